This is an optimization exercise on Yosys and OpenROAD, whose aim is small area and a short achievable clock period, not a production implementation. At most, simulation tests tie the RTL to the original design; equivalence was not proved. The runs stand in the order in which they began. Some may have run side by side, so a run need not build on the results above it, and the first need not be the original design. Some runs may be left out. An edit can pass the tests and still lose a function that they never use. Only the layout flow was run in runs 2 to 16, 19 to 25, 27 to 30, 32, 33, 36, 37, 39, 40, 42 to 44, 46, 47, 52, 54 to 58, 62 and 63; the RTL was not checked for function there. Power and IR drop assume default switching activity.

## flow/design.v

```verilog
`timescale 1ns / 1ps
`default_nettype none
module ArithmaticUnit(
		input wire clock_i, isWb_i, enable_i,
		input wire [4:0] wbAddress_i,
		input wire [6:0] opCode_i,
		input wire [15:0] pOperand_i, sOperand_i,
		output reg wbEnable_o, 
		output reg [4:0] wbAddress_o,
		output reg [15:0] wbData_o,
		output reg [1:0] statusWriteback_o  
    );
	always @(posedge clock_i)
	begin
		if(enable_i)
		begin
			wbEnable_o <= isWb_i;
			wbAddress_o <= wbAddress_i; 
			case(opCode_i)
			0: begin wbEnable_o <= 0; wbData_o <= 0; end 
			1: begin wbData_o <= pOperand_i + sOperand_i; if ((pOperand_i + sOperand_i) < pOperand_i) begin statusWriteback_o[0] <= 0; statusWriteback_o[1] <= 1; end else begin statusWriteback_o[0] <= 0; statusWriteback_o[1] <= 0; end end 
			2: begin wbData_o <= pOperand_i - sOperand_i; if ((pOperand_i - sOperand_i) > pOperand_i) begin statusWriteback_o[0] <= 1; statusWriteback_o[1] <= 0;end else begin statusWriteback_o[0] <= 0; statusWriteback_o[1] <= 0; end end 
			3: begin wbData_o <= pOperand_i * sOperand_i; end 
			endcase
		end
	end
endmodule
```

## flow/run.sh

```bash
#!/bin/bash
# synth_recipe.tcl (not shown) runs the flow's synth.tcl, then flattens the netlist and writes it again
# the make line also repeats each setting of config.mk as NAME=value (left out here)
make -C /OpenROAD-flow-scripts/flow DESIGN_CONFIG=/design/flow/config.mk WORK_HOME=/design/flow/orfs CLKGATE_MAP_FILE= SYNTH_SCRIPT=/design/flow/synth_recipe.tcl finish
```

## flow/config.mk

```make
export PLATFORM = sky130hd
export DESIGN_NAME = ArithmaticUnit
export DESIGN_NICKNAME = ArithmaticUnit
export VERILOG_FILES = /design/flow/design.v
export SDC_FILE = /design/flow/constraint.sdc
export NUM_CORES = 4
export LEC_CHECK = 0
export CAP_MARGIN = 20
export CORE_MARGIN = 2
export CORE_UTILIZATION = 40
export SLEW_MARGIN = 20
```

## flow/constraint.sdc

```tcl
create_clock -name core_clock -period 8.0 [get_ports {clock_i}]
set_input_delay 1.6000 -clock core_clock [delete_from_list [all_inputs] [get_ports {clock_i}]]
set_output_delay 1.6000 -clock core_clock [all_outputs]
set_load 0.01 [all_outputs]
```

==> results of run 1 <==
## power groups by stage
| stage | clock [uW] | sequential [uW] | combinational (uW) |
|---|---|---|---|
| after global placement | 0 | 146 | 1860 |
| after global routing | 111 | 143 | 2090 |
| after floorplan | 0 | 148 | 1320 |
| after CTS | 106 | 143 | 1890 |
| after detailed placement | 0 | 146 | 1870 |
| final | 104 | 143 | 1880 |
## worst max-delay path by stage
stage	from	endpoint	slack (ns)	cells past startpoint
finish	sOperand_i[5]	wbData_o[15]$_DFFE_PP_	0.59	20
floorplan	sOperand_i[1]	wbData_o[15]$_DFFE_PP_	1.18	20
CTS	sOperand_i[5]	wbData_o[15]$_DFFE_PP_	0.59	20
global placement	sOperand_i[5]	wbData_o[15]$_DFFE_PP_	0.35	20
global route	sOperand_i[5]	wbData_o[15]$_DFFE_PP_	0.31	20
detailed placement	sOperand_i[5]	wbData_o[15]$_DFFE_PP_	0.37	20
## synthesized netlist by cell type (6+ instances only)
cell	count	area, um2
o21a_1	11	82.6
nor3_1	14	70.1
xnor2_1	47	412
a21oi_1	34	170
edfxtp_1	24	721
nand2b_1	6	37.5
and2_1	15	93.8
fa_1	81	1620
xor2_1	14	123
a21o_1	14	105
nand3_1	10	50.1
o21ai_0	16	80.1
nor2b_1	8	50.1
nor2_1	92	345
ha_1	111	1390
o21ai_1	7	35.0
nand2_1	89	334
clkbuf_1	10	37.5
a211oi_1	6	45.0
inv_1	157	589
## metal layers
layer  vias to the layer above  global-route usage  routed length (um)
met3                        31              0.0267                1220
met2                       203               0.368                9810
met1                      2899               0.309                9200
met4                         0              0.0467                 484
met5                         -                   0                   0
li1                       2950                   -                   -
## stage by stage
step | power [uW] | instances
global route | 2350 | 1164
global placement | 2010 | 1161
finish | 2130 | 1164
floorplan | 1460 | 863
detailed placement | 2020 | 1161
CTS | 2140 | 1164
## state kept, by name, indices dropped and copies added (netlist names)
| register | cells |
|---|---|
| wbData_o | 16 |
| statusWriteback_o | 2 |
| wbEnable_o | 1 |
| wbAddress_o | 5 |
## cell usage in the layout (no fill, tap or decap), types with 3 or more instances in the layout
cell type,Yosys,layout
inv_1,157,157
ha_1,111,111
nor2_1,92,92
nand2_1,89,89
fa_1,81,81
clkdlybuf4s50_1,0,70
xnor2_1,47,47
a21oi_1,34,34
edfxtp_1,24,24
buf_4,0,19
o21ai_0,16,16
and2_1,15,15
nor3_1,14,14
a21o_1,14,14
xor2_1,14,14
o21a_1,11,11
nand3_1,10,10
nor2b_1,8,8
o21ai_1,7,7
nand2b_1,6,6
a211oi_1,6,6
clkinv_1,5,5
a31oi_1,5,5
or3_1,5,5
nand4_1,5,5
a22oi_1,5,5
o21bai_1,4,4
mux2_2,4,4
o31ai_1,3,3
o221ai_1,3,3
and3_1,3,3
mux2i_1,3,3
clkbuf_16,0,3
## final cells by class
| cell class | instances | area [um2] |
|---|---|---|
| clock buffer | 3 | 75.1 |
| inverter | 162 | 608 |
| timing repair buffer | 89 | 843 |
| fill | 1760 | 9530 |
| multi-input combinational | 657 | 5780 |
| sequential | 24 | 721 |
| tap | 229 | 287 |
## cells by family after synthesis
family / Yosys count
AOI/OAI and AO/OA: 135
buffers and inverters: 182
DFF: 24
adders and majority gates: 192
xor gates and xnor gates: 62
muxes: 7
and+or+nand+nor: 261
==> summary.txt, run 1 <==
deepest clock path buffer count=2; largest net degree at the start of global routing=22; Finished Core Util=0.466; outcome=timing/DRC/antenna clean; Worst Hold Depth=1; CP Max Fanout=8; WP data required=8.10 ns; ANT nets after route=0; asr flop ratio synth=0; cts bufs inserted=3; Slowest cell on crit path=clkdlybuf4s50_1; ys flop type=edfxtp_1; Clock power frac=0.049; complex-gate fraction of the synthesized area=0.133; Logic pwr share=0.884; largest family of logic cells by synthesized area=adder cells; crit end category=flip-flop; Mapped Area=7220 um2; Startpoint Class=input port; Mapped Cells=863; port buffer count=70; Flop pwr share=0.067; Layout area overhead=15.1%; global-route wire length before repair=33600 um; post-CTS setup buffers=0; Seq/Total Area, Yosys=0.0998; H-tree Lvls=1; Max transition margin=0.410; DRC Markers=0; Fin. Hold Viols=0; switch share=0.536; initial antenna violation count=0; fin crit share=0.927; CTS sink cnt=24; Placed Area=8230 um2; post-DR wirelength/cell=17.8 um; CP cell instances=clkdlybuf4s50_1, clkinv_1, nor2_1, fa_1, inv_1, fa_1, inv_1, fa_1, fa_1, fa_1, inv_1, fa_1, inv_1, ha_1, nand3_1, a21oi_1, nor3_1, or3_2, a21bo_2, o211ai_2; total gr overflow=0; PD cells=256 nW/um2; RD Place Congestion=0.929; Via Count=6083; setup ws final=0.587 ns; TritonCTS clock tree=done; crit-path max cell delay=0.64 ns; final WL=20700 um; CP delay by family, top=adder cells; post-synthesis mux area share=0.0104; XOR/XNOR Fraction of Synth Area=0.0771; Synthesis Warnings=1; IO Count=71; final net count=1176; design area=8310 um2; Slew @ Worst Pin=0.883 ns; syn nets=1102; initial core utilization=0.405; Synth cell types=72; Place WS=0.373 ns; Int Pwr=987 uW; drt first pass iters=5; Setup Crit Path Kind=input port to flip-flop; number of gates resized after CTS=0; Pleak=0.00395 uW; post-synthesis adder-cell area fraction=0.417; highest clock rate=135 MHz; Tmin final=7.41 ns; RSZ-0062 raised after global routing=false; Rows=49; hold buffer count at CTS=0; Net Switching=1140 uW; Synth Register Bits=24; setup TNS=0 ns; simple-gate share of the synthesized area=0.163; Post-synth EDFFs=24; Via-to-Cell Ratio=5.23; Top cell by count, worst path=fa_1; CTS root buf=clkbuf_16; hold endpoint=wbAddress_o[2]$_DFFE_PP_; worst path buffer plus inverter count=6; vias in the first global route=6157; share of cells above drive strength 1=0.0449; Tot GR Track Use=0.220; HP Start=wbAddress_i[2]; Max Cap Violations=0; Placeable Area=17800 um2; CTS clk-pin slew, worst paths=0.06 ns; Die Width=138 um; Final Hold Slack=1.90 ns; Data arrival, critical path=7.51 ns; Post-Syn Area per Cell=8.37 um2; Worst IR Drop VDD=0.176 mV; Hold Path Class=input port to flip-flop; DPL Wire Length=17900 um; Pins Over Slew Limit=0; die area=19100 um2; DIE HEIGHT=138 um; Inserted Diodes=0; Final setup viols=0; DRT iter0 DRCs=466
## Run 2: large edit since run 1, in outline
flow/design.v: 27 -> 241 lines; modules unchanged: 0
  ArithmaticUnit: edited, 25 -> 239 lines, shown in part
==> module ArithmaticUnit, changes in run 2, first 26 of 248 lines <==
@@ -3,23 +3,237 @@
 		input wire [4:0] wbAddress_i,
 		input wire [6:0] opCode_i,
 		input wire [15:0] pOperand_i, sOperand_i,
-		output reg wbEnable_o, 
+		output reg wbEnable_o,
 		output reg [4:0] wbAddress_o,
 		output reg [15:0] wbData_o,
 		output reg [1:0] statusWriteback_o  
     );
+	wire [15:0] P = pOperand_i;
+	wire [15:0] S = sOperand_i;
+	wire mul = opCode_i[1] & opCode_i[0];
+	wire sub = opCode_i[1] & ~opCode_i[0];
+	wire as  = opCode_i[1] ^ opCode_i[0];
+	wire [7:0] one, two, neg;
+	assign one[0] = (mul & P[0]) | as;
+	assign two[0] = mul & P[1] & ~P[0];
+	assign neg[0] = (mul & P[1]) | sub;
+	genvar k;
+	generate for (k = 1; k < 8; k = k + 1) begin : enc
+		assign one[k] = mul & (P[2*k] ^ P[2*k-1]);
+		assign two[k] = mul & ((P[2*k+1] & ~P[2*k] & ~P[2*k-1]) | (~P[2*k+1] & P[2*k] & P[2*k-1]));
+		assign neg[k] = mul & P[2*k+1];
+	end endgenerate
+	wire pp0_0 = ((one[0] & S[0]) | (two[0] & 1'b0)) ^ neg[0];
==> run 2 against run 1 <==
  * Highest routed layer unchanged
  * Setup slack improved by 0.45 ns
  * Die area decreased by 26%
  * Critical path depth decreased by 3
  * Sequential share of layout area increased by 3.1 points
  * Final area decreased by 26%
  * Via count decreased by 15%
  * Sequential power increased by 25%
  * Hold slack improved by 0.0011 ns
  * Synthesized cell count decreased by 20%
  * Final cell count decreased by 24%
  * Power decreased by 48%
==> summary.txt, run 2 <==
Seq/Total Area, Yosys=0.136 (was 0.0998); Slowest cell on crit path=ha_1 (was clkdlybuf4s50_1); Pleak=0.00249 uW (was 0.00395 uW); Hold Path Class=input port to flip-flop (unchanged); ys flop type=edfxtp_1 (unchanged); Synth top cells by count=94 x o21ai_0, 67 x nor2_1, 66 x inv_1 (was 157 x inv_1, 111 x ha_1, 92 x nor2_1); port buffer count=70 (unchanged); Slew @ Worst Pin=0.906 ns (was 0.883 ns); Mapped Area=5280 um2 (was 7220 um2); CTS sink cnt=24 (unchanged); ANT nets after route=0 (unchanged); Final setup viols=0 (unchanged); setup ws final=1.04 ns (was 0.587 ns); Max Cap Violations=0 (unchanged); max reg flops=16 (unchanged); Tmin final=6.96 ns (was 7.41 ns); Startpoint Class=input port (unchanged); DRC Markers=0 (unchanged); Fin. Hold Viols=0 (unchanged); Synth cell types=54 (was 72); share of cells above drive strength 1=0.0376 (was 0.0449); syn nets=818 (was 1102); hold endpoint=wbAddress_o[3]$_DFFE_PP_ (was wbAddress_o[2]$_DFFE_PP_); Worst Hold Depth=1 (unchanged); largest net degree at the start of global routing=45 (was 22); Most flops, register=wbData_o (unchanged); crit end category=flip-flop (unchanged); Inserted Diodes=0 (unchanged); CTS clk-pin slew, worst paths=0.06 ns (about the same); Via Count=5141 (was 6083); RD Place Congestion=0.935 (was 0.929); Place WS=0.791 ns (was 0.373 ns); CP delay by family, top=adder cells (unchanged); Post-Syn Area per Cell=7.62 um2 (was 8.37 um2); Placeable Area=12800 um2 (was 17800 um2); Data arrival, critical path=7.07 ns (was 7.51 ns); RSZ-0062 raised after global routing=false (unchanged); crit-path max cell delay=0.77 ns (was 0.64 ns); DRT iter0 DRCs=459 (was 466); outcome=timing/DRC/antenna clean (unchanged); hold buffer count at CTS=0 (unchanged); TritonCTS clock tree=done (unchanged); H-tree Lvls=1 (unchanged); cts bufs inserted=3 (unchanged); Die Width=119 um (was 138 um); highest clock rate=144 MHz (was 135 MHz); initial core utilization=0.413 (was 0.405); fin crit share=0.870 (was 0.927); Largest regs=wbData_o (16), wbAddress_o (5), statusWriteback_o (2) (unchanged); Max transition margin=0.396 (was 0.410); total gr overflow=0 (unchanged); die area=14100 um2 (was 19100 um2); final net count=844 (was 1176); number of gates resized after CTS=0 (unchanged); Layout area overhead=15.9% (was 15.1%); drt first pass iters=6 (was 5); IO Count=71 (unchanged); asr flop ratio synth=0 (unchanged); Rows=41 (was 49); Finished Core Util=0.479 (was 0.466); DPL Wire Length=11800 um (was 17900 um); setup TNS=0 ns (unchanged); Pins Over Slew Limit=0 (unchanged); worst path buffer plus inverter count=3 (was 6); vias in the first global route=4779 (was 6157); DIE HEIGHT=119 um (was 138 um); Final Hold Slack=1.90 ns (about the same); commonest non-fill, non-tap cells in the layout=94 x o21ai_0, 70 x clkdlybuf4s50_1, 67 x nor2_1 (was 157 x inv_1, 111 x ha_1, 92 x nor2_1); Synthesis Warnings=1 (unchanged); final WL=15200 um (was 20700 um); WP data required=8.12 ns (was 8.10 ns)
[run 2: cells by family after synthesis]
| logic type | Yosys count | synth area share |
|---|---|---|
| fa+ha+maj | 82 | 0.255 |
| xor+xnor | 41 | 0.0680 |
| compound gates | 238 | 0.290 |
| buf+inv | 129 | 0.0943 |
| mux | 1 | 0.00190 |
| flops | 24 | 0.136 |
| simple gates | 178 | 0.154 |
[run 2: report_power, final]
group,internal [uW],switching (uW)
Combinational,347,477
Clock,66.6,37.7
Sequential,178,1.18
[run 2: worst max-delay path by stage]
| stage | from | to | slack (ns) | depth (start not counted) |
|---|---|---|---|---|
| 2_1_floorplan | opCode_i[1] | wbData_o[15]$_DFFE_PP_ | 2.07 | 16 |
| 3_3_place_gp | pOperand_i[1] | statusWriteback_o[1]$_DFFE_PP_ | 0.93 | 19 |
| 3_5_place_dp | opCode_i[1] | wbData_o[15]$_DFFE_PP_ | 0.79 | 17 |
| 4_1_cts | opCode_i[1] | wbData_o[15]$_DFFE_PP_ | 1.03 | 17 |
| 5_1_grt | opCode_i[1] | wbData_o[15]$_DFFE_PP_ | 0.69 | 17 |
| 6_report | opCode_i[1] | wbData_o[15]$_DFFE_PP_ | 1.04 | 17 |
[run 2: layout make-up]
class	count	area, um2	share of cell area
timing repair buffer	82	791	0.129
sequential	24	721	0.118
clock inverter	1	3.75	0.000613
inverter	68	255	0.0417
tap	172	215	0.0351
clock buffer	3	75.1	0.0123
multi-input combinational	540	4060	0.663
[run 2: through the flow]
step	total power, uW	instances	area [um2]
CTS	1110	890	6120
finish	1110	890	6120
global placement	982	886	6040
floorplan	800	693	5280
global route	1220	890	6120
detailed placement	998	886	6040
[run 2: metal layers]
| metal | vias to the layer above | wire, um | global-route usage |
|---|---|---|---|
| li1 | 2473 | - | - |
| met1 | 2383 | 6630 | 0.287 |
| met2 | 251 | 6960 | 0.351 |
| met3 | 34 | 1130 | 0.0230 |
| met4 | 0 | 475 | 0.0759 |
| met5 | - | 0 | 0 |
==> run 3, diff against run 2 <==
--- a/flow/config.mk
+++ b/flow/config.mk
@@ -8,4 +8,5 @@
 export CAP_MARGIN = 20
 export CORE_MARGIN = 2
 export CORE_UTILIZATION = 40
+export SETUP_SLACK_MARGIN = 2.5
 export SLEW_MARGIN = 20
==> run 3 against run 2 <==
  * Routed wire length grew 15%
  * Die area is the same
  * Via count is 6.0% higher
  * Clock power hardly changed
  * Final cell count increased by 4.5%
  * Sequential share of layout area decreased by 1.4 points
  * Largest cell class unchanged
==> summary.txt, run 3 <==
Synth Register Bits=24 (unchanged); Via Count=5449 (was 5141); DPL Wire Length=12200 um (was 11800 um); syn nets=818 (unchanged); cts bufs inserted=3 (unchanged); Synthesis Warnings=1 (unchanged); Setup Crit Path Kind=input port to flip-flop (unchanged); Startpoint Class=input port (unchanged); ANT nets after route=0 (unchanged); PD cells=196 nW/um2 (was 181 nW/um2); port buffer count=70 (unchanged); ys flop type=edfxtp_1 (unchanged); Place WS=1.19 ns (was 0.791 ns); Die Width=119 um (unchanged); Pins Over Slew Limit=0 (unchanged); CTS sink cnt=24 (unchanged); commonest non-fill, non-tap cells in the layout=83 x o21ai_0, 57 x nor2_1, 56 x inv_1 (was 94 x o21ai_0, 70 x clkdlybuf4s50_1, 67 x nor2_1); Tot GR Track Use=0.237 (was 0.212); Placeable Area=12800 um2 (unchanged); Data arrival, critical path=5.52 ns (was 7.07 ns); Worst IR Drop VDD=0.110 mV (was 0.0942 mV); Rows=41 (unchanged); H-tree Lvls=1 (unchanged); Mapped Area=5280 um2 (unchanged); Most flops, register=wbData_o (unchanged); CTS root buf=clkbuf_16 (unchanged); worst path buffer plus inverter count=3 (unchanged); Mapped Cells=693 (unchanged); post-synthesis adder-cell area fraction=0.255 (unchanged); Slowest cell on crit path=fa_1 (was ha_1); CP delay by family, top=adder cells (unchanged); hold endpoint=statusWriteback_o[1]$_DFFE_PP_ (was wbAddress_o[3]$_DFFE_PP_); Via-to-Cell Ratio=5.86 (was 5.78); CP cell instances=buf_4, inv_1, o21ai_0, o221ai_1, a222oi_1, a2bb2oi_2, fa_1, fa_1, inv_1, fa_1, fa_2, ha_2, or4_4, a21oi_2, nand4_1, o21a_1 (was clkdlybuf4s50_1, ha_1, a21o_1, a22oi_1, xnor2_1, ha_1, fa_1, inv_1, fa_1, fa_1, inv_1, ha_1, a21oi_1, nand2_1, and3_1, or4b_1, nand4bb_1); most frequent cell after synthesis=o21ai_0 (unchanged); DIE HEIGHT=119 um (unchanged); Top cell by count, worst path=fa_1; Seq/Total Area, Yosys=0.136 (unchanged); IO Count=71 (unchanged); global-route wire length before repair=26900 um (was 24500 um); outcome=timing/DRC/antenna clean (unchanged); XOR/XNOR Fraction of Synth Area=0.0680 (unchanged); crit end category=flip-flop (unchanged); CP Max Fanout=9 (was 23); Synth cell types=54 (unchanged); Final setup viols=0 (unchanged); Tmin final=5.51 ns (was 6.96 ns); Post-Syn Area per Cell=7.62 um2 (unchanged); WP data required=8.01 ns (was 8.12 ns); top cells by area, synth=fa_1 17%, edfxtp_1 14%, o21ai_0 8.9% (unchanged); CTS clk-pin slew, worst paths=0.06 ns (about the same); share of cells above drive strength 1=0.220 (was 0.0376); hold buffer count at CTS=0 (unchanged); Worst Hold Depth=4 (was 1); final net count=884 (was 844); post-DR wirelength/cell=18.7 um (was 17.1 um); crit-path max cell delay=0.48 ns (was 0.77 ns); HP Start=opCode_i[1] (was wbAddress_i[3]); complex-gate fraction of the synthesized area=0.290 (unchanged); final WL=17400 um (was 15200 um); DRC Markers=0 (unchanged); Layout area overhead=31.5% (was 15.9%); setup TNS=0 ns (unchanged); asr flop ratio synth=0 (unchanged); initial core utilization=0.413 (unchanged); biggest area consumer among synthesized cells=fa_1 (unchanged); simple-gate share of the synthesized area=0.154 (unchanged); Final Hold Slack=1.82 ns (was 1.90 ns); total gr overflow=0 (unchanged); setup ws final=2.49 ns (was 1.04 ns); highest clock rate=181 MHz (was 144 MHz)
==> run 3: metrics by stage <==
step	util	instance area (um2)	std cells	power, uW
4_1_cts	0.525	6700	917	1230
5_1_grt	0.544	6940	930	1480
3_3_place_gp	0.482	6160	881	1040
2_1_floorplan	-	5490	693	871
6_report	0.544	6940	930	1360
3_5_place_dp	0.482	6160	881	1060
==> run 3: how the worst max path moves through the flow <==
| stage | start | end | slack, ns |
|---|---|---|---|
| 2_1_floorplan | pOperand_i[2] | wbData_o[15]$_DFFE_PP_ | 2.33 |
| 3_3_place_gp | opCode_i[1] | wbData_o[15]$_DFFE_PP_ | 1.32 |
| 3_5_place_dp | opCode_i[1] | wbData_o[15]$_DFFE_PP_ | 1.19 |
| 4_1_cts | opCode_i[1] | wbData_o[15]$_DFFE_PP_ | 2.43 |
| 5_1_grt | pOperand_i[11] | statusWriteback_o[1]$_DFFE_PP_ | 2.37 |
| 6_report | sOperand_i[11] | statusWriteback_o[1]$_DFFE_PP_ | 2.49 |
==> run 3: what timing repair did <==
item | 4_1_cts | 5_1_grt
cloned | 4 | 1
pin swaps | 35 | 47
setup endpoints to repair | 10 | 8
buffers inserted | 28 | 12
gates resized for setup | 184 | 71
==> run 3: area by class of cell <==
cell class              instances  area [um2]
well taps                     172         215
repair buffers                121        1210
inverters                      68         273
multi-input cells             541        4450
flip-flops and latches         24         721
fillers                      1169        5830
clock buffers                   3        75.1
clock inverters                 1        3.75
==> run 3: metal layers <==
layer  wire, um  global-route usage
met5          0                   0
met4        788               0.101
met3       1280              0.0263
met2       8010               0.398
met1       7340               0.309
==> run 3: where the power goes <==
part | leakage [uW] | switching, uW | internal, uW
Sequential | 0.000220 | 1.06 | 178
Combinational | 0.00257 | 582 | 492
Clock | 0.0000385 | 40.2 | 66.8
==> run 4, diff against run 3 <==
--- a/flow/config.mk
+++ b/flow/config.mk
@@ -8,5 +8,5 @@
 export CAP_MARGIN = 20
 export CORE_MARGIN = 2
 export CORE_UTILIZATION = 40
-export SETUP_SLACK_MARGIN = 2.5
+export SETUP_SLACK_MARGIN = 3.5
 export SLEW_MARGIN = 20
==> run 4 against run 3 <==
  * First-iteration DRC count shrank 28%
  * Flip-flop and latch count unchanged
  * Largest power group unchanged
  * Die area did not move
  * Power rose by 11%
  * Still clean on timing, DRC and antenna
==> summary.txt, run 4 <==
worst path buffer plus inverter count=3 (unchanged); RSZ-0062 raised after global routing=true (unchanged); syn nets=818 (unchanged); Worst IR Drop VDD=0.116 mV (was 0.110 mV); dpl cells=880 (was 881); Slowest cell on crit path=a222oi_1 (was fa_1); CP cell instances=buf_12, and2_4, buf_6, a222oi_1, a2bb2oi_2, fa_1, fa_2, inv_1, fa_1, fa_2, ha_4, or4_4, a21oi_2, nand4_1, o21a_1 (was buf_4, inv_1, o21ai_0, o221ai_1, a222oi_1, a2bb2oi_2, fa_1, fa_1, inv_1, fa_1, fa_2, ha_2, or4_4, a21oi_2, nand4_1, o21a_1); Worst Hold Depth=3 (was 4); Tmin final=5.51 ns (about the same); setup ws final=2.49 ns (about the same); port buffer count=70 (unchanged); Finished Core Util=0.554 (was 0.544); IO Count=71 (unchanged); fin crit share=0.689 (about the same); met3 Track Usage GR=0.0283 (was 0.0263); met2 GRT Util=0.386 (was 0.398); RD Place Congestion=0.925 (was 0.961); Setup Crit Path Kind=input port to flip-flop (unchanged); post-synth top area share=0.167 (unchanged); Non-Filler Instances=940 (was 930); CTS clk-pin slew, worst paths=0.06 ns (about the same); HP Start=opCode_i[1] (unchanged); gr busiest metal=met2 (unchanged); cts bufs inserted=3 (unchanged); Highest Signal Layer=met4 (unchanged); initial core utilization=0.413 (unchanged); setup TNS=0 ns (unchanged); initial antenna violation count=0 (unchanged); max reg flops=16 (unchanged); Routed met3 length=1060 um (was 1280 um); Fin. Hold Viols=0 (unchanged); Layout area overhead=33.9% (was 31.5%); Place WS=1.11 ns (was 1.19 ns); hold buffer count at CTS=0 (unchanged); power consumption=1510 uW (was 1360 uW); highest clock rate=181 MHz (about the same); ys flop type=edfxtp_1 (unchanged); ANT nets after route=0 (unchanged); DPL Wire Length=12100 um (was 12200 um); CP Max Fanout=8 (was 9); Pleak=0.00285 uW (was 0.00283 uW); Layout fillers=1129 (was 1169); Hold Path Class=input port to flip-flop (unchanged); Rows=41 (unchanged); Max Cap Violations=0 (unchanged); share of cells above drive strength 1=0.254 (was 0.220); most frequent cell after synthesis=o21ai_0 (unchanged); deepest clock path buffer count=2 (unchanged); WL met1=7490 um (was 7340 um); post-DR wirelength/cell=18.0 um (was 18.7 um); TritonCTS clock tree=done (unchanged); Mapped Area=5280 um2 (unchanged); H-tree Lvls=1 (unchanged); Final Hold Slack=1.74 ns (was 1.82 ns); PD cells=213 nW/um2 (was 196 nW/um2); Pins Over Slew Limit=0 (unchanged); Synthesis Warnings=1 (unchanged); final net count=894 (was 884); outcome=timing/DRC/antenna clean (unchanged); crit-path max cell delay=0.56 ns (was 0.48 ns); Placed Area=6280 um2 (was 6160 um2); Synth cell types=54 (unchanged); total gr overflow=0 (unchanged); Mapped Cells=693 (unchanged); Startpoint Class=input port (unchanged); Synth Register Bits=24 (unchanged); final WL=16900 um (was 17400 um); Via Count=5377 (was 5449); Data arrival, critical path=5.53 ns (was 5.52 ns); grt met1 use=0.323 (was 0.309); asr flop ratio synth=0 (unchanged)
-- run 4: cell counts after synthesis --
No cell type changed its count.
-- run 4: what timing repair did --
action                                  in CTS  in global routing
gates cloned                                 2                  0
endpoints found under the setup margin      16                 13
gates resized for setup                    197                 36
setup buffers                               44                 10
pin swaps                                   61                 31
-- run 4: kinds of logic (layout without fill, tap and decap cells) --
family | after synthesis | count (layout) | share of synthesized area
AO/OA/AOI/OAI | 238 | 238 | 0.290
XOR/XNOR | 41 | 41 | 0.0680
adder cells (fa/ha/maj) | 82 | 82 | 0.255
buffers and inverters | 129 | 203 | 0.0943
flip-flops | 24 | 24 | 0.136
multiplexers | 1 | 1 | 0.00190
AND/OR/NAND/NOR | 178 | 179 | 0.154
-- run 4: worst max path at each step --
stage	start	to	slack, ns	cells past startpoint
final	pOperand_i[1]	statusWriteback_o[1]$_DFFE_PP_	2.49	15
after detailed placement	opCode_i[0]	statusWriteback_o[1]$_DFFE_PP_	1.11	20
after global placement	opCode_i[0]	statusWriteback_o[1]$_DFFE_PP_	1.20	20
after CTS	pOperand_i[4]	statusWriteback_o[1]$_DFFE_PP_	2.51	18
after floorplan	pOperand_i[2]	statusWriteback_o[1]$_DFFE_PP_	2.42	20
after global routing	pOperand_i[1]	statusWriteback_o[0]$_DFFE_PP_	2.33	18
-- run 4: final cells by class --
| class | count | area [um2] | share of cell area |
|---|---|---|---|
| Multi-Input combinational cell | 541 | 4540 | 0.642 |
| Sequential cell | 24 | 721 | 0.102 |
| Clock inverter | 1 | 30.0 | 0.00425 |
| Timing Repair Buffer | 131 | 1220 | 0.173 |
| Inverter | 68 | 272 | 0.0384 |
| Clock buffer | 3 | 75.1 | 0.0106 |
| Tap cell | 172 | 215 | 0.0304 |
-- run 4: where the power goes --
part / switching [uW] / total, uW / internal, uW
clock: 41.0 / 140 / 99.4
combinational: 623 / 1190 / 563
sequential: 1.28 / 179 / 178
==> run 5, diff against run 4 <==
--- a/flow/config.mk
+++ b/flow/config.mk
@@ -7,6 +7,6 @@
 export LEC_CHECK = 0
 export CAP_MARGIN = 20
 export CORE_MARGIN = 2
-export CORE_UTILIZATION = 40
-export SETUP_SLACK_MARGIN = 3.5
+export CORE_UTILIZATION = 60
+export SETUP_SLACK_MARGIN = 2.5
 export SLEW_MARGIN = 20
==> run 5 against run 4 <==
  * Final area fell by 4.4%
  * Setup slack got worse by 0.068 ns
  * Area after synthesis did not move
  * Maximum frequency is 1.2% lower
  * Core utilization grew 23 points
  * Via count rose by 4.9%
  * Global-route usage is 11 points higher
  * Sequential share of layout area is 0.47 points higher
  * Critical path type unchanged
  * Critical endpoint is now wbData_o[15]$_DFFE_PP_
  * Largest power group unchanged
==> summary.txt, run 5 <==
Inserted Diodes=0 (unchanged); syn nets=818 (unchanged); Synth Register Bits=24 (unchanged); switch share=0.477 (was 0.442); Setup Crit Path Kind=input port to flip-flop (unchanged); TritonCTS clock tree=done (unchanged); RSZ-0062 raised after global routing=true (unchanged); share of cells above drive strength 1=0.221 (was 0.254); CP delay by family, top=adder cells (unchanged); Layout area overhead=28.0% (was 33.9%); Pleak=0.00280 uW (was 0.00285 uW); Die Width=97.8 um (was 119 um); design area=6760 um2 (was 7070 um2); Worst IR Drop VDD=0.141 mV (was 0.116 mV); CTS clk-pin slew, worst paths=0.08 ns (was 0.06 ns); Hold Path Class=input port to flip-flop (unchanged); initial core utilization=0.612 (was 0.413); ys flop type=edfxtp_1 (unchanged); Largest regs=wbData_o (16), wbAddress_o (5), statusWriteback_o (2) (unchanged); Mapped Area=5280 um2 (unchanged); DPL Wire Length=11800 um (was 12100 um); Int Pwr=681 uW (was 841 uW); CP Max Fanout=5 (was 8); Via-to-Cell Ratio=6.47 (was 5.72); vias in the first global route=5409 (was 5115); post-synth top area share=0.167 (unchanged); Slowest cell on crit path=fa_2 (was a222oi_1); PD cells=193 nW/um2 (was 213 nW/um2); commonest non-fill, non-tap cells in the layout=76 x o21ai_0, 58 x nor2_1, 56 x inv_1 (was 76 x o21ai_0, 59 x nor2_1, 53 x nand2_1); Via Count=5641 (was 5377); Synth top cells by count=94 x o21ai_0, 67 x nor2_1, 66 x inv_1 (unchanged); Clock power frac=0.054 (was 0.093); fin crit share=0.698 (was 0.689); Final Hold Slack=1.83 ns (was 1.74 ns); post-DR wirelength/cell=19.6 um (was 18.0 um); WP data required=8.12 ns (was 8.01 ns); port buffer count=70 (unchanged); cts bufs inserted=3 (unchanged); Non-Filler Instances=872 (was 940); Synth cell types=54 (unchanged); Synthesis Warnings=1 (unchanged); Data arrival, critical path=5.70 ns (was 5.53 ns); comb pwr=1050 uW (was 1190 uW); outcome=timing/DRC/antenna clean (unchanged); drt first pass iters=6 (unchanged); Net Switching=621 uW (was 666 uW); Final setup viols=0 (unchanged); Placed Area=6060 um2 (was 6280 um2); Finished Core Util=0.783 (was 0.554); Clk. pwr=70.7 uW (was 140 uW); Max transition margin=0.542 (was 0.564); Most flops, register=wbData_o (unchanged); CTS root buf=clkbuf_8 (was clkbuf_16); Post-synth EDFFs=24 (unchanged); die area=9570 um2 (was 14100 um2); top cells by area, synth=fa_1 17%, edfxtp_1 14%, o21ai_0 8.9% (unchanged); Max Cap Violations=0 (unchanged); RD Place Congestion=1.03 (was 0.925); total gr overflow=0 (unchanged); initial antenna violation count=0 (unchanged); dpl cells=817 (was 880); deepest clock path buffer count=2 (unchanged); Logic pwr share=0.808 (was 0.788); H-tree Lvls=1 (unchanged); setup TNS=0 ns (unchanged); Tot GR Track Use=0.348 (was 0.235); power consumption=1300 uW (was 1510 uW); DRT iter0 DRCs=633 (was 456); IO Count=71 (unchanged); Fin. Hold Viols=0 (unchanged); crit end category=flip-flop (unchanged)
run 5: changes by cell type in the layout (fill, tap and decap cells not counted), sizes merged:
cell / before / now
buf: 81 / 77
bufbuf: 1 / 2
bufinv: 1 / 0
clkbuf: 6 / 11
clkdlybuf4s15: 3 / 0
clkinv: 2 / 3
dlygate4sd2: 4 / 2
nor3: 7 / 6
run 5: cell type report:
cell class,count,area [um2]
well taps,108,135
multi-input cells,540,4420
flip-flops and latches,24,721
fillers,633,1880
clock inverters,1,3.75
repair buffers,128,1170
inverters,68,269
clock buffers,3,41.3
run 5: worst min-delay path by stage:
stage                         startpoint                             end  slack (ns)  depth (start not counted)
after floorplan           wbAddress_i[0]        wbAddress_o[0]$_DFFE_PP_        1.70                          0
after global placement    wbAddress_i[3]        wbAddress_o[3]$_DFFE_PP_        2.16                          1
after CTS                    opCode_i[1]  statusWriteback_o[0]$_DFFE_PP_        1.82                          4
after global routing         opCode_i[1]  statusWriteback_o[0]$_DFFE_PP_        1.84                          4
final                        opCode_i[1]  statusWriteback_o[0]$_DFFE_PP_        1.83                          4
after detailed placement  wbAddress_i[3]        wbAddress_o[3]$_DFFE_PP_        2.16                          1
run 5: per-layer routing:
layer | wire, um | vias up | global-route usage
met5 | 0 | - | 0
met4 | 798 | 0 | 0.130
met3 | 1540 | 68 | 0.0344
met2 | 8130 | 371 | 0.594
met1 | 6670 | 2634 | 0.458
li1 | - | 2568 | -
run 5: logic make-up (layout without fill, tap and decap cells):
kind of cell	count (synthesis)	after routing	synth area share
flip-flops	24	24	0.136
AO/OA/AOI/OAI	238	238	0.290
multiplexers	1	1	0.00190
AND/OR/NAND/NOR	178	178	0.154
buffers and inverters	129	200	0.0943
XOR/XNOR	41	41	0.0680
adder cells (fa/ha/maj)	82	82	0.255
run 5: timing repair:
item / in CTS / in global routing
endpoints found under the hold margin: 0 / 0
buffers inserted: 42 / 7
gates resized for setup: 208 / 43
gates cloned: 2 / 0
setup endpoints to repair: 13 / 7
pin swaps: 55 / 40
==> run 6, diff against run 5 <==
--- a/flow/config.mk
+++ b/flow/config.mk
@@ -5,8 +5,9 @@
 export SDC_FILE = /design/flow/constraint.sdc
 export NUM_CORES = 4
 export LEC_CHECK = 0
+export ABC_CLOCK_PERIOD_IN_PS = 1000
 export CAP_MARGIN = 20
 export CORE_MARGIN = 2
-export CORE_UTILIZATION = 60
+export CORE_UTILIZATION = 40
 export SETUP_SLACK_MARGIN = 2.5
 export SLEW_MARGIN = 20
==> run 6 against run 5 <==
  * Still clean
  * Sequential power about the same
  * Setup slack better by 0.069 ns
  * Routed wire length up 1.6%
  * Synthesized cell count unchanged
  * Largest power group unchanged
==> summary.txt, run 6 <==
CTS root buf=clkbuf_16 (was clkbuf_8); DRC Markers=0 (unchanged); Top cell by count, worst path=fa_1; CTS sink cnt=24 (unchanged); final WL=17400 um (was 17100 um); commonest non-fill, non-tap cells in the layout=83 x o21ai_0, 57 x nor2_1, 56 x inv_1 (was 76 x o21ai_0, 58 x nor2_1, 56 x inv_1); Data arrival, critical path=5.52 ns (was 5.70 ns); Most flops, register=wbData_o (unchanged); Layout fillers=1169 (was 633); CP delay by family, top=adder cells (unchanged); dpl cells=881 (was 817); ys flop type=edfxtp_1 (unchanged); post-DR wirelength/cell=18.7 um (was 19.6 um); Final setup viols=0 (unchanged); setup ws final=2.49 ns (was 2.42 ns); Layout area overhead=31.5% (was 28.0%); asr flop ratio synth=0 (unchanged); initial antenna violation count=0 (unchanged); Max transition margin=0.526 (was 0.542); Placeable Area=12800 um2 (was 8640 um2); Fin. Hold Viols=0 (unchanged); DIE HEIGHT=119 um (was 97.8 um); Largest regs=wbData_o (16), wbAddress_o (5), statusWriteback_o (2) (unchanged); Post-synth EDFFs=24 (unchanged); TritonCTS clock tree=done (unchanged); power consumption=1360 uW (was 1300 uW); CP Max Fanout=9 (was 5); Placed Area=6160 um2 (was 6060 um2); design area=6940 um2 (was 6760 um2); fin crit share=0.689 (was 0.698); CTS clk-pin slew, worst paths=0.06 ns (was 0.08 ns); Inserted Diodes=0 (unchanged); final net count=884 (was 890); Mapped Area=5280 um2 (unchanged); max reg flops=16 (unchanged); Finished Core Util=0.544 (was 0.783); Mapped Cells=693 (unchanged); deepest clock path buffer count=2 (unchanged); Synth cell types=54 (unchanged); ANT nets after route=0 (unchanged); RD Place Congestion=0.961 (was 1.03); most frequent cell after synthesis=o21ai_0 (unchanged); WP data required=8.01 ns (was 8.12 ns); Die Width=119 um (was 97.8 um); drt first pass iters=7 (was 6); biggest area consumer among synthesized cells=fa_1 (unchanged); CP cell instances=buf_4, inv_1, o21ai_0, o221ai_1, a222oi_1, a2bb2oi_2, fa_1, fa_1, inv_1, fa_1, fa_2, ha_2, or4_4, a21oi_2, nand4_1, o21a_1 (was buf_12, or2_4, buf_6, buf_4, o221ai_1, a222oi_1, a2bb2oi_1, fa_1, inv_1, fa_2, fa_2, fa_1, ha_4, a21o_2, or4b_1, nand4bb_1); Via-to-Cell Ratio=5.86 (was 6.47); Synthesis Warnings=1 (unchanged); global-route wire length before repair=26900 um (was 27100 um); crit end category=flip-flop (unchanged); DRT iter0 DRCs=632 (was 633); initial core utilization=0.413 (was 0.612); Synth top cells by count=94 x o21ai_0, 67 x nor2_1, 66 x inv_1 (unchanged); top cells by area, synth=fa_1 17%, edfxtp_1 14%, o21ai_0 8.9% (unchanged); Place WS=1.19 ns (was 1.03 ns); Final Hold Slack=1.82 ns (was 1.83 ns); Startpoint Class=input port (unchanged); worst path buffer plus inverter count=3 (was 4); IO Count=71 (unchanged); Slew @ Worst Pin=0.710 ns (was 0.687 ns); share of cells above drive strength 1=0.220 (was 0.221); H-tree Lvls=1 (unchanged); commonest non-fill, non-tap cell in the layout=o21ai_0 (unchanged); Slowest cell on crit path=fa_1 (was fa_2); outcome=timing/DRC/antenna clean (unchanged); Synth Register Bits=24 (unchanged); post-synth top area share=0.167 (unchanged); highest clock rate=181 MHz (was 179 MHz); Non-Filler Instances=930 (was 872); Worst IR Drop VDD=0.110 mV (was 0.141 mV)
==> run 6: changes by cell type in the layout (fill, tap and decap cells not counted), sizes merged <==
cell	before	now
or2	5	6
clkdlybuf4s15	0	2
bufbuf	2	3
buf	77	67
==> run 6: report_power, final <==
part           total, uW  internal [uW]  switching [uW]
registers            179            178            1.06
logic               1070            492             582
clock network        107           66.8            40.2
==> run 6: routing by layer <==
metal	vias up	share of wire	global-route usage
met4	0	0.045	0.101
met3	58	0.073	0.0263
met2	276	0.46	0.398
met1	2557	0.42	0.309
li1	2558	-	-
met5	-	0	0
==> run 6: cell families after synthesis <==
logic type / count (synthesis) / share of synthesized area
compound gates: 238 / 0.290
xor+xnor: 41 / 0.0680
fa+ha+maj: 82 / 0.255
buf+inv: 129 / 0.0943
flops: 24 / 0.136
mux: 1 / 0.00190
simple gates: 178 / 0.154
==> run 6: final cells by class <==
| type | count | area, um2 | share of cell area |
|---|---|---|---|
| Inverter | 68 | 273 | 0.0393 |
| Sequential cell | 24 | 721 | 0.104 |
| Clock buffer | 3 | 75.1 | 0.0108 |
| Timing Repair Buffer | 121 | 1210 | 0.174 |
| Clock inverter | 1 | 3.75 | 0.000541 |
| Multi-Input combinational cell | 541 | 4450 | 0.641 |
| Tap cell | 172 | 215 | 0.0310 |
==> run 6: what timing repair did <==
item	CTS	global route
gates cloned	4	1
setup endpoints to repair	10	8
pin swaps	35	47
hold buffers	0	0
setup buffers	28	12
gates resized for setup	184	71
==> run 6: final timing paths <==
path                  slack, ns           start                              to  cells after the start
worst max-delay path       2.49  sOperand_i[11]  statusWriteback_o[1]$_DFFE_PP_                     16
worst min-delay path       1.82     opCode_i[1]  statusWriteback_o[1]$_DFFE_PP_                      4
## Run 7: large edit since run 6, in outline
flow/design.v: 241 -> 343 lines; modules unchanged: 0
  ArithmaticUnit: edited, 239 -> 341 lines, not shown
--- a/flow/config.mk
+++ b/flow/config.mk
@@ -5,9 +5,8 @@
 export SDC_FILE = /design/flow/constraint.sdc
 export NUM_CORES = 4
 export LEC_CHECK = 0
-export ABC_CLOCK_PERIOD_IN_PS = 1000
 export CAP_MARGIN = 20
 export CORE_MARGIN = 2
-export CORE_UTILIZATION = 40
+export CORE_UTILIZATION = 60
 export SETUP_SLACK_MARGIN = 2.5
 export SLEW_MARGIN = 20
==> run 7 against run 6 <==
  * Non-clock buffer count is 2 lower
  * Critical path depth is 1 higher
  * Die area fell by 33%
  * Global-route usage increased by 10 points
  * First-iteration DRC count rose by 8.1%
  * Area after synthesis is 1.6% lower
  * Flip-flop and latch count stayed put
  * Clock power is essentially flat
  * Setup slack lost 0.070 ns
  * Sequential power barely moved
  * Final area shrank 3.8%
  * Critical path type unchanged
  * Highest routed layer unchanged
==> summary.txt, run 7 <==
outcome=timing/DRC/antenna clean (unchanged); Pleak=0.00276 uW (was 0.00283 uW); dpl cells=803 (was 881); post-synthesis mux area share=0.00193 (was 0.00190); simple-gate share of the synthesized area=0.144 (was 0.154); Top cell by count, worst path=fa_2 (was fa_1); CTS sink cnt=24 (unchanged); Seq/Total Area, Yosys=0.139 (was 0.136); global-route wire length before repair=26500 um (was 26900 um); Tmin final=5.58 ns (was 5.51 ns); Most flops, register=wbData_o (unchanged); Worst Hold Depth=2 (was 4); Fin. Hold Viols=0 (unchanged); die area=9420 um2 (was 14100 um2); post-synthesis adder-cell area fraction=0.259 (was 0.255); DPL Wire Length=11700 um (was 12200 um); DRC Markers=0 (unchanged); Rows=33 (was 41); H-tree Lvls=1 (unchanged); HP Start=opCode_i[1] (unchanged); Synth cell types=52 (was 54); crit end category=flip-flop (unchanged); drt first pass iters=7 (unchanged); max reg flops=16 (unchanged); Final Hold Slack=1.68 ns (was 1.82 ns); CTS root buf=clkbuf_8 (was clkbuf_16); Pins Over Slew Limit=0 (unchanged); Synth top cells by count=104 x o21ai_0, 62 x nor2_1, 60 x nand2_1 (was 94 x o21ai_0, 67 x nor2_1, 66 x inv_1); Finished Core Util=0.805 (was 0.544); highest clock rate=179 MHz (was 181 MHz); post-DR wirelength/cell=20.4 um (was 18.7 um); Setup Crit Path Kind=input port to flip-flop (unchanged); total gr overflow=0 (unchanged); Synth Register Bits=24 (unchanged); Layout area overhead=28.6% (was 31.5%); Via-to-Cell Ratio=6.68 (was 5.86); largest net degree at the start of global routing=31 (unchanged); Max Cap Violations=0 (unchanged); post-synth top area share=0.170 (was 0.167); cts bufs inserted=3 (unchanged); XOR/XNOR Fraction of Synth Area=0.0691 (was 0.0680); complex-gate fraction of the synthesized area=0.299 (was 0.290); hold endpoint=statusWriteback_o[1]$_DFFE_PP_ (unchanged); commonest non-fill, non-tap cell in the layout=o21ai_0 (unchanged); most frequent cell after synthesis=o21ai_0 (unchanged); Inserted Diodes=0 (unchanged); Non-Filler Instances=851 (was 930); PD cells=204 nW/um2 (was 196 nW/um2); Via Count=5688 (was 5449); DIE HEIGHT=97.1 um (was 119 um); Synthesis Warnings=1 (unchanged); Largest regs=wbData_o (16), wbAddress_o (5), statusWriteback_o (2) (unchanged); syn nets=810 (was 818); fin crit share=0.698 (was 0.689); commonest non-fill, non-tap cells in the layout=93 x o21ai_0, 57 x nand2_1, 55 x nor2_1 (was 83 x o21ai_0, 57 x nor2_1, 56 x inv_1); vias in the first global route=5189 (was 5247); port buffer count=70 (unchanged); Max transition margin=0.529 (was 0.526); final WL=17300 um (was 17400 um); Data arrival, critical path=5.61 ns (was 5.52 ns); initial antenna violation count=0 (unchanged); ys flop type=edfxtp_1 (unchanged); largest family of logic cells by synthesized area=compound AO/OA/AOI/OAI gates (unchanged); top cells by area, synth=fa_1 17%, edfxtp_1 14%, o21ai_0 10% (was fa_1 17%, edfxtp_1 14%, o21ai_0 8.9%); IO Count=71 (unchanged); Worst IR Drop VDD=0.130 mV (was 0.110 mV); TritonCTS clock tree=done (unchanged); Mapped Cells=685 (was 693); Worst path depth=17 (was 16); Placeable Area=8300 um2 (was 12800 um2); CP delay by family, top=adder cells (unchanged)
run 7: changes by cell type after synthesis, sizes merged, moves of 5 or more:
cell    delta
a21oi      +5
a222oi     -5
a22oi     +10
a32oi      -5
buf        -7
clkbuf    +10
inv       -10
o21ai      +8
run 7: metal layers:
| metal | track usage | part of all wire | vias to the layer above | wire, um |
|---|---|---|---|---|
| met1 | 0.443 | 0.37 | 2624 | 6480 |
| met5 | 0 | 0 | - | 0 |
| li1 | - | - | 2520 | - |
| met2 | 0.593 | 0.47 | 431 | 8190 |
| met3 | 0.0338 | 0.098 | 113 | 1700 |
| met4 | 0.120 | 0.056 | 0 | 971 |
run 7: how the worst max path moves through the flow:
stage                         from                        endpoint  slack, ns
finish               pOperand_i[2]  statusWriteback_o[0]$_DFFE_PP_       2.42
global route         pOperand_i[1]          wbData_o[13]$_DFFE_PP_       2.28
CTS                 sOperand_i[11]  statusWriteback_o[1]$_DFFE_PP_       2.50
detailed placement     opCode_i[1]  statusWriteback_o[0]$_DFFE_PP_       1.04
global placement       opCode_i[1]  statusWriteback_o[0]$_DFFE_PP_       1.16
floorplan              opCode_i[1]          wbData_o[15]$_DFFE_PP_       2.38
run 7: timing repair:
action,CTS,global route
setup buffers,23,18
pin swaps,27,47
gates cloned,3,0
gates resized for setup,156,56
endpoints found under the setup margin,11,8
hold endpoints to repair,0,0
run 7: layout make-up:
class	instances	area, um2
well taps	105	131
clock inverters	1	30.0
clock buffers	3	41.3
repair buffers	119	1100
multi-input cells	542	4420
inverters	57	238
flip-flops and latches	24	721
fillers	551	1620
run 7: power breakdown:
group          leakage [uW]  internal (uW)  switching, uW  total, uW
clock network     0.0000357           66.9           38.4        105
logic               0.00251            499            584       1080
registers          0.000219            178           1.41        179
run 7: per-stage QoR:
step	setup slack (ns)	power (uW)	cell area, um2
after floorplan	2.38	836	5360
after global placement	1.16	959	5940
after detailed placement	1.04	997	5940
after CTS	2.50	1210	6420
after global routing	2.28	1460	6680
final	2.42	1370	6680
==> run 8, diff against run 7 <==
--- a/flow/design.v
+++ b/flow/design.v
@@ -228,87 +228,53 @@
 	wire [15:0] g0 = ra & rb;
 	wire [15:0] p0 = ra ^ rb;
 	wire g1_1 = g0[1] | (p0[1] & g0[0]);
-	wire g1_2 = g0[2] | (p0[2] & g0[1]);
-	wire p1_2 = p0[2] & p0[1];
 	wire g1_3 = g0[3] | (p0[3] & g0[2]);
 	wire p1_3 = p0[3] & p0[2];
-	wire g1_4 = g0[4] | (p0[4] & g0[3]);
-	wire p1_4 = p0[4] & p0[3];
 	wire g1_5 = g0[5] | (p0[5] & g0[4]);
 	wire p1_5 = p0[5] & p0[4];
-	wire g1_6 = g0[6] | (p0[6] & g0[5]);
-	wire p1_6 = p0[6] & p0[5];
 	wire g1_7 = g0[7] | (p0[7] & g0[6]);
 	wire p1_7 = p0[7] & p0[6];
-	wire g1_8 = g0[8] | (p0[8] & g0[7]);
-	wire p1_8 = p0[8] & p0[7];
 	wire g1_9 = g0[9] | (p0[9] & g0[8]);
 	wire p1_9 = p0[9] & p0[8];
-	wire g1_10 = g0[10] | (p0[10] & g0[9]);
-	wire p1_10 = p0[10] & p0[9];
 	wire g1_11 = g0[11] | (p0[11] & g0[10]);
 	wire p1_11 = p0[11] & p0[10];
-	wire g1_12 = g0[12] | (p0[12] & g0[11]);
-	wire p1_12 = p0[12] & p0[11];
 	wire g1_13 = g0[13] | (p0[13] & g0[12]);
 	wire p1_13 = p0[13] & p0[12];
-	wire g1_14 = g0[14] | (p0[14] & g0[13]);
-	wire p1_14 = p0[14] & p0[13];
 	wire g1_15 = g0[15] | (p0[15] & g0[14]);
 	wire p1_15 = p0[15] & p0[14];
-	wire g2_2 = g1_2 | (p1_2 & g0[0]);
+	wire g2_2 = g0[2] | (p0[2] & g1_1);
 	wire g2_3 = g1_3 | (p1_3 & g1_1);
-	wire g2_4 = g1_4 | (p1_4 & g1_2);
-	wire p2_4 = p1_4 & p1_2;
-	wire g2_5 = g1_5 | (p1_5 & g1_3);
-	wire p2_5 = p1_5 & p1_3;
-	wire g2_6 = g1_6 | (p1_6 & g1_4);
-	wire p2_6 = p1_6 & p1_4;
+	wire g2_6 = g0[6] | (p0[6] & g1_5);
+	wire p2_6 = p0[6] & p1_5;
 	wire g2_7 = g1_7 | (p1_7 & g1_5);
 	wire p2_7 = p1_7 & p1_5;
-	wire g2_8 = g1_8 | (p1_8 & g1_6);
-	wire p2_8 = p1_8 & p1_6;
-	wire g2_9 = g1_9 | (p1_9 & g1_7);
-	wire p2_9 = p1_9 & p1_7;
-	wire g2_10 = g1_10 | (p1_10 & g1_8);
-	wire p2_10 = p1_10 & p1_8;
+	wire g2_10 = g0[10] | (p0[10] & g1_9);
+	wire p2_10 = p0[10] & p1_9;
 	wire g2_11 = g1_11 | (p1_11 & g1_9);
 	wire p2_11 = p1_11 & p1_9;
-	wire g2_12 = g1_12 | (p1_12 & g1_10);
-	wire p2_12 = p1_12 & p1_10;
-	wire g2_13 = g1_13 | (p1_13 & g1_11);
-	wire p2_13 = p1_13 & p1_11;
-	wire g2_14 = g1_14 | (p1_14 & g1_12);
-	wire p2_14 = p1_14 & p1_12;
+	wire g2_14 = g0[14] | (p0[14] & g1_13);
+	wire p2_14 = p0[14] & p1_13;
 	wire g2_15 = g1_15 | (p1_15 & g1_13);
 	wire p2_15 = p1_15 & p1_13;
-	wire g3_4 = g2_4 | (p2_4 & g0[0]);
-	wire g3_5 = g2_5 | (p2_5 & g1_1);
-	wire g3_6 = g2_6 | (p2_6 & g2_2);
+	wire g3_4 = g0[4] | (p0[4] & g2_3);
+	wire g3_5 = g1_5 | (p1_5 & g2_3);
+	wire g3_6 = g2_6 | (p2_6 & g2_3);
 	wire g3_7 = g2_7 | (p2_7 & g2_3);
-	wire g3_8 = g2_8 | (p2_8 & g2_4);
-	wire p3_8 = p2_8 & p2_4;
-	wire g3_9 = g2_9 | (p2_9 & g2_5);
-	wire p3_9 = p2_9 & p2_5;
-	wire g3_10 = g2_10 | (p2_10 & g2_6);
-	wire p3_10 = p2_10 & p2_6;
-	wire g3_11 = g2_11 | (p2_11 & g2_7);
-	wire p3_11 = p2_11 & p2_7;
-	wire g3_12 = g2_12 | (p2_12 & g2_8);
-	wire p3_12 = p2_12 & p2_8;
-	wire g3_13 = g2_13 | (p2_13 & g2_9);
-	wire p3_13 = p2_13 & p2_9;
-	wire g3_14 = g2_14 | (p2_14 & g2_10);
-	wire p3_14 = p2_14 & p2_10;
+	wire g3_12 = g0[12] | (p0[12] & g2_11);
+	wire p3_12 = p0[12] & p2_11;
+	wire g3_13 = g1_13 | (p1_13 & g2_11);
+	wire p3_13 = p1_13 & p2_11;
+	wire g3_14 = g2_14 | (p2_14 & g2_11);
+	wire p3_14 = p2_14 & p2_11;
 	wire g3_15 = g2_15 | (p2_15 & g2_11);
 	wire p3_15 = p2_15 & p2_11;
-	wire g4_8 = g3_8 | (p3_8 & g0[0]);
-	wire g4_9 = g3_9 | (p3_9 & g1_1);
-	wire g4_10 = g3_10 | (p3_10 & g2_2);
-	wire g4_11 = g3_11 | (p3_11 & g2_3);
-	wire g4_12 = g3_12 | (p3_12 & g3_4);
-	wire g4_13 = g3_13 | (p3_13 & g3_5);
-	wire g4_14 = g3_14 | (p3_14 & g3_6);
+	wire g4_8 = g0[8] | (p0[8] & g3_7);
+	wire g4_9 = g1_9 | (p1_9 & g3_7);
+	wire g4_10 = g2_10 | (p2_10 & g3_7);
+	wire g4_11 = g2_11 | (p2_11 & g3_7);
+	wire g4_12 = g3_12 | (p3_12 & g3_7);
+	wire g4_13 = g3_13 | (p3_13 & g3_7);
+	wire g4_14 = g3_14 | (p3_14 & g3_7);
 	wire g4_15 = g3_15 | (p3_15 & g3_7);
 	wire [16:0] sum;
 	assign sum[0] = p0[0];
==> run 8 against run 7 <==
  * Synthesized cell count shrank 3.1%
  * Area after synthesis grew 2.2%
  * Maximum frequency grew 2.0%
  * Clock power is essentially flat
  * Global-route usage shrank 2.3 points
  * Routed wire length shrank 12%
  * Final area shrank 2.9%
  * Via count shrank 9.5%
  * Non-clock buffer count shrank 11
  * Still clean
  * Power shrank 12%
  * Largest power group unchanged
  * Setup slack gained 0.11 ns
  * Critical path type unchanged
==> summary.txt, run 8 <==
global-route wire length before repair=25000 um (was 26500 um); Seq/Total Area, Yosys=0.136 (was 0.139); final net count=844 (was 872); Post-synth EDFFs=24 (unchanged); top cells by area, synth=fa_1 18%, edfxtp_1 14%, o21ai_0 8.6% (was fa_1 17%, edfxtp_1 14%, o21ai_0 10%); Tot GR Track Use=0.317 (was 0.341); Tmin final=5.47 ns (was 5.58 ns); deepest clock path buffer count=2 (unchanged); Final Hold Slack=1.63 ns (was 1.68 ns); Layout area overhead=22.2% (was 28.6%); post-CTS setup buffers=23 (unchanged); Layout fillers=646 (was 551); RSZ-0062 raised after global routing=true (unchanged); WP data required=8.03 ns (about the same); hold endpoint=statusWriteback_o[1]$_DFFE_PP_ (unchanged); CTS sink cnt=24 (unchanged); CTS clk-pin slew, worst paths=0.08 ns (about the same); Synth top cells by count=91 x o21ai_0, 59 x inv_1, 58 x nand2_1 (was 104 x o21ai_0, 62 x nor2_1, 60 x nand2_1); Synthesis Warnings=1 (unchanged); post-synth top area share=0.177 (was 0.170); DRT iter0 DRCs=624 (was 683); Top cell by count, worst path=fa_2 (unchanged); Rows=34 (was 33); Pleak=0.00273 uW (was 0.00276 uW); HP Start=opCode_i[1] (unchanged); Non-Filler Instances=824 (was 851); crit end category=flip-flop (unchanged); port buffer count=70 (unchanged); largest net degree at the start of global routing=43 (was 31); syn nets=791 (was 810); Inserted Diodes=0 (unchanged); ys flop type=edfxtp_1 (unchanged); RD Place Congestion=0.953 (was 0.995); Mapped Cells=664 (was 685); CP Max Fanout=4 (was 6); initial core utilization=0.615 (was 0.626); Pins Over Slew Limit=0 (unchanged); H-tree Lvls=1 (unchanged); Place WS=1.24 ns (was 1.04 ns); Data arrival, critical path=5.50 ns (was 5.61 ns); Startpoint Class=input port (unchanged); Max Cap Violations=0 (unchanged); highest clock rate=183 MHz (was 179 MHz); DPL Wire Length=10600 um (was 11700 um); Mapped Area=5310 um2 (was 5200 um2); total gr overflow=0 (unchanged); dpl cells=785 (was 803); worst path buffer plus inverter count=4 (was 3); final WL=15300 um (was 17300 um); Worst Hold Depth=2 (unchanged); outcome=timing/DRC/antenna clean (unchanged); initial antenna violation count=0 (unchanged); cts bufs inserted=3 (unchanged); max reg flops=16 (unchanged); Fin. Hold Viols=0 (unchanged); DRC Markers=0 (unchanged); IO Count=71 (unchanged); Largest regs=wbData_o (16), wbAddress_o (5), statusWriteback_o (2) (unchanged); setup TNS=0 ns (unchanged); TritonCTS clock tree=done (unchanged); crit-path max cell delay=0.56 ns (was 0.58 ns); Hold Path Class=input port to flip-flop (unchanged); power consumption=1200 uW (was 1370 uW); Most flops, register=wbData_o (unchanged); CP cell instances=buf_4, ha_4, buf_6, a21o_4, buf_4, a22oi_2, xnor2_1, fa_1, inv_1, fa_2, fa_2, fa_2, ha_4, and3_4, o211ai_1, and3_1 (was buf_12, and2_4, nor3_4, buf_4, a22oi_2, a21oi_2, a21oi_2, fa_1, inv_1, fa_2, fa_2, fa_2, ha_4, and4_4, o2111ai_2, nand3_1, nor2_1); Die Width=98.1 um (was 97.1 um); Worst IR Drop VDD=0.110 mV (was 0.130 mV); Final setup viols=0 (unchanged); hold buffer count at CTS=0 (unchanged); drt first pass iters=6 (was 7); Synth Register Bits=24 (unchanged)
==> run 8: routing by layer <==
| layer | share of wire | global-route usage |
|---|---|---|
| met2 | 0.47 | 0.541 |
| met5 | 0 | 0 |
| met4 | 0.042 | 0.125 |
| met1 | 0.40 | 0.418 |
| met3 | 0.087 | 0.0308 |
==> run 8: cells by family (layout without fill, tap and decap cells) <==
kind of cell / Yosys count / count (layout) / share of synthesized area
buffers and inverters: 121 / 172 / 0.0971
adder cells (fa/ha/maj): 84 / 84 / 0.262
flip-flops: 24 / 24 / 0.136
multiplexers: 2 / 2 / 0.00377
AND/OR/NAND/NOR: 166 / 167 / 0.145
XOR/XNOR: 37 / 37 / 0.0624
AO/OA/AOI/OAI: 230 / 230 / 0.294
==> run 8: report_power, final <==
group	internal (uW)	leakage [uW]	switching (uW)
logic	428	0.00247	490
clock network	66.9	0.0000357	37.2
registers	177	0.000220	1.18
total	672	0.00273	529
==> run 8: worst max path at each step <==
stage,from,endpoint,slack [ns],cells past startpoint
6_report,opCode_i[0],statusWriteback_o[0]$_DFFE_PP_,2.53,16
5_1_grt,opCode_i[0],statusWriteback_o[0]$_DFFE_PP_,2.45,16
4_1_cts,sOperand_i[3],statusWriteback_o[1]$_DFFE_PP_,2.48,17
3_5_place_dp,pOperand_i[3],statusWriteback_o[1]$_DFFE_PP_,1.24,16
3_3_place_gp,pOperand_i[3],statusWriteback_o[1]$_DFFE_PP_,1.34,16
2_1_floorplan,opCode_i[0],wbData_o[12]$_DFFE_PP_,2.50,18
==> run 8: layout make-up <==
type                       instances  area (um2)  area share
tap                              108         135      0.0208
clock buffer                       3        41.3     0.00636
sequential                        24         721       0.111
clock inverter                     1        30.0     0.00463
multi-input combinational        520        4410       0.680
timing repair buffer             108         925       0.142
inverter                          60         228      0.0351
==> run 9, diff against run 8 <==
--- a/flow/design.v
+++ b/flow/design.v
@@ -225,75 +225,7 @@
 	wire fc42 = (fs19 & fc28) | (fs19 & fs29) | (fc28 & fs29);
 	wire [15:0] ra = {fc41, fc40, fc39, fc38, fc37, fc36, fc35, fc34, fc33, fc32, fc31, hc14, fc30, hc13, hc12, hs12};
 	wire [15:0] rb = {fs42, fs41, fs40, fs39, fs38, fs37, fs36, fs35, fs34, fs33, fs32, fs31, hs14, fs30, hs13, pp0_0};
-	wire [15:0] g0 = ra & rb;
-	wire [15:0] p0 = ra ^ rb;
-	wire g1_1 = g0[1] | (p0[1] & g0[0]);
-	wire g1_3 = g0[3] | (p0[3] & g0[2]);
-	wire p1_3 = p0[3] & p0[2];
-	wire g1_5 = g0[5] | (p0[5] & g0[4]);
-	wire p1_5 = p0[5] & p0[4];
-	wire g1_7 = g0[7] | (p0[7] & g0[6]);
-	wire p1_7 = p0[7] & p0[6];
-	wire g1_9 = g0[9] | (p0[9] & g0[8]);
-	wire p1_9 = p0[9] & p0[8];
-	wire g1_11 = g0[11] | (p0[11] & g0[10]);
-	wire p1_11 = p0[11] & p0[10];
-	wire g1_13 = g0[13] | (p0[13] & g0[12]);
-	wire p1_13 = p0[13] & p0[12];
-	wire g1_15 = g0[15] | (p0[15] & g0[14]);
-	wire p1_15 = p0[15] & p0[14];
-	wire g2_2 = g0[2] | (p0[2] & g1_1);
-	wire g2_3 = g1_3 | (p1_3 & g1_1);
-	wire g2_6 = g0[6] | (p0[6] & g1_5);
-	wire p2_6 = p0[6] & p1_5;
-	wire g2_7 = g1_7 | (p1_7 & g1_5);
-	wire p2_7 = p1_7 & p1_5;
-	wire g2_10 = g0[10] | (p0[10] & g1_9);
-	wire p2_10 = p0[10] & p1_9;
-	wire g2_11 = g1_11 | (p1_11 & g1_9);
-	wire p2_11 = p1_11 & p1_9;
-	wire g2_14 = g0[14] | (p0[14] & g1_13);
-	wire p2_14 = p0[14] & p1_13;
-	wire g2_15 = g1_15 | (p1_15 & g1_13);
-	wire p2_15 = p1_15 & p1_13;
-	wire g3_4 = g0[4] | (p0[4] & g2_3);
-	wire g3_5 = g1_5 | (p1_5 & g2_3);
-	wire g3_6 = g2_6 | (p2_6 & g2_3);
-	wire g3_7 = g2_7 | (p2_7 & g2_3);
-	wire g3_12 = g0[12] | (p0[12] & g2_11);
-	wire p3_12 = p0[12] & p2_11;
-	wire g3_13 = g1_13 | (p1_13 & g2_11);
-	wire p3_13 = p1_13 & p2_11;
-	wire g3_14 = g2_14 | (p2_14 & g2_11);
-	wire p3_14 = p2_14 & p2_11;
-	wire g3_15 = g2_15 | (p2_15 & g2_11);
-	wire p3_15 = p2_15 & p2_11;
-	wire g4_8 = g0[8] | (p0[8] & g3_7);
-	wire g4_9 = g1_9 | (p1_9 & g3_7);
-	wire g4_10 = g2_10 | (p2_10 & g3_7);
-	wire g4_11 = g2_11 | (p2_11 & g3_7);
-	wire g4_12 = g3_12 | (p3_12 & g3_7);
-	wire g4_13 = g3_13 | (p3_13 & g3_7);
-	wire g4_14 = g3_14 | (p3_14 & g3_7);
-	wire g4_15 = g3_15 | (p3_15 & g3_7);
-	wire [16:0] sum;
-	assign sum[0] = p0[0];
-	assign sum[1] = p0[1] ^ g0[0];
-	assign sum[2] = p0[2] ^ g1_1;
-	assign sum[3] = p0[3] ^ g2_2;
-	assign sum[4] = p0[4] ^ g2_3;
-	assign sum[5] = p0[5] ^ g3_4;
-	assign sum[6] = p0[6] ^ g3_5;
-	assign sum[7] = p0[7] ^ g3_6;
-	assign sum[8] = p0[8] ^ g3_7;
-	assign sum[9] = p0[9] ^ g4_8;
-	assign sum[10] = p0[10] ^ g4_9;
-	assign sum[11] = p0[11] ^ g4_10;
-	assign sum[12] = p0[12] ^ g4_11;
-	assign sum[13] = p0[13] ^ g4_12;
-	assign sum[14] = p0[14] ^ g4_13;
-	assign sum[15] = p0[15] ^ g4_14;
-	assign sum[16] = g4_15;
+	wire [16:0] sum = ra + rb;
 	wire cout = sum[16] | fc4 | fc5 | hc5 | fc18 | fc19 | fc29 | fc42;
 	wire arith = ~|opCode_i[6:2];
 	always @(posedge clock_i)
--- a/flow/config.mk
+++ b/flow/config.mk
@@ -8,5 +8,5 @@
 export CAP_MARGIN = 20
 export CORE_MARGIN = 2
 export CORE_UTILIZATION = 60
-export SETUP_SLACK_MARGIN = 2.5
+export SETUP_SLACK_MARGIN = 2.0
 export SLEW_MARGIN = 20
==> run 9 against run 8 <==
  * Area after synthesis is 0.57% lower
  * Hold slack better by 0.18 ns
  * Sequential share of layout area is 0.38 points higher
  * Highest routed layer unchanged
  * Still clean on timing, DRC and antenna
  * Routed wire length is 0.95% higher
  * First-iteration DRC count is 12% lower
  * Combinational power is 2% lower
  * Non-clock buffer count is 11 lower
  * Setup slack worse by 0.55 ns
  * Power is 4.1% lower
  * Critical path depth is 3 higher
==> summary.txt, run 9 <==
commonest non-fill, non-tap cells in the layout=91 x o21ai_0, 64 x inv_1, 61 x nor2_1 (was 89 x o21ai_0, 54 x inv_1, 54 x nand2_1); share of cells above drive strength 1=0.121 (was 0.211); HP Start=opCode_i[1] (unchanged); total gr overflow=0 (unchanged); deepest clock path buffer count=2 (unchanged); Fin. Hold Viols=0 (unchanged); DPL Wire Length=11500 um (was 10600 um); WP data required=8.03 ns (about the same); DIE HEIGHT=97.8 um (was 98.1 um); initial antenna violation count=0 (unchanged); Net Switching=558 uW (was 529 uW); Synth top cells by count=94 x o21ai_0, 67 x nor2_1, 66 x inv_1 (was 91 x o21ai_0, 59 x inv_1, 58 x nand2_1); H-tree Lvls=1 (unchanged); top cells by area, synth=fa_1 17%, edfxtp_1 14%, o21ai_0 8.9% (was fa_1 18%, edfxtp_1 14%, o21ai_0 8.6%); Rows=34 (unchanged); CTS root buf=clkbuf_8 (unchanged); register area=721 um2 (unchanged); Data arrival, critical path=6.04 ns (was 5.50 ns); asr flop ratio synth=0 (unchanged); hold buffer count at CTS=0 (unchanged); simple-gate share of the synthesized area=0.154 (was 0.145); largest net degree at the start of global routing=31 (was 43); Via-to-Cell Ratio=6.30 (was 6.25); ANT nets after route=0 (unchanged); Mapped Area=5280 um2 (was 5310 um2); crit path launch=pOperand_i[2] (was opCode_i[0]); Synth cell types=54 (was 59); CTS clk-pin slew, worst paths=0.08 ns (about the same); post-synth top area share=0.167 (was 0.177); XOR/XNOR Fraction of Synth Area=0.0680 (was 0.0624); Setup Crit Path Kind=input port to flip-flop (unchanged); CP Max Fanout=10 (was 4); max reg flops=16 (unchanged); CTS sink cnt=24 (unchanged); Logic pwr share=0.783 (was 0.765); Flop pwr share=0.156 (was 0.149); DRC Markers=0 (unchanged); global-route wire length before repair=24600 um (was 25000 um); footprint of the multi-input gates=4210 um2 (was 4410 um2); Worst Hold Depth=3 (was 2); Hold Path Class=input port to flip-flop (unchanged); Slew @ Worst Pin=0.799 ns (was 0.724 ns); Via Count=5298 (was 5150); Largest regs=wbData_o (16), wbAddress_o (5), statusWriteback_o (2) (unchanged); Layout fillers=682 (was 646); outcome=timing/DRC/antenna clean (unchanged); syn nets=818 (was 791); Pins Over Slew Limit=0 (unchanged); Post-Syn Area per Cell=7.62 um2 (was 8.00 um2); Most flops, register=wbData_o (unchanged); DRT iter0 DRCs=548 (was 624); final WL=15400 um (was 15300 um); die area=9570 um2 (was 9620 um2); Clock power frac=0.062 (was 0.087); RSZ-0062 raised after global routing=true (unchanged); crit end category=flip-flop (unchanged); post-synthesis mux area share=0.00190 (was 0.00377); largest family of logic cells by synthesized area=compound AO/OA/AOI/OAI gates (unchanged); Tot GR Track Use=0.311 (was 0.317); biggest area consumer among synthesized cells=fa_1 (unchanged); Layout area overhead=18.8% (was 22.2%); Int Pwr=594 uW (was 672 uW); Synthesis Warnings=1 (unchanged); Worst IR Drop VDD=0.112 mV (was 0.110 mV); Mapped Cells=693 (was 664); Die Width=97.8 um (was 98.1 um); RD Place Congestion=0.950 (was 0.953); fin crit share=0.752 (was 0.684); post-DR wirelength/cell=18.3 um (was 18.5 um); TritonCTS clock tree=done (unchanged); Startpoint Class=input port (unchanged)
==> run 9: layout make-up <==
type,count,area share
Multi-Input combinational cell,540,0.671
Timing Repair Buffer,97,0.143
Tap cell,108,0.0215
Clock buffer,3,0.00658
Inverter,68,0.0415
Clock inverter,1,0.000598
Sequential cell,24,0.115
==> run 9: metal layers <==
layer	global-route usage	routed length (um)
met4	0.122	597
met1	0.433	6520
met3	0.0222	1150
met2	0.507	7130
met5	0	0
==> run 9: cells by family after synthesis <==
kind of cell,Yosys count
AOI/OAI and AO/OA,238
and+or+nand+nor,178
buffers and inverters,129
adders and majority gates,82
xor gates and xnor gates,41
DFF,24
muxes,1
==> run 9: critical path, cell delays in order <==
cell and delay [ns]:
buf_4 0.16, and2_4 0.16, buf_6 0.13, nor3_4 0.06, a222oi_1 0.67, o21ai_1 0.21, fa_2 0.43, inv_1 0.08
fa_1 0.16, inv_1 0.05, fa_1 0.49, inv_1 0.05, fa_1 0.48, inv_1 0.04, ha_1 0.18, or4_1 0.54
a21oi_2 0.12, nand4_1 0.18, o21a_1 0.23
==> run 9: per-stage QoR <==
step / hold WS [ns] / power [uW] / std cells / area [um2]
2_1_floorplan: 1.70 / 800 / 693 / 5280
3_3_place_gp: 2.16 / 963 / 821 / 5960
3_5_place_dp: 2.16 / 996 / 821 / 5960
4_1_cts: 1.89 / 1090 / 830 / 6110
5_1_grt: 1.84 / 1250 / 841 / 6270
6_report: 1.80 / 1150 / 841 / 6270
==> run 9: what timing repair did <==
action	in CTS	in global routing
gates cloned	0	1
hold endpoints to repair	0	0
setup endpoints to repair	9	7
buffers inserted	5	10
resized for setup	60	67
pin swaps	11	20
==> run 9: power by group through the flow <==
stage	Clock (uW)	Combinational, uW	Sequential [uW]
floorplan	0	615	185
CTS	69.8	839	179
detailed placement	0	813	182
global placement	0	781	182
finish	70.9	901	179
global route	74.0	994	180
--- run 10: outline of the changes from run 9 ---
flow/design.v: 241 -> 317 lines; modules unchanged: 0
  ArithmaticUnit: edited, 239 -> 307 lines, shown in part
  pa_fa: new, 4 lines
  pa_ha: new, 4 lines
==> module ArithmaticUnit as of run 10, first 9 of 307 lines <==
module ArithmaticUnit(
		input wire clock_i, isWb_i, enable_i,
		input wire [4:0] wbAddress_i,
		input wire [6:0] opCode_i,
		input wire [15:0] pOperand_i, sOperand_i,
		output reg wbEnable_o,
		output reg [4:0] wbAddress_o,
		output reg [15:0] wbData_o,
		output reg [1:0] statusWriteback_o  
==> module pa_fa as of run 10 <==
module pa_fa(input wire a, b, c, output wire s, co);
	assign s = a ^ b ^ c;
	assign co = (a & b) | (a & c) | (b & c);
endmodule
==> module pa_ha as of run 10 <==
module pa_ha(input wire a, b, output wire s, co);
	assign s = a ^ b;
	assign co = a & b;
endmodule
--- a/flow/config.mk
+++ b/flow/config.mk
@@ -5,8 +5,11 @@
 export SDC_FILE = /design/flow/constraint.sdc
 export NUM_CORES = 4
 export LEC_CHECK = 0
+export ABC_AREA = 1
 export CAP_MARGIN = 20
 export CORE_MARGIN = 2
 export CORE_UTILIZATION = 60
-export SETUP_SLACK_MARGIN = 2.0
+export SETUP_SLACK_MARGIN = 2.5
 export SLEW_MARGIN = 20
+export SYNTH_HIERARCHICAL = 1
+export SYNTH_MINIMUM_KEEP_SIZE = 0
==> run 10 against run 9 <==
  * Still clean
  * Die area decreased by 17%
  * Setup slack improved by 0.56 ns
  * Clock-buffer cell count unchanged
  * Core utilization increased by 9.9 points
  * Hold slack got worse by 0.21 ns
  * Critical endpoint is now wbData_o[15]$_DFFE_PP_
  * Largest cell class unchanged
  * Highest routed layer unchanged
==> summary.txt, run 10 <==
initial antenna violation count=0 (unchanged); Seq/Total Area, Yosys=0.166 (was 0.136); IO Count=71 (unchanged); Data arrival, critical path=5.51 ns (was 6.04 ns); initial core utilization=0.609 (was 0.612); vias in the first global route=4178 (was 4988); highest clock rate=183 MHz (was 166 MHz); Layout fillers=464 (was 682); final net count=756 (was 859); Fin. Hold Viols=0 (unchanged); cts bufs inserted=3 (unchanged); Slew @ Worst Pin=0.640 ns (was 0.799 ns); crit end category=flip-flop (unchanged); Post-Syn Area per Cell=8.28 um2 (was 7.62 um2); Most flops, register=wbData_o (unchanged); crit path launch=opCode_i[0] (was pOperand_i[2]); total gr overflow=0 (unchanged); grt met1 use=0.421 (was 0.433); Final Hold Slack=1.59 ns (was 1.80 ns); largest net degree at the start of global routing=29 (was 31); Synth cell types=39 (was 54); number of gates resized after CTS=50 (was 60); metal2 WL=6580 um (was 7130 um); Synth top cells by count=125 x nand2_1, 65 x xor2_1, 47 x fa_1 (was 94 x o21ai_0, 67 x nor2_1, 66 x inv_1); Post-synth EDFFs=24 (unchanged); HP Start=opCode_i[1] (unchanged); Pleak=0.00284 uW (was 0.00267 uW); DPL Wire Length=9620 um (was 11500 um); gr busiest metal=met2 (unchanged); H-tree Lvls=1 (unchanged); Inserted Diodes=0 (unchanged); Placed Area=5080 um2 (was 5960 um2); switch share=0.455 (was 0.484); Tot GR Track Use=0.334 (was 0.311); share of cells above drive strength 1=0.213 (was 0.121); Net Switching=659 uW (was 558 uW); Mapped Cells=525 (was 693); Final setup viols=0 (unchanged); Max transition margin=0.572 (was 0.467); CP Max Fanout=8 (was 10); ANT nets after route=0 (unchanged); deepest clock path buffer count=2 (unchanged); hold endpoint=statusWriteback_o[1]$_DFFE_PP_ (unchanged); Highest Signal Layer=met4 (unchanged); Hold Path Class=input port to flip-flop (unchanged); Clock power frac=0.079 (was 0.062); biggest area consumer among synthesized cells=fa_1 (unchanged); Int Pwr=789 uW (was 594 uW); met3 Track Usage GR=0.0342 (was 0.0222); hold buffer count at CTS=0 (unchanged); CTS clk-pin slew, worst paths=0.10 ns (was 0.08 ns); commonest non-fill, non-tap cell in the layout=nand2_1 (was o21ai_0); global-route wire length before repair=20200 um (was 24600 um); Rows=31 (was 34); Largest regs=wbData_o (16), wbAddress_o (5), statusWriteback_o (2) (unchanged); RD Place Congestion=0.949 (was 0.950); Placeable Area=7140 um2 (was 8640 um2); top cells by area, synth=fa_1 22%, edfxtp_1 17%, xor2_1 13% (was fa_1 17%, edfxtp_1 14%, o21ai_0 8.9%); port buffer count=70 (unchanged); CP Capture Point=wbData_o[15]$_DFFE_PP_ (was statusWriteback_o[1]$_DFFE_PP_); Mapped Area=4350 um2 (was 5280 um2); DIE HEIGHT=89.1 um (was 97.8 um); Via Count=4217 (was 5298); Tmin final=5.45 ns (was 6.02 ns); Die Width=89.1 um (was 97.8 um); fin crit share=0.681 (was 0.752); TritonCTS clock tree=done (unchanged); Synthesis Warnings=7 (was 1); met2 GRT Util=0.580 (was 0.507); outcome=timing/DRC/antenna clean (unchanged); Startpoint Class=input port (unchanged)
-- run 10: cell families after synthesis --
family	synth area share
adders and majority gates	0.312
xor gates and xnor gates	0.133
AOI/OAI and AO/OA	0.116
DFF	0.166
buffers and inverters	0.0700
and+or+nand+nor	0.204
-- run 10: through the flow --
step | utilization | total power, uW | std cells | worst slack (ns)
CTS | 0.775 | 1240 | 716 | 2.50
floorplan | - | 792 | 525 | 2.51
detailed placement | 0.712 | 1010 | 681 | 1.07
global placement | 0.712 | 970 | 681 | 1.23
global route | 0.825 | 1570 | 727 | 2.43
finish | 0.825 | 1450 | 727 | 2.55
-- run 10: Yosys stat by module (local to each module, per instance) --
module          flip-flops and latches  times used  cell area [um2]  cells
ArithmaticUnit                      24           1             3300    467
pa_fa                                0          43             20.0      1
pa_ha                                0          15             12.5      1
-- run 10: worst max-delay path, stage by stage --
cell and delay, ns:
buf_8 0.08, ha_4 0.17, buf_6 0.16, nand3b_1 0.10, buf_4 0.18, o22ai_2 0.19, xor2_2 0.19, fa_1 0.48
fa_2 0.41, fa_1 0.53, fa_1 0.46, ha_4 0.28, a21oi_4 0.15, o21bai_1 0.11, a31oi_2 0.20, nand2_1 0.08
nand2_1 0.08, nand2_1 0.04
-- run 10: area by class of cell --
cell class / instances / area, um2 / share of cell area
clock buffer: 3 / 41.3 / 0.00701
tap: 99 / 124 / 0.0210
inverter: 49 / 210 / 0.0357
timing repair buffer: 116 / 1070 / 0.182
multi-input combinational: 435 / 3690 / 0.627
clock inverter: 1 / 30.0 / 0.00510
sequential: 24 / 721 / 0.122
-- run 10: power by group through the flow --
stage | clock (uW) | sequential (uW) | combinational, uW
global route | 119 | 193 | 1260
CTS | 114 | 192 | 937
finish | 114 | 192 | 1140
detailed placement | 0 | 195 | 818
global placement | 0 | 195 | 775
floorplan | 0 | 198 | 594
==> run 11, diff against run 10 <==
--- a/flow/config.mk
+++ b/flow/config.mk
@@ -9,7 +9,7 @@
 export CAP_MARGIN = 20
 export CORE_MARGIN = 2
 export CORE_UTILIZATION = 60
-export SETUP_SLACK_MARGIN = 2.5
+export SETUP_SLACK_MARGIN = 2.0
 export SLEW_MARGIN = 20
 export SYNTH_HIERARCHICAL = 1
 export SYNTH_MINIMUM_KEEP_SIZE = 0
==> run 11 against run 10 <==
  * Global-route usage is 2.5 points lower
  * Die area did not move
  * Maximum frequency is 6.4% lower
  * Critical path type unchanged
  * Largest cell class unchanged
  * Highest routed layer unchanged
==> summary.txt, run 11 <==
footprint of the multi-input gates=3470 um2 (was 3690 um2); simple-gate share of the synthesized area=0.204 (unchanged); worst path buffer plus inverter count=2 (was 3); Tmin final=5.82 ns (was 5.45 ns); TritonCTS clock tree=done (unchanged); CTS root buf=clkbuf_8 (unchanged); syn nets=652 (unchanged); share of cells above drive strength 1=0.110 (was 0.213); top cells by area, synth=fa_1 22%, edfxtp_1 17%, xor2_1 13% (unchanged); Most flops, register=wbData_o (unchanged); WP data required=8.03 ns (was 8.05 ns); Tot GR Track Use=0.309 (was 0.334); asr flop ratio synth=0 (unchanged); Post-synth EDFFs=24 (unchanged); drt first pass iters=5 (unchanged); total gr overflow=0 (unchanged); Int Pwr=670 uW (was 789 uW); post-synthesis mux area share=0 (unchanged); Max transition margin=0.556 (was 0.572); CP delay by family, top=adder cells (unchanged); cts bufs inserted=3 (unchanged); Rows=31 (unchanged); Seq/Total Area, Yosys=0.166 (unchanged); Synth cell types=39 (unchanged); post-DR wirelength/cell=17.8 um (was 18.0 um); deepest clock path buffer count=2 (unchanged); DRC Markers=0 (unchanged); commonest non-fill, non-tap cell in the layout=nand2_1 (unchanged); outcome=timing/DRC/antenna clean (unchanged); port buffer count=70 (unchanged); Layout fillers=584 (was 464); complex-gate fraction of the synthesized area=0.116 (unchanged); Placeable Area=7140 um2 (unchanged); die area=7940 um2 (unchanged); initial antenna violation count=0 (unchanged); setup TNS=0 ns (unchanged); H-tree Lvls=1 (unchanged); global-route wire length before repair=18500 um (was 20200 um); Slew @ Worst Pin=0.663 ns (was 0.640 ns); ys flop type=edfxtp_1 (unchanged); Synthesis Warnings=7 (unchanged); setup ws final=2.18 ns (was 2.55 ns); Final setup viols=0 (unchanged); Slowest cell on crit path=clkdlybuf4s50_1 (was fa_1); Mapped Cells=525 (unchanged); PD cells=223 nW/um2 (was 246 nW/um2); ANT nets after route=0 (unchanged); Top power group=combinational cells (unchanged); Worst IR Drop VDD=0.367 mV (was 0.472 mV); Via-to-Cell Ratio=5.70 (was 5.80); Place WS=1.07 ns (about the same); biggest area consumer among synthesized cells=fa_1 (unchanged); switch share=0.454 (was 0.455); Hold Path Class=input port to flip-flop (unchanged); post-synthesis adder-cell area fraction=0.312 (unchanged); P_seq=192 uW (about the same); Clk. pwr=115 uW (was 114 uW); Pins Over Slew Limit=0 (unchanged); Fin. Hold Viols=0 (unchanged); commonest non-fill, non-tap cells in the layout=121 x nand2_1, 68 x clkdlybuf4s50_1, 65 x xor2_1 (was 117 x nand2_1, 63 x xor2_1, 55 x clkdlybuf4s50_1); Layout area overhead=26.6% (was 35.5%); RD Place Congestion=0.927 (was 0.949); register area=721 um2 (unchanged); CP Max Fanout=6 (was 8); Logic pwr share=0.750 (was 0.789); Post-Syn Area per Cell=8.28 um2 (unchanged); fin crit share=0.728 (was 0.681); XOR/XNOR Fraction of Synth Area=0.133 (unchanged); Data arrival, critical path=5.86 ns (was 5.51 ns); hold buffer count at CTS=0 (unchanged); comb pwr=921 uW (was 1140 uW)
-- run 11: final cells by class --
type / count / area share
Multi-Input combinational cell: 435 / 0.630
Timing Repair Buffer: 96 / 0.169
Sequential cell: 24 / 0.131
Inverter: 49 / 0.0346
Clock inverter: 1 / 0.00546
Clock buffer: 3 / 0.00750
Tap cell: 99 / 0.0225
-- run 11: metal layers --
metal | vias up | share of wire | global-route usage
met5 | - | 0 | 0
met4 | 0 | 0.037 | 0.115
met3 | 46 | 0.065 | 0.0295
met2 | 204 | 0.50 | 0.545
met1 | 1879 | 0.39 | 0.392
li1 | 1903 | - | -
-- run 11: kinds of logic (layout without fill, tap and decap cells) --
kind of cell               after synthesis  after routing
and+or+nand+nor                        203            203
AOI/OAI and AO/OA                       86             86
DFF                                     24             24
xor gates and xnor gates                66             66
buffers and inverters                   66            149
adders and majority gates               80             80
-- run 11: stage by stage --
stage | std cells | hold slack [ns] | power (uW) | utilization | instance area (um2)
floorplan | 525 | 1.70 | 787 | - | 4350
global placement | 681 | 2.16 | 946 | 0.712 | 5080
detailed placement | 681 | 2.16 | 990 | 0.712 | 5080
CTS | 695 | 1.87 | 1120 | 0.739 | 5270
global route | 707 | 1.86 | 1340 | 0.771 | 5500
finish | 707 | 1.87 | 1230 | 0.771 | 5500
-- run 11: path summary, 6_finish.rpt --
path / cells after the start / startpoint / slack (ns) / endpoint
min: 1 / wbAddress_i[0] / 1.87 / wbAddress_o[0]$_DFFE_PP_
max: 16 / pOperand_i[1] / 2.18 / statusWriteback_o[1]$_DFFE_PP_
-- run 11: Yosys stat by module, one instance, submodules excluded --
module | flops+latches | area [um2]
pa_ha | 0 | 12.5
pa_fa | 0 | 20.0
ArithmaticUnit | 24 | 3300
-- run 11: timing repair --
| action | 4_1_cts | 5_1_grt |
|---|---|---|
| pin swaps | 4 | 10 |
| buffers inserted | 10 | 12 |
| resized for setup | 10 | 29 |
| setup endpoints to repair | 10 | 8 |
## Run 12: large edit since run 11, in outline
flow/design.v: 317 -> 396 lines; modules unchanged: 2
  ArithmaticUnit: edited, 307 -> 386 lines, shown in part
==> module ArithmaticUnit as of run 12, first 22 of 386 lines <==
module ArithmaticUnit(
		input wire clock_i, isWb_i, enable_i,
		input wire [4:0] wbAddress_i,
		input wire [6:0] opCode_i,
		input wire [15:0] pOperand_i, sOperand_i,
		output reg wbEnable_o,
		output reg [4:0] wbAddress_o,
		output reg [15:0] wbData_o,
		output reg [1:0] statusWriteback_o  
    );
	wire [15:0] P = pOperand_i;
	wire [15:0] S = sOperand_i;
	wire mul = opCode_i[1] & opCode_i[0];
	wire sub = opCode_i[1] & ~opCode_i[0];
	wire as  = opCode_i[1] ^ opCode_i[0];
	wire [15:0] sm;
	assign sm[0] = (mul & S[0]) | as;
	assign sm[15:1] = S[15:1] & {15{mul}};
	wire pp0_0 = P[0] & sm[0];
	wire pp0_1 = P[1] & sm[0];
	wire pp0_2 = P[2] & sm[0];
	wire pp0_3 = P[3] & sm[0];
--- a/flow/config.mk
+++ b/flow/config.mk
@@ -9,7 +9,7 @@
 export CAP_MARGIN = 20
 export CORE_MARGIN = 2
 export CORE_UTILIZATION = 60
-export SETUP_SLACK_MARGIN = 2.0
+export SETUP_SLACK_MARGIN = 2.5
 export SLEW_MARGIN = 20
 export SYNTH_HIERARCHICAL = 1
 export SYNTH_MINIMUM_KEEP_SIZE = 0
==> run 12 against run 11 <==
  * Still clean
  * First-iteration DRC count decreased by 2.9%
  * Area after synthesis increased by 6.8%
  * Sequential share of layout area decreased by 1.9 points
  * Hold slack got worse by 0.18 ns
  * Die area increased by 6.5%
  * Flip-flop and latch count unchanged
  * Setup slack improved by 0.051 ns
  * Combinational power increased by 2.9%
  * Via count increased by 9.2%
  * Synthesized cell count decreased by 3.2%
  * Non-clock buffer count increased by 25
  * Maximum frequency increased by 0.89%
  * Critical path type unchanged
==> summary.txt, run 12 <==
Final Hold Slack=1.69 ns (was 1.87 ns); Post-Syn Area per Cell=9.14 um2 (was 8.28 um2); Startpoint Class=input port (unchanged); Clk. pwr=107 uW (was 115 uW); global-route wire length before repair=22100 um (was 18500 um); Placed Area=5540 um2 (was 5080 um2); initial antenna violation count=0 (unchanged); Inserted Diodes=0 (unchanged); Die Width=92.0 um (was 89.1 um); ANT nets after route=0 (unchanged); syn nets=682 (was 652); Max Cap Violations=0 (unchanged); Finished Core Util=0.843 (was 0.771); Data arrival, critical path=5.81 ns (was 5.86 ns); largest family of logic cells by synthesized area=adder cells (unchanged); share of cells above drive strength 1=0.246 (was 0.110); post-CTS setup buffers=33 (was 10); PD cells=191 nW/um2 (was 223 nW/um2); Int Pwr=648 uW (was 670 uW); Logic pwr share=0.774 (was 0.750); power consumption=1230 uW (about the same); Layout area overhead=38.2% (was 26.6%); post-DR wirelength/cell=20.8 um (was 17.8 um); comb pwr=948 uW (was 921 uW); max reg flops=16 (unchanged); IO Count=71 (unchanged); Seq/Total Area, Yosys=0.155 (was 0.166); setup TNS=0 ns (unchanged); Hold Path Class=input port to flip-flop (unchanged); Net Switching=578 uW (was 558 uW); Top cell by count, worst path=fa_1 (unchanged); CTS sink cnt=24 (unchanged); Fin. Hold Viols=0 (unchanged); Rows=32 (was 31); Synth cell types=29 (was 39); complex-gate fraction of the synthesized area=0.0491 (was 0.116); Mapped Area=4640 um2 (was 4350 um2); Slew @ Worst Pin=0.356 ns (was 0.663 ns); Final setup viols=0 (unchanged); Max transition margin=0.762 (was 0.556); RD Place Congestion=0.964 (was 0.927); ys flop type=edfxtp_1 (unchanged); Flop pwr share=0.139 (was 0.156); final net count=792 (was 736); Tmin final=5.77 ns (was 5.82 ns); Most flops, register=wbData_o (unchanged); Synth Register Bits=24 (unchanged); metal2 WL=7540 um (was 6320 um); initial core utilization=0.610 (was 0.609); hold buffer count at CTS=0 (unchanged); post-synthesis adder-cell area fraction=0.493 (was 0.312); setup ws final=2.23 ns (was 2.18 ns); switch share=0.472 (was 0.454); dpl cells=665 (was 681); outcome=timing/DRC/antenna clean (unchanged); Mapped Cells=508 (was 525); Layout fillers=409 (was 584); RSZ-0062 raised after global routing=true (was false); crit path launch=pOperand_i[5] (was pOperand_i[1]); Via-to-Cell Ratio=6.12 (was 5.70); CP Capture Point=statusWriteback_o[0]$_DFFE_PP_ (was statusWriteback_o[1]$_DFFE_PP_); die area=8460 um2 (was 7940 um2); Top power group=combinational cells (unchanged); most frequent cell after synthesis=nor2_1 (was nand2_1); Slowest cell on crit path=fa_1 (was clkdlybuf4s50_1); Pleak=0.00303 uW (was 0.00265 uW); cts bufs inserted=3 (unchanged); post-synthesis mux area share=0 (unchanged); number of gates resized after CTS=86 (was 10); Pins Over Slew Limit=0 (unchanged); Highest Signal Layer=met4 (unchanged)
## run 12: cell types whose count changed after synthesis, sizes merged, moves of 6 or more
cell	delta
xnor2	+15
nand3	-16
nor2	+128
buf	-9
a21oi	+6
xor2	-56
fa	+46
nand2	-52
or2	-18
inv	-11
o22ai	-6
clkbuf	+9
o21ai	-44
## run 12: worst max-delay path: cells and delay by family
| family | cells | cell delay, ns |
|---|---|---|
| fa+ha+maj | 6 | 2.80 |
| buf+inv | 3 | 0.87 |
| simple gates | 6 | 0.54 |
## run 12: logic make-up (layout without fill, tap and decap cells)
kind of cell / Yosys count / in the layout
simple gates: 240 / 240
xor+xnor: 25 / 25
compound gates: 37 / 37
flops: 24 / 24
buf+inv: 55 / 164
fa+ha+maj: 127 / 127
## run 12: worst min path at each step
| stage | startpoint | to | slack (ns) | cells after the start |
|---|---|---|---|---|
| 2_1_floorplan | wbAddress_i[0] | wbAddress_o[0]$_DFFE_PP_ | 1.70 | 0 |
| 3_3_place_gp | wbAddress_i[4] | wbAddress_o[4]$_DFFE_PP_ | 2.16 | 1 |
| 3_5_place_dp | wbAddress_i[1] | wbAddress_o[1]$_DFFE_PP_ | 2.16 | 1 |
| 4_1_cts | opCode_i[1] | statusWriteback_o[0]$_DFFE_PP_ | 1.67 | 3 |
| 5_1_grt | opCode_i[1] | statusWriteback_o[0]$_DFFE_PP_ | 1.72 | 3 |
| 6_report | opCode_i[1] | statusWriteback_o[0]$_DFFE_PP_ | 1.69 | 3 |
## run 12: metal layers
metal | up-vias | global-route usage
met5 | - | 0
met4 | 0 | 0.157
met3 | 107 | 0.0403
met2 | 351 | 0.622
met1 | 2110 | 0.407
li1 | 1834 | -
## run 12: final cells by class
cell class	instances	area (um2)	share of cell area
well taps	102	128	0.0199
repair inverters	1	5.00	0.000780
clock buffers	3	41.3	0.00644
multi-input cells	429	4170	0.650
flip-flops and latches	24	721	0.112
inverters	38	179	0.0279
repair buffers	121	1140	0.178
clock inverters	1	30.0	0.00468
## Run 13: large edit since run 12, in outline
flow/design.v: 396 -> 329 lines; modules unchanged: 2
  ArithmaticUnit: edited, 386 -> 307 lines, shown in part
  pa_bpp: new, 3 lines, not shown
  pa_bpp0: new, 3 lines
  pa_bppx: new, 3 lines, not shown
  pa_bpp0x: new, 3 lines
==> module ArithmaticUnit as of run 13, first 12 of 307 lines <==
module ArithmaticUnit(
		input wire clock_i, isWb_i, enable_i,
		input wire [4:0] wbAddress_i,
		input wire [6:0] opCode_i,
		input wire [15:0] pOperand_i, sOperand_i,
		output reg wbEnable_o,
		output reg [4:0] wbAddress_o,
		output reg [15:0] wbData_o,
		output reg [1:0] statusWriteback_o  
    );
	wire [15:0] P = pOperand_i;
	wire [15:0] S = sOperand_i;
==> module pa_bpp0 as of run 13 <==
module pa_bpp0(input wire one, a, neg, output wire y);
	assign y = (one & a) ^ neg;
endmodule
==> module pa_bpp0x as of run 13 <==
module pa_bpp0x(input wire one, a, neg, e, p, output wire y);
	assign y = ((one & a) | (e & p)) ^ neg;
endmodule
--- a/flow/config.mk
+++ b/flow/config.mk
@@ -5,7 +5,7 @@
 export SDC_FILE = /design/flow/constraint.sdc
 export NUM_CORES = 4
 export LEC_CHECK = 0
-export ABC_AREA = 1
+export ABC_AREA = 0
 export CAP_MARGIN = 20
 export CORE_MARGIN = 2
 export CORE_UTILIZATION = 60
==> run 13 against run 12 <==
  * Die area decreased by 6.5%
  * Final area is 7.7% lower
  * Still clean
  * First-iteration DRC count decreased by 27%
  * Maximum frequency is 2.0% lower
  * Power up 41%
  * Core utilization is 1.9 points higher
  * Critical path type unchanged
  * Final cell count shrank 17%
  * Critical path depth fell by 1
  * Clock power increased by 5%
  * Routed wire length fell by 12%
==> summary.txt, run 13 <==
CTS sink cnt=24 (unchanged); Synth cell types=37 (was 29); Inserted Diodes=0 (unchanged); commonest non-fill, non-tap cells in the layout=76 x xnor2_1, 52 x a22oi_2, 43 x clkdlybuf4s50_1 (was 123 x nor2_1, 85 x fa_1, 58 x clkdlybuf4s50_1); Logic pwr share=0.822 (was 0.774); TritonCTS clock tree=done (unchanged); Startpoint Class=input port (unchanged); P_seq=195 uW (was 170 uW); vias in the first global route=3835 (was 4489); crit-path max cell delay=0.56 ns (was 0.54 ns); hold endpoint=statusWriteback_o[1]$_DFFE_PP_ (was statusWriteback_o[0]$_DFFE_PP_); Synth Register Bits=24 (unchanged); Die Width=88.9 um (was 92.0 um); Pins Over Slew Limit=0 (unchanged); initial core utilization=0.630 (was 0.610); Slowest cell on crit path=a222oi_1 (was fa_1); XOR/XNOR Fraction of Synth Area=0.180 (was 0.0472); Net Switching=778 uW (was 578 uW); H-tree Lvls=1 (unchanged); hold buffer count at CTS=0 (unchanged); RSZ-0062 raised after global routing=true (unchanged); IO Count=71 (unchanged); complex-gate fraction of the synthesized area=0.236 (was 0.0491); DRT iter0 DRCs=319 (was 438); fin crit share=0.736 (was 0.722); WP data required=8.07 ns (was 8.04 ns); number of gates resized after CTS=90 (was 86); post-synth top area share=0.218 (was 0.401); Clk. pwr=112 uW (was 107 uW); Worst IR Drop VDD=0.199 mV (was 0.133 mV); syn nets=510 (was 682); Tot GR Track Use=0.335 (was 0.343); HP Start=opCode_i[1] (unchanged); Layout fillers=354 (was 409); post-synthesis mux area share=0 (unchanged); Synthesis Warnings=7 (unchanged); die area=7900 um2 (was 8460 um2); Final setup viols=0 (unchanged); switch share=0.451 (was 0.472); PD cells=291 nW/um2 (was 191 nW/um2); Placeable Area=6870 um2 (was 7610 um2); highest clock rate=170 MHz (was 173 MHz); CP cell instances=buf_12, ha_4, and2_4, a222oi_1, xnor2_1, fa_1, fa_2, fa_1, fa_2, ha_4, inv_2, or3_1, or4_4, o311ai_2 (was clkdlybuf4s50_1, clkinvlp_4, buf_4, nor2_1, fa_1, fa_1, fa_1, fa_1, fa_1, ha_4, nand2_1, nand2_1, nor2_4, nand2_1, nor2_1); Via Count=3847 (was 4402); asr flop ratio synth=0 (unchanged); Seq/Total Area, Yosys=0.167 (was 0.155); Largest regs=wbData_o (16), wbAddress_o (5), statusWriteback_o (2) (unchanged); Max Cap Violations=0 (unchanged); CP delay by family, top=adder cells (unchanged); Flop pwr share=0.113 (was 0.139); port buffer count=70 (unchanged); DPL Wire Length=8480 um (was 9870 um); Placed Area=5210 um2 (was 5540 um2); deepest clock path buffer count=2 (unchanged); power consumption=1730 uW (was 1230 uW); design area=5920 um2 (was 6410 um2); Mapped Area=4320 um2 (was 4640 um2); global-route wire length before repair=19900 um (was 22100 um); Most flops, register=wbData_o (unchanged); share of cells above drive strength 1=0.349 (was 0.246); Max transition margin=0.453 (was 0.762); ANT nets after route=0 (unchanged); post-CTS setup buffers=41 (was 33); Int Pwr=948 uW (was 648 uW); post-DR wirelength/cell=22.1 um (was 20.8 um); outcome=timing/DRC/antenna clean (unchanged); Hold Path Class=input port to flip-flop (unchanged); Data arrival, critical path=5.97 ns (was 5.81 ns); ys flop type=edfxtp_1 (unchanged); comb pwr=1420 uW (was 948 uW); DRC Markers=0 (unchanged)
[run 13: worst max path at each step]
stage	startpoint	endpoint	slack [ns]	cells after the start
floorplan	opCode_i[0]	wbData_o[14]$_DFFE_PP_	2.28	14
global placement	opCode_i[1]	wbData_o[14]$_DFFE_PP_	1.12	15
detailed placement	opCode_i[1]	wbData_o[14]$_DFFE_PP_	0.99	15
CTS	opCode_i[1]	wbData_o[14]$_DFFE_PP_	2.30	14
global route	opCode_i[1]	wbData_o[14]$_DFFE_PP_	2.11	14
finish	opCode_i[1]	wbData_o[14]$_DFFE_PP_	2.11	14
[run 13: per-module statistics from Yosys, one instance, submodules excluded, excerpt]
| module | cells inside | cell area [um2] |
|---|---|---|
| ArithmaticUnit | 181 | 1840 |
| pa_bpp | 2 | 21.3 |
| pa_bpp0 | 2 | 12.5 |
| pa_bpp0x | 2 | 21.3 |
| pa_fa | 1 | 20.0 |
| pa_ha | 1 | 12.5 |
[run 13: logic make-up after synthesis]
group                    Yosys count
adder cells (fa/ha/maj)           80
XOR/XNOR                          89
buffers and inverters              9
flip-flops                        24
AND/OR/NAND/NOR                   81
AO/OA/AOI/OAI                    100
[run 13: layout make-up]
class / instances / area [um2] / share of cell area
multi-input combinational: 350 / 3880 / 0.655
timing repair buffer: 119 / 1100 / 0.187
sequential: 24 / 721 / 0.122
tap: 96 / 120 / 0.0203
clock buffer: 3 / 41.3 / 0.00697
clock inverter: 1 / 30.0 / 0.00507
inverter: 7 / 26.3 / 0.00444
[run 13: worst min-delay path: stages]
cell	delay (ns)
buf_12	0.08
buf_4	0.11
buf_4	0.11
a21oi_1	0.04
[run 13: metal layers]
metal	track usage	routed length, um
met2	0.596	6880
met4	0.105	396
met3	0.0240	728
met1	0.436	5230
met5	0	0
[run 13: metrics by stage]
stage	hold WS [ns]	instances	setup WS, ns
floorplan	1.70	383	2.28
global placement	2.16	548	1.12
detailed placement	2.17	548	0.989
CTS	1.83	593	2.30
global route	1.83	600	2.11
finish	1.83	600	2.11
==> run 14, diff against run 13 <==
==> flow/flow/run.sh (new file) <==
#!/bin/bash
# Standard ORFS layout, with smaller port buffers and free cell resizing.
set -euo pipefail
bash standard.sh MATCH_CELL_FOOTPRINT=0 "BUFFER_PORTS_ARGS=-buffer_cell sky130_fd_sc_hd__buf_2" finish > make_finish.log 2>&1
==> flow/standard.sh (new file) <==
#!/bin/bash
# synth_recipe.tcl (not shown) runs the flow's synth.tcl, then flattens the netlist and writes it again
# the make line also repeats each setting of config.mk as NAME=value (left out here)
make -C /OpenROAD-flow-scripts/flow DESIGN_CONFIG=/design/flow/config.mk WORK_HOME=/design/flow/orfs CLKGATE_MAP_FILE= SYNTH_SCRIPT=/design/flow/synth_recipe.tcl "${@:-finish}"
removed: flow/run.sh
==> run 14 against run 13 <==
  * Via count is 6.9% lower
  * Global-route usage decreased by 2.7 points
  * Synthesized cell count stayed put
  * Hold slack got worse by 0.35 ns
  * Clock-buffer cell count unchanged
  * Sequential power about the same
==> summary.txt, run 14 <==
outcome=timing/DRC/antenna clean (unchanged); Net Switching=636 uW (was 778 uW); Int Pwr=805 uW (was 948 uW); dpl cells=547 (was 548); RD Place Congestion=0.845 (was 0.879); syn nets=510 (unchanged); Worst IR Drop VDD=0.154 mV (was 0.199 mV); met3 Track Usage GR=0.0212 (was 0.0240); Place WS=1.50 ns (was 0.989 ns); setup ws final=2.35 ns (was 2.11 ns); HP Start=wbAddress_i[1] (was opCode_i[1]); Max Cap Violations=0 (unchanged); post-CTS setup buffers=24 (was 41); switch share=0.441 (was 0.451); CTS sink cnt=24 (unchanged); Tmin final=5.65 ns (was 5.89 ns); Seq/Total Area, Yosys=0.167 (unchanged); CTS root buf=clkbuf_8 (unchanged); max reg flops=16 (unchanged); Post-synth EDFFs=24 (unchanged); top cells by area, synth=fa_1 22%, edfxtp_1 17%, xnor2_1 16% (unchanged); commonest non-fill, non-tap cells in the layout=78 x xnor2_1, 68 x buf_2, 52 x a22oi_2 (was 76 x xnor2_1, 52 x a22oi_2, 43 x clkdlybuf4s50_1); die area=7900 um2 (unchanged); Logic pwr share=0.787 (was 0.822); Clock power frac=0.078 (was 0.065); cts bufs inserted=3 (unchanged); DIE HEIGHT=88.9 um (unchanged); WL met1=4940 um (was 5230 um); P_seq=195 uW (about the same); ys flop type=edfxtp_1 (unchanged); Final setup viols=0 (unchanged); Layout area overhead=24.5% (was 36.9%); total gr overflow=0 (unchanged); DRC Markers=0 (unchanged); port buffer count=70 (unchanged); Fin. Hold Viols=0 (unchanged); Pleak=0.00210 uW (was 0.00226 uW); commonest non-fill, non-tap cell in the layout=xnor2_1 (unchanged); Data arrival, critical path=5.74 ns (was 5.97 ns); design area=5380 um2 (was 5920 um2); gr busiest metal=met2 (unchanged); initial core utilization=0.630 (unchanged); Synth top cells by count=78 x xnor2_1, 52 x a22oi_2, 47 x fa_1 (unchanged); Mapped Cells=383 (unchanged); Hold Path Class=input port to flip-flop (unchanged); Startpoint Class=input port (unchanged); PD cells=268 nW/um2 (was 291 nW/um2); hold buffer count at CTS=0 (unchanged); Synth cell types=37 (unchanged); fin crit share=0.707 (was 0.736); share of cells above drive strength 1=0.417 (was 0.349); Die Width=88.9 um (unchanged); biggest area consumer among synthesized cells=fa_1 (unchanged); Non-Filler Instances=583 (was 600); Placed Area=4860 um2 (was 5210 um2); Slew @ Worst Pin=0.815 ns (was 0.820 ns); crit path launch=opCode_i[1] (unchanged); TritonCTS clock tree=done (unchanged); Pins Over Slew Limit=0 (unchanged); Via Count=3580 (was 3847); post-synth top area share=0.218 (unchanged); Via-to-Cell Ratio=6.14 (was 6.41); CP Max Fanout=7 (was 8); Synth Register Bits=24 (unchanged); final WL=11600 um (was 13200 um); vias in the first global route=3693 (was 3835); DRT iter0 DRCs=236 (was 319); most frequent cell after synthesis=xnor2_1 (unchanged); final net count=615 (was 632); Max transition margin=0.457 (was 0.453); Routed met3 length=572 um (was 728 um)
==> run 14: cell types whose count changed in the layout (fill, tap and decap cells not counted), moves of 3 or more <==
cell | previous run | this run
dlygate4sd2_1 | 17 | 0
and2_1 | 8 | 15
and2_4 | 11 | 5
clkdlybuf4s50_1 | 43 | 0
buf_2 | 4 | 68
buf_4 | 40 | 25
clkbuf_2 | 3 | 0
==> run 14: modules after synthesis (local to each module, per instance) <==
module | area, um2 | copies in the design | cells
ArithmaticUnit | 1840 | 1 | 181
pa_bpp | 21.3 | 51 | 2
pa_bpp0 | 12.5 | 7 | 2
pa_bpp0x | 21.3 | 1 | 2
pa_bppx | 18.8 | 13 | 2
pa_fa | 20.0 | 43 | 1
pa_ha | 12.5 | 15 | 1
==> run 14: worst max-delay path by stage <==
stage,end,slack [ns],depth (start not counted)
floorplan,wbData_o[14]$_DFFE_PP_,2.30,14
global placement,wbData_o[14]$_DFFE_PP_,1.56,15
detailed placement,wbData_o[14]$_DFFE_PP_,1.50,15
CTS,wbData_o[14]$_DFFE_PP_,2.41,15
global route,wbData_o[15]$_DFFE_PP_,2.26,16
finish,wbData_o[14]$_DFFE_PP_,2.35,15
==> run 14: final cells by class <==
class	count	area, um2
Clock buffer	3	41.3
Sequential cell	24	721
Clock inverter	1	30.0
Multi-Input combinational cell	350	3770
Fill cell	466	1490
Inverter	7	26.3
Tap cell	96	120
Timing Repair Buffer	102	672
==> run 14: cells by family after synthesis <==
family                   synth area share
adder cells (fa/ha/maj)             0.313
AND/OR/NAND/NOR                    0.0958
buffers and inverters             0.00781
XOR/XNOR                            0.180
AO/OA/AOI/OAI                       0.236
flip-flops                          0.167
==> run 14: worst max-delay path: stages <==
cell,delay [ns]
buf_8,0.10
ha_4,0.17
buf_6,0.14
and2_4,0.17
a222oi_1,0.31
xnor2_1,0.20
fa_1,0.48
fa_2,0.36
fa_1,0.51
fa_2,0.48
ha_4,0.29
inv_1,0.06
or3_1,0.36
or4_1,0.41
o311ai_1,0.10
==> run 15, diff against run 14 <==
--- a/flow/config.mk
+++ b/flow/config.mk
@@ -5,11 +5,11 @@
 export SDC_FILE = /design/flow/constraint.sdc
 export NUM_CORES = 4
 export LEC_CHECK = 0
-export ABC_AREA = 0
+export ABC_AREA = 1
 export CAP_MARGIN = 20
 export CORE_MARGIN = 2
 export CORE_UTILIZATION = 60
-export SETUP_SLACK_MARGIN = 2.5
+export SETUP_SLACK_MARGIN = 3.0
 export SLEW_MARGIN = 20
 export SYNTH_HIERARCHICAL = 1
 export SYNTH_MINIMUM_KEEP_SIZE = 0
==> run 15 against run 14 <==
  * First-iteration DRC count rose by 150%
  * Area after synthesis rose by 14%
  * Die area rose by 13%
  * Sequential share of layout area fell by 2.1 points
  * Maximum frequency rose by 2.8%
  * Combinational power fell by 4%
  * Flip-flop and latch count did not move
  * Critical endpoint is now wbData_o[15]$_DFFE_PP_
  * Largest power group unchanged
  * Highest routed layer unchanged
==> summary.txt, run 15 <==
outcome=timing/DRC/antenna clean (unchanged); initial antenna violation count=0 (unchanged); Logic pwr share=0.808 (was 0.787); TritonCTS clock tree=done (unchanged); RSZ-0062 raised after global routing=true (unchanged); fin crit share=0.688 (was 0.707); Finished Core Util=0.790 (was 0.784); die area=8940 um2 (was 7900 um2); CP delay by family, top=adder cells (unchanged); P_seq=184 uW (was 195 uW); highest clock rate=182 MHz (was 177 MHz); Place WS=1.48 ns (was 1.50 ns); biggest area consumer among synthesized cells=nand2_1 (was fa_1); crit end category=flip-flop (unchanged); power consumption=1350 uW (was 1440 uW); grt met1 use=0.427 (was 0.411); vias in the first global route=5458 (was 3693); CTS clk-pin slew, worst paths=0.09 ns (was 0.11 ns); setup ws final=2.50 ns (was 2.35 ns); CP Max Fanout=7 (unchanged); Non-Filler Instances=1014 (was 583); Pins Over Slew Limit=0 (unchanged); DRT iter0 DRCs=583 (was 236); Fin. Hold Viols=0 (unchanged); hold buffer count at CTS=0 (unchanged); Slowest cell on crit path=fa_1 (unchanged); DPL Wire Length=11100 um (was 8200 um); switch share=0.472 (was 0.441); Max Cap Violations=0 (unchanged); Clk. pwr=76.2 uW (was 112 uW); comb pwr=1090 uW (was 1130 uW); Worst path depth=21 (was 15); top cells by area, synth=nand2_1 31%, fa_1 19%, edfxtp_1 15% (was fa_1 22%, edfxtp_1 17%, xnor2_1 16%); Max transition margin=0.629 (was 0.457); met3 Track Usage GR=0.0487 (was 0.0212); Int Pwr=715 uW (was 805 uW); met2 GRT Util=0.648 (was 0.533); crit-path max cell delay=0.58 ns (was 0.51 ns); Top power group=combinational cells (unchanged); DRC Markers=0 (unchanged); Synthesis Warnings=7 (unchanged); CTS root buf=clkbuf_8 (unchanged); Mapped Cells=781 (was 383); total gr overflow=0 (unchanged); setup TNS=0 ns (unchanged); share of cells above drive strength 1=0.238 (was 0.417); CP cell instances=buf_8, ha_4, clkinvlp_4, buf_12, o31ai_4, buf_6, nand2_4, nand3_2, nand2_1, nand2_1, fa_1, fa_2, fa_1, fa_1, ha_4, inv_2, o21bai_1, a31oi_1, nand2_1, nand2_1, nand2_1 (was buf_8, ha_4, buf_6, and2_4, a222oi_1, xnor2_1, fa_1, fa_2, fa_1, fa_2, ha_4, inv_1, or3_1, or4_1, o311ai_1); Hold Path Class=input port to flip-flop (unchanged); commonest non-fill, non-tap cells in the layout=383 x nand2_1, 109 x inv_1, 76 x nand3_1 (was 78 x xnor2_1, 68 x buf_2, 52 x a22oi_2); Most flops, register=wbData_o (unchanged); Net Switching=639 uW (was 636 uW); Tmin final=5.50 ns (was 5.65 ns); RD Place Congestion=0.943 (was 0.845); Top cell by count, worst path=nand2_1; Via Count=5738 (was 3580); drt first pass iters=6 (unchanged); Tot GR Track Use=0.360 (was 0.308); Synth top cells by count=400 x nand2_1, 119 x inv_1, 84 x nand3_1 (was 78 x xnor2_1, 52 x a22oi_2, 47 x fa_1); ANT nets after route=0 (unchanged); Slew @ Worst Pin=0.553 ns (was 0.815 ns); Inserted Diodes=0 (unchanged); port buffer count=70 (unchanged); Placed Area=5560 um2 (was 4860 um2); cts bufs inserted=3 (unchanged); Startpoint Class=input port (unchanged); asr flop ratio synth=0 (unchanged); Seq/Total Area, Yosys=0.146 (was 0.167); post-synth top area share=0.305 (was 0.218); Placeable Area=8090 um2 (was 6870 um2); largest net degree at the start of global routing=24 (was 18); PD cells=212 nW/um2 (was 268 nW/um2)
-- run 15: area by class of cell --
type,instances,area [um2]
Multi-Input combinational cell,635,4190
Fill cell,589,1700
Clock inverter,1,3.75
Inverter,120,473
Timing Repair Buffer,123,815
Sequential cell,24,721
Timing Repair inverter,3,20.0
Clock buffer,3,41.3
Tap cell,105,131
-- run 15: how the worst min path moves through the flow --
stage,startpoint,end,cells after the start
after global routing,wbAddress_i[2],wbAddress_o[2]$_DFFE_PP_,1
after global placement,wbAddress_i[4],wbAddress_o[4]$_DFFE_PP_,1
final,wbAddress_i[2],wbAddress_o[2]$_DFFE_PP_,1
after floorplan,wbAddress_i[0],wbAddress_o[0]$_DFFE_PP_,0
after CTS,wbAddress_i[3],wbAddress_o[3]$_DFFE_PP_,1
after detailed placement,wbAddress_i[3],wbAddress_o[3]$_DFFE_PP_,1
-- run 15: cells by family after synthesis --
group | after synthesis | synth area share
compound gates | 25 | 0.0333
xor+xnor | 8 | 0.0142
fa+ha+maj | 80 | 0.275
buf+inv | 122 | 0.0936
flops | 24 | 0.146
simple gates | 522 | 0.437
-- run 15: what timing repair did --
| item | in CTS | in global routing |
|---|---|---|
| buffers inserted | 36 | 12 |
| gates cloned | 4 | 0 |
| setup endpoints to repair | 14 | 10 |
| resized for setup | 54 | 38 |
| pin swaps | 33 | 20 |
-- run 15: per-layer routing --
metal	wire length, um	share of wire
met1	6010	0.37
met2	8230	0.51
met3	1310	0.080
met4	729	0.045
met5	0	0
-- run 15: Yosys stat by module (local to each module, per instance) --
module          times used  cell area, um2  cells inside
ArithmaticUnit           1            1860           220
pa_bpp0x                 1            27.5             7
pa_ha                   15            12.5             1
pa_fa                   43            20.0             1
pa_bpp0                  7            20.0             5
pa_bpp                  51            27.5             7
pa_bppx                 13            33.8             8
==> run 16, diff against run 15 <==
--- a/flow/config.mk
+++ b/flow/config.mk
@@ -9,7 +9,7 @@
 export CAP_MARGIN = 20
 export CORE_MARGIN = 2
 export CORE_UTILIZATION = 60
-export SETUP_SLACK_MARGIN = 3.0
+export SETUP_SLACK_MARGIN = 2.5
 export SLEW_MARGIN = 20
 export SYNTH_HIERARCHICAL = 1
 export SYNTH_MINIMUM_KEEP_SIZE = 0
==> run 16 against run 15 <==
  * First-iteration DRC count down 4.1%
  * Non-clock buffer count down 8
  * Clock power up 54%
  * Final area down 2.0%
  * Maximum frequency down 0.95%
  * Critical path type unchanged
  * Critical endpoint unchanged
  * Largest cell class unchanged
==> summary.txt, run 16 <==
global-route wire length before repair=24500 um (was 24900 um); Hold Path Class=input port to flip-flop (unchanged); Layout fillers=613 (was 589); CTS root buf=clkbuf_8 (unchanged); highest clock rate=180 MHz (was 182 MHz); deepest clock path buffer count=2 (unchanged); asr flop ratio synth=0 (unchanged); post-synth top area share=0.305 (unchanged); RSZ-0062 raised after global routing=true (unchanged); hold buffer count at CTS=0 (unchanged); CP Capture Point=wbData_o[15]$_DFFE_PP_ (unchanged); Die Width=94.6 um (unchanged); DRC Markers=0 (unchanged); HP Start=wbAddress_i[1] (was wbAddress_i[2]); WP data required=8.04 ns (was 8.03 ns); final WL=16100 um (was 16300 um); Post-Syn Area per Cell=6.30 um2 (unchanged); Max transition margin=0.536 (was 0.629); Non-Filler Instances=1007 (was 1014); Inserted Diodes=0 (unchanged); power consumption=1330 uW (was 1350 uW); max reg flops=16 (unchanged); hold endpoint=wbAddress_o[1]$_DFFE_PP_ (was wbAddress_o[2]$_DFFE_PP_); outcome=timing/DRC/antenna clean (unchanged); biggest area consumer among synthesized cells=nand2_1 (unchanged); share of cells above drive strength 1=0.205 (was 0.238); Mapped Cells=781 (unchanged); footprint of the multi-input gates=4100 um2 (was 4190 um2); setup TNS=0 ns (unchanged); worst path buffer plus inverter count=5 (unchanged); cts bufs inserted=3 (unchanged); Final setup viols=0 (unchanged); Worst IR Drop VDD=0.155 mV (was 0.192 mV); CP cell instances=buf_8, ha_4, clkinvlp_4, buf_12, o31ai_4, buf_4, nand2_1, nand2_1, nand2_1, nand2_1, fa_2, fa_2, fa_1, fa_1, ha_4, inv_2, o21bai_1, a31oi_4, nand3_1, nand2_1 (was buf_8, ha_4, clkinvlp_4, buf_12, o31ai_4, buf_6, nand2_4, nand3_2, nand2_1, nand2_1, fa_1, fa_2, fa_1, fa_1, ha_4, inv_2, o21bai_1, a31oi_1, nand2_1, nand2_1, nand2_1); ANT nets after route=0 (unchanged); Synthesis Warnings=7 (unchanged); CTS sink cnt=24 (unchanged); initial core utilization=0.608 (unchanged); Post-synth EDFFs=24 (unchanged); crit end category=flip-flop (unchanged); Most flops, register=wbData_o (unchanged); Rows=33 (unchanged); RD Place Congestion=0.927 (was 0.943); final net count=1030 (was 1037); Finished Core Util=0.775 (was 0.790); CTS clk-pin slew, worst paths=0.11 ns (was 0.09 ns); Setup Crit Path Kind=input port to flip-flop (unchanged); Seq/Total Area, Yosys=0.146 (unchanged); Final Hold Slack=1.48 ns (was 1.50 ns); Layout area overhead=27.4% (was 29.9%); die area=8940 um2 (unchanged); Largest regs=wbData_o (16), wbAddress_o (5), statusWriteback_o (2) (unchanged); setup ws final=2.45 ns (was 2.50 ns); vias in the first global route=5219 (was 5458); Place WS=1.40 ns (was 1.48 ns); Pins Over Slew Limit=0 (unchanged); PD cells=212 nW/um2 (about the same); Worst path depth=20 (was 21); design area=6270 um2 (was 6390 um2); port buffer count=70 (unchanged); CP delay by family, top=adder cells (unchanged); post-DR wirelength/cell=16.0 um (about the same); Mapped Area=4920 um2 (unchanged); Synth Register Bits=24 (unchanged); CP Max Fanout=6 (was 7); Pleak=0.00334 uW (was 0.00340 uW); Tmin final=5.55 ns (was 5.50 ns); Data arrival, critical path=5.59 ns (was 5.53 ns); Startpoint Class=input port (unchanged); most frequent cell after synthesis=nand2_1 (unchanged); IO Count=71 (unchanged)
==> run 16: what timing repair did <==
action | CTS | global route
endpoints found under the setup margin | 10 | 8
buffers inserted | 35 | 7
pin swaps | 21 | 18
endpoints found under the hold margin | 0 | 0
resized for setup | 26 | 27
cloned | 4 | 0
==> run 16: layout make-up <==
class | instances | share of cell area
clock inverters | 1 | 0.00479
repair inverters | 3 | 0.00240
clock buffers | 3 | 0.00659
multi-input cells | 636 | 0.653
repair buffers | 115 | 0.121
well taps | 105 | 0.0210
flip-flops and latches | 24 | 0.115
inverters | 120 | 0.0760
==> run 16: cells by family after synthesis <==
group                    synth area share
AND/OR/NAND/NOR                     0.437
buffers and inverters              0.0936
flip-flops                          0.146
XOR/XNOR                           0.0142
adder cells (fa/ha/maj)             0.275
AO/OA/AOI/OAI                      0.0333
==> run 16: routing by layer <==
| metal | GRT usage | wire, um | up-vias | part of all wire |
|---|---|---|---|---|
| met3 | 0.0423 | 1380 | 78 | 0.086 |
| met5 | 0 | 0 | - | 0 |
| met2 | 0.638 | 7850 | 343 | 0.49 |
| met4 | 0.161 | 761 | 0 | 0.047 |
| li1 | - | - | 2703 | - |
| met1 | 0.434 | 6090 | 2616 | 0.38 |
==> run 16: Yosys stat by module (local to each module, per instance) <==
module          cell area [um2]  cells inside  flip-flops and latches
ArithmaticUnit             1860           220                      24
pa_bpp                     27.5             7                       0
pa_fa                      20.0             1                       0
pa_bpp0                    20.0             5                       0
pa_ha                      12.5             1                       0
pa_bpp0x                   27.5             7                       0
pa_bppx                    33.8             8                       0
==> run 16: where the power goes <==
part | leakage [uW] | switching (uW) | internal, uW
combinational | 0.00308 | 561 | 464
sequential | 0.000218 | 1.10 | 183
clock | 0.0000357 | 50.0 | 67.2
total | 0.00334 | 612 | 715
--- run 17: outline of the changes from run 16 ---
flow/design.v: 329 -> 401 lines; modules unchanged: 2
  ArithmaticUnit: edited, 307 -> 379 lines, shown in part
  pa_aoi22: new, 3 lines, not shown
  pa_aoi222: new, 3 lines, not shown
  pa_nand2: new, 3 lines
  pa_xnor2: new, 3 lines
  removed: pa_bpp, pa_bpp0, pa_bppx, pa_bpp0x
==> module ArithmaticUnit as of run 17, first 5 of 379 lines <==
module ArithmaticUnit(
		input wire clock_i, isWb_i, enable_i,
		input wire [4:0] wbAddress_i,
		input wire [6:0] opCode_i,
		input wire [15:0] pOperand_i, sOperand_i,
==> module pa_nand2 as of run 17 <==
module pa_nand2(input wire a, b, output wire y);
	assign y = ~(a & b);
endmodule
==> module pa_xnor2 as of run 17 <==
module pa_xnor2(input wire a, b, output wire y);
	assign y = ~(a ^ b);
endmodule
==> flow/flow/run.sh (replaced) <==
#!/bin/bash
# Standard ORFS layout, with smaller port buffers and free cell resizing.
set -euo pipefail
bash standard.sh MATCH_CELL_FOOTPRINT=0 ABC_LOAD_IN_FF=1 "BUFFER_PORTS_ARGS=-buffer_cell sky130_fd_sc_hd__buf_1" finish > make_finish.log 2>&1
--- a/flow/config.mk
+++ b/flow/config.mk
@@ -5,7 +5,6 @@
 export SDC_FILE = /design/flow/constraint.sdc
 export NUM_CORES = 4
 export LEC_CHECK = 0
-export ABC_AREA = 1
 export CAP_MARGIN = 20
 export CORE_MARGIN = 2
 export CORE_UTILIZATION = 60
==> run 17 against run 16 <==
  * Flip-flop and latch count is the same
  * Synthesized cell count decreased by 51%
  * Setup slack worse by 0.15 ns
  * Final cell count decreased by 45%
  * Clock-buffer cell count did not move
  * Clock power down 7%
  * Maximum frequency shrank 2.5%
  * Via count is 37% lower
  * Final area decreased by 21%
  * Sequential power up 6%
  * Hold slack better by 0.016 ns
  * Critical path type unchanged
==> summary.txt, run 17 <==
outcome=timing/DRC/antenna clean (unchanged); Synth top cells by count=79 x xnor2_1, 52 x a22oi_1, 47 x fa_1 (was 400 x nand2_1, 119 x inv_1, 84 x nand3_1); Largest regs=wbData_o (16), wbAddress_o (5), statusWriteback_o (2) (unchanged); Synthesis Warnings=7 (unchanged); Seq/Total Area, Yosys=0.177 (was 0.146); deepest clock path buffer count=2 (unchanged); CTS clk-pin slew, worst paths=0.09 ns (was 0.11 ns); post-synthesis mux area share=0 (unchanged); Tmin final=5.70 ns (was 5.55 ns); Fin. Hold Viols=0 (unchanged); Setup Crit Path Kind=input port to flip-flop (unchanged); initial antenna violation count=0 (unchanged); ANT nets after route=0 (unchanged); post-synthesis adder-cell area fraction=0.333 (was 0.275); DRT iter0 DRCs=360 (was 559); Place WS=1.47 ns (was 1.40 ns); share of cells above drive strength 1=0.172 (was 0.205); commonest non-fill, non-tap cell in the layout=xnor2_1 (was nand2_1); RSZ-0062 raised after global routing=true (unchanged); crit-path max cell delay=0.52 ns (was 0.57 ns); hold buffer count at CTS=0 (unchanged); Layout area overhead=21.7% (was 27.4%); cts bufs inserted=3 (unchanged); CP delay by family, top=adder cells (unchanged); Placed Area=4500 um2 (was 5540 um2); CP Capture Point=wbData_o[14]$_DFFE_PP_ (was wbData_o[15]$_DFFE_PP_); Slew @ Worst Pin=1.09 ns (was 0.695 ns); Rows=29 (was 33); asr flop ratio synth=0 (unchanged); Non-Filler Instances=554 (was 1007); CTS root buf=clkbuf_8 (unchanged); worst path buffer plus inverter count=2 (was 5); Pleak=0.00185 uW (was 0.00334 uW); complex-gate fraction of the synthesized area=0.187 (was 0.0333); crit end category=flip-flop (unchanged); DRC Markers=0 (unchanged); H-tree Lvls=1 (unchanged); IO Count=71 (unchanged); vias in the first global route=3616 (was 5219); CTS sink cnt=24 (unchanged); Pins Over Slew Limit=0 (unchanged); DPL Wire Length=7850 um (was 11200 um); most frequent cell after synthesis=xnor2_1 (was nand2_1); power consumption=1440 uW (was 1330 uW); XOR/XNOR Fraction of Synth Area=0.192 (was 0.0142); Mapped Cells=384 (was 781); Placeable Area=6460 um2 (was 8090 um2); simple-gate share of the synthesized area=0.102 (was 0.437); Most flops, register=wbData_o (unchanged); initial core utilization=0.629 (was 0.608); setup ws final=2.30 ns (was 2.45 ns); drt first pass iters=8 (was 6); syn nets=511 (was 908); Die Width=86.3 um (was 94.6 um); Mapped Area=4070 um2 (was 4920 um2); Via Count=3590 (was 5740); setup TNS=0 ns (unchanged); PD cells=290 nW/um2 (was 212 nW/um2); die area=7450 um2 (was 8940 um2); Via-to-Cell Ratio=6.48 (was 5.70); post-DR wirelength/cell=19.9 um (was 16.0 um); Post-Syn Area per Cell=10.6 um2 (was 6.30 um2); Finished Core Util=0.766 (was 0.775); TritonCTS clock tree=done (unchanged); largest net degree at the start of global routing=18 (was 24); CP Max Fanout=4 (was 6); Max Cap Violations=0 (unchanged); Layout fillers=458 (was 613); Final setup viols=0 (unchanged); Worst IR Drop VDD=0.193 mV (was 0.155 mV); top cells by area, synth=fa_1 23%, edfxtp_1 18%, xnor2_1 17% (was nand2_1 31%, fa_1 19%, edfxtp_1 15%)
-- run 17: changes by cell type after synthesis, sizes merged, moves of 6 or more --
cell / delta
o21ai: +10
nor2: +6
a22oi: +52
nand3: -87
a222oi: +13
and2: +24
xnor2: +77
nand4: -13
o31ai: -6
nand2: -378
inv: -111
-- run 17: layout make-up --
cell class | count | area (um2) | area share
Tap cell | 77 | 96.3 | 0.0195
Multi-Input combinational cell | 351 | 3540 | 0.715
Inverter | 8 | 30.0 | 0.00607
Timing Repair Buffer | 90 | 490 | 0.0992
Clock buffer | 3 | 41.3 | 0.00835
Clock inverter | 1 | 30.0 | 0.00607
Sequential cell | 24 | 721 | 0.146
-- run 17: modules after synthesis, one instance, submodules excluded --
module | cells inside | flip-flops and latches | copies in the design | area, um2
pa_aoi222 | 1 | 0 | 13 | 10.0
pa_aoi22 | 1 | 0 | 52 | 7.51
pa_nand2 | 1 | 0 | 7 | 3.75
pa_fa | 1 | 0 | 43 | 20.0
pa_xnor2 | 1 | 0 | 72 | 8.76
pa_ha | 1 | 0 | 15 | 12.5
ArithmaticUnit | 182 | 24 | 1 | 1840
-- run 17: report_power, final --
group          switching, uW  total, uW  internal [uW]  leakage [uW]
Sequential              1.23        195            194      0.000219
Clock                   42.1        109           67.0     0.0000357
Combinational            589       1130            543       0.00160
Total                    633       1440            803       0.00185
-- run 17: routing by layer --
layer,global-route usage,vias to the layer above,wire length [um]
met3,0.0343,24,831
met4,0.0966,0,267
met5,0,-,0
met2,0.517,212,5410
met1,0.408,1742,4500
li1,-,1612,-
-- run 17: timing repair --
item	in CTS	in global routing
pin swaps	18	13
endpoints found under the setup margin	9	8
setup buffers	14	6
hold endpoints to repair	0	0
gates cloned	1	0
gates resized for setup	38	32
-- run 17: kinds of logic (layout without fill, tap and decap cells) --
family,after synthesis,after routing
xor+xnor,89,89
buf+inv,10,102
fa+ha+maj,80,80
simple gates,81,81
flops,24,24
compound gates,100,101
==> run 18, diff against run 17 <==
==> flow/flow/run.sh (replaced) <==
#!/bin/bash
# Standard ORFS layout, with smaller port buffers and free cell resizing.
set -euo pipefail
bash standard.sh MATCH_CELL_FOOTPRINT=0 ABC_LOAD_IN_FF=1 "BUFFER_PORTS_ARGS=-buffer_cell sky130_fd_sc_hd__buf_2" finish > make_finish.log 2>&1
==> run 18 against run 17 <==
  * Synthesized cell count did not move
  * Sequential share of layout area shrank 0.29 points
  * Area after synthesis unchanged
  * Routed wire length increased by 0.53%
  * Non-clock buffer count grew 1
  * Final cell count did not move
  * Clock-buffer cell count unchanged
  * Largest cell class unchanged
  * Highest routed layer unchanged
==> summary.txt, run 18 <==
Mapped Area=4070 um2 (unchanged); Pleak=0.00201 uW (was 0.00185 uW); Synthesis Warnings=7 (unchanged); Synth top cells by count=79 x xnor2_1, 52 x a22oi_1, 47 x fa_1 (unchanged); Largest regs=wbData_o (16), wbAddress_o (5), statusWriteback_o (2) (unchanged); vias in the first global route=3564 (was 3616); H-tree Lvls=1 (unchanged); DIE HEIGHT=86.3 um (unchanged); Worst IR Drop VDD=0.184 mV (was 0.193 mV); TritonCTS clock tree=done (unchanged); CTS sink cnt=24 (unchanged); DRC Markers=0 (unchanged); share of cells above drive strength 1=0.321 (was 0.172); HP Start=wbAddress_i[4] (was wbAddress_i[2]); Most flops, register=wbData_o (unchanged); setup TNS=0 ns (unchanged); fin crit share=0.710 (was 0.712); crit end category=flip-flop (unchanged); Fin. Hold Viols=0 (unchanged); drt first pass iters=8 (unchanged); Synth cell types=37 (unchanged); DPL Wire Length=7970 um (was 7850 um); post-synth top area share=0.231 (unchanged); global-route wire length before repair=17400 um (was 17700 um); Clock power frac=0.075 (was 0.076); initial core utilization=0.629 (unchanged); crit path launch=opCode_i[1] (was pOperand_i[2]); Synth Register Bits=24 (unchanged); die area=7450 um2 (unchanged); ys flop type=edfxtp_1 (unchanged); biggest area consumer among synthesized cells=fa_1 (unchanged); initial antenna violation count=0 (unchanged); Non-Filler Instances=554 (unchanged); CP Max Fanout=8 (was 4); switch share=0.435 (was 0.441); Worst Hold Depth=1 (unchanged); total gr overflow=0 (unchanged); top cells by area, synth=fa_1 23%, edfxtp_1 18%, xnor2_1 17% (unchanged); commonest non-fill, non-tap cells in the layout=77 x xnor2_1, 67 x buf_2, 48 x a22oi_1 (was 78 x xnor2_1, 62 x buf_1, 50 x a22oi_1); Seq/Total Area, Yosys=0.177 (unchanged); Placeable Area=6460 um2 (unchanged); RSZ-0062 raised after global routing=true (unchanged); Rows=29 (unchanged); CTS root buf=clkbuf_8 (unchanged); Via Count=3621 (was 3590); asr flop ratio synth=0 (unchanged); deepest clock path buffer count=2 (unchanged); RD Place Congestion=0.911 (was 0.946); outcome=timing/DRC/antenna clean (unchanged); IO Count=71 (unchanged); final WL=11100 um (was 11000 um); commonest non-fill, non-tap cell in the layout=xnor2_1 (unchanged); Via-to-Cell Ratio=6.54 (was 6.48); CTS clk-pin slew, worst paths=0.10 ns (was 0.09 ns); Hold Path Class=input port to flip-flop (unchanged); most frequent cell after synthesis=xnor2_1 (unchanged); Logic pwr share=0.793 (was 0.788); Data arrival, critical path=5.78 ns (about the same); Post-Syn Area per Cell=10.6 um2 (unchanged); post-DR wirelength/cell=20.0 um (was 19.9 um); power consumption=1470 uW (was 1440 uW); Pins Over Slew Limit=0 (unchanged); Mapped Cells=384 (unchanged); ANT nets after route=0 (unchanged); Int Pwr=830 uW (was 803 uW); largest net degree at the start of global routing=18 (unchanged); Inserted Diodes=0 (unchanged); Post-synth EDFFs=24 (unchanged); DRT iter0 DRCs=340 (was 360); final net count=605 (unchanged); PD cells=291 nW/um2 (was 290 nW/um2)
## run 18: logic make-up (layout without fill, tap and decap cells)
family	Yosys count	count (layout)	synth area share
compound gates	100	100	0.187
xor+xnor	89	89	0.192
fa+ha+maj	80	80	0.333
buf+inv	10	103	0.00923
flops	24	24	0.177
simple gates	81	81	0.102
## run 18: metal layers
metal,up-vias,wire (um),GRT usage
met3,30,743,0.0286
met5,-,0,0
met2,186,5290,0.499
li1,1614,-,-
met4,0,327,0.119
met1,1791,4710,0.403
## run 18: power by group through the flow
stage	Sequential [uW]	Combinational (uW)	Clock, uW
finish	195	1160	110
global route	195	1280	113
CTS	195	1030	110
detailed placement	197	947	0
global placement	197	919	0
floorplan	201	740	0
## run 18: worst paths after layout
kind / end
setup / recovery: wbData_o[14]$_DFFE_PP_
hold / removal: wbAddress_o[4]$_DFFE_PP_
## run 18: per-stage QoR
stage	hold slack, ns	worst slack (ns)	cell area [um2]	util
2_1_floorplan	1.70	2.28	4160	-
3_3_place_gp	1.78	1.70	4590	0.710
3_5_place_dp	1.78	1.60	4590	0.710
4_1_cts	1.50	2.32	4870	0.754
5_1_grt	1.49	2.24	5050	0.781
6_report	1.50	2.32	5050	0.781
## run 18: layout make-up
type                            count  area, um2
Fill cell                         424       1410
Clock inverter                      1       30.0
Sequential cell                    24        721
Multi-Input combinational cell    350       3590
Clock buffer                        3       41.3
Timing Repair Buffer               91        534
Inverter                            8       30.0
Tap cell                           77       96.3
## run 18: what timing repair did
item / CTS / global route
pin swaps: 24 / 28
resized for setup: 36 / 29
hold buffers: 0 / 0
gates cloned: 0 / 0
setup endpoints to repair: 8 / 8
setup buffers: 14 / 7
## run 18: critical path: stages
cell	delay, ns
buf_8	0.10
ha_4	0.18
and2_4	0.16
a222oi_1	0.38
xnor2_1	0.20
fa_2	0.53
fa_2	0.41
fa_1	0.54
fa_1	0.47
ha_4	0.30
inv_2	0.04
or3_4	0.36
or4_4	0.43
o311ai_2	0.09
--- run 19: outline of the changes from run 18 ---
flow/design.v: 401 -> 352 lines; modules unchanged: 6
  ArithmaticUnit: edited, 379 -> 321 lines, not shown
  pa_xor2: new, 3 lines
  pa_and2: new, 3 lines
  pa_maj3: new, 3 lines
==> module pa_xor2 as of run 19 <==
module pa_xor2(input wire a, b, output wire y);
	assign y = a ^ b;
endmodule
==> module pa_and2 as of run 19 <==
module pa_and2(input wire a, b, output wire y);
	assign y = a & b;
endmodule
==> module pa_maj3 as of run 19 <==
module pa_maj3(input wire a, b, c, output wire y);
	assign y = (a & b) | (a & c) | (b & c);
endmodule
==> flow/flow/run.sh (replaced) <==
#!/bin/bash
# Standard ORFS layout, with smaller port buffers and free cell resizing.
set -euo pipefail
bash standard.sh MATCH_CELL_FOOTPRINT=0 ABC_LOAD_IN_FF=1 "BUFFER_PORTS_ARGS=-buffer_cell sky130_fd_sc_hd__buf_1" finish > make_finish.log 2>&1
==> run 19 against run 18 <==
  * Still clean
  * Core utilization shrank 6.0 points
  * Clock power is essentially flat
  * Synthesized cell count grew 26%
  * Critical endpoint is now statusWriteback_o[1]$_DFFE_PP_
  * Largest cell class unchanged
==> summary.txt, run 19 <==
outcome=timing/DRC/antenna clean (unchanged); CP delay by family, top=adder cells (unchanged); final WL=11700 um (was 11100 um); largest family of logic cells by synthesized area=XOR/XNOR gates (was adder cells); share of cells above drive strength 1=0.187 (was 0.321); syn nets=554 (was 511); Mapped Cells=485 (was 384); commonest non-fill, non-tap cells in the layout=110 x xor2_1, 79 x xnor2_1, 67 x buf_1 (was 77 x xnor2_1, 67 x buf_2, 48 x a22oi_1); CTS root buf=clkbuf_8 (unchanged); worst path buffer plus inverter count=5 (was 2); total gr overflow=0 (unchanged); CTS sink cnt=24 (unchanged); DIE HEIGHT=90.4 um (was 86.3 um); initial antenna violation count=0 (unchanged); cts bufs inserted=3 (unchanged); Placeable Area=7250 um2 (was 6460 um2); post-synth top area share=0.217 (was 0.231); fin crit share=0.684 (was 0.710); DPL Wire Length=8610 um (was 7970 um); Setup Crit Path Kind=input port to flip-flop (unchanged); Largest regs=wbData_o (16), wbAddress_o (5), statusWriteback_o (2) (unchanged); Hold Path Class=input port to flip-flop (unchanged); biggest area consumer among synthesized cells=xor2_1 (was fa_1); simple-gate share of the synthesized area=0.113 (was 0.102); highest clock rate=183 MHz (was 176 MHz); DRT iter0 DRCs=333 (was 340); deepest clock path buffer count=2 (unchanged); ANT nets after route=0 (unchanged); PD cells=273 nW/um2 (was 291 nW/um2); Seq/Total Area, Yosys=0.161 (was 0.177); crit-path max cell delay=0.32 ns (was 0.54 ns); CP Max Fanout=16 (was 8); ys flop type=edfxtp_1 (unchanged); Layout area overhead=16.8% (was 24.2%); CP cell instances=buf_1, inv_1, ha_4, a21o_4, a22oi_1, xnor2_1, xor2_1, buf_4, buf_4, maj3_2, xor2_1, xor2_1, buf_4, maj3_2, ha_1, nor4_1, nand2_1, a21oi_1, a21oi_1 (was buf_8, ha_4, and2_4, a222oi_1, xnor2_1, fa_2, fa_2, fa_1, fa_1, ha_4, inv_2, or3_4, or4_4, o311ai_2); top cells by area, synth=xor2_1 22%, edfxtp_1 16%, xnor2_1 15% (was fa_1 23%, edfxtp_1 18%, xnor2_1 17%); register area=721 um2 (unchanged); H-tree Lvls=1 (unchanged); RD Place Congestion=0.849 (was 0.911); Most flops, register=wbData_o (unchanged); Final Hold Slack=1.48 ns (was 1.50 ns); vias in the first global route=3878 (was 3564); Via-to-Cell Ratio=5.96 (was 6.54); Via Count=4072 (was 3621); WP data required=8.01 ns (was 8.10 ns); Layout fillers=623 (was 424); Fin. Hold Viols=0 (unchanged); Synth cell types=38 (was 37); Synth Register Bits=24 (unchanged); port buffer count=70 (unchanged); Tot GR Track Use=0.277 (was 0.299); Data arrival, critical path=5.48 ns (was 5.78 ns); Synth top cells by count=111 x xor2_1, 79 x xnor2_1, 52 x a22oi_1 (was 79 x xnor2_1, 52 x a22oi_1, 47 x fa_1); hold buffer count at CTS=0 (unchanged); Max Cap Violations=0 (unchanged); asr flop ratio synth=0 (unchanged); XOR/XNOR Fraction of Synth Area=0.372 (was 0.192); die area=8170 um2 (was 7450 um2); Tmin final=5.47 ns (was 5.68 ns); final net count=654 (was 605); crit end category=flip-flop (unchanged); drt first pass iters=6 (was 8); most frequent cell after synthesis=xor2_1 (was xnor2_1); Post-synth EDFFs=24 (unchanged); Synthesis Warnings=7 (unchanged); Mapped Area=4480 um2 (was 4070 um2); RSZ-0062 raised after global routing=true (unchanged); Die Width=90.4 um (was 86.3 um); Startpoint Class=input port (unchanged); setup TNS=0 ns (unchanged); footprint of the multi-input gates=3830 um2 (was 3590 um2)
==> run 19: cell count changes after synthesis <==
cell	delta
maj3_2	+43
fa_1	-43
and2_0	+15
ha_1	-15
xor2_1	+101
==> run 19: cells by family after synthesis <==
kind of cell,count (synthesis)
xor+xnor,190
compound gates,100
simple gates,96
fa+ha+maj,65
flops,24
buf+inv,10
==> run 19: layout make-up <==
class                           instances  share of cell area
Clock buffer                            3             0.00789
Clock inverter                          1             0.00574
Inverter                                8             0.00574
Multi-Input combinational cell        452               0.731
Sequential cell                        24               0.138
Tap cell                               99              0.0237
Timing Repair Buffer                   96              0.0882
==> run 19: power by group <==
| group | internal (uW) | switching, uW | total (uW) |
|---|---|---|---|
| Clock | 67.0 | 45.6 | 113 |
| Sequential | 194 | 1.20 | 195 |
| Combinational | 525 | 596 | 1120 |
==> run 19: final timing paths <==
path,start,end,slack (ns),cells after the start
max,opCode_i[0],statusWriteback_o[1]$_DFFE_PP_,2.53,19
min,wbAddress_i[2],wbAddress_o[2]$_DFFE_PP_,1.48,1
==> run 19: timing repair <==
action	in CTS	in global routing
pin swaps	6	25
cloned	0	1
endpoints found under the setup margin	12	6
resized for setup	29	25
setup buffers	6	20
hold endpoints to repair	0	0
==> run 19: metrics by stage <==
stage	utilization	power, uW	area (um2)	setup slack (ns)	instances
after floorplan	-	997	4480	2.52	485
after global placement	0.670	1150	4860	1.35	652
after detailed placement	0.670	1190	4860	1.25	652
after CTS	0.694	1320	5030	2.51	662
after global routing	0.722	1540	5230	2.38	683
final	0.722	1430	5230	2.53	683
==> run 19: routing by layer <==
metal  track usage  wire (um)
met4        0.0731        241
met2         0.493       5710
met1         0.354       4860
met3        0.0334        876
met5             0          0
==> run 19: Yosys stat by module (local to each module, per instance) <==
module	cells	flops+latches	times used
pa_xnor2	1	0	72
pa_maj3	1	0	43
ArithmaticUnit	182	24	1
pa_xor2	1	0	101
pa_and2	1	0	15
pa_aoi222	1	0	13
pa_nand2	1	0	7
pa_aoi22	1	0	52
==> run 20, diff against run 19 <==
--- a/flow/config.mk
+++ b/flow/config.mk
@@ -8,7 +8,7 @@
 export CAP_MARGIN = 20
 export CORE_MARGIN = 2
 export CORE_UTILIZATION = 60
-export SETUP_SLACK_MARGIN = 2.5
+export SETUP_SLACK_MARGIN = 3.0
 export SLEW_MARGIN = 20
 export SYNTH_HIERARCHICAL = 1
 export SYNTH_MINIMUM_KEEP_SIZE = 0
==> run 20 against run 19 <==
  * Clock-buffer cell count did not move
  * Critical path type unchanged
  * Routed wire length grew 16%
  * Maximum frequency grew 3.5%
  * Via count increased by 8.0%
  * Hold slack lost 0.0036 ns
  * Clock power about the same
  * Global-route usage is 2.7 points higher
  * Flip-flop and latch count unchanged
  * Highest routed layer unchanged
  * Still clean on timing, DRC and antenna
  * Core utilization rose by 11 points
==> summary.txt, run 20 <==
Logic pwr share=0.831 (was 0.785); Via-to-Cell Ratio=6.00 (was 5.96); drt first pass iters=6 (unchanged); dpl cells=653 (was 652); Rows=31 (unchanged); crit end category=flip-flop (unchanged); Worst Hold Depth=1 (unchanged); final net count=704 (was 654); design area=6040 um2 (was 5230 um2); Net Switching=820 uW (was 643 uW); CP Max Fanout=6 (was 16); Synth Register Bits=24 (unchanged); ANT nets after route=0 (unchanged); H-tree Lvls=1 (unchanged); Startpoint Class=input port (unchanged); non-clk buf share=0.150 (was 0.0882); Pins Over Slew Limit=0 (unchanged); Top power group=combinational cells (unchanged); total gr overflow=0 (unchanged); non-clock inverter count in the final layout=8 (unchanged); largest net degree at the start of global routing=19 (was 24); commonest non-fill, non-tap cell in the layout=xor2_1 (unchanged); hold endpoint=wbAddress_o[4]$_DFFE_PP_ (was wbAddress_o[2]$_DFFE_PP_); CTS root buf=clkbuf_8 (unchanged); TritonCTS clock tree=done (unchanged); WP data required=8.04 ns (was 8.01 ns); hold buffer count at CTS=0 (unchanged); max reg flops=16 (unchanged); Int Pwr=1010 uW (was 786 uW); Final setup viols=0 (unchanged); sequential cells=24 (unchanged); ys flop type=edfxtp_1 (unchanged); setup ws final=2.72 ns (was 2.53 ns); CTS sink cnt=24 (unchanged); DRC Markers=0 (unchanged); Most flops, register=wbData_o (unchanged); Flop pwr share=0.107 (was 0.136); Highest Signal Layer=met4 (unchanged); non-clock buffer count=146 (was 96); WL met1=5450 um (was 4860 um); multi-input combinational area share=0.694 (was 0.731); vias in the first global route=4218 (was 3878); Data arrival, critical path=5.32 ns (was 5.48 ns); Placed Area=4940 um2 (was 4860 um2); most frequent cell after synthesis=xor2_1 (unchanged); PD cells=303 nW/um2 (was 273 nW/um2); Seq/Total Area, Yosys=0.161 (unchanged); biggest area consumer among synthesized cells=xor2_1 (unchanged); setup TNS=0 ns (unchanged); DPL Wire Length=8820 um (was 8610 um); HP Start=wbAddress_i[4] (was wbAddress_i[2]); Max transition margin=0.265 (was 0.430); Place WS=1.82 ns (was 1.25 ns); RD Place Congestion=0.901 (was 0.849); syn nets=554 (unchanged); Synthesis Warnings=7 (unchanged); Setup Crit Path Kind=input port to flip-flop (unchanged); Routed met3 length=894 um (was 876 um); switch share=0.449 (was 0.450); Layout area overhead=34.8% (was 16.8%); Non-Filler Instances=733 (was 683); clkbuf count=3 (unchanged); post-DR wirelength/cell=18.5 um (was 17.1 um); fin crit share=0.661 (was 0.684); DIE HEIGHT=90.4 um (unchanged); share of cells above drive strength 1=0.338 (was 0.187); asr flop ratio synth=0 (unchanged); Placeable Area=7250 um2 (unchanged); top cell category=multi-input combinational cells (unchanged); n_taps=99 (unchanged); outcome=timing/DRC/antenna clean (unchanged)
-- run 20: cell counts after synthesis --
Identical to the previous run, type by type.
-- run 20: cell families after synthesis --
logic type / synth area share
DFF: 0.161
and+or+nand+nor: 0.113
AOI/OAI and AO/OA: 0.170
xor gates and xnor gates: 0.372
adders and majority gates: 0.176
buffers and inverters: 0.00838
-- run 20: how the worst max path moves through the flow --
| stage | startpoint | end | slack [ns] | depth (start not counted) |
|---|---|---|---|---|
| after floorplan | opCode_i[0] | wbData_o[14]$_DFFE_PP_ | 2.86 | 16 |
| after global placement | opCode_i[1] | wbData_o[14]$_DFFE_PP_ | 1.96 | 17 |
| after detailed placement | opCode_i[1] | wbData_o[14]$_DFFE_PP_ | 1.82 | 17 |
| after CTS | opCode_i[1] | wbData_o[14]$_DFFE_PP_ | 2.84 | 17 |
| after global routing | opCode_i[1] | wbData_o[15]$_DFFE_PP_ | 2.61 | 18 |
| final | opCode_i[1] | wbData_o[15]$_DFFE_PP_ | 2.72 | 18 |
-- run 20: timing repair --
item | in CTS | in global routing
hold endpoints to repair | 0 | 0
pin swaps | 44 | 71
setup buffers | 46 | 29
gates resized for setup | 53 | 51
setup endpoints to repair | 11 | 10
gates cloned | 1 | 0
-- run 20: worst max-delay path: stages --
cell and delay (ns):
buf_8 0.10, ha_4 0.17, buf_4 0.16, a21o_4 0.24, a22oi_2 0.21, xnor2_1 0.18, and2_4 0.20, xor2_1 0.16
xor2_1 0.40, maj3_2 0.34, xor2_2 0.21, xor2_2 0.20, ha_4 0.25, a21oi_4 0.19, o21bai_4 0.10, or3_4 0.38
o21ai_4 0.14, xnor2_1 0.09
-- run 20: metrics by stage --
stage	utilization	hold WS [ns]	power [uW]
CTS	0.763	1.48	1520
detailed placement	0.682	1.77	1240
global route	0.833	1.47	1940
finish	0.833	1.47	1830
global placement	0.682	1.77	1190
floorplan	-	1.70	1030
==> run 21, diff against run 20 <==
--- a/flow/config.mk
+++ b/flow/config.mk
@@ -8,7 +8,7 @@
 export CAP_MARGIN = 20
 export CORE_MARGIN = 2
 export CORE_UTILIZATION = 60
-export SETUP_SLACK_MARGIN = 3.0
+export SETUP_SLACK_MARGIN = 0
 export SLEW_MARGIN = 20
 export SYNTH_HIERARCHICAL = 1
 export SYNTH_MINIMUM_KEEP_SIZE = 0
==> run 21 against run 20 <==
  * Core utilization down 15 points
  * Largest cell class unchanged
  * Sequential power is essentially flat
  * Die area unchanged
  * Final area is 18% lower
  * Global-route usage is 3.6 points lower
  * Hold slack gained 0.015 ns
  * Maximum frequency shrank 20%
  * Non-clock buffer count is 74 lower
  * Critical path depth shrank 1
  * Synthesized cell count unchanged
  * Highest routed layer unchanged
  * Critical path type unchanged
  * Area after synthesis did not move
  * Final cell count fell by 10%
==> summary.txt, run 21 <==
cts bufs inserted=3 (unchanged); Slew @ Worst Pin=1.07 ns (was 1.10 ns); Post-synth EDFFs=24 (unchanged); highest clock rate=151 MHz (was 189 MHz); CP delay by family, top=simple AND/OR/NAND/NOR gates (was XOR/XNOR gates); final net count=629 (was 704); Pins Over Slew Limit=0 (unchanged); post-CTS setup buffers=0 (was 46); deepest clock path buffer count=2 (unchanged); TritonCTS clock tree=done (unchanged); crit end category=flip-flop (unchanged); DRT iter0 DRCs=290 (was 422); Post-Syn Area per Cell=9.24 um2 (unchanged); Tot GR Track Use=0.268 (was 0.304); grt met1 use=0.350 (was 0.380); CP cell instances=buf_1, ha_1, nand2_1, nor2_1, a22oi_1, xnor2_1, xor2_1, xor2_1, xor2_1, maj3_2, xor2_1, xor2_1, ha_1, inv_1, or3_1, or4_1, o311ai_0 (was buf_8, ha_4, buf_4, a21o_4, a22oi_2, xnor2_1, and2_4, xor2_1, xor2_1, maj3_2, xor2_2, xor2_2, ha_4, a21oi_4, o21bai_4, or3_4, o21ai_4, xnor2_1); CP Max Fanout=23 (was 6); Pleak=0.00195 uW (was 0.00248 uW); worst path buffer plus inverter count=2 (unchanged); Slowest cell on crit path=nor2_1 (was xor2_1); Synth Register Bits=24 (unchanged); top cells by area, synth=xor2_1 22%, edfxtp_1 16%, xnor2_1 15% (unchanged); Synth top cells by count=111 x xor2_1, 79 x xnor2_1, 52 x a22oi_1 (unchanged); Final Hold Slack=1.49 ns (was 1.47 ns); commonest non-fill, non-tap cell in the layout=xor2_1 (unchanged); DIE HEIGHT=90.4 um (unchanged); hold buffer count at CTS=0 (unchanged); WP data required=8.08 ns (was 8.04 ns); vias in the first global route=3879 (was 4218); Via Count=3879 (was 4399); share of cells above drive strength 1=0.102 (was 0.338); ys flop type=edfxtp_1 (unchanged); Startpoint Class=input port (unchanged); WL met1=4900 um (was 5450 um); most frequent cell after synthesis=xor2_1 (unchanged); syn nets=554 (unchanged); post-DR wirelength/cell=16.4 um (was 18.5 um); Synthesis Warnings=7 (unchanged); setup TNS=0 ns (unchanged); Tmin final=6.61 ns (was 5.28 ns); Mapped Cells=485 (unchanged); RD Place Congestion=0.870 (was 0.901); port buffer count=70 (unchanged); metal2 WL=5180 um (was 6750 um); Highest Signal Layer=met4 (unchanged); H-tree Lvls=1 (unchanged); Routed met3 length=538 um (was 894 um); post-synth top area share=0.217 (unchanged); Layout area overhead=10.4% (was 34.8%); met3 Track Usage GR=0.0275 (was 0.0326); die area=8170 um2 (unchanged); outcome=timing/DRC/antenna clean (unchanged); PD cells=262 nW/um2 (was 303 nW/um2); CP Capture Point=wbData_o[14]$_DFFE_PP_ (was wbData_o[15]$_DFFE_PP_); RSZ-0062 raised after global routing=false (was true); register area=721 um2 (unchanged); Top cell by count, worst path=xor2_1; CTS sink cnt=24 (unchanged); largest net degree at the start of global routing=24 (was 19); initial core utilization=0.618 (unchanged); Inserted Diodes=0 (unchanged); CTS root buf=clkbuf_8 (unchanged); total gr overflow=0 (unchanged); Data arrival, critical path=6.69 ns (was 5.32 ns); Seq/Total Area, Yosys=0.161 (unchanged); DPL Wire Length=8530 um (was 8820 um); CTS clk-pin slew, worst paths=0.10 ns (about the same); crit path launch=opCode_i[1] (unchanged); Die Width=90.4 um (unchanged); Setup Crit Path Kind=input port to flip-flop (unchanged); Placeable Area=7250 um2 (unchanged)
## run 21: modules after synthesis, one instance, submodules excluded
module,cell area (um2),cells inside,flip-flops and latches
pa_xnor2,8.76,1,0
pa_nand2,3.75,1,0
pa_maj3,11.3,1,0
ArithmaticUnit,1840,182,24
pa_aoi222,10.0,1,0
pa_aoi22,7.51,1,0
pa_xor2,8.76,1,0
pa_and2,6.26,1,0
## run 21: cells by family after synthesis
| logic type | share of synthesized area |
|---|---|
| flip-flops | 0.161 |
| XOR/XNOR | 0.372 |
| AO/OA/AOI/OAI | 0.170 |
| adder cells (fa/ha/maj) | 0.176 |
| AND/OR/NAND/NOR | 0.113 |
| buffers and inverters | 0.00838 |
## run 21: report_power, final
group	internal [uW]	switching, uW
logic	444	546
clock network	67.0	44.6
registers	194	1.27
total	705	592
## run 21: how the worst min path moves through the flow
stage / from / cells after the start / to / slack (ns)
2_1_floorplan: wbAddress_i[0] / 0 / wbAddress_o[0]$_DFFE_PP_ / 1.70
3_3_place_gp: wbAddress_i[0] / 1 / wbAddress_o[0]$_DFFE_PP_ / 1.77
3_5_place_dp: wbAddress_i[3] / 1 / wbAddress_o[3]$_DFFE_PP_ / 1.77
4_1_cts: wbAddress_i[3] / 1 / wbAddress_o[3]$_DFFE_PP_ / 1.48
5_1_grt: wbAddress_i[1] / 1 / wbAddress_o[1]$_DFFE_PP_ / 1.47
6_report: wbAddress_i[3] / 1 / wbAddress_o[3]$_DFFE_PP_ / 1.49
## run 21: cell type report
type / count / share of cell area
clock buffer: 3 / 0.00835
clock inverter: 1 / 0.00607
sequential: 24 / 0.146
timing repair buffer: 72 / 0.0562
tap: 99 / 0.0251
multi-input combinational: 451 / 0.753
inverter: 8 / 0.00607
## run 21: stage by stage
step	std cells	power (uW)	area, um2	setup WS (ns)
floorplan	485	997	4480	2.35
global placement	654	1150	4870	1.33
detailed placement	654	1180	4870	1.17
CTS	658	1290	4940	1.45
global route	658	1410	4940	1.09
finish	658	1300	4940	1.39
==> run 22, diff against run 21 <==
--- a/flow/config.mk
+++ b/flow/config.mk
@@ -8,7 +8,7 @@
 export CAP_MARGIN = 20
 export CORE_MARGIN = 2
 export CORE_UTILIZATION = 60
-export SETUP_SLACK_MARGIN = 0
+export SETUP_SLACK_MARGIN = 2.0
 export SLEW_MARGIN = 20
 export SYNTH_HIERARCHICAL = 1
 export SYNTH_MINIMUM_KEEP_SIZE = 0
==> run 22 against run 21 <==
  * Final cell count did not move
  * Synthesized cell count did not move
  * Largest power group unchanged
  * Core utilization rose by 0.59 points
  * Critical path type unchanged
  * Sequential share of layout area fell by 0.12 points
  * Maximum frequency rose by 15%
  * Power rose by 0.35%
  * Combinational power rose by 0.4%
==> summary.txt, run 22 <==
CTS clk-pin slew, worst paths=0.10 ns (about the same); commonest non-fill, non-tap cells in the layout=111 x xor2_1, 79 x xnor2_1, 69 x buf_1 (was 111 x xor2_1, 79 x xnor2_1, 70 x buf_1); Pins Over Slew Limit=0 (unchanged); asr flop ratio synth=0 (unchanged); final WL=10900 um (was 10800 um); CP Max Fanout=18 (was 23); XOR/XNOR Fraction of Synth Area=0.372 (unchanged); Max Cap Violations=0 (unchanged); Inserted Diodes=0 (unchanged); design area=4990 um2 (was 4940 um2); Startpoint Class=input port (unchanged); syn nets=554 (unchanged); top cells by area, synth=xor2_1 22%, edfxtp_1 16%, xnor2_1 15% (unchanged); Fin. Hold Viols=0 (unchanged); CTS sink cnt=24 (unchanged); Worst Hold Depth=1 (unchanged); Flop pwr share=0.150 (about the same); Finished Core Util=0.688 (was 0.682); crit end category=flip-flop (unchanged); die area=8170 um2 (unchanged); ys flop type=edfxtp_1 (unchanged); post-CTS setup buffers=0 (unchanged); CP Capture Point=wbData_o[14]$_DFFE_PP_ (unchanged); simple-gate share of the synthesized area=0.113 (unchanged); Die Width=90.4 um (unchanged); Mapped Cells=485 (unchanged); Via Count=3894 (was 3879); DRC Markers=0 (unchanged); Slew @ Worst Pin=0.808 ns (was 1.07 ns); Layout area overhead=11.3% (was 10.4%); hold endpoint=wbAddress_o[3]$_DFFE_PP_ (unchanged); outcome=timing/DRC/antenna clean (unchanged); complex-gate fraction of the synthesized area=0.170 (unchanged); global-route wire length before repair=18200 um (was 18100 um); total gr overflow=0 (unchanged); Place WS=1.17 ns (unchanged); H-tree Lvls=1 (unchanged); switch share=0.456 (about the same); Rows=31 (unchanged); Tmin final=5.75 ns (was 6.61 ns); Final setup viols=0 (unchanged); hold buffer count at CTS=0 (unchanged); PD cells=261 nW/um2 (was 262 nW/um2); Mapped Area=4480 um2 (unchanged); post-DR wirelength/cell=16.5 um (was 16.4 um); Setup Crit Path Kind=input port to flip-flop (unchanged); largest net degree at the start of global routing=24 (unchanged); Net Switching=594 uW (was 592 uW); Seq/Total Area, Yosys=0.161 (unchanged); vias in the first global route=3894 (was 3879); highest clock rate=174 MHz (was 151 MHz); fin crit share=0.718 (was 0.826); ANT nets after route=0 (unchanged); post-synthesis adder-cell area fraction=0.176 (unchanged); Synth cell types=38 (unchanged); Synth top cells by count=111 x xor2_1, 79 x xnor2_1, 52 x a22oi_1 (unchanged); largest family of logic cells by synthesized area=XOR/XNOR gates (unchanged); setup ws final=2.25 ns (was 1.39 ns); TritonCTS clock tree=done (unchanged); RD Place Congestion=0.870 (unchanged); final net count=629 (unchanged); Largest regs=wbData_o (16), wbAddress_o (5), statusWriteback_o (2) (unchanged); Post-Syn Area per Cell=9.24 um2 (unchanged); cts bufs inserted=3 (unchanged); biggest area consumer among synthesized cells=xor2_1 (unchanged); port buffer count=70 (unchanged); Data arrival, critical path=5.83 ns (was 6.69 ns); HP Start=wbAddress_i[3] (unchanged); DRT iter0 DRCs=292 (was 290); drt first pass iters=7 (was 5); commonest non-fill, non-tap cell in the layout=xor2_1 (unchanged)
==> run 22: metrics by stage <==
| step | hold slack, ns | total power (uW) |
|---|---|---|
| after global routing | 1.47 | 1410 |
| after detailed placement | 1.77 | 1180 |
| final | 1.49 | 1300 |
| after CTS | 1.48 | 1300 |
| after floorplan | 1.70 | 997 |
| after global placement | 1.77 | 1150 |
==> run 22: layout make-up <==
| class | instances | area, um2 |
|---|---|---|
| Multi-Input combinational cell | 451 | 3760 |
| Fill cell | 630 | 2270 |
| Sequential cell | 24 | 721 |
| Timing Repair Buffer | 72 | 279 |
| Tap cell | 99 | 124 |
| Clock buffer | 3 | 41.3 |
| Clock inverter | 1 | 30.0 |
| Inverter | 8 | 30.0 |
==> run 22: critical path, cell delays in order <==
cell	delay (ns)
buf_1	0.17
inv_1	0.13
ha_4	0.41
a21o_2	0.32
a22oi_1	0.16
xnor2_1	0.28
xor2_1	0.31
xor2_1	0.24
xor2_1	0.32
maj3_2	0.30
xor2_1	0.16
xor2_1	0.09
ha_1	0.38
inv_1	0.08
or3_1	0.37
or4_1	0.42
o311ai_0	0.11
==> run 22: cell families (layout without fill, tap and decap cells) <==
logic type | count (synthesis) | after routing
AOI/OAI and AO/OA | 100 | 100
adders and majority gates | 65 | 65
DFF | 24 | 24
buffers and inverters | 10 | 84
xor gates and xnor gates | 190 | 190
and+or+nand+nor | 96 | 96
==> run 22: per-layer routing <==
layer  vias to the layer above  wire (um)  global-route usage
li1                       1920          -                   -
met1                      1832       4980               0.350
met2                       128       5180               0.469
met3                        14        516              0.0275
met4                         0        184              0.0782
met5                         -          0                   0
==> run 22: power by group through the flow <==
stage	Clock [uW]	Combinational [uW]	Sequential, uW
2_1_floorplan	0	795	201
3_3_place_gp	0	952	198
3_5_place_dp	0	979	198
4_1_cts	114	987	195
5_1_grt	118	1100	195
6_report	112	994	195
## Run 23: large edit since run 22, in outline
flow/design.v: 352 -> 352 lines; modules unchanged: 9
  ArithmaticUnit: edited, 321 -> 321 lines, shown in part
==> module ArithmaticUnit, changes in run 23, first 17 of 111 lines <==
@@ -14,9 +14,9 @@
 	wire sub = opCode_i[1] & ~opCode_i[0];
 	wire as  = opCode_i[1] ^ opCode_i[0];
 	wire [7:0] one, two, neg;
-	assign one[0] = (mul & P[0]) | as;
-	assign two[0] = mul & P[1] & ~P[0];
-	assign neg[0] = (mul & P[1]) | sub;
+	assign one[0] = opCode_i[0] ? (~opCode_i[1] | P[0]) : opCode_i[1];
+	assign two[0] = opCode_i[1] & opCode_i[0] & P[1] & ~P[0];
+	assign neg[0] = opCode_i[1] & (~opCode_i[0] | P[1]);
 	genvar k;
 	generate for (k = 1; k < 8; k = k + 1) begin : enc
 		assign one[k] = mul & (P[2*k] ^ P[2*k-1]);
@@ -177,44 +177,44 @@
 	wire ng7 = neg[7];
 	wire xp0 = as & P[0];
 	wire xp1 = as & P[1];
--- a/flow/config.mk
+++ b/flow/config.mk
@@ -8,7 +8,7 @@
 export CAP_MARGIN = 20
 export CORE_MARGIN = 2
 export CORE_UTILIZATION = 60
-export SETUP_SLACK_MARGIN = 2.0
+export SETUP_SLACK_MARGIN = 2.5
 export SLEW_MARGIN = 20
 export SYNTH_HIERARCHICAL = 1
 export SYNTH_MINIMUM_KEEP_SIZE = 0
==> run 23 against run 22 <==
  * Sequential share of layout area hardly changed
  * Die area is 0.41% lower
  * Combinational power down 5.3%
  * Clock-buffer cell count stayed put
  * Critical path depth is 1 lower
  * First-iteration DRC count fell by 8.6%
  * Setup slack better by 0.42 ns
  * Final cell count up 0.30%
  * Core utilization up 0.39 points
  * Global-route usage fell by 1.0 points
  * Routed wire length fell by 3.5%
  * Flip-flop and latch count is the same
  * Critical path type unchanged
==> summary.txt, run 23 <==
CTS root buf=clkbuf_8 (unchanged); Max Cap Violations=0 (unchanged); most frequent cell after synthesis=xor2_1 (unchanged); syn nets=554 (unchanged); post-CTS setup buffers=0 (unchanged); post-synth top area share=0.228 (was 0.217); met2 GRT Util=0.433 (was 0.469); total gr overflow=0 (unchanged); asr flop ratio synth=0 (unchanged); Hold Path Class=input port to flip-flop (unchanged); Setup Crit Path Kind=input port to flip-flop (unchanged); Fin. Hold Viols=0 (unchanged); Layout fillers=630 (unchanged); outcome=timing/DRC/antenna clean (unchanged); switch share=0.467 (was 0.456); DPL Wire Length=8470 um (was 8530 um); global-route wire length before repair=17600 um (was 18200 um); WP data required=8.03 ns (was 8.08 ns); ANT nets after route=0 (unchanged); register area=721 um2 (unchanged); grt met1 use=0.365 (was 0.350); Non-Filler Instances=660 (was 658); footprint of the multi-input gates=3750 um2 (was 3760 um2); Placed Area=4850 um2 (was 4870 um2); Inserted Diodes=0 (unchanged); highest clock rate=188 MHz (was 174 MHz); Seq/Total Area, Yosys=0.162 (was 0.161); CP cell instances=buf_1, ha_4, and2_1, xnor2_2, xor2_1, xor2_1, xor2_1, xor2_1, xor2_1, xor2_1, ha_1, a21o_1, a21o_1, a21oi_1, o21ai_1, and2_0 (was buf_1, inv_1, ha_4, a21o_2, a22oi_1, xnor2_1, xor2_1, xor2_1, xor2_1, maj3_2, xor2_1, xor2_1, ha_1, inv_1, or3_1, or4_1, o311ai_0); DRC Markers=0 (unchanged); setup TNS=0 ns (unchanged); final net count=630 (was 629); Placeable Area=7210 um2 (was 7250 um2); Mapped Cells=486 (was 485); share of cells above drive strength 1=0.127 (was 0.120); metal2 WL=4860 um (was 5180 um); H-tree Lvls=1 (unchanged); Die Width=90.2 um (was 90.4 um); Pleak=0.00198 uW (was 0.00196 uW); number of gates resized after CTS=14 (was 11); Max transition margin=0.295 (was 0.461); Layout area overhead=11.8% (was 11.3%); Data arrival, critical path=5.36 ns (was 5.83 ns); die area=8140 um2 (was 8170 um2); design area=4990 um2 (about the same); crit-path max cell delay=0.54 ns (was 0.42 ns); Top cell by count, worst path=xor2_1 (unchanged); Tot GR Track Use=0.258 (was 0.268); fin crit share=0.666 (was 0.718); power consumption=1240 uW (was 1300 uW); max reg flops=16 (unchanged); Worst IR Drop VDD=0.126 mV (was 0.116 mV); Net Switching=579 uW (was 594 uW); Slew @ Worst Pin=1.06 ns (was 0.808 ns); Place WS=1.77 ns (was 1.17 ns); Final Hold Slack=1.50 ns (was 1.49 ns); Final setup viols=0 (unchanged); RD Place Congestion=0.917 (was 0.870); Startpoint Class=input port (unchanged); IO Count=71 (unchanged); Post-Syn Area per Cell=9.18 um2 (was 9.24 um2); TritonCTS clock tree=done (unchanged); met3 Track Usage GR=0.0142 (was 0.0275); CP Max Fanout=22 (was 18); Synth Register Bits=24 (unchanged); Clock power frac=0.085 (was 0.086); Tmin final=5.33 ns (was 5.75 ns); DRT iter0 DRCs=267 (was 292); dpl cells=655 (was 654); port buffer count=70 (unchanged); ys flop type=edfxtp_1 (unchanged); RSZ-0062 raised after global routing=true (was false)
[run 23: changes by cell type after synthesis, sizes merged, moves of 2 or more]
cell,before,now
and3,4,1
a311oi,2,0
nand3,0,2
a31o,2,0
xor2,111,116
o21ai,10,13
nor2,12,14
or3,2,0
o211ai,0,2
nor3,1,3
xnor2,79,74
[run 23: logic make-up after synthesis]
logic type                 count (synthesis)  share of synthesized area
xor gates and xnor gates                 190                      0.373
muxes                                      1                    0.00224
DFF                                       24                      0.162
adders and majority gates                 64                      0.174
AOI/OAI and AO/OA                        101                      0.171
buffers and inverters                     11                    0.00926
and+or+nand+nor                           95                      0.109
[run 23: power groups by stage]
stage	sequential, uW	combinational, uW	clock [uW]
2_1_floorplan	199	735	0
3_3_place_gp	196	879	0
3_5_place_dp	196	920	0
4_1_cts	193	929	106
5_1_grt	193	1050	112
6_report	193	941	106
[run 23: critical path: cells and delay by family]
family,cells,cell delay [ns]
adders and majority gates,2,0.59
AOI/OAI and AO/OA,4,0.69
and+or+nand+nor,2,0.74
buffers and inverters,1,0.18
xor gates and xnor gates,7,1.54
[run 23: final timing paths]
check | from | slack [ns] | to | depth (start not counted)
worst min-delay path | wbAddress_i[4] | 1.50 | wbAddress_o[4]$_DFFE_PP_ | 1
worst max-delay path | opCode_i[1] | 2.67 | statusWriteback_o[1]$_DFFE_PP_ | 16
[run 23: per-module statistics from Yosys, one instance, submodules excluded, excerpt]
module,flops+latches,times used,cells inside
ArithmaticUnit,24,1,183
pa_maj3,0,43,1
pa_aoi222,0,13,1
pa_xnor2,0,72,1
pa_aoi22,0,52,1
pa_and2,0,15,1
[run 23: layout make-up]
type	count	share of cell area
clock buffer	3	0.00828
clock inverter	1	0.00602
inverter	9	0.00677
multi-input combinational	451	0.752
sequential	24	0.144
tap	99	0.0248
timing repair buffer	73	0.0574
==> run 24, diff against run 23 <==
--- a/flow/design.v
+++ b/flow/design.v
@@ -186,11 +186,11 @@
 	wire hs3, hc3; pa_xor2 u_hs3 (.a(pp2_13), .b(pp3_13), .y(hs3)); pa_and2 u_hc3 (.a(pp2_13), .b(pp3_13), .y(hc3));
 	wire fs1_x, fs1, fc1; pa_xor2 u_fs1_x (.a(pp4_13), .b(pp5_13), .y(fs1_x)); pa_xor2 u_fs1 (.a(fs1_x), .b(pp6_13), .y(fs1)); pa_maj3 u_fc1 (.a(pp4_13), .b(pp5_13), .c(pp6_13), .y(fc1));
 	wire hs4, hc4; pa_xor2 u_hs4 (.a(ng7), .b(pp2_14), .y(hs4)); pa_and2 u_hc4 (.a(ng7), .b(pp2_14), .y(hc4));
-	wire fs2_x, fs2, fc2; pa_xor2 u_fs2_x (.a(pp3_14), .b(pp4_14), .y(fs2_x)); pa_xor2 u_fs2 (.a(fs2_x), .b(pp0_14), .y(fs2)); pa_maj3 u_fc2 (.a(pp3_14), .b(pp4_14), .c(pp0_14), .y(fc2));
+	wire fs2, fc2; pa_fa u_fs2 (.a(pp3_14), .b(pp4_14), .c(pp0_14), .s(fs2), .co(fc2));
 	wire fs3_x, fs3, fc3; pa_xor2 u_fs3_x (.a(pp5_14), .b(pp6_14), .y(fs3_x)); pa_xor2 u_fs3 (.a(fs3_x), .b(pp7_14), .y(fs3)); pa_maj3 u_fc3 (.a(pp5_14), .b(pp6_14), .c(pp7_14), .y(fc3));
 	wire hs5, hc5; pa_xor2 u_hs5 (.a(pp2_15), .b(pp3_15), .y(hs5)); pa_and2 u_hc5 (.a(pp2_15), .b(pp3_15), .y(hc5));
-	wire fs4_x, fs4, fc4; pa_xor2 u_fs4_x (.a(pp4_15), .b(pp5_15), .y(fs4_x)); pa_xor2 u_fs4 (.a(fs4_x), .b(pp1_15), .y(fs4)); pa_maj3 u_fc4 (.a(pp4_15), .b(pp5_15), .c(pp1_15), .y(fc4));
-	wire fs5_x, fs5, fc5; pa_xor2 u_fs5_x (.a(pp6_15), .b(pp7_15), .y(fs5_x)); pa_xor2 u_fs5 (.a(fs5_x), .b(pp0_15), .y(fs5)); pa_maj3 u_fc5 (.a(pp6_15), .b(pp7_15), .c(pp0_15), .y(fc5));
+	wire fs4, fc4; pa_fa u_fs4 (.a(pp4_15), .b(pp5_15), .c(pp1_15), .s(fs4), .co(fc4));
+	wire fs5, fc5; pa_fa u_fs5 (.a(pp6_15), .b(pp7_15), .c(pp0_15), .s(fs5), .co(fc5));
 	wire hs6, hc6; pa_xor2 u_hs6 (.a(ng3), .b(pp2_6), .y(hs6)); pa_and2 u_hc6 (.a(ng3), .b(pp2_6), .y(hc6));
 	wire hs7, hc7; pa_xor2 u_hs7 (.a(pp2_7), .b(pp3_7), .y(hs7)); pa_and2 u_hc7 (.a(pp2_7), .b(pp3_7), .y(hc7));
 	wire hs8, hc8; pa_xor2 u_hs8 (.a(ng4), .b(pp2_8), .y(hs8)); pa_and2 u_hc8 (.a(ng4), .b(pp2_8), .y(hc8));
@@ -211,9 +211,9 @@
 	wire fs19_x, fs19, fc19; pa_xor2 u_fs19_x (.a(fc3), .b(fs4), .y(fs19_x)); pa_xor2 u_fs19 (.a(fs19_x), .b(fs5), .y(fs19)); pa_maj3 u_fc19 (.a(fc3), .b(fs4), .c(fs5), .y(fc19));
 	wire hs10, hc10; pa_xor2 u_hs10 (.a(ng2), .b(pp2_4), .y(hs10)); pa_and2 u_hc10 (.a(ng2), .b(pp2_4), .y(hc10));
 	wire hs11, hc11; pa_xor2 u_hs11 (.a(pp2_5), .b(pp0_5), .y(hs11)); pa_and2 u_hc11 (.a(pp2_5), .b(pp0_5), .y(hc11));
-	wire fs20_x, fs20, fc20; pa_xor2 u_fs20_x (.a(pp3_6), .b(pp0_6), .y(fs20_x)); pa_xor2 u_fs20 (.a(fs20_x), .b(pp1_6), .y(fs20)); pa_maj3 u_fc20 (.a(pp3_6), .b(pp0_6), .c(pp1_6), .y(fc20));
-	wire fs21_x, fs21, fc21; pa_xor2 u_fs21_x (.a(pp0_7), .b(pp1_7), .y(fs21_x)); pa_xor2 u_fs21 (.a(fs21_x), .b(hc6), .y(fs21)); pa_maj3 u_fc21 (.a(pp0_7), .b(pp1_7), .c(hc6), .y(fc21));
-	wire fs22_x, fs22, fc22; pa_xor2 u_fs22_x (.a(pp1_8), .b(hc7), .y(fs22_x)); pa_xor2 u_fs22 (.a(fs22_x), .b(hs8), .y(fs22)); pa_maj3 u_fc22 (.a(pp1_8), .b(hc7), .c(hs8), .y(fc22));
+	wire fs20, fc20; pa_fa u_fs20 (.a(pp3_6), .b(pp0_6), .c(pp1_6), .s(fs20), .co(fc20));
+	wire fs21, fc21; pa_fa u_fs21 (.a(pp0_7), .b(pp1_7), .c(hc6), .s(fs21), .co(fc21));
+	wire fs22, fc22; pa_fa u_fs22 (.a(pp1_8), .b(hc7), .c(hs8), .s(fs22), .co(fc22));
 	wire fs23_x, fs23, fc23; pa_xor2 u_fs23_x (.a(hc8), .b(hs9), .y(fs23_x)); pa_xor2 u_fs23 (.a(fs23_x), .b(fc6), .y(fs23)); pa_maj3 u_fc23 (.a(hc8), .b(hs9), .c(fc6), .y(fc23));
 	wire fs24_x, fs24, fc24; pa_xor2 u_fs24_x (.a(hc9), .b(fc7), .y(fs24_x)); pa_xor2 u_fs24 (.a(fs24_x), .b(fs8), .y(fs24)); pa_maj3 u_fc24 (.a(hc9), .b(fc7), .c(fs8), .y(fc24));
 	wire fs25_x, fs25, fc25; pa_xor2 u_fs25_x (.a(fc9), .b(fs10), .y(fs25_x)); pa_xor2 u_fs25 (.a(fs25_x), .b(fs11), .y(fs25)); pa_maj3 u_fc25 (.a(fc9), .b(fs10), .c(fs11), .y(fc25));
@@ -223,14 +223,14 @@
 	wire fs29_x, fs29, fc29; pa_xor2 u_fs29_x (.a(fs18), .b(fc16), .y(fs29_x)); pa_xor2 u_fs29 (.a(fs29_x), .b(fc17), .y(fs29)); pa_maj3 u_fc29 (.a(fs18), .b(fc16), .c(fc17), .y(fc29));
 	wire hs12, hc12; pa_xor2 u_hs12 (.a(xp0), .b(ng0), .y(hs12)); pa_and2 u_hc12 (.a(xp0), .b(ng0), .y(hc12));
 	wire hs13, hc13; pa_xor2 u_hs13 (.a(xp1), .b(pp0_1), .y(hs13)); pa_and2 u_hc13 (.a(xp1), .b(pp0_1), .y(hc13));
-	wire fs30_x, fs30, fc30; pa_xor2 u_fs30_x (.a(ng1), .b(pp0_2), .y(fs30_x)); pa_xor2 u_fs30 (.a(fs30_x), .b(pp1_2), .y(fs30)); pa_maj3 u_fc30 (.a(ng1), .b(pp0_2), .c(pp1_2), .y(fc30));
+	wire fs30, fc30; pa_fa u_fs30 (.a(ng1), .b(pp0_2), .c(pp1_2), .s(fs30), .co(fc30));
 	wire hs14, hc14; pa_xor2 u_hs14 (.a(pp0_3), .b(pp1_3), .y(hs14)); pa_and2 u_hc14 (.a(pp0_3), .b(pp1_3), .y(hc14));
-	wire fs31_x, fs31, fc31; pa_xor2 u_fs31_x (.a(pp0_4), .b(pp1_4), .y(fs31_x)); pa_xor2 u_fs31 (.a(fs31_x), .b(hs10), .y(fs31)); pa_maj3 u_fc31 (.a(pp0_4), .b(pp1_4), .c(hs10), .y(fc31));
-	wire fs32_x, fs32, fc32; pa_xor2 u_fs32_x (.a(pp1_5), .b(hc10), .y(fs32_x)); pa_xor2 u_fs32 (.a(fs32_x), .b(hs11), .y(fs32)); pa_maj3 u_fc32 (.a(pp1_5), .b(hc10), .c(hs11), .y(fc32));
-	wire fs33_x, fs33, fc33; pa_xor2 u_fs33_x (.a(hs6), .b(hc11), .y(fs33_x)); pa_xor2 u_fs33 (.a(fs33_x), .b(fs20), .y(fs33)); pa_maj3 u_fc33 (.a(hs6), .b(hc11), .c(fs20), .y(fc33));
-	wire fs34_x, fs34, fc34; pa_xor2 u_fs34_x (.a(hs7), .b(fc20), .y(fs34_x)); pa_xor2 u_fs34 (.a(fs34_x), .b(fs21), .y(fs34)); pa_maj3 u_fc34 (.a(hs7), .b(fc20), .c(fs21), .y(fc34));
-	wire fs35_x, fs35, fc35; pa_xor2 u_fs35_x (.a(fs6), .b(fc21), .y(fs35_x)); pa_xor2 u_fs35 (.a(fs35_x), .b(fs22), .y(fs35)); pa_maj3 u_fc35 (.a(fs6), .b(fc21), .c(fs22), .y(fc35));
-	wire fs36_x, fs36, fc36; pa_xor2 u_fs36_x (.a(fs7), .b(fc22), .y(fs36_x)); pa_xor2 u_fs36 (.a(fs36_x), .b(fs23), .y(fs36)); pa_maj3 u_fc36 (.a(fs7), .b(fc22), .c(fs23), .y(fc36));
+	wire fs31, fc31; pa_fa u_fs31 (.a(pp0_4), .b(pp1_4), .c(hs10), .s(fs31), .co(fc31));
+	wire fs32, fc32; pa_fa u_fs32 (.a(pp1_5), .b(hc10), .c(hs11), .s(fs32), .co(fc32));
+	wire fs33, fc33; pa_fa u_fs33 (.a(hs6), .b(hc11), .c(fs20), .s(fs33), .co(fc33));
+	wire fs34, fc34; pa_fa u_fs34 (.a(hs7), .b(fc20), .c(fs21), .s(fs34), .co(fc34));
+	wire fs35, fc35; pa_fa u_fs35 (.a(fs6), .b(fc21), .c(fs22), .s(fs35), .co(fc35));
+	wire fs36, fc36; pa_fa u_fs36 (.a(fs7), .b(fc22), .c(fs23), .s(fs36), .co(fc36));
 	wire fs37_x, fs37, fc37; pa_xor2 u_fs37_x (.a(fs9), .b(fc23), .y(fs37_x)); pa_xor2 u_fs37 (.a(fs37_x), .b(fs24), .y(fs37)); pa_maj3 u_fc37 (.a(fs9), .b(fc23), .c(fs24), .y(fc37));
 	wire fs38_x, fs38, fc38; pa_xor2 u_fs38_x (.a(fc8), .b(fc24), .y(fs38_x)); pa_xor2 u_fs38 (.a(fs38_x), .b(fs25), .y(fs38)); pa_maj3 u_fc38 (.a(fc8), .b(fc24), .c(fs25), .y(fc38));
 	wire fs39_x, fs39, fc39; pa_xor2 u_fs39_x (.a(fs12), .b(fc25), .y(fs39_x)); pa_xor2 u_fs39 (.a(fs39_x), .b(fs26), .y(fs39)); pa_maj3 u_fc39 (.a(fs12), .b(fc25), .c(fs26), .y(fc39));
==> run 24 against run 23 <==
  * Sequential share of layout area shrank 0.097 points
  * Hold slack worse by 0.0011 ns
  * Routed wire length up 7.3%
  * Global-route usage increased by 1.8 points
  * Core utilization is 4.0 points higher
  * Clock-buffer cell count is the same
  * Critical path depth unchanged
  * Maximum frequency down 1.9%
  * Synthesized cell count down 7.2%
  * Final cell count is 3.8% lower
  * First-iteration DRC count shrank 1.1%
  * Critical path type unchanged
  * Critical endpoint is now wbData_o[15]$_DFFE_PP_
  * Largest cell class unchanged
==> summary.txt, run 24 <==
crit path launch=opCode_i[1] (unchanged); Synth top cells by count=86 x xor2_1, 78 x xnor2_1, 52 x a22oi_1 (was 116 x xor2_1, 74 x xnor2_1, 52 x a22oi_1); Max transition margin=0.422 (was 0.295); Worst IR Drop VDD=0.299 mV (was 0.126 mV); clkbuf count=3 (unchanged); biggest area consumer among synthesized cells=xor2_1 (unchanged); global-route wire length before repair=16900 um (was 17600 um); Synthesis Warnings=7 (unchanged); Logic pwr share=0.757 (was 0.759); syn nets=532 (was 554); top cell category=multi-input combinational cells (unchanged); CTS sink cnt=24 (unchanged); Placeable Area=6870 um2 (was 7210 um2); hold buffer count at CTS=0 (unchanged); Seq/Total Area, Yosys=0.167 (was 0.162); DRT iter0 DRCs=264 (was 267); Slew @ Worst Pin=0.868 ns (was 1.06 ns); switch share=0.449 (was 0.467); RSZ-0062 raised after global routing=false (was true); max reg flops=16 (unchanged); Layout fillers=571 (was 630); Synth cell types=35 (unchanged); Worst path depth=16 (unchanged); total gr overflow=0 (unchanged); Net Switching=552 uW (was 579 uW); Via Count=3806 (was 3905); post-synthesis mux area share=0 (was 0.00224); deepest clock path buffer count=2 (unchanged); ys flop type=edfxtp_1 (unchanged); drt first pass iters=6 (unchanged); CP cell instances=clkbuf_2, ha_4, buf_4, and2_2, a222oi_1, xnor2_1, maj3_2, xor2_1, xor2_1, xor2_2, ha_4, and3_1, a31o_2, o31ai_4, o21bai_1, xor2_1 (was buf_1, ha_4, and2_1, xnor2_2, xor2_1, xor2_1, xor2_1, xor2_1, xor2_1, xor2_1, ha_1, a21o_1, a21o_1, a21oi_1, o21ai_1, and2_0); H-tree Lvls=1 (unchanged); Setup Crit Path Kind=input port to flip-flop (unchanged); CP Capture Point=wbData_o[15]$_DFFE_PP_ (was statusWriteback_o[1]$_DFFE_PP_); crit-path max cell delay=0.37 ns (was 0.54 ns); largest net degree at the start of global routing=23 (unchanged); Max Cap Violations=0 (unchanged); CTS root buf=clkbuf_8 (unchanged); DRC Markers=0 (unchanged); CP delay by family, top=compound AO/OA/AOI/OAI gates (was XOR/XNOR gates); footprint of the multi-input gates=3700 um2 (was 3750 um2); Largest regs=wbData_o (16), wbAddress_o (5), statusWriteback_o (2) (unchanged); share of cells above drive strength 1=0.158 (was 0.127); Flop pwr share=0.157 (was 0.155); CTS clk-pin slew, worst paths=0.09 ns (about the same); Pleak=0.00198 uW (about the same); fin crit share=0.679 (was 0.666); final net count=621 (was 630); Data arrival, critical path=5.45 ns (was 5.36 ns); Synth Register Bits=24 (unchanged); DIE HEIGHT=88.7 um (was 90.2 um); clk cell area share=0.0142 (was 0.0143); final WL=11200 um (was 10500 um); PD cells=245 nW/um2 (was 249 nW/um2); top cells by area, synth=xor2_1 18%, edfxtp_1 17%, xnor2_1 16% (was xor2_1 23%, edfxtp_1 16%, xnor2_1 15%); DPL Wire Length=8190 um (was 8470 um); Tmin final=5.43 ns (was 5.33 ns); CP Max Fanout=13 (was 22); most frequent cell after synthesis=xor2_1 (unchanged); Slowest cell on crit path=a222oi_1 (was and2_1); port buffer count=70 (unchanged); Clock power frac=0.086 (was 0.085); largest family of logic cells by synthesized area=XOR/XNOR gates (unchanged); comb_multi_in=418 (was 451); worst path buffer plus inverter count=2 (was 1); Most flops, register=wbData_o (unchanged); WP data required=8.02 ns (was 8.03 ns); Top cell by count, worst path=xor2_1 (unchanged); outcome=timing/DRC/antenna clean (unchanged); highest clock rate=184 MHz (was 188 MHz); multi-input combinational area share=0.737 (was 0.752)
-- run 24: cell count changes after synthesis, moves of 3 or more --
cell | before | now
xor2_1 | 116 | 86
maj3_2 | 43 | 30
xnor2_1 | 74 | 78
o21ai_1 | 5 | 0
fa_1 | 4 | 17
a21oi_1 | 9 | 5
nand2_1 | 28 | 25
-- run 24: power by group through the flow --
stage	Combinational, uW	Sequential, uW	Clock (uW)
after floorplan	665	199	0
after global placement	820	196	0
after detailed placement	837	196	0
after CTS	846	193	109
after global routing	1030	194	113
final	932	193	106
-- run 24: how the worst min path moves through the flow --
stage	from	to	slack, ns	cells past startpoint
after CTS	wbAddress_i[4]	wbAddress_o[4]$_DFFE_PP_	1.49	1
after detailed placement	wbAddress_i[4]	wbAddress_o[4]$_DFFE_PP_	1.78	1
after global routing	wbAddress_i[0]	wbAddress_o[0]$_DFFE_PP_	1.48	1
after global placement	wbAddress_i[4]	wbAddress_o[4]$_DFFE_PP_	1.77	1
after floorplan	wbAddress_i[0]	wbAddress_o[0]$_DFFE_PP_	1.70	0
final	wbAddress_i[4]	wbAddress_o[4]$_DFFE_PP_	1.50	1
-- run 24: metal layers --
layer / GRT usage / up-vias / routed length [um]
met4: 0.0510 / 0 / 149
met1: 0.405 / 1786 / 4940
met2: 0.439 / 201 / 5190
li1: - / 1803 / -
met5: 0 / - / 0
met3: 0.0382 / 16 / 970
-- run 24: through the flow --
stage	total power, uW	setup WS, ns	instance area [um2]	hold WS, ns	instances
6_report	1230	2.57	5020	1.50	635
5_1_grt	1340	2.42	5020	1.48	635
4_1_cts	1150	2.54	4790	1.49	620
3_5_place_dp	1030	1.56	4690	1.78	616
3_3_place_gp	1020	1.67	4690	1.77	616
2_1_floorplan	865	2.56	4300	1.70	451
-- run 24: repair_timing --
item	CTS	global route
pin swaps	0	24
resized for setup	23	35
setup buffers	0	14
setup endpoints to repair	10	6
gates cloned	0	1
==> run 25, diff against run 24 <==
==> flow/design.v: back to that of run 23 <==
--- a/flow/config.mk
+++ b/flow/config.mk
@@ -8,7 +8,7 @@
 export CAP_MARGIN = 20
 export CORE_MARGIN = 2
 export CORE_UTILIZATION = 60
-export SETUP_SLACK_MARGIN = 2.5
+export SETUP_SLACK_MARGIN = 2.8
 export SLEW_MARGIN = 20
 export SYNTH_HIERARCHICAL = 1
 export SYNTH_MINIMUM_KEEP_SIZE = 0
==> run 25 against run 24 <==
  * Still clean
  * Global-route usage shrank 2.6 points
  * Core utilization is 0.39 points higher
  * Non-clock buffer count grew 10
  * Sequential share of layout area shrank 0.76 points
  * Area after synthesis rose by 3.7%
  * Final cell count is 7.6% higher
  * Sequential power is essentially flat
  * Critical path depth shrank 1
  * Setup slack gained 0.35 ns
  * Final area is 5.6% higher
  * First-iteration DRC count rose by 19%
  * Critical path type unchanged
  * Critical endpoint is now statusWriteback_o[1]$_DFFE_PP_
  * Largest power group unchanged
  * Highest routed layer unchanged
==> summary.txt, run 25 <==
Routed met3 length=617 um (was 970 um); design area=5300 um2 (was 5020 um2); TritonCTS clock tree=done (unchanged); worst path buffer plus inverter count=1 (was 2); Final Hold Slack=1.49 ns (was 1.50 ns); commonest non-fill, non-tap cell in the layout=xor2_1 (unchanged); Setup Crit Path Kind=input port to flip-flop (unchanged); top cells by area, synth=xor2_1 23%, edfxtp_1 16%, xnor2_1 15% (was xor2_1 18%, edfxtp_1 17%, xnor2_1 16%); WL met1=5080 um (was 4940 um); Fin. Hold Viols=0 (unchanged); Max Cap Violations=0 (unchanged); PD cells=251 nW/um2 (was 245 nW/um2); Top cell by count, worst path=xor2_1 (unchanged); RD Place Congestion=0.921 (was 0.918); total gr overflow=0 (unchanged); Layout area overhead=18.9% (was 16.7%); Highest Signal Layer=met4 (unchanged); final WL=11100 um (was 11200 um); Seq/Total Area, Yosys=0.162 (was 0.167); WP data required=8.02 ns (about the same); dpl cells=654 (was 616); port buffer count=70 (unchanged); post-DR wirelength/cell=16.2 um (was 17.7 um); asr flop ratio synth=0 (unchanged); Max transition margin=0.294 (was 0.422); Post-synth EDFFs=24 (unchanged); IO Count=71 (unchanged); Tot GR Track Use=0.250 (was 0.276); commonest non-fill, non-tap cells in the layout=114 x xor2_1, 70 x xnor2_1, 61 x buf_1 (was 81 x xor2_1, 75 x xnor2_1, 67 x buf_1); Final setup viols=0 (unchanged); Pleak=0.00216 uW (was 0.00198 uW); Placed Area=4850 um2 (was 4690 um2); CTS clk-pin slew, worst paths=0.10 ns (was 0.09 ns); Via-to-Cell Ratio=5.85 (was 5.99); DIE HEIGHT=90.2 um (was 88.7 um); most frequent cell after synthesis=xor2_1 (unchanged); Synth top cells by count=116 x xor2_1, 74 x xnor2_1, 52 x a22oi_1 (was 86 x xor2_1, 78 x xnor2_1, 52 x a22oi_1); Worst Hold Depth=1 (unchanged); RSZ-0062 raised after global routing=false (unchanged); fin crit share=0.635 (was 0.679); drt first pass iters=8 (was 6); ANT nets after route=0 (unchanged); Synth cell types=35 (unchanged); Synthesis Warnings=7 (unchanged); Startpoint Class=input port (unchanged); outcome=timing/DRC/antenna clean (unchanged); crit path launch=sOperand_i[2] (was opCode_i[1]); vias in the first global route=3600 (was 3454); DRC Markers=0 (unchanged); metal2 WL=5170 um (was 5190 um); cts bufs inserted=3 (unchanged); syn nets=554 (was 532); Pins Over Slew Limit=0 (unchanged); initial core utilization=0.618 (was 0.626); DPL Wire Length=8400 um (was 8190 um); HP Start=wbAddress_i[2] (was wbAddress_i[4]); H-tree Lvls=1 (unchanged); DRT iter0 DRCs=315 (was 264); global-route wire length before repair=17200 um (was 16900 um); Post-Syn Area per Cell=9.18 um2 (was 9.54 um2); Largest regs=wbData_o (16), wbAddress_o (5), statusWriteback_o (2) (unchanged); setup TNS=0 ns (unchanged); CP Max Fanout=14 (was 13); Most flops, register=wbData_o (unchanged); Inserted Diodes=0 (unchanged); post-synth top area share=0.228 (was 0.175); crit end category=flip-flop (unchanged); deepest clock path buffer count=2 (unchanged); ys flop type=edfxtp_1 (unchanged); hold buffer count at CTS=0 (unchanged); crit-path max cell delay=0.54 ns (was 0.37 ns)
==> run 25: cell count changes after synthesis, sizes merged, moves of 3 or more <==
cell	change
xor2	+30
fa	-13
maj3	+13
a21oi	+4
xnor2	-4
o21ai	+3
==> run 25: area by class of cell <==
type / instances / area (um2)
multi-input cells: 452 / 3870
fillers: 558 / 1910
flip-flops and latches: 24 / 721
repair buffers: 95 / 487
well taps: 99 / 124
clock buffers: 3 / 41.3
inverters: 9 / 33.8
clock inverters: 1 / 30.0
==> run 25: report_power, final <==
part	internal (uW)	switching, uW
combinational	468	563
sequential	191	1.24
clock	66.9	40.9
==> run 25: cell families after synthesis <==
logic type | share of synthesized area
xor gates and xnor gates | 0.373
AOI/OAI and AO/OA | 0.171
and+or+nand+nor | 0.109
adders and majority gates | 0.174
DFF | 0.162
buffers and inverters | 0.00926
muxes | 0.00224
==> run 25: path summary, 6_finish.rpt <==
path                              to
min         wbAddress_o[2]$_DFFE_PP_
max   statusWriteback_o[1]$_DFFE_PP_
==> run 25: routing by layer <==
layer | track usage | vias up
met3 | 0.0126 | 16
met1 | 0.357 | 1870
met4 | 0.0590 | 0
met5 | 0 | -
li1 | - | 1961
met2 | 0.419 | 146
==> run 25: what timing repair did <==
action                     4_1_cts  5_1_grt
gates resized for setup         23       51
gates cloned                     0        1
buffers inserted                 0       24
setup endpoints to repair        9        7
pin swaps                        0       36
==> run 25: per-stage QoR <==
step	total power [uW]	worst slack (ns)	utilization
after floorplan	934	2.76	-
after global placement	1070	2.14	0.672
after detailed placement	1100	1.97	0.672
after CTS	1220	2.72	0.686
after global routing	1440	2.75	0.735
final	1330	2.92	0.735
==> run 25: modules after synthesis, one instance, submodules excluded <==
module,flip-flops and latches,times used
ArithmaticUnit,24,1
pa_xor2,0,101
pa_xnor2,0,72
pa_nand2,0,7
pa_maj3,0,43
pa_aoi22,0,52
pa_aoi222,0,13
pa_and2,0,15
==> run 26, diff against run 25 <==
--- a/flow/design.v
+++ b/flow/design.v
@@ -239,8 +239,23 @@
 	wire fs42_x, fs42, fc42; pa_xor2 u_fs42_x (.a(fs19), .b(fc28), .y(fs42_x)); pa_xor2 u_fs42 (.a(fs42_x), .b(fs29), .y(fs42)); pa_maj3 u_fc42 (.a(fs19), .b(fc28), .c(fs29), .y(fc42));
 	wire [15:0] ra = {fc41, fc40, fc39, fc38, fc37, fc36, fc35, fc34, fc33, fc32, fc31, hc14, fc30, hc13, hc12, hs12};
 	wire [15:0] rb = {fs42, fs41, fs40, fs39, fs38, fs37, fs36, fs35, fs34, fs33, fs32, fs31, hs14, fs30, hs13, pp0_0};
-	wire [15:0] g0 = ra & rb;
-	wire [15:0] p0 = ra ^ rb;
+	wire [15:0] g0, p0;
+	pa_xor2 u_p0_0 (.a(ra[0]), .b(rb[0]), .y(p0[0])); pa_and2 u_g0_0 (.a(ra[0]), .b(rb[0]), .y(g0[0]));
+	pa_xor2 u_p0_1 (.a(ra[1]), .b(rb[1]), .y(p0[1])); pa_and2 u_g0_1 (.a(ra[1]), .b(rb[1]), .y(g0[1]));
+	pa_xor2 u_p0_2 (.a(ra[2]), .b(rb[2]), .y(p0[2])); pa_and2 u_g0_2 (.a(ra[2]), .b(rb[2]), .y(g0[2]));
+	pa_xor2 u_p0_3 (.a(ra[3]), .b(rb[3]), .y(p0[3])); pa_and2 u_g0_3 (.a(ra[3]), .b(rb[3]), .y(g0[3]));
+	pa_xor2 u_p0_4 (.a(ra[4]), .b(rb[4]), .y(p0[4])); pa_and2 u_g0_4 (.a(ra[4]), .b(rb[4]), .y(g0[4]));
+	pa_xor2 u_p0_5 (.a(ra[5]), .b(rb[5]), .y(p0[5])); pa_and2 u_g0_5 (.a(ra[5]), .b(rb[5]), .y(g0[5]));
+	pa_xor2 u_p0_6 (.a(ra[6]), .b(rb[6]), .y(p0[6])); pa_and2 u_g0_6 (.a(ra[6]), .b(rb[6]), .y(g0[6]));
+	pa_xor2 u_p0_7 (.a(ra[7]), .b(rb[7]), .y(p0[7])); pa_and2 u_g0_7 (.a(ra[7]), .b(rb[7]), .y(g0[7]));
+	pa_xor2 u_p0_8 (.a(ra[8]), .b(rb[8]), .y(p0[8])); pa_and2 u_g0_8 (.a(ra[8]), .b(rb[8]), .y(g0[8]));
+	pa_xor2 u_p0_9 (.a(ra[9]), .b(rb[9]), .y(p0[9])); pa_and2 u_g0_9 (.a(ra[9]), .b(rb[9]), .y(g0[9]));
+	pa_xor2 u_p0_10 (.a(ra[10]), .b(rb[10]), .y(p0[10])); pa_and2 u_g0_10 (.a(ra[10]), .b(rb[10]), .y(g0[10]));
+	pa_xor2 u_p0_11 (.a(ra[11]), .b(rb[11]), .y(p0[11])); pa_and2 u_g0_11 (.a(ra[11]), .b(rb[11]), .y(g0[11]));
+	pa_xor2 u_p0_12 (.a(ra[12]), .b(rb[12]), .y(p0[12])); pa_and2 u_g0_12 (.a(ra[12]), .b(rb[12]), .y(g0[12]));
+	pa_xor2 u_p0_13 (.a(ra[13]), .b(rb[13]), .y(p0[13])); pa_and2 u_g0_13 (.a(ra[13]), .b(rb[13]), .y(g0[13]));
+	pa_xor2 u_p0_14 (.a(ra[14]), .b(rb[14]), .y(p0[14])); pa_and2 u_g0_14 (.a(ra[14]), .b(rb[14]), .y(g0[14]));
+	pa_xor2 u_p0_15 (.a(ra[15]), .b(rb[15]), .y(p0[15])); pa_and2 u_g0_15 (.a(ra[15]), .b(rb[15]), .y(g0[15]));
 	wire g1_1 = g0[1] | (p0[1] & g0[0]);
 	wire g1_3 = g0[3] | (p0[3] & g0[2]);
 	wire p1_3 = p0[3] & p0[2];
@@ -292,21 +307,21 @@
 	wire g4_15 = g3_15 | (p3_15 & g3_7);
 	wire [16:0] sum;
 	assign sum[0] = p0[0];
-	assign sum[1] = p0[1] ^ g0[0];
-	assign sum[2] = p0[2] ^ g1_1;
-	assign sum[3] = p0[3] ^ g2_2;
-	assign sum[4] = p0[4] ^ g2_3;
-	assign sum[5] = p0[5] ^ g3_4;
-	assign sum[6] = p0[6] ^ g3_5;
-	assign sum[7] = p0[7] ^ g3_6;
-	assign sum[8] = p0[8] ^ g3_7;
-	assign sum[9] = p0[9] ^ g4_8;
-	assign sum[10] = p0[10] ^ g4_9;
-	assign sum[11] = p0[11] ^ g4_10;
-	assign sum[12] = p0[12] ^ g4_11;
-	assign sum[13] = p0[13] ^ g4_12;
-	assign sum[14] = p0[14] ^ g4_13;
-	assign sum[15] = p0[15] ^ g4_14;
+	pa_xor2 u_sum_1 (.a(p0[1]), .b(g0[0]), .y(sum[1]));
+	pa_xor2 u_sum_2 (.a(p0[2]), .b(g1_1), .y(sum[2]));
+	pa_xor2 u_sum_3 (.a(p0[3]), .b(g2_2), .y(sum[3]));
+	pa_xor2 u_sum_4 (.a(p0[4]), .b(g2_3), .y(sum[4]));
+	pa_xor2 u_sum_5 (.a(p0[5]), .b(g3_4), .y(sum[5]));
+	pa_xor2 u_sum_6 (.a(p0[6]), .b(g3_5), .y(sum[6]));
+	pa_xor2 u_sum_7 (.a(p0[7]), .b(g3_6), .y(sum[7]));
+	pa_xor2 u_sum_8 (.a(p0[8]), .b(g3_7), .y(sum[8]));
+	pa_xor2 u_sum_9 (.a(p0[9]), .b(g4_8), .y(sum[9]));
+	pa_xor2 u_sum_10 (.a(p0[10]), .b(g4_9), .y(sum[10]));
+	pa_xor2 u_sum_11 (.a(p0[11]), .b(g4_10), .y(sum[11]));
+	pa_xor2 u_sum_12 (.a(p0[12]), .b(g4_11), .y(sum[12]));
+	pa_xor2 u_sum_13 (.a(p0[13]), .b(g4_12), .y(sum[13]));
+	pa_xor2 u_sum_14 (.a(p0[14]), .b(g4_13), .y(sum[14]));
+	pa_xor2 u_sum_15 (.a(p0[15]), .b(g4_14), .y(sum[15]));
 	assign sum[16] = g4_15;
 	wire cout = sum[16] | hc5 | fc4 | fc5 | fc18 | fc19 | fc29 | fc42;
 	wire arith = ~|opCode_i[6:2];
--- a/flow/config.mk
+++ b/flow/config.mk
@@ -8,7 +8,7 @@
 export CAP_MARGIN = 20
 export CORE_MARGIN = 2
 export CORE_UTILIZATION = 60
-export SETUP_SLACK_MARGIN = 2.8
+export SETUP_SLACK_MARGIN = 2.5
 export SLEW_MARGIN = 20
 export SYNTH_HIERARCHICAL = 1
 export SYNTH_MINIMUM_KEEP_SIZE = 0
==> run 26 against run 25 <==
  * Critical path depth increased by 3
  * Clock power about the same
  * Combinational power decreased by 16%
  * Largest power group unchanged
  * Highest routed layer unchanged
==> summary.txt, run 26 <==
outcome=timing/DRC/antenna clean (unchanged); Fin. Hold Viols=0 (unchanged); non-clk buf share=0.0627 (was 0.0918); max reg flops=16 (unchanged); Most flops, register=wbData_o (unchanged); Via-to-Cell Ratio=5.88 (was 5.85); commonest non-fill, non-tap cell in the layout=xor2_1 (unchanged); Hold Path Class=input port to flip-flop (unchanged); sequential cells=24 (unchanged); Non-Filler Instances=665 (was 683); CTS clk-pin slew, worst paths=0.10 ns (about the same); Rows=31 (unchanged); PD cells=233 nW/um2 (was 251 nW/um2); multi-input combinational area share=0.751 (was 0.729); n_taps=99 (unchanged); footprint of the multi-input gates=3750 um2 (was 3870 um2); met2 GRT Util=0.475 (was 0.419); post-synth top area share=0.276 (was 0.228); ANT nets after route=0 (unchanged); Placeable Area=7180 um2 (was 7210 um2); Die Width=89.8 um (was 90.2 um); Int Pwr=624 uW (was 727 uW); Inserted Diodes=0 (unchanged); Synth cell types=28 (was 35); share of cells above drive strength 1=0.143 (was 0.212); setup ws final=2.79 ns (was 2.92 ns); gr busiest metal=met2 (unchanged); non-clock inverter count in the final layout=4 (was 9); Tot GR Track Use=0.265 (was 0.250); CTS root buf=clkbuf_8 (unchanged); Flop pwr share=0.166 (was 0.145); vias in the first global route=3755 (was 3600); deepest clock path buffer count=2 (unchanged); fin crit share=0.652 (was 0.635); Mapped Cells=488 (was 486); worst path buffer plus inverter count=2 (was 1); CTS sink cnt=24 (unchanged); syn nets=537 (was 554); Layout fillers=592 (was 558); comb_multi_in=458 (was 452); die area=8060 um2 (was 8140 um2); met3 Track Usage GR=0.0335 (was 0.0126); clkbuf count=3 (unchanged); TritonCTS clock tree=done (unchanged); global-route wire length before repair=17700 um (was 17200 um); grt met1 use=0.334 (was 0.357); Seq/total area=0.144 (was 0.136); Net Switching=539 uW (was 606 uW); largest net degree at the start of global routing=23 (unchanged); dpl cells=658 (was 654); top cell category=multi-input combinational cells (unchanged); clk cell area share=0.0143 (was 0.0134); crit end category=flip-flop (unchanged); Routed met3 length=793 um (was 617 um); Post-synth EDFFs=24 (unchanged); Synthesis Warnings=7 (unchanged); CP cell instances=buf_1, ha_4, nand2_1, nor2_2, buf_4, a22oi_1, xnor2_1, maj3_2, maj3_2, xor2_1, xor2_1, xor2_2, a21oi_1, o21ai_1, a21o_1, a21o_1, a21o_1, xor2_1 (was buf_1, a22oi_1, xnor2_1, xor2_1, xor2_2, xor2_2, xor2_1, xor2_1, maj3_2, ha_1, nor4_1, nand2_1, a21oi_2, o21ai_2, and2_0); most frequent cell after synthesis=xor2_1 (unchanged); hold buffer count at CTS=0 (unchanged); asr flop ratio synth=0 (unchanged); Mapped Area=4420 um2 (was 4460 um2); Largest regs=wbData_o (16), wbAddress_o (5), statusWriteback_o (2) (unchanged); CP delay by family, top=compound AO/OA/AOI/OAI gates (was XOR/XNOR gates); metal2 WL=5400 um (was 5170 um); Pleak=0.00201 uW (was 0.00216 uW); Max Cap Violations=0 (unchanged); switch share=0.463 (was 0.455); register area=721 um2 (unchanged); Tmin final=5.21 ns (was 5.08 ns); RSZ-0062 raised after global routing=false (unchanged); Placed Area=4820 um2 (was 4850 um2)
[run 26: cell families (layout without fill, tap and decap cells)]
logic type / Yosys count / count (layout) / synth area share
DFF: 24 / 24 / 0.163
buffers and inverters: 6 / 84 / 0.00510
and+or+nand+nor: 102 / 102 / 0.123
AOI/OAI and AO/OA: 100 / 100 / 0.175
xor gates and xnor gates: 211 / 211 / 0.419
adders and majority gates: 45 / 45 / 0.115
[run 26: modules after synthesis, one instance, submodules excluded]
module	flip-flops and latches	area, um2	cells inside
pa_and2	0	6.26	1
pa_aoi22	0	7.51	1
pa_xnor2	0	8.76	1
ArithmaticUnit	24	1400	138
pa_maj3	0	11.3	1
pa_xor2	0	8.76	1
pa_nand2	0	3.75	1
pa_aoi222	0	10.0	1
[run 26: power by group through the flow]
stage / logic, uW / registers (uW) / clock network (uW)
2_1_floorplan: 684 / 200 / 0
3_3_place_gp: 807 / 196 / 0
3_5_place_dp: 841 / 196 / 0
4_1_cts: 845 / 193 / 109
5_1_grt: 955 / 194 / 114
6_report: 862 / 193 / 107
[run 26: repair_timing]
| item | 4_1_cts | 5_1_grt |
|---|---|---|
| endpoints found under the setup margin | 7 | 7 |
| gates resized for setup | 16 | 31 |
| setup buffers | 0 | 3 |
| pin swaps | 0 | 8 |
[run 26: how the worst max path moves through the flow]
stage | start | to | slack, ns | cells after the start
global route | opCode_i[1] | wbData_o[14]$_DFFE_PP_ | 2.50 | 17
CTS | opCode_i[1] | wbData_o[14]$_DFFE_PP_ | 2.61 | 16
finish | opCode_i[1] | wbData_o[14]$_DFFE_PP_ | 2.79 | 18
global placement | opCode_i[1] | wbData_o[14]$_DFFE_PP_ | 2.01 | 16
detailed placement | opCode_i[1] | wbData_o[14]$_DFFE_PP_ | 1.76 | 16
floorplan | opCode_i[0] | wbData_o[14]$_DFFE_PP_ | 2.55 | 16
==> run 27, diff against run 26 <==
--- a/flow/design.v
+++ b/flow/design.v
@@ -257,53 +257,87 @@
 	pa_xor2 u_p0_14 (.a(ra[14]), .b(rb[14]), .y(p0[14])); pa_and2 u_g0_14 (.a(ra[14]), .b(rb[14]), .y(g0[14]));
 	pa_xor2 u_p0_15 (.a(ra[15]), .b(rb[15]), .y(p0[15])); pa_and2 u_g0_15 (.a(ra[15]), .b(rb[15]), .y(g0[15]));
 	wire g1_1 = g0[1] | (p0[1] & g0[0]);
+	wire g1_2 = g0[2] | (p0[2] & g0[1]);
+	wire p1_2 = p0[2] & p0[1];
 	wire g1_3 = g0[3] | (p0[3] & g0[2]);
 	wire p1_3 = p0[3] & p0[2];
+	wire g1_4 = g0[4] | (p0[4] & g0[3]);
+	wire p1_4 = p0[4] & p0[3];
 	wire g1_5 = g0[5] | (p0[5] & g0[4]);
 	wire p1_5 = p0[5] & p0[4];
+	wire g1_6 = g0[6] | (p0[6] & g0[5]);
+	wire p1_6 = p0[6] & p0[5];
 	wire g1_7 = g0[7] | (p0[7] & g0[6]);
 	wire p1_7 = p0[7] & p0[6];
+	wire g1_8 = g0[8] | (p0[8] & g0[7]);
+	wire p1_8 = p0[8] & p0[7];
 	wire g1_9 = g0[9] | (p0[9] & g0[8]);
 	wire p1_9 = p0[9] & p0[8];
+	wire g1_10 = g0[10] | (p0[10] & g0[9]);
+	wire p1_10 = p0[10] & p0[9];
 	wire g1_11 = g0[11] | (p0[11] & g0[10]);
 	wire p1_11 = p0[11] & p0[10];
+	wire g1_12 = g0[12] | (p0[12] & g0[11]);
+	wire p1_12 = p0[12] & p0[11];
 	wire g1_13 = g0[13] | (p0[13] & g0[12]);
 	wire p1_13 = p0[13] & p0[12];
+	wire g1_14 = g0[14] | (p0[14] & g0[13]);
+	wire p1_14 = p0[14] & p0[13];
 	wire g1_15 = g0[15] | (p0[15] & g0[14]);
 	wire p1_15 = p0[15] & p0[14];
-	wire g2_2 = g0[2] | (p0[2] & g1_1);
+	wire g2_2 = g1_2 | (p1_2 & g0[0]);
 	wire g2_3 = g1_3 | (p1_3 & g1_1);
-	wire g2_6 = g0[6] | (p0[6] & g1_5);
-	wire p2_6 = p0[6] & p1_5;
+	wire g2_4 = g1_4 | (p1_4 & g1_2);
+	wire p2_4 = p1_4 & p1_2;
+	wire g2_5 = g1_5 | (p1_5 & g1_3);
+	wire p2_5 = p1_5 & p1_3;
+	wire g2_6 = g1_6 | (p1_6 & g1_4);
+	wire p2_6 = p1_6 & p1_4;
 	wire g2_7 = g1_7 | (p1_7 & g1_5);
 	wire p2_7 = p1_7 & p1_5;
-	wire g2_10 = g0[10] | (p0[10] & g1_9);
-	wire p2_10 = p0[10] & p1_9;
+	wire g2_8 = g1_8 | (p1_8 & g1_6);
+	wire p2_8 = p1_8 & p1_6;
+	wire g2_9 = g1_9 | (p1_9 & g1_7);
+	wire p2_9 = p1_9 & p1_7;
+	wire g2_10 = g1_10 | (p1_10 & g1_8);
+	wire p2_10 = p1_10 & p1_8;
 	wire g2_11 = g1_11 | (p1_11 & g1_9);
 	wire p2_11 = p1_11 & p1_9;
-	wire g2_14 = g0[14] | (p0[14] & g1_13);
-	wire p2_14 = p0[14] & p1_13;
+	wire g2_12 = g1_12 | (p1_12 & g1_10);
+	wire p2_12 = p1_12 & p1_10;
+	wire g2_13 = g1_13 | (p1_13 & g1_11);
+	wire p2_13 = p1_13 & p1_11;
+	wire g2_14 = g1_14 | (p1_14 & g1_12);
+	wire p2_14 = p1_14 & p1_12;
 	wire g2_15 = g1_15 | (p1_15 & g1_13);
 	wire p2_15 = p1_15 & p1_13;
-	wire g3_4 = g0[4] | (p0[4] & g2_3);
-	wire g3_5 = g1_5 | (p1_5 & g2_3);
-	wire g3_6 = g2_6 | (p2_6 & g2_3);
+	wire g3_4 = g2_4 | (p2_4 & g0[0]);
+	wire g3_5 = g2_5 | (p2_5 & g1_1);
+	wire g3_6 = g2_6 | (p2_6 & g2_2);
 	wire g3_7 = g2_7 | (p2_7 & g2_3);
-	wire g3_12 = g0[12] | (p0[12] & g2_11);
-	wire p3_12 = p0[12] & p2_11;
-	wire g3_13 = g1_13 | (p1_13 & g2_11);
-	wire p3_13 = p1_13 & p2_11;
-	wire g3_14 = g2_14 | (p2_14 & g2_11);
-	wire p3_14 = p2_14 & p2_11;
+	wire g3_8 = g2_8 | (p2_8 & g2_4);
+	wire p3_8 = p2_8 & p2_4;
+	wire g3_9 = g2_9 | (p2_9 & g2_5);
+	wire p3_9 = p2_9 & p2_5;
+	wire g3_10 = g2_10 | (p2_10 & g2_6);
+	wire p3_10 = p2_10 & p2_6;
+	wire g3_11 = g2_11 | (p2_11 & g2_7);
+	wire p3_11 = p2_11 & p2_7;
+	wire g3_12 = g2_12 | (p2_12 & g2_8);
+	wire p3_12 = p2_12 & p2_8;
+	wire g3_13 = g2_13 | (p2_13 & g2_9);
+	wire p3_13 = p2_13 & p2_9;
+	wire g3_14 = g2_14 | (p2_14 & g2_10);
+	wire p3_14 = p2_14 & p2_10;
 	wire g3_15 = g2_15 | (p2_15 & g2_11);
 	wire p3_15 = p2_15 & p2_11;
-	wire g4_8 = g0[8] | (p0[8] & g3_7);
-	wire g4_9 = g1_9 | (p1_9 & g3_7);
-	wire g4_10 = g2_10 | (p2_10 & g3_7);
-	wire g4_11 = g2_11 | (p2_11 & g3_7);
-	wire g4_12 = g3_12 | (p3_12 & g3_7);
-	wire g4_13 = g3_13 | (p3_13 & g3_7);
-	wire g4_14 = g3_14 | (p3_14 & g3_7);
+	wire g4_8 = g3_8 | (p3_8 & g0[0]);
+	wire g4_9 = g3_9 | (p3_9 & g1_1);
+	wire g4_10 = g3_10 | (p3_10 & g2_2);
+	wire g4_11 = g3_11 | (p3_11 & g2_3);
+	wire g4_12 = g3_12 | (p3_12 & g3_4);
+	wire g4_13 = g3_13 | (p3_13 & g3_5);
+	wire g4_14 = g3_14 | (p3_14 & g3_6);
 	wire g4_15 = g3_15 | (p3_15 & g3_7);
 	wire [16:0] sum;
 	assign sum[0] = p0[0];
==> run 27 against run 26 <==
  * Sequential share of layout area fell by 0.73 points
  * Hold slack improved by 0.0060 ns
  * Area after synthesis increased by 2.2%
  * Clock-buffer cell count did not move
  * Critical path type unchanged
  * Critical endpoint is now wbData_o[15]$_DFFE_PP_
  * Combinational power increased by 9.7%
  * Final cell count grew 4.4%
  * Core utilization up 2.9 points
  * Global-route usage decreased by 0.20 points
  * Die area up 2.1%
  * Setup slack worse by 0.086 ns
  * Synthesized cell count rose by 3.1%
==> summary.txt, run 27 <==
register area=721 um2 (unchanged); Fin. Hold Viols=0 (unchanged); Die Width=90.7 um (was 89.8 um); Net Switching=582 uW (was 539 uW); Top power group=combinational cells (unchanged); global-route wire length before repair=17900 um (was 17700 um); setup TNS=0 ns (unchanged); switch share=0.468 (was 0.463); drt first pass iters=6 (unchanged); Flop pwr share=0.155 (was 0.166); Hold Path Class=input port to flip-flop (unchanged); clkbuf count=3 (unchanged); post-synth top area share=0.270 (was 0.276); Rows=31 (unchanged); Synth Register Bits=24 (unchanged); commonest non-fill, non-tap cells in the layout=137 x xor2_1, 71 x xnor2_1, 65 x buf_1 (was 137 x xor2_1, 71 x xnor2_1, 66 x buf_1); initial core utilization=0.622 (was 0.615); most frequent cell after synthesis=xor2_1 (unchanged); comb_multi_in=474 (was 458); port buffer count=70 (unchanged); cts bufs inserted=3 (unchanged); Synthesis Warnings=7 (unchanged); Pleak=0.00211 uW (was 0.00201 uW); WP data required=8.00 ns (was 8.01 ns); PD cells=237 nW/um2 (was 233 nW/um2); ys flop type=edfxtp_1 (unchanged); syn nets=552 (was 537); DRC Markers=0 (unchanged); total gr overflow=0 (unchanged); Slew @ Worst Pin=1.02 ns (was 0.868 ns); Int Pwr=662 uW (was 624 uW); Worst IR Drop VDD=0.105 mV (about the same); DRT iter0 DRCs=288 (was 303); Tmin final=5.30 ns (was 5.21 ns); commonest non-fill, non-tap cell in the layout=xor2_1 (unchanged); clk cell area share=0.0136 (was 0.0143); vias in the first global route=3652 (was 3755); footprint of the multi-input gates=3890 um2 (was 3750 um2); non-clock buffer count=90 (was 76); comb pwr=946 uW (was 862 uW); CTS clk-pin slew, worst paths=0.09 ns (was 0.10 ns); number of gates resized after CTS=21 (was 16); Inserted Diodes=0 (unchanged); IO Count=71 (unchanged); max reg flops=16 (unchanged); Post-synth EDFFs=24 (unchanged); H-tree Lvls=1 (unchanged); metal2 WL=5090 um (was 5400 um); Routed met3 length=621 um (was 793 um); initial antenna violation count=0 (unchanged); TritonCTS clock tree=done (unchanged); Mapped Area=4510 um2 (was 4420 um2); Data arrival, critical path=5.30 ns (was 5.23 ns); power consumption=1240 uW (was 1160 uW); Layout fillers=613 (was 592); Clock power frac=0.084 (was 0.092); Pins Over Slew Limit=0 (unchanged); CP Max Fanout=13 (was 22); hold buffer count at CTS=0 (unchanged); RD Place Congestion=0.915 (was 0.918); Largest regs=wbData_o (16), wbAddress_o (5), statusWriteback_o (2) (unchanged); CTS sink cnt=24 (unchanged); outcome=timing/DRC/antenna clean (unchanged); Mapped Cells=503 (was 488); met2 GRT Util=0.428 (was 0.475); Max Cap Violations=0 (unchanged); largest net degree at the start of global routing=23 (unchanged); DPL Wire Length=8560 um (was 8530 um); Synth top cells by count=139 x xor2_1, 72 x xnor2_1, 56 x and2_0 (unchanged); Tot GR Track Use=0.263 (was 0.265); n_taps=99 (unchanged)
==> run 27: cell count changes after synthesis, sizes merged, moves of 2 or more <==
cell / previous run / this run
nand3: 0 / 4
a221o: 0 / 2
o211ai: 0 / 2
a211oi: 0 / 2
nand2: 26 / 28
a21o: 10 / 8
and4: 0 / 2
a31oi: 0 / 2
==> run 27: per-module statistics from Yosys, one instance, submodules excluded, excerpt <==
| module | area [um2] | flip-flops and latches |
|---|---|---|
| pa_and2 | 6.26 | 0 |
| pa_aoi22 | 7.51 | 0 |
| pa_aoi222 | 10.0 | 0 |
| pa_maj3 | 11.3 | 0 |
| pa_nand2 | 3.75 | 0 |
| pa_xnor2 | 8.76 | 0 |
| pa_xor2 | 8.76 | 0 |
==> run 27: critical path, stage by stage <==
cell      delay (ns)
clkbuf_2        0.14
ha_4            0.18
clkbuf_2        0.16
nand2_1         0.10
nor2_4          0.19
buf_12          0.15
a22oi_1         0.08
xnor2_1         0.22
maj3_2          0.37
maj3_2          0.33
xor2_1          0.20
xor2_1          0.29
xor2_2          0.19
a22o_2          0.23
o41a_1          0.36
a221o_1         0.32
xor2_1          0.17
==> run 27: cell families after synthesis <==
family,share of synthesized area
simple gates,0.129
xor+xnor,0.410
compound gates,0.184
fa+ha+maj,0.113
buf+inv,0.00416
flops,0.160
==> run 27: through the flow <==
step | hold slack [ns] | setup slack [ns] | instance area, um2
2_1_floorplan | 1.70 | 2.59 | 4510
3_3_place_gp | 1.77 | 1.70 | 4890
3_5_place_dp | 1.77 | 1.76 | 4900
4_1_cts | 1.49 | 2.50 | 5020
5_1_grt | 1.50 | 2.45 | 5260
6_report | 1.49 | 2.70 | 5260
==> run 27: path summary, 6_finish.rpt <==
| path | end | from | slack [ns] |
|---|---|---|---|
| max | wbData_o[15]$_DFFE_PP_ | opCode_i[1] | 2.70 |
| min | wbAddress_o[1]$_DFFE_PP_ | wbAddress_i[1] | 1.49 |
==> run 28: too many edits to list; what changed since run 27 <==
flow/design.v: 401 -> 433 lines; modules unchanged: 9
  ArithmaticUnit: edited, 370 -> 390 lines, not shown
  pa_nor2: new, 3 lines
  pa_inv: new, 3 lines
  pa_aoi21: new, 3 lines
  pa_oai21: new, 3 lines
==> module pa_nor2 as of run 28 <==
module pa_nor2(input wire a, b, output wire y);
	assign y = ~(a | b);
endmodule
==> module pa_inv as of run 28 <==
module pa_inv(input wire a, output wire y);
	assign y = ~a;
endmodule
==> module pa_aoi21 as of run 28 <==
module pa_aoi21(input wire a1, a2, b1, output wire y);
	assign y = ~((a1 & a2) | b1);
endmodule
==> module pa_oai21 as of run 28 <==
module pa_oai21(input wire a1, a2, b1, output wire y);
	assign y = ~((a1 | a2) & b1);
endmodule
==> run 28 against run 27 <==
  * Still clean on timing, DRC and antenna
  * Combinational power rose by 21%
  * Critical path type unchanged
  * Hold slack got worse by 0.0093 ns
  * Routed wire length rose by 15%
  * Final cell count rose by 5.8%
  * Largest cell class unchanged
  * Flip-flop and latch count did not move
  * Power rose by 16%
  * Critical endpoint is now statusWriteback_o[1]$_DFFE_PP_
  * Via count rose by 8.7%
  * Maximum frequency fell by 1.2%
  * Setup slack got worse by 0.067 ns
  * Non-clock buffer count rose by 2
==> summary.txt, run 28 <==
outcome=timing/DRC/antenna clean (unchanged); most frequent cell after synthesis=xor2_1 (unchanged); biggest area consumer among synthesized cells=xor2_1 (unchanged); Int Pwr=712 uW (was 662 uW); clk cell area share=0.0132 (was 0.0136); Logic pwr share=0.786 (was 0.760); ys flop type=edfxtp_1 (unchanged); multi-input combinational area share=0.743 (was 0.740); Inserted Diodes=0 (unchanged); worst path buffer plus inverter count=2 (was 3); drt first pass iters=5 (was 6); HP Start=wbAddress_i[3] (was wbAddress_i[1]); highest clock rate=186 MHz (was 189 MHz); initial antenna violation count=0 (unchanged); commonest non-fill, non-tap cells in the layout=120 x xor2_1, 82 x xnor2_1, 63 x buf_1 (was 137 x xor2_1, 71 x xnor2_1, 65 x buf_1); Seq/Total Area, Yosys=0.157 (was 0.160); Synthesis Warnings=7 (unchanged); WP data required=8.03 ns (was 8.00 ns); Mapped Area=4590 um2 (was 4510 um2); max reg flops=16 (unchanged); Largest regs=wbData_o (16), wbAddress_o (5), statusWriteback_o (2) (unchanged); asr flop ratio synth=0 (unchanged); Max transition margin=0.461 (was 0.318); Slew @ Worst Pin=0.808 ns (was 1.02 ns); Rows=31 (unchanged); grt met1 use=0.372 (was 0.385); Final setup viols=0 (unchanged); Most flops, register=wbData_o (unchanged); RSZ-0062 raised after global routing=true (was false); setup ws final=2.63 ns (was 2.70 ns); vias in the first global route=4176 (was 3652); Startpoint Class=input port (unchanged); final WL=12700 um (was 11000 um); Tmin final=5.37 ns (was 5.30 ns); port buffer count=70 (unchanged); Clock power frac=0.079 (was 0.084); Pleak=0.00206 uW (was 0.00211 uW); setup TNS=0 ns (unchanged); non-clock inverter count in the final layout=7 (was 3); Net Switching=734 uW (was 582 uW); RD Place Congestion=0.916 (was 0.915); TritonCTS clock tree=done (unchanged); non-clock buffer count=92 (was 90); Placeable Area=7330 um2 (was 7250 um2); Worst Hold Depth=1 (unchanged); DIE HEIGHT=91.5 um (was 90.7 um); register area=721 um2 (unchanged); global-route wire length before repair=19900 um (was 17900 um); Final Hold Slack=1.49 ns (about the same)
run 28: how the worst max path moves through the flow:
stage | startpoint | end | cells after the start
CTS | pOperand_i[5] | statusWriteback_o[1]$_DFFE_PP_ | 19
global route | opCode_i[0] | statusWriteback_o[0]$_DFFE_PP_ | 19
global placement | opCode_i[1] | statusWriteback_o[1]$_DFFE_PP_ | 18
finish | pOperand_i[4] | statusWriteback_o[1]$_DFFE_PP_ | 18
floorplan | opCode_i[0] | statusWriteback_o[1]$_DFFE_PP_ | 18
detailed placement | opCode_i[1] | statusWriteback_o[1]$_DFFE_PP_ | 17
run 28: metrics by stage:
stage	instances	utilization	cell area, um2	power, uW
final	734	0.735	5390	1450
after global routing	734	0.735	5390	1560
after CTS	718	0.699	5120	1350
after detailed placement	714	0.685	5020	1230
after global placement	714	0.685	5020	1210
after floorplan	541	-	4590	1020
run 28: logic make-up after synthesis:
logic type | count (synthesis) | share of synthesized area
AOI/OAI and AO/OA | 125 | 0.183
adders and majority gates | 45 | 0.111
buffers and inverters | 9 | 0.00735
and+or+nand+nor | 127 | 0.139
DFF | 24 | 0.157
xor gates and xnor gates | 211 | 0.402
run 28: Yosys stat by module (local to each module, per instance):
module          cells  cell area [um2]  times used  flip-flops and latches
pa_and2             1             6.26          15                       0
pa_aoi22            1             7.51          52                       0
pa_nand2            1             3.75          35                       0
pa_aoi222           1             10.0          13                       0
pa_oai21            1             5.00          27                       0
pa_xnor2            1             8.76          82                       0
pa_inv              1             3.75           4                       0
ArithmaticUnit     89             1180           1                      24
pa_maj3             1             11.3          43                       0
pa_xor2             1             8.76         122                       0
pa_aoi21            1             5.00          22                       0
pa_nor2             1             3.75          37                       0
run 28: power groups by stage:
stage | Clock (uW) | Sequential (uW) | Combinational (uW)
after floorplan | 0 | 202 | 821
after global placement | 0 | 198 | 1010
after detailed placement | 0 | 198 | 1030
after CTS | 115 | 195 | 1040
after global routing | 121 | 196 | 1240
final | 114 | 195 | 1140
--- run 29: outline of the changes from run 28 ---
flow/design.v: 433 -> 406 lines; modules unchanged: 13
  ArithmaticUnit: edited, 390 -> 363 lines, not shown
==> run 29 against run 28 <==
  * Global-route usage down 1.4 points
  * Sequential power about the same
  * Setup slack improved by 0.073 ns
  * Flip-flop and latch count stayed put
  * Maximum frequency rose by 1.4%
  * Area after synthesis shrank 2.7%
  * Still clean
  * Synthesized cell count down 5.0%
  * Sequential share of layout area increased by 0.50 points
==> summary.txt, run 29 <==
PD cells=254 nW/um2 (was 268 nW/um2); DRC Markers=0 (unchanged); post-synthesis adder-cell area fraction=0.114 (was 0.111); crit path launch=opCode_i[0] (was pOperand_i[4]); met3 Track Usage GR=0.0259 (was 0.0241); Synth top cells by count=132 x xor2_1, 79 x xnor2_1, 52 x a22oi_1 (was 129 x xor2_1, 82 x xnor2_1, 52 x a22oi_1); Layout area overhead=16.2% (was 17.3%); Placed Area=4900 um2 (was 5020 um2); Data arrival, critical path=5.29 ns (was 5.39 ns); ys flop type=edfxtp_1 (unchanged); setup ws final=2.71 ns (was 2.63 ns); Setup Crit Path Kind=input port to flip-flop (unchanged); Via-to-Cell Ratio=5.92 (was 6.03); Final Hold Slack=1.48 ns (was 1.49 ns); Max transition margin=0.460 (was 0.461); H-tree Lvls=1 (unchanged); Inserted Diodes=0 (unchanged); Post-Syn Area per Cell=8.70 um2 (was 8.49 um2); Hold Path Class=input port to flip-flop (unchanged); vias in the first global route=3920 (was 4176); max reg flops=16 (unchanged); total gr overflow=0 (unchanged); Highest Signal Layer=met4 (unchanged); deepest clock path buffer count=2 (unchanged); IO Count=71 (unchanged); post-synthesis mux area share=0 (unchanged); crit end category=flip-flop (unchanged); die area=8160 um2 (was 8370 um2); commonest non-fill, non-tap cells in the layout=128 x xor2_1, 75 x xnor2_1, 64 x buf_1 (was 120 x xor2_1, 82 x xnor2_1, 63 x buf_1); DIE HEIGHT=90.3 um (was 91.5 um); Tmin final=5.29 ns (was 5.37 ns); CTS root buf=clkbuf_8 (unchanged); complex-gate fraction of the synthesized area=0.169 (was 0.183); Slew @ Worst Pin=0.810 ns (was 0.808 ns); Via Count=4148 (was 4425); biggest area consumer among synthesized cells=xor2_1 (unchanged); Layout fillers=594 (was 561); top cells by area, synth=xor2_1 26%, edfxtp_1 16%, xnor2_1 15% (was xor2_1 25%, edfxtp_1 16%, xnor2_1 16%); WL met1=5060 um (was 5370 um); Synth Register Bits=24 (unchanged); CP Capture Point=statusWriteback_o[1]$_DFFE_PP_ (unchanged); commonest non-fill, non-tap cell in the layout=xor2_1 (unchanged); Rows=31 (unchanged); Synth cell types=27 (unchanged); outcome=timing/DRC/antenna clean (unchanged); design area=5200 um2 (was 5390 um2); global-route wire length before repair=18800 um (was 19900 um); power consumption=1320 uW (was 1450 uW); DRT iter0 DRCs=303 (was 332); CP Max Fanout=22 (was 5); Pleak=0.00204 uW (was 0.00206 uW); Placeable Area=7250 um2 (was 7330 um2); Max Cap Violations=0 (unchanged); highest clock rate=189 MHz (was 186 MHz); grt met1 use=0.366 (was 0.372); port buffer count=70 (unchanged); Worst Hold Depth=1 (unchanged); CTS sink cnt=24 (unchanged); Mapped Cells=514 (was 541); Synthesis Warnings=7 (unchanged); metal2 WL=5500 um (was 6180 um); TritonCTS clock tree=done (unchanged); most frequent cell after synthesis=xor2_1 (unchanged); cts bufs inserted=3 (unchanged); share of cells above drive strength 1=0.159 (was 0.169); hold endpoint=wbAddress_o[4]$_DFFE_PP_ (was wbAddress_o[3]$_DFFE_PP_); asr flop ratio synth=0 (unchanged); Worst IR Drop VDD=0.165 mV (was 0.119 mV); Largest regs=wbData_o (16), wbAddress_o (5), statusWriteback_o (2) (unchanged); Die Width=90.3 um (was 91.5 um); largest net degree at the start of global routing=23 (unchanged)
[run 29: changes by cell type after synthesis, sizes merged]
cell / previous run / this run
a21oi: 24 / 14
nor2: 39 / 29
inv: 7 / 14
nand2: 36 / 29
o21ai: 27 / 20
xnor2: 82 / 79
xor2: 129 / 132
[run 29: per-module statistics from Yosys (local to each module, per instance), excerpt]
module | cell area, um2 | cells inside | times used | flip-flops and latches
ArithmaticUnit | 1180 | 89 | 1 | 24
pa_nand2 | 3.75 | 1 | 28 | 0
pa_and2 | 6.26 | 1 | 15 | 0
pa_aoi22 | 7.51 | 1 | 52 | 0
pa_xnor2 | 8.76 | 1 | 79 | 0
pa_inv | 3.75 | 1 | 11 | 0
pa_aoi21 | 5.00 | 1 | 12 | 0
[run 29: critical path: stages]
cell     delay, ns
buf_1         0.18
ha_4          0.28
and2_0        0.27
a22oi_1       0.14
xnor2_1       0.31
xor2_1        0.22
xor2_1        0.29
xor2_1        0.17
buf_4         0.16
maj3_2        0.33
xor2_2        0.19
xor2_2        0.18
nor2_1        0.15
nor2_1        0.07
a21oi_1       0.16
o21ai_1       0.08
a21oi_1       0.13
nor4b_4       0.26
a21oi_1       0.10
[run 29: report_power, final]
part	leakage, uW	internal [uW]	total (uW)	switching, uW
Sequential	0.000219	194	195	1.21
Clock	0.0000357	67.0	110	42.8
Combinational	0.00178	432	1020	585
Total	0.00204	693	1320	629
[run 29: cell type report]
| type | instances | area share |
|---|---|---|
| multi-input cells | 474 | 0.738 |
| clock buffers | 3 | 0.00795 |
| repair buffers | 86 | 0.0758 |
| inverters | 14 | 0.0101 |
| flip-flops and latches | 24 | 0.139 |
| clock inverters | 1 | 0.00578 |
| well taps | 99 | 0.0238 |
[run 29: what timing repair did]
item                                    in CTS  in global routing
endpoints found under the setup margin       9                  7
setup buffers                                0                  9
pin swaps                                    0                 11
resized for setup                           17                 31
cloned                                       0                  1
endpoints found under the hold margin        0                  0
## Run 30: large edit since run 29, in outline
flow/design.v: 406 -> 380 lines; modules unchanged: 13
  ArithmaticUnit: edited, 363 -> 337 lines, not shown
==> run 30 against run 29 <==
  * Still clean
  * Core utilization shrank 1.3 points
  * Critical path depth is 4 lower
  * Sequential share of layout area grew 0.32 points
  * Non-clock buffer count decreased by 12
==> summary.txt, run 30 <==
Routed met3 length=762 um (was 794 um); metal2 WL=5290 um (was 5500 um); crit-path max cell delay=0.59 ns (was 0.33 ns); Synthesis Warnings=7 (unchanged); Largest regs=wbData_o (16), wbAddress_o (5), statusWriteback_o (2) (unchanged); max reg flops=16 (unchanged); HP Start=wbAddress_i[4] (unchanged); crit end category=flip-flop (unchanged); design area=5080 um2 (was 5200 um2); total gr overflow=0 (unchanged); Placed Area=4840 um2 (was 4900 um2); Post-synth EDFFs=24 (unchanged); Synth Register Bits=24 (unchanged); post-DR wirelength/cell=16.5 um (was 16.4 um); Worst IR Drop VDD=0.128 mV (was 0.165 mV); PD cells=232 nW/um2 (was 254 nW/um2); Mapped Cells=480 (was 514); most frequent cell after synthesis=xor2_1 (unchanged); WP data required=8.02 ns (was 7.99 ns); ys flop type=edfxtp_1 (unchanged); Worst Hold Depth=1 (unchanged); largest net degree at the start of global routing=23 (unchanged); deepest clock path buffer count=2 (unchanged); die area=8090 um2 (was 8160 um2); Final setup viols=0 (unchanged); H-tree Lvls=1 (unchanged); Finished Core Util=0.704 (was 0.716); gr busiest metal=met2 (unchanged); Max transition margin=0.476 (was 0.460); post-CTS setup buffers=0 (unchanged); Slew @ Worst Pin=0.787 ns (was 0.810 ns); Tmin final=5.20 ns (was 5.29 ns); dpl cells=650 (was 687); post-synth top area share=0.275 (was 0.259); final net count=606 (was 652); asr flop ratio synth=0 (unchanged); number of gates resized after CTS=22 (was 17); Setup Crit Path Kind=input port to flip-flop (unchanged); Most flops, register=wbData_o (unchanged); Place WS=1.79 ns (was 1.47 ns); Net Switching=554 uW (was 629 uW); Post-Syn Area per Cell=9.24 um2 (was 8.70 um2); Data arrival, critical path=5.22 ns (was 5.29 ns); biggest area consumer among synthesized cells=xor2_1 (unchanged); CP Max Fanout=14 (was 22); Die Width=90.0 um (was 90.3 um); Max Cap Violations=0 (unchanged); DRC Markers=0 (unchanged); setup TNS=0 ns (unchanged); commonest non-fill, non-tap cell in the layout=xor2_1 (unchanged); CTS root buf=clkbuf_8 (unchanged); Seq/Total Area, Yosys=0.163 (was 0.161); met2 GRT Util=0.461 (was 0.491); Inserted Diodes=0 (unchanged); outcome=timing/DRC/antenna clean (unchanged); CTS sink cnt=24 (unchanged); Mapped Area=4430 um2 (was 4470 um2); Slowest cell on crit path=xor2_2 (was maj3_2); DIE HEIGHT=90.0 um (was 90.3 um); port buffer count=70 (unchanged); TritonCTS clock tree=done (unchanged); syn nets=529 (was 563); WL met1=4630 um (was 5060 um); setup ws final=2.80 ns (was 2.71 ns); Non-Filler Instances=655 (was 701); fin crit share=0.650 (was 0.662); initial core utilization=0.615 (was 0.617); Fin. Hold Viols=0 (unchanged); Pins Over Slew Limit=0 (unchanged); global-route wire length before repair=17300 um (was 18800 um); DPL Wire Length=8560 um (was 8830 um)
-- run 30: per-module statistics from Yosys (local to each module, per instance) --
module          cell area [um2]  copies in the design  cells inside
ArithmaticUnit             1420                     1           130
pa_and2                    6.26                    31             1
pa_aoi22                   7.51                    52             1
pa_aoi222                  10.0                    13             1
pa_maj3                    11.3                    43             1
pa_nand2                   3.75                     7             1
pa_xnor2                   8.76                    72             1
pa_xor2                    8.76                   132             1
-- run 30: layout make-up --
type | instances | area [um2] | area share
clock inverters | 1 | 30.0 | 0.00591
well taps | 99 | 124 | 0.0244
flip-flops and latches | 24 | 721 | 0.142
multi-input cells | 450 | 3850 | 0.758
repair buffers | 74 | 297 | 0.0584
clock buffers | 3 | 41.3 | 0.00813
inverters | 4 | 15.0 | 0.00296
-- run 30: cells by family (layout without fill, tap and decap cells) --
group,after synthesis,count (layout),share of synthesized area
compound gates,100,100,0.174
xor+xnor,211,211,0.417
fa+ha+maj,45,45,0.115
buf+inv,6,82,0.00508
flops,24,24,0.163
simple gates,94,94,0.127
-- run 30: worst max-delay path, delay by kind of cell --
family                     cells  cell delay (ns)
adders and majority gates      2             0.69
xor gates and xnor gates       6             1.55
buffers and inverters          1             0.23
AOI/OAI and AO/OA              6             1.15
-- run 30: worst max-delay path by stage --
stage,start,to,slack [ns]
6_report,pOperand_i[1],wbData_o[14]$_DFFE_PP_,2.80
5_1_grt,opCode_i[1],wbData_o[14]$_DFFE_PP_,2.48
4_1_cts,opCode_i[1],statusWriteback_o[0]$_DFFE_PP_,2.50
3_5_place_dp,opCode_i[1],statusWriteback_o[0]$_DFFE_PP_,1.79
3_3_place_gp,opCode_i[1],statusWriteback_o[0]$_DFFE_PP_,1.93
2_1_floorplan,opCode_i[0],wbData_o[14]$_DFFE_PP_,2.55
-- run 30: power by group through the flow --
stage                     clock (uW)  combinational (uW)  sequential, uW
after global routing             115                 961             194
after CTS                        111                 845             193
after floorplan                    0                 691             200
final                            110                 875             193
after detailed placement           0                 839             196
after global placement             0                 809             196
==> run 31, diff against run 30 <==
==> flow/design.v: back to that of run 26 <==
--- a/flow/config.mk
+++ b/flow/config.mk
@@ -7,7 +7,7 @@
 export LEC_CHECK = 0
 export CAP_MARGIN = 20
 export CORE_MARGIN = 2
-export CORE_UTILIZATION = 60
+export CORE_UTILIZATION = 70
 export SETUP_SLACK_MARGIN = 2.5
 export SLEW_MARGIN = 20
 export SYNTH_HIERARCHICAL = 1
==> run 31 against run 30 <==
  * Flip-flop and latch count is the same
  * Core utilization is 13 points higher
  * Synthesized cell count is 1.7% higher
  * Highest routed layer unchanged
  * Die area shrank 14%
  * Critical endpoint unchanged
  * Area after synthesis down 0.42%
==> summary.txt, run 31 <==
setup TNS=0 ns (unchanged); outcome=timing/DRC/antenna clean (unchanged); syn nets=537 (was 529); ANT nets after route=0 (unchanged); Die Width=83.4 um (was 90.0 um); Via-to-Cell Ratio=6.41 (was 5.95); hold buffer count at CTS=0 (unchanged); Synth Register Bits=24 (unchanged); Mapped Area=4420 um2 (was 4430 um2); Inserted Diodes=0 (unchanged); Synth cell types=28 (was 30); Setup Crit Path Kind=input port to flip-flop (unchanged); Most flops, register=wbData_o (unchanged); max reg flops=16 (unchanged); crit end category=flip-flop (unchanged); crit-path max cell delay=0.31 ns (was 0.59 ns); commonest non-fill, non-tap cells in the layout=133 x xor2_1, 71 x xnor2_1, 67 x buf_1 (was 131 x xor2_1, 72 x xnor2_1, 67 x buf_1); Pleak=0.00204 uW (was 0.00200 uW); DIE HEIGHT=83.4 um (was 90.0 um); RSZ-0062 raised after global routing=true (was false); die area=6960 um2 (was 8090 um2); Synth top cells by count=139 x xor2_1, 72 x xnor2_1, 56 x and2_0 (unchanged); hold endpoint=wbAddress_o[3]$_DFFE_PP_ (was wbAddress_o[4]$_DFFE_PP_); deepest clock path buffer count=2 (unchanged); HP Start=wbAddress_i[3] (was wbAddress_i[4]); cts bufs inserted=3 (unchanged); TritonCTS clock tree=done (unchanged); Seq/Total Area, Yosys=0.163 (about the same); largest net degree at the start of global routing=23 (unchanged); Pins Over Slew Limit=0 (unchanged); CTS root buf=clkbuf_8 (unchanged); total gr overflow=0 (unchanged); Data arrival, critical path=5.43 ns (was 5.22 ns); Synthesis Warnings=7 (unchanged); Mapped Cells=488 (was 480); ys flop type=edfxtp_1 (unchanged); Tmin final=5.41 ns (was 5.20 ns); commonest non-fill, non-tap cell in the layout=xor2_1 (unchanged); final net count=622 (was 606); CTS sink cnt=24 (unchanged); highest clock rate=185 MHz (was 192 MHz); Slowest cell on crit path=xnor2_1 (was xor2_2); Layout area overhead=14.2% (was 14.5%); CP Capture Point=wbData_o[14]$_DFFE_PP_ (unchanged); Final setup viols=0 (unchanged); Via Count=4150 (was 3898); CP delay by family, top=XOR/XNOR gates (unchanged); Largest regs=wbData_o (16), wbAddress_o (5), statusWriteback_o (2) (unchanged); final WL=12300 um (was 10800 um); worst path buffer plus inverter count=2 (was 1); CTS clk-pin slew, worst paths=0.10 ns (about the same); Slew @ Worst Pin=1.13 ns (was 0.787 ns); Max Cap Violations=0 (unchanged); Worst path depth=18 (was 15); asr flop ratio synth=0 (unchanged); Rows=28 (was 31); PD cells=247 nW/um2 (was 232 nW/um2); RD Place Congestion=0.948 (was 0.935); drt first pass iters=9 (unchanged); vias in the first global route=3876 (was 3634); CP Max Fanout=12 (was 14); most frequent cell after synthesis=xor2_1 (unchanged); Post-Syn Area per Cell=9.05 um2 (was 9.24 um2); DRC Markers=0 (unchanged); Placeable Area=6030 um2 (was 7210 um2); Fin. Hold Viols=0 (unchanged); Final Hold Slack=1.49 ns (was 1.48 ns); Worst Hold Depth=1 (unchanged); WP data required=8.02 ns (about the same); Top cell by count, worst path=xor2_1; H-tree Lvls=1 (unchanged)
## run 31: cell count changes in the layout (fill, tap and decap cells not counted), sizes merged
| cell | before | now |
|---|---|---|
| nor2 | 4 | 12 |
| nand3b | 7 | 0 |
| nand2b | 8 | 1 |
| and3b | 1 | 0 |
| nand2 | 11 | 26 |
| clkbuf | 6 | 7 |
| buf | 71 | 78 |
## run 31: layout make-up
| class | count | area (um2) |
|---|---|---|
| Timing Repair Buffer | 82 | 369 |
| Clock buffer | 3 | 41.3 |
| Tap cell | 75 | 93.8 |
| Clock inverter | 1 | 30.0 |
| Inverter | 4 | 15.0 |
| Multi-Input combinational cell | 458 | 3770 |
| Fill cell | 365 | 982 |
| Sequential cell | 24 | 721 |
## run 31: cells by family (layout without fill, tap and decap cells)
group,after synthesis,in the layout,synth area share
buf+inv,6,90,0.00510
xor+xnor,211,211,0.419
flops,24,24,0.163
fa+ha+maj,45,45,0.115
compound gates,100,100,0.175
simple gates,102,102,0.123
## run 31: through the flow
step,instances,setup WS [ns],power (uW),area [um2],util
finish,647,2.59,1250,5040,0.837
global route,647,2.43,1320,5040,0.837
CTS,636,2.54,1170,4860,0.807
detailed placement,632,1.62,1050,4770,0.792
global placement,632,1.92,993,4770,0.792
floorplan,488,2.55,883,4420,-
## run 31: per-layer routing
| metal | part of all wire | vias to the layer above | GRT usage |
|---|---|---|---|
| li1 | - | 1919 | - |
| met1 | 0.41 | 1979 | 0.409 |
| met2 | 0.49 | 217 | 0.567 |
| met3 | 0.067 | 35 | 0.0368 |
| met4 | 0.028 | 0 | 0.123 |
| met5 | 0 | - | 0 |
## run 31: where the power goes
part | leakage (uW) | switching [uW] | internal (uW)
logic | 0.00179 | 559 | 382
clock network | 0.0000357 | 43.3 | 67.0
registers | 0.000219 | 1.58 | 192
## run 31: timing repair
item / 4_1_cts / 5_1_grt
resized for setup: 22 / 28
setup buffers: 0 / 11
endpoints found under the setup margin: 8 / 6
pin swaps: 0 / 17
==> run 32: too many edits to list; what changed since run 31 <==
flow/design.v: 367 -> 407 lines; modules unchanged: 9
  ArithmaticUnit: edited, 336 -> 364 lines, not shown
  pa_nor2: new, 3 lines
  pa_inv: new, 3 lines
  pa_aoi21: new, 3 lines
  pa_oai21: new, 3 lines, not shown
==> module pa_nor2 as of run 32 <==
module pa_nor2(input wire a, b, output wire y);
	assign y = ~(a | b);
endmodule
==> module pa_inv as of run 32 <==
module pa_inv(input wire a, output wire y);
	assign y = ~a;
endmodule
==> module pa_aoi21 as of run 32 <==
module pa_aoi21(input wire a1, a2, b1, output wire y);
	assign y = ~((a1 & a2) | b1);
endmodule
--- a/flow/config.mk
+++ b/flow/config.mk
@@ -7,7 +7,7 @@
 export LEC_CHECK = 0
 export CAP_MARGIN = 20
 export CORE_MARGIN = 2
-export CORE_UTILIZATION = 70
+export CORE_UTILIZATION = 60
 export SETUP_SLACK_MARGIN = 2.5
 export SLEW_MARGIN = 20
 export SYNTH_HIERARCHICAL = 1
==> run 32 against run 31 <==
  * Still clean
  * Power shrank 0.37%
  * Hold slack lost 0.010 ns
  * Non-clock buffer count shrank 2
  * Core utilization shrank 13 points
  * Setup slack gained 0.17 ns
  * Clock-buffer cell count is the same
  * Sequential share of layout area shrank 0.16 points
  * First-iteration DRC count grew 43%
  * Largest cell class unchanged
==> summary.txt, run 32 <==
Pleak=0.00197 uW (was 0.00204 uW); Rows=31 (was 28); largest net degree at the start of global routing=23 (unchanged); Via-to-Cell Ratio=5.91 (was 6.41); Placed Area=4910 um2 (was 4770 um2); WL met1=5090 um (was 5100 um); footprint of the multi-input gates=3790 um2 (was 3770 um2); hold buffer count at CTS=0 (unchanged); CP delay by family, top=adder cells (was XOR/XNOR gates); DPL Wire Length=8760 um (was 8890 um); initial core utilization=0.617 (was 0.733); complex-gate fraction of the synthesized area=0.168 (was 0.175); metal2 WL=5290 um (was 6060 um); register area=721 um2 (unchanged); drt first pass iters=6 (was 9); Non-Filler Instances=697 (was 647); Final setup viols=0 (unchanged); Hold Path Class=input port to flip-flop (unchanged); biggest area consumer among synthesized cells=xor2_1 (unchanged); Die Width=90.3 um (was 83.4 um); comb pwr=936 uW (was 942 uW); simple-gate share of the synthesized area=0.130 (was 0.123); grt met1 use=0.369 (was 0.409); fin crit share=0.655 (was 0.676); final WL=11400 um (was 12300 um); Net Switching=594 uW (was 604 uW); IO Count=71 (unchanged); ANT nets after route=0 (unchanged); Setup Crit Path Kind=input port to flip-flop (unchanged); post-synthesis mux area share=0 (unchanged); asr flop ratio synth=0 (unchanged); P_seq=195 uW (was 194 uW); share of cells above drive strength 1=0.135 (was 0.156); global-route wire length before repair=18400 um (was 18600 um); Inserted Diodes=0 (unchanged); Mapped Area=4470 um2 (was 4420 um2); Mapped Cells=515 (was 488); H-tree Lvls=1 (unchanged); met2 GRT Util=0.450 (was 0.567); PD cells=243 nW/um2 (was 247 nW/um2); Int Pwr=647 uW (was 641 uW); Fin. Hold Viols=0 (unchanged); vias in the first global route=3841 (was 3876); Synth cell types=27 (was 28); Data arrival, critical path=5.26 ns (was 5.43 ns); XOR/XNOR Fraction of Synth Area=0.413 (was 0.419); worst path buffer plus inverter count=2 (unchanged); DRT iter0 DRCs=429 (was 300); Tot GR Track Use=0.271 (was 0.325); commonest non-fill, non-tap cell in the layout=xor2_1 (unchanged); Flop pwr share=0.157 (was 0.155); crit path launch=opCode_i[1] (was opCode_i[0]); commonest non-fill, non-tap cells in the layout=130 x xor2_1, 78 x xnor2_1, 65 x buf_1 (was 133 x xor2_1, 71 x xnor2_1, 67 x buf_1); cts bufs inserted=3 (unchanged); Pins Over Slew Limit=0 (unchanged); Clk. pwr=110 uW (about the same); outcome=timing/DRC/antenna clean (unchanged); initial antenna violation count=0 (unchanged); Placeable Area=7250 um2 (was 6030 um2); WP data required=8.03 ns (was 8.02 ns); TritonCTS clock tree=done (unchanged); highest clock rate=191 MHz (was 185 MHz); crit-path max cell delay=0.45 ns (was 0.31 ns); Largest regs=wbData_o (16), wbAddress_o (5), statusWriteback_o (2) (unchanged); post-DR wirelength/cell=16.3 um (was 19.1 um); post-synth top area share=0.259 (was 0.276); CTS sink cnt=24 (unchanged); Top power group=combinational cells (unchanged); Tmin final=5.24 ns (was 5.41 ns); Routed met3 length=717 um (was 820 um); CP Max Fanout=23 (was 12)
-- run 32: Yosys stat by module (local to each module, per instance), excerpt --
| module | cells | times used | area (um2) |
|---|---|---|---|
| pa_maj3 | 1 | 43 | 11.3 |
| pa_oai21 | 1 | 20 | 5.00 |
| ArithmaticUnit | 89 | 1 | 1170 |
| pa_inv | 1 | 11 | 3.75 |
| pa_xor2 | 1 | 125 | 8.76 |
| pa_and2 | 1 | 15 | 6.26 |
| pa_aoi21 | 1 | 12 | 5.00 |
| pa_nor2 | 1 | 27 | 3.75 |
| pa_aoi222 | 1 | 13 | 10.0 |
| pa_nand2 | 1 | 29 | 3.75 |
-- run 32: stage by stage --
stage | worst slack, ns | util | total power [uW] | hold WS (ns)
2_1_floorplan | 2.66 | - | 945 | 1.70
3_3_place_gp | 1.30 | 0.677 | 1070 | 1.77
4_1_cts | 2.50 | 0.691 | 1220 | 1.48
6_report | 2.76 | 0.703 | 1240 | 1.48
5_1_grt | 2.43 | 0.703 | 1360 | 1.48
3_5_place_dp | 1.65 | 0.677 | 1100 | 1.77
-- run 32: repair_timing --
item | in CTS | in global routing
resized for setup | 15 | 20
cloned | 0 | 1
pin swaps | 0 | 6
setup endpoints to repair | 9 | 9
setup buffers | 0 | 2
-- run 32: logic make-up after synthesis --
family | Yosys count
XOR/XNOR | 211
AND/OR/NAND/NOR | 112
AO/OA/AOI/OAI | 107
flip-flops | 24
buffers and inverters | 16
adder cells (fa/ha/maj) | 45
-- run 32: final timing paths --
path                                             end  slack [ns]  depth (start not counted)
worst min-delay path        wbAddress_o[1]$_DFFE_PP_        1.48                          1
worst max-delay path  statusWriteback_o[1]$_DFFE_PP_        2.76                         15
-- run 32: layout make-up --
cell class / count / area share
multi-input combinational: 476 / 0.743
sequential: 24 / 0.141
timing repair buffer: 80 / 0.0675
tap: 99 / 0.0243
inverter: 14 / 0.0103
clock buffer: 3 / 0.00810
clock inverter: 1 / 0.00589
==> run 33: too many edits to list; what changed since run 32 <==
flow/design.v: 407 -> 434 lines; modules unchanged: 13
  ArithmaticUnit: edited, 364 -> 391 lines, not shown
==> run 33 against run 32 <==
  * Still clean
  * Synthesized cell count increased by 5.2%
  * Setup slack better by 0.049 ns
  * Hold slack better by 0.012 ns
  * Maximum frequency increased by 0.95%
  * Flip-flop and latch count unchanged
  * Clock-buffer cell count unchanged
  * Final cell count up 4.7%
  * Area after synthesis grew 2.7%
  * Sequential power about the same
  * Critical path type unchanged
  * Highest routed layer unchanged
==> summary.txt, run 33 <==
outcome=timing/DRC/antenna clean (unchanged); HP Start=wbAddress_i[1] (unchanged); port buffer count=70 (unchanged); Pins Over Slew Limit=0 (unchanged); final WL=11800 um (was 11400 um); ys flop type=edfxtp_1 (unchanged); deepest clock path buffer count=2 (unchanged); Post-Syn Area per Cell=8.48 um2 (was 8.68 um2); TritonCTS clock tree=done (unchanged); Data arrival, critical path=5.22 ns (was 5.26 ns); highest clock rate=193 MHz (was 191 MHz); post-DR wirelength/cell=16.2 um (was 16.3 um); Synth cell types=27 (unchanged); Highest Signal Layer=met4 (unchanged); Fin. Hold Viols=0 (unchanged); Via Count=4336 (was 4119); Net Switching=688 uW (was 594 uW); top cells by area, synth=xor2_1 25%, edfxtp_1 16%, xnor2_1 16% (was xor2_1 26%, edfxtp_1 16%, xnor2_1 15%); Most flops, register=wbData_o (unchanged); most frequent cell after synthesis=xor2_1 (unchanged); Die Width=91.5 um (was 90.3 um); H-tree Lvls=1 (unchanged); Final setup viols=0 (unchanged); Inserted Diodes=0 (unchanged); grt met1 use=0.380 (was 0.369); vias in the first global route=4019 (was 3841); Setup Crit Path Kind=input port to flip-flop (unchanged); CP cell instances=buf_1, inv_1, ha_1, a222oi_1, xnor2_1, maj3_2, maj3_2, xor2_1, xor2_1, nor2_1, nor2_1, nand2_1, nor2_1, a21oi_2, nand2_1, nor2b_1 (was clkbuf_2, ha_4, a21boi_0, buf_4, a22oi_1, xnor2_1, xor2_1, xor2_2, maj3_2, maj3_2, maj3_2, or4_1, nor4_4, nand2_1, nor2b_1); initial core utilization=0.627 (was 0.617); Worst IR Drop VDD=0.134 mV (was 0.110 mV); ANT nets after route=0 (unchanged); Place WS=1.78 ns (was 1.65 ns); Tmin final=5.19 ns (was 5.24 ns); DRT iter0 DRCs=298 (was 429); crit path launch=opCode_i[0] (was opCode_i[1]); Max Cap Violations=0 (unchanged); Clock power frac=0.080 (was 0.089); Hold Path Class=input port to flip-flop (unchanged); Largest regs=wbData_o (16), wbAddress_o (5), statusWriteback_o (2) (unchanged); fin crit share=0.649 (was 0.655); Flop pwr share=0.142 (was 0.157); Layout area overhead=13.9% (was 14.0%); switch share=0.502 (was 0.479); max reg flops=16 (unchanged); Startpoint Class=input port (unchanged); DPL Wire Length=9390 um (was 8760 um); PD cells=262 nW/um2 (was 243 nW/um2); post-synth top area share=0.246 (was 0.259); Tot GR Track Use=0.280 (was 0.271); Non-Filler Instances=730 (was 697); biggest area consumer among synthesized cells=xor2_1 (unchanged); setup TNS=0 ns (unchanged); Logic pwr share=0.778 (was 0.754); Placeable Area=7330 um2 (was 7250 um2); initial antenna violation count=0 (unchanged); total gr overflow=0 (unchanged); commonest non-fill, non-tap cell in the layout=xor2_1 (unchanged); cts bufs inserted=3 (unchanged); WL met1=5290 um (was 5090 um); Seq/Total Area, Yosys=0.157 (was 0.161); Pleak=0.00201 uW (was 0.00197 uW); Top cell by count, worst path=nor2_1 (was maj3_2); drt first pass iters=6 (unchanged); Finished Core Util=0.714 (was 0.703); Synth Register Bits=24 (unchanged); crit end category=flip-flop (unchanged); asr flop ratio synth=0 (unchanged); final net count=681 (was 648); Mapped Cells=542 (was 515); setup ws final=2.81 ns (was 2.76 ns); gr busiest metal=met2 (unchanged)
[run 33: cell types whose count changed after synthesis, sizes merged]
cell,before,now
a21oi,13,23
xor2,132,129
inv,14,7
nand2,30,37
nor2,30,40
o21ai,20,27
xnor2,79,82
[run 33: cells by family after synthesis]
logic type,count (synthesis),share of synthesized area
AO/OA/AOI/OAI,124,0.182
XOR/XNOR,211,0.402
adder cells (fa/ha/maj),45,0.111
buffers and inverters,9,0.00735
flip-flops,24,0.157
AND/OR/NAND/NOR,129,0.141
[run 33: cell type report]
class | count | area, um2
Multi-Input combinational cell | 509 | 3900
Fill cell | 613 | 2100
Sequential cell | 24 | 721
Timing Repair Buffer | 87 | 394
Tap cell | 99 | 124
Clock buffer | 3 | 41.3
Clock inverter | 1 | 30.0
Inverter | 7 | 26.3
[run 33: critical path: cells and delay by family]
kind	cells	cell delay [ns]
adder cells (fa/ha/maj)	3	1.19
buffers and inverters	2	0.27
XOR/XNOR	3	0.57
AO/OA/AOI/OAI	2	0.77
AND/OR/NAND/NOR	6	0.80
[run 33: what timing repair did]
item / CTS / global route
endpoints found under the setup margin: 4 / 7
gates resized for setup: 11 / 18
setup buffers: 0 / 9
hold endpoints to repair: 0 / 0
pin swaps: 0 / 14
hold buffers: 0 / 0
[run 33: power groups by stage]
stage               Combinational [uW]  Sequential, uW  Clock (uW)
floorplan                          817             202           0
global placement                   996             198           0
detailed placement                1030             198           0
CTS                               1030             195         111
global route                      1180             196         116
finish                            1070             195         110
[run 33: worst paths after layout]
kind | slack (ns) | cells after the start | to
worst max-delay path | 2.81 | 16 | statusWriteback_o[1]$_DFFE_PP_
worst min-delay path | 1.49 | 1 | wbAddress_o[1]$_DFFE_PP_
[run 33: through the flow]
| stage | total power, uW | area (um2) |
|---|---|---|
| floorplan | 1020 | 4590 |
| global placement | 1190 | 5030 |
| detailed placement | 1220 | 5030 |
| CTS | 1340 | 5110 |
| global route | 1490 | 5230 |
| finish | 1370 | 5230 |
==> run 34, diff against run 33 <==
==> flow/design.v: back to that of run 26 <==
--- a/flow/config.mk
+++ b/flow/config.mk
@@ -8,7 +8,7 @@
 export CAP_MARGIN = 20
 export CORE_MARGIN = 2
 export CORE_UTILIZATION = 60
-export SETUP_SLACK_MARGIN = 2.5
+export SETUP_SLACK_MARGIN = 2.7
 export SLEW_MARGIN = 20
 export SYNTH_HIERARCHICAL = 1
 export SYNTH_MINIMUM_KEEP_SIZE = 0
==> run 34 against run 33 <==
  * Largest power group unchanged
  * Critical endpoint is now wbData_o[14]$_DFFE_PP_
  * Synthesized cell count down 10%
  * Sequential share of layout area is 0.14 points higher
  * Global-route usage is 2.1 points lower
  * Sequential power is essentially flat
  * Flip-flop and latch count did not move
  * Still clean on timing, DRC and antenna
==> summary.txt, run 34 <==
DIE HEIGHT=89.8 um (was 91.5 um); register area=721 um2 (unchanged); global-route wire length before repair=17400 um (was 19300 um); Max Cap Violations=0 (unchanged); clk cell area share=0.0138 (was 0.0136); Post-synth EDFFs=24 (unchanged); port buffer count=70 (unchanged); ys flop type=edfxtp_1 (unchanged); Rows=31 (unchanged); Via Count=3996 (was 4336); DRT iter0 DRCs=296 (was 298); Top cell by count, worst path=xor2_1 (was nor2_1); post-DR wirelength/cell=16.1 um (was 16.2 um); Synth Register Bits=24 (unchanged); PD cells=237 nW/um2 (was 262 nW/um2); CTS clk-pin slew, worst paths=0.10 ns (about the same); worst path buffer plus inverter count=2 (unchanged); H-tree Lvls=1 (unchanged); Pleak=0.00211 uW (was 0.00201 uW); Flop pwr share=0.158 (was 0.142); hold buffer count at CTS=0 (unchanged); commonest non-fill, non-tap cell in the layout=xor2_1 (unchanged); Via-to-Cell Ratio=5.92 (was 5.94); CTS root buf=clkbuf_8 (unchanged); Die Width=89.8 um (was 91.5 um); largest net degree at the start of global routing=23 (unchanged); Mapped Area=4420 um2 (was 4590 um2); comb pwr=925 uW (was 1070 uW); Setup Crit Path Kind=input port to flip-flop (unchanged); drt first pass iters=6 (unchanged); Layout fillers=588 (was 613); Synth top cells by count=139 x xor2_1, 72 x xnor2_1, 56 x and2_0 (was 129 x xor2_1, 82 x xnor2_1, 52 x a22oi_1); Worst IR Drop VDD=0.116 mV (was 0.134 mV); Mapped Cells=488 (was 542); Post-Syn Area per Cell=9.05 um2 (was 8.48 um2); outcome=timing/DRC/antenna clean (unchanged); RD Place Congestion=0.949 (was 0.982); Logic pwr share=0.754 (was 0.778); RSZ-0062 raised after global routing=true (was false); multi-input combinational area share=0.742 (was 0.745); Clock power frac=0.088 (was 0.080); asr flop ratio synth=0 (unchanged); Max transition margin=0.460 (was 0.428); top cells by area, synth=xor2_1 28%, edfxtp_1 16%, xnor2_1 14% (was xor2_1 25%, edfxtp_1 16%, xnor2_1 16%); cts bufs inserted=3 (unchanged); CP delay by family, top=XOR/XNOR gates (was adder cells); final WL=10900 um (was 11800 um); Largest regs=wbData_o (16), wbAddress_o (5), statusWriteback_o (2) (unchanged); post-synth top area share=0.276 (was 0.246); initial core utilization=0.615 (was 0.627); TritonCTS clock tree=done (unchanged); P_seq=193 uW (was 195 uW); biggest area consumer among synthesized cells=xor2_1 (unchanged); Data arrival, critical path=5.11 ns (was 5.22 ns); Tot GR Track Use=0.259 (was 0.280); Startpoint Class=input port (unchanged); final net count=626 (was 681); deepest clock path buffer count=2 (unchanged); IO Count=71 (unchanged); switch share=0.463 (was 0.502); setup TNS=0 ns (unchanged); Seq/Total Area, Yosys=0.163 (was 0.157); fin crit share=0.636 (was 0.649); ANT nets after route=0 (unchanged); sequential cells=24 (unchanged); Seq/total area=0.139 (was 0.138); Synthesis Warnings=7 (unchanged); Slew @ Worst Pin=0.811 ns (was 0.858 ns); highest clock rate=196 MHz (was 193 MHz); DPL Wire Length=8230 um (was 9390 um); CTS sink cnt=24 (unchanged)
## run 34: cell types whose count changed after synthesis, sizes merged, moves of 2 or more
cell,change
a21boi,-6
a21o,+10
a21oi,-16
a31o,+2
and2,+25
inv,-3
nand2,-11
nand3b,-7
nor2,-28
o21ai,-17
or3b,-7
xnor2,-10
xor2,+10
## run 34: metrics by stage
step / setup WS [ns] / cell area, um2 / util / std cells / hold slack [ns]
after global routing: 2.63 / 5180 / 0.722 / 675 / 1.48
after floorplan: 2.73 / 4420 / - / 488 / 1.70
final: 2.91 / 5180 / 0.722 / 675 / 1.49
after global placement: 2.04 / 4810 / 0.671 / 657 / 1.77
after CTS: 2.69 / 4900 / 0.682 / 661 / 1.48
after detailed placement: 1.93 / 4810 / 0.671 / 657 / 1.77
## run 34: cells by family after synthesis
| logic type | synth area share |
|---|---|
| buffers and inverters | 0.00510 |
| and+or+nand+nor | 0.123 |
| xor gates and xnor gates | 0.419 |
| DFF | 0.163 |
| AOI/OAI and AO/OA | 0.175 |
| adders and majority gates | 0.115 |
## run 34: path summary, 6_finish.rpt
check / slack (ns) / cells past startpoint / start / endpoint
max: 2.91 / 17 / opCode_i[0] / wbData_o[14]$_DFFE_PP_
min: 1.49 / 1 / wbAddress_i[3] / wbAddress_o[3]$_DFFE_PP_
## run 34: per-layer routing
layer | global-route usage | share of wire | vias to the layer above
met5 | 0 | 0 | -
li1 | - | - | 1919
met2 | 0.435 | 0.48 | 189
met3 | 0.0310 | 0.076 | 13
met4 | 0.0615 | 0.013 | 0
met1 | 0.357 | 0.43 | 1875
## run 34: Yosys stat by module (local to each module, per instance)
module / flip-flops and latches / cell area (um2) / cells inside
ArithmaticUnit: 24 / 1400 / 138
pa_maj3: 0 / 11.3 / 1
pa_aoi222: 0 / 10.0 / 1
pa_xnor2: 0 / 8.76 / 1
pa_xor2: 0 / 8.76 / 1
pa_aoi22: 0 / 7.51 / 1
pa_and2: 0 / 6.26 / 1
pa_nand2: 0 / 3.75 / 1
==> run 35, diff against run 34 <==
--- a/flow/config.mk
+++ b/flow/config.mk
@@ -7,8 +7,8 @@
 export LEC_CHECK = 0
 export CAP_MARGIN = 20
 export CORE_MARGIN = 2
-export CORE_UTILIZATION = 60
-export SETUP_SLACK_MARGIN = 2.7
+export CORE_UTILIZATION = 50
+export SETUP_SLACK_MARGIN = 2.5
 export SLEW_MARGIN = 20
 export SYNTH_HIERARCHICAL = 1
 export SYNTH_MINIMUM_KEEP_SIZE = 0
==> run 35 against run 34 <==
  * Still clean
  * First-iteration DRC count down 20%
  * Routed wire length grew 1.4%
  * Synthesized cell count unchanged
  * Power fell by 6.5%
  * Core utilization fell by 15 points
  * Final area is 4.2% lower
  * Largest cell class unchanged
==> summary.txt, run 35 <==
outcome=timing/DRC/antenna clean (unchanged); commonest non-fill, non-tap cell in the layout=xor2_1 (unchanged); highest clock rate=192 MHz (was 196 MHz); PD cells=231 nW/um2 (was 237 nW/um2); Synthesis Warnings=7 (unchanged); Synth cell types=28 (unchanged); Flop pwr share=0.169 (was 0.158); Post-Syn Area per Cell=9.05 um2 (unchanged); setup ws final=2.78 ns (was 2.91 ns); P_seq=193 uW (about the same); DPL Wire Length=8750 um (was 8230 um); largest net degree at the start of global routing=23 (unchanged); Clk. pwr=110 uW (was 108 uW); Post-synth EDFFs=24 (unchanged); Hold Path Class=input port to flip-flop (unchanged); Logic pwr share=0.735 (was 0.754); TritonCTS clock tree=done (unchanged); Pleak=0.00198 uW (was 0.00211 uW); biggest area consumer among synthesized cells=xor2_1 (unchanged); non-clock buffer count=73 (was 86); port buffer count=70 (unchanged); Clock power frac=0.096 (was 0.088); Fin. Hold Viols=0 (unchanged); ys flop type=edfxtp_1 (unchanged); IO Count=71 (unchanged); deepest clock path buffer count=2 (unchanged); non-clk buf share=0.0577 (was 0.0785); final net count=613 (was 626); CTS sink cnt=24 (unchanged); post-CTS setup buffers=0 (unchanged); footprint of the multi-input gates=3740 um2 (was 3840 um2); vias in the first global route=3760 (was 3633); Placeable Area=8640 um2 (was 7180 um2); Setup Crit Path Kind=input port to flip-flop (unchanged); RSZ-0062 raised after global routing=true (unchanged); share of cells above drive strength 1=0.126 (was 0.186); most frequent cell after synthesis=xor2_1 (unchanged); Most flops, register=wbData_o (unchanged); top cell category=multi-input combinational cells (unchanged); Startpoint Class=input port (unchanged); Final setup viols=0 (unchanged); H-tree Lvls=1 (unchanged); final WL=11000 um (was 10900 um); global-route wire length before repair=17600 um (was 17400 um); commonest non-fill, non-tap cells in the layout=136 x xor2_1, 72 x xnor2_1, 69 x buf_1 (was 132 x xor2_1, 68 x xnor2_1, 64 x buf_1); Slew @ Worst Pin=0.815 ns (was 0.811 ns); register area=721 um2 (unchanged); multi-input combinational area share=0.753 (was 0.742); Synth top cells by count=139 x xor2_1, 72 x xnor2_1, 56 x and2_0 (unchanged); max reg flops=16 (unchanged); post-synth top area share=0.276 (unchanged); Die Width=98.0 um (was 89.8 um); Synth Register Bits=24 (unchanged); Tmin final=5.22 ns (was 5.09 ns); Finished Core Util=0.575 (was 0.722); RD Place Congestion=0.890 (was 0.949); Data arrival, critical path=5.25 ns (was 5.11 ns); total gr overflow=0 (unchanged); Seq/Total Area, Yosys=0.163 (unchanged); Via Count=3915 (was 3996); Pins Over Slew Limit=0 (unchanged); CTS clk-pin slew, worst paths=0.10 ns (about the same); DRC Markers=0 (unchanged); Tot GR Track Use=0.223 (was 0.259); Net Switching=527 uW (was 568 uW); post-DR wirelength/cell=16.4 um (was 16.1 um); WP data required=8.02 ns (about the same); Seq/total area=0.145 (was 0.139); n_taps=108 (was 99); initial antenna violation count=0 (unchanged); design area=4970 um2 (was 5180 um2)
## run 35: cell counts after synthesis
Identical to the previous run, type by type.
## run 35: metrics by stage
| stage | std cells | power [uW] | hold WS, ns |
|---|---|---|---|
| 2_1_floorplan | 488 | 883 | 1.70 |
| 3_3_place_gp | 667 | 1010 | 1.77 |
| 3_5_place_dp | 667 | 1030 | 1.77 |
| 4_1_cts | 671 | 1140 | 1.48 |
| 5_1_grt | 671 | 1250 | 1.49 |
| 6_report | 671 | 1150 | 1.49 |
## run 35: what timing repair did
| action | CTS | global route |
|---|---|---|
| setup endpoints to repair | 6 | 6 |
| hold endpoints to repair | 0 | 0 |
| pin swaps | 0 | 3 |
| resized for setup | 14 | 22 |
## run 35: per-layer routing
layer / part of all wire / global-route usage / vias up
met3: 0.055 / 0.0165 / 29
met2: 0.47 / 0.393 / 138
met5: 0 / 0 / -
met4: 0.031 / 0.0823 / 0
li1: - / - / 1903
met1: 0.45 / 0.286 / 1845
## run 35: critical path, stage by stage
cell and delay, ns:
buf_1 0.16, inv_1 0.20, ha_4 0.34, a222oi_1 0.38, xnor2_1 0.20, maj3_2 0.37
maj3_2 0.34, xor2_1 0.18, xor2_1 0.27, xor2_2 0.15, a21oi_1 0.17, o21ai_1 0.14
a21o_1 0.20, a21o_1 0.20, a21o_1 0.18, xor2_1 0.15
## run 35: final timing paths
kind	start	depth (start not counted)	end	slack (ns)
setup / recovery	opCode_i[1]	16	wbData_o[14]$_DFFE_PP_	2.78
hold / removal	wbAddress_i[4]	1	wbAddress_o[4]$_DFFE_PP_	1.49
## run 35: cell families (layout without fill, tap and decap cells)
group | count (synthesis) | count (layout) | share of synthesized area
buf+inv | 6 | 81 | 0.00510
fa+ha+maj | 45 | 45 | 0.115
compound gates | 100 | 100 | 0.175
flops | 24 | 24 | 0.163
simple gates | 102 | 102 | 0.123
xor+xnor | 211 | 211 | 0.419
==> run 36, diff against run 35 <==
--- a/flow/design.v
+++ b/flow/design.v
@@ -14,7 +14,8 @@
 	wire [15:0] S = sOperand_i;
 	wire mul = opCode_i[1] & opCode_i[0];
 	wire sub = opCode_i[1] & ~opCode_i[0];
-	wire as  = opCode_i[1] ^ opCode_i[0];
+	wire as;   
+	pa_xor2 u_as (.a(opCode_i[1]), .b(opCode_i[0]), .y(as));
 	wire [7:0] one, two, neg;
 	assign one[0] = opCode_i[0] ? (~opCode_i[1] | P[0]) : opCode_i[1];
 	assign two[0] = opCode_i[1] & opCode_i[0] & P[1] & ~P[0];
@@ -357,6 +358,18 @@
 module pa_maj3(input wire a, b, c, output wire y);
 	assign y = (a & b) | (a & c) | (b & c);
 endmodule
+module pa_nor2(input wire a, b, output wire y);
+	assign y = ~(a | b);
+endmodule
+module pa_inv(input wire a, output wire y);
+	assign y = ~a;
+endmodule
+module pa_aoi21(input wire a1, a2, b1, output wire y);
+	assign y = ~((a1 & a2) | b1);
+endmodule
+module pa_oai21(input wire a1, a2, b1, output wire y);
+	assign y = ~((a1 | a2) & b1);
+endmodule
 module pa_fa(input wire a, b, c, output wire s, co);
 	assign s = a ^ b ^ c;
 	assign co = (a & b) | (a & c) | (b & c);
==> run 36 against run 35 <==
  * Final area rose by 4.3%
  * Critical path depth rose by 2
  * Synthesized cell count fell by 0.82%
  * Core utilization rose by 4.9 points
  * Still clean on timing, DRC and antenna
  * Clock power rose by 5%
  * Die area fell by 1.8%
  * Global-route usage rose by 1.5 points
  * Clock-buffer cell count did not move
  * Largest power group unchanged
  * Power fell by 0.29%
  * Area after synthesis fell by 1.9%
==> summary.txt, run 36 <==
Logic pwr share=0.730 (was 0.735); initial antenna violation count=0 (unchanged); outcome=timing/DRC/antenna clean (unchanged); Post-Syn Area per Cell=8.95 um2 (was 9.05 um2); crit path launch=opCode_i[1] (unchanged); Via-to-Cell Ratio=5.80 (was 5.83); die area=9420 um2 (was 9600 um2); hold buffer count at CTS=0 (unchanged); Slowest cell on crit path=maj3_2 (was a222oi_1); Top cell by count, worst path=xor2_1; Inserted Diodes=0 (unchanged); Most flops, register=wbData_o (unchanged); Mapped Area=4330 um2 (was 4420 um2); Largest regs=wbData_o (16), wbAddress_o (5), statusWriteback_o (2) (unchanged); worst path buffer plus inverter count=2 (unchanged); Data arrival, critical path=5.34 ns (was 5.25 ns); Max Cap Violations=0 (unchanged); CP delay by family, top=compound AO/OA/AOI/OAI gates (unchanged); TritonCTS clock tree=done (unchanged); post-synth top area share=0.269 (was 0.276); port buffer count=70 (unchanged); vias in the first global route=3760 (unchanged); Placeable Area=8300 um2 (was 8640 um2); crit-path max cell delay=0.35 ns (was 0.38 ns); met2 GRT Util=0.395 (was 0.393); Layout area overhead=19.6% (was 12.5%); initial core utilization=0.522 (was 0.511); post-DR wirelength/cell=16.6 um (was 16.4 um); Slew @ Worst Pin=0.848 ns (was 0.815 ns); syn nets=531 (was 537); drt first pass iters=6 (unchanged); IO Count=71 (unchanged); Layout fillers=793 (was 849); H-tree Lvls=1 (unchanged); gr busiest metal=met2 (unchanged); Via Count=3993 (was 3915); fin crit share=0.666 (was 0.653); Int Pwr=619 uW (was 620 uW); Final setup viols=0 (unchanged); Net Switching=525 uW (was 527 uW); power consumption=1140 uW (was 1150 uW); Flop pwr share=0.169 (about the same); Synthesis Warnings=7 (unchanged); PD cells=221 nW/um2 (was 231 nW/um2); CP Capture Point=wbData_o[15]$_DFFE_PP_ (was wbData_o[14]$_DFFE_PP_); Worst Hold Depth=1 (unchanged); top cells by area, synth=xor2_1 27%, edfxtp_1 17%, xnor2_1 16% (was xor2_1 28%, edfxtp_1 16%, xnor2_1 14%); Synth top cells by count=133 x xor2_1, 79 x xnor2_1, 52 x a22oi_1 (was 139 x xor2_1, 72 x xnor2_1, 56 x and2_0); Synth Register Bits=24 (unchanged); Pleak=0.00212 uW (was 0.00198 uW); highest clock rate=188 MHz (was 192 MHz); DIE HEIGHT=97.1 um (was 98.0 um); post-CTS setup buffers=4 (was 0); Worst IR Drop VDD=0.0974 mV (was 0.107 mV); WP data required=8.01 ns (was 8.02 ns); Setup Crit Path Kind=input port to flip-flop (unchanged); switch share=0.459 (about the same); CTS clk-pin slew, worst paths=0.12 ns (was 0.10 ns); cts bufs inserted=3 (unchanged); Finished Core Util=0.624 (was 0.575); commonest non-fill, non-tap cells in the layout=132 x xor2_1, 78 x xnor2_1, 65 x buf_1 (was 136 x xor2_1, 72 x xnor2_1, 69 x buf_1); CP Max Fanout=16 (was 17); Clock power frac=0.100 (was 0.096); Hold Path Class=input port to flip-flop (unchanged); max reg flops=16 (unchanged); Fin. Hold Viols=0 (unchanged); share of cells above drive strength 1=0.171 (was 0.126); Startpoint Class=input port (unchanged); Worst path depth=18 (was 16); DPL Wire Length=8710 um (was 8750 um); grt met1 use=0.327 (was 0.286)
[run 36: cell types whose count changed in the layout (fill, tap and decap cells not counted), moves of 7 or more]
| cell | delta |
|---|---|
| nand2_1 | -9 |
| and2_2 | -12 |
| and2_0 | -7 |
| nor2_4 | +10 |
| buf_4 | +23 |
| nor2_1 | +10 |
[run 36: per-layer routing]
layer,wire [um],share of wire
met5,0,0
met4,267,0.023
met1,5300,0.46
met2,5160,0.45
met3,734,0.064
[run 36: metrics by stage]
stage / hold slack, ns / cells / worst slack, ns / area [um2]
final: 1.47 / 689 / 2.67 / 5180
after global routing: 1.47 / 689 / 2.45 / 5180
after CTS: 1.47 / 667 / 2.58 / 4960
after detailed placement: 1.77 / 659 / 1.61 / 4750
after global placement: 1.77 / 659 / 1.79 / 4750
after floorplan: 1.70 / 484 / 2.54 / 4350
[run 36: cells by family after synthesis]
family	count (synthesis)	share of synthesized area
AO/OA/AOI/OAI	98	0.170
XOR/XNOR	212	0.429
adder cells (fa/ha/maj)	43	0.112
buffers and inverters	4	0.00347
flip-flops	24	0.166
AND/OR/NAND/NOR	103	0.119
[run 36: power groups by stage]
stage               logic (uW)  registers (uW)  clock network [uW]
floorplan                  655             200                   0
global placement           778             196                   0
detailed placement         806             196                   0
CTS                        816             194                 115
global route               929             194                 123
finish                     835             193                 115
[run 36: area by class of cell]
class | instances | area, um2 | area share
tap | 105 | 131 | 0.0254
inverter | 2 | 7.51 | 0.00145
clock inverter | 1 | 30.0 | 0.00580
timing repair buffer | 98 | 507 | 0.0978
multi-input combinational | 456 | 3740 | 0.722
clock buffer | 3 | 41.3 | 0.00797
sequential | 24 | 721 | 0.139
[run 36: per-module statistics from Yosys (local to each module, per instance)]
module,flops+latches,cells,area [um2]
pa_xor2,0,1,8.76
ArithmaticUnit,24,133,1310
pa_and2,0,1,6.26
pa_aoi22,0,1,7.51
pa_xnor2,0,1,8.76
pa_maj3,0,1,11.3
pa_aoi222,0,1,10.0
pa_nand2,0,1,3.75
==> run 37, diff against run 36 <==
--- a/flow/config.mk
+++ b/flow/config.mk
@@ -7,7 +7,7 @@
 export LEC_CHECK = 0
 export CAP_MARGIN = 20
 export CORE_MARGIN = 2
-export CORE_UTILIZATION = 50
+export CORE_UTILIZATION = 60
 export SETUP_SLACK_MARGIN = 2.5
 export SLEW_MARGIN = 20
 export SYNTH_HIERARCHICAL = 1
==> run 37 against run 36 <==
  * Still clean on timing, DRC and antenna
  * Global-route usage up 3.3 points
  * Combinational power down 2%
  * Synthesized cell count unchanged
  * Flip-flop and latch count unchanged
  * Die area down 16%
  * Critical path type unchanged
  * Highest routed layer unchanged
==> summary.txt, run 37 <==
Tmin final=5.35 ns (was 5.33 ns); final net count=627 (was 632); Max transition margin=0.499 (was 0.435); crit end category=flip-flop (unchanged); CTS clk-pin slew, worst paths=0.10 ns (was 0.12 ns); DIE HEIGHT=89.0 um (was 97.1 um); Synth top cells by count=133 x xor2_1, 79 x xnor2_1, 52 x a22oi_1 (unchanged); gr busiest metal=met2 (unchanged); CP Max Fanout=16 (unchanged); footprint of the multi-input gates=3710 um2 (was 3740 um2); Pleak=0.00207 uW (was 0.00212 uW); outcome=timing/DRC/antenna clean (unchanged); highest clock rate=187 MHz (was 188 MHz); Slew @ Worst Pin=0.752 ns (was 0.848 ns); Largest regs=wbData_o (16), wbAddress_o (5), statusWriteback_o (2) (unchanged); vias in the first global route=3638 (was 3760); asr flop ratio synth=0 (unchanged); RSZ-0062 raised after global routing=false (unchanged); Setup Crit Path Kind=input port to flip-flop (unchanged); Data arrival, critical path=5.36 ns (was 5.34 ns); grt met1 use=0.375 (was 0.327); WP data required=8.01 ns (about the same); Placeable Area=6910 um2 (was 8300 um2); Slowest cell on crit path=xnor2_1 (was maj3_2); Tot GR Track Use=0.271 (was 0.239); hold buffer count at CTS=0 (unchanged); H-tree Lvls=1 (unchanged); Mapped Area=4330 um2 (unchanged); biggest area consumer among synthesized cells=xor2_1 (unchanged); largest net degree at the start of global routing=19 (was 17); register area=721 um2 (unchanged); top cells by area, synth=xor2_1 27%, edfxtp_1 17%, xnor2_1 16% (unchanged); DRT iter0 DRCs=349 (was 324); most frequent cell after synthesis=xor2_1 (unchanged); Synth Register Bits=24 (unchanged); Max Cap Violations=0 (unchanged); CTS sink cnt=24 (unchanged); die area=7910 um2 (was 9420 um2); drt first pass iters=6 (unchanged); crit-path max cell delay=0.34 ns (was 0.35 ns); Pins Over Slew Limit=0 (unchanged); Seq/Total Area, Yosys=0.166 (unchanged); Inserted Diodes=0 (unchanged); DRC Markers=0 (unchanged); post-synth top area share=0.269 (unchanged); CTS root buf=clkbuf_8 (unchanged); Layout fillers=561 (was 793); CP delay by family, top=XOR/XNOR gates (was compound AO/OA/AOI/OAI gates); Post-synth EDFFs=24 (unchanged); Via Count=4022 (was 3993); met2 GRT Util=0.454 (was 0.395); Top cell by count, worst path=xor2_1 (unchanged); DPL Wire Length=8270 um (was 8710 um); Via-to-Cell Ratio=5.96 (was 5.80); Synthesis Warnings=7 (unchanged); Most flops, register=wbData_o (unchanged); Worst IR Drop VDD=0.0943 mV (was 0.0974 mV); commonest non-fill, non-tap cells in the layout=132 x xor2_1, 79 x xnor2_1, 66 x buf_1 (was 132 x xor2_1, 78 x xnor2_1, 65 x buf_1); Final setup viols=0 (unchanged); setup TNS=0 ns (unchanged); initial antenna violation count=0 (unchanged); TritonCTS clock tree=done (unchanged); RD Place Congestion=0.905 (was 0.890); Die Width=89.0 um (was 97.1 um); PD cells=220 nW/um2 (was 221 nW/um2); Post-Syn Area per Cell=8.95 um2 (unchanged); initial core utilization=0.627 (was 0.522); Rows=30 (was 33); Final Hold Slack=1.49 ns (was 1.47 ns); post-DR wirelength/cell=16.2 um (was 16.6 um); Hold Path Class=input port to flip-flop (unchanged)
run 37: cell counts after synthesis:
Identical to the previous run, type by type.
run 37: per-stage QoR:
stage	worst slack [ns]	power, uW	util	std cells	area (um2)
2_1_floorplan	2.54	855	-	484	4350
3_3_place_gp	1.80	961	0.687	650	4740
5_1_grt	2.44	1210	0.734	675	5070
3_5_place_dp	1.57	995	0.687	650	4740
6_report	2.65	1120	0.734	675	5070
4_1_cts	2.51	1110	0.712	658	4910
run 37: cell families (layout without fill, tap and decap cells):
group / Yosys count / after routing / synth area share
AND/OR/NAND/NOR: 103 / 103 / 0.119
buffers and inverters: 4 / 99 / 0.00347
XOR/XNOR: 212 / 212 / 0.429
adder cells (fa/ha/maj): 43 / 43 / 0.112
flip-flops: 24 / 24 / 0.166
AO/OA/AOI/OAI: 98 / 98 / 0.170
run 37: worst paths after layout:
check	start	end	slack [ns]	cells past startpoint
min	wbAddress_i[1]	wbAddress_o[1]$_DFFE_PP_	1.49	1
max	opCode_i[1]	wbData_o[15]$_DFFE_PP_	2.65	17
run 37: final cells by class:
cell class | count | share of cell area
inverter | 2 | 0.00148
clock buffer | 3 | 0.00814
multi-input combinational | 456 | 0.732
clock inverter | 1 | 0.00592
tap | 96 | 0.0237
timing repair buffer | 93 | 0.0868
sequential | 24 | 0.142
run 37: per-module statistics from Yosys, one instance, submodules excluded:
module          cells  copies in the design  area, um2  flops+latches
pa_aoi22            1                    52       7.51              0
pa_xor2             1                   133       8.76              0
pa_aoi222           1                    13       10.0              0
pa_maj3             1                    43       11.3              0
pa_nand2            1                     7       3.75              0
pa_xnor2            1                    72       8.76              0
ArithmaticUnit    133                     1       1310             24
pa_and2             1                    31       6.26              0
run 37: routing by layer:
metal / share of wire / up-vias
li1: - / 1938
met1: 0.43 / 1833
met2: 0.46 / 225
met3: 0.086 / 26
met4: 0.021 / 0
met5: 0 / -
run 37: where the power goes:
part / internal, uW / switching (uW)
clock: 67.0 / 40.6
sequential: 192 / 1.22
combinational: 351 / 466
==> run 38, diff against run 37 <==
--- a/flow/design.v
+++ b/flow/design.v
@@ -14,8 +14,7 @@
 	wire [15:0] S = sOperand_i;
 	wire mul = opCode_i[1] & opCode_i[0];
 	wire sub = opCode_i[1] & ~opCode_i[0];
-	wire as;   
-	pa_xor2 u_as (.a(opCode_i[1]), .b(opCode_i[0]), .y(as));
+	wire as  = opCode_i[1] ^ opCode_i[0];
 	wire [7:0] one, two, neg;
 	assign one[0] = opCode_i[0] ? (~opCode_i[1] | P[0]) : opCode_i[1];
 	assign two[0] = opCode_i[1] & opCode_i[0] & P[1] & ~P[0];
@@ -358,18 +357,6 @@
 module pa_maj3(input wire a, b, c, output wire y);
 	assign y = (a & b) | (a & c) | (b & c);
 endmodule
-module pa_nor2(input wire a, b, output wire y);
-	assign y = ~(a | b);
-endmodule
-module pa_inv(input wire a, output wire y);
-	assign y = ~a;
-endmodule
-module pa_aoi21(input wire a1, a2, b1, output wire y);
-	assign y = ~((a1 & a2) | b1);
-endmodule
-module pa_oai21(input wire a1, a2, b1, output wire y);
-	assign y = ~((a1 | a2) & b1);
-endmodule
 module pa_fa(input wire a, b, c, output wire s, co);
 	assign s = a ^ b ^ c;
 	assign co = (a & b) | (a & c) | (b & c);
--- a/flow/config.mk
+++ b/flow/config.mk
@@ -7,7 +7,8 @@
 export LEC_CHECK = 0
 export CAP_MARGIN = 20
 export CORE_MARGIN = 2
-export CORE_UTILIZATION = 60
+export CORE_UTILIZATION = 50
+export GPL_TIMING_DRIVEN = 0
 export SETUP_SLACK_MARGIN = 2.5
 export SLEW_MARGIN = 20
 export SYNTH_HIERARCHICAL = 1
==> run 38 against run 37 <==
  * Still clean on timing, DRC and antenna
  * Flip-flop and latch count stayed put
  * Maximum frequency grew 0.86%
  * Final cell count down 0.15%
  * Clock-buffer cell count did not move
  * First-iteration DRC count decreased by 30%
  * Combinational power grew 5.9%
  * Setup slack improved by 0.046 ns
==> summary.txt, run 38 <==
commonest non-fill, non-tap cell in the layout=xor2_1 (unchanged); highest clock rate=188 MHz (was 187 MHz); post-CTS setup buffers=0 (was 4); Synth top cells by count=139 x xor2_1, 72 x xnor2_1, 56 x and2_0 (was 133 x xor2_1, 79 x xnor2_1, 52 x a22oi_1); Hold Path Class=input port to flip-flop (unchanged); post-synth top area share=0.276 (was 0.269); n_taps=108 (was 96); ys flop type=edfxtp_1 (unchanged); DRC Markers=0 (unchanged); met2 GRT Util=0.386 (was 0.454); Seq/total area=0.144 (was 0.142); Post-synth EDFFs=24 (unchanged); Worst Hold Depth=1 (unchanged); Max transition margin=0.456 (was 0.499); Mapped Area=4420 um2 (was 4330 um2); commonest non-fill, non-tap cells in the layout=134 x xor2_1, 72 x xnor2_1, 70 x buf_1 (was 132 x xor2_1, 79 x xnor2_1, 66 x buf_1); ANT nets after route=0 (unchanged); Mapped Cells=488 (was 484); DPL Wire Length=8270 um (about the same); Int Pwr=627 uW (was 610 uW); Startpoint Class=input port (unchanged); Flop pwr share=0.165 (was 0.173); simple-gate share of the synthesized area=0.123 (was 0.119); fin crit share=0.663 (was 0.669); P_seq=193 uW (about the same); initial antenna violation count=0 (unchanged); Max Cap Violations=0 (unchanged); DRT iter0 DRCs=245 (was 349); Clock power frac=0.094 (was 0.096); post-synthesis adder-cell area fraction=0.115 (was 0.112); outcome=timing/DRC/antenna clean (unchanged); setup TNS=0 ns (unchanged); RSZ-0062 raised after global routing=false (unchanged); crit end category=flip-flop (unchanged); gr busiest metal=met2 (unchanged); number of gates resized after CTS=25 (was 19); Pins Over Slew Limit=0 (unchanged); Post-Syn Area per Cell=9.05 um2 (was 8.95 um2); asr flop ratio synth=0 (unchanged); HP Start=wbAddress_i[4] (was wbAddress_i[1]); syn nets=537 (was 531); Finished Core Util=0.581 (was 0.734); Via-to-Cell Ratio=5.79 (was 5.96); Clk. pwr=110 uW (was 108 uW); comb pwr=865 uW (was 817 uW); Via Count=3901 (was 4022); top cells by area, synth=xor2_1 28%, edfxtp_1 16%, xnor2_1 14% (was xor2_1 27%, edfxtp_1 17%, xnor2_1 16%); H-tree Lvls=1 (unchanged); TritonCTS clock tree=done (unchanged); port buffer count=70 (unchanged); Layout fillers=811 (was 561); final net count=616 (was 627); die area=9600 um2 (was 7910 um2); power consumption=1170 uW (was 1120 uW); share of cells above drive strength 1=0.145 (was 0.161); biggest area consumer among synthesized cells=xor2_1 (unchanged); largest family of logic cells by synthesized area=XOR/XNOR gates (unchanged); initial core utilization=0.511 (was 0.627); hold endpoint=wbAddress_o[4]$_DFFE_PP_ (was wbAddress_o[1]$_DFFE_PP_); XOR/XNOR Fraction of Synth Area=0.419 (was 0.429); Synth Register Bits=24 (unchanged); setup ws final=2.69 ns (was 2.65 ns); Tot GR Track Use=0.223 (was 0.271); Placeable Area=8640 um2 (was 6910 um2); clk cell area share=0.0142 (was 0.0141); final WL=10800 um (was 10900 um); grt met1 use=0.297 (was 0.375); Final setup viols=0 (unchanged); RD Place Congestion=0.873 (was 0.905); Layout area overhead=13.7% (was 17.1%); Rows=34 (was 30)
-- run 38: worst max-delay path, stage by stage --
cell	delay, ns
buf_1	0.10
inv_1	0.23
ha_2	0.46
a222oi_1	0.43
xnor2_1	0.17
maj3_2	0.37
maj3_2	0.34
xor2_1	0.19
xor2_1	0.27
xor2_2	0.15
a21oi_1	0.15
o21ai_1	0.13
a21o_1	0.20
a21o_1	0.20
a21o_1	0.18
xor2_1	0.15
-- run 38: per-module statistics from Yosys, one instance, submodules excluded, a selection --
| module | cell area, um2 | copies in the design | flip-flops and latches | cells |
|---|---|---|---|---|
| ArithmaticUnit | 1400 | 1 | 24 | 138 |
| pa_aoi22 | 7.51 | 52 | 0 | 1 |
| pa_aoi222 | 10.0 | 13 | 0 | 1 |
| pa_nand2 | 3.75 | 7 | 0 | 1 |
| pa_and2 | 6.26 | 31 | 0 | 1 |
| pa_xor2 | 8.76 | 132 | 0 | 1 |
-- run 38: through the flow --
step                      instances  hold WS (ns)  instance area [um2]
after floorplan                 488          1.70                 4420
after global placement          666          1.77                 4810
after detailed placement        666          1.77                 4820
after CTS                       670          1.48                 4910
after global routing            674          1.47                 5020
final                           674          1.49                 5020
-- run 38: per-layer routing --
layer / share of wire / vias up
li1: - / 1902
met1: 0.46 / 1840
met2: 0.46 / 142
met3: 0.058 / 17
met4: 0.018 / 0
met5: 0 / -
-- run 38: how the worst max path moves through the flow --
stage          depth (start not counted)  slack [ns]         from                        endpoint
6_report                              16        2.69  opCode_i[1]          wbData_o[14]$_DFFE_PP_
5_1_grt                               18        2.46  opCode_i[1]  statusWriteback_o[1]$_DFFE_PP_
4_1_cts                               17        2.51  opCode_i[1]  statusWriteback_o[0]$_DFFE_PP_
3_5_place_dp                          17        1.54  opCode_i[1]  statusWriteback_o[0]$_DFFE_PP_
3_3_place_gp                          16        1.54  opCode_i[1]  statusWriteback_o[0]$_DFFE_PP_
2_1_floorplan                         16        2.55  opCode_i[0]          wbData_o[14]$_DFFE_PP_
--- run 39: outline of the changes from run 38 ---
flow/design.v: 367 -> 379 lines; modules unchanged: 9
  ArithmaticUnit: edited, 336 -> 336 lines, not shown
  pa_nor2: new, 3 lines
  pa_inv: new, 3 lines
  pa_aoi21: new, 3 lines
  pa_oai21: new, 3 lines, not shown
==> module pa_nor2 as of run 39 <==
module pa_nor2(input wire a, b, output wire y);
	assign y = ~(a | b);
endmodule
==> module pa_inv as of run 39 <==
module pa_inv(input wire a, output wire y);
	assign y = ~a;
endmodule
==> module pa_aoi21 as of run 39 <==
module pa_aoi21(input wire a1, a2, b1, output wire y);
	assign y = ~((a1 & a2) | b1);
endmodule
--- a/flow/config.mk
+++ b/flow/config.mk
@@ -8,7 +8,6 @@
 export CAP_MARGIN = 20
 export CORE_MARGIN = 2
 export CORE_UTILIZATION = 50
-export GPL_TIMING_DRIVEN = 0
 export SETUP_SLACK_MARGIN = 2.5
 export SLEW_MARGIN = 20
 export SYNTH_HIERARCHICAL = 1
==> run 39 against run 38 <==
  * Non-clock buffer count up 3
  * Routed wire length is 2.2% higher
  * Combinational power shrank 0.6%
  * Global-route usage increased by 2.4 points
  * Clock-buffer cell count unchanged
  * Sequential power about the same
  * Power decreased by 0.41%
  * Area after synthesis fell by 4.4%
  * Maximum frequency is 1.4% lower
  * Synthesized cell count decreased by 10%
  * Core utilization up 1.2 points
  * Critical endpoint is now statusWriteback_o[1]$_DFFE_PP_
  * Highest routed layer unchanged
==> summary.txt, run 39 <==
CP Max Fanout=11 (was 17); HP Start=wbAddress_i[0] (was wbAddress_i[4]); outcome=timing/DRC/antenna clean (unchanged); Die Width=95.9 um (was 98.0 um); ys flop type=edfxtp_1 (unchanged); Synth Register Bits=24 (unchanged); commonest non-fill, non-tap cells in the layout=84 x xor2_1, 71 x xnor2_1, 65 x buf_1 (was 134 x xor2_1, 72 x xnor2_1, 70 x buf_1); deepest clock path buffer count=2 (unchanged); Post-Syn Area per Cell=9.66 um2 (was 9.05 um2); commonest non-fill, non-tap cell in the layout=xor2_1 (unchanged); post-synth top area share=0.183 (was 0.276); Max Cap Violations=0 (unchanged); Layout area overhead=15.5% (was 13.7%); Pleak=0.00193 uW (was 0.00200 uW); Inserted Diodes=0 (unchanged); DRT iter0 DRCs=350 (was 245); crit-path max cell delay=0.37 ns (was 0.46 ns); RSZ-0062 raised after global routing=true (was false); met3 Track Usage GR=0.0243 (was 0.0172); CTS root buf=clkbuf_8 (unchanged); die area=9190 um2 (was 9600 um2); final net count=602 (was 616); asr flop ratio synth=0 (unchanged); gr busiest metal=met2 (unchanged); highest clock rate=186 MHz (was 188 MHz); Pins Over Slew Limit=0 (unchanged); DRC Markers=0 (unchanged); CP Capture Point=statusWriteback_o[1]$_DFFE_PP_ (was wbData_o[14]$_DFFE_PP_); fin crit share=0.673 (was 0.663); Largest regs=wbData_o (16), wbAddress_o (5), statusWriteback_o (2) (unchanged); Tot GR Track Use=0.247 (was 0.223); ANT nets after route=0 (unchanged); cts bufs inserted=3 (unchanged); Hold Path Class=input port to flip-flop (unchanged); CTS clk-pin slew, worst paths=0.10 ns (about the same); biggest area consumer among synthesized cells=xor2_1 (unchanged); Finished Core Util=0.593 (was 0.581); drt first pass iters=6 (unchanged); grt met1 use=0.347 (was 0.297); Placeable Area=8220 um2 (was 8640 um2); DPL Wire Length=8430 um (was 8270 um); Place WS=1.75 ns (was 1.54 ns); Layout fillers=728 (was 811); WP data required=8.04 ns (was 8.02 ns); Rows=33 (was 34); Non-Filler Instances=624 (was 674); global-route wire length before repair=17500 um (was 17600 um); Data arrival, critical path=5.42 ns (was 5.33 ns); TritonCTS clock tree=done (unchanged); Synth top cells by count=88 x xor2_1, 72 x xnor2_1, 52 x a22oi_1 (was 139 x xor2_1, 72 x xnor2_1, 56 x and2_0); Mapped Cells=437 (was 488); Worst Hold Depth=1 (unchanged); Slowest cell on crit path=maj3_2 (was ha_2); crit end category=flip-flop (unchanged); register area=721 um2 (unchanged); most frequent cell after synthesis=xor2_1 (unchanged); IO Count=71 (unchanged); Most flops, register=wbData_o (unchanged); total gr overflow=0 (unchanged); footprint of the multi-input gates=3590 um2 (was 3770 um2); port buffer count=70 (unchanged); syn nets=519 (was 537); Via Count=3654 (was 3901); Mapped Area=4220 um2 (was 4420 um2); setup ws final=2.62 ns (was 2.69 ns); dpl cells=611 (was 666); Final Hold Slack=1.49 ns (about the same); setup TNS=0 ns (unchanged); power consumption=1160 uW (was 1170 uW); Fin. Hold Viols=0 (unchanged); Startpoint Class=input port (unchanged)
[run 39: how the worst min path moves through the flow]
stage | end | slack, ns
global route | wbAddress_o[4]$_DFFE_PP_ | 1.46
global placement | wbAddress_o[3]$_DFFE_PP_ | 1.77
detailed placement | wbAddress_o[0]$_DFFE_PP_ | 1.77
finish | wbAddress_o[0]$_DFFE_PP_ | 1.49
CTS | wbAddress_o[0]$_DFFE_PP_ | 1.48
floorplan | wbAddress_o[0]$_DFFE_PP_ | 1.70
[run 39: what timing repair did]
item / 4_1_cts / 5_1_grt
resized for setup: 19 / 31
hold buffers: 0 / 0
gates cloned: 0 / 1
endpoints found under the hold margin: 0 / 0
buffers inserted: 0 / 8
pin swaps: 0 / 9
setup endpoints to repair: 9 / 7
[run 39: critical path: cells and delay by family]
family,cells,cell delay (ns)
xor gates and xnor gates,5,1.06
and+or+nand+nor,5,1.04
adders and majority gates,3,0.89
AOI/OAI and AO/OA,3,0.47
buffers and inverters,2,0.37
[run 39: power breakdown]
group	leakage [uW]	switching (uW)	total [uW]	internal, uW
combinational	0.00168	487	860	373
sequential	0.000219	1.32	194	192
clock	0.0000357	42.8	110	66.9
[run 39: cell type report]
class | count | area share
Clock buffer | 3 | 0.00847
Inverter | 4 | 0.00308
Tap cell | 105 | 0.0269
Sequential cell | 24 | 0.148
Multi-Input combinational cell | 408 | 0.736
Clock inverter | 1 | 0.00616
Timing Repair Buffer | 79 | 0.0716
[run 39: cells by family (layout without fill, tap and decap cells)]
| logic type | after synthesis | after routing | share of synthesized area |
|---|---|---|---|
| simple gates | 87 | 88 | 0.106 |
| fa+ha+maj | 60 | 60 | 0.202 |
| xor+xnor | 160 | 160 | 0.332 |
| compound gates | 100 | 100 | 0.183 |
| buf+inv | 6 | 87 | 0.00534 |
| flops | 24 | 24 | 0.171 |
[run 39: routing by layer]
metal  routed length [um]  share of wire
met5                    0              0
met4                   89         0.0080
met3                  682          0.062
met2                 5220           0.47
met1                 5070           0.46
==> run 40, diff against run 39 <==
--- a/flow/design.v
+++ b/flow/design.v
@@ -198,7 +198,7 @@
 	wire hs9, hc9; pa_ha u_hs9 (.a(pp2_9), .b(pp3_9), .s(hs9), .co(hc9));
 	wire fs7, fc7; pa_fa u_fs7 (.a(pp4_9), .b(pp0_9), .c(pp1_9), .s(fs7), .co(fc7));
 	wire fs8, fc8; pa_fa u_fs8 (.a(pp3_10), .b(pp4_10), .c(hs0), .s(fs8), .co(fc8));
-	wire fs9, fc9; pa_fa u_fs9 (.a(pp5_10), .b(pp0_10), .c(pp1_10), .s(fs9), .co(fc9));
+	wire fs9_x, fs9, fc9; pa_xor2 u_fs9_x (.a(pp5_10), .b(pp0_10), .y(fs9_x)); pa_xor2 u_fs9 (.a(fs9_x), .b(pp1_10), .y(fs9)); pa_maj3 u_fc9 (.a(pp5_10), .b(pp0_10), .c(pp1_10), .y(fc9));
 	wire fs10_x, fs10, fc10; pa_xor2 u_fs10_x (.a(pp4_11), .b(pp5_11), .y(fs10_x)); pa_xor2 u_fs10 (.a(fs10_x), .b(hs1), .y(fs10)); pa_maj3 u_fc10 (.a(pp4_11), .b(pp5_11), .c(hs1), .y(fc10));
 	wire fs11_x, fs11, fc11; pa_xor2 u_fs11_x (.a(pp0_11), .b(pp1_11), .y(fs11_x)); pa_xor2 u_fs11 (.a(fs11_x), .b(hc0), .y(fs11)); pa_maj3 u_fc11 (.a(pp0_11), .b(pp1_11), .c(hc0), .y(fc11));
 	wire fs12_x, fs12, fc12; pa_xor2 u_fs12_x (.a(pp6_12), .b(pp0_12), .y(fs12_x)); pa_xor2 u_fs12 (.a(fs12_x), .b(fs0), .y(fs12)); pa_maj3 u_fc12 (.a(pp6_12), .b(pp0_12), .c(fs0), .y(fc12));
@@ -214,9 +214,9 @@
 	wire fs20, fc20; pa_fa u_fs20 (.a(pp3_6), .b(pp0_6), .c(pp1_6), .s(fs20), .co(fc20));
 	wire fs21, fc21; pa_fa u_fs21 (.a(pp0_7), .b(pp1_7), .c(hc6), .s(fs21), .co(fc21));
 	wire fs22, fc22; pa_fa u_fs22 (.a(pp1_8), .b(hc7), .c(hs8), .s(fs22), .co(fc22));
-	wire fs23, fc23; pa_fa u_fs23 (.a(hc8), .b(hs9), .c(fc6), .s(fs23), .co(fc23));
+	wire fs23_x, fs23, fc23; pa_xor2 u_fs23_x (.a(hc8), .b(hs9), .y(fs23_x)); pa_xor2 u_fs23 (.a(fs23_x), .b(fc6), .y(fs23)); pa_maj3 u_fc23 (.a(hc8), .b(hs9), .c(fc6), .y(fc23));
 	wire fs24_x, fs24, fc24; pa_xor2 u_fs24_x (.a(hc9), .b(fc7), .y(fs24_x)); pa_xor2 u_fs24 (.a(fs24_x), .b(fs9), .y(fs24)); pa_maj3 u_fc24 (.a(hc9), .b(fc7), .c(fs9), .y(fc24));
-	wire fs25, fc25; pa_fa u_fs25 (.a(fc9), .b(fs11), .c(fs10), .s(fs25), .co(fc25));
+	wire fs25_x, fs25, fc25; pa_xor2 u_fs25_x (.a(fc9), .b(fs11), .y(fs25_x)); pa_xor2 u_fs25 (.a(fs25_x), .b(fs10), .y(fs25)); pa_maj3 u_fc25 (.a(fc9), .b(fs11), .c(fs10), .y(fc25));
 	wire fs26_x, fs26, fc26; pa_xor2 u_fs26_x (.a(fc11), .b(fs12), .y(fs26_x)); pa_xor2 u_fs26 (.a(fs26_x), .b(fc10), .y(fs26)); pa_maj3 u_fc26 (.a(fc11), .b(fs12), .c(fc10), .y(fc26));
 	wire fs27_x, fs27, fc27; pa_xor2 u_fs27_x (.a(fs14), .b(fc13), .y(fs27_x)); pa_xor2 u_fs27 (.a(fs27_x), .b(fs15), .y(fs27)); pa_maj3 u_fc27 (.a(fs14), .b(fc13), .c(fs15), .y(fc27));
 	wire fs28_x, fs28, fc28; pa_xor2 u_fs28_x (.a(fc15), .b(fs16), .y(fs28_x)); pa_xor2 u_fs28 (.a(fs28_x), .b(fc14), .y(fs28)); pa_maj3 u_fc28 (.a(fc15), .b(fs16), .c(fc14), .y(fc28));
@@ -229,8 +229,8 @@
 	wire fs32, fc32; pa_fa u_fs32 (.a(pp1_5), .b(hc10), .c(hs11), .s(fs32), .co(fc32));
 	wire fs33, fc33; pa_fa u_fs33 (.a(hs6), .b(hc11), .c(fs20), .s(fs33), .co(fc33));
 	wire fs34, fc34; pa_fa u_fs34 (.a(hs7), .b(fc20), .c(fs21), .s(fs34), .co(fc34));
-	wire fs35, fc35; pa_fa u_fs35 (.a(fs6), .b(fc21), .c(fs22), .s(fs35), .co(fc35));
-	wire fs36_x, fs36, fc36; pa_xor2 u_fs36_x (.a(fs7), .b(fc22), .y(fs36_x)); pa_xor2 u_fs36 (.a(fs36_x), .b(fs23), .y(fs36)); pa_maj3 u_fc36 (.a(fs7), .b(fc22), .c(fs23), .y(fc36));
+	wire fs35_x, fs35, fc35; pa_xor2 u_fs35_x (.a(fs6), .b(fc21), .y(fs35_x)); pa_xor2 u_fs35 (.a(fs35_x), .b(fs22), .y(fs35)); pa_maj3 u_fc35 (.a(fs6), .b(fc21), .c(fs22), .y(fc35));
+	wire fs36, fc36; pa_fa u_fs36 (.a(fs7), .b(fc22), .c(fs23), .s(fs36), .co(fc36));
 	wire fs37_x, fs37, fc37; pa_xor2 u_fs37_x (.a(fs8), .b(fc23), .y(fs37_x)); pa_xor2 u_fs37 (.a(fs37_x), .b(fs24), .y(fs37)); pa_maj3 u_fc37 (.a(fs8), .b(fc23), .c(fs24), .y(fc37));
 	wire fs38_x, fs38, fc38; pa_xor2 u_fs38_x (.a(fc8), .b(fc24), .y(fs38_x)); pa_xor2 u_fs38 (.a(fs38_x), .b(fs25), .y(fs38)); pa_maj3 u_fc38 (.a(fc8), .b(fc24), .c(fs25), .y(fc38));
 	wire fs39_x, fs39, fc39; pa_xor2 u_fs39_x (.a(fs13), .b(fc25), .y(fs39_x)); pa_xor2 u_fs39 (.a(fs39_x), .b(fs26), .y(fs39)); pa_maj3 u_fc39 (.a(fs13), .b(fc25), .c(fs26), .y(fc39));
==> run 40 against run 39 <==
  * Die area up 0.61%
  * Power down 2.9%
  * Maximum frequency up 1.3%
  * Combinational power down 4.1%
  * Sequential power about the same
  * Core utilization down 0.59 points
  * Final area down 1.0%
  * Via count down 1.3%
  * Final cell count down 0.16%
  * Critical path type unchanged
  * Critical endpoint is now wbData_o[14]$_DFFE_PP_
  * Largest cell class unchanged
  * Largest power group unchanged
==> summary.txt, run 40 <==
initial core utilization=0.517 (was 0.514); initial antenna violation count=0 (unchanged); Pins Over Slew Limit=0 (unchanged); Placed Area=4640 um2 (was 4620 um2); commonest non-fill, non-tap cell in the layout=xor2_1 (unchanged); Synth cell types=29 (unchanged); global-route wire length before repair=16700 um (was 17500 um); HP Start=wbAddress_i[3] (was wbAddress_i[0]); Worst IR Drop VDD=0.0825 mV (was 0.102 mV); WP data required=8.02 ns (was 8.04 ns); ys flop type=edfxtp_1 (unchanged); fin crit share=0.664 (was 0.673); RD Place Congestion=0.862 (was 0.888); Int Pwr=617 uW (was 632 uW); DIE HEIGHT=96.2 um (was 95.9 um); commonest non-fill, non-tap cells in the layout=93 x xor2_1, 70 x xnor2_1, 69 x buf_1 (was 84 x xor2_1, 71 x xnor2_1, 65 x buf_1); Slew @ Worst Pin=0.837 ns (was 0.856 ns); highest clock rate=188 MHz (was 186 MHz); Most flops, register=wbData_o (unchanged); total gr overflow=0 (unchanged); Synth Register Bits=24 (unchanged); Finished Core Util=0.587 (was 0.593); Layout area overhead=13.7% (was 15.5%); DRC Markers=0 (unchanged); largest family of logic cells by synthesized area=XOR/XNOR gates (unchanged); biggest area consumer among synthesized cells=xor2_1 (unchanged); post-synthesis mux area share=0 (unchanged); CP cell instances=buf_1, inv_1, ha_4, a222oi_1, xnor2_1, fa_1, fa_1, xor2_1, a21oi_1, o21ai_0, a31o_4, a21o_1, a21o_1, a21o_1, xor2_1 (was buf_1, ha_4, clkbuf_4, and2_2, a22oi_1, xnor2_1, xor2_1, xor2_1, maj3_2, maj3_2, xor2_1, xor2_1, and2_0, nor4_1, nand2_1, a21oi_1, o31ai_2, and2_0); ANT nets after route=0 (unchanged); Clock power frac=0.098 (was 0.094); Top power group=combinational cells (unchanged); Tot GR Track Use=0.233 (was 0.247); Seq/Total Area, Yosys=0.170 (was 0.171); most frequent cell after synthesis=xor2_1 (unchanged); Synth top cells by count=94 x xor2_1, 72 x xnor2_1, 52 x a22oi_1 (was 88 x xor2_1, 72 x xnor2_1, 52 x a22oi_1); Flop pwr share=0.171 (was 0.166); Post-synth EDFFs=24 (unchanged); Mapped Area=4250 um2 (was 4220 um2); XOR/XNOR Fraction of Synth Area=0.342 (was 0.332); Clk. pwr=111 uW (was 110 uW); max reg flops=16 (unchanged); Die Width=96.2 um (was 95.9 um); setup TNS=0 ns (unchanged); DRT iter0 DRCs=251 (was 350); share of cells above drive strength 1=0.108 (was 0.139); cts bufs inserted=3 (unchanged); post-synth top area share=0.194 (was 0.183); Placeable Area=8220 um2 (unchanged); Setup Crit Path Kind=input port to flip-flop (unchanged); simple-gate share of the synthesized area=0.106 (about the same); outcome=timing/DRC/antenna clean (unchanged); crit end category=flip-flop (unchanged); TritonCTS clock tree=done (unchanged); drt first pass iters=5 (was 6); Max transition margin=0.442 (was 0.430); post-DR wirelength/cell=16.9 um (was 17.7 um); Post-Syn Area per Cell=9.59 um2 (was 9.66 um2); Final Hold Slack=1.48 ns (was 1.49 ns); Worst Hold Depth=1 (unchanged); Non-Filler Instances=623 (was 624); final WL=10600 um (was 11100 um); post-synthesis adder-cell area fraction=0.195 (was 0.202); Largest regs=wbData_o (16), wbAddress_o (5), statusWriteback_o (2) (unchanged); port buffer count=70 (unchanged); power consumption=1130 uW (was 1160 uW); die area=9250 um2 (was 9190 um2); CTS clk-pin slew, worst paths=0.10 ns (about the same); PD cells=234 nW/um2 (was 238 nW/um2); Pleak=0.00191 uW (was 0.00193 uW); Fin. Hold Viols=0 (unchanged); Synthesis Warnings=7 (unchanged)
-- run 40: changes by cell type after synthesis --
cell,previous run,this run
maj3_2,25,28
xor2_1,88,94
fa_1,18,15
-- run 40: modules after synthesis, one instance, submodules excluded, excerpt --
module | cells | area, um2 | times used | flip-flops and latches
pa_fa | 1 | 20.0 | 15 | 0
pa_ha | 1 | 12.5 | 15 | 0
ArithmaticUnit | 138 | 1400 | 1 | 24
pa_aoi222 | 1 | 10.0 | 13 | 0
pa_and2 | 1 | 6.26 | 16 | 0
pa_nand2 | 1 | 3.75 | 7 | 0
-- run 40: logic make-up after synthesis --
group / after synthesis
and+or+nand+nor: 87
xor gates and xnor gates: 166
AOI/OAI and AO/OA: 100
adders and majority gates: 60
DFF: 24
buffers and inverters: 6
-- run 40: layer usage --
layer,track usage,up-vias,part of all wire
met5,0,-,0
met1,0.333,1705,0.46
met2,0.381,128,0.47
met3,0.0172,12,0.056
met4,0.0524,0,0.014
li1,-,1761,-
-- run 40: worst max-delay path by stage --
stage               cells past startpoint        start                     end  slack, ns
CTS                                    15  opCode_i[1]  wbData_o[14]$_DFFE_PP_       2.49
global route                           15  opCode_i[1]  wbData_o[14]$_DFFE_PP_       2.50
detailed placement                     16  opCode_i[1]  wbData_o[14]$_DFFE_PP_       1.77
global placement                       16  opCode_i[1]  wbData_o[14]$_DFFE_PP_       1.87
floorplan                              16  opCode_i[0]  wbData_o[14]$_DFFE_PP_       2.56
finish                                 15  opCode_i[1]  wbData_o[14]$_DFFE_PP_       2.69
-- run 40: area by class of cell --
type	count	share of cell area
Clock buffer	3	0.00855
Clock inverter	1	0.00622
Inverter	4	0.00311
Multi-Input combinational cell	413	0.741
Sequential cell	24	0.149
Tap cell	105	0.0272
Timing Repair Buffer	73	0.0645
-- run 40: repair_timing --
item | in CTS | in global routing
resized for setup | 18 | 20
pin swaps | 0 | 4
hold buffers | 0 | 0
setup buffers | 0 | 2
setup endpoints to repair | 9 | 8
==> run 41, diff against run 40 <==
--- a/flow/design.v
+++ b/flow/design.v
@@ -194,10 +194,10 @@
 	wire hs6, hc6; pa_ha u_hs6 (.a(ng3), .b(pp2_6), .s(hs6), .co(hc6));
 	wire hs7, hc7; pa_ha u_hs7 (.a(pp2_7), .b(pp3_7), .s(hs7), .co(hc7));
 	wire hs8, hc8; pa_ha u_hs8 (.a(ng4), .b(pp2_8), .s(hs8), .co(hc8));
-	wire fs6, fc6; pa_fa u_fs6 (.a(pp3_8), .b(pp4_8), .c(pp0_8), .s(fs6), .co(fc6));
+	wire fs6_x, fs6, fc6; pa_xor2 u_fs6_x (.a(pp3_8), .b(pp4_8), .y(fs6_x)); pa_xor2 u_fs6 (.a(fs6_x), .b(pp0_8), .y(fs6)); pa_maj3 u_fc6 (.a(pp3_8), .b(pp4_8), .c(pp0_8), .y(fc6));
 	wire hs9, hc9; pa_ha u_hs9 (.a(pp2_9), .b(pp3_9), .s(hs9), .co(hc9));
-	wire fs7, fc7; pa_fa u_fs7 (.a(pp4_9), .b(pp0_9), .c(pp1_9), .s(fs7), .co(fc7));
-	wire fs8, fc8; pa_fa u_fs8 (.a(pp3_10), .b(pp4_10), .c(hs0), .s(fs8), .co(fc8));
+	wire fs7_x, fs7, fc7; pa_xor2 u_fs7_x (.a(pp4_9), .b(pp0_9), .y(fs7_x)); pa_xor2 u_fs7 (.a(fs7_x), .b(pp1_9), .y(fs7)); pa_maj3 u_fc7 (.a(pp4_9), .b(pp0_9), .c(pp1_9), .y(fc7));
+	wire fs8_x, fs8, fc8; pa_xor2 u_fs8_x (.a(pp3_10), .b(pp4_10), .y(fs8_x)); pa_xor2 u_fs8 (.a(fs8_x), .b(hs0), .y(fs8)); pa_maj3 u_fc8 (.a(pp3_10), .b(pp4_10), .c(hs0), .y(fc8));
 	wire fs9_x, fs9, fc9; pa_xor2 u_fs9_x (.a(pp5_10), .b(pp0_10), .y(fs9_x)); pa_xor2 u_fs9 (.a(fs9_x), .b(pp1_10), .y(fs9)); pa_maj3 u_fc9 (.a(pp5_10), .b(pp0_10), .c(pp1_10), .y(fc9));
 	wire fs10_x, fs10, fc10; pa_xor2 u_fs10_x (.a(pp4_11), .b(pp5_11), .y(fs10_x)); pa_xor2 u_fs10 (.a(fs10_x), .b(hs1), .y(fs10)); pa_maj3 u_fc10 (.a(pp4_11), .b(pp5_11), .c(hs1), .y(fc10));
 	wire fs11_x, fs11, fc11; pa_xor2 u_fs11_x (.a(pp0_11), .b(pp1_11), .y(fs11_x)); pa_xor2 u_fs11 (.a(fs11_x), .b(hc0), .y(fs11)); pa_maj3 u_fc11 (.a(pp0_11), .b(pp1_11), .c(hc0), .y(fc11));
@@ -228,9 +228,9 @@
 	wire fs31, fc31; pa_fa u_fs31 (.a(pp0_4), .b(pp1_4), .c(hs10), .s(fs31), .co(fc31));
 	wire fs32, fc32; pa_fa u_fs32 (.a(pp1_5), .b(hc10), .c(hs11), .s(fs32), .co(fc32));
 	wire fs33, fc33; pa_fa u_fs33 (.a(hs6), .b(hc11), .c(fs20), .s(fs33), .co(fc33));
-	wire fs34, fc34; pa_fa u_fs34 (.a(hs7), .b(fc20), .c(fs21), .s(fs34), .co(fc34));
+	wire fs34_x, fs34, fc34; pa_xor2 u_fs34_x (.a(hs7), .b(fc20), .y(fs34_x)); pa_xor2 u_fs34 (.a(fs34_x), .b(fs21), .y(fs34)); pa_maj3 u_fc34 (.a(hs7), .b(fc20), .c(fs21), .y(fc34));
 	wire fs35_x, fs35, fc35; pa_xor2 u_fs35_x (.a(fs6), .b(fc21), .y(fs35_x)); pa_xor2 u_fs35 (.a(fs35_x), .b(fs22), .y(fs35)); pa_maj3 u_fc35 (.a(fs6), .b(fc21), .c(fs22), .y(fc35));
-	wire fs36, fc36; pa_fa u_fs36 (.a(fs7), .b(fc22), .c(fs23), .s(fs36), .co(fc36));
+	wire fs36_x, fs36, fc36; pa_xor2 u_fs36_x (.a(fs7), .b(fc22), .y(fs36_x)); pa_xor2 u_fs36 (.a(fs36_x), .b(fs23), .y(fs36)); pa_maj3 u_fc36 (.a(fs7), .b(fc22), .c(fs23), .y(fc36));
 	wire fs37_x, fs37, fc37; pa_xor2 u_fs37_x (.a(fs8), .b(fc23), .y(fs37_x)); pa_xor2 u_fs37 (.a(fs37_x), .b(fs24), .y(fs37)); pa_maj3 u_fc37 (.a(fs8), .b(fc23), .c(fs24), .y(fc37));
 	wire fs38_x, fs38, fc38; pa_xor2 u_fs38_x (.a(fc8), .b(fc24), .y(fs38_x)); pa_xor2 u_fs38 (.a(fs38_x), .b(fs25), .y(fs38)); pa_maj3 u_fc38 (.a(fc8), .b(fc24), .c(fs25), .y(fc38));
 	wire fs39_x, fs39, fc39; pa_xor2 u_fs39_x (.a(fs13), .b(fc25), .y(fs39_x)); pa_xor2 u_fs39 (.a(fs39_x), .b(fs26), .y(fs39)); pa_maj3 u_fc39 (.a(fs13), .b(fc25), .c(fs26), .y(fc39));
==> run 41 against run 40 <==
  * First-iteration DRC count increased by 12%
  * Clock power about the same
  * Routed wire length increased by 2.7%
  * Combinational power increased by 2.9%
  * Flip-flop and latch count unchanged
  * Setup slack improved by 0.072 ns
  * Area after synthesis increased by 1.0%
  * Critical endpoint unchanged
==> summary.txt, run 41 <==
outcome=timing/DRC/antenna clean (unchanged); DRC Markers=0 (unchanged); Synth Register Bits=24 (unchanged); Rows=33 (unchanged); clk cell area share=0.0146 (was 0.0148); Mapped Cells=453 (was 443); Max Cap Violations=0 (unchanged); non-clock inverter count in the final layout=4 (unchanged); die area=9340 um2 (was 9250 um2); Layout fillers=761 (was 762); Slew @ Worst Pin=0.828 ns (was 0.837 ns); Data arrival, critical path=5.27 ns (was 5.33 ns); Seq/total area=0.148 (was 0.149); CP cell instances=buf_1, ha_4, and2_2, a222oi_1, xnor2_1, fa_1, fa_1, xor2_1, and3_1, a31o_4, a21o_1, a21o_1, a21o_1, xor2_1 (was buf_1, inv_1, ha_4, a222oi_1, xnor2_1, fa_1, fa_1, xor2_1, a21oi_1, o21ai_0, a31o_4, a21o_1, a21o_1, a21o_1, xor2_1); Logic pwr share=0.735 (was 0.731); commonest non-fill, non-tap cells in the layout=102 x xor2_1, 70 x xnor2_1, 70 x buf_1 (was 93 x xor2_1, 70 x xnor2_1, 69 x buf_1); global-route wire length before repair=17600 um (was 16700 um); footprint of the multi-input gates=3640 um2 (was 3580 um2); comb_multi_in=423 (was 413); Post-synth EDFFs=24 (unchanged); RSZ-0062 raised after global routing=false (unchanged); clkbuf count=3 (unchanged); port buffer count=70 (unchanged); final net count=605 (was 598); post-DR wirelength/cell=17.1 um (was 16.9 um); crit-path max cell delay=0.48 ns (was 0.50 ns); non-clock buffer count=75 (was 73); biggest area consumer among synthesized cells=xor2_1 (unchanged); CTS clk-pin slew, worst paths=0.09 ns (was 0.10 ns); top cells by area, synth=xor2_1 21%, edfxtp_1 17%, xnor2_1 15% (was xor2_1 19%, edfxtp_1 17%, xnor2_1 15%); setup TNS=0 ns (unchanged); final WL=10800 um (was 10600 um); Final setup viols=0 (unchanged); CP delay by family, top=compound AO/OA/AOI/OAI gates (unchanged); DPL Wire Length=8490 um (was 8210 um); most frequent cell after synthesis=xor2_1 (unchanged); CP Max Fanout=22 (was 17); vias in the first global route=3533 (was 3318); deepest clock path buffer count=2 (unchanged); initial core utilization=0.520 (was 0.517); DRT iter0 DRCs=280 (was 251); top cell category=multi-input combinational cells (unchanged); fin crit share=0.655 (was 0.664); Clock power frac=0.097 (was 0.098); Setup Crit Path Kind=input port to flip-flop (unchanged); largest net degree at the start of global routing=23 (unchanged); sequential cells=24 (unchanged); design area=4880 um2 (was 4830 um2); Seq/Total Area, Yosys=0.168 (was 0.170); DIE HEIGHT=96.6 um (was 96.2 um); commonest non-fill, non-tap cell in the layout=xor2_1 (unchanged); Tot GR Track Use=0.229 (was 0.233); Hold Path Class=input port to flip-flop (unchanged); Via-to-Cell Ratio=5.83 (was 5.79); Top cell by count, worst path=a21o_1 (unchanged); WP data required=8.03 ns (was 8.02 ns); Largest regs=wbData_o (16), wbAddress_o (5), statusWriteback_o (2) (unchanged); Fin. Hold Viols=0 (unchanged); Synth top cells by count=104 x xor2_1, 72 x xnor2_1, 52 x a22oi_1 (was 94 x xor2_1, 72 x xnor2_1, 52 x a22oi_1); H-tree Lvls=1 (unchanged); ys flop type=edfxtp_1 (unchanged); Via Count=3702 (was 3606); switch share=0.461 (was 0.453); drt first pass iters=6 (was 5); CTS root buf=clkbuf_8 (unchanged); Most flops, register=wbData_o (unchanged); PD cells=237 nW/um2 (was 234 nW/um2); initial antenna violation count=0 (unchanged); Synthesis Warnings=7 (unchanged); Layout area overhead=13.6% (was 13.7%); Tmin final=5.24 ns (was 5.31 ns)
## run 41: through the flow
| step | worst slack [ns] | power (uW) | utilization | hold slack (ns) |
|---|---|---|---|---|
| floorplan | 2.54 | 874 | - | 1.70 |
| global placement | 1.87 | 1000 | 0.568 | 1.77 |
| detailed placement | 1.64 | 1030 | 0.568 | 1.77 |
| CTS | 2.59 | 1150 | 0.579 | 1.47 |
| global route | 2.48 | 1260 | 0.590 | 1.48 |
| finish | 2.76 | 1150 | 0.590 | 1.48 |
## run 41: cell families (layout without fill, tap and decap cells)
family	count (synthesis)	in the layout	share of synthesized area
xor gates and xnor gates	176	176	0.359
adders and majority gates	60	60	0.183
DFF	24	24	0.168
and+or+nand+nor	87	87	0.105
AOI/OAI and AO/OA	100	100	0.180
buffers and inverters	6	83	0.00525
## run 41: repair_timing
action | 4_1_cts | 5_1_grt
gates resized for setup | 19 | 22
pin swaps | 0 | 5
setup buffers | 0 | 3
setup endpoints to repair | 9 | 7
## run 41: power groups by stage
stage / combinational (uW) / clock (uW) / sequential, uW
3_5_place_dp: 831 / 0 / 197
3_3_place_gp: 808 / 0 / 196
2_1_floorplan: 675 / 0 / 200
6_report: 849 / 112 / 194
4_1_cts: 836 / 118 / 194
5_1_grt: 942 / 123 / 194
## run 41: per-layer routing
metal / part of all wire / up-vias / global-route usage
li1: - / 1805 / -
met1: 0.45 / 1739 / 0.311
met2: 0.47 / 143 / 0.393
met3: 0.055 / 15 / 0.0181
met4: 0.019 / 0 / 0.0628
met5: 0 / - / 0
## run 41: final timing paths
kind	start	end	slack (ns)	cells after the start
worst max-delay path	opCode_i[1]	wbData_o[14]$_DFFE_PP_	2.76	14
worst min-delay path	wbAddress_i[4]	wbAddress_o[4]$_DFFE_PP_	1.48	1
==> run 42, diff against run 41 <==
--- a/flow/design.v
+++ b/flow/design.v
@@ -323,7 +323,10 @@
 	pa_xor2 u_sum_14 (.a(p0[14]), .b(g4_13), .y(sum[14]));
 	pa_xor2 u_sum_15 (.a(p0[15]), .b(g4_14), .y(sum[15]));
 	assign sum[16] = g4_15;
-	wire cout = sum[16] | hc5 | fc4 | fc5 | fc18 | fc19 | fc29 | fc42;
+	wire x15 = P[15] ^ S[15] ^ (opCode_i[1] & ~opCode_i[0]);
+	wire cout_g1 = x15 ? p0[15] : P[15];    
+	wire cout_g0 = x15 ? ~p0[15] : P[15];   
+	wire cout = g4_14 ? cout_g1 : cout_g0;
 	wire arith = ~|opCode_i[6:2];
 	always @(posedge clock_i)
 	begin
==> run 42 against run 41 <==
  * Synthesized cell count up 2.0%
  * Via count increased by 4.9%
  * Area after synthesis increased by 0.76%
  * Clock-buffer cell count unchanged
  * Global-route usage up 0.66 points
  * Sequential power about the same
  * Highest routed layer unchanged
  * Critical endpoint is now wbData_o[15]$_DFFE_PP_
  * Core utilization up 3.5 points
  * Critical path type unchanged
  * First-iteration DRC count fell by 7.9%
==> summary.txt, run 42 <==
Tot GR Track Use=0.236 (was 0.229); Final setup viols=0 (unchanged); commonest non-fill, non-tap cells in the layout=97 x xor2_1, 70 x xnor2_1, 60 x buf_1 (was 102 x xor2_1, 70 x xnor2_1, 70 x buf_1); Logic pwr share=0.769 (was 0.735); Layout fillers=740 (was 761); Most flops, register=wbData_o (unchanged); Mapped Cells=462 (was 453); Layout area overhead=20.1% (was 13.6%); initial antenna violation count=0 (unchanged); Pins Over Slew Limit=0 (unchanged); CP delay by family, top=XOR/XNOR gates (was compound AO/OA/AOI/OAI gates); footprint of the multi-input gates=3780 um2 (was 3640 um2); Die Width=97.0 um (was 96.6 um); highest clock rate=187 MHz (was 191 MHz); WP data required=8.00 ns (was 8.03 ns); Seq/Total Area, Yosys=0.167 (was 0.168); Mapped Area=4320 um2 (was 4290 um2); final net count=632 (was 605); Slew @ Worst Pin=0.791 ns (was 0.828 ns); Net Switching=608 uW (was 532 uW); power consumption=1320 uW (was 1150 uW); top cells by area, synth=xor2_1 21%, edfxtp_1 17%, xnor2_1 15% (unchanged); global-route wire length before repair=18000 um (was 17600 um); Place WS=1.43 ns (was 1.64 ns); TritonCTS clock tree=done (unchanged); Synthesis Warnings=7 (unchanged); Synth cell types=36 (was 29); total gr overflow=0 (unchanged); RD Place Congestion=0.974 (was 0.896); Max transition margin=0.473 (was 0.448); PD cells=254 nW/um2 (was 237 nW/um2); CTS root buf=clkbuf_8 (unchanged); port buffer count=70 (unchanged); Placed Area=4720 um2 (was 4690 um2); Via Count=3882 (was 3702); Hold Path Class=input port to flip-flop (unchanged); Seq/total area=0.139 (was 0.148); deepest clock path buffer count=2 (unchanged); Top power group=combinational cells (unchanged); biggest area consumer among synthesized cells=xor2_1 (unchanged); vias in the first global route=3339 (was 3533); CTS sink cnt=24 (unchanged); ys flop type=edfxtp_1 (unchanged); initial core utilization=0.521 (was 0.520); post-synth top area share=0.213 (was 0.212); most frequent cell after synthesis=xor2_1 (unchanged); outcome=timing/DRC/antenna clean (unchanged); Post-synth EDFFs=24 (unchanged); n_taps=105 (unchanged); final WL=11900 um (was 10800 um); Flop pwr share=0.149 (was 0.168); DIE HEIGHT=97.0 um (was 96.6 um); clkbuf count=3 (unchanged); comb pwr=1010 uW (was 849 uW); Placeable Area=8300 um2 (was 8260 um2); Inserted Diodes=0 (unchanged); syn nets=537 (was 527); Finished Core Util=0.626 (was 0.590); Clock power frac=0.082 (was 0.097); post-DR wirelength/cell=17.9 um (was 17.1 um); Post-Syn Area per Cell=9.36 um2 (was 9.47 um2); Clk. pwr=109 uW (was 112 uW); Slowest cell on crit path=or2_2 (was fa_1); non-clock inverter count in the final layout=5 (was 4); IO Count=71 (unchanged); Worst IR Drop VDD=0.160 mV (was 0.108 mV); commonest non-fill, non-tap cell in the layout=xor2_1 (unchanged); CTS clk-pin slew, worst paths=0.10 ns (was 0.09 ns); sequential cells=24 (unchanged); Pleak=0.00212 uW (was 0.00194 uW); CP cell instances=clkbuf_4, ha_4, buf_12, and2_2, a22oi_1, xnor2_1, xor2_1, xor2_1, xor2_1, xor2_1, xor2_2, xor2_2, xor2_2, nand3_1, or2_2, and2_4, nand2_1, xor2_1 (was buf_1, ha_4, and2_2, a222oi_1, xnor2_1, fa_1, fa_1, xor2_1, and3_1, a31o_4, a21o_1, a21o_1, a21o_1, xor2_1)
-- run 42: cell count changes in the layout (fill, tap and decap cells not counted), sizes merged, moves of 2 or more --
| cell | change |
|---|---|
| maj3 | -4 |
| nand3 | +2 |
| buf | +5 |
| nor4 | -2 |
| clkbuf | +11 |
| or2 | +3 |
| a31o | -2 |
| o211ai | +2 |
-- run 42: path summary, 6_finish.rpt --
path	cells after the start	slack, ns	end	from
max	18	2.65	wbData_o[15]$_DFFE_PP_	opCode_i[1]
min	1	1.48	wbAddress_o[1]$_DFFE_PP_	wbAddress_i[1]
-- run 42: logic make-up after synthesis --
| kind of cell | share of synthesized area |
|---|---|
| fa+ha+maj | 0.174 |
| simple gates | 0.111 |
| compound gates | 0.183 |
| buf+inv | 0.00608 |
| xor+xnor | 0.359 |
| flops | 0.167 |
-- run 42: timing repair --
action                                  4_1_cts  5_1_grt
gates cloned                                  0        1
endpoints found under the setup margin       12        8
pin swaps                                     3       28
setup buffers                                 1       19
resized for setup                            31       52
-- run 42: routing by layer --
| metal | routed length, um | GRT usage | up-vias |
|---|---|---|---|
| met5 | 0 | 0 | - |
| met4 | 182 | 0.0379 | 0 |
| met3 | 688 | 0.0195 | 14 |
| met2 | 5810 | 0.401 | 137 |
| met1 | 5180 | 0.332 | 1857 |
| li1 | - | - | 1874 |
-- run 42: modules after synthesis, one instance, submodules excluded --
| module | area (um2) | cells inside | flip-flops and latches | copies in the design |
|---|---|---|---|---|
| pa_fa | 20.0 | 1 | 0 | 10 |
| pa_and2 | 6.26 | 1 | 0 | 15 |
| ArithmaticUnit | 1490 | 152 | 24 | 1 |
| pa_xor2 | 8.76 | 1 | 0 | 97 |
| pa_nand2 | 3.75 | 1 | 0 | 7 |
| pa_aoi22 | 7.51 | 1 | 0 | 52 |
| pa_ha | 12.5 | 1 | 0 | 15 |
| pa_xnor2 | 8.76 | 1 | 0 | 72 |
| pa_aoi222 | 10.0 | 1 | 0 | 13 |
| pa_maj3 | 11.3 | 1 | 0 | 29 |
## Run 43: large edit since run 42, in outline
flow/design.v: 382 -> 409 lines; modules unchanged: 13
  ArithmaticUnit: edited, 339 -> 366 lines, not shown
==> run 43 against run 42 <==
  * Routed wire length grew 2.5%
  * Final area rose by 3.6%
  * Sequential power hardly changed
  * Final cell count rose by 4.4%
  * Maximum frequency is essentially flat
  * First-iteration DRC count rose by 14%
  * Global-route usage increased by 2.2 points
  * Core utilization grew 2.6 points
  * Combinational power increased by 13%
  * Clock-buffer cell count unchanged
  * Die area fell by 1.0%
  * Via count grew 2.9%
  * Critical path type unchanged
  * Largest power group unchanged
==> summary.txt, run 43 <==
Worst IR Drop VDD=0.110 mV (was 0.160 mV); Pleak=0.00211 uW (was 0.00212 uW); crit-path max cell delay=0.37 ns (about the same); DRC Markers=0 (unchanged); port buffer count=70 (unchanged); initial core utilization=0.518 (was 0.521); Int Pwr=779 uW (was 711 uW); CTS clk-pin slew, worst paths=0.11 ns (was 0.10 ns); Slowest cell on crit path=maj3_2 (was or2_2); final WL=12200 um (was 11900 um); commonest non-fill, non-tap cells in the layout=89 x xor2_1, 77 x xnor2_1, 63 x buf_1 (was 97 x xor2_1, 70 x xnor2_1, 60 x buf_1); commonest non-fill, non-tap cell in the layout=xor2_1 (unchanged); max reg flops=16 (unchanged); Startpoint Class=input port (unchanged); Pins Over Slew Limit=0 (unchanged); Via Count=3995 (was 3882); total gr overflow=0 (unchanged); Seq/Total Area, Yosys=0.169 (was 0.167); Largest regs=wbData_o (16), wbAddress_o (5), statusWriteback_o (2) (unchanged); DPL Wire Length=8610 um (was 8910 um); DIE HEIGHT=96.5 um (was 97.0 um); Tmin final=5.35 ns (about the same); outcome=timing/DRC/antenna clean (unchanged); cts bufs inserted=3 (unchanged); Top cell by count, worst path=maj3_2 (was xor2_1); highest clock rate=187 MHz (about the same); most frequent cell after synthesis=xor2_1 (unchanged); Clock power frac=0.079 (was 0.082); DRT iter0 DRCs=293 (was 258); setup ws final=2.65 ns (about the same); metal2 WL=5830 um (was 5810 um); Slew @ Worst Pin=0.853 ns (was 0.791 ns); Routed met3 length=871 um (was 688 um); largest net degree at the start of global routing=18 (was 23); CTS root buf=clkbuf_8 (unchanged); Synth Register Bits=24 (unchanged); Net Switching=676 uW (was 608 uW); post-DR wirelength/cell=17.6 um (was 17.9 um); top cells by area, synth=xor2_1 20%, edfxtp_1 17%, xnor2_1 16% (was xor2_1 21%, edfxtp_1 17%, xnor2_1 15%); drt first pass iters=7 (was 8); die area=9310 um2 (was 9410 um2); RSZ-0062 raised after global routing=false (unchanged); Logic pwr share=0.785 (was 0.769); Rows=33 (unchanged); switch share=0.465 (was 0.461); Placeable Area=8260 um2 (was 8300 um2); WP data required=8.06 ns (was 8.00 ns); H-tree Lvls=1 (unchanged); PD cells=271 nW/um2 (was 254 nW/um2); initial antenna violation count=0 (unchanged); syn nets=549 (was 537); Place WS=1.48 ns (was 1.43 ns); Data arrival, critical path=5.41 ns (was 5.35 ns); Hold Path Class=input port to flip-flop (unchanged); crit end category=flip-flop (unchanged); Tot GR Track Use=0.258 (was 0.236); worst path buffer plus inverter count=5 (was 2); biggest area consumer among synthesized cells=xor2_1 (unchanged); ys flop type=edfxtp_1 (unchanged); hold buffer count at CTS=0 (unchanged); Max Cap Violations=0 (unchanged); TritonCTS clock tree=done (unchanged); setup TNS=0 ns (unchanged); Highest Signal Layer=met4 (unchanged); Synth top cells by count=98 x xor2_1, 80 x xnor2_1, 52 x a22oi_1 (was 105 x xor2_1, 72 x xnor2_1, 52 x a22oi_1); CTS sink cnt=24 (unchanged); Synthesis Warnings=7 (unchanged); Most flops, register=wbData_o (unchanged); post-CTS setup buffers=23 (was 1); deepest clock path buffer count=2 (unchanged); Mapped Area=4280 um2 (was 4320 um2)
==> run 43: final cells by class <==
| type | instances | area (um2) |
|---|---|---|
| repair buffers | 108 | 604 |
| clock buffers | 3 | 41.3 |
| fillers | 710 | 2880 |
| flip-flops and latches | 24 | 721 |
| well taps | 105 | 131 |
| clock inverters | 1 | 30.0 |
| inverters | 13 | 48.8 |
| multi-input cells | 436 | 3800 |
==> run 43: cells by family (layout without fill, tap and decap cells) <==
group	Yosys count	in the layout	share of synthesized area
xor gates and xnor gates	178	178	0.365
AOI/OAI and AO/OA	103	103	0.171
and+or+nand+nor	96	97	0.104
adders and majority gates	58	58	0.178
DFF	24	24	0.169
buffers and inverters	15	125	0.0132
==> run 43: through the flow <==
| step | cells | hold slack (ns) | utilization | instance area, um2 | total power [uW] |
|---|---|---|---|---|---|
| 2_1_floorplan | 474 | 1.70 | - | 4320 | 919 |
| 3_3_place_gp | 649 | 1.77 | 0.572 | 4720 | 1060 |
| 3_5_place_dp | 649 | 1.77 | 0.572 | 4720 | 1090 |
| 4_1_cts | 676 | 1.49 | 0.617 | 5090 | 1310 |
| 5_1_grt | 690 | 1.48 | 0.652 | 5380 | 1560 |
| 6_report | 690 | 1.50 | 0.652 | 5380 | 1460 |
==> run 43: layer usage <==
layer	global-route usage	up-vias
li1	-	1912
met1	0.326	1887
met2	0.442	162
met3	0.0341	34
met4	0.104	0
met5	0	-
==> run 43: final timing paths <==
path	from	end	depth (start not counted)	slack [ns]
hold / removal	wbAddress_i[4]	wbAddress_o[4]$_DFFE_PP_	1	1.50
setup / recovery	opCode_i[1]	statusWriteback_o[1]$_DFFE_PP_	21	2.65
==> run 43: power by group through the flow <==
stage | clock network (uW) | registers, uW | logic [uW]
2_1_floorplan | 0 | 204 | 715
3_3_place_gp | 0 | 200 | 865
3_5_place_dp | 0 | 200 | 888
4_1_cts | 117 | 197 | 992
5_1_grt | 122 | 198 | 1240
6_report | 115 | 197 | 1140
--- run 44: outline of the changes from run 43 ---
flow/design.v: 409 -> 385 lines; modules unchanged: 13
  ArithmaticUnit: edited, 366 -> 339 lines, not shown
  pa_ao21: new, 3 lines
==> module pa_ao21 as of run 44 <==
module pa_ao21(input wire a1, a2, b1, output wire y);
	assign y = (a1 & a2) | b1;
endmodule
==> run 44 against run 43 <==
  * Combinational power is essentially flat
  * Largest power group unchanged
  * Sequential share of layout area shrank 0.52 points
  * Hold slack lost 0.025 ns
  * Critical path type unchanged
  * Core utilization grew 2.3 points
==> summary.txt, run 44 <==
clkbuf count=3 (unchanged); setup TNS=0 ns (unchanged); Most flops, register=wbData_o (unchanged); post-synth top area share=0.213 (was 0.201); Fin. Hold Viols=0 (unchanged); ys flop type=edfxtp_1 (unchanged); RSZ-0062 raised after global routing=true (was false); Post-synth EDFFs=24 (unchanged); syn nets=524 (was 549); deepest clock path buffer count=2 (unchanged); largest family of logic cells by synthesized area=XOR/XNOR gates (unchanged); Post-Syn Area per Cell=9.63 um2 (was 9.02 um2); Seq/Total Area, Yosys=0.167 (was 0.169); CTS clk-pin slew, worst paths=0.12 ns (was 0.11 ns); commonest non-fill, non-tap cell in the layout=xor2_1 (unchanged); CP Max Fanout=5 (was 11); Routed met3 length=768 um (was 871 um); Data arrival, critical path=5.59 ns (was 5.41 ns); port buffer count=70 (unchanged); top cell category=multi-input combinational cells (unchanged); hold endpoint=wbAddress_o[4]$_DFFE_PP_ (unchanged); Logic pwr share=0.784 (was 0.785); Rows=33 (unchanged); die area=9410 um2 (was 9310 um2); metal2 WL=6080 um (was 5830 um); sequential cells=24 (unchanged); complex-gate fraction of the synthesized area=0.186 (was 0.171); multi-input combinational area share=0.691 (was 0.707); XOR/XNOR Fraction of Synth Area=0.360 (was 0.365); Slew @ Worst Pin=0.819 ns (was 0.853 ns); DIE HEIGHT=97.0 um (was 96.5 um); H-tree Lvls=1 (unchanged); footprint of the multi-input gates=3860 um2 (was 3800 um2); Setup Crit Path Kind=input port to flip-flop (unchanged); biggest area consumer among synthesized cells=xor2_1 (unchanged); Highest Signal Layer=met4 (unchanged); grt met1 use=0.326 (about the same); max reg flops=16 (unchanged); drt first pass iters=7 (unchanged); TritonCTS clock tree=done (unchanged); Flop pwr share=0.135 (was 0.136); Startpoint Class=input port (unchanged); share of cells above drive strength 1=0.261 (was 0.226); highest clock rate=181 MHz (was 187 MHz); gr busiest metal=met2 (unchanged); Placeable Area=8300 um2 (was 8260 um2); ANT nets after route=0 (unchanged); DRT iter0 DRCs=346 (was 293); Worst Hold Depth=1 (unchanged); Mapped Cells=449 (was 474); Tot GR Track Use=0.252 (was 0.258); DRC Markers=0 (unchanged); global-route wire length before repair=19400 um (was 18500 um); crit end category=flip-flop (unchanged); Layout area overhead=29.4% (was 25.8%); PD cells=260 nW/um2 (was 271 nW/um2); Via Count=3981 (was 3995); final WL=12200 um (about the same); outcome=timing/DRC/antenna clean (unchanged); Final setup viols=0 (unchanged); Die Width=97.0 um (was 96.5 um); Placed Area=4790 um2 (was 4720 um2); Inserted Diodes=0 (unchanged); initial core utilization=0.521 (was 0.518); met2 GRT Util=0.444 (was 0.442); comb pwr=1140 uW (about the same); met3 Track Usage GR=0.0231 (was 0.0341); commonest non-fill, non-tap cells in the layout=102 x xor2_1, 66 x xnor2_1, 61 x buf_1 (was 89 x xor2_1, 77 x xnor2_1, 63 x buf_1); Clock power frac=0.081 (was 0.079); design area=5600 um2 (was 5380 um2); post-synthesis mux area share=0 (unchanged)
[run 44: cell count changes after synthesis, sizes merged]
cell,delta
and2,+29
a21o,+28
nor2,-24
nand2,-19
o21ai,-18
inv,-11
a21oi,-10
xnor2,-7
xor2,+7
[run 44: per-stage QoR]
step | worst slack [ns] | instances | hold WS (ns) | util | total power, uW
final | 2.47 | 684 | 1.47 | 0.674 | 1460
after global routing | 2.34 | 684 | 1.46 | 0.674 | 1570
after floorplan | 2.50 | 449 | 1.70 | - | 903
after detailed placement | 1.39 | 624 | 1.77 | 0.577 | 1070
after global placement | 1.55 | 624 | 1.77 | 0.577 | 1050
after CTS | 2.50 | 671 | 1.46 | 0.648 | 1330
[run 44: how the worst max path moves through the flow]
stage / from / end / slack [ns] / cells past startpoint
2_1_floorplan: opCode_i[0] / statusWriteback_o[1]$_DFFE_PP_ / 2.50 / 18
6_report: opCode_i[0] / statusWriteback_o[1]$_DFFE_PP_ / 2.47 / 20
3_5_place_dp: opCode_i[1] / statusWriteback_o[1]$_DFFE_PP_ / 1.39 / 19
5_1_grt: opCode_i[1] / statusWriteback_o[1]$_DFFE_PP_ / 2.34 / 20
4_1_cts: sOperand_i[3] / statusWriteback_o[1]$_DFFE_PP_ / 2.50 / 17
3_3_place_gp: opCode_i[1] / statusWriteback_o[1]$_DFFE_PP_ / 1.55 / 19
[run 44: worst max-delay path, stage by stage]
cell and delay [ns]:
buf_6 0.09, ha_4 0.19, buf_12 0.12, a21boi_4 0.27, buf_6 0.14, a22oi_2 0.06
xnor2_2 0.20, ha_1 0.36, maj3_2 0.33, maj3_2 0.34, xor2_2 0.20, xor2_2 0.19
xor2_2 0.21, and2_4 0.17, and2_4 0.15, and2_4 0.15, a21o_4 0.23, xnor2_2 0.14
maj3_2 0.31, and2_0 0.14
[run 44: what timing repair did]
item | CTS | global route
gates resized for setup | 47 | 28
hold buffers | 0 | 0
pin swaps | 44 | 40
setup endpoints to repair | 9 | 2
cloned | 1 | 2
setup buffers | 42 | 11
==> run 45, diff against run 44 <==
==> flow/design.v: back to that of run 41 <==
--- a/flow/config.mk
+++ b/flow/config.mk
@@ -8,7 +8,7 @@
 export CAP_MARGIN = 20
 export CORE_MARGIN = 2
 export CORE_UTILIZATION = 50
-export SETUP_SLACK_MARGIN = 2.5
+export SETUP_SLACK_MARGIN = 2.6
 export SLEW_MARGIN = 20
 export SYNTH_HIERARCHICAL = 1
 export SYNTH_MINIMUM_KEEP_SIZE = 0
==> run 45 against run 44 <==
  * Power decreased by 18%
  * Final cell count decreased by 5.0%
  * Sequential share of layout area increased by 1.4 points
  * Core utilization decreased by 6.5 points
  * Critical path depth decreased by 2
  * Critical endpoint is now wbData_o[14]$_DFFE_PP_
  * Maximum frequency increased by 6.7%
  * Setup slack improved by 0.35 ns
  * Clock-buffer cell count unchanged
==> summary.txt, run 45 <==
post-synth top area share=0.212 (was 0.213); biggest area consumer among synthesized cells=xor2_1 (unchanged); crit end category=flip-flop (unchanged); Data arrival, critical path=5.21 ns (was 5.59 ns); largest net degree at the start of global routing=23 (was 18); TritonCTS clock tree=done (unchanged); initial antenna violation count=0 (unchanged); crit-path max cell delay=0.36 ns (about the same); DRT iter0 DRCs=266 (was 346); ys flop type=edfxtp_1 (unchanged); share of cells above drive strength 1=0.176 (was 0.261); post-synthesis mux area share=0 (unchanged); top cells by area, synth=xor2_1 21%, edfxtp_1 17%, xnor2_1 15% (unchanged); Hold Path Class=input port to flip-flop (unchanged); vias in the first global route=3676 (was 3943); post-synthesis adder-cell area fraction=0.183 (was 0.176); WP data required=8.02 ns (was 8.06 ns); DIE HEIGHT=96.6 um (was 97.0 um); Synth cell types=29 (was 24); final net count=620 (was 655); initial core utilization=0.520 (was 0.521); RD Place Congestion=0.888 (was 0.958); CP Max Fanout=11 (was 5); max reg flops=16 (unchanged); Seq/Total Area, Yosys=0.168 (was 0.167); highest clock rate=193 MHz (was 181 MHz); global-route wire length before repair=17900 um (was 19400 um); syn nets=527 (was 524); Pleak=0.00204 uW (was 0.00243 uW); grt met1 use=0.314 (was 0.326); Via-to-Cell Ratio=5.82 (about the same); fin crit share=0.648 (was 0.692); crit path launch=opCode_i[1] (was opCode_i[0]); H-tree Lvls=1 (unchanged); CTS clk-pin slew, worst paths=0.10 ns (was 0.12 ns); Slew @ Worst Pin=0.828 ns (was 0.819 ns); die area=9340 um2 (was 9410 um2); largest family of logic cells by synthesized area=XOR/XNOR gates (unchanged); post-CTS setup buffers=1 (was 42); drt first pass iters=5 (was 7); Tmin final=5.18 ns (was 5.53 ns); CTS sink cnt=24 (unchanged); Synth Register Bits=24 (unchanged); hold buffer count at CTS=0 (unchanged); met2 GRT Util=0.389 (was 0.444); post-DR wirelength/cell=16.9 um (was 17.8 um); CTS root buf=clkbuf_8 (unchanged); complex-gate fraction of the synthesized area=0.180 (was 0.186); DRC Markers=0 (unchanged); Max transition margin=0.448 (was 0.454); IO Count=71 (unchanged); Worst Hold Depth=1 (unchanged); ANT nets after route=0 (unchanged); simple-gate share of the synthesized area=0.105 (was 0.108); Synth top cells by count=104 x xor2_1, 72 x xnor2_1, 52 x a22oi_1 (was 105 x xor2_1, 73 x xnor2_1, 52 x a22oi_1); setup TNS=0 ns (unchanged); Mapped Area=4290 um2 (was 4330 um2); Final setup viols=0 (unchanged); Via Count=3781 (was 3981); Setup Crit Path Kind=input port to flip-flop (unchanged); cts bufs inserted=3 (unchanged); met3 Track Usage GR=0.0260 (was 0.0231); total gr overflow=0 (unchanged); Post-synth EDFFs=24 (unchanged); Mapped Cells=453 (was 449); Worst IR Drop VDD=0.0983 mV (was 0.186 mV); Final Hold Slack=1.49 ns (was 1.47 ns); Pins Over Slew Limit=0 (unchanged); Layout fillers=733 (was 686); Startpoint Class=input port (unchanged); outcome=timing/DRC/antenna clean (unchanged)
-- run 45: how the worst min path moves through the flow --
stage / start / end / slack (ns)
floorplan: wbAddress_i[0] / wbAddress_o[0]$_DFFE_PP_ / 1.70
global placement: wbAddress_i[0] / wbAddress_o[0]$_DFFE_PP_ / 1.77
detailed placement: wbAddress_i[0] / wbAddress_o[0]$_DFFE_PP_ / 1.77
CTS: wbAddress_i[0] / wbAddress_o[0]$_DFFE_PP_ / 1.48
global route: wbAddress_i[0] / wbAddress_o[0]$_DFFE_PP_ / 1.49
finish: wbAddress_i[0] / wbAddress_o[0]$_DFFE_PP_ / 1.49
-- run 45: power by group --
| group | total [uW] | switching (uW) | internal [uW] |
|---|---|---|---|
| Combinational | 894 | 498 | 396 |
| Clock | 111 | 43.9 | 67.0 |
| Sequential | 193 | 1.21 | 192 |
-- run 45: routing by layer --
| layer | up-vias | part of all wire |
|---|---|---|
| met5 | - | 0 |
| met2 | 135 | 0.48 |
| met3 | 10 | 0.055 |
| li1 | 1827 | - |
| met1 | 1809 | 0.45 |
| met4 | 0 | 0.0092 |
-- run 45: final cells by class --
cell class,count,area (um2),area share
Tap cell,105,131,0.0261
Timing Repair Buffer,90,425,0.0845
Multi-Input combinational cell,423,3670,0.729
Inverter,4,15.0,0.00298
Clock buffer,3,41.3,0.00820
Clock inverter,1,30.0,0.00597
Sequential cell,24,721,0.143
-- run 45: per-stage QoR --
stage / setup WS, ns / area (um2) / utilization / power [uW] / cells
floorplan: 2.63 / 4290 / - / 874 / 453
global placement: 1.81 / 4690 / 0.568 / 1000 / 628
detailed placement: 1.70 / 4690 / 0.568 / 1020 / 628
CTS: 2.61 / 4800 / 0.581 / 1140 / 633
global route: 2.48 / 5030 / 0.609 / 1310 / 650
finish: 2.82 / 5030 / 0.609 / 1200 / 650
-- run 45: worst max-delay path, delay by kind of cell --
family	cells	cell delay [ns]
simple gates	1	0.19
xor+xnor	5	0.94
fa+ha+maj	3	0.90
compound gates	6	1.13
buf+inv	3	0.43
==> run 46, diff against run 45 <==
--- a/flow/design.v
+++ b/flow/design.v
@@ -256,55 +256,55 @@
 	pa_xor2 u_p0_13 (.a(ra[13]), .b(rb[13]), .y(p0[13])); pa_and2 u_g0_13 (.a(ra[13]), .b(rb[13]), .y(g0[13]));
 	pa_xor2 u_p0_14 (.a(ra[14]), .b(rb[14]), .y(p0[14])); pa_and2 u_g0_14 (.a(ra[14]), .b(rb[14]), .y(g0[14]));
 	pa_xor2 u_p0_15 (.a(ra[15]), .b(rb[15]), .y(p0[15])); pa_and2 u_g0_15 (.a(ra[15]), .b(rb[15]), .y(g0[15]));
-	wire g1_1 = g0[1] | (p0[1] & g0[0]);
-	wire g1_3 = g0[3] | (p0[3] & g0[2]);
-	wire p1_3 = p0[3] & p0[2];
-	wire g1_5 = g0[5] | (p0[5] & g0[4]);
-	wire p1_5 = p0[5] & p0[4];
-	wire g1_7 = g0[7] | (p0[7] & g0[6]);
-	wire p1_7 = p0[7] & p0[6];
-	wire g1_9 = g0[9] | (p0[9] & g0[8]);
-	wire p1_9 = p0[9] & p0[8];
-	wire g1_11 = g0[11] | (p0[11] & g0[10]);
-	wire p1_11 = p0[11] & p0[10];
-	wire g1_13 = g0[13] | (p0[13] & g0[12]);
-	wire p1_13 = p0[13] & p0[12];
-	wire g1_15 = g0[15] | (p0[15] & g0[14]);
-	wire p1_15 = p0[15] & p0[14];
-	wire g2_2 = g0[2] | (p0[2] & g1_1);
-	wire g2_3 = g1_3 | (p1_3 & g1_1);
-	wire g2_6 = g0[6] | (p0[6] & g1_5);
-	wire p2_6 = p0[6] & p1_5;
-	wire g2_7 = g1_7 | (p1_7 & g1_5);
-	wire p2_7 = p1_7 & p1_5;
-	wire g2_10 = g0[10] | (p0[10] & g1_9);
-	wire p2_10 = p0[10] & p1_9;
-	wire g2_11 = g1_11 | (p1_11 & g1_9);
-	wire p2_11 = p1_11 & p1_9;
-	wire g2_14 = g0[14] | (p0[14] & g1_13);
-	wire p2_14 = p0[14] & p1_13;
-	wire g2_15 = g1_15 | (p1_15 & g1_13);
-	wire p2_15 = p1_15 & p1_13;
-	wire g3_4 = g0[4] | (p0[4] & g2_3);
-	wire g3_5 = g1_5 | (p1_5 & g2_3);
-	wire g3_6 = g2_6 | (p2_6 & g2_3);
-	wire g3_7 = g2_7 | (p2_7 & g2_3);
-	wire g3_12 = g0[12] | (p0[12] & g2_11);
-	wire p3_12 = p0[12] & p2_11;
-	wire g3_13 = g1_13 | (p1_13 & g2_11);
-	wire p3_13 = p1_13 & p2_11;
-	wire g3_14 = g2_14 | (p2_14 & g2_11);
-	wire p3_14 = p2_14 & p2_11;
-	wire g3_15 = g2_15 | (p2_15 & g2_11);
-	wire p3_15 = p2_15 & p2_11;
-	wire g4_8 = g0[8] | (p0[8] & g3_7);
-	wire g4_9 = g1_9 | (p1_9 & g3_7);
-	wire g4_10 = g2_10 | (p2_10 & g3_7);
-	wire g4_11 = g2_11 | (p2_11 & g3_7);
-	wire g4_12 = g3_12 | (p3_12 & g3_7);
-	wire g4_13 = g3_13 | (p3_13 & g3_7);
-	wire g4_14 = g3_14 | (p3_14 & g3_7);
-	wire g4_15 = g3_15 | (p3_15 & g3_7);
+	wire g1_1; pa_ao21 u_g1_1 (.a1(p0[1]), .a2(g0[0]), .b1(g0[1]), .y(g1_1));
+	wire g1_3; pa_ao21 u_g1_3 (.a1(p0[3]), .a2(g0[2]), .b1(g0[3]), .y(g1_3));
+	wire p1_3; pa_and2 u_p1_3 (.a(p0[3]), .b(p0[2]), .y(p1_3));
+	wire g1_5; pa_ao21 u_g1_5 (.a1(p0[5]), .a2(g0[4]), .b1(g0[5]), .y(g1_5));
+	wire p1_5; pa_and2 u_p1_5 (.a(p0[5]), .b(p0[4]), .y(p1_5));
+	wire g1_7; pa_ao21 u_g1_7 (.a1(p0[7]), .a2(g0[6]), .b1(g0[7]), .y(g1_7));
+	wire p1_7; pa_and2 u_p1_7 (.a(p0[7]), .b(p0[6]), .y(p1_7));
+	wire g1_9; pa_ao21 u_g1_9 (.a1(p0[9]), .a2(g0[8]), .b1(g0[9]), .y(g1_9));
+	wire p1_9; pa_and2 u_p1_9 (.a(p0[9]), .b(p0[8]), .y(p1_9));
+	wire g1_11; pa_ao21 u_g1_11 (.a1(p0[11]), .a2(g0[10]), .b1(g0[11]), .y(g1_11));
+	wire p1_11; pa_and2 u_p1_11 (.a(p0[11]), .b(p0[10]), .y(p1_11));
+	wire g1_13; pa_ao21 u_g1_13 (.a1(p0[13]), .a2(g0[12]), .b1(g0[13]), .y(g1_13));
+	wire p1_13; pa_and2 u_p1_13 (.a(p0[13]), .b(p0[12]), .y(p1_13));
+	wire g1_15; pa_ao21 u_g1_15 (.a1(p0[15]), .a2(g0[14]), .b1(g0[15]), .y(g1_15));
+	wire p1_15; pa_and2 u_p1_15 (.a(p0[15]), .b(p0[14]), .y(p1_15));
+	wire g2_2; pa_ao21 u_g2_2 (.a1(p0[2]), .a2(g1_1), .b1(g0[2]), .y(g2_2));
+	wire g2_3; pa_ao21 u_g2_3 (.a1(p1_3), .a2(g1_1), .b1(g1_3), .y(g2_3));
+	wire g2_6; pa_ao21 u_g2_6 (.a1(p0[6]), .a2(g1_5), .b1(g0[6]), .y(g2_6));
+	wire p2_6; pa_and2 u_p2_6 (.a(p0[6]), .b(p1_5), .y(p2_6));
+	wire g2_7; pa_ao21 u_g2_7 (.a1(p1_7), .a2(g1_5), .b1(g1_7), .y(g2_7));
+	wire p2_7; pa_and2 u_p2_7 (.a(p1_7), .b(p1_5), .y(p2_7));
+	wire g2_10; pa_ao21 u_g2_10 (.a1(p0[10]), .a2(g1_9), .b1(g0[10]), .y(g2_10));
+	wire p2_10; pa_and2 u_p2_10 (.a(p0[10]), .b(p1_9), .y(p2_10));
+	wire g2_11; pa_ao21 u_g2_11 (.a1(p1_11), .a2(g1_9), .b1(g1_11), .y(g2_11));
+	wire p2_11; pa_and2 u_p2_11 (.a(p1_11), .b(p1_9), .y(p2_11));
+	wire g2_14; pa_ao21 u_g2_14 (.a1(p0[14]), .a2(g1_13), .b1(g0[14]), .y(g2_14));
+	wire p2_14; pa_and2 u_p2_14 (.a(p0[14]), .b(p1_13), .y(p2_14));
+	wire g2_15; pa_ao21 u_g2_15 (.a1(p1_15), .a2(g1_13), .b1(g1_15), .y(g2_15));
+	wire p2_15; pa_and2 u_p2_15 (.a(p1_15), .b(p1_13), .y(p2_15));
+	wire g3_4; pa_ao21 u_g3_4 (.a1(p0[4]), .a2(g2_3), .b1(g0[4]), .y(g3_4));
+	wire g3_5; pa_ao21 u_g3_5 (.a1(p1_5), .a2(g2_3), .b1(g1_5), .y(g3_5));
+	wire g3_6; pa_ao21 u_g3_6 (.a1(p2_6), .a2(g2_3), .b1(g2_6), .y(g3_6));
+	wire g3_7; pa_ao21 u_g3_7 (.a1(p2_7), .a2(g2_3), .b1(g2_7), .y(g3_7));
+	wire g3_12; pa_ao21 u_g3_12 (.a1(p0[12]), .a2(g2_11), .b1(g0[12]), .y(g3_12));
+	wire p3_12; pa_and2 u_p3_12 (.a(p0[12]), .b(p2_11), .y(p3_12));
+	wire g3_13; pa_ao21 u_g3_13 (.a1(p1_13), .a2(g2_11), .b1(g1_13), .y(g3_13));
+	wire p3_13; pa_and2 u_p3_13 (.a(p1_13), .b(p2_11), .y(p3_13));
+	wire g3_14; pa_ao21 u_g3_14 (.a1(p2_14), .a2(g2_11), .b1(g2_14), .y(g3_14));
+	wire p3_14; pa_and2 u_p3_14 (.a(p2_14), .b(p2_11), .y(p3_14));
+	wire g3_15; pa_ao21 u_g3_15 (.a1(p2_15), .a2(g2_11), .b1(g2_15), .y(g3_15));
+	wire p3_15; pa_and2 u_p3_15 (.a(p2_15), .b(p2_11), .y(p3_15));
+	wire g4_8; pa_ao21 u_g4_8 (.a1(p0[8]), .a2(g3_7), .b1(g0[8]), .y(g4_8));
+	wire g4_9; pa_ao21 u_g4_9 (.a1(p1_9), .a2(g3_7), .b1(g1_9), .y(g4_9));
+	wire g4_10; pa_ao21 u_g4_10 (.a1(p2_10), .a2(g3_7), .b1(g2_10), .y(g4_10));
+	wire g4_11; pa_ao21 u_g4_11 (.a1(p2_11), .a2(g3_7), .b1(g2_11), .y(g4_11));
+	wire g4_12; pa_ao21 u_g4_12 (.a1(p3_12), .a2(g3_7), .b1(g3_12), .y(g4_12));
+	wire g4_13; pa_ao21 u_g4_13 (.a1(p3_13), .a2(g3_7), .b1(g3_13), .y(g4_13));
+	wire g4_14; pa_ao21 u_g4_14 (.a1(p3_14), .a2(g3_7), .b1(g3_14), .y(g4_14));
+	wire g4_15; pa_ao21 u_g4_15 (.a1(p3_15), .a2(g3_7), .b1(g3_15), .y(g4_15));
 	wire [16:0] sum;
 	assign sum[0] = p0[0];
 	pa_xor2 u_sum_1 (.a(p0[1]), .b(g0[0]), .y(sum[1]));
@@ -360,6 +360,9 @@
 module pa_nor2(input wire a, b, output wire y);
 	assign y = ~(a | b);
 endmodule
+module pa_ao21(input wire a1, a2, b1, output wire y);
+	assign y = (a1 & a2) | b1;
+endmodule
 module pa_inv(input wire a, output wire y);
 	assign y = ~a;
 endmodule
--- a/flow/config.mk
+++ b/flow/config.mk
@@ -8,7 +8,7 @@
 export CAP_MARGIN = 20
 export CORE_MARGIN = 2
 export CORE_UTILIZATION = 50
-export SETUP_SLACK_MARGIN = 2.6
+export SETUP_SLACK_MARGIN = 2.5
 export SLEW_MARGIN = 20
 export SYNTH_HIERARCHICAL = 1
 export SYNTH_MINIMUM_KEEP_SIZE = 0
==> run 46 against run 45 <==
  * Still clean
  * First-iteration DRC count shrank 18%
  * Routed wire length is 11% higher
  * Global-route usage is 1.3 points higher
  * Sequential power barely moved
  * Critical path type unchanged
  * Largest power group unchanged
==> summary.txt, run 46 <==
outcome=timing/DRC/antenna clean (unchanged); asr flop ratio synth=0 (unchanged); Synthesis Warnings=7 (unchanged); Synth Register Bits=24 (unchanged); Pleak=0.00244 uW (was 0.00204 uW); Fin. Hold Viols=0 (unchanged); final net count=647 (was 620); TritonCTS clock tree=done (unchanged); WP data required=8.02 ns (about the same); Tmin final=5.46 ns (was 5.18 ns); crit-path max cell delay=0.40 ns (was 0.36 ns); Non-Filler Instances=680 (was 650); CP delay by family, top=XOR/XNOR gates (was compound AO/OA/AOI/OAI gates); post-CTS setup buffers=20 (was 1); Layout fillers=718 (was 733); biggest area consumer among synthesized cells=xor2_1 (unchanged); highest clock rate=183 MHz (was 193 MHz); Tot GR Track Use=0.243 (was 0.229); RSZ-0062 raised after global routing=true (unchanged); Worst IR Drop VDD=0.128 mV (was 0.0983 mV); DIE HEIGHT=97.9 um (was 96.6 um); Via Count=3944 (was 3781); total gr overflow=0 (unchanged); Synth cell types=27 (was 29); initial antenna violation count=0 (unchanged); Place WS=1.31 ns (was 1.70 ns); Final setup viols=0 (unchanged); Flop pwr share=0.141 (was 0.161); CTS clk-pin slew, worst paths=0.12 ns (was 0.10 ns); PD cells=245 nW/um2 (was 238 nW/um2); CTS sink cnt=24 (unchanged); Final Hold Slack=1.49 ns (about the same); ys flop type=edfxtp_1 (unchanged); DPL Wire Length=8740 um (was 8320 um); CTS root buf=clkbuf_8 (unchanged); Hold Path Class=input port to flip-flop (unchanged); hold buffer count at CTS=0 (unchanged); DRC Markers=0 (unchanged); Net Switching=605 uW (was 544 uW); Inserted Diodes=0 (unchanged); initial core utilization=0.511 (was 0.520); max reg flops=16 (unchanged); Top cell by count, worst path=xor2_1; Seq/Total Area, Yosys=0.163 (was 0.168); dpl cells=632 (was 628); Synth top cells by count=104 x xor2_1, 72 x xnor2_1, 52 x a22oi_1 (unchanged); commonest non-fill, non-tap cell in the layout=xor2_1 (unchanged); Max Cap Violations=0 (unchanged); fin crit share=0.683 (was 0.648); Logic pwr share=0.774 (was 0.746); Finished Core Util=0.648 (was 0.609); Placeable Area=8640 um2 (was 8260 um2); Setup Crit Path Kind=input port to flip-flop (unchanged); Rows=34 (was 33); setup TNS=0 ns (unchanged); number of gates resized after CTS=34 (was 19); RD Place Congestion=0.850 (was 0.888); Startpoint Class=input port (unchanged); post-synth top area share=0.207 (was 0.212); Int Pwr=769 uW (was 655 uW); worst path buffer plus inverter count=2 (was 3); Mapped Cells=453 (unchanged); largest net degree at the start of global routing=18 (was 23); vias in the first global route=3841 (was 3676); Via-to-Cell Ratio=5.80 (was 5.82); ANT nets after route=0 (unchanged); global-route wire length before repair=18900 um (was 17900 um); footprint of the multi-input gates=3960 um2 (was 3670 um2); H-tree Lvls=1 (unchanged); post-DR wirelength/cell=17.9 um (was 16.9 um); Slew @ Worst Pin=0.865 ns (was 0.828 ns)
## run 46: cell count changes after synthesis, moves of 10 or more
cell,before,now
a21o_1,10,32
nand2_1,26,8
nor2_1,12,2
o21ai_0,10,0
## run 46: layout make-up
type | count | area share
multi-input cells | 425 | 0.707
flip-flops and latches | 24 | 0.129
repair buffers | 116 | 0.125
well taps | 108 | 0.0241
clock buffers | 3 | 0.00737
clock inverters | 1 | 0.00536
inverters | 3 | 0.00201
## run 46: path summary, 6_finish.rpt
kind                           start  cells past startpoint                             end  slack (ns)
worst min-delay path  wbAddress_i[4]                      1        wbAddress_o[4]$_DFFE_PP_        1.49
worst max-delay path   pOperand_i[9]                     19  statusWriteback_o[1]$_DFFE_PP_        2.54
## run 46: Yosys stat by module, one instance, submodules excluded, excerpt
module	flip-flops and latches	cells	times used	area [um2]
pa_maj3	0	1	33	11.3
pa_nand2	0	1	7	3.75
pa_aoi222	0	1	13	10.0
pa_and2	0	1	33	6.26
pa_ha	0	1	15	12.5
pa_aoi22	0	1	52	7.51
ArithmaticUnit	24	89	1	1180
pa_fa	0	1	10	20.0
pa_xor2	0	1	97	8.76
## run 46: cell families after synthesis
kind of cell    after synthesis  share of synthesized area
xor+xnor                    176                      0.350
flops                        24                      0.163
buf+inv                       5                    0.00426
simple gates                 80                      0.115
compound gates              108                      0.190
fa+ha+maj                    60                      0.178
## run 46: power by group through the flow
| stage | clock (uW) | sequential, uW | combinational (uW) |
|---|---|---|---|
| 6_report | 116 | 194 | 1060 |
| 3_3_place_gp | 0 | 197 | 890 |
| 4_1_cts | 115 | 194 | 948 |
| 3_5_place_dp | 0 | 197 | 911 |
| 2_1_floorplan | 0 | 200 | 737 |
| 5_1_grt | 121 | 195 | 1170 |
## run 46: per-layer routing
metal | vias to the layer above | track usage | part of all wire
li1 | 1900 | - | -
met1 | 1891 | 0.318 | 0.44
met2 | 143 | 0.423 | 0.50
met3 | 10 | 0.0258 | 0.051
met4 | 0 | 0.0716 | 0.012
met5 | - | 0 | 0
==> run 47: too many edits to list; what changed since run 46 <==
flow/design.v: 382 -> 401 lines; modules unchanged: 14
  ArithmaticUnit: edited, 336 -> 344 lines, shown in part
  pa_benc: new, 6 lines
  pa_benc0: new, 5 lines
==> module ArithmaticUnit, changes in run 47, first 10 of 270 lines <==
@@ -14,15 +14,23 @@
 	wire sub = opCode_i[1] & ~opCode_i[0];
 	wire as  = opCode_i[1] ^ opCode_i[0];
 	wire [7:0] one, two, neg;
-	assign one[0] = opCode_i[0] ? (~opCode_i[1] | P[0]) : opCode_i[1];
-	assign two[0] = opCode_i[1] & opCode_i[0] & P[1] & ~P[0];
-	assign neg[0] = opCode_i[1] & (~opCode_i[0] | P[1]);
-	genvar k;
-	generate for (k = 1; k < 8; k = k + 1) begin : enc
-		assign one[k] = mul & (P[2*k] ^ P[2*k-1]);
==> module pa_benc as of run 47 <==
module pa_benc(input wire op1, op0, b2, b1, b0, output wire one, two, neg);
	wire mul = op1 & op0;
	assign one = mul & (b1 ^ b0);
	assign two = mul & ((b2 & ~b1 & ~b0) | (~b2 & b1 & b0));
	assign neg = mul & b2;
endmodule
==> module pa_benc0 as of run 47 <==
module pa_benc0(input wire op1, op0, p1, p0, output wire one, two, neg);
	assign one = op0 ? (~op1 | p0) : op1;
	assign two = op1 & op0 & p1 & ~p0;
	assign neg = op1 & (~op0 | p1);
endmodule
==> run 47 against run 46 <==
  * Still clean on timing, DRC and antenna
  * Non-clock buffer count decreased by 40
  * Clock power decreased by 44%
  * Combinational power decreased by 14%
  * Global-route usage decreased by 1.4 points
  * Hold slack improved by 0.027 ns
  * Area after synthesis increased by 2.2%
  * First-iteration DRC count increased by 6.4%
  * Sequential share of layout area increased by 1.1 points
  * Critical path depth decreased by 4
  * Final cell count decreased by 1.0%
  * Flip-flop and latch count unchanged
  * Die area increased by 2.1%
==> summary.txt, run 47 <==
Fin. Hold Viols=0 (unchanged); deepest clock path buffer count=2 (unchanged); biggest area consumer among synthesized cells=xor2_1 (unchanged); DIE HEIGHT=98.9 um (was 97.9 um); Tot GR Track Use=0.229 (was 0.243); power consumption=1180 uW (was 1370 uW); max reg flops=16 (unchanged); setup ws final=2.77 ns (was 2.54 ns); CTS root buf=clkbuf_8 (unchanged); ys flop type=edfxtp_1 (unchanged); syn nets=559 (was 527); setup TNS=0 ns (unchanged); Startpoint Class=input port (unchanged); IO Count=71 (unchanged); Largest regs=wbData_o (16), wbAddress_o (5), statusWriteback_o (2) (unchanged); Top cell by count, worst path=a21oi_2 (was xor2_1); Synth cell types=37 (was 27); Flop pwr share=0.165 (was 0.141); Synth top cells by count=97 x xor2_1, 82 x xnor2_1, 52 x a22oi_1 (was 104 x xor2_1, 72 x xnor2_1, 52 x a22oi_1); Placed Area=4930 um2 (was 4840 um2); Post-synth EDFFs=24 (unchanged); outcome=timing/DRC/antenna clean (unchanged); Hold Path Class=input port to flip-flop (unchanged); die area=9790 um2 (was 9590 um2); Layout area overhead=14.4% (was 27.0%); Pins Over Slew Limit=0 (unchanged); share of cells above drive strength 1=0.143 (was 0.253); comb pwr=915 uW (was 1060 uW); crit-path max cell delay=0.49 ns (was 0.40 ns); crit end category=flip-flop (unchanged); DPL Wire Length=8940 um (was 8740 um); highest clock rate=191 MHz (was 183 MHz); vias in the first global route=3662 (was 3841); WL met1=5320 um (was 5360 um); Pleak=0.00203 uW (was 0.00244 uW); P_seq=194 uW (about the same); switch share=0.476 (was 0.440); H-tree Lvls=1 (unchanged); Place WS=1.68 ns (was 1.31 ns); Clk. pwr=65.5 uW (was 116 uW); design area=5160 um2 (was 5600 um2); Inserted Diodes=0 (unchanged); final WL=11200 um (was 12200 um); drt first pass iters=6 (unchanged); CTS sink cnt=24 (unchanged); Logic pwr share=0.779 (was 0.774); commonest non-fill, non-tap cells in the layout=93 x xor2_1, 79 x xnor2_1, 61 x buf_1 (was 96 x xor2_1, 65 x xnor2_1, 59 x buf_1); Slowest cell on crit path=fa_1 (was or3b_4); Finished Core Util=0.591 (was 0.648); Rows=34 (unchanged); worst path buffer plus inverter count=1 (was 2); commonest non-fill, non-tap cell in the layout=xor2_1 (unchanged); fin crit share=0.654 (was 0.683); post-DR wirelength/cell=16.6 um (was 17.9 um); Max transition margin=0.456 (was 0.423); Synthesis Warnings=7 (unchanged); WP data required=7.99 ns (was 8.02 ns); Via-to-Cell Ratio=5.83 (was 5.80); Data arrival, critical path=5.22 ns (was 5.49 ns); final net count=640 (was 647); Most flops, register=wbData_o (unchanged); CP delay by family, top=compound AO/OA/AOI/OAI gates (was XOR/XNOR gates); Mapped Cells=486 (was 453); Placeable Area=8720 um2 (was 8640 um2); metal2 WL=5180 um (was 6050 um); Worst IR Drop VDD=0.110 mV (was 0.128 mV); cts bufs inserted=3 (unchanged); Via Count=3924 (was 3944); CTS clk-pin slew, worst paths=0.07 ns (was 0.12 ns); initial antenna violation count=0 (unchanged); Highest Signal Layer=met4 (unchanged)
run 47: cell types whose count changed after synthesis, sizes merged, moves of 4 or more:
cell / change
and2: -30
a21o: -26
a21oi: +20
nor2: +17
nand2: +14
and3: +12
xnor2: +10
xor2: -7
inv: +5
a21boi: -4
nor2b: +4
run 47: routing by layer:
metal,vias to the layer above,GRT usage
met5,-,0
met2,139,0.378
met3,4,0.00993
met1,1837,0.338
met4,0,0.0358
li1,1944,-
run 47: cell families (layout without fill, tap and decap cells):
kind of cell,count (synthesis),after routing,share of synthesized area
buffers and inverters,8,87,0.00666
flip-flops,24,24,0.160
AND/OR/NAND/NOR,112,112,0.144
AO/OA/AOI/OAI,104,104,0.170
XOR/XNOR,179,179,0.348
adder cells (fa/ha/maj),59,59,0.171
run 47: cell type report:
cell class | instances | area [um2]
clock buffers | 3 | 41.3
fillers | 816 | 3560
inverters | 8 | 30.0
multi-input cells | 454 | 3900
flip-flops and latches | 24 | 721
well taps | 108 | 135
repair buffers | 76 | 328
run 47: worst paths after layout:
path,start,end,cells after the start
max,pOperand_i[5],wbData_o[15]$_DFFE_PP_,15
min,wbAddress_i[0],wbAddress_o[0]$_DFFE_PP_,1
run 47: per-module statistics from Yosys (local to each module, per instance), a selection:
module | times used | flops+latches | cells inside | cell area (um2)
pa_xnor2 | 72 | 0 | 1 | 8.76
pa_aoi222 | 13 | 0 | 1 | 10.0
pa_ha | 15 | 0 | 1 | 12.5
ArithmaticUnit | 1 | 24 | 89 | 1100
pa_xor2 | 97 | 0 | 1 | 8.76
pa_benc | 10 | 0 | 7 | 43.8
pa_benc0 | 2 | 0 | 6 | 40.0
pa_maj3 | 33 | 0 | 1 | 11.3
pa_and2 | 16 | 0 | 1 | 6.26
pa_fa | 10 | 0 | 1 | 20.0
run 47: what timing repair did:
item                       4_1_cts  5_1_grt
hold buffers                     0        0
gates resized for setup         11       36
setup endpoints to repair       10        9
pin swaps                        0        6
buffers inserted                 0        3
gates cloned                     0        0
==> run 48, diff against run 47 <==
==> flow/design.v: back to that of run 41 <==
--- a/flow/config.mk
+++ b/flow/config.mk
@@ -7,7 +7,7 @@
 export LEC_CHECK = 0
 export CAP_MARGIN = 20
 export CORE_MARGIN = 2
-export CORE_UTILIZATION = 50
+export CORE_UTILIZATION = 45
 export SETUP_SLACK_MARGIN = 2.5
 export SLEW_MARGIN = 20
 export SYNTH_HIERARCHICAL = 1
==> run 48 against run 47 <==
  * Synthesized cell count down 6.8%
  * Combinational power decreased by about 10%
  * Via count decreased by 8.9%
  * Final cell count down 2.5%
  * Clock power is 63% higher
  * Sequential share of layout area increased by 0.86 points
  * Critical path type unchanged
==> summary.txt, run 48 <==
outcome=timing/DRC/antenna clean (unchanged); Top cell by count, worst path=a21o_1 (was a21oi_2); biggest area consumer among synthesized cells=xor2_1 (unchanged); XOR/XNOR Fraction of Synth Area=0.359 (was 0.348); Via-to-Cell Ratio=5.45 (was 5.83); Slowest cell on crit path=fa_1 (unchanged); crit-path max cell delay=0.48 ns (was 0.49 ns); post-synthesis adder-cell area fraction=0.183 (was 0.171); Startpoint Class=input port (unchanged); Final Hold Slack=1.49 ns (was 1.52 ns); worst path buffer plus inverter count=2 (was 1); Final setup viols=0 (unchanged); WP data required=8.01 ns (was 7.99 ns); vias in the first global route=3389 (was 3662); highest clock rate=189 MHz (was 191 MHz); CP delay by family, top=adder cells (was compound AO/OA/AOI/OAI gates); Mapped Area=4290 um2 (was 4510 um2); CTS clk-pin slew, worst paths=0.09 ns (was 0.07 ns); Int Pwr=617 uW (was 616 uW); drt first pass iters=5 (was 6); Post-synth EDFFs=24 (unchanged); CP cell instances=buf_1, inv_1, ha_4, a222oi_1, xnor2_1, fa_1, fa_1, xor2_1, and3_1, a31o_4, a21o_1, a21o_1, a21o_1, xor2_1 (was buf_2, or3b_1, a21oi_2, a22oi_1, xnor2_1, ha_1, fa_1, maj3_2, and2_0, a21o_1, a21oi_2, o221ai_2, o21ai_2, a21oi_1, xor2_1); Inserted Diodes=0 (unchanged); Clock power frac=0.096 (was 0.056); TritonCTS clock tree=done (unchanged); PD cells=231 nW/um2 (was 228 nW/um2); CP Max Fanout=17 (was 13); commonest non-fill, non-tap cells in the layout=104 x xor2_1, 70 x xnor2_1, 68 x buf_1 (was 93 x xor2_1, 79 x xnor2_1, 61 x buf_1); complex-gate fraction of the synthesized area=0.180 (was 0.170); Flop pwr share=0.173 (was 0.165); Logic pwr share=0.732 (was 0.779); global-route wire length before repair=16500 um (was 18500 um); Rows=35 (was 34); ys flop type=edfxtp_1 (unchanged); Tot GR Track Use=0.197 (was 0.229); CTS sink cnt=24 (unchanged); P_seq=193 uW (was 194 uW); max reg flops=16 (unchanged); Placeable Area=9240 um2 (was 8720 um2); ANT nets after route=0 (unchanged); share of cells above drive strength 1=0.112 (was 0.143); syn nets=527 (was 559); Data arrival, critical path=5.30 ns (was 5.22 ns); CTS root buf=clkbuf_8 (unchanged); Slew @ Worst Pin=1.04 ns (was 0.816 ns); Clk. pwr=107 uW (was 65.5 uW); Synth cell types=29 (was 37); Worst Hold Depth=1 (unchanged); largest family of logic cells by synthesized area=XOR/XNOR gates (unchanged); setup TNS=0 ns (unchanged); H-tree Lvls=1 (unchanged); final WL=9870 um (was 11200 um); HP Start=wbAddress_i[4] (was wbAddress_i[0]); Worst IR Drop VDD=0.0987 mV (was 0.110 mV); DPL Wire Length=8120 um (was 8940 um); RD Place Congestion=0.901 (was 0.888); asr flop ratio synth=0 (unchanged); Finished Core Util=0.526 (was 0.591); Pleak=0.00193 uW (was 0.00203 uW); Pins Over Slew Limit=0 (unchanged); Most flops, register=wbData_o (unchanged); fin crit share=0.661 (was 0.654); Placed Area=4710 um2 (was 4930 um2); design area=4860 um2 (was 5160 um2); Hold Path Class=input port to flip-flop (unchanged); Die Width=102 um (was 98.9 um); Via Count=3574 (was 3924); Post-Syn Area per Cell=9.47 um2 (was 9.27 um2); most frequent cell after synthesis=xor2_1 (unchanged); commonest non-fill, non-tap cell in the layout=xor2_1 (unchanged); deepest clock path buffer count=2 (unchanged)
==> run 48: cell types whose count changed after synthesis, moves of 4 or more <==
| cell | delta |
|---|---|
| and2_0 | +22 |
| a21oi_1 | -13 |
| and3_1 | -12 |
| nand3b_1 | -10 |
| or3b_1 | -10 |
| xnor2_1 | -10 |
| o21ai_0 | +8 |
| nor2_1 | -7 |
| xor2_1 | +7 |
| a21o_1 | +4 |
| nand2_1 | +4 |
==> run 48: how the worst max path moves through the flow <==
stage                start                              to  slack (ns)  cells after the start
6_report       opCode_i[1]          wbData_o[14]$_DFFE_PP_        2.71                     14
5_1_grt        opCode_i[1]          wbData_o[14]$_DFFE_PP_        2.48                     17
4_1_cts        opCode_i[1]  statusWriteback_o[0]$_DFFE_PP_        2.58                     16
3_5_place_dp   opCode_i[1]  statusWriteback_o[0]$_DFFE_PP_        1.72                     17
3_3_place_gp   opCode_i[1]  statusWriteback_o[0]$_DFFE_PP_        1.89                     17
2_1_floorplan  opCode_i[0]          wbData_o[14]$_DFFE_PP_        2.54                     15
==> run 48: timing repair <==
action | 4_1_cts | 5_1_grt
gates resized for setup | 15 | 23
pin swaps | 0 | 2
setup endpoints to repair | 9 | 6
buffers inserted | 0 | 1
==> run 48: layout make-up <==
type | count | area [um2]
Fill cell | 913 | 4380
Multi-Input combinational cell | 423 | 3610
Sequential cell | 24 | 721
Timing Repair Buffer | 72 | 280
Tap cell | 129 | 161
Clock buffer | 3 | 41.3
Clock inverter | 1 | 30.0
Inverter | 4 | 15.0
==> run 48: routing by layer <==
layer | GRT usage | up-vias | share of wire
met5 | 0 | - | 0
met4 | 0.0613 | 0 | 0.0094
met3 | 0.0104 | 6 | 0.051
met2 | 0.309 | 119 | 0.46
met1 | 0.290 | 1651 | 0.48
li1 | - | 1798 | -
==> run 48: per-stage QoR <==
step                      std cells  worst slack, ns
after floorplan                 453             2.54
after global placement          651             1.89
after detailed placement        651             1.72
after CTS                       655             2.58
after global routing            656             2.48
final                           656             2.71
==> run 49, diff against run 48 <==
--- a/flow/config.mk
+++ b/flow/config.mk
@@ -7,8 +7,8 @@
 export LEC_CHECK = 0
 export CAP_MARGIN = 20
 export CORE_MARGIN = 2
-export CORE_UTILIZATION = 45
-export SETUP_SLACK_MARGIN = 2.5
+export CORE_UTILIZATION = 50
+export SETUP_SLACK_MARGIN = 2.4
 export SLEW_MARGIN = 20
 export SYNTH_HIERARCHICAL = 1
 export SYNTH_MINIMUM_KEEP_SIZE = 0
==> run 49 against run 48 <==
  * Highest routed layer unchanged
  * Clock power up 5%
  * Flip-flop and latch count unchanged
  * Hold slack worse by 0.0029 ns
  * Clock-buffer cell count unchanged
  * Non-clock buffer count up 13
  * Core utilization up 7.5 points
  * Critical path depth up 2
  * Via count up 7.0%
  * Combinational power up 7.7%
  * Die area down 9.6%
  * Global-route usage up 3.8 points
==> summary.txt, run 49 <==
largest net degree at the start of global routing=23 (unchanged); Placeable Area=8260 um2 (was 9240 um2); asr flop ratio synth=0 (unchanged); Final setup viols=0 (unchanged); syn nets=527 (unchanged); Die Width=96.6 um (was 102 um); met3 Track Usage GR=0.0188 (was 0.0104); drt first pass iters=6 (was 5); Rows=33 (was 35); biggest area consumer among synthesized cells=xor2_1 (unchanged); setup ws final=2.60 ns (was 2.71 ns); post-DR wirelength/cell=17.4 um (was 15.0 um); crit path launch=opCode_i[1] (unchanged); HP Start=wbAddress_i[1] (was wbAddress_i[4]); total gr overflow=0 (unchanged); ys flop type=edfxtp_1 (unchanged); Startpoint Class=input port (unchanged); CP Max Fanout=12 (was 17); Layout area overhead=15.6% (was 13.2%); Slew @ Worst Pin=0.869 ns (was 1.04 ns); Setup Crit Path Kind=input port to flip-flop (unchanged); Tmin final=5.40 ns (was 5.29 ns); Synth Register Bits=24 (unchanged); post-synth top area share=0.212 (unchanged); simple-gate share of the synthesized area=0.105 (unchanged); DIE HEIGHT=96.6 um (was 102 um); Inserted Diodes=0 (unchanged); ANT nets after route=0 (unchanged); Via-to-Cell Ratio=5.93 (was 5.45); Pleak=0.00199 uW (was 0.00193 uW); grt met1 use=0.326 (was 0.290); post-synthesis mux area share=0 (unchanged); CTS clk-pin slew, worst paths=0.10 ns (was 0.09 ns); Pins Over Slew Limit=0 (unchanged); Tot GR Track Use=0.235 (was 0.197); complex-gate fraction of the synthesized area=0.180 (unchanged); largest family of logic cells by synthesized area=XOR/XNOR gates (unchanged); top cells by area, synth=xor2_1 21%, edfxtp_1 17%, xnor2_1 15% (unchanged); global-route wire length before repair=18100 um (was 16500 um); Finished Core Util=0.601 (was 0.526); deepest clock path buffer count=2 (unchanged); Max Cap Violations=0 (unchanged); Most flops, register=wbData_o (unchanged); PD cells=240 nW/um2 (was 231 nW/um2); Worst IR Drop VDD=0.102 mV (was 0.0987 mV); share of cells above drive strength 1=0.139 (was 0.112); outcome=timing/DRC/antenna clean (unchanged); final net count=615 (was 602); WP data required=8.02 ns (was 8.01 ns); initial core utilization=0.520 (was 0.464); post-synthesis adder-cell area fraction=0.183 (unchanged); commonest non-fill, non-tap cell in the layout=xor2_1 (unchanged); Mapped Area=4290 um2 (unchanged); RSZ-0062 raised after global routing=true (unchanged); initial antenna violation count=0 (unchanged); DRC Markers=0 (unchanged); CP Capture Point=wbData_o[14]$_DFFE_PP_ (unchanged); CTS root buf=clkbuf_8 (unchanged); IO Count=71 (unchanged); Mapped Cells=453 (unchanged); gr busiest metal=met2 (unchanged); Largest regs=wbData_o (16), wbAddress_o (5), statusWriteback_o (2) (unchanged); Non-Filler Instances=645 (was 656); final WL=11200 um (was 9870 um); setup TNS=0 ns (unchanged); DRT iter0 DRCs=297 (was 222); Place WS=1.71 ns (was 1.72 ns); hold buffer count at CTS=0 (unchanged); Synthesis Warnings=7 (unchanged); dpl cells=631 (was 651); most frequent cell after synthesis=xor2_1 (unchanged)
## run 49: cell type report
type                            count  area, um2  share of cell area
Multi-Input combinational cell    423       3650               0.735
Sequential cell                    24        721               0.145
Timing Repair Buffer               85        375              0.0757
Tap cell                          105        131              0.0265
Clock buffer                        3       41.3             0.00832
Clock inverter                      1       30.0             0.00605
Inverter                            4       15.0             0.00303
## run 49: logic make-up (layout without fill, tap and decap cells)
family                     count (synthesis)  in the layout
adders and majority gates                 60             60
AOI/OAI and AO/OA                        100            100
buffers and inverters                      6             93
DFF                                       24             24
and+or+nand+nor                           87             87
xor gates and xnor gates                 176            176
## run 49: timing repair
action / CTS / global route
pin swaps: 0 / 11
hold endpoints to repair: 0 / 0
resized for setup: 7 / 32
endpoints found under the setup margin: 7 / 7
buffers inserted: 0 / 10
## run 49: where the power goes
group | switching (uW) | total (uW) | internal [uW] | leakage, uW
registers | 1.35 | 194 | 192 | 0.000219
clock network | 45.3 | 112 | 67.0 | 0.0000357
logic | 493 | 883 | 390 | 0.00174
## run 49: critical path: stages
cell and delay [ns]:
buf_1 0.14, ha_4 0.22, clkbuf_4 0.19, and2_4 0.19
buf_4 0.14, a222oi_1 0.37, xnor2_1 0.20, fa_1 0.46
fa_1 0.50, xor2_2 0.23, and3_1 0.19, a31o_4 0.28
a21o_1 0.18, a21o_1 0.20, a21o_1 0.18, xor2_1 0.16
## run 49: per-module statistics from Yosys, one instance, submodules excluded, excerpt
module / cells inside / area, um2 / copies in the design / flops+latches
pa_maj3: 1 / 11.3 / 33 / 0
pa_fa: 1 / 20.0 / 10 / 0
pa_aoi22: 1 / 7.51 / 52 / 0
pa_aoi222: 1 / 10.0 / 13 / 0
pa_ha: 1 / 12.5 / 15 / 0
ArithmaticUnit: 138 / 1400 / 1 / 24
## run 49: layer usage
layer,wire length (um),share of wire,up-vias
li1,-,-,1821
met1,5080,0.45,1832
met2,5310,0.47,153
met3,629,0.056,18
met4,191,0.017,0
met5,0,0,-
==> run 50, diff against run 49 <==
--- a/flow/config.mk
+++ b/flow/config.mk
@@ -7,8 +7,9 @@
 export LEC_CHECK = 0
 export CAP_MARGIN = 20
 export CORE_MARGIN = 2
-export CORE_UTILIZATION = 50
-export SETUP_SLACK_MARGIN = 2.4
+export CORE_UTILIZATION = 45
+export SETUP_SLACK_MARGIN = 2.5
 export SLEW_MARGIN = 20
 export SYNTH_HIERARCHICAL = 1
 export SYNTH_MINIMUM_KEEP_SIZE = 0
+export TNS_END_PERCENT = 0
==> run 50 against run 49 <==
  * Largest cell class unchanged
  * Setup slack better by 0.12 ns
  * Critical path depth is 2 lower
  * Routed wire length is 12% lower
  * Area after synthesis stayed put
  * Critical endpoint unchanged
  * Still clean
==> summary.txt, run 50 <==
Worst IR Drop VDD=0.0987 mV (was 0.102 mV); fin crit share=0.661 (was 0.675); comb pwr=820 uW (was 883 uW); Pleak=0.00193 uW (was 0.00199 uW); Tmin final=5.29 ns (was 5.40 ns); port buffer count=70 (unchanged); syn nets=527 (unchanged); Via-to-Cell Ratio=5.45 (was 5.93); Slew @ Worst Pin=1.04 ns (was 0.869 ns); Seq/Total Area, Yosys=0.168 (unchanged); Synth top cells by count=104 x xor2_1, 72 x xnor2_1, 52 x a22oi_1 (unchanged); P_seq=193 uW (was 194 uW); Synth Register Bits=24 (unchanged); RSZ-0062 raised after global routing=true (unchanged); vias in the first global route=3389 (was 3657); CP Max Fanout=17 (was 12); ANT nets after route=0 (unchanged); Final setup viols=0 (unchanged); switch share=0.449 (was 0.454); Mapped Cells=453 (unchanged); Net Switching=503 uW (was 540 uW); drt first pass iters=5 (was 6); footprint of the multi-input gates=3610 um2 (was 3650 um2); crit-path max cell delay=0.48 ns (was 0.50 ns); TritonCTS clock tree=done (unchanged); post-synth top area share=0.212 (unchanged); Slowest cell on crit path=fa_1 (unchanged); Seq/total area=0.148 (was 0.145); CP cell instances=buf_1, inv_1, ha_4, a222oi_1, xnor2_1, fa_1, fa_1, xor2_1, and3_1, a31o_4, a21o_1, a21o_1, a21o_1, xor2_1 (was buf_1, ha_4, clkbuf_4, and2_4, buf_4, a222oi_1, xnor2_1, fa_1, fa_1, xor2_2, and3_1, a31o_4, a21o_1, a21o_1, a21o_1, xor2_1); crit end category=flip-flop (unchanged); DRT iter0 DRCs=222 (was 297); DRC Markers=0 (unchanged); largest net degree at the start of global routing=23 (unchanged); metal2 WL=4520 um (was 5310 um); asr flop ratio synth=0 (unchanged); post-DR wirelength/cell=15.0 um (was 17.4 um); outcome=timing/DRC/antenna clean (unchanged); grt met1 use=0.290 (was 0.326); Clk. pwr=107 uW (was 112 uW); Layout area overhead=13.2% (was 15.6%); Fin. Hold Viols=0 (unchanged); hold buffer count at CTS=0 (unchanged); CTS sink cnt=24 (unchanged); cts bufs inserted=3 (unchanged); ys flop type=edfxtp_1 (unchanged); Flop pwr share=0.173 (was 0.163); Synth cell types=29 (unchanged); DPL Wire Length=8120 um (was 8700 um); IO Count=71 (unchanged); WP data required=8.01 ns (was 8.02 ns); H-tree Lvls=1 (unchanged); max reg flops=16 (unchanged); Via Count=3574 (was 3824); met2 GRT Util=0.309 (was 0.395); Routed met3 length=501 um (was 629 um); global-route wire length before repair=16500 um (was 18100 um); total gr overflow=0 (unchanged); Startpoint Class=input port (unchanged); most frequent cell after synthesis=xor2_1 (unchanged); share of cells above drive strength 1=0.112 (was 0.139); clk cell area share=0.0147 (was 0.0144); Placeable Area=9240 um2 (was 8260 um2); CTS clk-pin slew, worst paths=0.09 ns (was 0.10 ns); Int Pwr=617 uW (was 649 uW); PD cells=231 nW/um2 (was 240 nW/um2); deepest clock path buffer count=2 (unchanged); Post-synth EDFFs=24 (unchanged); top cells by area, synth=xor2_1 21%, edfxtp_1 17%, xnor2_1 15% (unchanged); met3 Track Usage GR=0.0104 (was 0.0188); final WL=9870 um (was 11200 um); commonest non-fill, non-tap cell in the layout=xor2_1 (unchanged)
[run 50: cell counts after synthesis]
No cell type changed its count.
[run 50: stage by stage]
step | cells | total power, uW | utilization | hold WS (ns) | setup slack [ns]
floorplan | 453 | 874 | - | 1.70 | 2.54
global placement | 651 | 1000 | 0.510 | 1.78 | 1.89
detailed placement | 651 | 1020 | 0.510 | 1.78 | 1.72
CTS | 655 | 1130 | 0.520 | 1.49 | 2.58
global route | 656 | 1230 | 0.526 | 1.49 | 2.48
finish | 656 | 1120 | 0.526 | 1.49 | 2.71
[run 50: modules after synthesis, one instance, submodules excluded]
module,flip-flops and latches,times used
pa_fa,0,10
pa_aoi22,0,52
pa_ha,0,15
pa_nand2,0,7
pa_aoi222,0,13
pa_xor2,0,97
pa_xnor2,0,72
ArithmaticUnit,24,1
pa_and2,0,16
pa_maj3,0,33
[run 50: critical path: cells and delay by family]
kind                       cells  cell delay [ns]
adders and majority gates      3             1.28
xor gates and xnor gates       3             0.60
AOI/OAI and AO/OA              5             1.21
and+or+nand+nor                1             0.20
buffers and inverters          2             0.40
[run 50: repair_timing]
item                                    4_1_cts  5_1_grt
pin swaps                                     0        2
hold endpoints to repair                      0        0
setup buffers                                 0        1
gates resized for setup                      15       23
endpoints found under the setup margin        9        6
[run 50: final timing paths]
| kind | start | to | slack (ns) | cells past startpoint |
|---|---|---|---|---|
| hold / removal | wbAddress_i[4] | wbAddress_o[4]$_DFFE_PP_ | 1.49 | 1 |
| setup / recovery | opCode_i[1] | wbData_o[14]$_DFFE_PP_ | 2.71 | 14 |
[run 50: cell families after synthesis]
family                   after synthesis  share of synthesized area
AO/OA/AOI/OAI                        100                      0.180
XOR/XNOR                             176                      0.359
adder cells (fa/ha/maj)               60                      0.183
buffers and inverters                  6                    0.00525
flip-flops                            24                      0.168
AND/OR/NAND/NOR                       87                      0.105
==> run 51, diff against run 50 <==
--- a/flow/config.mk
+++ b/flow/config.mk
@@ -12,4 +12,4 @@
 export SLEW_MARGIN = 20
 export SYNTH_HIERARCHICAL = 1
 export SYNTH_MINIMUM_KEEP_SIZE = 0
-export TNS_END_PERCENT = 0
+export TNS_END_PERCENT = 30
==> run 51 against run 50 <==
  * Highest routed layer unchanged
  * Setup slack unchanged
  * Clock power about the same
  * Non-clock buffer count unchanged
  * Still clean on timing, DRC and antenna
==> summary.txt, run 51 <==
metal2 WL=4520 um (unchanged); RD Place Congestion=0.901 (unchanged); post-DR wirelength/cell=15.0 um (unchanged); Pins Over Slew Limit=0 (unchanged); DRT iter0 DRCs=222 (unchanged); global-route wire length before repair=16500 um (unchanged); PD cells=231 nW/um2 (unchanged); vias in the first global route=3389 (unchanged); grt met1 use=0.290 (unchanged); drt first pass iters=5 (unchanged); largest family of logic cells by synthesized area=XOR/XNOR gates (unchanged); CP cell instances=buf_1, inv_1, ha_4, a222oi_1, xnor2_1, fa_1, fa_1, xor2_1, and3_1, a31o_4, a21o_1, a21o_1, a21o_1, xor2_1 (unchanged); highest clock rate=189 MHz (unchanged); Routed met3 length=501 um (unchanged); Layout fillers=913 (unchanged); biggest area consumer among synthesized cells=xor2_1 (unchanged); Hold Path Class=input port to flip-flop (unchanged); hold buffer count at CTS=0 (unchanged); worst path buffer plus inverter count=2 (unchanged); Final Hold Slack=1.49 ns (unchanged); commonest non-fill, non-tap cells in the layout=104 x xor2_1, 70 x xnor2_1, 68 x buf_1 (unchanged); Highest Signal Layer=met4 (unchanged); dpl cells=651 (unchanged); Seq/Total Area, Yosys=0.168 (unchanged); Tot GR Track Use=0.197 (unchanged); WP data required=8.01 ns (about the same); port buffer count=70 (unchanged); Synth cell types=29 (unchanged); setup TNS=0 ns (unchanged); Via-to-Cell Ratio=5.45 (unchanged); DIE HEIGHT=102 um (unchanged); Die Width=102 um (unchanged); Final setup viols=0 (unchanged); hold endpoint=wbAddress_o[4]$_DFFE_PP_ (unchanged); top cells by area, synth=xor2_1 21%, edfxtp_1 17%, xnor2_1 15% (unchanged); complex-gate fraction of the synthesized area=0.180 (unchanged); total gr overflow=0 (unchanged); Tmin final=5.29 ns (unchanged); Fin. Hold Viols=0 (unchanged); Top cell by count, worst path=a21o_1 (unchanged); crit-path max cell delay=0.48 ns (about the same); Layout area overhead=13.2% (unchanged); IO Count=71 (unchanged); share of cells above drive strength 1=0.112 (unchanged); Mapped Area=4290 um2 (unchanged); Synth Register Bits=24 (unchanged); die area=10300 um2 (unchanged); Via Count=3574 (unchanged); CTS clk-pin slew, worst paths=0.09 ns (about the same); outcome=timing/DRC/antenna clean (unchanged); Max Cap Violations=0 (unchanged); post-synthesis mux area share=0 (unchanged); largest net degree at the start of global routing=23 (unchanged); TritonCTS clock tree=done (unchanged); cts bufs inserted=3 (unchanged); Setup Crit Path Kind=input port to flip-flop (unchanged); XOR/XNOR Fraction of Synth Area=0.359 (unchanged); Slowest cell on crit path=fa_1 (unchanged); DRC Markers=0 (unchanged); CP delay by family, top=adder cells (unchanged); Finished Core Util=0.526 (unchanged); Data arrival, critical path=5.30 ns (about the same); initial antenna violation count=0 (unchanged); ys flop type=edfxtp_1 (unchanged); Most flops, register=wbData_o (unchanged); Worst Hold Depth=1 (unchanged); post-synthesis adder-cell area fraction=0.183 (unchanged); ANT nets after route=0 (unchanged); Max transition margin=0.306 (unchanged); Rows=35 (unchanged); Placed Area=4710 um2 (unchanged)
==> run 51: final cells by class <==
type / count / area (um2) / area share
multi-input cells: 423 / 3610 / 0.743
flip-flops and latches: 24 / 721 / 0.148
repair buffers: 72 / 280 / 0.0577
well taps: 129 / 161 / 0.0332
clock buffers: 3 / 41.3 / 0.00850
clock inverters: 1 / 30.0 / 0.00618
inverters: 4 / 15.0 / 0.00309
==> run 51: modules after synthesis, one instance, submodules excluded <==
module	cell area, um2	copies in the design	cells	flip-flops and latches
ArithmaticUnit	1400	1	138	24
pa_and2	6.26	16	1	0
pa_aoi22	7.51	52	1	0
pa_aoi222	10.0	13	1	0
pa_fa	20.0	10	1	0
pa_ha	12.5	15	1	0
pa_maj3	11.3	33	1	0
pa_nand2	3.75	7	1	0
pa_xnor2	8.76	72	1	0
pa_xor2	8.76	97	1	0
==> run 51: power breakdown <==
part / internal [uW] / switching [uW] / leakage, uW / total (uW)
Sequential: 192 / 1.15 / 0.000219 / 193
Clock: 66.9 / 40.0 / 0.0000357 / 107
Combinational: 358 / 462 / 0.00168 / 820
Total: 617 / 503 / 0.00193 / 1120
==> run 51: repair_timing <==
| action | in CTS | in global routing |
|---|---|---|
| setup endpoints to repair | 9 | 6 |
| buffers inserted | 0 | 1 |
| pin swaps | 0 | 2 |
| gates resized for setup | 15 | 23 |
==> run 51: worst max-delay path by stage <==
stage / start / end / slack (ns) / cells after the start
6_report: opCode_i[1] / wbData_o[14]$_DFFE_PP_ / 2.71 / 14
4_1_cts: opCode_i[1] / statusWriteback_o[0]$_DFFE_PP_ / 2.58 / 16
5_1_grt: opCode_i[1] / wbData_o[14]$_DFFE_PP_ / 2.48 / 17
3_5_place_dp: opCode_i[1] / statusWriteback_o[0]$_DFFE_PP_ / 1.72 / 17
3_3_place_gp: opCode_i[1] / statusWriteback_o[0]$_DFFE_PP_ / 1.89 / 17
2_1_floorplan: opCode_i[0] / wbData_o[14]$_DFFE_PP_ / 2.54 / 15
==> run 52, diff against run 51 <==
==> flow/design.v: back to that of run 40 <==
--- a/flow/config.mk
+++ b/flow/config.mk
@@ -12,4 +12,3 @@
 export SLEW_MARGIN = 20
 export SYNTH_HIERARCHICAL = 1
 export SYNTH_MINIMUM_KEEP_SIZE = 0
-export TNS_END_PERCENT = 30
==> run 52 against run 51 <==
  * Critical path type unchanged
  * Final area decreased by 0.21%
  * Routed wire length increased by 7.5%
  * Critical path depth increased by 2
  * Power grew 2.3%
  * Hold slack gained 0.0088 ns
  * Non-clock buffer count is 6 higher
  * Combinational power rose by 3.2%
  * Core utilization up 0.14 points
  * Final cell count is 3.4% lower
  * Largest cell class unchanged
  * Largest power group unchanged
  * Die area decreased by 0.97%
==> summary.txt, run 52 <==
Placed Area=4660 um2 (was 4710 um2); Highest Signal Layer=met4 (unchanged); H-tree Lvls=1 (unchanged); RD Place Congestion=0.926 (was 0.901); design area=4850 um2 (was 4860 um2); largest family of logic cells by synthesized area=XOR/XNOR gates (unchanged); worst path buffer plus inverter count=1 (was 2); Synth cell types=29 (unchanged); Synth top cells by count=94 x xor2_1, 72 x xnor2_1, 52 x a22oi_1 (was 104 x xor2_1, 72 x xnor2_1, 52 x a22oi_1); Tot GR Track Use=0.212 (was 0.197); asr flop ratio synth=0 (unchanged); Setup Crit Path Kind=input port to flip-flop (unchanged); syn nets=522 (was 527); PD cells=236 nW/um2 (was 231 nW/um2); switch share=0.454 (was 0.449); Rows=35 (unchanged); Worst IR Drop VDD=0.111 mV (was 0.0987 mV); met3 Track Usage GR=0.0269 (was 0.0104); Slowest cell on crit path=fa_1 (unchanged); Layout area overhead=14.2% (was 13.2%); number of gates resized after CTS=14 (was 15); Synth Register Bits=24 (unchanged); Data arrival, critical path=5.30 ns (about the same); Seq/Total Area, Yosys=0.170 (was 0.168); Final Hold Slack=1.50 ns (was 1.49 ns); Pins Over Slew Limit=0 (unchanged); Synthesis Warnings=7 (unchanged); most frequent cell after synthesis=xor2_1 (unchanged); Max Cap Violations=0 (unchanged); initial antenna violation count=0 (unchanged); Place WS=1.79 ns (was 1.72 ns); post-synthesis mux area share=0 (unchanged); DPL Wire Length=8330 um (was 8120 um); Most flops, register=wbData_o (unchanged); initial core utilization=0.462 (was 0.464); post-CTS setup buffers=0 (unchanged); Tmin final=5.30 ns (was 5.29 ns); met2 GRT Util=0.359 (was 0.309); Die Width=101 um (was 102 um); biggest area consumer among synthesized cells=xor2_1 (unchanged); CTS root buf=clkbuf_8 (unchanged); DIE HEIGHT=101 um (was 102 um); Routed met3 length=722 um (was 501 um); outcome=timing/DRC/antenna clean (unchanged); Inserted Diodes=0 (unchanged); die area=10200 um2 (was 10300 um2); post-synth top area share=0.194 (was 0.212); global-route wire length before repair=17200 um (was 16500 um); Mapped Area=4250 um2 (was 4290 um2); Max transition margin=0.477 (was 0.306); top cells by area, synth=xor2_1 19%, edfxtp_1 17%, xnor2_1 15% (was xor2_1 21%, edfxtp_1 17%, xnor2_1 15%); Net Switching=520 uW (was 503 uW); highest clock rate=189 MHz (about the same); crit end category=flip-flop (unchanged); IO Count=71 (unchanged); Pleak=0.00192 uW (was 0.00193 uW); max reg flops=16 (unchanged); setup TNS=0 ns (unchanged); port buffer count=70 (unchanged); commonest non-fill, non-tap cells in the layout=92 x xor2_1, 72 x xnor2_1, 68 x buf_1 (was 104 x xor2_1, 70 x xnor2_1, 68 x buf_1); Clock power frac=0.093 (was 0.096); Int Pwr=625 uW (was 617 uW); gr busiest metal=met2 (unchanged); Startpoint Class=input port (unchanged); crit-path max cell delay=0.50 ns (was 0.48 ns); hold buffer count at CTS=0 (unchanged); CP Max Fanout=22 (was 17); CP cell instances=buf_1, ha_4, and2_2, a22oi_1, xnor2_1, ha_1, fa_1, fa_1, xor2_1, a21oi_1, o21ai_0, a31o_4, a21o_1, a21o_1, a21o_1, xor2_1 (was buf_1, inv_1, ha_4, a222oi_1, xnor2_1, fa_1, fa_1, xor2_1, and3_1, a31o_4, a21o_1, a21o_1, a21o_1, xor2_1); drt first pass iters=6 (was 5); share of cells above drive strength 1=0.120 (was 0.112); HP Start=wbAddress_i[3] (was wbAddress_i[4])
[run 52: cell types whose count changed in the layout (fill, tap and decap cells not counted), moves of 2 or more]
cell,before,now
xnor2_1,70,72
xor2_1,104,92
buf_4,2,8
fa_1,10,15
xor2_2,0,2
maj3_2,33,28
xnor2_2,2,0
[run 52: modules after synthesis, one instance, submodules excluded]
module	area, um2	flip-flops and latches
ArithmaticUnit	1400	24
pa_fa	20.0	0
pa_ha	12.5	0
pa_maj3	11.3	0
pa_aoi222	10.0	0
pa_xnor2	8.76	0
pa_xor2	8.76	0
pa_aoi22	7.51	0
pa_and2	6.26	0
pa_nand2	3.75	0
[run 52: cell type report]
cell class / count / area (um2)
clock inverter: 1 / 30.0
timing repair buffer: 78 / 325
fill: 876 / 4350
multi-input combinational: 413 / 3580
tap: 111 / 139
sequential: 24 / 721
clock buffer: 3 / 41.3
inverter: 4 / 15.0
[run 52: power groups by stage]
stage	Clock, uW	Sequential (uW)	Combinational (uW)
after detailed placement	0	197	825
after floorplan	0	200	667
after global placement	0	196	805
after CTS	113	194	828
final	106	193	846
after global routing	116	194	947
[run 52: kinds of logic (layout without fill, tap and decap cells)]
kind of cell | after synthesis | in the layout
buf+inv | 6 | 86
xor+xnor | 166 | 166
simple gates | 87 | 87
fa+ha+maj | 60 | 60
flops | 24 | 24
compound gates | 100 | 100
[run 52: final timing paths]
path                  slack (ns)                        to  depth (start not counted)
worst max-delay path        2.70    wbData_o[14]$_DFFE_PP_                         16
worst min-delay path        1.50  wbAddress_o[3]$_DFFE_PP_                          1
[run 52: per-stage QoR]
stage | total power [uW] | cells | utilization
2_1_floorplan | 866 | 443 | -
6_report | 1150 | 634 | 0.527
4_1_cts | 1130 | 628 | 0.516
5_1_grt | 1260 | 634 | 0.527
3_5_place_dp | 1020 | 624 | 0.507
3_3_place_gp | 1000 | 624 | 0.507
==> run 53, diff against run 52 <==
==> flow/design.v: back to that of run 41 <==
==> flow/flow/run.sh (replaced) <==
#!/bin/bash
# Standard ORFS layout, with smaller port buffers and free cell resizing.
set -euo pipefail
bash standard.sh MATCH_CELL_FOOTPRINT=0 ABC_LOAD_IN_FF=2 "BUFFER_PORTS_ARGS=-buffer_cell sky130_fd_sc_hd__buf_1" finish > make_finish.log 2>&1
==> run 53 against run 52 <==
  * Still clean on timing, DRC and antenna
  * Synthesized cell count up 2.3%
  * Power increased by 0.80%
  * Sequential power is essentially flat
  * Clock power about the same
  * Area after synthesis grew 1.1%
  * Via count increased by 0.85%
  * Critical endpoint unchanged
==> summary.txt, run 53 <==
outcome=timing/DRC/antenna clean (unchanged); number of gates resized after CTS=13 (was 14); ANT nets after route=0 (unchanged); ys flop type=edfxtp_1 (unchanged); Tot GR Track Use=0.195 (was 0.212); CTS clk-pin slew, worst paths=0.09 ns (about the same); commonest non-fill, non-tap cells in the layout=101 x xor2_1, 69 x xnor2_1, 67 x buf_1 (was 92 x xor2_1, 72 x xnor2_1, 68 x buf_1); Synth Register Bits=24 (unchanged); Slew @ Worst Pin=0.751 ns (was 0.785 ns); Place WS=1.73 ns (was 1.79 ns); DRC Markers=0 (unchanged); Largest regs=wbData_o (16), wbAddress_o (5), statusWriteback_o (2) (unchanged); total gr overflow=0 (unchanged); setup TNS=0 ns (unchanged); RD Place Congestion=0.909 (was 0.926); post-synthesis mux area share=0 (unchanged); Data arrival, critical path=5.29 ns (was 5.30 ns); Fin. Hold Viols=0 (unchanged); Post-synth EDFFs=24 (unchanged); largest family of logic cells by synthesized area=XOR/XNOR gates (unchanged); biggest area consumer among synthesized cells=xor2_1 (unchanged); Placeable Area=9240 um2 (was 9200 um2); Logic pwr share=0.742 (was 0.739); post-synth top area share=0.212 (was 0.194); H-tree Lvls=1 (unchanged); largest net degree at the start of global routing=23 (unchanged); post-DR wirelength/cell=15.2 um (was 16.7 um); Synth top cells by count=104 x xor2_1, 72 x xnor2_1, 52 x a22oi_1 (was 94 x xor2_1, 72 x xnor2_1, 52 x a22oi_1); die area=10300 um2 (was 10200 um2); dpl cells=651 (was 624); WP data required=8.01 ns (about the same); crit end category=flip-flop (unchanged); PD cells=233 nW/um2 (was 236 nW/um2); IO Count=71 (unchanged); deepest clock path buffer count=2 (unchanged); Post-Syn Area per Cell=9.48 um2 (was 9.59 um2); vias in the first global route=3392 (was 3550); TritonCTS clock tree=done (unchanged); Net Switching=530 uW (was 520 uW); Via-to-Cell Ratio=5.57 (was 5.77); Die Width=102 um (was 101 um); initial core utilization=0.465 (was 0.462); Mapped Cells=453 (was 443); switch share=0.459 (was 0.454); max reg flops=16 (unchanged); Setup Crit Path Kind=input port to flip-flop (unchanged); fin crit share=0.661 (was 0.662); Synth cell types=30 (was 29); Inserted Diodes=0 (unchanged); Flop pwr share=0.168 (was 0.169); XOR/XNOR Fraction of Synth Area=0.359 (was 0.342); Startpoint Class=input port (unchanged); Worst IR Drop VDD=0.101 mV (was 0.111 mV); Synthesis Warnings=7 (unchanged); Layout area overhead=15.4% (was 14.2%); Max Cap Violations=0 (unchanged); Via Count=3692 (was 3661); Max transition margin=0.499 (was 0.477); post-synthesis adder-cell area fraction=0.183 (was 0.195); Most flops, register=wbData_o (unchanged); CTS sink cnt=24 (unchanged); Tmin final=5.29 ns (was 5.30 ns); power consumption=1150 uW (about the same); final net count=609 (was 603); final WL=10100 um (was 10600 um); CP Max Fanout=12 (was 22); global-route wire length before repair=16300 um (was 17200 um); Pins Over Slew Limit=0 (unchanged); CTS root buf=clkbuf_8 (unchanged); Rows=35 (unchanged); most frequent cell after synthesis=xor2_1 (unchanged)
## run 53: changes by cell type after synthesis, sizes merged
cell  before  now
fa        15   10
xor2      94  104
maj3      28   33
## run 53: power by group through the flow
stage | clock network, uW | logic (uW) | registers [uW]
3_5_place_dp | 0 | 831 | 197
2_1_floorplan | 0 | 682 | 200
3_3_place_gp | 0 | 813 | 196
4_1_cts | 108 | 834 | 194
5_1_grt | 111 | 953 | 194
6_report | 104 | 857 | 193
## run 53: cell families (layout without fill, tap and decap cells)
group / Yosys count / after routing
XOR/XNOR: 176 / 176
AO/OA/AOI/OAI: 100 / 100
adder cells (fa/ha/maj): 60 / 60
flip-flops: 24 / 24
buffers and inverters: 6 / 86
AND/OR/NAND/NOR: 87 / 88
## run 53: cell type report
cell class / count / area [um2]
Sequential cell: 24 / 721
Fill cell: 875 / 4280
Clock inverter: 1 / 30.0
Multi-Input combinational cell: 424 / 3660
Inverter: 4 / 15.0
Tap cell: 129 / 161
Timing Repair Buffer: 78 / 327
Clock buffer: 3 / 41.3
## run 53: worst max-delay path: stages
cell and delay [ns]:
clkbuf_2 0.13, ha_4 0.19, clkbuf_4 0.18, and2_4 0.18, a222oi_1 0.49, xnor2_2 0.21
xor2_1 0.20, xor2_1 0.24, xor2_1 0.20, xor2_1 0.24, xor2_1 0.28, xor2_2 0.16
a21oi_2 0.18, o21ai_2 0.09, a21o_1 0.18, a21o_1 0.20, a21o_1 0.18, xor2_1 0.15
## run 53: final timing paths
| path | startpoint | endpoint | slack (ns) | cells past startpoint |
|---|---|---|---|---|
| hold / removal | wbAddress_i[2] | wbAddress_o[2]$_DFFE_PP_ | 1.50 | 1 |
| setup / recovery | opCode_i[1] | wbData_o[14]$_DFFE_PP_ | 2.71 | 18 |
## run 53: per-layer routing
metal,up-vias,part of all wire,track usage
met4,0,0.0090,0.0437
met2,123,0.46,0.316
met1,1751,0.48,0.283
met3,6,0.049,0.0117
met5,-,0,0
li1,1812,-,-
## Run 54: large edit since run 53, in outline
flow/design.v: 379 -> 447 lines; modules unchanged: 13
  ArithmaticUnit: edited, 336 -> 398 lines, not shown
  pa_mux2i: new, 3 lines
  pa_ao21: new, 3 lines
==> module pa_mux2i as of run 54 <==
module pa_mux2i(input wire s, a1, a0, output wire y);
	assign y = ~(s ? a1 : a0);
endmodule
==> module pa_ao21 as of run 54 <==
module pa_ao21(input wire a1, a2, b1, output wire y);
	assign y = (a1 & a2) | b1;
endmodule
==> flow/flow/run.sh (replaced) <==
#!/bin/bash
# Standard ORFS layout, with smaller port buffers and free cell resizing.
set -euo pipefail
bash standard.sh MATCH_CELL_FOOTPRINT=0 ABC_LOAD_IN_FF=1 "BUFFER_PORTS_ARGS=-buffer_cell sky130_fd_sc_hd__buf_1" finish > make_finish.log 2>&1
==> run 54 against run 53 <==
  * Combinational power is 19% higher
  * Core utilization is 1.4 points lower
  * Critical endpoint is now statusWriteback_o[1]$_DFFE_PP_
  * Non-clock buffer count is 2 higher
  * Still clean
  * First-iteration DRC count is 20% higher
  * Largest power group unchanged
  * Synthesized cell count is 12% higher
==> summary.txt, run 54 <==
Via Count=4027 (was 3692); met2 GRT Util=0.407 (was 0.316); commonest non-fill, non-tap cells in the layout=94 x xor2_1, 82 x xnor2_1, 69 x buf_1 (was 101 x xor2_1, 69 x xnor2_1, 67 x buf_1); crit end category=flip-flop (unchanged); Finished Core Util=0.522 (was 0.536); H-tree Lvls=1 (unchanged); Synth cell types=26 (was 30); Die Width=103 um (was 102 um); Top cell by count, worst path=fa_1 (was xor2_1); setup ws final=2.81 ns (was 2.71 ns); Clock power frac=0.054 (was 0.090); share of cells above drive strength 1=0.104 (was 0.139); Mapped Cells=506 (was 453); DRT iter0 DRCs=262 (was 218); Pins Over Slew Limit=0 (unchanged); Synth Register Bits=24 (unchanged); CP delay by family, top=adder cells (was XOR/XNOR gates); Most flops, register=wbData_o (unchanged); CTS clk-pin slew, worst paths=0.08 ns (was 0.09 ns); hold buffer count at CTS=0 (unchanged); Max transition margin=0.240 (was 0.499); total gr overflow=0 (unchanged); highest clock rate=193 MHz (was 189 MHz); post-DR wirelength/cell=16.3 um (was 15.2 um); grt met1 use=0.287 (was 0.283); RSZ-0062 raised after global routing=false (was true); Routed met3 length=516 um (was 492 um); Fin. Hold Viols=0 (unchanged); worst path buffer plus inverter count=2 (unchanged); max reg flops=16 (unchanged); Final Hold Slack=1.50 ns (about the same); largest net degree at the start of global routing=23 (unchanged); deepest clock path buffer count=2 (unchanged); top cells by area, synth=xor2_1 19%, edfxtp_1 16%, xnor2_1 16% (was xor2_1 21%, edfxtp_1 17%, xnor2_1 15%); CTS root buf=clkbuf_8 (unchanged); met3 Track Usage GR=0.0114 (was 0.0117); Pleak=0.00189 uW (was 0.00198 uW); CP Max Fanout=14 (was 12); Net Switching=640 uW (was 530 uW); cts bufs inserted=3 (unchanged); asr flop ratio synth=0 (unchanged); Max Cap Violations=0 (unchanged); Place WS=1.59 ns (was 1.73 ns); Largest regs=wbData_o (16), wbAddress_o (5), statusWriteback_o (2) (unchanged); Tmin final=5.19 ns (was 5.29 ns); ANT nets after route=0 (unchanged); Flop pwr share=0.155 (was 0.168); global-route wire length before repair=18900 um (was 16300 um); Seq/Total Area, Yosys=0.163 (was 0.168); WL met1=5120 um (was 4850 um); switch share=0.499 (was 0.459); Logic pwr share=0.791 (was 0.742); Placeable Area=9680 um2 (was 9240 um2); fin crit share=0.649 (was 0.661); PD cells=254 nW/um2 (was 233 nW/um2); IO Count=71 (unchanged); outcome=timing/DRC/antenna clean (unchanged); crit-path max cell delay=0.50 ns (was 0.49 ns); final WL=11800 um (was 10100 um); Post-synth EDFFs=24 (unchanged); Synthesis Warnings=7 (unchanged); Highest Signal Layer=met4 (unchanged); P_seq=199 uW (was 193 uW); Hold Path Class=input port to flip-flop (unchanged); setup TNS=0 ns (unchanged); DPL Wire Length=9360 um (was 8210 um); die area=10700 um2 (was 10300 um2); initial antenna violation count=0 (unchanged); Slew @ Worst Pin=1.14 ns (was 0.751 ns); most frequent cell after synthesis=xor2_1 (unchanged); ys flop type=edfxtp_1 (unchanged)
[run 54: cells by family (layout without fill, tap and decap cells)]
kind of cell / count (synthesis) / count (layout) / synth area share
buf+inv: 8 / 90 / 0.00678
flops: 24 / 24 / 0.163
fa+ha+maj: 57 / 57 / 0.170
simple gates: 114 / 114 / 0.116
compound gates: 124 / 124 / 0.190
xor+xnor: 177 / 177 / 0.350
mux: 2 / 2 / 0.00452
[run 54: final cells by class]
| class | instances | share of cell area |
|---|---|---|
| clock buffers | 3 | 0.00816 |
| repair buffers | 80 | 0.0670 |
| well taps | 133 | 0.0329 |
| flip-flops and latches | 24 | 0.143 |
| inverters | 6 | 0.00445 |
| multi-input cells | 474 | 0.744 |
| clock inverters | 1 | 0.000742 |
[run 54: final timing paths]
kind	startpoint	endpoint	slack, ns	cells after the start
worst min-delay path	wbAddress_i[1]	wbAddress_o[1]$_DFFE_PP_	1.50	1
worst max-delay path	opCode_i[1]	statusWriteback_o[1]$_DFFE_PP_	2.81	14
[run 54: what timing repair did]
item | 4_1_cts | 5_1_grt
buffers inserted | 0 | 6
endpoints found under the hold margin | 0 | 0
gates resized for setup | 17 | 18
pin swaps | 0 | 7
endpoints found under the setup margin | 11 | 7
[run 54: modules after synthesis (local to each module, per instance)]
module | flip-flops and latches | times used
pa_nand2 | 0 | 33
pa_aoi222 | 0 | 13
pa_maj3 | 0 | 29
pa_oai21 | 0 | 25
pa_xnor2 | 0 | 82
pa_ha | 0 | 15
pa_inv | 0 | 4
ArithmaticUnit | 24 | 1
pa_xor2 | 0 | 87
pa_mux2i | 0 | 2
pa_nor2 | 0 | 34
pa_aoi21 | 0 | 20
pa_aoi22 | 0 | 52
pa_fa | 0 | 10
[run 54: stage by stage]
stage               cells  instance area, um2
floorplan             506                4430
finish                721                5060
global placement      711                4880
CTS                   715                4950
detailed placement    711                4880
global route          721                5060
--- run 55: outline of the changes from run 54 ---
flow/design.v: 447 -> 420 lines; modules unchanged: 15
  ArithmaticUnit: edited, 398 -> 371 lines, not shown
==> run 55 against run 54 <==
  * Largest cell class unchanged
  * Final area shrank 1.5%
  * Highest routed layer unchanged
  * Critical endpoint is now statusWriteback_o[0]$_DFFE_PP_
  * Still clean on timing, DRC and antenna
  * Power shrank 4.0%
  * Sequential share of layout area grew 0.22 points
  * Hold slack lost 0.0031 ns
==> summary.txt, run 55 <==
Mapped Area=4310 um2 (was 4430 um2); DPL Wire Length=8730 um (was 9360 um); Placeable Area=9280 um2 (was 9680 um2); met3 Track Usage GR=0.0294 (was 0.0114); HP Start=wbAddress_i[0] (was wbAddress_i[1]); gr busiest metal=met2 (unchanged); Synthesis Warnings=7 (unchanged); largest family of logic cells by synthesized area=XOR/XNOR gates (unchanged); Startpoint Class=input port (unchanged); asr flop ratio synth=0 (unchanged); n_taps=129 (was 133); highest clock rate=188 MHz (was 193 MHz); vias in the first global route=3671 (was 3829); Rows=35 (was 36); H-tree Lvls=1 (unchanged); CTS clk-pin slew, worst paths=0.09 ns (was 0.08 ns); cts bufs inserted=3 (unchanged); power consumption=1230 uW (was 1280 uW); Synth Register Bits=24 (unchanged); Inserted Diodes=0 (unchanged); commonest non-fill, non-tap cell in the layout=xor2_1 (unchanged); dpl cells=682 (was 711); Seq/Total Area, Yosys=0.167 (was 0.163); setup TNS=0 ns (unchanged); max reg flops=16 (unchanged); post-synthesis adder-cell area fraction=0.175 (was 0.170); Non-Filler Instances=695 (was 721); crit path launch=opCode_i[1] (unchanged); complex-gate fraction of the synthesized area=0.175 (was 0.190); met2 GRT Util=0.381 (was 0.407); simple-gate share of the synthesized area=0.105 (was 0.116); Layout area overhead=15.6% (was 14.2%); XOR/XNOR Fraction of Synth Area=0.360 (was 0.350); footprint of the multi-input gates=3600 um2 (was 3760 um2); Tmin final=5.31 ns (was 5.19 ns); multi-input combinational area share=0.723 (was 0.744); outcome=timing/DRC/antenna clean (unchanged); CTS root buf=clkbuf_8 (unchanged); Pins Over Slew Limit=0 (unchanged); non-clk buf share=0.0756 (was 0.0670); most frequent cell after synthesis=xor2_1 (unchanged); top cell category=multi-input combinational cells (unchanged); final WL=11200 um (was 11800 um); RSZ-0062 raised after global routing=false (unchanged); port buffer count=70 (unchanged); TritonCTS clock tree=done (unchanged); non-clock inverter count in the final layout=13 (was 6); sequential cells=24 (unchanged); Via Count=3882 (was 4027); Layout fillers=918 (was 954); deepest clock path buffer count=2 (unchanged); commonest non-fill, non-tap cells in the layout=98 x xor2_1, 78 x xnor2_1, 69 x buf_1 (was 94 x xor2_1, 82 x xnor2_1, 69 x buf_1); register area=721 um2 (unchanged); total gr overflow=0 (unchanged); drt first pass iters=6 (unchanged); CTS sink cnt=24 (unchanged); DRT iter0 DRCs=260 (was 262); initial antenna violation count=0 (unchanged); Seq/total area=0.145 (was 0.143); Final setup viols=0 (unchanged); post-synth top area share=0.199 (was 0.188); Synth cell types=26 (unchanged); Max Cap Violations=0 (unchanged); post-DR wirelength/cell=16.2 um (was 16.3 um); ys flop type=edfxtp_1 (unchanged); largest net degree at the start of global routing=23 (unchanged); Synth top cells by count=98 x xor2_1, 79 x xnor2_1, 52 x a22oi_1 (was 95 x xor2_1, 82 x xnor2_1, 52 x a22oi_1); Hold Path Class=input port to flip-flop (unchanged); Max transition margin=0.358 (was 0.240); WP data required=8.10 ns (was 8.11 ns); biggest area consumer among synthesized cells=xor2_1 (unchanged)
run 55: modules after synthesis, one instance, submodules excluded, a selection:
module          cells inside  flops+latches  times used
ArithmaticUnit           100             24           1
pa_nand2                   1              0          26
pa_mux2i                   1              0           2
pa_fa                      1              0          10
pa_aoi22                   1              0          52
pa_ha                      1              0          15
pa_aoi21                   1              0          10
pa_maj3                    1              0          29
run 55: timing repair:
item                       4_1_cts  5_1_grt
resized for setup               25       10
setup endpoints to repair       10        3
pin swaps                        0        8
hold endpoints to repair         0        0
buffers inserted                 0        9
run 55: power breakdown:
group,total (uW),internal (uW),switching (uW)
registers,198,197,1.31
clock network,105,66.8,38.0
logic,928,400,528
total,1230,664,567
run 55: per-layer routing:
metal / wire length [um] / vias to the layer above / part of all wire
met4: 121 / 0 / 0.011
met1: 5040 / 1844 / 0.45
met3: 691 / 8 / 0.061
met2: 5380 / 139 / 0.48
met5: 0 / - / 0
li1: - / 1891 / -
run 55: worst paths after layout:
check,cells past startpoint,slack [ns],to
worst max-delay path,16,2.69,statusWriteback_o[0]$_DFFE_PP_
worst min-delay path,1,1.49,wbAddress_o[0]$_DFFE_PP_
run 55: worst max-delay path, cell delays in order:
cell and delay (ns):
clkbuf_2 0.18, ha_4 0.25, clkbuf_4 0.19, a21boi_0 0.13, buf_4 0.18, a222oi_1 0.33, xnor2_1 0.20, fa_1 0.47
fa_1 0.55, nor2_1 0.09, nor2_1 0.14, nand2_1 0.08, o21ai_2 0.29, inv_1 0.18, o21ai_2 0.29, mux2i_1 0.24
run 55: stage by stage:
| stage | area (um2) | hold slack (ns) |
|---|---|---|
| 3_5_place_dp | 4770 | 1.77 |
| 3_3_place_gp | 4770 | 1.77 |
| 6_report | 4980 | 1.49 |
| 5_1_grt | 4980 | 1.49 |
| 4_1_cts | 4880 | 1.49 |
| 2_1_floorplan | 4310 | 1.70 |
--- run 56: outline of the changes from run 55 ---
flow/design.v: 420 -> 447 lines; modules unchanged: 15
  ArithmaticUnit: edited, 371 -> 398 lines, not shown
==> run 56 against run 55 <==
  * Core utilization down 1.1 points
  * Critical endpoint is now wbData_o[15]$_DFFE_PP_
  * Largest cell class unchanged
  * Highest routed layer unchanged
  * Combinational power up 8%
  * Largest power group unchanged
  * Sequential power about the same
==> summary.txt, run 56 <==
outcome=timing/DRC/antenna clean (unchanged); Die Width=103 um (was 102 um); Max transition margin=0.414 (was 0.358); Max Cap Violations=0 (unchanged); Non-Filler Instances=728 (was 695); met3 Track Usage GR=0.0188 (was 0.0294); Via Count=4070 (was 3882); Mapped Area=4440 um2 (was 4310 um2); RSZ-0062 raised after global routing=false (unchanged); Synth Register Bits=24 (unchanged); commonest non-fill, non-tap cells in the layout=101 x xor2_1, 81 x xnor2_1, 69 x buf_1 (was 98 x xor2_1, 78 x xnor2_1, 69 x buf_1); CP Max Fanout=22 (was 13); DRT iter0 DRCs=241 (was 260); Most flops, register=wbData_o (unchanged); initial antenna violation count=0 (unchanged); drt first pass iters=5 (was 6); Pins Over Slew Limit=0 (unchanged); Rows=36 (was 35); share of cells above drive strength 1=0.106 (was 0.118); Mapped Cells=511 (was 479); Hold Path Class=input port to flip-flop (unchanged); DRC Markers=0 (unchanged); Fin. Hold Viols=0 (unchanged); asr flop ratio synth=0 (unchanged); Highest Signal Layer=met4 (unchanged); dpl cells=719 (was 682); final net count=668 (was 642); fin crit share=0.642 (was 0.664); die area=10700 um2 (was 10400 um2); Post-synth EDFFs=24 (unchanged); Seq/Total Area, Yosys=0.162 (was 0.167); total gr overflow=0 (unchanged); Tot GR Track Use=0.232 (was 0.217); Tmin final=5.14 ns (was 5.31 ns); Final setup viols=0 (unchanged); CTS root buf=clkbuf_8 (unchanged); PD cells=257 nW/um2 (was 247 nW/um2); cts bufs inserted=3 (unchanged); Startpoint Class=input port (unchanged); Inserted Diodes=0 (unchanged); CTS sink cnt=24 (unchanged); Pleak=0.00194 uW (was 0.00192 uW); gr busiest metal=met2 (unchanged); Setup Crit Path Kind=input port to flip-flop (unchanged); syn nets=583 (was 554); WP data required=8.02 ns (was 8.10 ns); WL met1=5210 um (was 5040 um); ANT nets after route=0 (unchanged); DPL Wire Length=9370 um (was 8730 um); crit end category=flip-flop (unchanged); port buffer count=70 (unchanged); metal2 WL=6020 um (was 5380 um); Largest regs=wbData_o (16), wbAddress_o (5), statusWriteback_o (2) (unchanged); Layout area overhead=14.5% (was 15.6%); ys flop type=edfxtp_1 (unchanged); final WL=11900 um (was 11200 um); Via-to-Cell Ratio=5.59 (about the same); IO Count=71 (unchanged); deepest clock path buffer count=2 (unchanged); vias in the first global route=4038 (was 3671); biggest area consumer among synthesized cells=xor2_1 (unchanged); Finished Core Util=0.526 (was 0.536); Worst IR Drop VDD=0.187 mV (was 0.133 mV); Placeable Area=9680 um2 (was 9280 um2); Synth cell types=26 (unchanged); H-tree Lvls=1 (unchanged); met2 GRT Util=0.425 (was 0.381); max reg flops=16 (unchanged); RD Place Congestion=0.855 (was 0.939); Data arrival, critical path=5.16 ns (was 5.41 ns); CTS clk-pin slew, worst paths=0.08 ns (was 0.09 ns)
run 56: path summary, 6_finish.rpt:
check	slack, ns	to	cells after the start	start
worst max-delay path	2.86	wbData_o[15]$_DFFE_PP_	19	opCode_i[1]
worst min-delay path	1.50	wbAddress_o[1]$_DFFE_PP_	1	wbAddress_i[1]
run 56: worst max-delay path: stages:
cell	delay (ns)
clkbuf_2	0.16
ha_1	0.18
buf_6	0.17
a21boi_0	0.20
buf_4	0.19
a22oi_1	0.09
xnor2_1	0.29
xor2_1	0.22
xor2_1	0.31
xor2_1	0.16
maj3_2	0.34
xor2_1	0.17
xor2_1	0.17
nor2_1	0.20
nor2_1	0.09
a21oi_1	0.14
o21ai_1	0.09
a21oi_2	0.25
xnor2_1	0.12
run 56: report_power, final:
part	internal [uW]	switching (uW)	total (uW)
clock network	66.8	37.0	104
registers	197	1.27	199
logic	409	595	1000
run 56: logic make-up (layout without fill, tap and decap cells):
family,after synthesis,after routing,synth area share
multiplexers,2,2,0.00450
adder cells (fa/ha/maj),56,56,0.161
AND/OR/NAND/NOR,114,114,0.116
AO/OA/AOI/OAI,124,124,0.189
XOR/XNOR,183,183,0.361
flip-flops,24,24,0.162
buffers and inverters,8,92,0.00676
run 56: timing repair:
| action | in CTS | in global routing |
|---|---|---|
| pin swaps | 0 | 6 |
| hold endpoints to repair | 0 | 0 |
| gates resized for setup | 11 | 19 |
| hold buffers | 0 | 0 |
| buffers inserted | 0 | 5 |
| endpoints found under the setup margin | 7 | 9 |
run 56: area by class of cell:
type,count,area (um2)
Multi-Input combinational cell,479,3750
Tap cell,133,166
Clock inverter,1,30.0
Timing Repair Buffer,82,358
Inverter,6,22.5
Fill cell,964,4590
Sequential cell,24,721
Clock buffer,3,41.3
run 56: per-stage QoR:
step | total power (uW) | area [um2]
after floorplan | 991 | 4440
after global placement | 1180 | 4920
after detailed placement | 1190 | 4920
after CTS | 1300 | 5000
after global routing | 1440 | 5090
final | 1310 | 5090
==> run 57: too many edits to list; what changed since run 56 <==
flow/design.v: 447 -> 447 lines; modules unchanged: 15
  ArithmaticUnit: edited, 398 -> 398 lines, not shown
==> run 57 against run 56 <==
  * Hold slack improved by 0.0024 ns
  * Sequential power about the same
  * Maximum frequency grew 0.18%
  * Area after synthesis is 1.1% higher
  * Final area shrank 0.22%
  * First-iteration DRC count down 0.83%
  * Critical path type unchanged
  * Critical endpoint unchanged
  * Largest power group unchanged
  * Highest routed layer unchanged
==> summary.txt, run 57 <==
Tmin final=5.13 ns (was 5.14 ns); Worst path depth=18 (was 19); Post-Syn Area per Cell=8.58 um2 (was 8.70 um2); crit end category=flip-flop (unchanged); Clock power frac=0.054 (was 0.079); final net count=668 (unchanged); vias in the first global route=3923 (was 4038); largest net degree at the start of global routing=23 (unchanged); TritonCTS clock tree=done (unchanged); non-clock buffer count=76 (was 82); deepest clock path buffer count=2 (unchanged); Placeable Area=9730 um2 (was 9680 um2); Seq/Total Area, Yosys=0.160 (was 0.162); Logic pwr share=0.791 (was 0.769); H-tree Lvls=1 (unchanged); top cells by area, synth=xor2_1 22%, edfxtp_1 16%, xnor2_1 16% (was xor2_1 20%, edfxtp_1 16%, xnor2_1 16%); share of cells above drive strength 1=0.108 (was 0.106); complex-gate fraction of the synthesized area=0.187 (was 0.189); global-route wire length before repair=18800 um (was 19700 um); XOR/XNOR Fraction of Synth Area=0.384 (was 0.361); n_taps=133 (unchanged); RSZ-0062 raised after global routing=false (unchanged); comb_multi_in=492 (was 479); clk cell area share=0.00887 (was 0.0140); Finished Core Util=0.522 (was 0.526); CP cell instances=clkbuf_2, ha_4, nand2_1, nor2_2, buf_4, a22oi_1, xnor2_1, xor2_1, xor2_1, maj3_2, xor2_1, xor2_1, nor2_1, nor2_1, nand2_1, o21ai_1, a21oi_2, xnor2_1 (was clkbuf_2, ha_1, buf_6, a21boi_0, buf_4, a22oi_1, xnor2_1, xor2_1, xor2_1, xor2_1, maj3_2, xor2_1, xor2_1, nor2_1, nor2_1, a21oi_1, o21ai_1, a21oi_2, xnor2_1); commonest non-fill, non-tap cell in the layout=xor2_1 (unchanged); Via Count=4073 (was 4070); register area=721 um2 (unchanged); Via-to-Cell Ratio=5.54 (was 5.59); hold buffer count at CTS=0 (unchanged); Data arrival, critical path=5.14 ns (was 5.16 ns); drt first pass iters=6 (was 5); top cell category=multi-input combinational cells (unchanged); comb pwr=1020 uW (was 1000 uW); DRC Markers=0 (unchanged); CTS root buf=clkbuf_8 (unchanged); Top cell by count, worst path=xor2_1 (unchanged); Clk. pwr=69.5 uW (was 104 uW); outcome=timing/DRC/antenna clean (unchanged); CTS clk-pin slew, worst paths=0.08 ns (about the same); Largest regs=wbData_o (16), wbAddress_o (5), statusWriteback_o (2) (unchanged); highest clock rate=195 MHz (about the same); Flop pwr share=0.155 (was 0.152); cts bufs inserted=3 (unchanged); Slew @ Worst Pin=1.05 ns (was 0.879 ns); footprint of the multi-input gates=3810 um2 (was 3750 um2); Most flops, register=wbData_o (unchanged); largest family of logic cells by synthesized area=XOR/XNOR gates (unchanged); DIE HEIGHT=104 um (was 103 um); Seq/total area=0.142 (about the same); Mapped Cells=524 (was 511); simple-gate share of the synthesized area=0.115 (was 0.116); non-clk buf share=0.0609 (was 0.0703); DRT iter0 DRCs=239 (was 241); Pleak=0.00193 uW (was 0.00194 uW); commonest non-fill, non-tap cells in the layout=115 x xor2_1, 82 x xnor2_1, 69 x buf_1 (was 101 x xor2_1, 81 x xnor2_1, 69 x buf_1); Final setup viols=0 (unchanged); total gr overflow=0 (unchanged); Synthesis Warnings=7 (unchanged); Die Width=104 um (was 103 um); post-synth top area share=0.224 (was 0.199); multi-input combinational area share=0.751 (was 0.737); DPL Wire Length=9560 um (was 9370 um); Tot GR Track Use=0.212 (was 0.232); max reg flops=16 (unchanged); Fin. Hold Viols=0 (unchanged); setup TNS=0 ns (unchanged); switch share=0.501 (was 0.485); initial core utilization=0.462 (was 0.459); sequential cells=24 (unchanged)
-- run 57: worst min-delay path by stage --
stage	cells after the start	end	start
CTS	1	wbAddress_o[4]$_DFFE_PP_	wbAddress_i[4]
finish	1	wbAddress_o[4]$_DFFE_PP_	wbAddress_i[4]
global placement	1	wbAddress_o[3]$_DFFE_PP_	wbAddress_i[3]
detailed placement	1	wbAddress_o[4]$_DFFE_PP_	wbAddress_i[4]
floorplan	0	wbAddress_o[0]$_DFFE_PP_	wbAddress_i[0]
global route	1	wbAddress_o[4]$_DFFE_PP_	wbAddress_i[4]
-- run 57: what timing repair did --
action                                 CTS  global route
pin swaps                                0             3
gates cloned                             0             0
buffers inserted                         0             1
resized for setup                       16            18
endpoints found under the hold margin    0             0
setup endpoints to repair                8             7
-- run 57: stage by stage --
stage | instances | hold slack (ns) | setup slack (ns) | total power (uW) | area (um2)
floorplan | 524 | 1.70 | 2.54 | 1000 | 4490
global placement | 730 | 1.77 | 1.61 | 1200 | 4950
detailed placement | 730 | 1.77 | 1.64 | 1210 | 4950
CTS | 734 | 1.49 | 2.51 | 1290 | 5020
global route | 735 | 1.50 | 2.59 | 1410 | 5080
finish | 735 | 1.50 | 2.87 | 1290 | 5080
-- run 57: routing by layer --
layer,track usage,wire length [um],vias to the layer above,share of wire
li1,-,-,2045,-
met4,0.0840,293,0,0.025
met2,0.385,5900,102,0.50
met5,0,0,-,0
met1,0.263,5210,1902,0.44
met3,0.0125,373,24,0.032
-- run 57: logic make-up (layout without fill, tap and decap cells) --
| group | Yosys count | in the layout |
|---|---|---|
| AOI/OAI and AO/OA | 124 | 124 |
| xor gates and xnor gates | 197 | 197 |
| adders and majority gates | 55 | 55 |
| buffers and inverters | 8 | 86 |
| DFF | 24 | 24 |
| muxes | 2 | 2 |
| and+or+nand+nor | 114 | 114 |
## Run 58: large edit since run 57, in outline
flow/design.v: 447 -> 397 lines; modules unchanged: 15
  ArithmaticUnit: edited, 398 -> 348 lines, not shown
==> run 58 against run 57 <==
  * Global-route usage shrank 2.1 points
  * Non-clock buffer count grew 1
  * Area after synthesis shrank 4.3%
  * Flip-flop and latch count is the same
  * Sequential share of layout area grew 0.44 points
  * Combinational power shrank 18%
  * Setup slack lost 0.11 ns
  * Sequential power shrank 3%
  * First-iteration DRC count shrank 20%
  * Clock-buffer cell count is the same
  * Core utilization grew 1.1 points
  * Clock power grew 48%
  * Critical path type unchanged
  * Largest power group unchanged
==> summary.txt, run 58 <==
outcome=timing/DRC/antenna clean (unchanged); post-CTS setup buffers=0 (unchanged); Mapped Cells=454 (was 524); CTS clk-pin slew, worst paths=0.09 ns (was 0.08 ns); highest clock rate=191 MHz (was 195 MHz); post-synth top area share=0.212 (was 0.224); Setup Crit Path Kind=input port to flip-flop (unchanged); final WL=9960 um (was 11800 um); Pleak=0.00196 uW (was 0.00193 uW); Hold Path Class=input port to flip-flop (unchanged); Synth cell types=28 (was 25); port buffer count=70 (unchanged); design area=4930 um2 (was 5080 um2); Via Count=3604 (was 4073); top cells by area, synth=xor2_1 21%, edfxtp_1 17%, xnor2_1 15% (was xor2_1 22%, edfxtp_1 16%, xnor2_1 16%); Net Switching=507 uW (was 644 uW); post-DR wirelength/cell=15.0 um (was 16.0 um); HP Start=wbAddress_i[3] (was wbAddress_i[4]); Worst IR Drop VDD=0.104 mV (was 0.107 mV); Max transition margin=0.334 (was 0.301); final net count=610 (was 668); setup TNS=0 ns (unchanged); Placed Area=4740 um2 (was 4950 um2); footprint of the multi-input gates=3640 um2 (was 3810 um2); Layout fillers=878 (was 1004); switch share=0.447 (was 0.501); CTS root buf=clkbuf_8 (unchanged); Int Pwr=627 uW (was 641 uW); gr busiest metal=met2 (unchanged); setup ws final=2.76 ns (was 2.87 ns); largest net degree at the start of global routing=18 (was 23); crit end category=flip-flop (unchanged); register area=721 um2 (unchanged); Flop pwr share=0.171 (was 0.155); Largest regs=wbData_o (16), wbAddress_o (5), statusWriteback_o (2) (unchanged); biggest area consumer among synthesized cells=xor2_1 (unchanged); ys flop type=edfxtp_1 (unchanged); dpl cells=655 (was 730); most frequent cell after synthesis=xor2_1 (unchanged); share of cells above drive strength 1=0.129 (was 0.108); global-route wire length before repair=16100 um (was 18800 um); post-synthesis mux area share=0 (was 0.00445); XOR/XNOR Fraction of Synth Area=0.358 (was 0.384); commonest non-fill, non-tap cells in the layout=101 x xor2_1, 71 x xnor2_1, 69 x buf_1 (was 115 x xor2_1, 82 x xnor2_1, 69 x buf_1); Mapped Area=4300 um2 (was 4490 um2); Fin. Hold Viols=0 (unchanged); Rows=35 (was 36); Layout area overhead=14.5% (was 13.0%); Post-Syn Area per Cell=9.47 um2 (was 8.58 um2); initial core utilization=0.466 (was 0.462); met3 Track Usage GR=0.00759 (was 0.0125); max reg flops=16 (unchanged); hold buffer count at CTS=0 (unchanged); hold endpoint=wbAddress_o[3]$_DFFE_PP_ (was wbAddress_o[4]$_DFFE_PP_); RSZ-0062 raised after global routing=false (unchanged); fin crit share=0.655 (was 0.641); Place WS=1.87 ns (was 1.64 ns); drt first pass iters=5 (was 6); Highest Signal Layer=met4 (unchanged); Via-to-Cell Ratio=5.43 (was 5.54); PD cells=230 nW/um2 (was 253 nW/um2); Clk. pwr=103 uW (was 69.5 uW); Die Width=102 um (was 104 um); Post-synth EDFFs=24 (unchanged); Worst Hold Depth=1 (unchanged); met2 GRT Util=0.316 (was 0.385); post-synthesis adder-cell area fraction=0.182 (was 0.143); Tmin final=5.24 ns (was 5.13 ns); Slew @ Worst Pin=0.999 ns (was 1.05 ns); CTS sink cnt=24 (unchanged); simple-gate share of the synthesized area=0.109 (was 0.115)
## run 58: worst max-delay path by stage
stage | from | slack [ns] | endpoint
after floorplan | opCode_i[0] | 2.66 | wbData_o[14]$_DFFE_PP_
after global placement | opCode_i[1] | 2.08 | statusWriteback_o[0]$_DFFE_PP_
after detailed placement | opCode_i[1] | 1.87 | statusWriteback_o[1]$_DFFE_PP_
after CTS | opCode_i[1] | 2.52 | statusWriteback_o[1]$_DFFE_PP_
after global routing | opCode_i[0] | 2.49 | wbData_o[14]$_DFFE_PP_
final | opCode_i[1] | 2.76 | wbData_o[14]$_DFFE_PP_
## run 58: layout make-up
cell class,instances,share of cell area
well taps,129,0.0328
inverters,4,0.00305
multi-input cells,426,0.739
repair buffers,77,0.0642
flip-flops and latches,24,0.146
clock inverters,1,0.00609
clock buffers,3,0.00838
## run 58: modules after synthesis (local to each module, per instance)
module	times used	area, um2	flops+latches	cells
pa_aoi22	52	7.51	0	1
pa_aoi222	13	10.0	0	1
ArithmaticUnit	1	1400	24	136
pa_xnor2	72	8.76	0	1
pa_ha	15	12.5	0	1
pa_xor2	97	8.76	0	1
pa_maj3	33	11.3	0	1
pa_fa	10	20.0	0	1
pa_and2	19	6.26	0	1
pa_nand2	7	3.75	0	1
## run 58: metrics by stage
step | utilization | total power [uW]
2_1_floorplan | - | 874
3_5_place_dp | 0.513 | 1020
5_1_grt | 0.533 | 1250
3_3_place_gp | 0.513 | 996
4_1_cts | 0.521 | 1130
6_report | 0.533 | 1130
## run 58: worst max-delay path: stages
cell and delay, ns:
buf_1 0.21, inv_2 0.14, ha_4 0.31, a222oi_1 0.38, xnor2_1 0.22, fa_1 0.50, fa_1 0.47, xor2_1 0.21
and3_1 0.20, a31o_4 0.27, a21o_1 0.18, a21o_1 0.20, a21o_1 0.19, xor2_1 0.16
==> run 59, diff against run 58 <==
--- a/flow/design.v
+++ b/flow/design.v
@@ -19,23 +19,11 @@
 	assign one[0] = opCode_i[0] ? (~opCode_i[1] | P[0]) : opCode_i[1];
 	assign two[0] = opCode_i[1] & opCode_i[0] & P[1] & ~P[0];
 	assign neg[0] = opCode_i[1] & (~opCode_i[0] | P[1]);
-	wire [7:0] mulr;
-	assign mulr[0] = 1'b0;
-	wire mul_0; pa_and2 u_mul_0 (.a(opCode_i[1]), .b(opCode_i[0]), .y(mul_0));
-	assign mulr[1] = mul_0;
-	assign mulr[2] = mul_0;
-	wire mul_1; pa_and2 u_mul_1 (.a(opCode_i[1]), .b(opCode_i[0]), .y(mul_1));
-	assign mulr[3] = mul_1;
-	assign mulr[4] = mul_1;
-	wire mul_2; pa_and2 u_mul_2 (.a(opCode_i[1]), .b(opCode_i[0]), .y(mul_2));
-	assign mulr[5] = mul_2;
-	assign mulr[6] = mul_2;
-	assign mulr[7] = mul_2;
 	genvar k;
 	generate for (k = 1; k < 8; k = k + 1) begin : enc
-		assign one[k] = mulr[k] & (P[2*k] ^ P[2*k-1]);
-		assign two[k] = mulr[k] & ((P[2*k+1] & ~P[2*k] & ~P[2*k-1]) | (~P[2*k+1] & P[2*k] & P[2*k-1]));
-		assign neg[k] = mulr[k] & P[2*k+1];
+		assign one[k] = mul & (P[2*k] ^ P[2*k-1]);
+		assign two[k] = mul & ((P[2*k+1] & ~P[2*k] & ~P[2*k-1]) | (~P[2*k+1] & P[2*k] & P[2*k-1]));
+		assign neg[k] = mul & P[2*k+1];
 	end endgenerate
 	wire pp0_0_n; pa_nand2 u_pp0_0_n (.a(one[0]), .b(S[0]), .y(pp0_0_n));
 	wire pp0_0; pa_xnor2 u_pp0_0 (.a(pp0_0_n), .b(neg[0]), .y(pp0_0));
@@ -372,12 +360,6 @@
 module pa_nor2(input wire a, b, output wire y);
 	assign y = ~(a | b);
 endmodule
-module pa_mux2i(input wire s, a1, a0, output wire y);
-	assign y = ~(s ? a1 : a0);
-endmodule
-module pa_ao21(input wire a1, a2, b1, output wire y);
-	assign y = (a1 & a2) | b1;
-endmodule
 module pa_inv(input wire a, output wire y);
 	assign y = ~a;
 endmodule
--- a/flow/config.mk
+++ b/flow/config.mk
@@ -8,6 +8,7 @@
 export CAP_MARGIN = 20
 export CORE_MARGIN = 2
 export CORE_UTILIZATION = 45
+export PLACE_DENSITY = 0.6
 export SETUP_SLACK_MARGIN = 2.5
 export SLEW_MARGIN = 20
 export SYNTH_HIERARCHICAL = 1
==> run 59 against run 58 <==
  * Hold slack lost 0.013 ns
  * Setup slack lost 0.048 ns
  * Clock-buffer cell count is the same
  * Routed wire length shrank 0.95%
  * Sequential power is essentially flat
  * Final cell count shrank 1.2%
  * Clock power grew 4%
  * Critical path depth is the same
  * Area after synthesis shrank 0.26%
  * Synthesized cell count shrank 0.22%
==> summary.txt, run 59 <==
worst path buffer plus inverter count=2 (unchanged); Max transition margin=0.306 (was 0.334); die area=10300 um2 (was 10400 um2); post-synth top area share=0.212 (about the same); Synth Register Bits=24 (unchanged); Setup Crit Path Kind=input port to flip-flop (unchanged); largest net degree at the start of global routing=23 (was 18); CP delay by family, top=adder cells (unchanged); Synth cell types=29 (was 28); register area=721 um2 (unchanged); Via Count=3574 (was 3604); Tot GR Track Use=0.197 (was 0.192); Slew @ Worst Pin=1.04 ns (was 0.999 ns); Slowest cell on crit path=fa_1 (unchanged); asr flop ratio synth=0 (unchanged); DIE HEIGHT=102 um (about the same); Max Cap Violations=0 (unchanged); vias in the first global route=3389 (was 3317); DRC Markers=0 (unchanged); fin crit share=0.661 (was 0.655); Int Pwr=617 uW (was 627 uW); syn nets=527 (was 528); WP data required=8.01 ns (was 8.00 ns); Fin. Hold Viols=0 (unchanged); Startpoint Class=input port (unchanged); Placeable Area=9240 um2 (unchanged); Hold Path Class=input port to flip-flop (unchanged); PD cells=231 nW/um2 (was 230 nW/um2); highest clock rate=189 MHz (was 191 MHz); Seq/Total Area, Yosys=0.168 (about the same); RSZ-0062 raised after global routing=true (was false); outcome=timing/DRC/antenna clean (unchanged); CP Max Fanout=17 (unchanged); Data arrival, critical path=5.30 ns (was 5.24 ns); largest family of logic cells by synthesized area=XOR/XNOR gates (unchanged); Logic pwr share=0.732 (was 0.739); biggest area consumer among synthesized cells=xor2_1 (unchanged); most frequent cell after synthesis=xor2_1 (unchanged); H-tree Lvls=1 (unchanged); ANT nets after route=0 (unchanged); Die Width=102 um (about the same); Pleak=0.00193 uW (was 0.00196 uW); Top cell by count, worst path=a21o_1 (unchanged); crit-path max cell delay=0.48 ns (was 0.50 ns); complex-gate fraction of the synthesized area=0.180 (was 0.179); Via-to-Cell Ratio=5.45 (was 5.43); post-CTS setup buffers=0 (unchanged); max reg flops=16 (unchanged); Net Switching=503 uW (was 507 uW); deepest clock path buffer count=2 (unchanged); Post-Syn Area per Cell=9.47 um2 (about the same); global-route wire length before repair=16500 um (was 16100 um); commonest non-fill, non-tap cells in the layout=104 x xor2_1, 70 x xnor2_1, 68 x buf_1 (was 101 x xor2_1, 71 x xnor2_1, 69 x buf_1); final net count=602 (was 610); Pins Over Slew Limit=0 (unchanged); post-DR wirelength/cell=15.0 um (about the same); top cells by area, synth=xor2_1 21%, edfxtp_1 17%, xnor2_1 15% (unchanged); post-synthesis adder-cell area fraction=0.183 (was 0.182); Final setup viols=0 (unchanged); Mapped Area=4290 um2 (was 4300 um2); RD Place Congestion=0.901 (was 0.906); Worst IR Drop VDD=0.0987 mV (was 0.104 mV); Finished Core Util=0.526 (was 0.533); Most flops, register=wbData_o (unchanged); Post-synth EDFFs=24 (unchanged); power consumption=1120 uW (was 1130 uW); CTS root buf=clkbuf_8 (unchanged); Synthesis Warnings=7 (unchanged); final WL=9870 um (was 9960 um); TritonCTS clock tree=done (unchanged); total gr overflow=0 (unchanged)
[run 59: cell count changes after synthesis, sizes merged]
cell and change:
clkbuf +2, and2 -3
[run 59: through the flow]
step           cell area, um2  worst slack, ns  cells  hold slack [ns]
6_report                 4860             2.71    656             1.49
3_5_place_dp             4710             1.72    651             1.78
3_3_place_gp             4710             1.89    651             1.78
4_1_cts                  4800             2.58    655             1.49
2_1_floorplan            4290             2.54    453             1.70
5_1_grt                  4860             2.48    656             1.49
[run 59: routing by layer]
metal	wire, um	track usage	share of wire
met5	0	0	0
met1	4750	0.290	0.48
met2	4520	0.309	0.46
met3	501	0.0104	0.051
met4	93	0.0613	0.0094
[run 59: path summary, 6_finish.rpt]
check / from / end / slack [ns] / depth (start not counted)
setup / recovery: opCode_i[1] / wbData_o[14]$_DFFE_PP_ / 2.71 / 14
hold / removal: wbAddress_i[4] / wbAddress_o[4]$_DFFE_PP_ / 1.49 / 1
[run 59: power by group through the flow]
stage          logic [uW]  clock network [uW]  registers, uW
2_1_floorplan         675                   0            200
3_3_place_gp          805                   0            196
3_5_place_dp          819                   0            196
4_1_cts               823                 109            193
5_1_grt               918                 113            194
6_report              820                 107            193
[run 59: per-module statistics from Yosys (local to each module, per instance), a selection]
module | cells inside | cell area (um2) | flops+latches
ArithmaticUnit | 138 | 1400 | 24
pa_xor2 | 1 | 8.76 | 0
pa_aoi22 | 1 | 7.51 | 0
pa_maj3 | 1 | 11.3 | 0
pa_nand2 | 1 | 3.75 | 0
pa_ha | 1 | 12.5 | 0
pa_fa | 1 | 20.0 | 0
pa_and2 | 1 | 6.26 | 0
pa_xnor2 | 1 | 8.76 | 0
[run 59: final cells by class]
class | instances | area share
Sequential cell | 24 | 0.148
Timing Repair Buffer | 72 | 0.0577
Clock buffer | 3 | 0.00850
Tap cell | 129 | 0.0332
Clock inverter | 1 | 0.00618
Inverter | 4 | 0.00309
Multi-Input combinational cell | 423 | 0.743
==> run 60, diff against run 59 <==
--- a/flow/config.mk
+++ b/flow/config.mk
@@ -8,7 +8,7 @@
 export CAP_MARGIN = 20
 export CORE_MARGIN = 2
 export CORE_UTILIZATION = 45
-export PLACE_DENSITY = 0.6
+export GPL_ROUTABILITY_DRIVEN = 0
 export SETUP_SLACK_MARGIN = 2.5
 export SLEW_MARGIN = 20
 export SYNTH_HIERARCHICAL = 1
==> run 60 against run 59 <==
  * Combinational power grew 2%
  * Via count grew 0.50%
  * Final cell count grew 0.30%
  * Flip-flop and latch count is the same
  * Maximum frequency shrank 0.84%
  * Clock-buffer cell count is the same
  * Highest routed layer unchanged
  * Die area is the same
  * Setup slack lost 0.045 ns
  * Synthesized cell count is the same
  * Global-route usage shrank 0.20 points
  * Critical path type unchanged
==> summary.txt, run 60 <==
outcome=timing/DRC/antenna clean (unchanged); DIE HEIGHT=102 um (unchanged); total gr overflow=0 (unchanged); Synth top cells by count=104 x xor2_1, 72 x xnor2_1, 52 x a22oi_1 (unchanged); design area=4890 um2 (was 4860 um2); final net count=604 (was 602); gr busiest metal=met2 (unchanged); initial core utilization=0.464 (unchanged); worst path buffer plus inverter count=2 (unchanged); Placeable Area=9240 um2 (unchanged); post-DR wirelength/cell=15.2 um (was 15.0 um); Mapped Area=4290 um2 (unchanged); vias in the first global route=3385 (was 3389); asr flop ratio synth=0 (unchanged); global-route wire length before repair=16200 um (was 16500 um); power consumption=1140 uW (was 1120 uW); Fin. Hold Viols=0 (unchanged); Tmin final=5.33 ns (was 5.29 ns); Pins Over Slew Limit=0 (unchanged); max reg flops=16 (unchanged); Setup Crit Path Kind=input port to flip-flop (unchanged); Die Width=102 um (unchanged); Synth cell types=29 (unchanged); setup ws final=2.67 ns (was 2.71 ns); Top cell by count, worst path=a21o_1 (unchanged); Data arrival, critical path=5.35 ns (was 5.30 ns); dpl cells=651 (unchanged); ANT nets after route=0 (unchanged); Pleak=0.00195 uW (was 0.00193 uW); port buffer count=70 (unchanged); commonest non-fill, non-tap cell in the layout=xor2_1 (unchanged); Worst IR Drop VDD=0.0913 mV (was 0.0987 mV); fin crit share=0.666 (was 0.661); Post-Syn Area per Cell=9.47 um2 (unchanged); Max transition margin=0.489 (was 0.306); Most flops, register=wbData_o (unchanged); Post-synth EDFFs=24 (unchanged); Startpoint Class=input port (unchanged); Hold Path Class=input port to flip-flop (unchanged); Seq/Total Area, Yosys=0.168 (unchanged); Placed Area=4710 um2 (unchanged); crit path launch=opCode_i[1] (unchanged); crit end category=flip-flop (unchanged); Routed met3 length=393 um (was 501 um); Layout area overhead=14.0% (was 13.2%); grt met1 use=0.279 (was 0.290); WL met1=4830 um (was 4750 um); ys flop type=edfxtp_1 (unchanged); CP delay by family, top=compound AO/OA/AOI/OAI gates (was adder cells); Mapped Cells=453 (unchanged); metal2 WL=4700 um (was 4520 um); RSZ-0062 raised after global routing=true (unchanged); final WL=10000 um (was 9870 um); CP Max Fanout=17 (unchanged); met3 Track Usage GR=0.0117 (was 0.0104); DRC Markers=0 (unchanged); top cells by area, synth=xor2_1 21%, edfxtp_1 17%, xnor2_1 15% (unchanged); IO Count=71 (unchanged); CTS root buf=clkbuf_8 (unchanged); Non-Filler Instances=658 (was 656); Rows=35 (unchanged); Inserted Diodes=0 (unchanged); syn nets=527 (unchanged); crit-path max cell delay=0.50 ns (was 0.48 ns); H-tree Lvls=1 (unchanged); Finished Core Util=0.529 (was 0.526); initial antenna violation count=0 (unchanged); Synth Register Bits=24 (unchanged); WP data required=8.02 ns (was 8.01 ns); deepest clock path buffer count=2 (unchanged); Slowest cell on crit path=fa_1 (unchanged)
## run 60: cell types whose count changed in the layout (fill, tap and decap cells not counted)
cell,before,now
and2_0,25,23
and2_1,6,8
and2_2,9,7
and2_4,1,3
buf_6,0,1
clkbuf_4,0,1
o31ai_1,1,0
o31ai_2,0,1
xor2_1,104,103
xor2_2,0,1
## run 60: worst paths after layout
path | end | cells past startpoint
max | wbData_o[14]$_DFFE_PP_ | 15
min | wbAddress_o[2]$_DFFE_PP_ | 1
## run 60: final cells by class
| class | count | area (um2) |
|---|---|---|
| multi-input combinational | 423 | 3620 |
| clock inverter | 1 | 30.0 |
| timing repair buffer | 74 | 299 |
| clock buffer | 3 | 41.3 |
| tap | 129 | 161 |
| fill | 894 | 4350 |
| inverter | 4 | 15.0 |
| sequential | 24 | 721 |
## run 60: power by group
group	switching, uW	total [uW]	internal, uW	leakage, uW
clock	39.3	106	66.9	0.0000357
sequential	1.21	193	192	0.000219
combinational	474	836	362	0.00169
total	515	1140	621	0.00195
## run 60: kinds of logic after synthesis
kind of cell    after synthesis  synth area share
compound gates              100             0.180
xor+xnor                    176             0.359
flops                        24             0.168
fa+ha+maj                    60             0.183
buf+inv                       6           0.00525
simple gates                 87             0.105
## run 60: modules after synthesis (local to each module, per instance)
module	flops+latches	area (um2)	cells	copies in the design
ArithmaticUnit	24	1400	138	1
pa_and2	0	6.26	1	16
pa_aoi22	0	7.51	1	52
pa_aoi222	0	10.0	1	13
pa_fa	0	20.0	1	10
pa_ha	0	12.5	1	15
pa_maj3	0	11.3	1	33
pa_nand2	0	3.75	1	7
pa_xnor2	0	8.76	1	72
pa_xor2	0	8.76	1	97
## run 60: repair_timing
item                                    CTS  global route
gates resized for setup                  13            31
pin swaps                                 0             4
hold buffers                              0             0
setup buffers                             0             2
endpoints found under the setup margin    9             6
==> run 61, diff against run 60 <==
==> flow/flow/run.sh (replaced) <==
#!/bin/bash
# The standard ORFS layout (standard.sh) with three ORFS variables changed:
#  - ports are buffered with buf_1 (buffer_ports otherwise picks clkdlybuf4s50_1,
#    a slow delay cell that MATCH_CELL_FOOTPRINT would then keep);
#  - MATCH_CELL_FOOTPRINT=0, so timing repair may resize cells across footprints;
#  - ABC_LOAD_IN_FF=1, so ABC maps the one-cell modules to their smallest size.
# make's output goes to make_finish.log; each ORFS step logs under orfs/logs/.
set -euo pipefail
bash standard.sh MATCH_CELL_FOOTPRINT=0 ABC_LOAD_IN_FF=1 "BUFFER_PORTS_ARGS=-buffer_cell sky130_fd_sc_hd__buf_1" finish > make_finish.log 2>&1
--- a/flow/config.mk
+++ b/flow/config.mk
@@ -8,7 +8,6 @@
 export CAP_MARGIN = 20
 export CORE_MARGIN = 2
 export CORE_UTILIZATION = 45
-export GPL_ROUTABILITY_DRIVEN = 0
 export SETUP_SLACK_MARGIN = 2.5
 export SLEW_MARGIN = 20
 export SYNTH_HIERARCHICAL = 1
==> run 61 against run 60 <==
  * Flip-flop and latch count is the same
  * Largest power group unchanged
  * Final cell count shrank 0.30%
  * Final area shrank 0.69%
  * Routed wire length shrank 1.6%
  * Critical endpoint unchanged
  * Hold slack lost 0.0082 ns
  * Still clean on timing, DRC and antenna
  * Synthesized cell count is the same
  * Global-route usage grew 0.20 points
  * Core utilization shrank 0.37 points
  * Area after synthesis is the same
  * Critical path depth shrank 1
==> summary.txt, run 61 <==
die area=10300 um2 (unchanged); DRT iter0 DRCs=222 (was 206); most frequent cell after synthesis=xor2_1 (unchanged); hold endpoint=wbAddress_o[4]$_DFFE_PP_ (was wbAddress_o[2]$_DFFE_PP_); Final setup viols=0 (unchanged); Worst path depth=14 (was 15); CTS sink cnt=24 (unchanged); Setup Crit Path Kind=input port to flip-flop (unchanged); crit end category=flip-flop (unchanged); Rows=35 (unchanged); Pins Over Slew Limit=0 (unchanged); syn nets=527 (unchanged); Int Pwr=617 uW (was 621 uW); post-DR wirelength/cell=15.0 um (was 15.2 um); biggest area consumer among synthesized cells=xor2_1 (unchanged); post-synth top area share=0.212 (unchanged); DRC Markers=0 (unchanged); initial core utilization=0.464 (unchanged); outcome=timing/DRC/antenna clean (unchanged); Synth Register Bits=24 (unchanged); Synth cell types=29 (unchanged); DPL Wire Length=8120 um (was 8200 um); ANT nets after route=0 (unchanged); H-tree Lvls=1 (unchanged); Logic pwr share=0.732 (was 0.736); switch share=0.449 (was 0.453); commonest non-fill, non-tap cell in the layout=xor2_1 (unchanged); Synthesis Warnings=7 (unchanged); CP cell instances=buf_1, inv_1, ha_4, a222oi_1, xnor2_1, fa_1, fa_1, xor2_1, and3_1, a31o_4, a21o_1, a21o_1, a21o_1, xor2_1 (was buf_1, inv_1, ha_4, a222oi_1, xnor2_1, fa_1, fa_1, and2_0, a21oi_1, o21ai_0, a31o_4, a21o_1, a21o_1, a21o_1, xor2_1); commonest non-fill, non-tap cells in the layout=104 x xor2_1, 70 x xnor2_1, 68 x buf_1 (was 103 x xor2_1, 70 x xnor2_1, 68 x buf_1); Clk. pwr=107 uW (was 106 uW); final WL=9870 um (was 10000 um); final net count=602 (was 604); Net Switching=503 uW (was 515 uW); Top power group=combinational cells (unchanged); comb pwr=820 uW (was 836 uW); Clock power frac=0.096 (was 0.094); RSZ-0062 raised after global routing=true (unchanged); CP delay by family, top=adder cells (was compound AO/OA/AOI/OAI gates); Tmin final=5.29 ns (was 5.33 ns); Worst Hold Depth=1 (unchanged); Tot GR Track Use=0.197 (was 0.195); Die Width=102 um (unchanged); initial antenna violation count=0 (unchanged); port buffer count=70 (unchanged); hold buffer count at CTS=0 (unchanged); Placeable Area=9240 um2 (unchanged); CP Capture Point=wbData_o[14]$_DFFE_PP_ (unchanged); PD cells=231 nW/um2 (was 232 nW/um2); Fin. Hold Viols=0 (unchanged); vias in the first global route=3389 (was 3385); Slowest cell on crit path=fa_1 (unchanged); global-route wire length before repair=16500 um (was 16200 um); max reg flops=16 (unchanged); Max Cap Violations=0 (unchanged); crit-path max cell delay=0.48 ns (was 0.50 ns); Seq/Total Area, Yosys=0.168 (unchanged); setup TNS=0 ns (unchanged); CP Max Fanout=17 (unchanged); Inserted Diodes=0 (unchanged); asr flop ratio synth=0 (unchanged); Mapped Area=4290 um2 (unchanged); share of cells above drive strength 1=0.112 (was 0.119); Mapped Cells=453 (unchanged); CTS root buf=clkbuf_8 (unchanged); Hold Path Class=input port to flip-flop (unchanged); Via Count=3574 (was 3592); crit path launch=opCode_i[1] (unchanged); Most flops, register=wbData_o (unchanged); Post-Syn Area per Cell=9.47 um2 (unchanged); Top cell by count, worst path=a21o_1 (unchanged)
[run 61: cell counts after synthesis]
No cell type changed its count.
[run 61: metal layers]
metal  vias to the layer above  GRT usage  wire [um]
li1                       1798          -          -
met1                      1651      0.290       4750
met2                       119      0.309       4520
met3                         6     0.0104        501
met4                         0     0.0613         93
met5                         -          0          0
[run 61: cell families (layout without fill, tap and decap cells)]
logic type | after synthesis | after routing | share of synthesized area
adder cells (fa/ha/maj) | 60 | 60 | 0.183
flip-flops | 24 | 24 | 0.168
XOR/XNOR | 176 | 176 | 0.359
buffers and inverters | 6 | 80 | 0.00525
AND/OR/NAND/NOR | 87 | 87 | 0.105
AO/OA/AOI/OAI | 100 | 100 | 0.180
[run 61: modules after synthesis, one instance, submodules excluded]
module          cells  flops+latches  area [um2]
pa_nand2            1              0        3.75
pa_and2             1              0        6.26
pa_aoi222           1              0        10.0
pa_xor2             1              0        8.76
pa_fa               1              0        20.0
pa_ha               1              0        12.5
ArithmaticUnit    138             24        1400
pa_aoi22            1              0        7.51
pa_xnor2            1              0        8.76
pa_maj3             1              0        11.3
[run 61: repair_timing]
item                       in CTS  in global routing
resized for setup              15                 23
pin swaps                       0                  2
setup endpoints to repair       9                  6
buffers inserted                0                  1
[run 61: through the flow]
step	hold slack [ns]	cell area (um2)	utilization	setup slack [ns]	power, uW
2_1_floorplan	1.70	4290	-	2.54	874
3_3_place_gp	1.78	4710	0.510	1.89	1000
3_5_place_dp	1.78	4710	0.510	1.72	1020
4_1_cts	1.49	4800	0.520	2.58	1130
5_1_grt	1.49	4860	0.526	2.48	1230
6_report	1.49	4860	0.526	2.71	1120
[run 61: final cells by class]
type / instances / area [um2]
Timing Repair Buffer: 72 / 280
Clock inverter: 1 / 30.0
Sequential cell: 24 / 721
Inverter: 4 / 15.0
Tap cell: 129 / 161
Fill cell: 913 / 4380
Clock buffer: 3 / 41.3
Multi-Input combinational cell: 423 / 3610
==> run 62, diff against run 61 <==
==> flow/design.v: back to that of run 57 <==
==> flow/flow/run.sh (replaced) <==
#!/bin/bash
# Standard ORFS layout, with smaller port buffers and free cell resizing.
set -euo pipefail
bash standard.sh MATCH_CELL_FOOTPRINT=0 ABC_LOAD_IN_FF=1 "BUFFER_PORTS_ARGS=-buffer_cell sky130_fd_sc_hd__buf_1" finish > make_finish.log 2>&1
--- a/flow/config.mk
+++ b/flow/config.mk
@@ -8,7 +8,7 @@
 export CAP_MARGIN = 20
 export CORE_MARGIN = 2
 export CORE_UTILIZATION = 45
-export SETUP_SLACK_MARGIN = 2.5
+export SETUP_SLACK_MARGIN = 2.35
 export SLEW_MARGIN = 20
 export SYNTH_HIERARCHICAL = 1
 export SYNTH_MINIMUM_KEEP_SIZE = 0
==> run 62 against run 61 <==
  * Clock power shrank 35%
  * Global-route usage increased by 1.5 points
  * Non-clock buffer count increased by 3
  * Final area is 3.6% higher
  * Area after synthesis increased by 4.8%
  * Critical endpoint is now wbData_o[15]$_DFFE_PP_
  * Clock-buffer cell count unchanged
  * Hold slack gained 0.0093 ns
  * Via count is 15% higher
  * Synthesized cell count rose by 16%
  * Die area rose by 4.6%
  * Critical path depth up 2
  * Flip-flop and latch count stayed put
==> summary.txt, run 62 <==
Top cell by count, worst path=xor2_1 (was a21o_1); CTS root buf=clkbuf_8 (unchanged); DRT iter0 DRCs=241 (was 222); Post-synth EDFFs=24 (unchanged); setup TNS=0 ns (unchanged); DIE HEIGHT=104 um (was 102 um); Post-Syn Area per Cell=8.58 um2 (was 9.47 um2); Fin. Hold Viols=0 (unchanged); Mapped Area=4490 um2 (was 4290 um2); post-DR wirelength/cell=16.0 um (was 15.0 um); Worst path depth=16 (was 14); Mapped Cells=524 (was 453); Pleak=0.00190 uW (was 0.00193 uW); crit path launch=opCode_i[1] (unchanged); RD Place Congestion=0.878 (was 0.901); CTS sink cnt=24 (unchanged); XOR/XNOR Fraction of Synth Area=0.384 (was 0.359); DPL Wire Length=9560 um (was 8120 um); fin crit share=0.668 (was 0.661); Clk. pwr=69.6 uW (was 107 uW); die area=10800 um2 (was 10300 um2); Most flops, register=wbData_o (unchanged); Placeable Area=9730 um2 (was 9240 um2); Final setup viols=0 (unchanged); largest family of logic cells by synthesized area=XOR/XNOR gates (unchanged); Worst IR Drop VDD=0.107 mV (was 0.0987 mV); P_seq=199 uW (was 193 uW); Synth top cells by count=115 x xor2_1, 82 x xnor2_1, 52 x a22oi_1 (was 104 x xor2_1, 72 x xnor2_1, 52 x a22oi_1); biggest area consumer among synthesized cells=xor2_1 (unchanged); cts bufs inserted=3 (unchanged); Pins Over Slew Limit=0 (unchanged); Startpoint Class=input port (unchanged); final WL=11700 um (was 9870 um); highest clock rate=187 MHz (was 189 MHz); Flop pwr share=0.155 (was 0.173); Via-to-Cell Ratio=5.58 (was 5.45); CTS clk-pin slew, worst paths=0.08 ns (was 0.09 ns); top cells by area, synth=xor2_1 22%, edfxtp_1 16%, xnor2_1 16% (was xor2_1 21%, edfxtp_1 17%, xnor2_1 15%); H-tree Lvls=1 (unchanged); post-synthesis adder-cell area fraction=0.143 (was 0.183); ANT nets after route=0 (unchanged); Tot GR Track Use=0.212 (was 0.197); Synth cell types=25 (was 29); Seq/Total Area, Yosys=0.160 (was 0.168); worst path buffer plus inverter count=2 (unchanged); hold buffer count at CTS=0 (unchanged); vias in the first global route=3914 (was 3389); initial core utilization=0.462 (was 0.464); Largest regs=wbData_o (16), wbAddress_o (5), statusWriteback_o (2) (unchanged); asr flop ratio synth=0 (unchanged); RSZ-0062 raised after global routing=false (was true); Rows=36 (was 35); post-CTS setup buffers=0 (unchanged); TritonCTS clock tree=done (unchanged); WP data required=8.01 ns (about the same); PD cells=255 nW/um2 (was 231 nW/um2); Layout area overhead=12.0% (was 13.2%); max reg flops=16 (unchanged); Max Cap Violations=0 (unchanged); most frequent cell after synthesis=xor2_1 (unchanged); deepest clock path buffer count=2 (unchanged); post-synth top area share=0.224 (was 0.212); final net count=667 (was 602); outcome=timing/DRC/antenna clean (unchanged); initial antenna violation count=0 (unchanged); number of gates resized after CTS=11 (was 15); commonest non-fill, non-tap cells in the layout=115 x xor2_1, 82 x xnor2_1, 70 x buf_1 (was 104 x xor2_1, 70 x xnor2_1, 68 x buf_1); global-route wire length before repair=18800 um (was 16500 um); Logic pwr share=0.791 (was 0.732); crit end category=flip-flop (unchanged); Clock power frac=0.054 (was 0.096)
run 62: changes by cell type in the layout (fill, tap and decap cells not counted), sizes merged, moves of 8 or more:
cell    change
a21boi      +8
o21ai      +17
xnor2      +10
xor2       +11
fa         -10
a21oi      +15
nor2       +32
nand2      +15
a21o       -10
and2       -24
run 62: layout make-up:
class,instances,area (um2)
Clock inverter,1,3.75
Multi-Input combinational cell,492,3780
Tap cell,133,166
Fill cell,1006,4700
Inverter,6,22.5
Timing Repair Buffer,75,300
Sequential cell,24,721
Clock buffer,3,41.3
run 62: cells by family after synthesis:
group | after synthesis
AND/OR/NAND/NOR | 114
AO/OA/AOI/OAI | 124
adder cells (fa/ha/maj) | 55
flip-flops | 24
multiplexers | 2
buffers and inverters | 8
XOR/XNOR | 197
run 62: how the worst min path moves through the flow:
stage | end | cells past startpoint | slack (ns) | start
after floorplan | wbAddress_o[0]$_DFFE_PP_ | 0 | 1.70 | wbAddress_i[0]
after global placement | wbAddress_o[3]$_DFFE_PP_ | 1 | 1.77 | wbAddress_i[3]
after detailed placement | wbAddress_o[4]$_DFFE_PP_ | 1 | 1.77 | wbAddress_i[4]
after CTS | wbAddress_o[4]$_DFFE_PP_ | 1 | 1.49 | wbAddress_i[4]
after global routing | wbAddress_o[4]$_DFFE_PP_ | 1 | 1.50 | wbAddress_i[4]
final | wbAddress_o[4]$_DFFE_PP_ | 1 | 1.50 | wbAddress_i[4]
run 62: metal layers:
layer	wire length [um]	GRT usage
met1	5120	0.262
met2	5800	0.383
met3	460	0.0125
met4	332	0.0840
met5	0	0
run 62: through the flow:
step	hold slack, ns	cell area, um2	std cells	power, uW	worst slack [ns]
2_1_floorplan	1.70	4490	524	1000	2.54
3_3_place_gp	1.77	4950	730	1200	1.61
3_5_place_dp	1.77	4950	730	1210	1.64
4_1_cts	1.49	5010	734	1290	2.37
5_1_grt	1.50	5030	734	1400	2.37
6_report	1.50	5030	734	1280	2.66
==> run 63, diff against run 62 <==
--- a/flow/config.mk
+++ b/flow/config.mk
@@ -8,7 +8,7 @@
 export CAP_MARGIN = 20
 export CORE_MARGIN = 2
 export CORE_UTILIZATION = 45
-export SETUP_SLACK_MARGIN = 2.35
+export SETUP_SLACK_MARGIN = 2.2
 export SLEW_MARGIN = 20
 export SYNTH_HIERARCHICAL = 1
 export SYNTH_MINIMUM_KEEP_SIZE = 0
==> run 63 against run 62 <==
  * Core utilization decreased by 0.10 points
  * Flip-flop and latch count unchanged
  * Final area fell by 0.20%
  * Maximum frequency fell by 1.7%
  * Sequential power about the same
  * Via count is 0.12% lower
  * Final cell count unchanged
  * First-iteration DRC count up 7.9%
  * Clock-buffer cell count is the same
  * Global-route usage about the same
  * Sequential share of layout area barely moved
  * Routed wire length rose by 0.28%
  * Highest routed layer unchanged
==> summary.txt, run 63 <==
CP Capture Point=statusWriteback_o[1]$_DFFE_PP_ (was wbData_o[15]$_DFFE_PP_); Final setup viols=0 (unchanged); biggest area consumer among synthesized cells=xor2_1 (unchanged); Via Count=4094 (was 4099); initial core utilization=0.462 (unchanged); hold buffer count at CTS=0 (unchanged); Slowest cell on crit path=nor2_1 (was a21oi_1); Pins Over Slew Limit=0 (unchanged); vias in the first global route=3914 (unchanged); max reg flops=16 (unchanged); DIE HEIGHT=104 um (unchanged); post-synthesis adder-cell area fraction=0.143 (unchanged); Worst IR Drop VDD=0.107 mV (about the same); Worst path depth=17 (was 16); Top cell by count, worst path=nor2_1 (was xor2_1); syn nets=589 (unchanged); total gr overflow=0 (unchanged); global-route wire length before repair=18700 um (was 18800 um); H-tree Lvls=1 (unchanged); Via-to-Cell Ratio=5.58 (about the same); Slew @ Worst Pin=1.05 ns (about the same); IO Count=71 (unchanged); worst path buffer plus inverter count=2 (unchanged); number of gates resized after CTS=6 (was 11); Mapped Cells=524 (unchanged); Max transition margin=0.299 (about the same); Placed Area=4950 um2 (unchanged); largest net degree at the start of global routing=23 (unchanged); Mapped Area=4490 um2 (unchanged); Setup Crit Path Kind=input port to flip-flop (unchanged); CTS clk-pin slew, worst paths=0.08 ns (about the same); CP Max Fanout=22 (was 9); Layout fillers=1009 (was 1006); Most flops, register=wbData_o (unchanged); ANT nets after route=0 (unchanged); complex-gate fraction of the synthesized area=0.187 (unchanged); outcome=timing/DRC/antenna clean (unchanged); Die Width=104 um (unchanged); final WL=11700 um (about the same); DPL Wire Length=9560 um (unchanged); post-synth top area share=0.224 (unchanged); largest family of logic cells by synthesized area=XOR/XNOR gates (unchanged); deepest clock path buffer count=2 (unchanged); highest clock rate=184 MHz (was 187 MHz); post-DR wirelength/cell=16.0 um (about the same); commonest non-fill, non-tap cells in the layout=115 x xor2_1, 82 x xnor2_1, 70 x buf_1 (unchanged); CTS sink cnt=24 (unchanged); RSZ-0062 raised after global routing=false (unchanged); Tot GR Track Use=0.212 (about the same); crit-path max cell delay=0.40 ns (was 0.72 ns); simple-gate share of the synthesized area=0.115 (unchanged); Largest regs=wbData_o (16), wbAddress_o (5), statusWriteback_o (2) (unchanged); asr flop ratio synth=0 (unchanged); most frequent cell after synthesis=xor2_1 (unchanged); initial antenna violation count=0 (unchanged); Tmin final=5.44 ns (was 5.34 ns); Hold Path Class=input port to flip-flop (unchanged); post-synthesis mux area share=0.00445 (unchanged); Placeable Area=9730 um2 (unchanged); PD cells=254 nW/um2 (was 255 nW/um2); Post-Syn Area per Cell=8.58 um2 (unchanged); fin crit share=0.680 (was 0.668); CTS root buf=clkbuf_8 (unchanged); TritonCTS clock tree=done (unchanged); crit path launch=opCode_i[1] (unchanged); Synth cell types=25 (unchanged); Post-synth EDFFs=24 (unchanged); drt first pass iters=6 (unchanged); ys flop type=edfxtp_1 (unchanged); Fin. Hold Viols=0 (unchanged); setup TNS=0 ns (unchanged)
==> run 63: routing by layer <==
metal | global-route usage | wire length [um] | part of all wire
met2 | 0.383 | 5820 | 0.50
met3 | 0.0125 | 401 | 0.034
met1 | 0.261 | 5210 | 0.44
met5 | 0 | 0 | 0
met4 | 0.0840 | 311 | 0.026
==> run 63: worst min path at each step <==
stage / start / endpoint / depth (start not counted)
2_1_floorplan: wbAddress_i[0] / wbAddress_o[0]$_DFFE_PP_ / 0
3_3_place_gp: wbAddress_i[3] / wbAddress_o[3]$_DFFE_PP_ / 1
3_5_place_dp: wbAddress_i[4] / wbAddress_o[4]$_DFFE_PP_ / 1
4_1_cts: wbAddress_i[4] / wbAddress_o[4]$_DFFE_PP_ / 1
5_1_grt: wbAddress_i[4] / wbAddress_o[4]$_DFFE_PP_ / 1
6_report: wbAddress_i[4] / wbAddress_o[4]$_DFFE_PP_ / 1
==> run 63: power breakdown <==
part	switching [uW]	internal [uW]	total (uW)
Combinational	604	405	1010
Sequential	1.28	197	199
Clock	35.3	34.2	69.6
Total	640	637	1280
==> run 63: through the flow <==
step	setup WS [ns]	cells	hold WS [ns]	utilization
after floorplan	2.54	524	1.70	-
after global placement	1.61	730	1.77	0.509
after detailed placement	1.64	730	1.77	0.509
after CTS	2.32	734	1.49	0.514
after global routing	2.21	734	1.50	0.516
final	2.56	734	1.50	0.516
==> run 63: kinds of logic after synthesis <==
| family | Yosys count |
|---|---|
| AO/OA/AOI/OAI | 124 |
| XOR/XNOR | 197 |
| multiplexers | 2 |
| flip-flops | 24 |
| buffers and inverters | 8 |
| AND/OR/NAND/NOR | 114 |
| adder cells (fa/ha/maj) | 55 |
==> run 63: cell type report <==
type                    count  area, um2  area share
multi-input cells         492       3770       0.750
well taps                 133        166      0.0331
inverters                   6       22.5     0.00448
repair buffers             75        300      0.0598
flip-flops and latches     24        721       0.143
clock buffers               3       41.3     0.00822
clock inverters             1       3.75    0.000747

port drivers added, routing unchanged:
The flow's constraints put no driver on any port. The routed layouts listed below were extracted and timed again, unchanged, in two steps. Step 1 sets driving cells, clkbuf_16 on the clock port and buf_2 on the other inputs (assumed; they add their load-dependent delay and slew). Step 2 times the ports against the registers' clock, not the clock port: input delays grow and output delays shrink by t, the midpoint of the rising clock arrivals with the driver on. Slacks: ideal ports / drivers / drivers and shift; pairs: ideal ports / drivers.
run	t (ns)	setup WS [ns]	slew at the worst register clock pin (ns)
run 1	0.282	0.587 / 0.570 / 0.288	0.06 / 0.06
run 2	0.282	1.042 / 1.040 / 0.758	0.06 / 0.06
run 3	0.283	2.489 / 2.476 / 2.192	0.06 / 0.06
run 4	0.286	2.488 / 2.454 / 2.168	0.06 / 0.06
run 5	0.286	2.420 / 2.384 / 2.097	0.08 / 0.08
run 6	0.283	2.489 / 2.476 / 2.192	0.06 / 0.06
run 7	0.290	2.419 / 2.390 / 2.100	0.08 / 0.08
run 8	0.284	2.531 / 2.523 / 2.239	0.08 / 0.08
run 9	0.289	1.984 / 1.985 / 1.696	0.08 / 0.08
run 10	0.317	2.548 / 2.533 / 2.216	0.10 / 0.10
run 11	0.308	2.175 / 2.183 / 1.874	0.11 / 0.11
run 12	0.299	2.227 / 2.226 / 1.926	0.08 / 0.08
run 13	0.300	2.109 / 2.091 / 1.791	0.10 / 0.10
run 14	0.302	2.347 / 2.339 / 2.037	0.11 / 0.11
run 15	0.298	2.499 / 2.478 / 2.180	0.09 / 0.09
run 16	0.315	2.446 / 2.397 / 2.082	0.11 / 0.11
run 17	0.301	2.301 / 2.301 / 2.000	0.09 / 0.09
run 18	0.299	2.317 / 2.311 / 2.011	0.10 / 0.10
run 19	0.303	2.529 / 2.538 / 2.235	0.11 / 0.11
run 20	0.312	2.715 / 2.708 / 2.396	0.10 / 0.10
run 21	0.300	1.389 / 1.396 / 1.096	0.10 / 0.10
run 22	0.301	2.252 / 2.257 / 1.956	0.10 / 0.10
run 23	0.288	2.673 / 2.678 / 2.390	0.09 / 0.09
run 24	0.291	2.569 / 2.567 / 2.275	0.09 / 0.09
run 25	0.289	2.923 / 2.915 / 2.626	0.10 / 0.10
run 26	0.295	2.787 / 2.797 / 2.502	0.10 / 0.10
run 27	0.292	2.701 / 2.705 / 2.413	0.09 / 0.09
run 28	0.307	2.634 / 2.642 / 2.335	0.10 / 0.10
run 29	0.298	2.707 / 2.715 / 2.417	0.10 / 0.10
run 30	0.299	2.798 / 2.805 / 2.506	0.10 / 0.10
run 31	0.301	2.591 / 2.600 / 2.299	0.10 / 0.10
run 32	0.301	2.761 / 2.738 / 2.437	0.10 / 0.10
run 33	0.295	2.810 / 2.806 / 2.511	0.10 / 0.10
run 34	0.297	2.908 / 2.915 / 2.618	0.10 / 0.10
run 35	0.300	2.779 / 2.789 / 2.488	0.10 / 0.10
run 36	0.312	2.673 / 2.680 / 2.367	0.12 / 0.12
run 37	0.297	2.649 / 2.655 / 2.358	0.10 / 0.10
run 38	0.299	2.695 / 2.704 / 2.405	0.10 / 0.10
run 39	0.296	2.619 / 2.626 / 2.330	0.10 / 0.10
run 40	0.300	2.690 / 2.698 / 2.398	0.10 / 0.10
run 41	0.309	2.763 / 2.774 / 2.465	0.09 / 0.09
run 42	0.296	2.653 / 2.655 / 2.359	0.10 / 0.10
run 43	0.307	2.650 / 2.659 / 2.352	0.11 / 0.11
run 44	0.312	2.467 / 2.456 / 2.144	0.12 / 0.12
run 45	0.296	2.815 / 2.821 / 2.525	0.10 / 0.10
run 46	0.307	2.536 / 2.532 / 2.224	0.12 / 0.12
run 47	0.280	2.768 / 2.777 / 2.496	0.07 / 0.07
run 48	0.292	2.713 / 2.718 / 2.426	0.09 / 0.09
run 49	0.299	2.597 / 2.607 / 2.308	0.10 / 0.10
run 50	0.292	2.713 / 2.718 / 2.426	0.09 / 0.09
run 51	0.292	2.713 / 2.718 / 2.426	0.09 / 0.09
run 52	0.292	2.704 / 2.710 / 2.418	0.09 / 0.09
run 53	0.285	2.713 / 2.719 / 2.433	0.09 / 0.09
run 54	0.289	2.807 / 2.805 / 2.516	0.08 / 0.08
run 55	0.286	2.690 / 2.697 / 2.411	0.09 / 0.09
run 56	0.290	2.862 / 2.856 / 2.566	0.08 / 0.08
run 57	0.286	2.871 / 2.876 / 2.589	0.08 / 0.08
run 58	0.283	2.762 / 2.767 / 2.484	0.09 / 0.09
run 59	0.292	2.713 / 2.718 / 2.426	0.09 / 0.09
run 60	0.290	2.668 / 2.675 / 2.384	0.09 / 0.09
run 61	0.292	2.713 / 2.718 / 2.426	0.09 / 0.09
run 62	0.286	2.655 / 2.660 / 2.374	0.08 / 0.08
run 63	0.286	2.561 / 2.566 / 2.279	0.08 / 0.08
After both steps every run listed still meets setup and hold. The setup slack of run 16, which loses most, moves by -0.049 ns with the drivers and by -0.364 ns with both steps.
